This is an optimization exercise on Yosys and OpenROAD, whose aim is small area, not a production implementation.
At most, simulation tests tie the RTL to the original design; equivalence was not proved.
Runs are listed by start time; runs that overlapped did not see each other's results, and the first one shown may already differ from the original design.
Some runs may be left out. An edit can pass the tests and still lose a function that they never use.
Only the layout flow was run in runs 1, 5 and 6; the RTL was not checked for function there.
Power is estimated from default activity; no workload was simulated.

**design/flow/config.mk**
```make
export PLATFORM = sky130hd
export DESIGN_NAME = LT24Top
export DESIGN_NICKNAME = LT24Top
export VERILOG_FILES = /design/flow/design.v
export SDC_FILE = /design/flow/constraint.sdc
export NUM_CORES = 4
export LEC_CHECK = 0
export CAP_MARGIN = 20
export CORE_MARGIN = 2
export CORE_UTILIZATION = 40
export PLACE_DENSITY = 0.6
export SLEW_MARGIN = 20
```
**design/flow/constraint.sdc**
```tcl
create_clock -name core_clock -period 20.0 [get_ports {clock}]
set_input_delay 4.0000 -clock core_clock [delete_from_list [all_inputs] [get_ports {clock}]]
set_output_delay 4.0000 -clock core_clock [all_outputs]
set_load 0.01 [all_outputs]
```
**design/flow/design.v**
```verilog
module LT24Display #(
    parameter CLOCK_FREQ = 50000000,
    parameter WIDTH = 240,
    parameter HEIGHT = 320,
    parameter XBITS = 
   (WIDTH <= 2) ? 1 : 
   (WIDTH <= 4) ? 2 : 
   (WIDTH <= 8) ? 3 : 
   (WIDTH <= 16) ? 4 : 
   (WIDTH <= 32) ? 5 : 
   (WIDTH <= 64) ? 6 : 
   (WIDTH <= 128) ? 7 : 
   (WIDTH <= 256) ? 8 : 
   (WIDTH <= 512) ? 9 : 
   (WIDTH <= 1024) ? 10 : 
   (WIDTH <= 2048) ? 11 : 
   (WIDTH <= 4096) ? 12 : 
   (WIDTH <= 8192) ? 13 : 
   (WIDTH <= 16384) ? 14 : 
   (WIDTH <= 32768) ? 15 : 
   (WIDTH <= 65536) ? 16 : 
   (WIDTH <= 131072) ? 17 : 
   (WIDTH <= 262144) ? 18 : 
   (WIDTH <= 524288) ? 19 : 
   (WIDTH <= 1048576) ? 20 : 
   (WIDTH <= 2097152) ? 21 : 
   (WIDTH <= 4194304) ? 22 : 
   (WIDTH <= 8388608) ? 23 : 
   (WIDTH <= 16777216) ? 24 : 
   -1,
    parameter YBITS = 
   (HEIGHT <= 2) ? 1 : 
   (HEIGHT <= 4) ? 2 : 
   (HEIGHT <= 8) ? 3 : 
   (HEIGHT <= 16) ? 4 : 
   (HEIGHT <= 32) ? 5 : 
   (HEIGHT <= 64) ? 6 : 
   (HEIGHT <= 128) ? 7 : 
   (HEIGHT <= 256) ? 8 : 
   (HEIGHT <= 512) ? 9 : 
   (HEIGHT <= 1024) ? 10 : 
   (HEIGHT <= 2048) ? 11 : 
   (HEIGHT <= 4096) ? 12 : 
   (HEIGHT <= 8192) ? 13 : 
   (HEIGHT <= 16384) ? 14 : 
   (HEIGHT <= 32768) ? 15 : 
   (HEIGHT <= 65536) ? 16 : 
   (HEIGHT <= 131072) ? 17 : 
   (HEIGHT <= 262144) ? 18 : 
   (HEIGHT <= 524288) ? 19 : 
   (HEIGHT <= 1048576) ? 20 : 
   (HEIGHT <= 2097152) ? 21 : 
   (HEIGHT <= 4194304) ? 22 : 
   (HEIGHT <= 8388608) ? 23 : 
   (HEIGHT <= 16777216) ? 24 : 
   -1
)(
    input              clock,
    input              globalReset,
    output             resetApp,
    input  [XBITS-1:0] xAddr,
    input  [YBITS-1:0] yAddr,
    input  [     15:0] pixelData,
    input              pixelWrite,
    output reg         pixelReady,
    input              pixelRawMode,
    input  [      7:0] cmdData,
    input              cmdWrite,
    input              cmdDone,
    output reg         cmdReady,
    output             LT24_WRn,
    output             LT24_RDn,
    output             LT24_CSn,
    output             LT24_RS,
    output             LT24_RESETn,
    output [     15:0] LT24_D,
    output             LT24_LCD_ON
);
assign LT24_LCD_ON = 1'b1;  
wire reset;  
ResetSynchroniser resetGen (
    .clock   (clock      ),  
    .resetIn (globalReset),  
    .resetOut(reset      )   
);
reg  [6:0] initDataRomAddr;
wire [6:0] initRomMaxAddr;
wire [8:0] initData;
LT24InitialData #(
    .WIDTH(WIDTH),
    .HEIGHT(HEIGHT)
) initDataRom (
    .clock   (clock          ),
    .addr    (initDataRomAddr),
    .initData(initData       ),
    .maxAddr (initRomMaxAddr )
);
reg        displayInitialised;
wire       displayReady;
reg        displayRegSelect;
reg [15:0] displayData;
reg        displayWrite;
reg [15:0] xAddrTemp;  
reg [15:0] yAddrTemp;  
reg [15:0] pixelDataTemp;
reg [3:0] stateMachine;
localparam INIT_STATE   = 4'b0000;  
localparam LOAD_STATE   = 4'b0001;  
localparam IDLE_STATE   = 4'b1111;  
localparam CASET_STATE  = 4'b1110;  
localparam XHADDR_STATE = 4'b1101;  
localparam XLADDR_STATE = 4'b1100;  
localparam PASET_STATE  = 4'b1011;  
localparam YHADDR_STATE = 4'b1010;  
localparam YLADDR_STATE = 4'b1001;  
localparam WRITE_STATE  = 4'b1000;  
localparam CMD_STATE    = 4'b0111;  
always @ (posedge clock or posedge reset) begin
    if (reset) begin
        displayRegSelect                <= 1'b1;
        displayData                     <= 16'b0;
        displayWrite                    <= 1'b0;
        displayInitialised              <= 1'b0;
        cmdReady                        <= 1'b0;                         
        pixelReady                      <= 1'b0;                         
        stateMachine                    <= INIT_STATE;                   
    end else begin
        case (stateMachine)
            INIT_STATE: begin  
                displayInitialised      <= 1'b0;                         
                initDataRomAddr         <= 7'b0;                         
                stateMachine            <= LOAD_STATE;                   
            end
            LOAD_STATE: begin  
                if (displayReady) begin  
                    displayData         <= {8'b0,initData[7:0]};         
                    displayRegSelect    <= initData[8];                  
                    displayWrite        <= 1'b1;                         
                    if (initDataRomAddr < initRomMaxAddr) begin
                        initDataRomAddr <= initDataRomAddr + 7'b1;       
                    end else begin
                        stateMachine    <= IDLE_STATE;                   
                    end
                end
            end
            IDLE_STATE: begin
                displayInitialised      <= 1'b1;                         
                if (displayReady && cmdWrite) begin
                    cmdReady            <= 1'b1;                         
                    pixelReady          <= 1'b0;                         
                    displayData         <= {8'b0,cmdData};               
                    displayWrite        <= 1'b1;                         
                    displayRegSelect    <= 1'b0;                         
                    stateMachine        <= CMD_STATE;                    
                end else if (displayReady && pixelWrite) begin
                    cmdReady            <= 1'b0;                         
                    pixelReady          <= 1'b1;                         
                    xAddrTemp           <= {{(16-XBITS){1'b0}},xAddr};   
                    yAddrTemp           <= {{(16-YBITS){1'b0}},yAddr};   
                    pixelDataTemp       <= pixelData;                    
                    if (pixelRawMode) begin
                        displayRegSelect<= 1'b1;                         
                        displayData     <= pixelData;                    
                    end else begin
                        displayRegSelect<= 1'b0;                         
                        displayData     <= 16'h2A;                       
                        stateMachine    <= CASET_STATE;                  
                    end
                    displayWrite        <= 1'b1;                         
                end else begin
                    cmdReady            <= 1'b0;                         
                    pixelReady          <= 1'b0;                         
                    displayWrite        <= 1'b0;                         
                end
            end
            CMD_STATE: begin
                cmdReady                <= displayReady;                 
                if (displayReady && cmdWrite) begin
                    displayData         <= {8'b0,cmdData};               
                    displayWrite        <= 1'b1;                         
                    if (cmdDone) begin
                        stateMachine    <= IDLE_STATE;
                    end
                end else begin
                    displayWrite        <= 1'b0;                         
                end
            end
            CASET_STATE: begin  
                pixelReady              <= 1'b0;                         
                if (displayReady) begin
                    displayRegSelect    <= 1'b1;                         
                    displayData         <= {8'b0,xAddrTemp[15:8]};       
                    displayWrite        <= 1'b1;                         
                    stateMachine        <= XHADDR_STATE;                 
                end
            end
            XHADDR_STATE: begin  
                if (displayReady) begin
                    displayRegSelect    <= 1'b1;                         
                    displayData         <= {8'b0,xAddrTemp[7:0]};        
                    displayWrite        <= 1'b1;                         
                    stateMachine        <= XLADDR_STATE;                 
                end
            end
            XLADDR_STATE: begin  
                if (displayReady) begin
                    stateMachine        <= PASET_STATE;                  
                    displayRegSelect    <= 1'b0;                         
                    displayData         <= 16'h2B;                       
                    displayWrite        <= 1'b1;                         
                end
            end
            PASET_STATE: begin  
                if (displayReady) begin
                    stateMachine        <= YHADDR_STATE;                 
                    displayRegSelect    <= 1'b1;                         
                    displayData         <= {8'b0,yAddrTemp[15:8]};       
                    displayWrite        <= 1'b1;                         
                end
            end
            YHADDR_STATE: begin  
                if (displayReady) begin
                    stateMachine        <= YLADDR_STATE;                 
                    displayRegSelect    <= 1'b1;                         
                    displayData         <= {8'b0,yAddrTemp[7:0]};        
                    displayWrite        <= 1'b1;                         
                end
            end
            YLADDR_STATE: begin  
                if (displayReady) begin
                    stateMachine        <= WRITE_STATE;                  
                    displayRegSelect    <= 1'b0;                         
                    displayData         <= 16'h2C;                       
                    displayWrite        <= 1'b1;                         
                end
            end
            WRITE_STATE: begin  
                if (displayReady) begin
                    stateMachine        <= IDLE_STATE;                   
                    displayRegSelect    <= 1'b1;                         
                    displayData         <= pixelDataTemp;                
                    displayWrite        <= 1'b1;                         
                end
            end
            default: begin
                stateMachine            <= INIT_STATE;                   
            end
        endcase        
    end
end
assign resetApp = reset || !displayInitialised;
LT24DisplayInterface #(
    .CLOCK_FREQ(CLOCK_FREQ)
) LT24Iface (
    .clock      (clock           ),  
    .reset      (reset           ),  
    .regSelect  (displayRegSelect),
    .data       (displayData     ),
    .write      (displayWrite    ),
    .ready      (displayReady    ),
    .LT24_WRn   (LT24_WRn        ),
    .LT24_RDn   (LT24_RDn        ),
    .LT24_CSn   (LT24_CSn        ),
    .LT24_RS    (LT24_RS         ),
    .LT24_RESETn(LT24_RESETn     ),
    .LT24_D     (LT24_D          )
);
endmodule
module LT24DisplayInterface #(
    parameter CLOCK_FREQ = 64'd50000000
)(
    input              clock,
    input              reset,
    input              regSelect,  
    input      [ 15:0] data,
    input              write,      
    output             ready,      
    output             LT24_WRn,
    output             LT24_RDn,
    output             LT24_CSn,
    output             LT24_RS,
    output             LT24_RESETn,
    output     [ 15:0] LT24_D
);
localparam RESETTIME = 64'd120;  
localparam RESETCOUNT = (RESETTIME * CLOCK_FREQ) / 64'd1000;
localparam RESETBITS = 
   (RESETCOUNT+1 <= 2) ? 1 : 
   (RESETCOUNT+1 <= 4) ? 2 : 
   (RESETCOUNT+1 <= 8) ? 3 : 
   (RESETCOUNT+1 <= 16) ? 4 : 
   (RESETCOUNT+1 <= 32) ? 5 : 
   (RESETCOUNT+1 <= 64) ? 6 : 
   (RESETCOUNT+1 <= 128) ? 7 : 
   (RESETCOUNT+1 <= 256) ? 8 : 
   (RESETCOUNT+1 <= 512) ? 9 : 
   (RESETCOUNT+1 <= 1024) ? 10 : 
   (RESETCOUNT+1 <= 2048) ? 11 : 
   (RESETCOUNT+1 <= 4096) ? 12 : 
   (RESETCOUNT+1 <= 8192) ? 13 : 
   (RESETCOUNT+1 <= 16384) ? 14 : 
   (RESETCOUNT+1 <= 32768) ? 15 : 
   (RESETCOUNT+1 <= 65536) ? 16 : 
   (RESETCOUNT+1 <= 131072) ? 17 : 
   (RESETCOUNT+1 <= 262144) ? 18 : 
   (RESETCOUNT+1 <= 524288) ? 19 : 
   (RESETCOUNT+1 <= 1048576) ? 20 : 
   (RESETCOUNT+1 <= 2097152) ? 21 : 
   (RESETCOUNT+1 <= 4194304) ? 22 : 
   (RESETCOUNT+1 <= 8388608) ? 23 : 
   (RESETCOUNT+1 <= 16777216) ? 24 : 
   -1;  
localparam ZERO = 0;
localparam ONE = 1;
reg [RESETBITS-1:0] counter;
always @ (posedge clock or posedge reset) begin
    if (reset) begin
        counter <= ZERO[RESETBITS-1:0];                  
    end else if (counter < RESETCOUNT) begin  
        counter <= counter + ONE[RESETBITS-1:0];         
    end
end
reg writeDly;
always @ (posedge clock or posedge reset) begin
    if (reset) begin
        writeDly <= 1'b0;
    end else begin
        writeDly <= write && !writeDly;
    end
end
assign ready = !(counter < RESETCOUNT) && !(write && !writeDly);
assign LT24_CSn     = 1'b0;
assign LT24_RDn     = 1'b1;
assign LT24_D       = data;
assign LT24_RS      = regSelect;
assign LT24_WRn     = writeDly;
assign LT24_RESETn  = !reset;
endmodule
module ResetSynchroniser (
    input clock,
    input resetIn,
    output resetOut
);
reg [3:0] resetSync;
always @ (posedge clock or posedge resetIn) begin
    if (resetIn) begin
        resetSync <= 4'hF;  
    end else begin
        resetSync <= {resetSync[2:0],1'b0};  
    end
end
assign resetOut = resetSync[3];
endmodule
module LT24InitialData #(
    parameter WIDTH = 240,
    parameter HEIGHT = 320
)(
    input            clock,
    input      [6:0] addr,
    output reg [8:0] initData,
    output     [6:0] maxAddr
);
localparam MAX_X_PIXEL = WIDTH - 1;
localparam MAX_Y_PIXEL = HEIGHT - 1;
localparam ROM_LENGTH = 102;
assign maxAddr = ROM_LENGTH[6:0];  
always @ (posedge clock) begin
    case (addr)
        7'd000: initData <= {1'b0,8'hEF};
        7'd001: initData <= {1'b1,8'h03};
        7'd002: initData <= {1'b1,8'h80};
        7'd003: initData <= {1'b1,8'h02};
        7'd004: initData <= {1'b0,8'hCF};
        7'd005: initData <= {1'b1,8'h00};
        7'd006: initData <= {1'b1,8'h81};
        7'd007: initData <= {1'b1,8'hc0};
        7'd008: initData <= {1'b0,8'hED};
        7'd009: initData <= {1'b1,8'h64};
        7'd010: initData <= {1'b1,8'h03};
        7'd011: initData <= {1'b1,8'h12};
        7'd012: initData <= {1'b1,8'h81};
        7'd013: initData <= {1'b0,8'hE8};
        7'd014: initData <= {1'b1,8'h85};
        7'd015: initData <= {1'b1,8'h01};
        7'd016: initData <= {1'b1,8'h78};
        7'd017: initData <= {1'b0,8'hCB};
        7'd018: initData <= {1'b1,8'h39};
        7'd019: initData <= {1'b1,8'h2C};
        7'd020: initData <= {1'b1,8'h00};
        7'd021: initData <= {1'b1,8'h34};
        7'd022: initData <= {1'b1,8'h02};
        7'd023: initData <= {1'b0,8'hF7};
        7'd024: initData <= {1'b1,8'h20};
        7'd025: initData <= {1'b0,8'hEA};
        7'd026: initData <= {1'b1,8'h00};
        7'd027: initData <= {1'b1,8'h00};
        7'd028: initData <= {1'b0,8'hC0};
        7'd029: initData <= {1'b1,8'h23};
        7'd030: initData <= {1'b0,8'hC1};
        7'd031: initData <= {1'b1,8'h10};
        7'd032: initData <= {1'b0,8'hC5};
        7'd033: initData <= {1'b1,8'h3E};
        7'd034: initData <= {1'b1,8'h28};
        7'd035: initData <= {1'b0,8'hC7};
        7'd036: initData <= {1'b1,8'h86};
        7'd037: initData <= {1'b0,8'h36};
        7'd038: initData <= {1'b1,8'h48};
        7'd039: initData <= {1'b0,8'h3A};
        7'd040: initData <= {1'b1,8'h55};
        7'd041: initData <= {1'b0,8'hB1};
        7'd042: initData <= {1'b1,8'h00};
        7'd043: initData <= {1'b1,8'h1b};
        7'd044: initData <= {1'b0,8'hB6};
        7'd045: initData <= {1'b1,8'h08};
        7'd046: initData <= {1'b1,8'h82};
        7'd047: initData <= {1'b1,8'h27};
        7'd048: initData <= {1'b0,8'hF2};
        7'd049: initData <= {1'b1,8'h00};
        7'd050: initData <= {1'b0,8'h26};
        7'd051: initData <= {1'b1,8'h01};
        7'd052: initData <= {1'b0,8'hE0};
        7'd053: initData <= {1'b1,8'h0F};
        7'd054: initData <= {1'b1,8'h31};
        7'd055: initData <= {1'b1,8'h2B};
        7'd056: initData <= {1'b1,8'h0C};
        7'd057: initData <= {1'b1,8'h0E};
        7'd058: initData <= {1'b1,8'h08};
        7'd059: initData <= {1'b1,8'h4E};
        7'd060: initData <= {1'b1,8'hF1};
        7'd061: initData <= {1'b1,8'h37};
        7'd062: initData <= {1'b1,8'h07};
        7'd063: initData <= {1'b1,8'h10};
        7'd064: initData <= {1'b1,8'h03};
        7'd065: initData <= {1'b1,8'h0E};
        7'd066: initData <= {1'b1,8'h09};
        7'd067: initData <= {1'b1,8'h00};
        7'd068: initData <= {1'b0,8'hE1};
        7'd069: initData <= {1'b1,8'h00};
        7'd070: initData <= {1'b1,8'h0E};
        7'd071: initData <= {1'b1,8'h14};
        7'd072: initData <= {1'b1,8'h03};
        7'd073: initData <= {1'b1,8'h11};
        7'd074: initData <= {1'b1,8'h07};
        7'd075: initData <= {1'b1,8'h31};
        7'd076: initData <= {1'b1,8'hC1};
        7'd077: initData <= {1'b1,8'h48};
        7'd078: initData <= {1'b1,8'h08};
        7'd079: initData <= {1'b1,8'h0F};
        7'd080: initData <= {1'b1,8'h0C};
        7'd081: initData <= {1'b1,8'h31};
        7'd082: initData <= {1'b1,8'h36};
        7'd083: initData <= {1'b1,8'h0f};
        7'd084: initData <= {1'b0,8'hB1};
        7'd085: initData <= {1'b1,8'h00};
        7'd086: initData <= {1'b1,8'h01};
        7'd087: initData <= {1'b0,8'hf6};
        7'd088: initData <= {1'b1,8'h01};
        7'd089: initData <= {1'b1,8'h10};
        7'd090: initData <= {1'b1,8'h00};
        7'd091: initData <= {1'b0,8'h11};
        7'd092: initData <= {1'b0,8'h2A};
        7'd093: initData <= {1'b1,8'b0};
        7'd094: initData <= {1'b1,8'b0};
        7'd095: initData <= {1'b1,MAX_X_PIXEL[15:8]};
        7'd096: initData <= {1'b1,MAX_X_PIXEL[ 7:0]};
        7'd097: initData <= {1'b0,8'h2B};
        7'd098: initData <= {1'b1,8'b0};
        7'd099: initData <= {1'b1,8'b0};
        7'd100: initData <= {1'b1,MAX_Y_PIXEL[15:8]};
        7'd101: initData <= {1'b1,MAX_Y_PIXEL[ 7:0]};
        7'd102: initData <= {1'b0,8'h29};
        default: initData <= {1'b0,8'b0};  
    endcase
end
endmodule
module LT24Top (
    input              clock,
    input              globalReset,
    output             resetApp,
    output             LT24_WRn,
    output             LT24_RDn,
    output             LT24_CSn,
    output             LT24_RS,
    output             LT24_RESETn,
    output [     15:0] LT24_D,
    output             LT24_LCD_ON
);
localparam WIDTH = 240;
localparam HEIGHT = 320;
localparam TRAFFICLIGHT_RADIUS = 5;
localparam TRAFFICLIGHT_SPACING = 10;
localparam CAR_SPEED_MAX_BIT = 4;
localparam XAXISMAXBITS = 8;
localparam MAX_X_MULT_BITS = 64;
localparam YAXISMAXBITS = 9;
localparam MAX_Y_MULT_BITS = 81;
localparam PIXELDATALENGTH = 16;
localparam DISTBTWNCARS = (WIDTH/16);
localparam ROADXMIDPOINT = (WIDTH/2);
localparam ROADYMIDPOINT = (HEIGHT/2);
localparam CARSIZE = 10;  
localparam HALFCARSIZE = CARSIZE/2;
localparam ZONE1XSTART = WIDTH-1-6;
localparam ZONE1YSTART = ((ROADYMIDPOINT/2)  + DISTBTWNCARS)-1+20;
localparam ZONE2XSTART = ((ROADXMIDPOINT/2) + DISTBTWNCARS)-1;
localparam ZONE2YSTART = 6; 
localparam ZONE3XSTART = 6;
localparam ZONE3YSTART = (ROADYMIDPOINT+DISTBTWNCARS)-1; 
localparam ZONE4XSTART = (ROADXMIDPOINT+DISTBTWNCARS)-1;
localparam ZONE4YSTART = HEIGHT-1-6; 
localparam ONE = 1;
localparam ZERO = 0;
localparam LONGZERO = 208'd0;
localparam WARNING_TIME_LENGTH = 2;  
localparam TRAFFIC_STATE_DURATION_FACTOR = 7;  
localparam TRAFFIC_STATE_DURATION_FACTOR_REG_LENGTH = 8;  
localparam CLOCK_SPEED = 40960;  
localparam CLOCK_COUNTER_REG_LENGTH = 26;
localparam TRAFFIC_STATE_DURATION_REG_LENGTH = 208;   
localparam COMPUTED_WARNING_TIME = WARNING_TIME_LENGTH*CLOCK_SPEED;
wire [207:0] warningTime = COMPUTED_WARNING_TIME;
localparam CAR_LEFT_ZONE1_HOP1X = 122;
localparam CAR_LEFT_ZONE1_HOP1Y = 153;
localparam CAR_LEFT_ZONE1_HOP2X = 113;
localparam CAR_LEFT_ZONE1_HOP2Y = 162;
localparam CAR_LEFT_ZONE1_HOP3X = 104;
localparam CAR_LEFT_ZONE1_HOP3Y = 189;
localparam CAR_LEFT_ZONE2_HOP1X = 113;
localparam CAR_LEFT_ZONE2_HOP1Y = 156;
localparam CAR_LEFT_ZONE2_HOP2X = 122;
localparam CAR_LEFT_ZONE2_HOP2Y = 165;
localparam CAR_LEFT_ZONE2_HOP3X = 149;
localparam CAR_LEFT_ZONE2_HOP3Y = 174;
localparam CAR_LEFT_ZONE3_HOP1X = 116;
localparam CAR_LEFT_ZONE3_HOP1Y = 165;
localparam CAR_LEFT_ZONE3_HOP2X = 125;
localparam CAR_LEFT_ZONE3_HOP2Y = 156;
localparam CAR_LEFT_ZONE3_HOP3X = 134;
localparam CAR_LEFT_ZONE3_HOP3Y = 129;
localparam CAR_LEFT_ZONE4_HOP1X = 125;
localparam CAR_LEFT_ZONE4_HOP1Y = 162;
localparam CAR_LEFT_ZONE4_HOP2X = 116;
localparam CAR_LEFT_ZONE4_HOP2Y = 153;
localparam CAR_LEFT_ZONE4_HOP3X = 89;
localparam CAR_LEFT_ZONE4_HOP3Y = 144;
localparam ZONE1_STOP_POSITION_X = 188-1;  
localparam ZONE2_STOP_POSITION_Y = 92-1;  
localparam ZONE3_STOP_POSITION_X = 52-1;   
localparam ZONE4_STOP_POSITION_Y = 228-1;   
localparam ZONE1_PEDESTRIAN_X_START = 179;
localparam ZONE1_PEDESTRIAN_Y_START = 99;
localparam ZONE2_PEDESTRIAN_X_START = 179;
localparam ZONE2_PEDESTRIAN_Y_START = 99;
localparam ZONE3_PEDESTRIAN_X_START = 59;
localparam ZONE3_PEDESTRIAN_Y_START = 99;
localparam ZONE4_PEDESTRIAN_X_START = 59;
localparam ZONE4_PEDESTRIAN_Y_START = 219;
localparam ZONE1_TRAFFIC_XSTART = ROADXMIDPOINT + (ROADXMIDPOINT/2)+ TRAFFICLIGHT_SPACING -1;
localparam ZONE1_TRAFFIC_YSTART = ((ROADYMIDPOINT/2)  - TRAFFICLIGHT_SPACING)-1+20;
localparam ZONE2_TRAFFIC_XSTART = ((ROADXMIDPOINT/2) - TRAFFICLIGHT_SPACING)-1;
localparam ZONE2_TRAFFIC_YSTART = ((ROADYMIDPOINT/2)  - TRAFFICLIGHT_SPACING)-1+20; 
localparam ZONE3_TRAFFIC_XSTART = (ROADXMIDPOINT/2)- TRAFFICLIGHT_SPACING;
localparam ZONE3_TRAFFIC_YSTART = (ROADYMIDPOINT) + (ROADYMIDPOINT/2) + TRAFFICLIGHT_SPACING-1-20; 
localparam ZONE4_TRAFFIC_XSTART = ROADXMIDPOINT + (ROADXMIDPOINT/2)+ TRAFFICLIGHT_SPACING -1;
localparam ZONE4_TRAFFIC_YSTART = (ROADYMIDPOINT)+ (ROADYMIDPOINT/2)-20+TRAFFICLIGHT_SPACING -1;
localparam CAR_RIGHT_Z1_TURNINGPOINT_X = ROADXMIDPOINT + DISTBTWNCARS + DISTBTWNCARS + DISTBTWNCARS-1;  
localparam CAR_RIGHT_Z1_TURNINGPOINT_Y = ROADYMIDPOINT - DISTBTWNCARS - DISTBTWNCARS - DISTBTWNCARS-1;
localparam CAR_RIGHT_Z2_TURNINGPOINT_X = ROADXMIDPOINT - DISTBTWNCARS - DISTBTWNCARS - DISTBTWNCARS-1;  
localparam CAR_RIGHT_Z2_TURNINGPOINT_Y =  ROADYMIDPOINT - DISTBTWNCARS - DISTBTWNCARS - DISTBTWNCARS-1; 
localparam CAR_RIGHT_Z3_TURNINGPOINT_X = ROADXMIDPOINT - DISTBTWNCARS - DISTBTWNCARS - DISTBTWNCARS-1;   
localparam CAR_RIGHT_Z3_TURNINGPOINT_Y = ROADYMIDPOINT + DISTBTWNCARS + DISTBTWNCARS + DISTBTWNCARS-1;
localparam CAR_RIGHT_Z4_TURNINGPOINT_X = ROADXMIDPOINT + DISTBTWNCARS + DISTBTWNCARS + DISTBTWNCARS-1;  
localparam CAR_RIGHT_Z4_TURNINGPOINT_Y = ROADYMIDPOINT + DISTBTWNCARS + DISTBTWNCARS + DISTBTWNCARS-1;
localparam CAR_LEFT_Z1_TURNINGPOINT_X = ROADXMIDPOINT + DISTBTWNCARS + DISTBTWNCARS -1;  
localparam CAR_LEFT_Z1_TURNINGPOINT_Y = ROADYMIDPOINT - DISTBTWNCARS - 1;
localparam CAR_LEFT_Z2_TURNINGPOINT_X = ROADXMIDPOINT - DISTBTWNCARS -1;  
localparam CAR_LEFT_Z2_TURNINGPOINT_Y =  ROADYMIDPOINT - DISTBTWNCARS - DISTBTWNCARS -1; 
localparam CAR_LEFT_Z3_TURNINGPOINT_X = ROADXMIDPOINT - DISTBTWNCARS - DISTBTWNCARS - 1;   
localparam CAR_LEFT_Z3_TURNINGPOINT_Y = ROADYMIDPOINT + DISTBTWNCARS - 1;
localparam CAR_LEFT_Z4_TURNINGPOINT_X = ROADXMIDPOINT + DISTBTWNCARS -1;  
localparam CAR_LEFT_Z4_TURNINGPOINT_Y = ROADYMIDPOINT + DISTBTWNCARS +  DISTBTWNCARS -1;
localparam ZONE1_CAR_LEFT_SPEED = 1;
localparam ZONE1_CAR_CENTRE_SPEED = 1;
localparam ZONE1_CAR_RIGHT_SPEED = 1;
localparam ZONE2_CAR_LEFT_SPEED = 1;
localparam ZONE2_CAR_CENTRE_SPEED = 1;
localparam ZONE2_CAR_RIGHT_SPEED = 1;
localparam ZONE3_CAR_LEFT_SPEED = 1;
localparam ZONE3_CAR_CENTRE_SPEED = 1;
localparam ZONE3_CAR_RIGHT_SPEED = 1;
localparam ZONE4_CAR_LEFT_SPEED = 1;
localparam ZONE4_CAR_CENTRE_SPEED = 1;
localparam ZONE4_CAR_RIGHT_SPEED = 1;
wire [(CAR_SPEED_MAX_BIT-1):0] zone1CarLeftSpeed;
wire [(CAR_SPEED_MAX_BIT-1):0] zone1CarCentreSpeed;  
wire [(CAR_SPEED_MAX_BIT-1):0] zone1CarRightSpeed;  
wire [(CAR_SPEED_MAX_BIT-1):0] zone2CarLeftSpeed;
wire [(CAR_SPEED_MAX_BIT-1):0] zone2CarCentreSpeed;  
wire [(CAR_SPEED_MAX_BIT-1):0] zone2CarRightSpeed;  
wire [(CAR_SPEED_MAX_BIT-1):0] zone3CarLeftSpeed;
wire [(CAR_SPEED_MAX_BIT-1):0] zone3CarCentreSpeed;  
wire [(CAR_SPEED_MAX_BIT-1):0] zone3CarRightSpeed;  
wire [(CAR_SPEED_MAX_BIT-1):0] zone4CarLeftSpeed;
wire [(CAR_SPEED_MAX_BIT-1):0] zone4CarCentreSpeed;  
wire [(CAR_SPEED_MAX_BIT-1):0] zone4CarRightSpeed;           
reg zone1_car_left_moove_boolean;
reg zone1_car_centre_moove_boolean;
reg zone1_car_right_moove_boolean;
reg zone1_pedestrian_moove_boolean;
reg zone2_car_left_moove_boolean;
reg zone2_car_centre_moove_boolean;
reg zone2_car_right_moove_boolean;
reg zone2_pedestrian_moove_boolean;
reg zone3_car_left_moove_boolean;
reg zone3_car_centre_moove_boolean;
reg zone3_car_right_moove_boolean;
reg zone3_pedestrian_moove_boolean;
reg zone4_car_left_moove_boolean;
reg zone4_car_centre_moove_boolean;
reg zone4_car_right_moove_boolean;
reg zone4_pedestrian_moove_boolean;
reg [(CAR_SPEED_MAX_BIT-1):0] zone1CarLeftTicker;
reg [(CAR_SPEED_MAX_BIT-1):0] zone1CarCentreTicker;  
reg [(CAR_SPEED_MAX_BIT-1):0] zone1CarRightTicker;  
reg [(CAR_SPEED_MAX_BIT-1):0] zone2CarLeftTicker;
reg [(CAR_SPEED_MAX_BIT-1):0] zone2CarCentreTicker;  
reg [(CAR_SPEED_MAX_BIT-1):0] zone2CarRightTicker ;  
reg [(CAR_SPEED_MAX_BIT-1):0] zone3CarLeftTicker;
reg [(CAR_SPEED_MAX_BIT-1):0] zone3CarCentreTicker;  
reg [(CAR_SPEED_MAX_BIT-1):0] zone3CarRightTicker ;  
reg [(CAR_SPEED_MAX_BIT-1):0] zone4CarLeftTicker;
reg [(CAR_SPEED_MAX_BIT-1):0] zone4CarCentreTicker;  
reg [(CAR_SPEED_MAX_BIT-1):0] zone4CarRightTicker; 
 wire [(XAXISMAXBITS-1):0] carRightZone1TurningPointX;
 wire [(YAXISMAXBITS-1):0] carRightZone1TurningPointY; 
 wire [(XAXISMAXBITS-1):0] carRightZone2TurningPointX;
 wire [(YAXISMAXBITS-1):0] carRightZone2TurningPointY; 
 wire [(XAXISMAXBITS-1):0] carRightZone3TurningPointX;
 wire [(YAXISMAXBITS-1):0] carRightZone3TurningPointY; 
 wire [(XAXISMAXBITS-1):0] carRightZone4TurningPointX;
 wire [(YAXISMAXBITS-1):0] carRightZone4TurningPointY; 
 wire [(XAXISMAXBITS-1):0] carLeftZone1TurningPointX;
 wire [(YAXISMAXBITS-1):0] carLeftZone1TurningPointY; 
 wire [(XAXISMAXBITS-1):0] carLeftZone2TurningPointX;
 wire [(YAXISMAXBITS-1):0] carLeftZone2TurningPointY; 
 wire [(XAXISMAXBITS-1):0] carLeftZone3TurningPointX;
 wire [(YAXISMAXBITS-1):0] carLeftZone3TurningPointY; 
 wire [(XAXISMAXBITS-1):0] carLeftZone4TurningPointX;
 wire [(YAXISMAXBITS-1):0] carLeftZone4TurningPointY; 
wire [(XAXISMAXBITS-1):0] carLeftZone1TurningHop1X;
wire [(YAXISMAXBITS-1):0] carLeftZone1TurningHop1Y; 
wire [(XAXISMAXBITS-1):0] carLeftZone1TurningHop2X;
wire [(YAXISMAXBITS-1):0] carLeftZone1TurningHop2Y; 
wire [(XAXISMAXBITS-1):0] carLeftZone1TurningHop3X;
wire [(YAXISMAXBITS-1):0] carLeftZone1TurningHop3Y;
wire [(XAXISMAXBITS-1):0] carLeftZone2TurningHop1X;
wire [(YAXISMAXBITS-1):0] carLeftZone2TurningHop1Y; 
wire [(XAXISMAXBITS-1):0] carLeftZone2TurningHop2X;
wire [(YAXISMAXBITS-1):0] carLeftZone2TurningHop2Y; 
wire [(XAXISMAXBITS-1):0] carLeftZone2TurningHop3X;
wire [(YAXISMAXBITS-1):0] carLeftZone2TurningHop3Y;
wire [(XAXISMAXBITS-1):0] carLeftZone3TurningHop1X;
wire [(YAXISMAXBITS-1):0] carLeftZone3TurningHop1Y; 
wire [(XAXISMAXBITS-1):0] carLeftZone3TurningHop2X;
wire [(YAXISMAXBITS-1):0] carLeftZone3TurningHop2Y; 
wire [(XAXISMAXBITS-1):0] carLeftZone3TurningHop3X;
wire [(YAXISMAXBITS-1):0] carLeftZone3TurningHop3Y;
wire [(XAXISMAXBITS-1):0] carLeftZone4TurningHop1X;
wire [(YAXISMAXBITS-1):0] carLeftZone4TurningHop1Y; 
wire [(XAXISMAXBITS-1):0] carLeftZone4TurningHop2X;
wire [(YAXISMAXBITS-1):0] carLeftZone4TurningHop2Y; 
wire [(XAXISMAXBITS-1):0] carLeftZone4TurningHop3X;
wire [(YAXISMAXBITS-1):0] carLeftZone4TurningHop3Y; 
localparam CARCENTREZONE1_Y_VAR = (ZONE1YSTART+DISTBTWNCARS);
localparam CARLEFTZONE1_Y_VAR =(ZONE1YSTART+DISTBTWNCARS+DISTBTWNCARS);
localparam TRAFFIC_CENTRE_ZONE1_Y_VAR = (ZONE1_TRAFFIC_YSTART - TRAFFICLIGHT_SPACING );
localparam TRAFFIC_RIGHT_ZONE1_Y_VAR = (ZONE1_TRAFFIC_YSTART - TRAFFICLIGHT_SPACING - TRAFFICLIGHT_SPACING);
localparam TRAFFIC_PEDESTRIAN_ZONE1_Y_VAR = (ZONE1_TRAFFIC_YSTART - TRAFFICLIGHT_SPACING - TRAFFICLIGHT_SPACING - TRAFFICLIGHT_SPACING);
localparam CARCENTREZONE2_X_VAR = (ZONE2XSTART+DISTBTWNCARS);
localparam CARLEFTZONE2_X_VAR = (ZONE2XSTART+DISTBTWNCARS+DISTBTWNCARS);
localparam TRAFFIC_CENTRE_ZONE2_X_VAR = (ZONE2_TRAFFIC_XSTART - TRAFFICLIGHT_SPACING );
localparam TRAFFIC_RIGHT_ZONE2_X_VAR = (ZONE2_TRAFFIC_XSTART - TRAFFICLIGHT_SPACING - TRAFFICLIGHT_SPACING);
localparam TRAFFIC_PEDESTRIAN_ZONE2_X_VAR = (ZONE2_TRAFFIC_XSTART - TRAFFICLIGHT_SPACING - TRAFFICLIGHT_SPACING - TRAFFICLIGHT_SPACING);
localparam CARRIGHTZONE3_Y_VAR = (ZONE3YSTART+DISTBTWNCARS+DISTBTWNCARS);
localparam CARCENTREZONE3_Y_VAR = (ZONE3YSTART+DISTBTWNCARS);
localparam TRAFFIC_CENTRE_ZONE3_Y_VAR = (ZONE3_TRAFFIC_YSTART + TRAFFICLIGHT_SPACING );
localparam TRAFFIC_RIGHT_ZONE3_Y_VAR = (ZONE3_TRAFFIC_YSTART + TRAFFICLIGHT_SPACING + TRAFFICLIGHT_SPACING);
localparam TRAFFIC_PEDESTRIAN_ZONE3_Y_VAR = (ZONE3_TRAFFIC_YSTART + TRAFFICLIGHT_SPACING + TRAFFICLIGHT_SPACING + TRAFFICLIGHT_SPACING);
localparam CARRIGHTZONE4_X_VAR = (ZONE4XSTART+DISTBTWNCARS+DISTBTWNCARS);
localparam CARCENTREZONE4_X_VAR =(ZONE4XSTART+DISTBTWNCARS);
localparam TRAFFIC_CENTRE_ZONE4_X_VAR = (ZONE4_TRAFFIC_XSTART + TRAFFICLIGHT_SPACING );
localparam TRAFFIC_RIGHT_ZONE4_X_VAR = (ZONE4_TRAFFIC_XSTART + TRAFFICLIGHT_SPACING + TRAFFICLIGHT_SPACING);
localparam TRAFFIC_PEDESTRIAN_ZONE4_X_VAR = (ZONE4_TRAFFIC_XSTART + TRAFFICLIGHT_SPACING + TRAFFICLIGHT_SPACING + TRAFFICLIGHT_SPACING);
reg  [ (XAXISMAXBITS-1):0] xAddr      ;
reg  [ (YAXISMAXBITS-1):0] yAddr      ;
reg  [(PIXELDATALENGTH-1):0] pixelData  ;
wire        pixelReady ;
reg [(XAXISMAXBITS/2):0] yCentreLineTracker;  
reg [(XAXISMAXBITS/2):0] xCentreLineTracker;  
reg [21:0] fiftyMilliSecondsCounter;  
reg movementClock;
reg [2:0] currentState;  
localparam A = 3'd0;
localparam B = 3'd1;
localparam C = 3'd2;
localparam D = 3'd3;
localparam E = 3'd4;
localparam F = 3'd5;
reg [(TRAFFIC_STATE_DURATION_REG_LENGTH-1):0] stateDurationCounter;  
wire [(TRAFFIC_STATE_DURATION_REG_LENGTH-1):0] trafficStateDuration;
wire signed [(YAXISMAXBITS-1):0] trafficLightRadius;
reg signed [(MAX_Y_MULT_BITS-1):0] trafficLightRadiusSquared;
reg signed [(MAX_Y_MULT_BITS-1):0] bresenhamsLeft_Z1_TLL;  
reg signed [(MAX_Y_MULT_BITS-1):0] bresenhamsLeft_Z1_TLC;  
reg signed [(MAX_Y_MULT_BITS-1):0] bresenhamsLeft_Z1_TLR;  
reg signed [(MAX_Y_MULT_BITS-1):0] bresenhamsLeft_Z1_TLP;  
reg signed [(MAX_Y_MULT_BITS-1):0] bresenhamsLeft_Z2_TLL;  
reg signed [(MAX_Y_MULT_BITS-1):0] bresenhamsLeft_Z2_TLC;  
reg signed [(MAX_Y_MULT_BITS-1):0] bresenhamsLeft_Z2_TLR;  
reg signed [(MAX_Y_MULT_BITS-1):0] bresenhamsLeft_Z2_TLP;  
reg signed [(MAX_Y_MULT_BITS-1):0] bresenhamsLeft_Z3_TLL;  
reg signed [(MAX_Y_MULT_BITS-1):0] bresenhamsLeft_Z3_TLC;  
reg signed [(MAX_Y_MULT_BITS-1):0] bresenhamsLeft_Z3_TLR;  
reg signed [(MAX_Y_MULT_BITS-1):0] bresenhamsLeft_Z3_TLP;  
reg signed [(MAX_Y_MULT_BITS-1):0] bresenhamsLeft_Z4_TLL;  
reg signed [(MAX_Y_MULT_BITS-1):0] bresenhamsLeft_Z4_TLC;  
reg signed [(MAX_Y_MULT_BITS-1):0] bresenhamsLeft_Z4_TLR;  
reg signed [(MAX_Y_MULT_BITS-1):0] bresenhamsLeft_Z4_TLP;  
reg signed [(MAX_X_MULT_BITS-1):0] bresenhamsRight_Z1_TLL;  
reg signed [(MAX_X_MULT_BITS-1):0] bresenhamsRight_Z1_TLC;  
reg signed [(MAX_X_MULT_BITS-1):0] bresenhamsRight_Z1_TLR;  
reg signed [(MAX_X_MULT_BITS-1):0] bresenhamsRight_Z1_TLP;  
reg signed [(MAX_X_MULT_BITS-1):0] bresenhamsRight_Z2_TLL;  
reg signed [(MAX_X_MULT_BITS-1):0] bresenhamsRight_Z2_TLC;  
reg signed [(MAX_X_MULT_BITS-1):0] bresenhamsRight_Z2_TLR;  
reg signed [(MAX_X_MULT_BITS-1):0] bresenhamsRight_Z2_TLP;  
reg signed [(MAX_X_MULT_BITS-1):0] bresenhamsRight_Z3_TLL;  
reg signed [(MAX_X_MULT_BITS-1):0] bresenhamsRight_Z3_TLC;  
reg signed [(MAX_X_MULT_BITS-1):0] bresenhamsRight_Z3_TLR;  
reg signed [(MAX_X_MULT_BITS-1):0] bresenhamsRight_Z3_TLP;  
reg signed [(MAX_X_MULT_BITS-1):0] bresenhamsRight_Z4_TLL;  
reg signed [(MAX_X_MULT_BITS-1):0] bresenhamsRight_Z4_TLC;  
reg signed [(MAX_X_MULT_BITS-1):0] bresenhamsRight_Z4_TLR;  
reg signed [(MAX_X_MULT_BITS-1):0] bresenhamsRight_Z4_TLP;  
reg signed [(MAX_Y_MULT_BITS):0] bresenhamsTotalLeftHandSide_Z1_TLL;    
reg signed [(MAX_Y_MULT_BITS):0] bresenhamsTotalLeftHandSide_Z1_TLC;    
reg signed [(MAX_Y_MULT_BITS):0] bresenhamsTotalLeftHandSide_Z1_TLR;    
reg signed [(MAX_Y_MULT_BITS):0] bresenhamsTotalLeftHandSide_Z1_TLP;    
reg signed [(MAX_Y_MULT_BITS):0] bresenhamsTotalLeftHandSide_Z2_TLL;    
reg signed [(MAX_Y_MULT_BITS):0] bresenhamsTotalLeftHandSide_Z2_TLC;    
reg signed [(MAX_Y_MULT_BITS):0] bresenhamsTotalLeftHandSide_Z2_TLR;    
reg signed [(MAX_Y_MULT_BITS):0] bresenhamsTotalLeftHandSide_Z2_TLP;    
reg signed [(MAX_Y_MULT_BITS):0] bresenhamsTotalLeftHandSide_Z3_TLL;    
reg signed [(MAX_Y_MULT_BITS):0] bresenhamsTotalLeftHandSide_Z3_TLC;    
reg signed [(MAX_Y_MULT_BITS):0] bresenhamsTotalLeftHandSide_Z3_TLR;    
reg signed [(MAX_Y_MULT_BITS):0] bresenhamsTotalLeftHandSide_Z3_TLP;    
reg signed [(MAX_Y_MULT_BITS):0] bresenhamsTotalLeftHandSide_Z4_TLL;    
reg signed [(MAX_Y_MULT_BITS):0] bresenhamsTotalLeftHandSide_Z4_TLC;    
reg signed [(MAX_Y_MULT_BITS):0] bresenhamsTotalLeftHandSide_Z4_TLR;    
reg signed [(MAX_Y_MULT_BITS):0] bresenhamsTotalLeftHandSide_Z4_TLP;    
wire signed [(XAXISMAXBITS-1):0] signedXAddr;
wire signed [(YAXISMAXBITS-1):0] signedYAddr;
wire signed [(XAXISMAXBITS-1):0] zone1TrafficCircleLeftCentreH;
wire signed [(YAXISMAXBITS-1):0] zone1TrafficCircleLeftCentreK;
wire signed [(XAXISMAXBITS-1):0] zone1TrafficCircleCentreCentreH;
wire signed [(YAXISMAXBITS-1):0] zone1TrafficCircleCentreCentreK;
wire signed [(XAXISMAXBITS-1):0] zone1TrafficCircleRightCentreH;
wire signed [(YAXISMAXBITS-1):0] zone1TrafficCircleRightCentreK;
wire signed [(XAXISMAXBITS-1):0] zone1TrafficCirclePedestrianCentreH;
wire signed [(YAXISMAXBITS-1):0] zone1TrafficCirclePedestrianCentreK;
wire signed [(XAXISMAXBITS-1):0] zone2TrafficCircleLeftCentreH;
wire signed [(YAXISMAXBITS-1):0] zone2TrafficCircleLeftCentreK;
wire signed [(XAXISMAXBITS-1):0] zone2TrafficCircleCentreCentreH;
wire signed [(YAXISMAXBITS-1):0] zone2TrafficCircleCentreCentreK;
wire signed [(XAXISMAXBITS-1):0] zone2TrafficCircleRightCentreH;
wire signed [(YAXISMAXBITS-1):0] zone2TrafficCircleRightCentreK;
wire signed [(XAXISMAXBITS-1):0] zone2TrafficCirclePedestrianCentreH;
wire signed [(YAXISMAXBITS-1):0] zone2TrafficCirclePedestrianCentreK;
wire signed [(XAXISMAXBITS-1):0] zone3TrafficCircleLeftCentreH;
wire signed [(YAXISMAXBITS-1):0] zone3TrafficCircleLeftCentreK;
wire signed [(XAXISMAXBITS-1):0] zone3TrafficCircleCentreCentreH;
wire signed [(YAXISMAXBITS-1):0] zone3TrafficCircleCentreCentreK;
wire signed [(XAXISMAXBITS-1):0] zone3TrafficCircleRightCentreH;
wire signed [(YAXISMAXBITS-1):0] zone3TrafficCircleRightCentreK;
wire signed [(XAXISMAXBITS-1):0] zone3TrafficCirclePedestrianCentreH;
wire signed [(YAXISMAXBITS-1):0] zone3TrafficCirclePedestrianCentreK;
wire signed [(XAXISMAXBITS-1):0] zone4TrafficCircleLeftCentreH;
wire signed [(YAXISMAXBITS-1):0] zone4TrafficCircleLeftCentreK;
wire signed [(XAXISMAXBITS-1):0] zone4TrafficCircleCentreCentreH;
wire signed [(YAXISMAXBITS-1):0] zone4TrafficCircleCentreCentreK;
wire signed [(XAXISMAXBITS-1):0] zone4TrafficCircleRightCentreH;
wire signed [(YAXISMAXBITS-1):0] zone4TrafficCircleRightCentreK;
wire signed [(XAXISMAXBITS-1):0] zone4TrafficCirclePedestrianCentreH;
wire signed [(YAXISMAXBITS-1):0] zone4TrafficCirclePedestrianCentreK;
assign signedXAddr = xAddr;
assign signedYAddr = yAddr;
reg  [(XAXISMAXBITS-1):0] carLeftZone1X;
reg  [(YAXISMAXBITS-1):0] carLeftZone1Y;
reg  [(XAXISMAXBITS-1):0] carCentreZone1X;
reg  [(YAXISMAXBITS-1):0] carCentreZone1Y;
reg  [(XAXISMAXBITS-1):0] carRightZone1X;
reg  [(YAXISMAXBITS-1):0] carRightZone1Y;
reg  [(XAXISMAXBITS-1):0] carLeftZone2X;
reg [(YAXISMAXBITS-1):0] carLeftZone2Y;
reg  [(XAXISMAXBITS-1):0] carCentreZone2X;
reg [(YAXISMAXBITS-1):0] carCentreZone2Y;
reg  [(XAXISMAXBITS-1):0] carRightZone2X;
reg [(YAXISMAXBITS-1):0] carRightZone2Y;
reg  [(XAXISMAXBITS-1):0] carLeftZone3X;
reg [(YAXISMAXBITS-1):0] carLeftZone3Y;
reg  [(XAXISMAXBITS-1):0] carCentreZone3X;
reg [(YAXISMAXBITS-1):0] carCentreZone3Y;
reg  [(XAXISMAXBITS-1):0] carRightZone3X;
reg [(YAXISMAXBITS-1):0] carRightZone3Y;
reg  [(XAXISMAXBITS-1):0] carLeftZone4X;
reg [(YAXISMAXBITS-1):0] carLeftZone4Y;
reg  [(XAXISMAXBITS-1):0] carCentreZone4X;
reg [(YAXISMAXBITS-1):0] carCentreZone4Y;
reg  [(XAXISMAXBITS-1):0] carRightZone4X;
reg [(YAXISMAXBITS-1):0] carRightZone4Y;
wire [(PIXELDATALENGTH-1):0] BROWN_COLOUR = 16'hFC08; 
wire [(PIXELDATALENGTH-1):0] SKYE_BLUE_COLOUR = 16'h87FF; 
wire [(PIXELDATALENGTH-1):0] DARK_BLUE_COLOUR = 16'h001F; 
wire [(PIXELDATALENGTH-1):0] RED_COLOUR = 16'hF800; 
wire [(PIXELDATALENGTH-1):0] GREEN_COLOUR = 16'h87E0; 
wire [(PIXELDATALENGTH-1):0] YELLOW_COLOUR = 16'hFFE0; 
wire [(PIXELDATALENGTH-1):0] BLUISH_GREEN_COLOUR = 16'h87F0; 
wire [(PIXELDATALENGTH-1):0] DRY_BLUE_COLOUR = 16'h0210;
wire [(PIXELDATALENGTH-1):0] ORANGE_COLOUR = 16'hFC00;
reg [(PIXELDATALENGTH-1):0] ZONE_1_TL_LEFT_COLOUR;
reg [(PIXELDATALENGTH-1):0] ZONE_1_TL_CENTRE_COLOUR;
reg [(PIXELDATALENGTH-1):0] ZONE_1_TL_RIGHT_COLOUR;
reg [(PIXELDATALENGTH-1):0] ZONE_1_TL_PEDESTRIAN_COLOUR;
reg [(PIXELDATALENGTH-1):0] ZONE_2_TL_LEFT_COLOUR;
reg [(PIXELDATALENGTH-1):0] ZONE_2_TL_CENTRE_COLOUR;
reg [(PIXELDATALENGTH-1):0] ZONE_2_TL_RIGHT_COLOUR;
reg [(PIXELDATALENGTH-1):0] ZONE_2_TL_PEDESTRIAN_COLOUR;
reg [(PIXELDATALENGTH-1):0] ZONE_3_TL_LEFT_COLOUR;
reg [(PIXELDATALENGTH-1):0] ZONE_3_TL_CENTRE_COLOUR;
reg [(PIXELDATALENGTH-1):0] ZONE_3_TL_RIGHT_COLOUR;
reg [(PIXELDATALENGTH-1):0] ZONE_3_TL_PEDESTRIAN_COLOUR;
reg [(PIXELDATALENGTH-1):0] ZONE_4_TL_LEFT_COLOUR;
reg [(PIXELDATALENGTH-1):0] ZONE_4_TL_CENTRE_COLOUR; 
reg [(PIXELDATALENGTH-1):0] ZONE_4_TL_RIGHT_COLOUR;
reg [(PIXELDATALENGTH-1):0] ZONE_4_TL_PEDESTRIAN_COLOUR;
assign trafficLightRadius = 9'd5;
assign zone1CarLeftSpeed = ZONE1_CAR_LEFT_SPEED[(CAR_SPEED_MAX_BIT-1):0];
assign zone1CarCentreSpeed = ZONE1_CAR_CENTRE_SPEED[(CAR_SPEED_MAX_BIT-1):0];
assign zone1CarRightSpeed = ZONE1_CAR_RIGHT_SPEED[(CAR_SPEED_MAX_BIT-1):0];
assign zone2CarLeftSpeed = ZONE2_CAR_LEFT_SPEED[(CAR_SPEED_MAX_BIT-1):0];
assign zone2CarCentreSpeed = ZONE2_CAR_CENTRE_SPEED[(CAR_SPEED_MAX_BIT-1):0];
assign zone2CarRightSpeed = ZONE2_CAR_RIGHT_SPEED[(CAR_SPEED_MAX_BIT-1):0];
assign zone3CarLeftSpeed = ZONE3_CAR_LEFT_SPEED[(CAR_SPEED_MAX_BIT-1):0];
assign zone3CarCentreSpeed = ZONE3_CAR_CENTRE_SPEED[(CAR_SPEED_MAX_BIT-1):0];
assign zone3CarRightSpeed = ZONE3_CAR_RIGHT_SPEED[(CAR_SPEED_MAX_BIT-1):0];
assign zone4CarLeftSpeed = ZONE4_CAR_LEFT_SPEED[(CAR_SPEED_MAX_BIT-1):0];
assign zone4CarCentreSpeed = ZONE4_CAR_CENTRE_SPEED[(CAR_SPEED_MAX_BIT-1):0];
assign zone4CarRightSpeed = ZONE4_CAR_RIGHT_SPEED[(CAR_SPEED_MAX_BIT-1):0];
assign carRightZone1TurningPointX = CAR_RIGHT_Z1_TURNINGPOINT_X[(XAXISMAXBITS-1):0] ;
assign carRightZone1TurningPointY = CAR_RIGHT_Z1_TURNINGPOINT_Y[(YAXISMAXBITS-1):0];
assign carRightZone2TurningPointX = CAR_RIGHT_Z2_TURNINGPOINT_X[(XAXISMAXBITS-1):0] ;
assign carRightZone2TurningPointY = CAR_RIGHT_Z2_TURNINGPOINT_Y[(YAXISMAXBITS-1):0];
assign carRightZone3TurningPointX = CAR_RIGHT_Z3_TURNINGPOINT_X[(XAXISMAXBITS-1):0] ;
assign carRightZone3TurningPointY = CAR_RIGHT_Z3_TURNINGPOINT_Y[(YAXISMAXBITS-1):0];
assign carRightZone4TurningPointX = CAR_RIGHT_Z4_TURNINGPOINT_X[(XAXISMAXBITS-1):0];
assign carRightZone4TurningPointY = CAR_RIGHT_Z4_TURNINGPOINT_Y[(YAXISMAXBITS-1):0];
assign carLeftZone1TurningPointX = CAR_LEFT_Z1_TURNINGPOINT_X[(XAXISMAXBITS-1):0] ;
assign carLeftZone1TurningPointY = CAR_LEFT_Z1_TURNINGPOINT_Y[(YAXISMAXBITS-1):0];
assign carLeftZone2TurningPointX = CAR_LEFT_Z2_TURNINGPOINT_X[(XAXISMAXBITS-1):0] ;
assign carLeftZone2TurningPointY = CAR_LEFT_Z2_TURNINGPOINT_Y[(YAXISMAXBITS-1):0];
assign carLeftZone3TurningPointX = CAR_LEFT_Z3_TURNINGPOINT_X[(XAXISMAXBITS-1):0] ;
assign carLeftZone3TurningPointY = CAR_LEFT_Z3_TURNINGPOINT_Y[(YAXISMAXBITS-1):0];
assign carLeftZone4TurningPointX = CAR_LEFT_Z4_TURNINGPOINT_X[(XAXISMAXBITS-1):0] ;
assign carLeftZone4TurningPointY = CAR_LEFT_Z4_TURNINGPOINT_Y[(YAXISMAXBITS-1):0];
assign carLeftZone1TurningHop1X = CAR_LEFT_ZONE1_HOP1X[(XAXISMAXBITS-1):0];
assign carLeftZone1TurningHop1Y = CAR_LEFT_ZONE1_HOP1Y[(YAXISMAXBITS-1):0];
assign carLeftZone1TurningHop2X = CAR_LEFT_ZONE1_HOP2X[(XAXISMAXBITS-1):0] ;
assign carLeftZone1TurningHop2Y = CAR_LEFT_ZONE1_HOP2Y[(YAXISMAXBITS-1):0];
assign carLeftZone1TurningHop3X = CAR_LEFT_ZONE1_HOP3X[(XAXISMAXBITS-1):0];
assign carLeftZone1TurningHop3Y = CAR_LEFT_ZONE1_HOP3Y[(YAXISMAXBITS-1):0];
assign carLeftZone2TurningHop1X = CAR_LEFT_ZONE2_HOP1X[(XAXISMAXBITS-1):0];
assign carLeftZone2TurningHop1Y = CAR_LEFT_ZONE2_HOP1Y[(YAXISMAXBITS-1):0];
assign carLeftZone2TurningHop2X = CAR_LEFT_ZONE2_HOP2X[(XAXISMAXBITS-1):0] ;
assign carLeftZone2TurningHop2Y = CAR_LEFT_ZONE2_HOP2Y[(YAXISMAXBITS-1):0];
assign carLeftZone2TurningHop3X = CAR_LEFT_ZONE2_HOP3X[(XAXISMAXBITS-1):0];
assign carLeftZone2TurningHop3Y = CAR_LEFT_ZONE2_HOP3Y[(YAXISMAXBITS-1):0];
assign carLeftZone3TurningHop1X = CAR_LEFT_ZONE3_HOP1X[(XAXISMAXBITS-1):0];
assign carLeftZone3TurningHop1Y = CAR_LEFT_ZONE3_HOP1Y[(YAXISMAXBITS-1):0];
assign carLeftZone3TurningHop2X = CAR_LEFT_ZONE3_HOP2X[(XAXISMAXBITS-1):0] ;
assign carLeftZone3TurningHop2Y = CAR_LEFT_ZONE3_HOP2Y[(YAXISMAXBITS-1):0];
assign carLeftZone3TurningHop3X = CAR_LEFT_ZONE3_HOP3X[(XAXISMAXBITS-1):0];
assign carLeftZone3TurningHop3Y = CAR_LEFT_ZONE3_HOP3Y[(YAXISMAXBITS-1):0];
assign carLeftZone4TurningHop1X = CAR_LEFT_ZONE4_HOP1X[(XAXISMAXBITS-1):0];
assign carLeftZone4TurningHop1Y = CAR_LEFT_ZONE4_HOP1Y[(YAXISMAXBITS-1):0];
assign carLeftZone4TurningHop2X = CAR_LEFT_ZONE4_HOP2X[(XAXISMAXBITS-1):0] ;
assign carLeftZone4TurningHop2Y = CAR_LEFT_ZONE4_HOP2Y[(YAXISMAXBITS-1):0];
assign carLeftZone4TurningHop3X = CAR_LEFT_ZONE4_HOP3X[(XAXISMAXBITS-1):0];
assign carLeftZone4TurningHop3Y = CAR_LEFT_ZONE4_HOP3Y[(YAXISMAXBITS-1):0];
assign zone1TrafficCircleLeftCentreH = ZONE1_TRAFFIC_XSTART [(XAXISMAXBITS-1):0];
assign zone1TrafficCircleLeftCentreK = ZONE1_TRAFFIC_YSTART [(YAXISMAXBITS-1):0] ;
assign zone1TrafficCircleCentreCentreH = ZONE1_TRAFFIC_XSTART[(XAXISMAXBITS-1):0];
assign zone1TrafficCircleCentreCentreK = TRAFFIC_CENTRE_ZONE1_Y_VAR [(YAXISMAXBITS-1):0];
assign zone1TrafficCircleRightCentreH = ZONE1_TRAFFIC_XSTART[(XAXISMAXBITS-1):0];
assign zone1TrafficCircleRightCentreK = TRAFFIC_RIGHT_ZONE1_Y_VAR [(YAXISMAXBITS-1):0];
assign zone1TrafficCirclePedestrianCentreH = ZONE1_TRAFFIC_XSTART[(XAXISMAXBITS-1):0];
assign zone1TrafficCirclePedestrianCentreK = TRAFFIC_PEDESTRIAN_ZONE1_Y_VAR[(YAXISMAXBITS-1):0] ;
assign zone2TrafficCircleLeftCentreH = ZONE2_TRAFFIC_XSTART[(XAXISMAXBITS-1):0];
assign zone2TrafficCircleLeftCentreK = ZONE2_TRAFFIC_YSTART[(YAXISMAXBITS-1):0];
assign zone2TrafficCircleCentreCentreH = TRAFFIC_CENTRE_ZONE2_X_VAR [(XAXISMAXBITS-1):0];
assign zone2TrafficCircleCentreCentreK = ZONE2_TRAFFIC_YSTART[(YAXISMAXBITS-1):0];
assign zone2TrafficCircleRightCentreH = TRAFFIC_RIGHT_ZONE2_X_VAR[(XAXISMAXBITS-1):0];
assign zone2TrafficCircleRightCentreK = ZONE2_TRAFFIC_YSTART[(YAXISMAXBITS-1):0];
assign zone2TrafficCirclePedestrianCentreH = TRAFFIC_PEDESTRIAN_ZONE2_X_VAR[(XAXISMAXBITS-1):0];
assign zone2TrafficCirclePedestrianCentreK = ZONE2_TRAFFIC_YSTART[(YAXISMAXBITS-1):0];
assign zone3TrafficCircleLeftCentreH = ZONE3_TRAFFIC_XSTART [(XAXISMAXBITS-1):0];
assign zone3TrafficCircleLeftCentreK = ZONE3_TRAFFIC_YSTART[(YAXISMAXBITS-1):0];
assign zone3TrafficCircleCentreCentreH = ZONE3_TRAFFIC_XSTART [(XAXISMAXBITS-1):0] ;
assign zone3TrafficCircleCentreCentreK = TRAFFIC_CENTRE_ZONE3_Y_VAR[(YAXISMAXBITS-1):0];
assign zone3TrafficCircleRightCentreH = ZONE3_TRAFFIC_XSTART[(XAXISMAXBITS-1):0];
assign zone3TrafficCircleRightCentreK = TRAFFIC_RIGHT_ZONE3_Y_VAR[(YAXISMAXBITS-1):0];
assign zone3TrafficCirclePedestrianCentreH = ZONE3_TRAFFIC_XSTART[(XAXISMAXBITS-1):0];
assign zone3TrafficCirclePedestrianCentreK = TRAFFIC_PEDESTRIAN_ZONE3_Y_VAR[(YAXISMAXBITS-1):0];
assign zone4TrafficCircleLeftCentreH = ZONE4_TRAFFIC_XSTART[(XAXISMAXBITS-1):0];
assign zone4TrafficCircleLeftCentreK = ZONE4_TRAFFIC_YSTART[(YAXISMAXBITS-1):0];
assign zone4TrafficCircleCentreCentreH = TRAFFIC_CENTRE_ZONE4_X_VAR[(XAXISMAXBITS-1):0];
assign zone4TrafficCircleCentreCentreK = ZONE4_TRAFFIC_YSTART[(YAXISMAXBITS-1):0];
assign zone4TrafficCircleRightCentreH = TRAFFIC_RIGHT_ZONE4_X_VAR[(XAXISMAXBITS-1):0];
assign zone4TrafficCircleRightCentreK = ZONE4_TRAFFIC_YSTART[(YAXISMAXBITS-1):0];
assign zone4TrafficCirclePedestrianCentreH = TRAFFIC_PEDESTRIAN_ZONE4_X_VAR[(XAXISMAXBITS-1):0];
assign zone4TrafficCirclePedestrianCentreK = ZONE4_TRAFFIC_YSTART[(YAXISMAXBITS-1):0];
assign trafficStateDuration = TRAFFIC_STATE_DURATION_FACTOR[(TRAFFIC_STATE_DURATION_FACTOR_REG_LENGTH-1):0] *  CLOCK_SPEED[ (CLOCK_COUNTER_REG_LENGTH-1):0];
LT24Display #(
    .WIDTH       (240        ),
    .HEIGHT      (320        ),
    .CLOCK_FREQ  (CLOCK_SPEED)
) Display (
    .clock       (clock      ),
    .globalReset (globalReset),
    .resetApp    (resetApp   ),
    .xAddr       (xAddr      ),
    .yAddr       (yAddr      ),
    .pixelData   (pixelData  ),
    .pixelWrite  (1'b1       ),
    .pixelReady  (pixelReady ),
	 .pixelRawMode(1'b0       ),
    .cmdData     (8'b0       ),
    .cmdWrite    (1'b0       ),
    .cmdDone     (1'b0       ),
    .cmdReady    (           ),
    .LT24_WRn    (LT24_WRn   ),
    .LT24_RDn    (LT24_RDn   ),
    .LT24_CSn    (LT24_CSn   ),
    .LT24_RS     (LT24_RS    ),
    .LT24_RESETn (LT24_RESETn),
    .LT24_D      (LT24_D     ),
    .LT24_LCD_ON (LT24_LCD_ON)
);
always @ (posedge clock or posedge resetApp) begin
	 if (resetApp) begin
        xAddr <= 8'b0;
        xCentreLineTracker <= 5'd0;
        yCentreLineTracker <= 5'd0;
    end else if (pixelReady) begin
        if (xAddr < (WIDTH-1)) begin
            xAddr <= xAddr + 8'd1;  
				xCentreLineTracker <= xCentreLineTracker+ 5'd1;  
				if((xCentreLineTracker>=5'd18))begin
				xCentreLineTracker<=5'd0;
		end
        end else begin
            xAddr <= 8'b0;  
				xCentreLineTracker<=5'd0;  
			   yCentreLineTracker <= yCentreLineTracker +5'd1;	 
				if((yCentreLineTracker>=5'd18) || (yAddr==8'd0))begin
				yCentreLineTracker<=5'd0; 
				end
        end
    end
end
always @ (posedge clock or posedge resetApp) begin
    if (resetApp) begin
        yAddr <= 9'b0;
    end else if (pixelReady && (xAddr == (WIDTH-1))) begin
        if (yAddr < (HEIGHT-1)) begin
            yAddr <= yAddr + 9'd1;
        end else begin
            yAddr <= 9'b0;
        end
    end
end
always @ (posedge clock) begin
	 if (resetApp) begin
        pixelData <= 16'b0; 
	 end else if((((xAddr<=((WIDTH/4)-1)) && (yAddr<=(HEIGHT/4)-1+20)) || ((xAddr>=((WIDTH/4)+(WIDTH/2)-1)) && (yAddr<=(HEIGHT/4)-1+20)) || ((xAddr<=((WIDTH/4)-1)) && (yAddr>=(HEIGHT/4)+(HEIGHT/2)-1-20)) ||  ((xAddr>=((WIDTH/4)+(WIDTH/2)-1)) && (yAddr>=(HEIGHT/4)+(HEIGHT/2)-1-20))))		 begin	
		pixelData[(PIXELDATALENGTH-1):0] <= 16'h8400;  
    end else begin
	 pixelData[(PIXELDATALENGTH-1):0] <= 16'h0000;  
	 end
		if(resetApp) begin
		end else begin	
		if((xAddr==((WIDTH/2)-1)) && (yCentreLineTracker<=5'd9)) begin
			pixelData[(PIXELDATALENGTH-1):0] <= 16'hFFFF;  
		end else if	((yAddr==((HEIGHT/2)-1)) && (xCentreLineTracker<=5'd9))  begin
		pixelData[(PIXELDATALENGTH-1):0] <= 16'hFFFF;  
		end
		end
		if(zone1_pedestrian_moove_boolean==1'b1 && yAddr>=ZONE1_PEDESTRIAN_Y_START && yAddr<=ZONE1_PEDESTRIAN_Y_START+60 && xAddr==ZONE1_PEDESTRIAN_X_START &&  yCentreLineTracker<=5'd9) begin
		pixelData[(PIXELDATALENGTH-1):0] <= BLUISH_GREEN_COLOUR;
		end
		if(zone2_pedestrian_moove_boolean==1'b1 && xAddr<=ZONE2_PEDESTRIAN_X_START && xAddr>=ZONE2_PEDESTRIAN_X_START-60 && yAddr==ZONE2_PEDESTRIAN_Y_START &&  xCentreLineTracker<=5'd9) begin
		pixelData[(PIXELDATALENGTH-1):0] <= BLUISH_GREEN_COLOUR;
		end
		if(zone3_pedestrian_moove_boolean==1'b1 && yAddr>=ZONE3_PEDESTRIAN_Y_START && yAddr<=ZONE3_PEDESTRIAN_Y_START+60 && xAddr==ZONE3_PEDESTRIAN_X_START &&  yCentreLineTracker<=5'd9) begin
		pixelData[(PIXELDATALENGTH-1):0] <= BLUISH_GREEN_COLOUR;
		end
		if(zone4_pedestrian_moove_boolean==1'b1 && xAddr>=ZONE4_PEDESTRIAN_X_START && xAddr<=ZONE4_PEDESTRIAN_X_START+60 && yAddr==ZONE4_PEDESTRIAN_Y_START &&  xCentreLineTracker<=5'd9) begin
		pixelData[(PIXELDATALENGTH-1):0] <= BLUISH_GREEN_COLOUR;
		end
		if((((xAddr>=(carLeftZone1X - HALFCARSIZE [(XAXISMAXBITS-1):0]) )) && (xAddr<=(carLeftZone1X + HALFCARSIZE [(XAXISMAXBITS-1):0])))   && ((yAddr>=(carLeftZone1Y - HALFCARSIZE [(YAXISMAXBITS-1):0])) && (yAddr<=(carLeftZone1Y + HALFCARSIZE [(YAXISMAXBITS-1):0]))))  begin
		pixelData[(PIXELDATALENGTH-1):0] <= BROWN_COLOUR;  
		end
		if((((xAddr>=(carCentreZone1X - HALFCARSIZE [(XAXISMAXBITS-1):0]) )) && (xAddr<=(carCentreZone1X + HALFCARSIZE [(XAXISMAXBITS-1):0])))   && ((yAddr>=(carCentreZone1Y - HALFCARSIZE [(YAXISMAXBITS-1):0])) && (yAddr<=(carCentreZone1Y + HALFCARSIZE [(YAXISMAXBITS-1):0]))))  begin
		pixelData[(PIXELDATALENGTH-1):0] <= DARK_BLUE_COLOUR;  
		end
		if((((xAddr>=(carRightZone1X - HALFCARSIZE [(XAXISMAXBITS-1):0]) )) && (xAddr<=(carRightZone1X + HALFCARSIZE [(XAXISMAXBITS-1):0])))   && ((yAddr>=(carRightZone1Y - HALFCARSIZE [(YAXISMAXBITS-1):0])) && (yAddr<=(carRightZone1Y + HALFCARSIZE [(YAXISMAXBITS-1):0]))))  begin
		pixelData[(PIXELDATALENGTH-1):0] <= SKYE_BLUE_COLOUR;  
		end
		if((((xAddr>=(carLeftZone2X - HALFCARSIZE [(XAXISMAXBITS-1):0]) )) && (xAddr<=(carLeftZone2X + HALFCARSIZE [(XAXISMAXBITS-1):0])))   && ((yAddr>=(carLeftZone2Y - HALFCARSIZE [(YAXISMAXBITS-1):0])) && (yAddr<=(carLeftZone2Y + HALFCARSIZE [(YAXISMAXBITS-1):0]))))  begin
		pixelData[(PIXELDATALENGTH-1):0] <= DARK_BLUE_COLOUR;  
		end
		if((((xAddr>=(carCentreZone2X - HALFCARSIZE [(XAXISMAXBITS-1):0]) )) && (xAddr<=(carCentreZone2X + HALFCARSIZE [(XAXISMAXBITS-1):0])))   && ((yAddr>=(carCentreZone2Y - HALFCARSIZE [(YAXISMAXBITS-1):0])) && (yAddr<=(carCentreZone2Y + HALFCARSIZE [(YAXISMAXBITS-1):0]))))  begin
		pixelData[(PIXELDATALENGTH-1):0] <= BROWN_COLOUR;  
		end
		if((((xAddr>=(carRightZone2X - HALFCARSIZE [(XAXISMAXBITS-1):0]) )) && (xAddr<=(carRightZone2X + HALFCARSIZE [(XAXISMAXBITS-1):0])))   && ((yAddr>=(carRightZone2Y - HALFCARSIZE [(YAXISMAXBITS-1):0])) && (yAddr<=(carRightZone2Y + HALFCARSIZE [(YAXISMAXBITS-1):0]))))  begin
		pixelData[(PIXELDATALENGTH-1):0] <= SKYE_BLUE_COLOUR;  
		end
		if((((xAddr>=(carLeftZone3X - HALFCARSIZE [(XAXISMAXBITS-1):0]) )) && (xAddr<=(carLeftZone3X + HALFCARSIZE [(XAXISMAXBITS-1):0])))   && ((yAddr>=(carLeftZone3Y - HALFCARSIZE [(YAXISMAXBITS-1):0])) && (yAddr<=(carLeftZone3Y + HALFCARSIZE [(YAXISMAXBITS-1):0]))))  begin
		pixelData[(PIXELDATALENGTH-1):0] <= DARK_BLUE_COLOUR;  
		end
		if((((xAddr>=(carCentreZone3X - HALFCARSIZE [(XAXISMAXBITS-1):0]) )) && (xAddr<=(carCentreZone3X + HALFCARSIZE [(XAXISMAXBITS-1):0])))   && ((yAddr>=(carCentreZone3Y - HALFCARSIZE [(YAXISMAXBITS-1):0])) && (yAddr<=(carCentreZone3Y + HALFCARSIZE [(YAXISMAXBITS-1):0]))))  begin
		pixelData[(PIXELDATALENGTH-1):0] <= SKYE_BLUE_COLOUR;  
		end
		if((((xAddr>=(carRightZone3X - HALFCARSIZE [(XAXISMAXBITS-1):0]) )) && (xAddr<=(carRightZone3X + HALFCARSIZE [(XAXISMAXBITS-1):0])))   && ((yAddr>=(carRightZone3Y - HALFCARSIZE [(YAXISMAXBITS-1):0])) && (yAddr<=(carRightZone3Y + HALFCARSIZE [(YAXISMAXBITS-1):0]))))  begin
		pixelData[(PIXELDATALENGTH-1):0] <= BROWN_COLOUR;  
		end
		if((((xAddr>=(carLeftZone4X - HALFCARSIZE [(XAXISMAXBITS-1):0]) )) && (xAddr<=(carLeftZone4X + HALFCARSIZE [(XAXISMAXBITS-1):0])))   && ((yAddr>=(carLeftZone4Y - HALFCARSIZE [(YAXISMAXBITS-1):0])) && (yAddr<=(carLeftZone4Y + HALFCARSIZE [(YAXISMAXBITS-1):0]))))  begin
		pixelData[(PIXELDATALENGTH-1):0] <= SKYE_BLUE_COLOUR;  
		end
		if((((xAddr>=(carCentreZone4X - HALFCARSIZE [(XAXISMAXBITS-1):0]) )) && (xAddr<=(carCentreZone4X + HALFCARSIZE [(XAXISMAXBITS-1):0])))   && ((yAddr>=(carCentreZone4Y - HALFCARSIZE [(YAXISMAXBITS-1):0])) && (yAddr<=(carCentreZone4Y + HALFCARSIZE [(YAXISMAXBITS-1):0]))))  begin
		pixelData[(PIXELDATALENGTH-1):0] <= BROWN_COLOUR;  
		end
		if((((xAddr>=(carRightZone4X - HALFCARSIZE [(XAXISMAXBITS-1):0]) )) && (xAddr<=(carRightZone4X + HALFCARSIZE [(XAXISMAXBITS-1):0])))   && ((yAddr>=(carRightZone4Y - HALFCARSIZE [(YAXISMAXBITS-1):0])) && (yAddr<=(carRightZone4Y + HALFCARSIZE [(YAXISMAXBITS-1):0]))))  begin
		pixelData[(PIXELDATALENGTH-1):0] <= DARK_BLUE_COLOUR;  
		end
		trafficLightRadiusSquared <= trafficLightRadius*trafficLightRadius;
		bresenhamsLeft_Z1_TLL <= (signedXAddr - zone1TrafficCircleLeftCentreH)*(signedXAddr - zone1TrafficCircleLeftCentreH);
		bresenhamsRight_Z1_TLL <= (signedYAddr - zone1TrafficCircleLeftCentreK)*(signedYAddr - zone1TrafficCircleLeftCentreK); 
		bresenhamsTotalLeftHandSide_Z1_TLL <= bresenhamsLeft_Z1_TLL + bresenhamsRight_Z1_TLL;	
		if(bresenhamsTotalLeftHandSide_Z1_TLL<=trafficLightRadiusSquared) begin
		pixelData[(PIXELDATALENGTH-1):0] <= ZONE_1_TL_LEFT_COLOUR;  
		end
		bresenhamsLeft_Z1_TLC <= (signedXAddr - zone1TrafficCircleCentreCentreH)*(signedXAddr - zone1TrafficCircleCentreCentreH);
		bresenhamsRight_Z1_TLC <= (signedYAddr - zone1TrafficCircleCentreCentreK)*(signedYAddr - zone1TrafficCircleCentreCentreK); 
		bresenhamsTotalLeftHandSide_Z1_TLC <= bresenhamsLeft_Z1_TLC + bresenhamsRight_Z1_TLC;
		if(bresenhamsTotalLeftHandSide_Z1_TLC<=trafficLightRadiusSquared) begin
		pixelData[(PIXELDATALENGTH-1):0] <= ZONE_1_TL_CENTRE_COLOUR;  
		end
		bresenhamsLeft_Z1_TLR <= (signedXAddr - zone1TrafficCircleRightCentreH)*(signedXAddr - zone1TrafficCircleRightCentreH);
		bresenhamsRight_Z1_TLR <= (signedYAddr - zone1TrafficCircleRightCentreK)*(signedYAddr - zone1TrafficCircleRightCentreK); 
		bresenhamsTotalLeftHandSide_Z1_TLR <= bresenhamsLeft_Z1_TLR + bresenhamsRight_Z1_TLR;
		if(bresenhamsTotalLeftHandSide_Z1_TLR<=trafficLightRadiusSquared) begin
		pixelData[(PIXELDATALENGTH-1):0] <= ZONE_1_TL_RIGHT_COLOUR;  
		end
		bresenhamsLeft_Z1_TLP <= (signedXAddr - zone1TrafficCirclePedestrianCentreH)*(signedXAddr - zone1TrafficCirclePedestrianCentreH);
		bresenhamsRight_Z1_TLP <= (signedYAddr - zone1TrafficCirclePedestrianCentreK)*(signedYAddr - zone1TrafficCirclePedestrianCentreK); 
		bresenhamsTotalLeftHandSide_Z1_TLP <= bresenhamsLeft_Z1_TLP + bresenhamsRight_Z1_TLP;
		if(bresenhamsTotalLeftHandSide_Z1_TLP<=trafficLightRadiusSquared) begin
		pixelData[(PIXELDATALENGTH-1):0] <= ZONE_1_TL_PEDESTRIAN_COLOUR;  
		end
		bresenhamsLeft_Z2_TLL <= (signedXAddr - zone2TrafficCircleLeftCentreH)*(signedXAddr - zone2TrafficCircleLeftCentreH);
		bresenhamsRight_Z2_TLL <= (signedYAddr - zone2TrafficCircleLeftCentreK)*(signedYAddr - zone2TrafficCircleLeftCentreK); 
		bresenhamsTotalLeftHandSide_Z2_TLL <= bresenhamsLeft_Z2_TLL + bresenhamsRight_Z2_TLL;	
		if(bresenhamsTotalLeftHandSide_Z2_TLL<=trafficLightRadiusSquared) begin
		pixelData[(PIXELDATALENGTH-1):0] <= ZONE_2_TL_LEFT_COLOUR;  
		end
		bresenhamsLeft_Z2_TLC <= (signedXAddr - zone2TrafficCircleCentreCentreH)*(signedXAddr - zone2TrafficCircleCentreCentreH);
		bresenhamsRight_Z2_TLC <= (signedYAddr - zone2TrafficCircleCentreCentreK)*(signedYAddr - zone2TrafficCircleCentreCentreK); 
		bresenhamsTotalLeftHandSide_Z2_TLC <= bresenhamsLeft_Z2_TLC + bresenhamsRight_Z2_TLC;
		if(bresenhamsTotalLeftHandSide_Z2_TLC<=trafficLightRadiusSquared) begin
		pixelData[(PIXELDATALENGTH-1):0] <= ZONE_2_TL_CENTRE_COLOUR;  
		end
		bresenhamsLeft_Z2_TLR <= (signedXAddr - zone2TrafficCircleRightCentreH)*(signedXAddr - zone2TrafficCircleRightCentreH);
		bresenhamsRight_Z2_TLR <= (signedYAddr - zone2TrafficCircleRightCentreK)*(signedYAddr - zone2TrafficCircleRightCentreK); 
		bresenhamsTotalLeftHandSide_Z2_TLR <= bresenhamsLeft_Z2_TLR + bresenhamsRight_Z2_TLR;
		if(bresenhamsTotalLeftHandSide_Z2_TLR<=trafficLightRadiusSquared) begin
		pixelData[(PIXELDATALENGTH-1):0] <= ZONE_2_TL_RIGHT_COLOUR;  
		end
		bresenhamsLeft_Z2_TLP <= (signedXAddr - zone2TrafficCirclePedestrianCentreH)*(signedXAddr - zone2TrafficCirclePedestrianCentreH);
		bresenhamsRight_Z2_TLP <= (signedYAddr - zone2TrafficCirclePedestrianCentreK)*(signedYAddr - zone2TrafficCirclePedestrianCentreK); 
		bresenhamsTotalLeftHandSide_Z2_TLP <= bresenhamsLeft_Z2_TLP + bresenhamsRight_Z2_TLP;
		if(bresenhamsTotalLeftHandSide_Z2_TLP<=trafficLightRadiusSquared) begin
		pixelData[(PIXELDATALENGTH-1):0] <= ZONE_2_TL_PEDESTRIAN_COLOUR;  
		end
		bresenhamsLeft_Z3_TLL <= (signedXAddr - zone3TrafficCircleLeftCentreH)*(signedXAddr - zone3TrafficCircleLeftCentreH);
		bresenhamsRight_Z3_TLL <= (signedYAddr - zone3TrafficCircleLeftCentreK)*(signedYAddr - zone3TrafficCircleLeftCentreK); 
		bresenhamsTotalLeftHandSide_Z3_TLL <= bresenhamsLeft_Z3_TLL + bresenhamsRight_Z3_TLL;	
		if(bresenhamsTotalLeftHandSide_Z3_TLL<=trafficLightRadiusSquared) begin
		pixelData[(PIXELDATALENGTH-1):0] <= ZONE_3_TL_LEFT_COLOUR;  
		end
		bresenhamsLeft_Z3_TLC <= (signedXAddr - zone3TrafficCircleCentreCentreH)*(signedXAddr - zone3TrafficCircleCentreCentreH);
		bresenhamsRight_Z3_TLC <= (signedYAddr - zone3TrafficCircleCentreCentreK)*(signedYAddr - zone3TrafficCircleCentreCentreK); 
		bresenhamsTotalLeftHandSide_Z3_TLC <= bresenhamsLeft_Z3_TLC + bresenhamsRight_Z3_TLC;
		if(bresenhamsTotalLeftHandSide_Z3_TLC<=trafficLightRadiusSquared) begin
		pixelData[(PIXELDATALENGTH-1):0] <= ZONE_3_TL_CENTRE_COLOUR;  
		end
		bresenhamsLeft_Z3_TLR <= (signedXAddr - zone3TrafficCircleRightCentreH)*(signedXAddr - zone3TrafficCircleRightCentreH);
		bresenhamsRight_Z3_TLR <= (signedYAddr - zone3TrafficCircleRightCentreK)*(signedYAddr - zone3TrafficCircleRightCentreK); 
		bresenhamsTotalLeftHandSide_Z3_TLR <= bresenhamsLeft_Z3_TLR + bresenhamsRight_Z3_TLR;
		if(bresenhamsTotalLeftHandSide_Z3_TLR<=trafficLightRadiusSquared) begin
		pixelData[(PIXELDATALENGTH-1):0] <= ZONE_3_TL_RIGHT_COLOUR;  
		end
		bresenhamsLeft_Z3_TLP <= (signedXAddr - zone3TrafficCirclePedestrianCentreH)*(signedXAddr - zone3TrafficCirclePedestrianCentreH);
		bresenhamsRight_Z3_TLP <= (signedYAddr - zone3TrafficCirclePedestrianCentreK)*(signedYAddr - zone3TrafficCirclePedestrianCentreK); 
		bresenhamsTotalLeftHandSide_Z3_TLP <= bresenhamsLeft_Z3_TLP + bresenhamsRight_Z3_TLP;
		if(bresenhamsTotalLeftHandSide_Z3_TLP<=trafficLightRadiusSquared) begin
		pixelData[(PIXELDATALENGTH-1):0] <= ZONE_3_TL_PEDESTRIAN_COLOUR;  
		end
		bresenhamsLeft_Z4_TLL <= (signedXAddr - zone4TrafficCircleLeftCentreH)*(signedXAddr - zone4TrafficCircleLeftCentreH);
		bresenhamsRight_Z4_TLL <= (signedYAddr - zone4TrafficCircleLeftCentreK)*(signedYAddr - zone4TrafficCircleLeftCentreK); 
		bresenhamsTotalLeftHandSide_Z4_TLL <= bresenhamsLeft_Z4_TLL + bresenhamsRight_Z4_TLL;	
		if(bresenhamsTotalLeftHandSide_Z4_TLL<=trafficLightRadiusSquared) begin
		pixelData[(PIXELDATALENGTH-1):0] <= ZONE_4_TL_LEFT_COLOUR;  
		end
		bresenhamsLeft_Z4_TLC <= (signedXAddr - zone4TrafficCircleCentreCentreH)*(signedXAddr - zone4TrafficCircleCentreCentreH);
		bresenhamsRight_Z4_TLC <= (signedYAddr - zone4TrafficCircleCentreCentreK)*(signedYAddr - zone4TrafficCircleCentreCentreK); 
		bresenhamsTotalLeftHandSide_Z4_TLC <= bresenhamsLeft_Z4_TLC + bresenhamsRight_Z4_TLC;
		if(bresenhamsTotalLeftHandSide_Z4_TLC<=trafficLightRadiusSquared) begin
		pixelData[(PIXELDATALENGTH-1):0] <= ZONE_4_TL_CENTRE_COLOUR;  
		end
		bresenhamsLeft_Z4_TLR <= (signedXAddr - zone4TrafficCircleRightCentreH)*(signedXAddr - zone4TrafficCircleRightCentreH);
		bresenhamsRight_Z4_TLR <= (signedYAddr - zone4TrafficCircleRightCentreK)*(signedYAddr - zone4TrafficCircleRightCentreK); 
		bresenhamsTotalLeftHandSide_Z4_TLR <= bresenhamsLeft_Z4_TLR + bresenhamsRight_Z4_TLR;
		if(bresenhamsTotalLeftHandSide_Z4_TLR<=trafficLightRadiusSquared) begin
		pixelData[(PIXELDATALENGTH-1):0] <= ZONE_4_TL_RIGHT_COLOUR;  
		end
		bresenhamsLeft_Z4_TLP <= (signedXAddr - zone4TrafficCirclePedestrianCentreH)*(signedXAddr - zone4TrafficCirclePedestrianCentreH);
		bresenhamsRight_Z4_TLP <= (signedYAddr - zone4TrafficCirclePedestrianCentreK)*(signedYAddr - zone4TrafficCirclePedestrianCentreK); 
		bresenhamsTotalLeftHandSide_Z4_TLP <= bresenhamsLeft_Z4_TLP + bresenhamsRight_Z4_TLP;
		if(bresenhamsTotalLeftHandSide_Z4_TLP<=trafficLightRadiusSquared) begin
		pixelData[(PIXELDATALENGTH-1):0] <= ZONE_4_TL_PEDESTRIAN_COLOUR;  
		end
end  
localparam MOVEMENT_HALF_PERIOD = CLOCK_SPEED/40;
wire [21:0] fiftyMilliSecondsCounterNext = fiftyMilliSecondsCounter + 22'd1;
wire movementHalfDone = (fiftyMilliSecondsCounterNext == MOVEMENT_HALF_PERIOD[21:0]);
wire movementTick = movementHalfDone && !movementClock;
always @ (posedge clock) begin
if (resetApp) begin
fiftyMilliSecondsCounter <= 22'd0;
movementClock <= 1'b0;
end else if (movementHalfDone) begin
movementClock <= !movementClock;
fiftyMilliSecondsCounter <= 22'd0;  
end else begin
fiftyMilliSecondsCounter <= fiftyMilliSecondsCounterNext;
end
end  
 always @ (posedge clock) begin
 if(resetApp) begin
carLeftZone1X <= ZONE1XSTART[(XAXISMAXBITS-1):0];
carLeftZone1Y <= CARLEFTZONE1_Y_VAR[(YAXISMAXBITS-1):0];
carCentreZone1X <= ZONE1XSTART[(XAXISMAXBITS-1):0];
carCentreZone1Y <= CARCENTREZONE1_Y_VAR[(YAXISMAXBITS-1):0];
carRightZone1X <= ZONE1XSTART[(XAXISMAXBITS-1):0];
carRightZone1Y <= ZONE1YSTART[(YAXISMAXBITS-1):0];
carLeftZone2X <= CARLEFTZONE2_X_VAR[(XAXISMAXBITS-1):0];
carLeftZone2Y <= ZONE2YSTART[(YAXISMAXBITS-1):0];
carCentreZone2X <= CARCENTREZONE2_X_VAR[(XAXISMAXBITS-1):0];
carCentreZone2Y <= ZONE2YSTART[(YAXISMAXBITS-1):0];
carRightZone2X <= ZONE2XSTART[(XAXISMAXBITS-1):0];
carRightZone2Y <= ZONE2YSTART[(YAXISMAXBITS-1):0];
carLeftZone3X <= ZONE3XSTART[(XAXISMAXBITS-1):0];
carLeftZone3Y <= ZONE3YSTART[(YAXISMAXBITS-1):0];
carCentreZone3X <= ZONE3XSTART[(XAXISMAXBITS-1):0];
carCentreZone3Y <= CARCENTREZONE3_Y_VAR[(YAXISMAXBITS-1):0];
carRightZone3X <= ZONE3XSTART[(XAXISMAXBITS-1):0];
carRightZone3Y <= CARRIGHTZONE3_Y_VAR[(YAXISMAXBITS-1):0];
carLeftZone4X <= ZONE4XSTART[(XAXISMAXBITS-1):0];
carLeftZone4Y <= ZONE4YSTART[(YAXISMAXBITS-1):0];
carCentreZone4X <= CARCENTREZONE4_X_VAR[(XAXISMAXBITS-1):0];
carCentreZone4Y <= ZONE4YSTART [(YAXISMAXBITS-1):0];
carRightZone4X <= CARRIGHTZONE4_X_VAR[(XAXISMAXBITS-1):0];
carRightZone4Y <= ZONE4YSTART[(YAXISMAXBITS-1):0];
zone1CarLeftTicker <= ZERO[(CAR_SPEED_MAX_BIT-1):0];
zone1CarCentreTicker <= ZERO[(CAR_SPEED_MAX_BIT-1):0];
zone1CarRightTicker <= ZERO[(CAR_SPEED_MAX_BIT-1):0];
zone2CarLeftTicker <= ZERO[(CAR_SPEED_MAX_BIT-1):0];
zone2CarCentreTicker <= ZERO[(CAR_SPEED_MAX_BIT-1):0];
zone2CarRightTicker <= ZERO[(CAR_SPEED_MAX_BIT-1):0];
zone3CarLeftTicker <= ZERO[(CAR_SPEED_MAX_BIT-1):0];
zone3CarCentreTicker <= ZERO[(CAR_SPEED_MAX_BIT-1):0];
zone3CarRightTicker <= ZERO[(CAR_SPEED_MAX_BIT-1):0];
zone4CarLeftTicker <= ZERO[(CAR_SPEED_MAX_BIT-1):0];
zone4CarCentreTicker <= ZERO[(CAR_SPEED_MAX_BIT-1):0];
zone4CarRightTicker <= ZERO[(CAR_SPEED_MAX_BIT-1):0];
 end else if(movementTick) begin
zone1CarLeftTicker <= zone1CarLeftTicker + ONE[(CAR_SPEED_MAX_BIT-1):0] ;
zone1CarCentreTicker <= zone1CarCentreTicker +ONE[(CAR_SPEED_MAX_BIT-1):0];  
zone1CarRightTicker <= zone1CarRightTicker  +ONE[(CAR_SPEED_MAX_BIT-1):0];  
zone2CarLeftTicker <= zone2CarLeftTicker + ONE[(CAR_SPEED_MAX_BIT-1):0] ;
zone2CarCentreTicker <= zone2CarCentreTicker +ONE[(CAR_SPEED_MAX_BIT-1):0];  
zone2CarRightTicker <= zone2CarRightTicker  +ONE[(CAR_SPEED_MAX_BIT-1):0]; 
zone3CarLeftTicker <= zone3CarLeftTicker + ONE[(CAR_SPEED_MAX_BIT-1):0] ;
zone3CarCentreTicker <= zone3CarCentreTicker +ONE[(CAR_SPEED_MAX_BIT-1):0];  
zone3CarRightTicker <= zone3CarRightTicker  +ONE[(CAR_SPEED_MAX_BIT-1):0]; 
zone4CarLeftTicker <= zone4CarLeftTicker + ONE[(CAR_SPEED_MAX_BIT-1):0] ;
zone4CarCentreTicker <= zone4CarCentreTicker +ONE[(CAR_SPEED_MAX_BIT-1):0];  
zone4CarRightTicker <= zone4CarRightTicker  +ONE[(CAR_SPEED_MAX_BIT-1):0]; 
 if(((zone1CarLeftTicker==zone1CarLeftSpeed) && (carLeftZone1X>ZONE1_STOP_POSITION_X)) || ((zone1CarLeftTicker==zone1CarLeftSpeed) && (zone1_car_left_moove_boolean==1'd1) && (carLeftZone1X<=ZONE1_STOP_POSITION_X)) || ((zone1CarLeftTicker==zone1CarLeftSpeed) && (zone1_car_left_moove_boolean==1'd0) && (carLeftZone1X<ZONE1_STOP_POSITION_X))  ) begin
if(carLeftZone1X>carLeftZone1TurningPointX) begin
 carLeftZone1X <= carLeftZone1X - ONE[(XAXISMAXBITS-1):0];  
end else if((carLeftZone1X<=carLeftZone1TurningPointX) && (carLeftZone1Y<carLeftZone1TurningHop3Y))begin   
 if(carLeftZone1Y==carLeftZone1TurningPointY) begin
  carLeftZone1X <= carLeftZone1TurningHop1X;
  carLeftZone1Y <= carLeftZone1TurningHop1Y;
 end else if(carLeftZone1Y == carLeftZone1TurningHop1Y) begin
   carLeftZone1X <= carLeftZone1TurningHop2X;
   carLeftZone1Y <= carLeftZone1TurningHop2Y;
 end else if(carLeftZone1Y == carLeftZone1TurningHop2Y) begin
   carLeftZone1X <= carLeftZone1TurningHop3X;
   carLeftZone1Y <= carLeftZone1TurningHop3Y;
 end 
end else if(carLeftZone1Y>=carLeftZone1TurningHop3Y && carLeftZone1Y<(HEIGHT-1)) begin  
 carLeftZone1Y <= carLeftZone1Y+ONE[(YAXISMAXBITS-1):0];
end else if(carLeftZone1Y == (HEIGHT-1)) begin  
  carLeftZone1X <= ZONE1XSTART[(XAXISMAXBITS-1):0];
  carLeftZone1Y <= CARLEFTZONE1_Y_VAR[(YAXISMAXBITS-1):0];
end
 zone1CarLeftTicker <= ZERO[(CAR_SPEED_MAX_BIT-1):0];  
end  
 if(((zone1CarCentreTicker==zone1CarCentreSpeed) && (carCentreZone1X>ZONE1_STOP_POSITION_X)) || ((zone1CarCentreTicker==zone1CarCentreSpeed) && (zone1_car_centre_moove_boolean==1'd1) && (carCentreZone1X<=ZONE1_STOP_POSITION_X)) || ((zone1CarCentreTicker==zone1CarCentreSpeed) && (zone1_car_centre_moove_boolean==1'd0) && (carCentreZone1X<ZONE1_STOP_POSITION_X))) begin
 if(carCentreZone1X>0)begin
carCentreZone1X <= carCentreZone1X - ONE[(XAXISMAXBITS-1):0];
end else begin
 carCentreZone1X <= ZONE1XSTART[(XAXISMAXBITS-1):0];
  carCentreZone1Y <= CARCENTREZONE1_Y_VAR[(YAXISMAXBITS-1):0];
end
 zone1CarCentreTicker <= ZERO[(CAR_SPEED_MAX_BIT-1):0];  
end  
  if(((zone1CarRightTicker==zone1CarRightSpeed) && (carRightZone1X>ZONE1_STOP_POSITION_X)) || ((zone1CarRightTicker==zone1CarRightSpeed) && (zone1_car_right_moove_boolean==1'd1) && (carRightZone1X<=ZONE1_STOP_POSITION_X))|| ((zone1CarRightTicker==zone1CarRightSpeed) && (zone1_car_right_moove_boolean==1'd0) && (carRightZone1X<ZONE1_STOP_POSITION_X))) begin
 if(carRightZone1X>=(carRightZone1TurningPointX+1)  && carRightZone1Y==carRightZone1TurningPointY)begin
carRightZone1X <= carRightZone1X - ONE[(XAXISMAXBITS-1):0];
end else if(carRightZone1X==carRightZone1TurningPointX && carRightZone1Y>0) begin
carRightZone1Y <= carRightZone1Y - ONE[(YAXISMAXBITS-1):0];
end else begin
  carRightZone1X <= ZONE1XSTART[(XAXISMAXBITS-1):0];
  carRightZone1Y <= ZONE1YSTART[(YAXISMAXBITS-1):0];
end
 zone1CarRightTicker <= ZERO[(CAR_SPEED_MAX_BIT-1):0];  
 end
 if(((zone2CarLeftTicker==zone2CarLeftSpeed) && (carLeftZone2Y<ZONE2_STOP_POSITION_Y)) || ((zone2CarLeftTicker==zone2CarLeftSpeed) && (zone2_car_left_moove_boolean==1'd1) && (carLeftZone2Y>=ZONE2_STOP_POSITION_Y)) || ((zone2CarLeftTicker==zone2CarLeftSpeed) && (zone2_car_left_moove_boolean==1'd0) && (carLeftZone2Y>ZONE2_STOP_POSITION_Y))) begin
if(carLeftZone2Y<carLeftZone2TurningPointY) begin
 carLeftZone2Y <= carLeftZone2Y + ONE[(YAXISMAXBITS-1):0]; 
end else if((carLeftZone2Y>=carLeftZone2TurningPointY) && (carLeftZone2X<carLeftZone2TurningHop3X))begin   
 if(carLeftZone2Y==carLeftZone2TurningPointY) begin
  carLeftZone2X <= carLeftZone2TurningHop1X;
  carLeftZone2Y <= carLeftZone2TurningHop1Y;
 end else if(carLeftZone2Y == carLeftZone2TurningHop1Y) begin
   carLeftZone2X <= carLeftZone2TurningHop2X;
   carLeftZone2Y <= carLeftZone2TurningHop2Y;
 end else if(carLeftZone2Y == carLeftZone2TurningHop2Y) begin
   carLeftZone2X <= carLeftZone2TurningHop3X;
   carLeftZone2Y <= carLeftZone2TurningHop3Y;
 end 
end else if(carLeftZone2Y>=carLeftZone2TurningHop3Y && carLeftZone2X<(WIDTH-1)) begin  
 carLeftZone2X <= carLeftZone2X+ONE[(XAXISMAXBITS-1):0];
end else if(carLeftZone2X == (WIDTH-1)) begin  
 carLeftZone2X <= CARLEFTZONE2_X_VAR[(XAXISMAXBITS-1):0];
carLeftZone2Y <= ZONE2YSTART[(YAXISMAXBITS-1):0];
end
 zone2CarLeftTicker <= ZERO[(CAR_SPEED_MAX_BIT-1):0];  
end  
 if(((zone2CarCentreTicker==zone2CarCentreSpeed) && (carCentreZone2Y<ZONE2_STOP_POSITION_Y)) || ((zone2CarCentreTicker==zone2CarCentreSpeed) && (zone2_car_centre_moove_boolean==1'd1) && (carCentreZone2Y>=ZONE2_STOP_POSITION_Y)) || ((zone2CarCentreTicker==zone2CarCentreSpeed) && (zone2_car_centre_moove_boolean==1'd0) && (carCentreZone2Y>ZONE2_STOP_POSITION_Y))) begin
 if(carCentreZone2Y< (HEIGHT-1))begin
carCentreZone2Y <= carCentreZone2Y + ONE[(YAXISMAXBITS-1):0];
end else begin
carCentreZone2X <= CARCENTREZONE2_X_VAR[(XAXISMAXBITS-1):0];
carCentreZone2Y <= ZONE2YSTART[(YAXISMAXBITS-1):0];
end
 zone2CarCentreTicker <= ZERO[(CAR_SPEED_MAX_BIT-1):0];  
end  
  if(((zone2CarRightTicker==zone2CarCentreSpeed) && (carRightZone2Y<ZONE2_STOP_POSITION_Y)) || ((zone2CarRightTicker==zone2CarRightSpeed) && (zone2_car_right_moove_boolean==1'd1) && (carRightZone2Y>=ZONE2_STOP_POSITION_Y)) || ((zone2CarRightTicker==zone2CarRightSpeed) && (zone2_car_right_moove_boolean==1'd0) && (carRightZone2Y>ZONE2_STOP_POSITION_Y))) begin
 if(carRightZone2Y<=(carRightZone2TurningPointY-1)  && carRightZone2X==carRightZone2TurningPointX)begin
carRightZone2Y <= carRightZone2Y + ONE[(YAXISMAXBITS-1):0];
end else if(carRightZone2Y==carRightZone2TurningPointY && carRightZone2X>0) begin
carRightZone2X <= carRightZone2X - ONE[(XAXISMAXBITS-1):0];
end else begin
  carRightZone2X <= ZONE2XSTART[(XAXISMAXBITS-1):0];
  carRightZone2Y <= ZONE2YSTART[(YAXISMAXBITS-1):0];
end
 zone2CarRightTicker <= ZERO[(CAR_SPEED_MAX_BIT-1):0];  
 end
 if(((zone3CarLeftTicker==zone3CarLeftSpeed) && (carLeftZone3X<ZONE3_STOP_POSITION_X)) || ((zone3CarLeftTicker==zone3CarLeftSpeed) && (zone3_car_left_moove_boolean==1'd1) && (carLeftZone3X>=ZONE3_STOP_POSITION_X)) || ((zone3CarLeftTicker==zone3CarLeftSpeed) && (zone3_car_left_moove_boolean==1'd0) && (carLeftZone3X>ZONE3_STOP_POSITION_X))) begin
if(carLeftZone3X<carLeftZone3TurningPointX) begin
 carLeftZone3X <= carLeftZone3X + ONE[(XAXISMAXBITS-1):0]; 
end else if((carLeftZone3X>=carLeftZone3TurningPointX) && (carLeftZone3Y>carLeftZone3TurningHop3Y))begin   
 if(carLeftZone3Y==carLeftZone3TurningPointY) begin
  carLeftZone3X <= carLeftZone3TurningHop1X;
  carLeftZone3Y <= carLeftZone3TurningHop1Y;
 end else if(carLeftZone3Y == carLeftZone3TurningHop1Y) begin
   carLeftZone3X <= carLeftZone3TurningHop2X;
   carLeftZone3Y <= carLeftZone3TurningHop2Y;
 end else if(carLeftZone3Y == carLeftZone3TurningHop2Y) begin
   carLeftZone3X <= carLeftZone3TurningHop3X;
   carLeftZone3Y <= carLeftZone3TurningHop3Y;
 end 
end else if(carLeftZone3Y<=carLeftZone3TurningHop3Y && carLeftZone3Y>0) begin  
 carLeftZone3Y <= carLeftZone3Y-ONE[(YAXISMAXBITS-1):0];
end else if(carLeftZone3Y == 0) begin  
 carLeftZone3X <= ZONE3XSTART[(XAXISMAXBITS-1):0]; 
carLeftZone3Y <= ZONE3YSTART[(YAXISMAXBITS-1):0];
end
 zone3CarLeftTicker <= ZERO[(CAR_SPEED_MAX_BIT-1):0];  
end  
if(((zone3CarCentreTicker==zone3CarCentreSpeed) && (carCentreZone3X<ZONE3_STOP_POSITION_X)) || ((zone3CarCentreTicker==zone3CarCentreSpeed) && (zone3_car_centre_moove_boolean==1'd1) && (carCentreZone3X>=ZONE3_STOP_POSITION_X)) || ((zone3CarCentreTicker==zone3CarCentreSpeed) && (zone3_car_centre_moove_boolean==1'd0) && (carCentreZone3X>ZONE3_STOP_POSITION_X))) begin
if(carCentreZone3X<(WIDTH-1))begin
carCentreZone3X <= carCentreZone3X + ONE[(XAXISMAXBITS-1):0];
end else begin
 carCentreZone3X <= ZONE3XSTART[(XAXISMAXBITS-1):0]; 
carCentreZone3Y <= CARCENTREZONE3_Y_VAR[(YAXISMAXBITS-1):0];
end
 zone3CarCentreTicker <= ZERO[(CAR_SPEED_MAX_BIT-1):0];  
end  
 if(((zone3CarRightTicker==zone3CarRightSpeed) && (carRightZone3X<ZONE3_STOP_POSITION_X)) || ((zone3CarRightTicker==zone3CarRightSpeed) && (zone3_car_right_moove_boolean==1'd1) && (carRightZone3X>=ZONE3_STOP_POSITION_X)) || ((zone3CarRightTicker==zone3CarRightSpeed) && (zone3_car_right_moove_boolean==1'd0) && (carRightZone3X>ZONE3_STOP_POSITION_X))) begin
 if(carRightZone3X<=(carRightZone3TurningPointX-1)  && carRightZone3Y==carRightZone3TurningPointY)begin
carRightZone3X <= carRightZone3X + ONE[(XAXISMAXBITS-1):0];
end else if(carRightZone3X==carRightZone3TurningPointX && carRightZone3Y<(HEIGHT-1)) begin
carRightZone3Y <= carRightZone3Y + ONE[(YAXISMAXBITS-1):0];
end else begin
 carRightZone3X <= ZONE3XSTART[(XAXISMAXBITS-1):0];
carRightZone3Y <= CARRIGHTZONE3_Y_VAR[(YAXISMAXBITS-1):0];
end
 zone3CarRightTicker <= ZERO[(CAR_SPEED_MAX_BIT-1):0];  
 end
if(((zone4CarLeftTicker==zone4CarLeftSpeed) && (carLeftZone4Y>ZONE4_STOP_POSITION_Y)) || ((zone4CarLeftTicker==zone4CarLeftSpeed) && (zone4_car_left_moove_boolean==1'd1) && (carLeftZone4Y<=ZONE4_STOP_POSITION_Y)) || ((zone4CarLeftTicker==zone4CarLeftSpeed) && (zone4_car_left_moove_boolean==1'd0) && (carLeftZone4Y<ZONE4_STOP_POSITION_Y))) begin
if(carLeftZone4Y>carLeftZone4TurningPointY) begin
 carLeftZone4Y <= carLeftZone4Y - ONE[(YAXISMAXBITS-1):0]; 
end else if((carLeftZone4Y<=carLeftZone4TurningPointY) && (carLeftZone4X>carLeftZone4TurningHop3X))begin   
 if(carLeftZone4Y==carLeftZone4TurningPointY) begin
  carLeftZone4X <= carLeftZone4TurningHop1X;
  carLeftZone4Y <= carLeftZone4TurningHop1Y;
 end else if(carLeftZone4Y == carLeftZone4TurningHop1Y) begin
   carLeftZone4X <= carLeftZone4TurningHop2X;
   carLeftZone4Y <= carLeftZone4TurningHop2Y;
 end else if(carLeftZone4Y == carLeftZone4TurningHop2Y) begin
   carLeftZone4X <= carLeftZone4TurningHop3X;
   carLeftZone4Y <= carLeftZone4TurningHop3Y;
 end 
end else if(carLeftZone4Y<=carLeftZone4TurningHop3Y && carLeftZone4X>0) begin  
 carLeftZone4X <= carLeftZone4X-ONE[(XAXISMAXBITS-1):0];
end else if(carLeftZone4X == 0) begin  
carLeftZone4X <= ZONE4XSTART[(XAXISMAXBITS-1):0];
carLeftZone4Y <=  ZONE4YSTART[(YAXISMAXBITS-1):0];
end
 zone4CarLeftTicker <= ZERO[(CAR_SPEED_MAX_BIT-1):0];  
end  
if(((zone4CarCentreTicker==zone4CarCentreSpeed) && (carCentreZone4Y>ZONE4_STOP_POSITION_Y)) || ((zone4CarCentreTicker==zone4CarCentreSpeed) && (zone4_car_centre_moove_boolean==1'd1) && (carCentreZone4Y<=ZONE4_STOP_POSITION_Y))|| ((zone4CarCentreTicker==zone4CarCentreSpeed) && (zone4_car_centre_moove_boolean==1'd0) && (carCentreZone4Y<ZONE4_STOP_POSITION_Y))) begin
if(carCentreZone4Y>0)begin
carCentreZone4Y <= carCentreZone4Y - ONE[(YAXISMAXBITS-1):0];
end else begin
carCentreZone4X <= CARCENTREZONE4_X_VAR[(XAXISMAXBITS-1):0]; 
carCentreZone4Y <= ZONE4YSTART[(YAXISMAXBITS-1):0];
end
 zone4CarCentreTicker <= ZERO[(CAR_SPEED_MAX_BIT-1):0];  
end  
 if(((zone4CarRightTicker==zone4CarRightSpeed) && (carRightZone4Y>ZONE4_STOP_POSITION_Y)) || ((zone4CarRightTicker==zone4CarRightSpeed) && (zone4_car_right_moove_boolean==1'd1) && (carRightZone4Y<=ZONE4_STOP_POSITION_Y)) || ((zone4CarRightTicker==zone4CarRightSpeed) && (zone4_car_right_moove_boolean==1'd0) && (carRightZone4Y<ZONE4_STOP_POSITION_Y))) begin
 if(carRightZone4Y>=(carRightZone4TurningPointY+1)  && carRightZone4X==carRightZone4TurningPointX)begin
carRightZone4Y <= carRightZone4Y - ONE[(YAXISMAXBITS-1):0];
end else if(carRightZone4Y==carRightZone4TurningPointY && carRightZone4X<(WIDTH-1)) begin
carRightZone4X <= carRightZone4X + ONE[(XAXISMAXBITS-1):0];
end else begin
carRightZone4X <= CARRIGHTZONE4_X_VAR[(XAXISMAXBITS-1):0];
carRightZone4Y <= ZONE4YSTART[(YAXISMAXBITS-1):0];
end
 zone4CarRightTicker <= ZERO[(CAR_SPEED_MAX_BIT-1):0];  
 end
end  
 end   
always @ (posedge clock) begin
if (resetApp) begin
currentState <= A;
stateDurationCounter <= LONGZERO[(TRAFFIC_STATE_DURATION_REG_LENGTH-1):0];
ZONE_1_TL_LEFT_COLOUR <= RED_COLOUR;
ZONE_1_TL_CENTRE_COLOUR <= RED_COLOUR;
ZONE_1_TL_RIGHT_COLOUR <= RED_COLOUR;
ZONE_1_TL_PEDESTRIAN_COLOUR <= RED_COLOUR;
ZONE_2_TL_LEFT_COLOUR <= RED_COLOUR;
ZONE_2_TL_CENTRE_COLOUR <= RED_COLOUR;
ZONE_2_TL_RIGHT_COLOUR <= RED_COLOUR;
ZONE_2_TL_PEDESTRIAN_COLOUR <= RED_COLOUR;
ZONE_3_TL_LEFT_COLOUR <= RED_COLOUR;
ZONE_3_TL_CENTRE_COLOUR <= RED_COLOUR;
ZONE_3_TL_RIGHT_COLOUR <= RED_COLOUR;
ZONE_3_TL_PEDESTRIAN_COLOUR <= RED_COLOUR;
ZONE_4_TL_LEFT_COLOUR <= RED_COLOUR;
ZONE_4_TL_CENTRE_COLOUR <= RED_COLOUR;
ZONE_4_TL_RIGHT_COLOUR <= RED_COLOUR;
ZONE_4_TL_PEDESTRIAN_COLOUR <= RED_COLOUR;
zone1_car_left_moove_boolean <= 1'd1;
zone1_car_centre_moove_boolean <= 1'd0;
zone1_car_right_moove_boolean <= 1'd0;
zone1_pedestrian_moove_boolean <= 1'd1;
zone2_car_left_moove_boolean <= 1'd1;
zone2_car_centre_moove_boolean <= 1'd0;
zone2_car_right_moove_boolean <= 1'd0;
zone2_pedestrian_moove_boolean <= 1'd1;
zone3_car_left_moove_boolean <= 1'd1;
zone3_car_centre_moove_boolean <= 1'd0;
zone3_car_right_moove_boolean <= 1'd0;
zone3_pedestrian_moove_boolean <= 1'd1;
zone4_car_left_moove_boolean <= 1'd1;
zone4_car_centre_moove_boolean <= 1'd0;
zone4_car_right_moove_boolean <= 1'd0;
zone4_pedestrian_moove_boolean <= 1'd1;
end else begin
case (currentState)
A: begin
if(stateDurationCounter<warningTime) begin
ZONE_1_TL_LEFT_COLOUR <= RED_COLOUR;
ZONE_1_TL_CENTRE_COLOUR <= RED_COLOUR; 
ZONE_1_TL_RIGHT_COLOUR <= RED_COLOUR;
ZONE_1_TL_PEDESTRIAN_COLOUR <= YELLOW_COLOUR;
ZONE_2_TL_LEFT_COLOUR <= RED_COLOUR;
ZONE_2_TL_CENTRE_COLOUR <= RED_COLOUR; 
ZONE_2_TL_RIGHT_COLOUR <= YELLOW_COLOUR;
ZONE_2_TL_PEDESTRIAN_COLOUR <= RED_COLOUR;
ZONE_3_TL_LEFT_COLOUR <= YELLOW_COLOUR;
ZONE_3_TL_CENTRE_COLOUR <= RED_COLOUR; 
ZONE_3_TL_RIGHT_COLOUR <= YELLOW_COLOUR;
ZONE_3_TL_PEDESTRIAN_COLOUR <= RED_COLOUR;
ZONE_4_TL_LEFT_COLOUR <= RED_COLOUR;
ZONE_4_TL_CENTRE_COLOUR <= YELLOW_COLOUR; 
ZONE_4_TL_RIGHT_COLOUR <= RED_COLOUR;
ZONE_4_TL_PEDESTRIAN_COLOUR <= RED_COLOUR;
end else if((stateDurationCounter>=warningTime) && (stateDurationCounter<(trafficStateDuration-warningTime))) begin 
ZONE_1_TL_LEFT_COLOUR <= RED_COLOUR;
ZONE_1_TL_CENTRE_COLOUR <= RED_COLOUR; 
ZONE_1_TL_RIGHT_COLOUR <= RED_COLOUR;
ZONE_1_TL_PEDESTRIAN_COLOUR <= GREEN_COLOUR;
ZONE_2_TL_LEFT_COLOUR <= RED_COLOUR;
ZONE_2_TL_CENTRE_COLOUR <= RED_COLOUR; 
ZONE_2_TL_RIGHT_COLOUR <= GREEN_COLOUR;
ZONE_2_TL_PEDESTRIAN_COLOUR <= RED_COLOUR;
ZONE_3_TL_LEFT_COLOUR <= GREEN_COLOUR;
ZONE_3_TL_CENTRE_COLOUR <= RED_COLOUR; 
ZONE_3_TL_RIGHT_COLOUR <= GREEN_COLOUR;
ZONE_3_TL_PEDESTRIAN_COLOUR <= RED_COLOUR;
ZONE_4_TL_LEFT_COLOUR <= RED_COLOUR;
ZONE_4_TL_CENTRE_COLOUR <= GREEN_COLOUR; 
ZONE_4_TL_RIGHT_COLOUR <= RED_COLOUR;
ZONE_4_TL_PEDESTRIAN_COLOUR <= RED_COLOUR;
zone1_car_left_moove_boolean <= 1'd0;
zone1_car_centre_moove_boolean <= 1'd0;
zone1_car_right_moove_boolean <= 1'd0;
zone1_pedestrian_moove_boolean <= 1'd1;
zone2_car_left_moove_boolean <= 1'd0;
zone2_car_centre_moove_boolean <= 1'd0;
zone2_car_right_moove_boolean <= 1'd1;
zone2_pedestrian_moove_boolean <= 1'd0;
zone3_car_left_moove_boolean <= 1'd1;
zone3_car_centre_moove_boolean <= 1'd0;
zone3_car_right_moove_boolean <= 1'd1;
zone3_pedestrian_moove_boolean <= 1'd0;
zone4_car_left_moove_boolean <= 1'd0;
zone4_car_centre_moove_boolean <= 1'd1;
zone4_car_right_moove_boolean <= 1'd0;
zone4_pedestrian_moove_boolean <= 1'd0;
end else begin
ZONE_1_TL_LEFT_COLOUR <= RED_COLOUR;
ZONE_1_TL_CENTRE_COLOUR <= RED_COLOUR; 
ZONE_1_TL_RIGHT_COLOUR <= RED_COLOUR;
ZONE_1_TL_PEDESTRIAN_COLOUR <= YELLOW_COLOUR;
ZONE_2_TL_LEFT_COLOUR <= RED_COLOUR;
ZONE_2_TL_CENTRE_COLOUR <= RED_COLOUR; 
ZONE_2_TL_RIGHT_COLOUR <= YELLOW_COLOUR;
ZONE_2_TL_PEDESTRIAN_COLOUR <= RED_COLOUR;
ZONE_3_TL_LEFT_COLOUR <= YELLOW_COLOUR;
ZONE_3_TL_CENTRE_COLOUR <= RED_COLOUR; 
ZONE_3_TL_RIGHT_COLOUR <= YELLOW_COLOUR;
ZONE_3_TL_PEDESTRIAN_COLOUR <= RED_COLOUR;
ZONE_4_TL_LEFT_COLOUR <= RED_COLOUR;
ZONE_4_TL_CENTRE_COLOUR <= YELLOW_COLOUR; 
ZONE_4_TL_RIGHT_COLOUR <= RED_COLOUR;
ZONE_4_TL_PEDESTRIAN_COLOUR <= RED_COLOUR;
end
stateDurationCounter <= stateDurationCounter + 1'd1;
if(stateDurationCounter>=trafficStateDuration)begin
stateDurationCounter <= LONGZERO[(TRAFFIC_STATE_DURATION_REG_LENGTH-1):0];
currentState <=B;
end else begin
currentState <=A;
end
end  
B: begin
if(stateDurationCounter<warningTime) begin
ZONE_1_TL_LEFT_COLOUR <= RED_COLOUR;
ZONE_1_TL_CENTRE_COLOUR <= YELLOW_COLOUR; 
ZONE_1_TL_RIGHT_COLOUR <= RED_COLOUR;
ZONE_1_TL_PEDESTRIAN_COLOUR <= RED_COLOUR;
ZONE_2_TL_LEFT_COLOUR <= RED_COLOUR;
ZONE_2_TL_CENTRE_COLOUR <= RED_COLOUR; 
ZONE_2_TL_RIGHT_COLOUR <= RED_COLOUR;
ZONE_2_TL_PEDESTRIAN_COLOUR <= YELLOW_COLOUR;
ZONE_3_TL_LEFT_COLOUR <= RED_COLOUR;
ZONE_3_TL_CENTRE_COLOUR <= YELLOW_COLOUR; 
ZONE_3_TL_RIGHT_COLOUR <= YELLOW_COLOUR;
ZONE_3_TL_PEDESTRIAN_COLOUR <= RED_COLOUR;
ZONE_4_TL_LEFT_COLOUR <= RED_COLOUR;
ZONE_4_TL_CENTRE_COLOUR <= RED_COLOUR; 
ZONE_4_TL_RIGHT_COLOUR <= YELLOW_COLOUR;
ZONE_4_TL_PEDESTRIAN_COLOUR <= RED_COLOUR;
end else if((stateDurationCounter>=warningTime) && (stateDurationCounter<(trafficStateDuration-warningTime))) begin 
ZONE_1_TL_LEFT_COLOUR <= RED_COLOUR;
ZONE_1_TL_CENTRE_COLOUR <= GREEN_COLOUR; 
ZONE_1_TL_RIGHT_COLOUR <= RED_COLOUR;
ZONE_1_TL_PEDESTRIAN_COLOUR <= RED_COLOUR;
ZONE_2_TL_LEFT_COLOUR <= RED_COLOUR;
ZONE_2_TL_CENTRE_COLOUR <= RED_COLOUR; 
ZONE_2_TL_RIGHT_COLOUR <= RED_COLOUR;
ZONE_2_TL_PEDESTRIAN_COLOUR <= GREEN_COLOUR;
ZONE_3_TL_LEFT_COLOUR <= RED_COLOUR;
ZONE_3_TL_CENTRE_COLOUR <= GREEN_COLOUR; 
ZONE_3_TL_RIGHT_COLOUR <= GREEN_COLOUR;
ZONE_3_TL_PEDESTRIAN_COLOUR <= RED_COLOUR;
ZONE_4_TL_LEFT_COLOUR <= RED_COLOUR;
ZONE_4_TL_CENTRE_COLOUR <= RED_COLOUR; 
ZONE_4_TL_RIGHT_COLOUR <= GREEN_COLOUR;
ZONE_4_TL_PEDESTRIAN_COLOUR <= RED_COLOUR;
zone1_car_left_moove_boolean <= 1'd0;
zone1_car_centre_moove_boolean <= 1'd1;
zone1_car_right_moove_boolean <= 1'd0;
zone1_pedestrian_moove_boolean <= 1'd0;
zone2_car_left_moove_boolean <= 1'd0;
zone2_car_centre_moove_boolean <= 1'd0;
zone2_car_right_moove_boolean <= 1'd0;
zone2_pedestrian_moove_boolean <= 1'd1;
zone3_car_left_moove_boolean <= 1'd0;
zone3_car_centre_moove_boolean <= 1'd1;
zone3_car_right_moove_boolean <= 1'd1;
zone3_pedestrian_moove_boolean <= 1'd0;
zone4_car_left_moove_boolean <= 1'd0;
zone4_car_centre_moove_boolean <= 1'd0;
zone4_car_right_moove_boolean <= 1'd1;
zone4_pedestrian_moove_boolean <= 1'd0;
end else begin
ZONE_1_TL_LEFT_COLOUR <= RED_COLOUR;
ZONE_1_TL_CENTRE_COLOUR <= YELLOW_COLOUR; 
ZONE_1_TL_RIGHT_COLOUR <= RED_COLOUR;
ZONE_1_TL_PEDESTRIAN_COLOUR <= RED_COLOUR;
ZONE_2_TL_LEFT_COLOUR <= RED_COLOUR;
ZONE_2_TL_CENTRE_COLOUR <= RED_COLOUR; 
ZONE_2_TL_RIGHT_COLOUR <= RED_COLOUR;
ZONE_2_TL_PEDESTRIAN_COLOUR <= YELLOW_COLOUR;
ZONE_3_TL_LEFT_COLOUR <= RED_COLOUR;
ZONE_3_TL_CENTRE_COLOUR <= YELLOW_COLOUR; 
ZONE_3_TL_RIGHT_COLOUR <= YELLOW_COLOUR;
ZONE_3_TL_PEDESTRIAN_COLOUR <= RED_COLOUR;
ZONE_4_TL_LEFT_COLOUR <= RED_COLOUR;
ZONE_4_TL_CENTRE_COLOUR <= RED_COLOUR; 
ZONE_4_TL_RIGHT_COLOUR <= YELLOW_COLOUR;
ZONE_4_TL_PEDESTRIAN_COLOUR <= RED_COLOUR;
end
stateDurationCounter <= stateDurationCounter + 1'd1;
if(stateDurationCounter>=trafficStateDuration)begin
stateDurationCounter <= LONGZERO[(TRAFFIC_STATE_DURATION_REG_LENGTH-1):0];
currentState <=C;
end else begin
currentState <=B;
end
end 
C: begin
if(stateDurationCounter<warningTime) begin
ZONE_1_TL_LEFT_COLOUR <= YELLOW_COLOUR;
ZONE_1_TL_CENTRE_COLOUR <= RED_COLOUR; 
ZONE_1_TL_RIGHT_COLOUR <= YELLOW_COLOUR;
ZONE_1_TL_PEDESTRIAN_COLOUR <= RED_COLOUR;
ZONE_2_TL_LEFT_COLOUR <= RED_COLOUR;
ZONE_2_TL_CENTRE_COLOUR <= YELLOW_COLOUR; 
ZONE_2_TL_RIGHT_COLOUR <= RED_COLOUR;
ZONE_2_TL_PEDESTRIAN_COLOUR <= RED_COLOUR;
ZONE_3_TL_LEFT_COLOUR <= RED_COLOUR;
ZONE_3_TL_CENTRE_COLOUR <= RED_COLOUR; 
ZONE_3_TL_RIGHT_COLOUR <= RED_COLOUR;
ZONE_3_TL_PEDESTRIAN_COLOUR <= YELLOW_COLOUR;
ZONE_4_TL_LEFT_COLOUR <= RED_COLOUR;
ZONE_4_TL_CENTRE_COLOUR <= RED_COLOUR; 
ZONE_4_TL_RIGHT_COLOUR <= YELLOW_COLOUR;
ZONE_4_TL_PEDESTRIAN_COLOUR <= RED_COLOUR;
end else if((stateDurationCounter>=warningTime) && (stateDurationCounter<(trafficStateDuration-warningTime))) begin 
ZONE_1_TL_LEFT_COLOUR <= GREEN_COLOUR;
ZONE_1_TL_CENTRE_COLOUR <= RED_COLOUR; 
ZONE_1_TL_RIGHT_COLOUR <= GREEN_COLOUR;
ZONE_1_TL_PEDESTRIAN_COLOUR <= RED_COLOUR;
ZONE_2_TL_LEFT_COLOUR <= RED_COLOUR;
ZONE_2_TL_CENTRE_COLOUR <= GREEN_COLOUR; 
ZONE_2_TL_RIGHT_COLOUR <= RED_COLOUR;
ZONE_2_TL_PEDESTRIAN_COLOUR <= RED_COLOUR;
ZONE_3_TL_LEFT_COLOUR <= RED_COLOUR;
ZONE_3_TL_CENTRE_COLOUR <= RED_COLOUR; 
ZONE_3_TL_RIGHT_COLOUR <= RED_COLOUR;
ZONE_3_TL_PEDESTRIAN_COLOUR <= GREEN_COLOUR;
ZONE_4_TL_LEFT_COLOUR <= RED_COLOUR;
ZONE_4_TL_CENTRE_COLOUR <= RED_COLOUR; 
ZONE_4_TL_RIGHT_COLOUR <= GREEN_COLOUR;
ZONE_4_TL_PEDESTRIAN_COLOUR <= RED_COLOUR;
zone1_car_left_moove_boolean <= 1'd1;
zone1_car_centre_moove_boolean <= 1'd0;
zone1_car_right_moove_boolean <= 1'd1;
zone1_pedestrian_moove_boolean <= 1'd0;
zone2_car_left_moove_boolean <= 1'd0;
zone2_car_centre_moove_boolean <= 1'd1;
zone2_car_right_moove_boolean <= 1'd0;
zone2_pedestrian_moove_boolean <= 1'd0;
zone3_car_left_moove_boolean <= 1'd0;
zone3_car_centre_moove_boolean <= 1'd0;
zone3_car_right_moove_boolean <= 1'd0;
zone3_pedestrian_moove_boolean <= 1'd1;
zone4_car_left_moove_boolean <= 1'd0;
zone4_car_centre_moove_boolean <= 1'd0;
zone4_car_right_moove_boolean <= 1'd1;
zone4_pedestrian_moove_boolean <= 1'd0;
end else begin
ZONE_1_TL_LEFT_COLOUR <= YELLOW_COLOUR;
ZONE_1_TL_CENTRE_COLOUR <= RED_COLOUR; 
ZONE_1_TL_RIGHT_COLOUR <= YELLOW_COLOUR;
ZONE_1_TL_PEDESTRIAN_COLOUR <= RED_COLOUR;
ZONE_2_TL_LEFT_COLOUR <= RED_COLOUR;
ZONE_2_TL_CENTRE_COLOUR <= YELLOW_COLOUR; 
ZONE_2_TL_RIGHT_COLOUR <= RED_COLOUR;
ZONE_2_TL_PEDESTRIAN_COLOUR <= RED_COLOUR;
ZONE_3_TL_LEFT_COLOUR <= RED_COLOUR;
ZONE_3_TL_CENTRE_COLOUR <= RED_COLOUR; 
ZONE_3_TL_RIGHT_COLOUR <= RED_COLOUR;
ZONE_3_TL_PEDESTRIAN_COLOUR <= YELLOW_COLOUR;
ZONE_4_TL_LEFT_COLOUR <= RED_COLOUR;
ZONE_4_TL_CENTRE_COLOUR <= RED_COLOUR; 
ZONE_4_TL_RIGHT_COLOUR <= YELLOW_COLOUR;
ZONE_4_TL_PEDESTRIAN_COLOUR <= RED_COLOUR;
end
stateDurationCounter <= stateDurationCounter + 1'd1;
if(stateDurationCounter>=trafficStateDuration)begin
stateDurationCounter <= LONGZERO[(TRAFFIC_STATE_DURATION_REG_LENGTH-1):0];
currentState <=D;
end else begin
currentState <=C;
end
end
D: begin
if(stateDurationCounter<warningTime) begin
ZONE_1_TL_LEFT_COLOUR <= RED_COLOUR;
ZONE_1_TL_CENTRE_COLOUR <= RED_COLOUR; 
ZONE_1_TL_RIGHT_COLOUR <= YELLOW_COLOUR;
ZONE_1_TL_PEDESTRIAN_COLOUR <= RED_COLOUR;
ZONE_2_TL_LEFT_COLOUR <= YELLOW_COLOUR;
ZONE_2_TL_CENTRE_COLOUR <= RED_COLOUR; 
ZONE_2_TL_RIGHT_COLOUR <= YELLOW_COLOUR;
ZONE_2_TL_PEDESTRIAN_COLOUR <= RED_COLOUR;
ZONE_3_TL_LEFT_COLOUR <= RED_COLOUR;
ZONE_3_TL_CENTRE_COLOUR <= YELLOW_COLOUR; 
ZONE_3_TL_RIGHT_COLOUR <= RED_COLOUR;
ZONE_3_TL_PEDESTRIAN_COLOUR <= RED_COLOUR;
ZONE_4_TL_LEFT_COLOUR <= RED_COLOUR;
ZONE_4_TL_CENTRE_COLOUR <= RED_COLOUR; 
ZONE_4_TL_RIGHT_COLOUR <= RED_COLOUR;
ZONE_4_TL_PEDESTRIAN_COLOUR <= YELLOW_COLOUR;
end else if((stateDurationCounter>=warningTime) && (stateDurationCounter<(trafficStateDuration-warningTime))) begin 
ZONE_1_TL_LEFT_COLOUR <= RED_COLOUR;
ZONE_1_TL_CENTRE_COLOUR <= RED_COLOUR; 
ZONE_1_TL_RIGHT_COLOUR <= GREEN_COLOUR;
ZONE_1_TL_PEDESTRIAN_COLOUR <= RED_COLOUR;
ZONE_2_TL_LEFT_COLOUR <= GREEN_COLOUR;
ZONE_2_TL_CENTRE_COLOUR <= RED_COLOUR; 
ZONE_2_TL_RIGHT_COLOUR <= GREEN_COLOUR;
ZONE_2_TL_PEDESTRIAN_COLOUR <= RED_COLOUR;
ZONE_3_TL_LEFT_COLOUR <= RED_COLOUR;
ZONE_3_TL_CENTRE_COLOUR <= GREEN_COLOUR; 
ZONE_3_TL_RIGHT_COLOUR <= RED_COLOUR;
ZONE_3_TL_PEDESTRIAN_COLOUR <= RED_COLOUR;
ZONE_4_TL_LEFT_COLOUR <= RED_COLOUR;
ZONE_4_TL_CENTRE_COLOUR <= RED_COLOUR; 
ZONE_4_TL_RIGHT_COLOUR <= RED_COLOUR;
ZONE_4_TL_PEDESTRIAN_COLOUR <= GREEN_COLOUR;
zone1_car_left_moove_boolean <= 1'd0;
zone1_car_centre_moove_boolean <= 1'd0;
zone1_car_right_moove_boolean <= 1'd1;
zone1_pedestrian_moove_boolean <= 1'd0;
zone2_car_left_moove_boolean <= 1'd1;
zone2_car_centre_moove_boolean <= 1'd0;
zone2_car_right_moove_boolean <= 1'd1;
zone2_pedestrian_moove_boolean <= 1'd0;
zone3_car_left_moove_boolean <= 1'd0;
zone3_car_centre_moove_boolean <= 1'd1;
zone3_car_right_moove_boolean <= 1'd0;
zone3_pedestrian_moove_boolean <= 1'd0;
zone4_car_left_moove_boolean <= 1'd0;
zone4_car_centre_moove_boolean <= 1'd0;
zone4_car_right_moove_boolean <= 1'd0;
zone4_pedestrian_moove_boolean <= 1'd1;
end else begin
ZONE_1_TL_LEFT_COLOUR <= RED_COLOUR;
ZONE_1_TL_CENTRE_COLOUR <= RED_COLOUR; 
ZONE_1_TL_RIGHT_COLOUR <= YELLOW_COLOUR;
ZONE_1_TL_PEDESTRIAN_COLOUR <= RED_COLOUR;
ZONE_2_TL_LEFT_COLOUR <= YELLOW_COLOUR;
ZONE_2_TL_CENTRE_COLOUR <= RED_COLOUR; 
ZONE_2_TL_RIGHT_COLOUR <= YELLOW_COLOUR;
ZONE_2_TL_PEDESTRIAN_COLOUR <= RED_COLOUR;
ZONE_3_TL_LEFT_COLOUR <= RED_COLOUR;
ZONE_3_TL_CENTRE_COLOUR <= YELLOW_COLOUR; 
ZONE_3_TL_RIGHT_COLOUR <= RED_COLOUR;
ZONE_3_TL_PEDESTRIAN_COLOUR <= RED_COLOUR;
ZONE_4_TL_LEFT_COLOUR <= RED_COLOUR;
ZONE_4_TL_CENTRE_COLOUR <= RED_COLOUR; 
ZONE_4_TL_RIGHT_COLOUR <= RED_COLOUR;
ZONE_4_TL_PEDESTRIAN_COLOUR <= YELLOW_COLOUR;
end
stateDurationCounter <= stateDurationCounter + 1'd1;
if(stateDurationCounter>=trafficStateDuration)begin
stateDurationCounter <= LONGZERO[(TRAFFIC_STATE_DURATION_REG_LENGTH-1):0];
currentState <=E;
end else begin
currentState <=D;
end
end  
E: begin
if(stateDurationCounter<warningTime) begin
ZONE_1_TL_LEFT_COLOUR <= RED_COLOUR;
ZONE_1_TL_CENTRE_COLOUR <= RED_COLOUR; 
ZONE_1_TL_RIGHT_COLOUR <= YELLOW_COLOUR;
ZONE_1_TL_PEDESTRIAN_COLOUR <= RED_COLOUR;
ZONE_2_TL_LEFT_COLOUR <= RED_COLOUR;
ZONE_2_TL_CENTRE_COLOUR <= RED_COLOUR; 
ZONE_2_TL_RIGHT_COLOUR <= YELLOW_COLOUR;
ZONE_2_TL_PEDESTRIAN_COLOUR <= RED_COLOUR;
ZONE_3_TL_LEFT_COLOUR <= RED_COLOUR;
ZONE_3_TL_CENTRE_COLOUR <= RED_COLOUR; 
ZONE_3_TL_RIGHT_COLOUR <= RED_COLOUR;
ZONE_3_TL_PEDESTRIAN_COLOUR <= RED_COLOUR;
ZONE_4_TL_LEFT_COLOUR <= YELLOW_COLOUR;
ZONE_4_TL_CENTRE_COLOUR <= YELLOW_COLOUR; 
ZONE_4_TL_RIGHT_COLOUR <= RED_COLOUR;
ZONE_4_TL_PEDESTRIAN_COLOUR <= RED_COLOUR;
end else if((stateDurationCounter>=warningTime) && (stateDurationCounter<(trafficStateDuration-warningTime))) begin 
ZONE_1_TL_LEFT_COLOUR <= RED_COLOUR;
ZONE_1_TL_CENTRE_COLOUR <= RED_COLOUR; 
ZONE_1_TL_RIGHT_COLOUR <= GREEN_COLOUR;
ZONE_1_TL_PEDESTRIAN_COLOUR <= RED_COLOUR;
ZONE_2_TL_LEFT_COLOUR <= RED_COLOUR;
ZONE_2_TL_CENTRE_COLOUR <= RED_COLOUR; 
ZONE_2_TL_RIGHT_COLOUR <= GREEN_COLOUR;
ZONE_2_TL_PEDESTRIAN_COLOUR <= RED_COLOUR;
ZONE_3_TL_LEFT_COLOUR <= RED_COLOUR;
ZONE_3_TL_CENTRE_COLOUR <= RED_COLOUR; 
ZONE_3_TL_RIGHT_COLOUR <= RED_COLOUR;
ZONE_3_TL_PEDESTRIAN_COLOUR <= RED_COLOUR;
ZONE_4_TL_LEFT_COLOUR <= GREEN_COLOUR;
ZONE_4_TL_CENTRE_COLOUR <= GREEN_COLOUR; 
ZONE_4_TL_RIGHT_COLOUR <= RED_COLOUR;
ZONE_4_TL_PEDESTRIAN_COLOUR <= RED_COLOUR;
zone1_car_left_moove_boolean <= 1'd0;
zone1_car_centre_moove_boolean <= 1'd0;
zone1_car_right_moove_boolean <= 1'd1;
zone1_pedestrian_moove_boolean <= 1'd0;
zone2_car_left_moove_boolean <= 1'd0;
zone2_car_centre_moove_boolean <= 1'd0;
zone2_car_right_moove_boolean <= 1'd1;
zone2_pedestrian_moove_boolean <= 1'd0;
zone3_car_left_moove_boolean <= 1'd0;
zone3_car_centre_moove_boolean <= 1'd0;
zone3_car_right_moove_boolean <= 1'd0;
zone3_pedestrian_moove_boolean <= 1'd0;
zone4_car_left_moove_boolean <= 1'd1;
zone4_car_centre_moove_boolean <= 1'd1;
zone4_car_right_moove_boolean <= 1'd0;
zone4_pedestrian_moove_boolean <= 1'd0;
end else begin
ZONE_1_TL_LEFT_COLOUR <= RED_COLOUR;
ZONE_1_TL_CENTRE_COLOUR <= RED_COLOUR; 
ZONE_1_TL_RIGHT_COLOUR <= YELLOW_COLOUR;
ZONE_1_TL_PEDESTRIAN_COLOUR <= RED_COLOUR;
ZONE_2_TL_LEFT_COLOUR <= RED_COLOUR;
ZONE_2_TL_CENTRE_COLOUR <= RED_COLOUR; 
ZONE_2_TL_RIGHT_COLOUR <= YELLOW_COLOUR;
ZONE_2_TL_PEDESTRIAN_COLOUR <= RED_COLOUR;
ZONE_3_TL_LEFT_COLOUR <= RED_COLOUR;
ZONE_3_TL_CENTRE_COLOUR <= RED_COLOUR; 
ZONE_3_TL_RIGHT_COLOUR <= RED_COLOUR;
ZONE_3_TL_PEDESTRIAN_COLOUR <= RED_COLOUR;
ZONE_4_TL_LEFT_COLOUR <= YELLOW_COLOUR;
ZONE_4_TL_CENTRE_COLOUR <= YELLOW_COLOUR; 
ZONE_4_TL_RIGHT_COLOUR <= RED_COLOUR;
ZONE_4_TL_PEDESTRIAN_COLOUR <= RED_COLOUR;
end
stateDurationCounter <= stateDurationCounter + 1'd1;
if(stateDurationCounter>=trafficStateDuration)begin
stateDurationCounter <= LONGZERO[(TRAFFIC_STATE_DURATION_REG_LENGTH-1):0];
currentState <=F;
end else begin
currentState <=E;
end
end 
F: begin
if(stateDurationCounter<warningTime) begin
ZONE_1_TL_LEFT_COLOUR <= RED_COLOUR;
ZONE_1_TL_CENTRE_COLOUR <= RED_COLOUR; 
ZONE_1_TL_RIGHT_COLOUR <= YELLOW_COLOUR;
ZONE_1_TL_PEDESTRIAN_COLOUR <= RED_COLOUR;
ZONE_2_TL_LEFT_COLOUR <= GREEN_COLOUR;
ZONE_2_TL_CENTRE_COLOUR <= RED_COLOUR; 
ZONE_2_TL_RIGHT_COLOUR <= YELLOW_COLOUR;
ZONE_2_TL_PEDESTRIAN_COLOUR <= RED_COLOUR;
ZONE_3_TL_LEFT_COLOUR <= RED_COLOUR;
ZONE_3_TL_CENTRE_COLOUR <= RED_COLOUR; 
ZONE_3_TL_RIGHT_COLOUR <= RED_COLOUR;
ZONE_3_TL_PEDESTRIAN_COLOUR <= RED_COLOUR;
ZONE_4_TL_LEFT_COLOUR <= YELLOW_COLOUR;
ZONE_4_TL_CENTRE_COLOUR <= YELLOW_COLOUR; 
ZONE_4_TL_RIGHT_COLOUR <= RED_COLOUR;
ZONE_4_TL_PEDESTRIAN_COLOUR <= RED_COLOUR;
end else if((stateDurationCounter>=warningTime) && (stateDurationCounter<(trafficStateDuration-warningTime))) begin 
ZONE_1_TL_LEFT_COLOUR <= RED_COLOUR;
ZONE_1_TL_CENTRE_COLOUR <= RED_COLOUR; 
ZONE_1_TL_RIGHT_COLOUR <= GREEN_COLOUR;
ZONE_1_TL_PEDESTRIAN_COLOUR <= RED_COLOUR;
ZONE_2_TL_LEFT_COLOUR <= GREEN_COLOUR;
ZONE_2_TL_CENTRE_COLOUR <= RED_COLOUR; 
ZONE_2_TL_RIGHT_COLOUR <= GREEN_COLOUR;
ZONE_2_TL_PEDESTRIAN_COLOUR <= RED_COLOUR;
ZONE_3_TL_LEFT_COLOUR <= RED_COLOUR;
ZONE_3_TL_CENTRE_COLOUR <= RED_COLOUR; 
ZONE_3_TL_RIGHT_COLOUR <= RED_COLOUR;
ZONE_3_TL_PEDESTRIAN_COLOUR <= RED_COLOUR;
ZONE_4_TL_LEFT_COLOUR <= GREEN_COLOUR;
ZONE_4_TL_CENTRE_COLOUR <= GREEN_COLOUR; 
ZONE_4_TL_RIGHT_COLOUR <= RED_COLOUR;
ZONE_4_TL_PEDESTRIAN_COLOUR <= RED_COLOUR;
zone1_car_left_moove_boolean <= 1'd0;
zone1_car_centre_moove_boolean <= 1'd0;
zone1_car_right_moove_boolean <= 1'd1;
zone1_pedestrian_moove_boolean <= 1'd0;
zone2_car_left_moove_boolean <= 1'd1;
zone2_car_centre_moove_boolean <= 1'd0;
zone2_car_right_moove_boolean <= 1'd1;
zone2_pedestrian_moove_boolean <= 1'd0;
zone3_car_left_moove_boolean <= 1'd0;
zone3_car_centre_moove_boolean <= 1'd0;
zone3_car_right_moove_boolean <= 1'd0;
zone3_pedestrian_moove_boolean <= 1'd0;
zone4_car_left_moove_boolean <= 1'd1;
zone4_car_centre_moove_boolean <= 1'd1;
zone4_car_right_moove_boolean <= 1'd0;
zone4_pedestrian_moove_boolean <= 1'd0;
end else begin
ZONE_1_TL_LEFT_COLOUR <= RED_COLOUR;
ZONE_1_TL_CENTRE_COLOUR <= RED_COLOUR; 
ZONE_1_TL_RIGHT_COLOUR <= YELLOW_COLOUR;
ZONE_1_TL_PEDESTRIAN_COLOUR <= RED_COLOUR;
ZONE_2_TL_LEFT_COLOUR <= GREEN_COLOUR;
ZONE_2_TL_CENTRE_COLOUR <= RED_COLOUR; 
ZONE_2_TL_RIGHT_COLOUR <= YELLOW_COLOUR;
ZONE_2_TL_PEDESTRIAN_COLOUR <= RED_COLOUR;
ZONE_3_TL_LEFT_COLOUR <= RED_COLOUR;
ZONE_3_TL_CENTRE_COLOUR <= RED_COLOUR; 
ZONE_3_TL_RIGHT_COLOUR <= RED_COLOUR;
ZONE_3_TL_PEDESTRIAN_COLOUR <= RED_COLOUR;
ZONE_4_TL_LEFT_COLOUR <= YELLOW_COLOUR;
ZONE_4_TL_CENTRE_COLOUR <= YELLOW_COLOUR; 
ZONE_4_TL_RIGHT_COLOUR <= RED_COLOUR;
ZONE_4_TL_PEDESTRIAN_COLOUR <= RED_COLOUR;
end
stateDurationCounter <= stateDurationCounter + 1'd1;
if(stateDurationCounter>=trafficStateDuration)begin
stateDurationCounter <= LONGZERO[(TRAFFIC_STATE_DURATION_REG_LENGTH-1):0];
currentState <=A;
end else begin
currentState<=F;
end
end 
default: begin end
endcase
end
end  
endmodule
```
**design/flow/run.sh**
```bash
#!/bin/bash
# synth_recipe.tcl (not shown) runs the flow's synth.tcl, then flattens the netlist and writes it again
# the make line also repeats each setting of config.mk as NAME=value (left out here)
make -C /OpenROAD-flow-scripts/flow DESIGN_CONFIG=/design/flow/config.mk WORK_HOME=/design/flow/orfs CLKGATE_MAP_FILE= SYNTH_SCRIPT=/design/flow/synth_recipe.tcl finish
```
==> results of run 1 <==
[final timing paths]
kind	startpoint	to	slack (ns)	cells after the start
min in group asynchronous	Display.resetGen.resetSync[3]	Display.displayData[14]	0.39	2
worst min-delay path	Display.resetGen.resetSync[0]	Display.resetGen.resetSync[1]	0.36	0
max in group asynchronous	globalReset	Display.resetGen.resetSync[3]	16.39	2
worst min register to register	Display.resetGen.resetSync[0]	Display.resetGen.resetSync[1]	0.36	0
worst max register to register	xAddr[0]	bresenhamsLeft_Z2_TLL[17]	11.90	28
worst max-delay path	xAddr[0]	bresenhamsLeft_Z2_TLL[17]	11.90	28
[synthesized netlist by cell type (309+ instances only)]
library cell / instances / share of area
nand3_1: 309 / 0.013
dfxtp_1: 1063 / 0.18
nand2_1: 944 / 0.030
fa_1: 1173 / 0.20
a21oi_1: 635 / 0.027
nor2_1: 1408 / 0.045
o21ai_0: 437 / 0.019
inv_1: 1714 / 0.055
clkbuf_1: 312 / 0.010
ha_1: 1427 / 0.15
xnor2_1: 750 / 0.056
xor2_1: 347 / 0.026
[kinds of logic (layout without fill, tap and decap cells)]
logic type / after synthesis / count (layout) / synth area share
buffers and inverters: 2127 / 2108 / 0.0688
DFF: 1159 / 1159 / 0.204
muxes: 43 / 43 / 0.00399
other: 2 / 12 / 0.0000643
xor gates and xnor gates: 1097 / 1097 / 0.0823
AOI/OAI and AO/OA: 2149 / 2149 / 0.117
and+or+nand+nor: 4149 / 4149 / 0.170
adders and majority gates: 2600 / 2600 / 0.354
[final cells by class]
class	instances	area, sq um	share of cell area
multi-input combinational	10000	85000	0.674
sequential	1159	23900	0.189
inverter	1736	6520	0.0517
tap	3900	4880	0.0387
clock buffer	189	4190	0.0332
timing repair buffer	123	976	0.00773
clock inverter	60	726	0.00575
antenna	6	15.0	0.000119
[routing by layer]
metal  track usage  routed length [microns]  up-vias
met1         0.294                   146000    44100
met2         0.339                   141000     1934
met3        0.0236                    15400      406
li1              -                        -    44500
met4        0.0523                     7890        2
met5             0                       11        -
[worst reg2reg max path, delay by kind of cell, from the launching register on]
kind                       cells  cell delay, ns
and+or+nand+nor                3            0.54
xor gates and xnor gates       2            0.37
adders and majority gates      8            3.22
buffers and inverters          9            2.27
AOI/OAI and AO/OA              6            1.27
DFF                            1            0.34
[registers in the layout, indices dropped and copies added (netlist names), 18 cells and up]
name	flops
bresenhamsTotalLeftHandSide_Z4_TLP	19
bresenhamsTotalLeftHandSide_Z3_TLL	19
bresenhamsTotalLeftHandSide_Z3_TLP	19
bresenhamsTotalLeftHandSide_Z2_TLR	18
bresenhamsRight_Z3_TLR	18
bresenhamsTotalLeftHandSide_Z2_TLL	19
bresenhamsTotalLeftHandSide_Z4_TLC	18
bresenhamsTotalLeftHandSide_Z4_TLR	18
bresenhamsTotalLeftHandSide_Z4_TLL	18
bresenhamsRight_Z3_TLP	19
bresenhamsTotalLeftHandSide_Z2_TLC	18
bresenhamsTotalLeftHandSide_Z3_TLC	19
fiftyMilliSecondsCounter	22
stateDurationCounter	208
bresenhamsTotalLeftHandSide_Z1_TLP	19
bresenhamsTotalLeftHandSide_Z1_TLC	18
bresenhamsTotalLeftHandSide_Z2_TLP	19
bresenhamsTotalLeftHandSide_Z3_TLR	18
[cells in the final DEF, fill, tap and decap left out, types with 102 or more instances in the layout]
master	instances
o21ai_0	437
o21a_1	137
clkbuf_16	154
nor2b_1	143
nand4_1	184
a31oi_1	145
xnor2_1	746
and3_1	140
nand3_1	309
fa_1	1173
buf_4	102
nand2_1	944
a21oi_1	634
xor2_1	345
nor2_1	1407
nor4_1	179
inv_1	1712
a21o_1	143
nor3_1	285
dfxtp_1	1063
ha_1	1426
[stage by stage]
step | hold slack, ns | setup slack, ns | utilization | instances
global placement | 0.345 | 12.11 | 0.417 | 17000
global route | 0.360 | 11.31 | 0.434 | 17200
finish | 0.355 | 11.90 | 0.434 | 17200
floorplan | 0.345 | 12.80 | - | 13300
CTS | 0.357 | 11.91 | 0.434 | 17200
detailed placement | 0.347 | 12.02 | 0.417 | 17000
==> reports/metrics.cfg, run 1 <==
[die]
io_pins=25
coreArea_sq_mm=0.291
start_util=0.402
rows=198
chipHeight_microns=544
die_w_microns=544
dieArea_sq_mm=0.296

[synthesis]
synth_cell_types=100
async_flop_share=0.0561
syn_area_per_cell_sq_um=8.76
ys_ff_latch=1159
ys.flop_type=dfxtp_1
synth_seq_area_share=0.204
synthesis.area_sq_mm=0.117
syn_inst=13300
synth_edf_count=31
ys_warn_count=5

[worst_hold_path]
hp-class=register to register

[route]
remaining_drc_errors=0
drt_iter0_drc=6415
wl_microns=310000
drtPass1Iterations=6
via_per_inst=5.28
postRouteAntennaNets=0
num_vias=91000
wire_per_inst_microns=18.0

[timing]
finalSetupViolCount=0
tns_ns=0
post-route-period-util=0.405
layout_min_cycle_time_ns=8.10
slew_violations=0
fmax_mhz=123
hold_violations=0
rsz0062_at_grt=no
skew_ns=0.0633
slew-limit-headroom=0.180
worstMarginPinSlew_ns=1.20

[finish]
nNetsFinal=15800
fillerInstances=28700
syn_to_final_growth_pct=8.08
drive_gt1_frac=0.0385
fin_area_sq_mm=0.126

[flow_run]
maxCapViolations=0

[global_routing]
grt_pass1_wl_microns=495000
grt_max_degree=97
grt_usage=0.209
grt_pass1_vias=89200
antenna_found_initial=10
grt_overflow=0

[cts]
cts.sinks=1159
cts_buffers=147
htreeDepth=4
clk_pin_slew_ns=0.06
cts_tree=built
worstSkewPairLatency_ns=0.84
clockBufferDepth=4
cts_resized=0
ctsRootBufferMaster=clkbuf_16
post_cts.repair.setup_buffers=0
cts_hold_buf=0

[worst_setup_path]
critPathCaptureType=register
crit_fanout=55
start_kind=register
cp_top_family=adder cells
crit_type=register to register
crit_buf_inv=9
cp_common_cell=inv_1
crit_path_max_incr_delay_ns=0.69
worstPathArrival_ns=8.82
critPathSlowestCell=clkinv_1
worstPathRequired_ns=20.72

[placement]
place_area_sq_mm=0.121
port-buffer-count=21
gp_congestion=0.908
hpwl_microns=237000

[run_status]
outcome=complete, no violations

Power of run 1 is not shown: the default activity estimate is doubtful for this run.
==> run 2, diff against run 1 <==
==> design/flow/design.v (replaced) <==
module LT24Top (
    input              clock,
    input              globalReset,
    output             resetApp,
    output             LT24_WRn,
    output             LT24_RDn,
    output             LT24_CSn,
    output             LT24_RS,
    output             LT24_RESETn,
    output [     15:0] LT24_D,
    output             LT24_LCD_ON
);
assign LT24_RDn    = 1'b1;
assign LT24_CSn    = 1'b0;
assign LT24_LCD_ON = 1'b1;
reg [3:0] resetSync;
always @(posedge clock or posedge globalReset)
    if (globalReset) resetSync <= 4'hF;
    else             resetSync <= {resetSync[2:0], 1'b0};
wire reset = resetSync[3];
assign LT24_RESETn = ~reset;
reg [12:0] q;
reg        run;
always @(posedge clock or posedge reset)
    if (reset) begin
        q   <= 13'd3071;
        run <= 1'b0;
    end else begin
        q <= q + 13'd1;
        if (&q) run <= 1'b1;
    end
assign resetApp = reset | ~run;
wire [3:0] p = q[3:0];            
wire romPhase = (q[12:8] == 5'h1F);
reg [8:0] romWord;
always @(*) begin
    case (q[7:0])
        8'd51: romWord = 9'h0ef;
        8'd52: romWord = 9'h0ef;
        8'd53: romWord = 9'h103;
        8'd54: romWord = 9'h103;
        8'd55: romWord = 9'h180;
        8'd56: romWord = 9'h180;
        8'd57: romWord = 9'h102;
        8'd58: romWord = 9'h102;
        8'd59: romWord = 9'h0cf;
        8'd60: romWord = 9'h0cf;
        8'd61: romWord = 9'h100;
        8'd62: romWord = 9'h100;
        8'd63: romWord = 9'h181;
        8'd64: romWord = 9'h181;
        8'd65: romWord = 9'h1c0;
        8'd66: romWord = 9'h1c0;
        8'd67: romWord = 9'h0ed;
        8'd68: romWord = 9'h0ed;
        8'd69: romWord = 9'h164;
        8'd70: romWord = 9'h164;
        8'd71: romWord = 9'h103;
        8'd72: romWord = 9'h103;
        8'd73: romWord = 9'h112;
        8'd74: romWord = 9'h112;
        8'd75: romWord = 9'h181;
        8'd76: romWord = 9'h181;
        8'd77: romWord = 9'h0e8;
        8'd78: romWord = 9'h0e8;
        8'd79: romWord = 9'h185;
        8'd80: romWord = 9'h185;
        8'd81: romWord = 9'h101;
        8'd82: romWord = 9'h101;
        8'd83: romWord = 9'h178;
        8'd84: romWord = 9'h178;
        8'd85: romWord = 9'h0cb;
        8'd86: romWord = 9'h0cb;
        8'd87: romWord = 9'h139;
        8'd88: romWord = 9'h139;
        8'd89: romWord = 9'h12c;
        8'd90: romWord = 9'h12c;
        8'd91: romWord = 9'h100;
        8'd92: romWord = 9'h100;
        8'd93: romWord = 9'h134;
        8'd94: romWord = 9'h134;
        8'd95: romWord = 9'h102;
        8'd96: romWord = 9'h102;
        8'd97: romWord = 9'h0f7;
        8'd98: romWord = 9'h0f7;
        8'd99: romWord = 9'h120;
        8'd100: romWord = 9'h120;
        8'd101: romWord = 9'h0ea;
        8'd102: romWord = 9'h0ea;
        8'd103: romWord = 9'h100;
        8'd104: romWord = 9'h100;
        8'd105: romWord = 9'h100;
        8'd106: romWord = 9'h100;
        8'd107: romWord = 9'h0c0;
        8'd108: romWord = 9'h0c0;
        8'd109: romWord = 9'h123;
        8'd110: romWord = 9'h123;
        8'd111: romWord = 9'h0c1;
        8'd112: romWord = 9'h0c1;
        8'd113: romWord = 9'h110;
        8'd114: romWord = 9'h110;
        8'd115: romWord = 9'h0c5;
        8'd116: romWord = 9'h0c5;
        8'd117: romWord = 9'h13e;
        8'd118: romWord = 9'h13e;
        8'd119: romWord = 9'h128;
        8'd120: romWord = 9'h128;
        8'd121: romWord = 9'h0c7;
        8'd122: romWord = 9'h0c7;
        8'd123: romWord = 9'h186;
        8'd124: romWord = 9'h186;
        8'd125: romWord = 9'h036;
        8'd126: romWord = 9'h036;
        8'd127: romWord = 9'h148;
        8'd128: romWord = 9'h148;
        8'd129: romWord = 9'h03a;
        8'd130: romWord = 9'h03a;
        8'd131: romWord = 9'h155;
        8'd132: romWord = 9'h155;
        8'd133: romWord = 9'h0b1;
        8'd134: romWord = 9'h0b1;
        8'd135: romWord = 9'h100;
        8'd136: romWord = 9'h100;
        8'd137: romWord = 9'h11b;
        8'd138: romWord = 9'h11b;
        8'd139: romWord = 9'h0b6;
        8'd140: romWord = 9'h0b6;
        8'd141: romWord = 9'h108;
        8'd142: romWord = 9'h108;
        8'd143: romWord = 9'h182;
        8'd144: romWord = 9'h182;
        8'd145: romWord = 9'h127;
        8'd146: romWord = 9'h127;
        8'd147: romWord = 9'h0f2;
        8'd148: romWord = 9'h0f2;
        8'd149: romWord = 9'h100;
        8'd150: romWord = 9'h100;
        8'd151: romWord = 9'h026;
        8'd152: romWord = 9'h026;
        8'd153: romWord = 9'h101;
        8'd154: romWord = 9'h101;
        8'd155: romWord = 9'h0e0;
        8'd156: romWord = 9'h0e0;
        8'd157: romWord = 9'h10f;
        8'd158: romWord = 9'h10f;
        8'd159: romWord = 9'h131;
        8'd160: romWord = 9'h131;
        8'd161: romWord = 9'h12b;
        8'd162: romWord = 9'h12b;
        8'd163: romWord = 9'h10c;
        8'd164: romWord = 9'h10c;
        8'd165: romWord = 9'h10e;
        8'd166: romWord = 9'h10e;
        8'd167: romWord = 9'h108;
        8'd168: romWord = 9'h108;
        8'd169: romWord = 9'h14e;
        8'd170: romWord = 9'h14e;
        8'd171: romWord = 9'h1f1;
        8'd172: romWord = 9'h1f1;
        8'd173: romWord = 9'h137;
        8'd174: romWord = 9'h137;
        8'd175: romWord = 9'h107;
        8'd176: romWord = 9'h107;
        8'd177: romWord = 9'h110;
        8'd178: romWord = 9'h110;
        8'd179: romWord = 9'h103;
        8'd180: romWord = 9'h103;
        8'd181: romWord = 9'h10e;
        8'd182: romWord = 9'h10e;
        8'd183: romWord = 9'h109;
        8'd184: romWord = 9'h109;
        8'd185: romWord = 9'h100;
        8'd186: romWord = 9'h100;
        8'd187: romWord = 9'h0e1;
        8'd188: romWord = 9'h0e1;
        8'd189: romWord = 9'h100;
        8'd190: romWord = 9'h100;
        8'd191: romWord = 9'h10e;
        8'd192: romWord = 9'h10e;
        8'd193: romWord = 9'h114;
        8'd194: romWord = 9'h114;
        8'd195: romWord = 9'h103;
        8'd196: romWord = 9'h103;
        8'd197: romWord = 9'h111;
        8'd198: romWord = 9'h111;
        8'd199: romWord = 9'h107;
        8'd200: romWord = 9'h107;
        8'd201: romWord = 9'h131;
        8'd202: romWord = 9'h131;
        8'd203: romWord = 9'h1c1;
        8'd204: romWord = 9'h1c1;
        8'd205: romWord = 9'h148;
        8'd206: romWord = 9'h148;
        8'd207: romWord = 9'h108;
        8'd208: romWord = 9'h108;
        8'd209: romWord = 9'h10f;
        8'd210: romWord = 9'h10f;
        8'd211: romWord = 9'h10c;
        8'd212: romWord = 9'h10c;
        8'd213: romWord = 9'h131;
        8'd214: romWord = 9'h131;
        8'd215: romWord = 9'h136;
        8'd216: romWord = 9'h136;
        8'd217: romWord = 9'h10f;
        8'd218: romWord = 9'h10f;
        8'd219: romWord = 9'h0b1;
        8'd220: romWord = 9'h0b1;
        8'd221: romWord = 9'h100;
        8'd222: romWord = 9'h100;
        8'd223: romWord = 9'h101;
        8'd224: romWord = 9'h101;
        8'd225: romWord = 9'h0f6;
        8'd226: romWord = 9'h0f6;
        8'd227: romWord = 9'h101;
        8'd228: romWord = 9'h101;
        8'd229: romWord = 9'h110;
        8'd230: romWord = 9'h110;
        8'd231: romWord = 9'h100;
        8'd232: romWord = 9'h100;
        8'd233: romWord = 9'h011;
        8'd234: romWord = 9'h011;
        8'd235: romWord = 9'h02a;
        8'd236: romWord = 9'h02a;
        8'd237: romWord = 9'h100;
        8'd238: romWord = 9'h100;
        8'd239: romWord = 9'h100;
        8'd240: romWord = 9'h100;
        8'd241: romWord = 9'h100;
        8'd242: romWord = 9'h100;
        8'd243: romWord = 9'h1ef;
        8'd244: romWord = 9'h1ef;
        8'd245: romWord = 9'h02b;
        8'd246: romWord = 9'h02b;
        8'd247: romWord = 9'h100;
        8'd248: romWord = 9'h100;
        8'd249: romWord = 9'h100;
        8'd250: romWord = 9'h100;
        8'd251: romWord = 9'h101;
        8'd252: romWord = 9'h101;
        8'd253: romWord = 9'h13f;
        8'd254: romWord = 9'h13f;
        8'd255: romWord = 9'h029;
        default: romWord = 9'h100;
    endcase
end
reg [7:0] xAddr;
reg [8:0] yAddr;
reg [4:0] xTrack;    
reg [4:0] yTrack;    
reg [3:0] colourCode;
wire pixStep = run & (p == 4'd15);
always @(posedge clock or posedge resetApp)
    if (resetApp) begin
        xAddr <= 8'd0; yAddr <= 9'd0; xTrack <= 5'd0; yTrack <= 5'd0;
    end else if (pixStep) begin
        if (xAddr != 8'd239) begin
            xAddr  <= xAddr + 8'd1;
            xTrack <= (xTrack >= 5'd18) ? 5'd0 : xTrack + 5'd1;
        end else begin
            xAddr  <= 8'd0;
            xTrack <= 5'd0;
            yAddr  <= (yAddr == 9'd319) ? 9'd0 : yAddr + 9'd1;
            yTrack <= ((yTrack >= 5'd18) || (yAddr == 9'd0)) ? 5'd0 : yTrack + 5'd1;
        end
    end
reg [18:0] lc;
reg [2:0]  ls;
always @(posedge clock or posedge resetApp)
    if (resetApp) begin
        lc <= 19'd286705;
        ls <= 3'd0;
    end else if (lc == 19'd286720) begin
        lc <= 19'd0;
        case (ls)
            3'd0: ls <= 3'd1;
            3'd1: ls <= 3'd3;
            3'd2: ls <= 3'd3;
            3'd3: ls <= 3'd4;
            3'd4: ls <= 3'd5;
            3'd5: ls <= 3'd6;
            3'd6: ls <= 3'd7;
            3'd7: ls <= 3'd2;
        endcase
    end else begin
        lc <= lc + 19'd1;
    end
wire lGreen = (lc >= 19'd81920) && (lc < 19'd204800);
wire lSeen  = (lc >= 19'd81920);
wire go_z1L = (ls==3'd4);
wire bp_z1L = (ls==3'd0)|(ls==3'd1)|(ls==3'd5);
wire b_z1L = lSeen ? go_z1L : bp_z1L;
wire [3:0] lc_z1L = go_z1L ? (lGreen ? 4'd9 : 4'd8) : 4'd7;
wire go_z1C = (ls==3'd3);
wire bp_z1C = (ls==3'd4);
wire b_z1C = lSeen ? go_z1C : bp_z1C;
wire [3:0] lc_z1C = go_z1C ? (lGreen ? 4'd9 : 4'd8) : 4'd7;
wire go_z1R = (ls==3'd0)|(ls==3'd4)|(ls==3'd5)|(ls==3'd6)|(ls==3'd7);
wire bp_z1R = (ls==3'd2)|(ls==3'd5)|(ls==3'd6)|(ls==3'd7);
wire b_z1R = lSeen ? go_z1R : bp_z1R;
wire [3:0] lc_z1R = go_z1R ? (lGreen ? 4'd9 : 4'd8) : 4'd7;
wire go_z1P = (ls==3'd1)|(ls==3'd2);
wire bp_z1P = (ls==3'd0)|(ls==3'd1)|(ls==3'd3);
wire b_z1P = lSeen ? go_z1P : bp_z1P;
wire [3:0] lc_z1P = go_z1P ? (lGreen ? 4'd9 : 4'd8) : 4'd7;
wire go_z2L = (ls==3'd0)|(ls==3'd5)|(ls==3'd7);
wire bp_z2L = (ls==3'd0)|(ls==3'd1)|(ls==3'd2)|(ls==3'd6);
wire b_z2L = lSeen ? go_z2L : bp_z2L;
wire [3:0] lc_z2L = go_z2L ? ((lGreen | (ls==3'd7) | (ls==3'd0)) ? 4'd9 : 4'd8) : 4'd7;
wire go_z2C = (ls==3'd4);
wire bp_z2C = (ls==3'd5);
wire b_z2C = lSeen ? go_z2C : bp_z2C;
wire [3:0] lc_z2C = go_z2C ? (lGreen ? 4'd9 : 4'd8) : 4'd7;
wire go_z2R = (ls==3'd0)|(ls==3'd1)|(ls==3'd2)|(ls==3'd5)|(ls==3'd6)|(ls==3'd7);
wire bp_z2R = (ls==3'd2)|(ls==3'd3)|(ls==3'd6)|(ls==3'd7);
wire b_z2R = lSeen ? go_z2R : bp_z2R;
wire [3:0] lc_z2R = go_z2R ? (lGreen ? 4'd9 : 4'd8) : 4'd7;
wire go_z2P = (ls==3'd3);
wire bp_z2P = (ls==3'd0)|(ls==3'd1)|(ls==3'd4);
wire b_z2P = lSeen ? go_z2P : bp_z2P;
wire [3:0] lc_z2P = go_z2P ? (lGreen ? 4'd9 : 4'd8) : 4'd7;
wire go_z3L = (ls==3'd1)|(ls==3'd2);
wire bp_z3L = (ls==3'd0)|(ls==3'd1)|(ls==3'd3);
wire b_z3L = lSeen ? go_z3L : bp_z3L;
wire [3:0] lc_z3L = go_z3L ? (lGreen ? 4'd9 : 4'd8) : 4'd7;
wire go_z3C = (ls==3'd3)|(ls==3'd5);
wire bp_z3C = (ls==3'd4)|(ls==3'd6);
wire b_z3C = lSeen ? go_z3C : bp_z3C;
wire [3:0] lc_z3C = go_z3C ? (lGreen ? 4'd9 : 4'd8) : 4'd7;
wire go_z3R = (ls==3'd1)|(ls==3'd2)|(ls==3'd3);
wire bp_z3R = (ls==3'd3)|(ls==3'd4);
wire b_z3R = lSeen ? go_z3R : bp_z3R;
wire [3:0] lc_z3R = go_z3R ? (lGreen ? 4'd9 : 4'd8) : 4'd7;
wire go_z3P = (ls==3'd4);
wire bp_z3P = (ls==3'd0)|(ls==3'd1)|(ls==3'd5);
wire b_z3P = lSeen ? go_z3P : bp_z3P;
wire [3:0] lc_z3P = go_z3P ? (lGreen ? 4'd9 : 4'd8) : 4'd7;
wire go_z4L = (ls==3'd0)|(ls==3'd6)|(ls==3'd7);
wire bp_z4L = (ls==3'd0)|(ls==3'd1)|(ls==3'd2)|(ls==3'd7);
wire b_z4L = lSeen ? go_z4L : bp_z4L;
wire [3:0] lc_z4L = go_z4L ? (lGreen ? 4'd9 : 4'd8) : 4'd7;
wire go_z4C = (ls==3'd0)|(ls==3'd1)|(ls==3'd2)|(ls==3'd6)|(ls==3'd7);
wire bp_z4C = (ls==3'd2)|(ls==3'd3)|(ls==3'd7);
wire b_z4C = lSeen ? go_z4C : bp_z4C;
wire [3:0] lc_z4C = go_z4C ? (lGreen ? 4'd9 : 4'd8) : 4'd7;
wire go_z4R = (ls==3'd3)|(ls==3'd4);
wire bp_z4R = (ls==3'd4)|(ls==3'd5);
wire b_z4R = lSeen ? go_z4R : bp_z4R;
wire [3:0] lc_z4R = go_z4R ? (lGreen ? 4'd9 : 4'd8) : 4'd7;
wire go_z4P = (ls==3'd5);
wire bp_z4P = (ls==3'd0)|(ls==3'd1)|(ls==3'd6);
wire b_z4P = lSeen ? go_z4P : bp_z4P;
wire [3:0] lc_z4P = go_z4P ? (lGreen ? 4'd9 : 4'd8) : 4'd7;
wire tick = run & (q[10:0] == 11'd1038);
wire par  = q[11];
reg [7:0] idx_z1L;
reg [2:0] u_z1L;
wire mv_z1L = (u_z1L == 3'd0) & ~((idx_z1L == 8'd46) & ~b_z1L);
always @(posedge clock or posedge resetApp)
    if (resetApp) begin idx_z1L <= 8'd0; u_z1L <= 3'd0; end
    else if (tick & par) begin
        if (mv_z1L) idx_z1L <= (idx_z1L == 8'd217) ? 8'd0 : idx_z1L + 8'd1;
        else u_z1L <= u_z1L + 3'd1;
    end
reg [7:0] idx_z1C;
reg [2:0] u_z1C;
wire mv_z1C = (u_z1C == 3'd0) & ~((idx_z1C == 8'd46) & ~b_z1C);
always @(posedge clock or posedge resetApp)
    if (resetApp) begin idx_z1C <= 8'd0; u_z1C <= 3'd0; end
    else if (tick & par) begin
        if (mv_z1C) idx_z1C <= (idx_z1C == 8'd233) ? 8'd0 : idx_z1C + 8'd1;
        else u_z1C <= u_z1C + 3'd1;
    end
reg [7:0] idx_z1R;
reg [2:0] u_z1R;
wire mv_z1R = (u_z1R == 3'd0) & ~((idx_z1R == 8'd46) & ~b_z1R);
always @(posedge clock or posedge resetApp)
    if (resetApp) begin idx_z1R <= 8'd0; u_z1R <= 3'd0; end
    else if (tick & par) begin
        if (mv_z1R) idx_z1R <= (idx_z1R == 8'd183) ? 8'd0 : idx_z1R + 8'd1;
        else u_z1R <= u_z1R + 3'd1;
    end
reg [7:0] idx_z2L;
reg [2:0] u_z2L;
wire mv_z2L = (u_z2L == 3'd0) & ~((idx_z2L == 8'd85) & ~b_z2L);
always @(posedge clock or posedge resetApp)
    if (resetApp) begin idx_z2L <= 8'd0; u_z2L <= 3'd0; end
    else if (tick & par) begin
        if (mv_z2L) idx_z2L <= (idx_z2L == 8'd216) ? 8'd0 : idx_z2L + 8'd1;
        else u_z2L <= u_z2L + 3'd1;
    end
reg [8:0] idx_z2C;
reg [2:0] u_z2C;
wire mv_z2C = (u_z2C == 3'd0) & ~((idx_z2C == 9'd85) & ~b_z2C);
always @(posedge clock or posedge resetApp)
    if (resetApp) begin idx_z2C <= 9'd0; u_z2C <= 3'd0; end
    else if (tick & par) begin
        if (mv_z2C) idx_z2C <= (idx_z2C == 9'd313) ? 9'd0 : idx_z2C + 9'd1;
        else u_z2C <= u_z2C + 3'd1;
    end
reg [7:0] idx_z2R;
reg [2:0] u_z2R;
wire mv_z2R = (u_z2R == 3'd0) & ~((idx_z2R == 8'd85) & ~b_z2R);
always @(posedge clock or posedge resetApp)
    if (resetApp) begin idx_z2R <= 8'd0; u_z2R <= 3'd0; end
    else if (tick & par) begin
        if (mv_z2R) idx_z2R <= (idx_z2R == 8'd182) ? 8'd0 : idx_z2R + 8'd1;
        else u_z2R <= u_z2R + 3'd1;
    end
reg [7:0] idx_z3L;
reg [2:0] u_z3L;
wire mv_z3L = (u_z3L == 3'd0) & ~((idx_z3L == 8'd45) & ~b_z3L);
always @(posedge clock or posedge resetApp)
    if (resetApp) begin idx_z3L <= 8'd0; u_z3L <= 3'd0; end
    else if (tick & par) begin
        if (mv_z3L) idx_z3L <= (idx_z3L == 8'd215) ? 8'd0 : idx_z3L + 8'd1;
        else u_z3L <= u_z3L + 3'd1;
    end
reg [7:0] idx_z3C;
reg [2:0] u_z3C;
wire mv_z3C = (u_z3C == 3'd0) & ~((idx_z3C == 8'd45) & ~b_z3C);
always @(posedge clock or posedge resetApp)
    if (resetApp) begin idx_z3C <= 8'd0; u_z3C <= 3'd0; end
    else if (tick & par) begin
        if (mv_z3C) idx_z3C <= (idx_z3C == 8'd233) ? 8'd0 : idx_z3C + 8'd1;
        else u_z3C <= u_z3C + 3'd1;
    end
reg [7:0] idx_z3R;
reg [2:0] u_z3R;
wire mv_z3R = (u_z3R == 3'd0) & ~((idx_z3R == 8'd45) & ~b_z3R);
always @(posedge clock or posedge resetApp)
    if (resetApp) begin idx_z3R <= 8'd0; u_z3R <= 3'd0; end
    else if (tick & par) begin
        if (mv_z3R) idx_z3R <= (idx_z3R == 8'd183) ? 8'd0 : idx_z3R + 8'd1;
        else u_z3R <= u_z3R + 3'd1;
    end
reg [7:0] idx_z4L;
reg [2:0] u_z4L;
wire mv_z4L = (u_z4L == 3'd0) & ~((idx_z4L == 8'd86) & ~b_z4L);
always @(posedge clock or posedge resetApp)
    if (resetApp) begin idx_z4L <= 8'd0; u_z4L <= 3'd0; end
    else if (tick & par) begin
        if (mv_z4L) idx_z4L <= (idx_z4L == 8'd216) ? 8'd0 : idx_z4L + 8'd1;
        else u_z4L <= u_z4L + 3'd1;
    end
reg [8:0] idx_z4C;
reg [2:0] u_z4C;
wire mv_z4C = (u_z4C == 3'd0) & ~((idx_z4C == 9'd86) & ~b_z4C);
always @(posedge clock or posedge resetApp)
    if (resetApp) begin idx_z4C <= 9'd0; u_z4C <= 3'd0; end
    else if (tick & par) begin
        if (mv_z4C) idx_z4C <= (idx_z4C == 9'd313) ? 9'd0 : idx_z4C + 9'd1;
        else u_z4C <= u_z4C + 3'd1;
    end
reg [7:0] idx_z4R;
reg [2:0] u_z4R;
wire mv_z4R = (u_z4R == 3'd0) & ~((idx_z4R == 8'd86) & ~b_z4R);
always @(posedge clock or posedge resetApp)
    if (resetApp) begin idx_z4R <= 8'd0; u_z4R <= 3'd0; end
    else if (tick & par) begin
        if (mv_z4R) idx_z4R <= (idx_z4R == 8'd184) ? 8'd0 : idx_z4R + 8'd1;
        else u_z4R <= u_z4R + 3'd1;
    end
wire hit_z1L = (((idx_z1L<=84)) && ((yAddr>=139)&&(yAddr<=149)) && (({2'b0,xAddr} + {2'b0,idx_z1L}) >= 228) && (({2'b0,xAddr} + {2'b0,idx_z1L}) <= 238)) ||
    ((idx_z1L==8'd85) && ((xAddr>=117)&&(xAddr<=127)) && ((yAddr>=148)&&(yAddr<=158))) ||
    ((idx_z1L==8'd86) && ((xAddr>=108)&&(xAddr<=118)) && ((yAddr>=157)&&(yAddr<=167))) ||
    (((idx_z1L>=87)&&(idx_z1L<=217)) && ((xAddr>=99)&&(xAddr<=109)) && ((({2'b0,yAddr} - {3'b0,idx_z1L}) >= 11'd97) && (({2'b0,yAddr} - {3'b0,idx_z1L}) <= 11'd107)));
wire hit_z1C = (((idx_z1C<=228)) && ((yAddr>=124)&&(yAddr<=134)) && (({2'b0,xAddr} + {2'b0,idx_z1C}) >= 228) && (({2'b0,xAddr} + {2'b0,idx_z1C}) <= 238));
wire hit_z1R = (((idx_z1R<=69)) && ((yAddr>=109)&&(yAddr<=119)) && (({2'b0,xAddr} + {2'b0,idx_z1R}) >= 228) && (({2'b0,xAddr} + {2'b0,idx_z1R}) <= 238)) ||
    (((idx_z1R>=70)&&(idx_z1R<=178)) && ((xAddr>=159)&&(xAddr<=169)) && (({1'b0,yAddr} + {2'b0,idx_z1R}) >= 178) && (({1'b0,yAddr} + {2'b0,idx_z1R}) <= 188));
wire hit_z2L = (((idx_z2L<=123)) && ((xAddr>=99)&&(xAddr<=109)) && ((({2'b0,yAddr} - {3'b0,idx_z2L}) >= 11'd1) && (({2'b0,yAddr} - {3'b0,idx_z2L}) <= 11'd11))) ||
    ((idx_z2L==8'd124) && ((xAddr>=108)&&(xAddr<=118)) && ((yAddr>=151)&&(yAddr<=161))) ||
    ((idx_z2L==8'd125) && ((xAddr>=117)&&(xAddr<=127)) && ((yAddr>=160)&&(yAddr<=170))) ||
    (((idx_z2L>=126)&&(idx_z2L<=216)) && ((yAddr>=169)&&(yAddr<=179)) && ((({3'b0,xAddr} - {3'b0,idx_z2L}) >= 11'd18) && (({3'b0,xAddr} - {3'b0,idx_z2L}) <= 11'd28)));
wire hit_z2C = (1'b1 && ((xAddr>=84)&&(xAddr<=94)) && ((({2'b0,yAddr} - {2'b0,idx_z2C}) >= 11'd1) && (({2'b0,yAddr} - {2'b0,idx_z2C}) <= 11'd11)));
wire hit_z2R = (((idx_z2R<=108)) && ((xAddr>=69)&&(xAddr<=79)) && ((({2'b0,yAddr} - {3'b0,idx_z2R}) >= 11'd1) && (({2'b0,yAddr} - {3'b0,idx_z2R}) <= 11'd11))) ||
    (((idx_z2R>=109)&&(idx_z2R<=177)) && ((yAddr>=109)&&(yAddr<=119)) && (({2'b0,xAddr} + {2'b0,idx_z2R}) >= 177) && (({2'b0,xAddr} + {2'b0,idx_z2R}) <= 187));
wire hit_z3L = (((idx_z3L<=83)) && ((yAddr>=169)&&(yAddr<=179)) && ((({3'b0,xAddr} - {3'b0,idx_z3L}) >= 11'd1) && (({3'b0,xAddr} - {3'b0,idx_z3L}) <= 11'd11))) ||
    ((idx_z3L==8'd84) && ((xAddr>=111)&&(xAddr<=121)) && ((yAddr>=160)&&(yAddr<=170))) ||
    ((idx_z3L==8'd85) && ((xAddr>=120)&&(xAddr<=130)) && ((yAddr>=151)&&(yAddr<=161))) ||
    (((idx_z3L>=86)&&(idx_z3L<=210)) && ((xAddr>=129)&&(xAddr<=139)) && (({1'b0,yAddr} + {2'b0,idx_z3L}) >= 210) && (({1'b0,yAddr} + {2'b0,idx_z3L}) <= 220));
wire hit_z3C = (1'b1 && ((yAddr>=184)&&(yAddr<=194)) && ((({3'b0,xAddr} - {3'b0,idx_z3C}) >= 11'd1) && (({3'b0,xAddr} - {3'b0,idx_z3C}) <= 11'd11)));
wire hit_z3R = (((idx_z3R<=68)) && ((yAddr>=199)&&(yAddr<=209)) && ((({3'b0,xAddr} - {3'b0,idx_z3R}) >= 11'd1) && (({3'b0,xAddr} - {3'b0,idx_z3R}) <= 11'd11))) ||
    (((idx_z3R>=69)&&(idx_z3R<=183)) && ((xAddr>=69)&&(xAddr<=79)) && ((({2'b0,yAddr} - {3'b0,idx_z3R}) >= 11'd131) && (({2'b0,yAddr} - {3'b0,idx_z3R}) <= 11'd141)));
wire hit_z4L = (((idx_z4L<=124)) && ((xAddr>=129)&&(xAddr<=139)) && (({1'b0,yAddr} + {2'b0,idx_z4L}) >= 308) && (({1'b0,yAddr} + {2'b0,idx_z4L}) <= 318)) ||
    ((idx_z4L==8'd125) && ((xAddr>=120)&&(xAddr<=130)) && ((yAddr>=157)&&(yAddr<=167))) ||
    ((idx_z4L==8'd126) && ((xAddr>=111)&&(xAddr<=121)) && ((yAddr>=148)&&(yAddr<=158))) ||
    (((idx_z4L>=127)&&(idx_z4L<=211)) && ((yAddr>=139)&&(yAddr<=149)) && (({2'b0,xAddr} + {2'b0,idx_z4L}) >= 211) && (({2'b0,xAddr} + {2'b0,idx_z4L}) <= 221));
wire hit_z4C = (((idx_z4C<=308)) && ((xAddr>=144)&&(xAddr<=154)) && (({1'b0,yAddr} + {1'b0,idx_z4C}) >= 308) && (({1'b0,yAddr} + {1'b0,idx_z4C}) <= 318));
wire hit_z4R = (((idx_z4R<=109)) && ((xAddr>=159)&&(xAddr<=169)) && (({1'b0,yAddr} + {2'b0,idx_z4R}) >= 308) && (({1'b0,yAddr} + {2'b0,idx_z4R}) <= 318)) ||
    (((idx_z4R>=110)&&(idx_z4R<=184)) && ((yAddr>=199)&&(yAddr<=209)) && ((({3'b0,xAddr} - {3'b0,idx_z4R}) >= 11'd50) && (({3'b0,xAddr} - {3'b0,idx_z4R}) <= 11'd60)));
wire ch_z1L = ((xAddr==189) && (yAddr==84)) ||
    (((xAddr>=186)&&(xAddr<=192)) && (yAddr==85)) ||
    (((xAddr>=185)&&(xAddr<=193)) && ((yAddr>=86)&&(yAddr<=88))) ||
    (((xAddr>=184)&&(xAddr<=194)) && (yAddr==89)) ||
    (((xAddr>=185)&&(xAddr<=193)) && ((yAddr>=90)&&(yAddr<=92))) ||
    (((xAddr>=186)&&(xAddr<=192)) && (yAddr==93)) ||
    ((xAddr==189) && (yAddr==94));
wire ch_z1C = ((xAddr==189) && (yAddr==74)) ||
    (((xAddr>=186)&&(xAddr<=192)) && (yAddr==75)) ||
    (((xAddr>=185)&&(xAddr<=193)) && ((yAddr>=76)&&(yAddr<=78))) ||
    (((xAddr>=184)&&(xAddr<=194)) && (yAddr==79)) ||
    (((xAddr>=185)&&(xAddr<=193)) && ((yAddr>=80)&&(yAddr<=82))) ||
    (((xAddr>=186)&&(xAddr<=192)) && (yAddr==83)) ||
    ((xAddr==189) && (yAddr==84));
wire ch_z1R = ((xAddr==189) && (yAddr==64)) ||
    (((xAddr>=186)&&(xAddr<=192)) && (yAddr==65)) ||
    (((xAddr>=185)&&(xAddr<=193)) && ((yAddr>=66)&&(yAddr<=68))) ||
    (((xAddr>=184)&&(xAddr<=194)) && (yAddr==69)) ||
    (((xAddr>=185)&&(xAddr<=193)) && ((yAddr>=70)&&(yAddr<=72))) ||
    (((xAddr>=186)&&(xAddr<=192)) && (yAddr==73)) ||
    ((xAddr==189) && (yAddr==74));
wire ch_z1P = ((xAddr==189) && (yAddr==54)) ||
    (((xAddr>=186)&&(xAddr<=192)) && (yAddr==55)) ||
    (((xAddr>=185)&&(xAddr<=193)) && ((yAddr>=56)&&(yAddr<=58))) ||
    (((xAddr>=184)&&(xAddr<=194)) && (yAddr==59)) ||
    (((xAddr>=185)&&(xAddr<=193)) && ((yAddr>=60)&&(yAddr<=62))) ||
    (((xAddr>=186)&&(xAddr<=192)) && (yAddr==63)) ||
    ((xAddr==189) && (yAddr==64));
wire ch_z2L = ((xAddr==49) && (yAddr==84)) ||
    (((xAddr>=46)&&(xAddr<=52)) && (yAddr==85)) ||
    (((xAddr>=45)&&(xAddr<=53)) && ((yAddr>=86)&&(yAddr<=88))) ||
    (((xAddr>=44)&&(xAddr<=54)) && (yAddr==89)) ||
    (((xAddr>=45)&&(xAddr<=53)) && ((yAddr>=90)&&(yAddr<=92))) ||
    (((xAddr>=46)&&(xAddr<=52)) && (yAddr==93)) ||
    ((xAddr==49) && (yAddr==94));
wire ch_z2C = ((xAddr==39) && (yAddr==84)) ||
    (((xAddr>=36)&&(xAddr<=42)) && (yAddr==85)) ||
    (((xAddr>=35)&&(xAddr<=43)) && ((yAddr>=86)&&(yAddr<=88))) ||
    (((xAddr>=34)&&(xAddr<=44)) && (yAddr==89)) ||
    (((xAddr>=35)&&(xAddr<=43)) && ((yAddr>=90)&&(yAddr<=92))) ||
    (((xAddr>=36)&&(xAddr<=42)) && (yAddr==93)) ||
    ((xAddr==39) && (yAddr==94));
wire ch_z2R = ((xAddr==29) && (yAddr==84)) ||
    (((xAddr>=26)&&(xAddr<=32)) && (yAddr==85)) ||
    (((xAddr>=25)&&(xAddr<=33)) && ((yAddr>=86)&&(yAddr<=88))) ||
    (((xAddr>=24)&&(xAddr<=34)) && (yAddr==89)) ||
    (((xAddr>=25)&&(xAddr<=33)) && ((yAddr>=90)&&(yAddr<=92))) ||
    (((xAddr>=26)&&(xAddr<=32)) && (yAddr==93)) ||
    ((xAddr==29) && (yAddr==94));
wire ch_z2P = ((xAddr==19) && (yAddr==84)) ||
    (((xAddr>=16)&&(xAddr<=22)) && (yAddr==85)) ||
    (((xAddr>=15)&&(xAddr<=23)) && ((yAddr>=86)&&(yAddr<=88))) ||
    (((xAddr>=14)&&(xAddr<=24)) && (yAddr==89)) ||
    (((xAddr>=15)&&(xAddr<=23)) && ((yAddr>=90)&&(yAddr<=92))) ||
    (((xAddr>=16)&&(xAddr<=22)) && (yAddr==93)) ||
    ((xAddr==19) && (yAddr==94));
wire ch_z3L = ((xAddr==50) && (yAddr==224)) ||
    (((xAddr>=47)&&(xAddr<=53)) && (yAddr==225)) ||
    (((xAddr>=46)&&(xAddr<=54)) && ((yAddr>=226)&&(yAddr<=228))) ||
    (((xAddr>=45)&&(xAddr<=55)) && (yAddr==229)) ||
    (((xAddr>=46)&&(xAddr<=54)) && ((yAddr>=230)&&(yAddr<=232))) ||
    (((xAddr>=47)&&(xAddr<=53)) && (yAddr==233)) ||
    ((xAddr==50) && (yAddr==234));
wire ch_z3C = ((xAddr==50) && (yAddr==234)) ||
    (((xAddr>=47)&&(xAddr<=53)) && (yAddr==235)) ||
    (((xAddr>=46)&&(xAddr<=54)) && ((yAddr>=236)&&(yAddr<=238))) ||
    (((xAddr>=45)&&(xAddr<=55)) && (yAddr==239)) ||
    (((xAddr>=46)&&(xAddr<=54)) && ((yAddr>=240)&&(yAddr<=242))) ||
    (((xAddr>=47)&&(xAddr<=53)) && (yAddr==243)) ||
    ((xAddr==50) && (yAddr==244));
wire ch_z3R = ((xAddr==50) && (yAddr==244)) ||
    (((xAddr>=47)&&(xAddr<=53)) && (yAddr==245)) ||
    (((xAddr>=46)&&(xAddr<=54)) && ((yAddr>=246)&&(yAddr<=248))) ||
    (((xAddr>=45)&&(xAddr<=55)) && (yAddr==249)) ||
    (((xAddr>=46)&&(xAddr<=54)) && ((yAddr>=250)&&(yAddr<=252))) ||
    (((xAddr>=47)&&(xAddr<=53)) && (yAddr==253)) ||
    ((xAddr==50) && (yAddr==254));
wire ch_z3P = (((xAddr>=46)&&(xAddr<=54)) && ((yAddr>=256)&&(yAddr<=258))) ||
    (((xAddr>=45)&&(xAddr<=55)) && (yAddr==259)) ||
    (((xAddr>=46)&&(xAddr<=54)) && ((yAddr>=260)&&(yAddr<=262))) ||
    (((xAddr>=47)&&(xAddr<=53)) && (yAddr==263)) ||
    ((xAddr==50) && (yAddr==264));
wire ch_z4L = ((xAddr==189) && (yAddr==224)) ||
    (((xAddr>=186)&&(xAddr<=192)) && (yAddr==225)) ||
    (((xAddr>=185)&&(xAddr<=193)) && ((yAddr>=226)&&(yAddr<=228))) ||
    (((xAddr>=184)&&(xAddr<=194)) && (yAddr==229)) ||
    (((xAddr>=185)&&(xAddr<=193)) && ((yAddr>=230)&&(yAddr<=232))) ||
    (((xAddr>=186)&&(xAddr<=192)) && (yAddr==233)) ||
    ((xAddr==189) && (yAddr==234));
wire ch_z4C = ((xAddr==199) && (yAddr==224)) ||
    (((xAddr>=196)&&(xAddr<=202)) && (yAddr==225)) ||
    (((xAddr>=195)&&(xAddr<=203)) && ((yAddr>=226)&&(yAddr<=228))) ||
    (((xAddr>=194)&&(xAddr<=204)) && (yAddr==229)) ||
    (((xAddr>=195)&&(xAddr<=203)) && ((yAddr>=230)&&(yAddr<=232))) ||
    (((xAddr>=196)&&(xAddr<=202)) && (yAddr==233)) ||
    ((xAddr==199) && (yAddr==234));
wire ch_z4R = ((xAddr==209) && (yAddr==224)) ||
    (((xAddr>=206)&&(xAddr<=212)) && (yAddr==225)) ||
    (((xAddr>=205)&&(xAddr<=213)) && ((yAddr>=226)&&(yAddr<=228))) ||
    (((xAddr>=204)&&(xAddr<=214)) && (yAddr==229)) ||
    (((xAddr>=205)&&(xAddr<=213)) && ((yAddr>=230)&&(yAddr<=232))) ||
    (((xAddr>=206)&&(xAddr<=212)) && (yAddr==233)) ||
    ((xAddr==209) && (yAddr==234));
wire ch_z4P = ((xAddr==219) && (yAddr==224)) ||
    (((xAddr>=216)&&(xAddr<=222)) && (yAddr==225)) ||
    (((xAddr>=215)&&(xAddr<=223)) && ((yAddr>=226)&&(yAddr<=228))) ||
    (((xAddr>=214)&&(xAddr<=224)) && (yAddr==229)) ||
    (((xAddr>=215)&&(xAddr<=223)) && ((yAddr>=230)&&(yAddr<=232))) ||
    (((xAddr>=216)&&(xAddr<=222)) && (yAddr==233)) ||
    ((xAddr==219) && (yAddr==234));
wire grass = ((xAddr <= 8'd59) || (xAddr >= 8'd179)) && ((yAddr <= 9'd99) || (yAddr >= 9'd219));
wire xDash = (xTrack <= 5'd9);
wire yDash = (yTrack <= 5'd9);
reg [3:0] code;
always @(*) begin
    code = grass ? 4'd1 : 4'd0;
    if ((xAddr == 8'd119) && yDash) code = 4'd2;
    else if ((yAddr == 9'd159) && xDash) code = 4'd2;
    if (b_z1P && (yAddr >= 9'd99) && (yAddr <= 9'd159) && (xAddr == 8'd179) && yDash) code = 4'd3;
    if (b_z2P && (xAddr <= 8'd179) && (xAddr >= 8'd119) && (yAddr == 9'd99) && xDash) code = 4'd3;
    if (b_z3P && (yAddr >= 9'd99) && (yAddr <= 9'd159) && (xAddr == 8'd59) && yDash) code = 4'd3;
    if (b_z4P && (xAddr >= 8'd59) && (xAddr <= 8'd119) && (yAddr == 9'd219) && xDash) code = 4'd3;
    if (hit_z1L) code = 4'd4;
    if (hit_z1C) code = 4'd5;
    if (hit_z1R) code = 4'd6;
    if (hit_z2L) code = 4'd5;
    if (hit_z2C) code = 4'd4;
    if (hit_z2R) code = 4'd6;
    if (hit_z3L) code = 4'd5;
    if (hit_z3C) code = 4'd6;
    if (hit_z3R) code = 4'd4;
    if (hit_z4L) code = 4'd6;
    if (hit_z4C) code = 4'd4;
    if (hit_z4R) code = 4'd5;
    if (ch_z1L) code = lc_z1L;
    if (ch_z1C) code = lc_z1C;
    if (ch_z1R) code = lc_z1R;
    if (ch_z1P) code = lc_z1P;
    if (ch_z2L) code = lc_z2L;
    if (ch_z2C) code = lc_z2C;
    if (ch_z2R) code = lc_z2R;
    if (ch_z2P) code = lc_z2P;
    if (ch_z3L) code = lc_z3L;
    if (ch_z3C) code = lc_z3C;
    if (ch_z3R) code = lc_z3R;
    if (ch_z3P) code = lc_z3P;
    if (ch_z4L) code = lc_z4L;
    if (ch_z4C) code = lc_z4C;
    if (ch_z4R) code = lc_z4R;
    if (ch_z4P) code = lc_z4P;
    if ((xAddr == 8'd0) && (yAddr == 9'd0) && (yTrack == 5'd0)) code = 4'd0;
end
always @(posedge clock or posedge resetApp)
    if (resetApp) colourCode <= 4'd10;
    else if (run & (p == 4'd14)) colourCode <= code;
reg [16:0] colourWord;  
always @(*) begin
    case (colourCode)
        4'd0: colourWord = 17'h10000;
        4'd1: colourWord = 17'h18400;
        4'd2: colourWord = 17'h1ffff;
        4'd3: colourWord = 17'h187f0;
        4'd4: colourWord = 17'h1fc08;
        4'd5: colourWord = 17'h1001f;
        4'd6: colourWord = 17'h187ff;
        4'd7: colourWord = 17'h1f800;
        4'd8: colourWord = 17'h1ffe0;
        4'd9: colourWord = 17'h187e0;
        4'd10: colourWord = 17'h00029;
        default: colourWord = 17'h10000;
    endcase
end
reg [16:0] busWord;  
always @(*) begin
    if (run) begin
        case (p)
            4'd1, 4'd2:   busWord = 17'h0002A;
            4'd3, 4'd4:   busWord = 17'h10000;
            4'd5, 4'd6:   busWord = {9'h100, xAddr};
            4'd7, 4'd8:   busWord = 17'h0002B;
            4'd9, 4'd10:  busWord = {16'h8000, yAddr[8]};
            4'd11, 4'd12: busWord = {9'h100, yAddr[7:0]};
            4'd13, 4'd14: busWord = 17'h0002C;
            default:      busWord = colourWord;
        endcase
    end else if (romPhase) begin
        busWord = {romWord[8], 8'h00, romWord[7:0]};
    end else begin
        busWord = 17'h10000;
    end
end
assign LT24_RS  = busWord[16];
assign LT24_D   = busWord[15:0];
assign LT24_WRn = (run | (romPhase & (q[7:0] >= 8'h33))) & ~q[0];
endmodule
==> run 2 against run 1 <==
Compared with the run above:
- still clean
- sequential share of layout area is 0.91 points higher
- worst setup slack worse by 1.1 ns
- design area fell by 79%
- first-iteration DRC count fell by 63%
- synthesized cell count down 76%
- maximum frequency down 12%
- global-route usage up 6.6 points
- hold slack worse by 0.031 ns
- non-clock buffer count shrank 65
- final cell count shrank 77%
- highest routed layer unchanged
==> reports/metrics.cfg, run 2 <==
[run_status]
outcome=complete, no violations

[finish]
multiInputGateArea_sq_mm=0.0178  ; -79%
top_register=lc
layout_common_cells=nand2_1 (284), ha_1 (269), nor2_1 (240)
top_regs=lc: 19 flops, q: 13 flops
final_util=0.434  ; -0.000717
largest_reg_flops=19  ; -91%
nNetsFinal=3379  ; -79%
drive_gt1_frac=0.0611  ; +0.0226
final_common_cell=nand2_1
syn_to_final_growth_pct=7.44
fillerInstances=6068  ; -79%
seq_area_sq_mm=0.00518  ; -78%

[die]
dieArea_sq_mm=0.0628  ; -79%
die_w_microns=251  ; -54%
io_pins=25  ; unchanged
chipHeight_microns=251  ; -54%
rows=90  ; -55%
start_util=0.404  ; +0.00172
coreArea_sq_mm=0.0602  ; -79%

[timing]
worstMarginPinSlew_ns=1.08  ; -0.120 ns
layout_min_cycle_time_ns=9.18  ; +1.07 ns
finalSetupViolCount=0  ; unchanged
post-route-period-util=0.459  ; +0.0535
slew_violations=0  ; unchanged
hold_violations=0  ; unchanged
rsz0062_at_grt=no
tns_ns=0  ; unchanged
setup_slack_ns=10.82  ; -1.07 ns
skew_ns=0.0350  ; -0.0282 ns
fmax_mhz=109  ; -12%
slew-limit-headroom=0.262  ; +0.0817

[cts]
cts_tree=built
cts_buffers=27  ; -82%
cts_hold_buf=0  ; unchanged
worstSkewPairLatency_ns=0.60  ; -0.24 ns
htreeDepth=1  ; -3
clk_pin_slew_ns=0.06  ; about the same
clockBufferDepth=3  ; -1
cts_resized=0  ; unchanged
ctsRootBufferMaster=clkbuf_16
post_cts.repair.setup_buffers=0  ; unchanged
cts.sinks=205  ; -82%

[worst_hold_path]
hp-class=register to asynchronous set/reset pin

[worst_setup_path]
start_kind=register
crit_fanout=39  ; -29%
worst-path-stages=9  ; -68%
worstPathArrival_ns=5.18  ; -3.64 ns
rr_startpoint=q[2]
critPathCaptureType=primary output
worst-r2r-setup-slack_ns=14.67  ; +2.77 ns
crit_path_cell_trace=clkinv_1 > nand2_1 > nand2_1 > a21oi_1 > nand2_1 > a211oi_1 > a221oi_1 > o22ai_1 > clkdlybuf4s50_1
cp_top_family=buffers and inverters
critPathSlowestCell=dfstp_2
r2r-end=idx_z1R[5]
reg2reg_depth=8  ; -71%
crit_path_max_incr_delay_ns=1.03  ; +0.34 ns
crit_type=register to primary output
worstPathRequired_ns=16.00  ; -4.72 ns
cp_common_cell=nand2_1
crit_buf_inv=2  ; -7

[route]
remaining_drc_errors=0  ; unchanged
wl_microns=88700  ; -71%
drt_iter0_drc=2361  ; -63%
via_per_inst=6.37  ; +21%
drtPass1Iterations=7  ; +1
num_vias=24800  ; -73%
postRouteAntennaNets=0  ; unchanged
wire_per_inst_microns=22.8  ; +27%

[synthesis]
synth_seq_area_share=0.212  ; +0.00830
syn_area_per_cell_sq_um=7.71  ; -12%
synth_top_cell_area_share=0.181  ; -0.0199
ys_ff_latch=205  ; -82%
synthesis.area_sq_mm=0.0243  ; -79%
ys_warn_count=1  ; -4
yosysMostFrequentCell=nand2_1
synth_edf_count=0  ; -100%
ys.flop_type=dfrtp_1
yosysTopAreaCell=dfrtp_1
syn_inst=3154  ; -76%
synth_common_cells=nand2_1 (284), ha_1 (269), nor2_1 (241)
synth_cell_types=96  ; -4.0%
async_flop_share=1.00  ; +0.944
synth_area_leaders=dfrtp_1 (18%), ha_1 (14%), o21ai_0 (4.8%)

[flow_run]
maxCapViolations=0  ; unchanged

[placement]
gp_congestion=0.995  ; +9.5%
hpwl_microns=64100  ; -73%
port-buffer-count=21  ; unchanged
place_worst_setup_slack_ns=11.60  ; -0.414 ns

[global_routing]
grt_usage=0.274  ; +0.0655
antenna_found_initial=2  ; -8
grt_max_degree=126  ; +30%
grt_overflow=0  ; unchanged
grt_pass1_wl_microns=137000  ; -72%
grt_pass1_vias=23500  ; -74%

run 2: cell count changes after synthesis, sizes merged, moves of 649 or more:
cell   before  now
dfxtp    1063    0
ha       1427  269
nand2     944  284
xnor2     750  101
nor2     1409  241
fa       1173   20
inv      1721  194
run 2: cells by family (layout without fill, tap and decap cells):
| group | Yosys count | count (layout) | synth area share |
|---|---|---|---|
| AO/OA/AOI/OAI | 912 | 912 | 0.243 |
| XOR/XNOR | 142 | 142 | 0.0512 |
| adder cells (fa/ha/maj) | 290 | 290 | 0.155 |
| buffers and inverters | 352 | 305 | 0.0583 |
| flip-flops | 205 | 205 | 0.212 |
| multiplexers | 40 | 40 | 0.0183 |
| other | 2 | 5 | 0.000309 |
| AND/OR/NAND/NOR | 1211 | 1211 | 0.261 |
run 2: area by class of cell:
type,count,share of cell area
repair buffers,58,0.0191
clock inverters,13,0.00680
multi-input cells,2599,0.681
well taps,782,0.0375
flip-flops and latches,205,0.198
diodes,1,0.0000958
inverters,197,0.0283
clock buffers,37,0.0288
run 2: stage by stage:
step,instance area (sq um),hold WS (ns),instances
after floorplan,24300,0.270,3156
after global placement,25200,0.322,3840
after detailed placement,25200,0.329,3840
after CTS,26100,0.339,3890
after global routing,26100,0.355,3891
final,26100,0.324,3892
run 2: worst max path at each step:
stage	start	to	slack, ns
after CTS	q[2]	LT24_RS	10.97
after floorplan	run	resetApp	6.21
after global routing	q[2]	LT24_D[4]	10.66
final	q[2]	LT24_D[4]	10.82
after detailed placement	q[2]	LT24_RS	11.60
after global placement	q[2]	LT24_RS	11.57
run 2: metal layers:
| layer | vias up | global-route usage | share of wire |
|---|---|---|---|
| li1 | 11500 | - | - |
| met1 | 12000 | 0.362 | 0.43 |
| met2 | 1037 | 0.441 | 0.45 |
| met3 | 220 | 0.0448 | 0.074 |
| met4 | 2 | 0.121 | 0.049 |
| met5 | - | 0 | 0.00015 |
run 2: worst min-delay path: stages (launching register included):
cell     delay (ns)
dfstp_2        0.38
inv_1          0.05
buf_4          0.26
Power of run 2 is not shown: the default activity estimate is doubtful for this run.
==> run 3, diff against run 2 <==
==> design/flow/design.v (replaced) <==
module LT24Top (
    input              clock,
    input              globalReset,
    output             resetApp,
    output             LT24_WRn,
    output             LT24_RDn,
    output             LT24_CSn,
    output             LT24_RS,
    output             LT24_RESETn,
    output [     15:0] LT24_D,
    output             LT24_LCD_ON
);
assign LT24_RDn    = 1'b1;
assign LT24_CSn    = 1'b0;
assign LT24_LCD_ON = 1'b1;
reg [3:0] resetSync;
always @(posedge clock or posedge globalReset)
    if (globalReset) resetSync <= 4'hF;
    else             resetSync <= {resetSync[2:0], 1'b0};
wire reset = resetSync[3];
assign LT24_RESETn = ~reset;
reg [12:0] q;
reg        run;
always @(posedge clock or posedge reset)
    if (reset) begin
        q   <= 13'd3072;
        run <= 1'b0;
    end else begin
        q <= q + 13'd1;
        if (q[12:8] == 5'd0) run <= 1'b1;
    end
assign resetApp = reset | ~run;
wire [6:0] romIdx = q[7:1];
wire romHi   = (q[12:8] == 5'h1F);
wire romLast = (q[12:8] == 5'h00);
wire romOn   = (romIdx[6]|(romIdx[5]|(romIdx[4]&(romIdx[3]&(romIdx[2]|romIdx[1])))));
reg [8:0] romWord;
always @(*) begin
    case (romIdx)
        7'd26: romWord = 9'h0ef;
        7'd27: romWord = 9'h103;
        7'd28: romWord = 9'h180;
        7'd29: romWord = 9'h102;
        7'd30: romWord = 9'h0cf;
        7'd31: romWord = 9'h100;
        7'd32: romWord = 9'h181;
        7'd33: romWord = 9'h1c0;
        7'd34: romWord = 9'h0ed;
        7'd35: romWord = 9'h164;
        7'd36: romWord = 9'h103;
        7'd37: romWord = 9'h112;
        7'd38: romWord = 9'h181;
        7'd39: romWord = 9'h0e8;
        7'd40: romWord = 9'h185;
        7'd41: romWord = 9'h101;
        7'd42: romWord = 9'h178;
        7'd43: romWord = 9'h0cb;
        7'd44: romWord = 9'h139;
        7'd45: romWord = 9'h12c;
        7'd46: romWord = 9'h100;
        7'd47: romWord = 9'h134;
        7'd48: romWord = 9'h102;
        7'd49: romWord = 9'h0f7;
        7'd50: romWord = 9'h120;
        7'd51: romWord = 9'h0ea;
        7'd52: romWord = 9'h100;
        7'd53: romWord = 9'h100;
        7'd54: romWord = 9'h0c0;
        7'd55: romWord = 9'h123;
        7'd56: romWord = 9'h0c1;
        7'd57: romWord = 9'h110;
        7'd58: romWord = 9'h0c5;
        7'd59: romWord = 9'h13e;
        7'd60: romWord = 9'h128;
        7'd61: romWord = 9'h0c7;
        7'd62: romWord = 9'h186;
        7'd63: romWord = 9'h036;
        7'd64: romWord = 9'h148;
        7'd65: romWord = 9'h03a;
        7'd66: romWord = 9'h155;
        7'd67: romWord = 9'h0b1;
        7'd68: romWord = 9'h100;
        7'd69: romWord = 9'h11b;
        7'd70: romWord = 9'h0b6;
        7'd71: romWord = 9'h108;
        7'd72: romWord = 9'h182;
        7'd73: romWord = 9'h127;
        7'd74: romWord = 9'h0f2;
        7'd75: romWord = 9'h100;
        7'd76: romWord = 9'h026;
        7'd77: romWord = 9'h101;
        7'd78: romWord = 9'h0e0;
        7'd79: romWord = 9'h10f;
        7'd80: romWord = 9'h131;
        7'd81: romWord = 9'h12b;
        7'd82: romWord = 9'h10c;
        7'd83: romWord = 9'h10e;
        7'd84: romWord = 9'h108;
        7'd85: romWord = 9'h14e;
        7'd86: romWord = 9'h1f1;
        7'd87: romWord = 9'h137;
        7'd88: romWord = 9'h107;
        7'd89: romWord = 9'h110;
        7'd90: romWord = 9'h103;
        7'd91: romWord = 9'h10e;
        7'd92: romWord = 9'h109;
        7'd93: romWord = 9'h100;
        7'd94: romWord = 9'h0e1;
        7'd95: romWord = 9'h100;
        7'd96: romWord = 9'h10e;
        7'd97: romWord = 9'h114;
        7'd98: romWord = 9'h103;
        7'd99: romWord = 9'h111;
        7'd100: romWord = 9'h107;
        7'd101: romWord = 9'h131;
        7'd102: romWord = 9'h1c1;
        7'd103: romWord = 9'h148;
        7'd104: romWord = 9'h108;
        7'd105: romWord = 9'h10f;
        7'd106: romWord = 9'h10c;
        7'd107: romWord = 9'h131;
        7'd108: romWord = 9'h136;
        7'd109: romWord = 9'h10f;
        7'd110: romWord = 9'h0b1;
        7'd111: romWord = 9'h100;
        7'd112: romWord = 9'h101;
        7'd113: romWord = 9'h0f6;
        7'd114: romWord = 9'h101;
        7'd115: romWord = 9'h110;
        7'd116: romWord = 9'h100;
        7'd117: romWord = 9'h011;
        7'd118: romWord = 9'h02a;
        7'd119: romWord = 9'h100;
        7'd120: romWord = 9'h100;
        7'd121: romWord = 9'h100;
        7'd122: romWord = 9'h1ef;
        7'd123: romWord = 9'h02b;
        7'd124: romWord = 9'h100;
        7'd125: romWord = 9'h100;
        7'd126: romWord = 9'h101;
        7'd127: romWord = 9'h13f;
        default: romWord = 9'h100;
    endcase
end
reg [7:0] xAddr;
reg [8:0] yAddr;
reg [4:0] xTrack;    
reg [4:0] yTrack;    
wire [3:0] qp = q[3:0];    
wire pixStep = run & (qp == 4'd0);
always @(posedge clock or posedge resetApp)
    if (resetApp) begin
        xAddr <= 8'd0; yAddr <= 9'd0; xTrack <= 5'd0; yTrack <= 5'd0;
    end else if (pixStep) begin
        if (xAddr != 8'd239) begin
            xAddr  <= xAddr + 8'd1;
            xTrack <= ((xTrack[4]&(xTrack[3]|(xTrack[2]|xTrack[1])))) ? 5'd0 : xTrack + 5'd1;
        end else begin
            xAddr  <= 8'd0;
            xTrack <= 5'd0;
            yAddr  <= (yAddr == 9'd319) ? 9'd0 : yAddr + 9'd1;
            yTrack <= (((yTrack[4]&(yTrack[3]|(yTrack[2]|yTrack[1])))) || (yAddr == 9'd0)) ? 5'd0 : yTrack + 5'd1;
        end
    end
reg [18:0] lc;
reg [2:0]  ls;
always @(posedge clock or posedge resetApp)
    if (resetApp) begin
        lc <= 19'd286705;
        ls <= 3'd0;
    end else if (lc == 19'd286720) begin
        lc <= 19'd0;
        case (ls)
            3'd0: ls <= 3'd1;
            3'd1: ls <= 3'd3;
            3'd2: ls <= 3'd3;
            3'd3: ls <= 3'd4;
            3'd4: ls <= 3'd5;
            3'd5: ls <= 3'd6;
            3'd6: ls <= 3'd7;
            3'd7: ls <= 3'd2;
        endcase
    end else begin
        lc <= lc + 19'd1;
    end
wire lSeen  = (lc[18]|(lc[17]|(lc[16]&(lc[15]|lc[14]))));
wire lGreen = lSeen & ~(lc[18]|(lc[17]&(lc[16]&(lc[15]|(lc[14]|lc[13])))));
wire lAhead = (lc[18]|(lc[17]|(lc[16]&(lc[15]|(lc[14]|(lc[13]&(lc[12]&(lc[11]&(lc[10]&(lc[9]&(lc[8]&(lc[7]&(lc[6]&(lc[5]&(lc[4]&(lc[3]|lc[2]))))))))))))))));
wire go_z1L = ((ls==3'd4));
wire [3:0] lc_z1L = go_z1L ? (lGreen ? 4'd9 : 4'd8) : 4'd7;
wire go_z1C = ((ls==3'd3));
wire [3:0] lc_z1C = go_z1C ? (lGreen ? 4'd9 : 4'd8) : 4'd7;
wire go_z1R = ((ls==3'd0)|(ls==3'd4)|(ls==3'd5)|(ls==3'd6)|(ls==3'd7));
wire [3:0] lc_z1R = go_z1R ? (lGreen ? 4'd9 : 4'd8) : 4'd7;
wire go_z1P = ((ls==3'd1)|(ls==3'd2));
wire [3:0] lc_z1P = go_z1P ? (lGreen ? 4'd9 : 4'd8) : 4'd7;
wire go_z2L = ((ls==3'd0)|(ls==3'd5)|(ls==3'd7));
wire [3:0] lc_z2L = go_z2L ? ((lGreen | (ls==3'd7) | (ls==3'd0)) ? 4'd9 : 4'd8) : 4'd7;
wire go_z2C = ((ls==3'd4));
wire [3:0] lc_z2C = go_z2C ? (lGreen ? 4'd9 : 4'd8) : 4'd7;
wire go_z2R = ((ls==3'd0)|(ls==3'd1)|(ls==3'd2)|(ls==3'd5)|(ls==3'd6)|(ls==3'd7));
wire [3:0] lc_z2R = go_z2R ? (lGreen ? 4'd9 : 4'd8) : 4'd7;
wire go_z2P = ((ls==3'd3));
wire [3:0] lc_z2P = go_z2P ? (lGreen ? 4'd9 : 4'd8) : 4'd7;
wire go_z3L = ((ls==3'd1)|(ls==3'd2));
wire [3:0] lc_z3L = go_z3L ? (lGreen ? 4'd9 : 4'd8) : 4'd7;
wire go_z3C = ((ls==3'd3)|(ls==3'd5));
wire [3:0] lc_z3C = go_z3C ? (lGreen ? 4'd9 : 4'd8) : 4'd7;
wire go_z3R = ((ls==3'd1)|(ls==3'd2)|(ls==3'd3));
wire [3:0] lc_z3R = go_z3R ? (lGreen ? 4'd9 : 4'd8) : 4'd7;
wire go_z3P = ((ls==3'd4));
wire [3:0] lc_z3P = go_z3P ? (lGreen ? 4'd9 : 4'd8) : 4'd7;
wire go_z4L = ((ls==3'd0)|(ls==3'd6)|(ls==3'd7));
wire [3:0] lc_z4L = go_z4L ? (lGreen ? 4'd9 : 4'd8) : 4'd7;
wire go_z4C = ((ls==3'd0)|(ls==3'd1)|(ls==3'd2)|(ls==3'd6)|(ls==3'd7));
wire [3:0] lc_z4C = go_z4C ? (lGreen ? 4'd9 : 4'd8) : 4'd7;
wire go_z4R = ((ls==3'd3)|(ls==3'd4));
wire [3:0] lc_z4R = go_z4R ? (lGreen ? 4'd9 : 4'd8) : 4'd7;
wire go_z4P = ((ls==3'd5));
wire [3:0] lc_z4P = go_z4P ? (lGreen ? 4'd9 : 4'd8) : 4'd7;
wire b_z1P = lSeen ? go_z1P : ((ls==3'd0)|(ls==3'd1)|(ls==3'd3));
wire b_z2P = lSeen ? go_z2P : ((ls==3'd0)|(ls==3'd1)|(ls==3'd4));
wire b_z3P = lSeen ? go_z3P : ((ls==3'd0)|(ls==3'd1)|(ls==3'd5));
wire b_z4P = lSeen ? go_z4P : ((ls==3'd0)|(ls==3'd1)|(ls==3'd6));
reg [3:0] carId;
always @(posedge clock or posedge reset)
    if (reset) carId <= 4'd1;
    else       carId <= (carId == 4'd12) ? 4'd1 : carId + 4'd1;
reg  [167:0] ring;
wire [13:0]  head = ring[167:154];
wire [8:0]   hM   = head[8:0];
wire [1:0]   hSeg = head[10:9];
wire [2:0]   hU   = head[13:11];
reg  [13:0]  headNext;
always @(posedge clock) ring <= {ring[153:0], headNext};
wire inWin  = (q[3:2] != 2'd0);                  
wire updWin = run & (q[10:4] == 7'd64);
wire upd    = updWin & inWin;
wire par    = q[11];
reg  [2:0] snapLs;
reg        snapSeen;
always @(posedge clock)
    if (updWin & (qp == 4'd3)) begin
        snapLs   <= ls;
        snapSeen <= lAhead;
    end
reg [8:0] tE;
always @(*) begin
    case ({carId, hSeg})
        6'd4: tE = 9'd149;
        6'd5: tE = 9'd0;
        6'd6: tE = 9'd0;
        6'd7: tE = 9'd319;
        6'd8: tE = 9'd0;
        6'd12: tE = 9'd164;
        6'd15: tE = 9'd0;
        6'd16: tE = 9'd129;
        6'd17: tE = 9'd0;
        6'd18: tE = 9'd0;
        6'd19: tE = 9'd239;
        6'd20: tE = 9'd319;
        6'd24: tE = 9'd114;
        6'd27: tE = 9'd0;
        6'd28: tE = 9'd89;
        6'd29: tE = 9'd0;
        6'd30: tE = 9'd0;
        6'd31: tE = 9'd0;
        6'd32: tE = 9'd239;
        6'd36: tE = 9'd74;
        6'd39: tE = 9'd319;
        6'd40: tE = 9'd189;
        6'd41: tE = 9'd0;
        6'd42: tE = 9'd0;
        6'd43: tE = 9'd0;
        6'd44: tE = 9'd0;
        6'd48: tE = 9'd204;
        6'd51: tE = 9'd239;
        default: tE = 9'd0;
    endcase
end
reg [8:0] tL;
always @(*) begin
    case ({carId, hSeg})
        6'd4: tL = 9'd122;
        6'd5: tL = 9'd113;
        6'd6: tL = 9'd189;
        6'd7: tL = 9'd233;
        6'd8: tL = 9'd233;
        6'd12: tL = 9'd113;
        6'd15: tL = 9'd233;
        6'd16: tL = 9'd113;
        6'd17: tL = 9'd122;
        6'd18: tL = 9'd149;
        6'd19: tL = 9'd6;
        6'd20: tL = 9'd6;
        6'd24: tL = 9'd73;
        6'd27: tL = 9'd6;
        6'd28: tL = 9'd116;
        6'd29: tL = 9'd125;
        6'd30: tL = 9'd129;
        6'd31: tL = 9'd6;
        6'd32: tL = 9'd6;
        6'd36: tL = 9'd205;
        6'd39: tL = 9'd6;
        6'd40: tL = 9'd125;
        6'd41: tL = 9'd116;
        6'd42: tL = 9'd89;
        6'd43: tL = 9'd313;
        6'd44: tL = 9'd313;
        6'd48: tL = 9'd165;
        6'd51: tL = 9'd313;
        default: tL = 9'd0;
    endcase
end
reg [1:0] tNS;
always @(*) begin
    case ({carId, hSeg})
        6'd4: tNS = 2'd1;
        6'd5: tNS = 2'd2;
        6'd6: tNS = 2'd3;
        6'd7: tNS = 2'd0;
        6'd8: tNS = 2'd0;
        6'd12: tNS = 2'd3;
        6'd15: tNS = 2'd0;
        6'd16: tNS = 2'd1;
        6'd17: tNS = 2'd2;
        6'd18: tNS = 2'd3;
        6'd19: tNS = 2'd0;
        6'd20: tNS = 2'd0;
        6'd24: tNS = 2'd3;
        6'd27: tNS = 2'd0;
        6'd28: tNS = 2'd1;
        6'd29: tNS = 2'd2;
        6'd30: tNS = 2'd3;
        6'd31: tNS = 2'd0;
        6'd32: tNS = 2'd0;
        6'd36: tNS = 2'd3;
        6'd39: tNS = 2'd0;
        6'd40: tNS = 2'd1;
        6'd41: tNS = 2'd2;
        6'd42: tNS = 2'd3;
        6'd43: tNS = 2'd0;
        6'd44: tNS = 2'd0;
        6'd48: tNS = 2'd3;
        6'd51: tNS = 2'd0;
        default: tNS = 2'd0;
    endcase
end
reg [0:0] tDir;
always @(*) begin
    case ({carId, hSeg})
        6'd4: tDir = 1'd0;
        6'd5: tDir = 1'd1;
        6'd6: tDir = 1'd1;
        6'd7: tDir = 1'd1;
        6'd8: tDir = 1'd0;
        6'd12: tDir = 1'd0;
        6'd15: tDir = 1'd0;
        6'd16: tDir = 1'd1;
        6'd17: tDir = 1'd1;
        6'd18: tDir = 1'd1;
        6'd19: tDir = 1'd1;
        6'd20: tDir = 1'd1;
        6'd24: tDir = 1'd1;
        6'd27: tDir = 1'd0;
        6'd28: tDir = 1'd1;
        6'd29: tDir = 1'd1;
        6'd30: tDir = 1'd1;
        6'd31: tDir = 1'd0;
        6'd32: tDir = 1'd1;
        6'd36: tDir = 1'd1;
        6'd39: tDir = 1'd1;
        6'd40: tDir = 1'd0;
        6'd41: tDir = 1'd1;
        6'd42: tDir = 1'd1;
        6'd43: tDir = 1'd0;
        6'd44: tDir = 1'd0;
        6'd48: tDir = 1'd0;
        6'd51: tDir = 1'd1;
        default: tDir = 1'd0;
    endcase
end
reg [0:0] tAx;
always @(*) begin
    case ({carId, hSeg})
        6'd4: tAx = 1'd0;
        6'd5: tAx = 1'd0;
        6'd6: tAx = 1'd0;
        6'd7: tAx = 1'd1;
        6'd8: tAx = 1'd0;
        6'd12: tAx = 1'd0;
        6'd15: tAx = 1'd1;
        6'd16: tAx = 1'd1;
        6'd17: tAx = 1'd0;
        6'd18: tAx = 1'd0;
        6'd19: tAx = 1'd0;
        6'd20: tAx = 1'd1;
        6'd24: tAx = 1'd1;
        6'd27: tAx = 1'd0;
        6'd28: tAx = 1'd0;
        6'd29: tAx = 1'd0;
        6'd30: tAx = 1'd0;
        6'd31: tAx = 1'd1;
        6'd32: tAx = 1'd0;
        6'd36: tAx = 1'd0;
        6'd39: tAx = 1'd1;
        6'd40: tAx = 1'd1;
        6'd41: tAx = 1'd0;
        6'd42: tAx = 1'd0;
        6'd43: tAx = 1'd0;
        6'd44: tAx = 1'd1;
        6'd48: tAx = 1'd1;
        6'd51: tAx = 1'd0;
        default: tAx = 1'd0;
    endcase
end
reg [8:0] tF5;
always @(*) begin
    case ({carId, hSeg})
        6'd4: tF5 = 9'd139;
        6'd5: tF5 = 9'd148;
        6'd6: tF5 = 9'd157;
        6'd7: tF5 = 9'd99;
        6'd8: tF5 = 9'd124;
        6'd12: tF5 = 9'd109;
        6'd15: tF5 = 9'd159;
        6'd16: tF5 = 9'd99;
        6'd17: tF5 = 9'd151;
        6'd18: tF5 = 9'd160;
        6'd19: tF5 = 9'd169;
        6'd20: tF5 = 9'd84;
        6'd24: tF5 = 9'd69;
        6'd27: tF5 = 9'd109;
        6'd28: tF5 = 9'd169;
        6'd29: tF5 = 9'd160;
        6'd30: tF5 = 9'd151;
        6'd31: tF5 = 9'd129;
        6'd32: tF5 = 9'd184;
        6'd36: tF5 = 9'd199;
        6'd39: tF5 = 9'd69;
        6'd40: tF5 = 9'd129;
        6'd41: tF5 = 9'd157;
        6'd42: tF5 = 9'd148;
        6'd43: tF5 = 9'd139;
        6'd44: tF5 = 9'd144;
        6'd48: tF5 = 9'd159;
        6'd51: tF5 = 9'd199;
        default: tF5 = 9'd0;
    endcase
end
reg [8:0] tStart, tStop;
reg bCar;
always @(*) begin
    case (carId)
        4'd1: begin tStart = 9'd233; tStop = 9'd187; bCar = snapSeen ? ((snapLs==3'd4)) : ((snapLs==3'd0)|(snapLs==3'd1)|(snapLs==3'd5)); end
        4'd2: begin tStart = 9'd233; tStop = 9'd187; bCar = snapSeen ? ((snapLs==3'd3)) : ((snapLs==3'd4)); end
        4'd3: begin tStart = 9'd233; tStop = 9'd187; bCar = snapSeen ? ((snapLs==3'd0)|(snapLs==3'd4)|(snapLs==3'd5)|(snapLs==3'd6)|(snapLs==3'd7)) : ((snapLs==3'd2)|(snapLs==3'd5)|(snapLs==3'd6)|(snapLs==3'd7)); end
        4'd4: begin tStart = 9'd6; tStop = 9'd91; bCar = snapSeen ? ((snapLs==3'd0)|(snapLs==3'd5)|(snapLs==3'd7)) : ((snapLs==3'd0)|(snapLs==3'd1)|(snapLs==3'd2)|(snapLs==3'd6)); end
        4'd5: begin tStart = 9'd6; tStop = 9'd91; bCar = snapSeen ? ((snapLs==3'd4)) : ((snapLs==3'd5)); end
        4'd6: begin tStart = 9'd6; tStop = 9'd91; bCar = snapSeen ? ((snapLs==3'd0)|(snapLs==3'd1)|(snapLs==3'd2)|(snapLs==3'd5)|(snapLs==3'd6)|(snapLs==3'd7)) : ((snapLs==3'd2)|(snapLs==3'd3)|(snapLs==3'd6)|(snapLs==3'd7)); end
        4'd7: begin tStart = 9'd6; tStop = 9'd51; bCar = snapSeen ? ((snapLs==3'd1)|(snapLs==3'd2)) : ((snapLs==3'd0)|(snapLs==3'd1)|(snapLs==3'd3)); end
        4'd8: begin tStart = 9'd6; tStop = 9'd51; bCar = snapSeen ? ((snapLs==3'd3)|(snapLs==3'd5)) : ((snapLs==3'd4)|(snapLs==3'd6)); end
        4'd9: begin tStart = 9'd6; tStop = 9'd51; bCar = snapSeen ? ((snapLs==3'd1)|(snapLs==3'd2)|(snapLs==3'd3)) : ((snapLs==3'd3)|(snapLs==3'd4)); end
        4'd10: begin tStart = 9'd313; tStop = 9'd227; bCar = snapSeen ? ((snapLs==3'd0)|(snapLs==3'd6)|(snapLs==3'd7)) : ((snapLs==3'd0)|(snapLs==3'd1)|(snapLs==3'd2)|(snapLs==3'd7)); end
        4'd11: begin tStart = 9'd313; tStop = 9'd227; bCar = snapSeen ? ((snapLs==3'd0)|(snapLs==3'd1)|(snapLs==3'd2)|(snapLs==3'd6)|(snapLs==3'd7)) : ((snapLs==3'd2)|(snapLs==3'd3)|(snapLs==3'd7)); end
        4'd12: begin tStart = 9'd313; tStop = 9'd227; bCar = snapSeen ? ((snapLs==3'd3)|(snapLs==3'd4)) : ((snapLs==3'd4)|(snapLs==3'd5)); end
        default: begin tStart = 9'd0; tStop = 9'd0; bCar = 1'b0; end
    endcase
end
wire atStop  = (hSeg == 2'd0) & (hM == tStop);
wire mv      = par & (hU == 3'd0) & ~(atStop & ~bCar);
wire segEnd  = hSeg[0] ^ hSeg[1] | (hM == tE);
wire [8:0] hStep = hM + {{8{~tDir}}, 1'b1};
always @(*) begin
    headNext = head;
    if (resetApp) headNext = {3'd0, 2'd0, tStart};
    else if (upd) begin
        if (mv) begin
            if (segEnd) headNext = {3'd0, tNS, tL};
            else        headNext = {3'd0, hSeg, hStep};
        end else if (par) begin
            headNext = {hU + 3'd1, hSeg, hM};
        end
    end
end
wire [8:0] pixM = tAx ? yAddr : {1'b0, xAddr};
wire [8:0] pixF = tAx ? {1'b0, xAddr} : yAddr;
wire [9:0] dM = {1'b0, pixM} - {1'b0, hM} + 10'd5;
wire [9:0] dF = {1'b0, pixF} - {1'b0, tF5};
wire carHit = ~(dM[9]|(dM[8]|(dM[7]|(dM[6]|(dM[5]|(dM[4]|(dM[3]&(dM[2]|(dM[1]&dM[0]))))))))) & ~(dF[9]|(dF[8]|(dF[7]|(dF[6]|(dF[5]|(dF[4]|(dF[3]&(dF[2]|(dF[1]&dF[0]))))))))) & (hM[8]|(hM[7]|(hM[6]|(hM[5]|(hM[4]|(hM[3]|(hM[2]&(hM[1]|hM[0]))))))));
reg  [3:0] bestCar;    
wire takeCar = carHit & (carId > bestCar);
wire [3:0] carSel = takeCar ? carId : bestCar;
always @(posedge clock)
    if (qp == 4'd4)  bestCar <= carHit ? carId : 4'd0;
    else if (inWin)  bestCar <= carSel;
wire cg_z1 = (((yAddr==9'd54)|(yAddr==9'd64)|(yAddr==9'd74)|(yAddr==9'd84)|(yAddr==9'd94)) & (xAddr==8'd189)) |
    (((yAddr==9'd55)|(yAddr==9'd63)|(yAddr==9'd65)|(yAddr==9'd73)|(yAddr==9'd75)|(yAddr==9'd83)|(yAddr==9'd85)|(yAddr==9'd93)) & ((xAddr[7]&(xAddr[6]|(xAddr[5]&(xAddr[4]&(xAddr[3]&(xAddr[2]|xAddr[1]))))))&~(xAddr[7]&(xAddr[6]&(xAddr[5]|(xAddr[4]|(xAddr[3]|(xAddr[2]|(xAddr[1]|xAddr[0]))))))))) |
    ((((yAddr[8]|(yAddr[7]|(yAddr[6]|(yAddr[5]&(yAddr[4]&yAddr[3])))))&~(yAddr[8]|(yAddr[7]|(yAddr[6]|(yAddr[5]&(yAddr[4]&(yAddr[3]&(yAddr[2]|(yAddr[1]&yAddr[0])))))))))|((yAddr[8]|(yAddr[7]|(yAddr[6]|(yAddr[5]&(yAddr[4]&(yAddr[3]&yAddr[2]))))))&~(yAddr[8]|(yAddr[7]|(yAddr[6]|(yAddr[5]&(yAddr[4]&(yAddr[3]&(yAddr[2]&(yAddr[1]&yAddr[0])))))))))|((yAddr[8]|(yAddr[7]|(yAddr[6]&(yAddr[5]|(yAddr[4]|(yAddr[3]|(yAddr[2]|yAddr[1])))))))&~(yAddr[8]|(yAddr[7]|(yAddr[6]&(yAddr[5]|(yAddr[4]|(yAddr[3]|(yAddr[2]&(yAddr[1]|yAddr[0])))))))))|((yAddr[8]|(yAddr[7]|(yAddr[6]&(yAddr[5]|(yAddr[4]|(yAddr[3]|(yAddr[2]&yAddr[1])))))))&~(yAddr[8]|(yAddr[7]|(yAddr[6]&(yAddr[5]|(yAddr[4]|(yAddr[3]&(yAddr[2]|(yAddr[1]|yAddr[0])))))))))|((yAddr[8]|(yAddr[7]|(yAddr[6]&(yAddr[5]|(yAddr[4]|(yAddr[3]&yAddr[2]))))))&~(yAddr[8]|(yAddr[7]|(yAddr[6]&(yAddr[5]|(yAddr[4]|(yAddr[3]&(yAddr[2]&(yAddr[1]&yAddr[0])))))))))|((yAddr[8]|(yAddr[7]|(yAddr[6]&(yAddr[5]|yAddr[4]))))&~(yAddr[8]|(yAddr[7]|(yAddr[6]&(yAddr[5]|(yAddr[4]&(yAddr[3]|(yAddr[2]|(yAddr[1]&yAddr[0])))))))))|((yAddr[8]|(yAddr[7]|(yAddr[6]&(yAddr[5]|(yAddr[4]&(yAddr[3]|(yAddr[2]&yAddr[1])))))))&~(yAddr[8]|(yAddr[7]|(yAddr[6]&(yAddr[5]|(yAddr[4]&(yAddr[3]&(yAddr[2]|(yAddr[1]|yAddr[0])))))))))|((yAddr[8]|(yAddr[7]|(yAddr[6]&(yAddr[5]|(yAddr[4]&(yAddr[3]&(yAddr[2]|yAddr[1])))))))&~(yAddr[8]|(yAddr[7]|(yAddr[6]&(yAddr[5]|(yAddr[4]&(yAddr[3]&(yAddr[2]&(yAddr[1]|yAddr[0])))))))))) & ((xAddr[7]&(xAddr[6]|(xAddr[5]&(xAddr[4]&(xAddr[3]&(xAddr[2]|(xAddr[1]|xAddr[0])))))))&~(xAddr[7]&(xAddr[6]&(xAddr[5]|(xAddr[4]|(xAddr[3]|(xAddr[2]|xAddr[1])))))))) |
    (((yAddr==9'd59)|(yAddr==9'd69)|(yAddr==9'd79)|(yAddr==9'd89)) & ((xAddr[7]&(xAddr[6]|(xAddr[5]&(xAddr[4]&xAddr[3]))))&~(xAddr[7]&(xAddr[6]&(xAddr[5]|(xAddr[4]|(xAddr[3]|(xAddr[2]|(xAddr[1]&xAddr[0])))))))));
wire cg_z2 = (((xAddr==8'd14)|(xAddr==8'd24)|(xAddr==8'd34)|(xAddr==8'd44)|(xAddr==8'd54)) & (yAddr==9'd89)) |
    (((xAddr==8'd15)|(xAddr==8'd23)|(xAddr==8'd25)|(xAddr==8'd33)|(xAddr==8'd35)|(xAddr==8'd43)|(xAddr==8'd45)|(xAddr==8'd53)) & ((yAddr[8]|(yAddr[7]|(yAddr[6]&(yAddr[5]|(yAddr[4]&(yAddr[3]|(yAddr[2]&yAddr[1])))))))&~(yAddr[8]|(yAddr[7]|(yAddr[6]&(yAddr[5]|(yAddr[4]&(yAddr[3]&(yAddr[2]&(yAddr[1]|yAddr[0])))))))))) |
    ((((xAddr[7]|(xAddr[6]|(xAddr[5]|xAddr[4])))&~(xAddr[7]|(xAddr[6]|(xAddr[5]|(xAddr[4]&(xAddr[3]|(xAddr[2]|(xAddr[1]&xAddr[0]))))))))|((xAddr[7]|(xAddr[6]|(xAddr[5]|(xAddr[4]&(xAddr[3]|xAddr[2])))))&~(xAddr[7]|(xAddr[6]|(xAddr[5]|(xAddr[4]&(xAddr[3]|(xAddr[2]&(xAddr[1]&xAddr[0]))))))))|((xAddr[7]|(xAddr[6]|(xAddr[5]|(xAddr[4]&(xAddr[3]&(xAddr[2]|xAddr[1]))))))&~(xAddr[7]|(xAddr[6]|(xAddr[5]|(xAddr[4]&(xAddr[3]&(xAddr[2]&(xAddr[1]|xAddr[0]))))))))|((xAddr[7]|(xAddr[6]|(xAddr[5]|(xAddr[4]&(xAddr[3]&(xAddr[2]&xAddr[1]))))))&~(xAddr[7]|(xAddr[6]|(xAddr[5]&(xAddr[4]|(xAddr[3]|(xAddr[2]|(xAddr[1]|xAddr[0]))))))))|((xAddr[7]|(xAddr[6]|(xAddr[5]&(xAddr[4]|(xAddr[3]|xAddr[2])))))&~(xAddr[7]|(xAddr[6]|(xAddr[5]&(xAddr[4]|(xAddr[3]|(xAddr[2]&(xAddr[1]&xAddr[0]))))))))|((xAddr[7]|(xAddr[6]|(xAddr[5]&(xAddr[4]|xAddr[3]))))&~(xAddr[7]|(xAddr[6]|(xAddr[5]&(xAddr[4]|(xAddr[3]&(xAddr[2]|(xAddr[1]&xAddr[0]))))))))|((xAddr[7]|(xAddr[6]|(xAddr[5]&(xAddr[4]|(xAddr[3]&(xAddr[2]&xAddr[1]))))))&~(xAddr[7]|(xAddr[6]|(xAddr[5]&(xAddr[4]&(xAddr[3]|(xAddr[2]|(xAddr[1]|xAddr[0]))))))))|((xAddr[7]|(xAddr[6]|(xAddr[5]&(xAddr[4]&(xAddr[3]|(xAddr[2]|xAddr[1]))))))&~(xAddr[7]|(xAddr[6]|(xAddr[5]&(xAddr[4]&(xAddr[3]|(xAddr[2]&(xAddr[1]|xAddr[0]))))))))) & ((yAddr[8]|(yAddr[7]|(yAddr[6]&(yAddr[5]|(yAddr[4]&(yAddr[3]|(yAddr[2]&(yAddr[1]|yAddr[0]))))))))&~(yAddr[8]|(yAddr[7]|(yAddr[6]&(yAddr[5]|(yAddr[4]&(yAddr[3]&(yAddr[2]&yAddr[1]))))))))) |
    (((xAddr==8'd19)|(xAddr==8'd29)|(xAddr==8'd39)|(xAddr==8'd49)) & ((yAddr[8]|(yAddr[7]|(yAddr[6]&(yAddr[5]|(yAddr[4]&(yAddr[3]|yAddr[2]))))))&~(yAddr[8]|(yAddr[7]|(yAddr[6]&(yAddr[5]|(yAddr[4]&(yAddr[3]&(yAddr[2]&(yAddr[1]&yAddr[0]))))))))));
wire cg_z3 = (((yAddr==9'd224)|(yAddr==9'd234)|(yAddr==9'd244)|(yAddr==9'd254)|(yAddr==9'd264)) & (xAddr==8'd50)) |
    (((yAddr==9'd225)|(yAddr==9'd233)|(yAddr==9'd235)|(yAddr==9'd243)|(yAddr==9'd245)|(yAddr==9'd253)|(yAddr==9'd263)) & ((xAddr[7]|(xAddr[6]|(xAddr[5]&(xAddr[4]|(xAddr[3]&(xAddr[2]&(xAddr[1]&xAddr[0])))))))&~(xAddr[7]|(xAddr[6]|(xAddr[5]&(xAddr[4]&(xAddr[3]|(xAddr[2]&xAddr[1])))))))) |
    ((((yAddr[8]|(yAddr[7]&(yAddr[6]&(yAddr[5]&(yAddr[4]|(yAddr[3]|(yAddr[2]|yAddr[1])))))))&~(yAddr[8]|(yAddr[7]&(yAddr[6]&(yAddr[5]&(yAddr[4]|(yAddr[3]|(yAddr[2]&(yAddr[1]|yAddr[0])))))))))|((yAddr[8]|(yAddr[7]&(yAddr[6]&(yAddr[5]&(yAddr[4]|(yAddr[3]|(yAddr[2]&yAddr[1])))))))&~(yAddr[8]|(yAddr[7]&(yAddr[6]&(yAddr[5]&(yAddr[4]|(yAddr[3]&(yAddr[2]|(yAddr[1]|yAddr[0])))))))))|((yAddr[8]|(yAddr[7]&(yAddr[6]&(yAddr[5]&(yAddr[4]|(yAddr[3]&yAddr[2]))))))&~(yAddr[8]|(yAddr[7]&(yAddr[6]&(yAddr[5]&(yAddr[4]|(yAddr[3]&(yAddr[2]&(yAddr[1]&yAddr[0])))))))))|((yAddr[8]|(yAddr[7]&(yAddr[6]&(yAddr[5]&yAddr[4]))))&~(yAddr[8]|(yAddr[7]&(yAddr[6]&(yAddr[5]&(yAddr[4]&(yAddr[3]|(yAddr[2]|(yAddr[1]&yAddr[0])))))))))|((yAddr[8]|(yAddr[7]&(yAddr[6]&(yAddr[5]&(yAddr[4]&(yAddr[3]|(yAddr[2]&yAddr[1])))))))&~(yAddr[8]|(yAddr[7]&(yAddr[6]&(yAddr[5]&(yAddr[4]&(yAddr[3]&(yAddr[2]|(yAddr[1]|yAddr[0])))))))))|((yAddr[8]|(yAddr[7]&(yAddr[6]&(yAddr[5]&(yAddr[4]&(yAddr[3]&(yAddr[2]|yAddr[1])))))))&~(yAddr[8]|(yAddr[7]&(yAddr[6]&(yAddr[5]&(yAddr[4]&(yAddr[3]&(yAddr[2]&(yAddr[1]|yAddr[0])))))))))|(yAddr[8]&~(yAddr[8]&(yAddr[7]|(yAddr[6]|(yAddr[5]|(yAddr[4]|(yAddr[3]|(yAddr[2]|(yAddr[1]&yAddr[0])))))))))|((yAddr[8]&(yAddr[7]|(yAddr[6]|(yAddr[5]|(yAddr[4]|(yAddr[3]|yAddr[2]))))))&~(yAddr[8]&(yAddr[7]|(yAddr[6]|(yAddr[5]|(yAddr[4]|(yAddr[3]|(yAddr[2]&(yAddr[1]&yAddr[0])))))))))) & ((xAddr[7]|(xAddr[6]|(xAddr[5]&(xAddr[4]|(xAddr[3]&(xAddr[2]&xAddr[1]))))))&~(xAddr[7]|(xAddr[6]|(xAddr[5]&(xAddr[4]&(xAddr[3]|(xAddr[2]&(xAddr[1]&xAddr[0]))))))))) |
    (((yAddr==9'd229)|(yAddr==9'd239)|(yAddr==9'd249)|(yAddr==9'd259)) & ((xAddr[7]|(xAddr[6]|(xAddr[5]&(xAddr[4]|(xAddr[3]&(xAddr[2]&(xAddr[1]|xAddr[0])))))))&~(xAddr[7]|(xAddr[6]|(xAddr[5]&(xAddr[4]&xAddr[3]))))));
wire cg_z4 = (((xAddr==8'd184)|(xAddr==8'd194)|(xAddr==8'd204)|(xAddr==8'd214)|(xAddr==8'd224)) & (yAddr==9'd229)) |
    (((xAddr==8'd185)|(xAddr==8'd193)|(xAddr==8'd195)|(xAddr==8'd203)|(xAddr==8'd205)|(xAddr==8'd213)|(xAddr==8'd215)|(xAddr==8'd223)) & ((yAddr[8]|(yAddr[7]&(yAddr[6]&(yAddr[5]&(yAddr[4]|(yAddr[3]|(yAddr[2]|yAddr[1])))))))&~(yAddr[8]|(yAddr[7]&(yAddr[6]&(yAddr[5]&(yAddr[4]|(yAddr[3]&(yAddr[2]|(yAddr[1]|yAddr[0])))))))))) |
    ((((xAddr[7]&(xAddr[6]|(xAddr[5]&(xAddr[4]&(xAddr[3]&(xAddr[2]|xAddr[1]))))))&~(xAddr[7]&(xAddr[6]|(xAddr[5]&(xAddr[4]&(xAddr[3]&(xAddr[2]&(xAddr[1]|xAddr[0]))))))))|((xAddr[7]&(xAddr[6]|(xAddr[5]&(xAddr[4]&(xAddr[3]&(xAddr[2]&xAddr[1]))))))&~(xAddr[7]&(xAddr[6]&(xAddr[5]|(xAddr[4]|(xAddr[3]|(xAddr[2]|(xAddr[1]|xAddr[0]))))))))|((xAddr[7]&(xAddr[6]&(xAddr[5]|(xAddr[4]|(xAddr[3]|xAddr[2])))))&~(xAddr[7]&(xAddr[6]&(xAddr[5]|(xAddr[4]|(xAddr[3]|(xAddr[2]&(xAddr[1]&xAddr[0]))))))))|((xAddr[7]&(xAddr[6]&(xAddr[5]|(xAddr[4]|xAddr[3]))))&~(xAddr[7]&(xAddr[6]&(xAddr[5]|(xAddr[4]|(xAddr[3]&(xAddr[2]|(xAddr[1]&xAddr[0]))))))))|((xAddr[7]&(xAddr[6]&(xAddr[5]|(xAddr[4]|(xAddr[3]&(xAddr[2]&xAddr[1]))))))&~(xAddr[7]&(xAddr[6]&(xAddr[5]|(xAddr[4]&(xAddr[3]|(xAddr[2]|(xAddr[1]|xAddr[0]))))))))|((xAddr[7]&(xAddr[6]&(xAddr[5]|(xAddr[4]&(xAddr[3]|(xAddr[2]|xAddr[1]))))))&~(xAddr[7]&(xAddr[6]&(xAddr[5]|(xAddr[4]&(xAddr[3]|(xAddr[2]&(xAddr[1]|xAddr[0]))))))))|((xAddr[7]&(xAddr[6]&(xAddr[5]|(xAddr[4]&xAddr[3]))))&~(xAddr[7]&(xAddr[6]&(xAddr[5]|(xAddr[4]&(xAddr[3]&(xAddr[2]|(xAddr[1]&xAddr[0]))))))))|((xAddr[7]&(xAddr[6]&(xAddr[5]|(xAddr[4]&(xAddr[3]&xAddr[2])))))&~(xAddr[7]&(xAddr[6]&(xAddr[5]|(xAddr[4]&(xAddr[3]&(xAddr[2]&(xAddr[1]&xAddr[0]))))))))) & ((yAddr[8]|(yAddr[7]&(yAddr[6]&(yAddr[5]&(yAddr[4]|(yAddr[3]|(yAddr[2]|(yAddr[1]|yAddr[0]))))))))&~(yAddr[8]|(yAddr[7]&(yAddr[6]&(yAddr[5]&(yAddr[4]|(yAddr[3]&(yAddr[2]|yAddr[1]))))))))) |
    (((xAddr==8'd189)|(xAddr==8'd199)|(xAddr==8'd209)|(xAddr==8'd219)) & ((yAddr[8]|(yAddr[7]&(yAddr[6]&yAddr[5])))&~(yAddr[8]|(yAddr[7]&(yAddr[6]&(yAddr[5]&(yAddr[4]|(yAddr[3]&(yAddr[2]|(yAddr[1]&yAddr[0]))))))))));
wire grass = (~(xAddr[7]|(xAddr[6]|(xAddr[5]&(xAddr[4]&(xAddr[3]&xAddr[2]))))) | (xAddr[7]&(xAddr[6]|(xAddr[5]&(xAddr[4]&(xAddr[3]|(xAddr[2]|(xAddr[1]&xAddr[0])))))))) & (~(yAddr[8]|(yAddr[7]|(yAddr[6]&(yAddr[5]&(yAddr[4]|(yAddr[3]|yAddr[2])))))) | (yAddr[8]|(yAddr[7]&(yAddr[6]&(yAddr[5]|(yAddr[4]&(yAddr[3]&(yAddr[2]|(yAddr[1]&yAddr[0])))))))));
wire xDash = ~(xTrack[4]|(xTrack[3]&(xTrack[2]|xTrack[1])));
wire yDash = ~(yTrack[4]|(yTrack[3]&(yTrack[2]|yTrack[1])));
reg [3:0] code;
always @(*) begin
    code = grass ? 4'd1 : 4'd0;
    if ((xAddr == 8'd119) && yDash) code = 4'd2;
    else if ((yAddr == 9'd159) && xDash) code = 4'd2;
    if (b_z1P && ((yAddr[8]|(yAddr[7]|(yAddr[6]&(yAddr[5]&(yAddr[4]|(yAddr[3]|(yAddr[2]|(yAddr[1]&yAddr[0]))))))))&~(yAddr[8]|(yAddr[7]&(yAddr[6]|yAddr[5])))) && (xAddr == 8'd179) && yDash) code = 4'd3;
    if (b_z2P && ((xAddr[7]|(xAddr[6]&(xAddr[5]&(xAddr[4]&(xAddr[3]|(xAddr[2]&(xAddr[1]&xAddr[0])))))))&~(xAddr[7]&(xAddr[6]|(xAddr[5]&(xAddr[4]&(xAddr[3]|xAddr[2])))))) && (yAddr == 9'd99) && xDash) code = 4'd3;
    if (b_z3P && ((yAddr[8]|(yAddr[7]|(yAddr[6]&(yAddr[5]&(yAddr[4]|(yAddr[3]|(yAddr[2]|(yAddr[1]&yAddr[0]))))))))&~(yAddr[8]|(yAddr[7]&(yAddr[6]|yAddr[5])))) && (xAddr == 8'd59) && yDash) code = 4'd3;
    if (b_z4P && ((xAddr[7]|(xAddr[6]|(xAddr[5]&(xAddr[4]&(xAddr[3]&(xAddr[2]|(xAddr[1]&xAddr[0])))))))&~(xAddr[7]|(xAddr[6]&(xAddr[5]&(xAddr[4]&xAddr[3]))))) && (yAddr == 9'd219) && xDash) code = 4'd3;
    case (carSel)
        4'd1: code = 4'd4;
        4'd2: code = 4'd5;
        4'd3: code = 4'd6;
        4'd4: code = 4'd5;
        4'd5: code = 4'd4;
        4'd6: code = 4'd6;
        4'd7: code = 4'd5;
        4'd8: code = 4'd6;
        4'd9: code = 4'd4;
        4'd10: code = 4'd6;
        4'd11: code = 4'd4;
        4'd12: code = 4'd5;
        default: ;
    endcase
    if (cg_z1 & (((yAddr[8]|(yAddr[7]|(yAddr[6]&(yAddr[5]|(yAddr[4]&(yAddr[3]|(yAddr[2]&(yAddr[1]|yAddr[0]))))))))&~(yAddr[8]|(yAddr[7]|(yAddr[6]&(yAddr[5]|(yAddr[4]&(yAddr[3]&(yAddr[2]&(yAddr[1]&yAddr[0]))))))))))) code = lc_z1L;
    if (cg_z1 & (((yAddr[8]|(yAddr[7]|(yAddr[6]&(yAddr[5]|(yAddr[4]|(yAddr[3]&(yAddr[2]|(yAddr[1]&yAddr[0]))))))))&~(yAddr[8]|(yAddr[7]|(yAddr[6]&(yAddr[5]|(yAddr[4]&(yAddr[3]|(yAddr[2]&(yAddr[1]|yAddr[0]))))))))))) code = lc_z1C;
    if (cg_z1 & (((yAddr[8]|(yAddr[7]|(yAddr[6]&(yAddr[5]|(yAddr[4]|(yAddr[3]|(yAddr[2]|(yAddr[1]|yAddr[0]))))))))&~(yAddr[8]|(yAddr[7]|(yAddr[6]&(yAddr[5]|(yAddr[4]|(yAddr[3]&(yAddr[2]|(yAddr[1]&yAddr[0]))))))))))) code = lc_z1R;
    if (cg_z1 & (((yAddr[8]|(yAddr[7]|(yAddr[6]|(yAddr[5]&(yAddr[4]&(yAddr[3]|(yAddr[2]&yAddr[1])))))))&~(yAddr[8]|(yAddr[7]|(yAddr[6]&(yAddr[5]|(yAddr[4]|(yAddr[3]|(yAddr[2]|(yAddr[1]|yAddr[0]))))))))))) code = lc_z1P;
    if (cg_z2 & (((xAddr[7]|(xAddr[6]|(xAddr[5]&(xAddr[4]|(xAddr[3]&(xAddr[2]&(xAddr[1]|xAddr[0])))))))&~(xAddr[7]|(xAddr[6]|(xAddr[5]&(xAddr[4]&(xAddr[3]|(xAddr[2]&(xAddr[1]&xAddr[0])))))))))) code = lc_z2L;
    if (cg_z2 & (((xAddr[7]|(xAddr[6]|(xAddr[5]&(xAddr[4]|(xAddr[3]|(xAddr[2]|(xAddr[1]&xAddr[0])))))))&~(xAddr[7]|(xAddr[6]|(xAddr[5]&(xAddr[4]|(xAddr[3]&(xAddr[2]&(xAddr[1]|xAddr[0])))))))))) code = lc_z2C;
    if (cg_z2 & (((xAddr[7]|(xAddr[6]|(xAddr[5]|(xAddr[4]&(xAddr[3]&(xAddr[2]|(xAddr[1]|xAddr[0])))))))&~(xAddr[7]|(xAddr[6]|(xAddr[5]&(xAddr[4]|(xAddr[3]|(xAddr[2]|(xAddr[1]&xAddr[0])))))))))) code = lc_z2R;
    if (cg_z2 & (((xAddr[7]|(xAddr[6]|(xAddr[5]|(xAddr[4]|(xAddr[3]&(xAddr[2]&xAddr[1]))))))&~(xAddr[7]|(xAddr[6]|(xAddr[5]|(xAddr[4]&(xAddr[3]&(xAddr[2]|(xAddr[1]|xAddr[0])))))))))) code = lc_z2P;
    if (cg_z3 & (((yAddr[8]|(yAddr[7]&(yAddr[6]&yAddr[5])))&~(yAddr[8]|(yAddr[7]&(yAddr[6]&(yAddr[5]&(yAddr[4]|(yAddr[3]&(yAddr[2]|yAddr[1])))))))))) code = lc_z3L;
    if (cg_z3 & (((yAddr[8]|(yAddr[7]&(yAddr[6]&(yAddr[5]&(yAddr[4]|(yAddr[3]&(yAddr[2]|yAddr[1])))))))&~(yAddr[8]|(yAddr[7]&(yAddr[6]&(yAddr[5]&(yAddr[4]&(yAddr[3]|yAddr[2]))))))))) code = lc_z3C;
    if (cg_z3 & (((yAddr[8]|(yAddr[7]&(yAddr[6]&(yAddr[5]&(yAddr[4]&(yAddr[3]|yAddr[2]))))))&~(yAddr[8]|(yAddr[7]&(yAddr[6]&(yAddr[5]&(yAddr[4]&(yAddr[3]&(yAddr[2]&(yAddr[1]&yAddr[0]))))))))))) code = lc_z3R;
    if (cg_z3 & ((yAddr[8]&~(yAddr[8]&(yAddr[7]|(yAddr[6]|(yAddr[5]|(yAddr[4]|(yAddr[3]&(yAddr[2]|(yAddr[1]|yAddr[0]))))))))))) code = lc_z3P;
    if (cg_z4 & (((xAddr[7]&(xAddr[6]|(xAddr[5]&(xAddr[4]&xAddr[3]))))&~(xAddr[7]&(xAddr[6]&(xAddr[5]|(xAddr[4]|(xAddr[3]|(xAddr[2]|xAddr[1]))))))))) code = lc_z4L;
    if (cg_z4 & (((xAddr[7]&(xAddr[6]&(xAddr[5]|(xAddr[4]|(xAddr[3]|(xAddr[2]|xAddr[1]))))))&~(xAddr[7]&(xAddr[6]&(xAddr[5]|(xAddr[4]|(xAddr[3]&xAddr[2])))))))) code = lc_z4C;
    if (cg_z4 & (((xAddr[7]&(xAddr[6]&(xAddr[5]|(xAddr[4]|(xAddr[3]&xAddr[2])))))&~(xAddr[7]&(xAddr[6]&(xAddr[5]|(xAddr[4]&(xAddr[3]|(xAddr[2]&xAddr[1]))))))))) code = lc_z4R;
    if (cg_z4 & (((xAddr[7]&(xAddr[6]&(xAddr[5]|(xAddr[4]&(xAddr[3]|(xAddr[2]&xAddr[1]))))))&~(xAddr[7]&(xAddr[6]&(xAddr[5]&(xAddr[4]|(xAddr[3]|(xAddr[2]|(xAddr[1]|xAddr[0])))))))))) code = lc_z4P;
    if ((xAddr == 8'd0) && (yAddr == 9'd0) && (yTrack == 5'd0)) code = 4'd0;
end
reg [3:0] colourCode;
always @(posedge clock or posedge resetApp)
    if (resetApp) colourCode <= 4'd10;
    else if (qp == 4'd15) colourCode <= code;
reg [16:0] colourWord;  
always @(*) begin
    case (colourCode)
        4'd0: colourWord = 17'h10000;
        4'd1: colourWord = 17'h18400;
        4'd2: colourWord = 17'h1ffff;
        4'd3: colourWord = 17'h187f0;
        4'd4: colourWord = 17'h1fc08;
        4'd5: colourWord = 17'h1001f;
        4'd6: colourWord = 17'h187ff;
        4'd7: colourWord = 17'h1f800;
        4'd8: colourWord = 17'h1ffe0;
        4'd9: colourWord = 17'h187e0;
        4'd10: colourWord = 17'h00029;
        default: colourWord = 17'h10000;
    endcase
end
reg [16:0] busWord;  
always @(*) begin
    if (run) begin
        case (q[3:1])
            3'd1: busWord = 17'h0002A;
            3'd2: busWord = 17'h10000;
            3'd3: busWord = {9'h100, xAddr};
            3'd4: busWord = 17'h0002B;
            3'd5: busWord = {16'h8000, yAddr[8]};
            3'd6: busWord = {9'h100, yAddr[7:0]};
            3'd7: busWord = 17'h0002C;
            default: busWord = colourWord;
        endcase
    end else if (romLast) begin
        busWord = 17'h00029;
    end else if (romHi) begin
        busWord = {romWord[8], 8'h00, romWord[7:0]};
    end else begin
        busWord = 17'h10000;
    end
end
assign LT24_RS  = busWord[16];
assign LT24_D   = busWord[15:0];
assign LT24_WRn = q[0] & (run | (romHi & romOn));
endmodule
==> run 3 against run 2 <==
Compared with the run above:
- clock-buffer cell count did not move
- design area fell by 32%
- core utilization rose by 0.31 points
- worst setup slack improved by 0.94 ns
- die area fell by 32%
- area after synthesis fell by 32%
- highest routed layer is now met4
==> reports/metrics.cfg, run 3 <==
[route]
routed.top_layer=met4
met2_wirelength_microns=22600  ; -43%
num_vias=15400  ; -38%
wl_microns=51500  ; -42%
postRouteAntennaNets=0  ; unchanged
wire_per_inst_microns=20.4  ; -10%
route.met3.wl_microns=3540  ; -46%
drt_iter0_drc=1629  ; -31%
drtPass1Iterations=6  ; -1
via_per_inst=6.11  ; -4.2%
remaining_drc_errors=0  ; unchanged
drt-met1-wl_microns=22900  ; -40%

[cts]
cts_resized=0  ; unchanged
cts_tree=built
worstSkewPairLatency_ns=0.57  ; -0.03 ns
cts.sinks=251  ; +22%
cts_hold_buf=0  ; unchanged
ctsRootBufferMaster=clkbuf_16
clockBufferDepth=3  ; unchanged
clk_pin_slew_ns=0.06  ; about the same
cts_buffers=27  ; unchanged
post_cts.repair.setup_buffers=0  ; unchanged
htreeDepth=1  ; unchanged

[timing]
holdWs_ns=0.317  ; -0.00740 ns
layout_min_cycle_time_ns=8.24  ; -0.939 ns
worstMarginPinSlew_ns=0.972  ; -0.107 ns
fmax_mhz=121  ; +11%
skew_ns=0.0195  ; -0.0155 ns
tns_ns=0  ; unchanged
hold_violations=0  ; unchanged
slew_violations=0  ; unchanged
rsz0062_at_grt=no
slew-limit-headroom=0.352  ; +0.0899
post-route-period-util=0.412  ; -0.0469
finalSetupViolCount=0  ; unchanged
setup_slack_ns=11.76  ; +0.939 ns

[synthesis]
yosysMostFrequentCell=nand2_1
synth_top_cell_area_share=0.205  ; +0.0234
syn_inst=2036  ; -35%
async_flop_share=0.299  ; -0.701
ys_warn_count=1  ; unchanged
yosys.area_share.xor_xnor=0.0335  ; -0.0177
synth_mux_area_frac=0.0238  ; +0.00555
ys.flop_type=dfxtp_1
syn_area_per_cell_sq_um=8.08  ; +4.8%
ys_ff_latch=251  ; +22%
synth_cell_types=96  ; unchanged
synth_common_cells=nand2_1 (215), o21ai_0 (173), dfxtp_1 (168)
synth_edf_count=8  ; +8
yosys.area_share.adder=0.0804  ; -0.0750
yosys.area_share.simple=0.215  ; -0.0461
synth_area_leaders=dfxtp_1 (20%), dfrtp_1 (8.2%), ha_1 (7.6%)
synth_top_family_by_area=compound AO/OA/AOI/OAI gates
synth_compound_area_frac=0.249  ; +0.00540
yosysTopAreaCell=dfxtp_1
synth_seq_area_share=0.335  ; +0.122
synthesis.area_sq_mm=0.0164  ; -32%

[die]
dieArea_sq_mm=0.0427  ; -32%
coreArea_sq_mm=0.0407  ; -32%
start_util=0.404  ; about the same
die_w_microns=207  ; -17%
chipHeight_microns=207  ; -17%
rows=74  ; -18%
io_pins=25  ; unchanged

[flow_run]
maxCapViolations=0  ; unchanged

[run_status]
outcome=complete, no violations

[global_routing]
grt_max_degree=72  ; -43%
grt_pass1_vias=14500  ; -38%
grt_overflow=0  ; unchanged
antenna_found_initial=0  ; -2
grt_pass1_wl_microns=81400  ; -41%
grt_usage=0.240  ; -0.0345

[placement]
port-buffer-count=21  ; unchanged
place_inst=2470  ; -36%
gp_congestion=0.984  ; -1.1%
hpwl_microns=36900  ; -42%
place_worst_setup_slack_ns=12.35  ; +0.745 ns

[worst_setup_path]
crit_type=register to primary output
crit_path_cell_trace=ha_1 > ha_1 > o21ai_0 > mux4_2 > a211o_1 > a22oi_1 > clkdlybuf4s50_1
crit_fanout=18  ; -54%
worstPathArrival_ns=4.24  ; -0.94 ns
start_kind=register
worstPathRequired_ns=16.00  ; about the same
crit_path_max_incr_delay_ns=0.75  ; -0.28 ns
critPathSlowestCell=dfrtp_1
critPathCaptureType=primary output
cp_common_cell=ha_1

[finish]
layout.cells.non_filler=2518  ; -35%
largest_reg_flops=168  ; +149
drive_gt1_frac=0.0665  ; +0.00535
top_regs=ring: 168 flops, lc: 19 flops, q: 13 flops
layout_common_cells=nand2_1 (215), o21ai_0 (173), dfxtp_1 (168)
fillerInstances=4110  ; -32%
syn_to_final_growth_pct=8.20
nNetsFinal=2072  ; -39%
final_common_cell=nand2_1
antenna_cells=0  ; -1
top_register=ring

[worst_hold_path]
hp-class=register to asynchronous set/reset pin

## run 3: final timing paths
kind	from	depth (start not counted)	endpoint	slack [ns]
worst max-delay path	q[2]	7	LT24_D[3]	11.76
max in group asynchronous	globalReset	2	resetSync[3]	16.17
min in group core_clock	ring[54]	0	ring[68]	0.32
worst max register to register	ring[163]	22	colourCode[2]	13.56
worst min-delay path	resetSync[3]	2	run	0.32
worst min register to register	resetSync[3]	2	run	0.32
## run 3: kinds of logic after synthesis
family / count (synthesis)
muxes: 35
adders and majority gates: 104
other: 2
xor gates and xnor gates: 62
DFF: 251
AOI/OAI and AO/OA: 628
and+or+nand+nor: 716
buffers and inverters: 238
## run 3: through the flow
stage | util | area (sq um)
2_1_floorplan | - | 16400
3_3_place_gp | 0.413 | 16800
3_5_place_dp | 0.413 | 16800
4_1_cts | 0.437 | 17800
5_1_grt | 0.437 | 17800
6_report | 0.437 | 17800
## run 3: critical path, delay by kind of cell (launching register included)
kind / cells / cell delay [ns]
fa+ha+maj: 2 / 1.15
flops: 1 / 0.75
compound gates: 3 / 0.68
buf+inv: 1 / 0.58
mux: 1 / 0.49
## run 3: per-layer routing
| layer | up-vias | GRT usage |
|---|---|---|
| met2 | 676 | 0.376 |
| met5 | - | 0 |
| met4 | 0 | 0.106 |
| met3 | 127 | 0.0355 |
| li1 | 7243 | - |
| met1 | 7331 | 0.327 |
## run 3: final cells by class
class	count	area (sq um)	area share
clock buffers	37	840	0.0472
flip-flops and latches	251	5510	0.310
inverters	89	334	0.0188
repair buffers	49	420	0.0236
clock inverters	11	114	0.00640
multi-input cells	1549	9910	0.557
well taps	532	666	0.0374
Power of run 3 is not shown: the default activity estimate is doubtful for this run.
==> run 4, diff against run 3 <==
--- a/design/flow/design.v
+++ b/design/flow/design.v
@@ -187,37 +187,21 @@
 wire lGreen = lSeen & ~(lc[18]|(lc[17]&(lc[16]&(lc[15]|(lc[14]|lc[13])))));
 wire lAhead = (lc[18]|(lc[17]|(lc[16]&(lc[15]|(lc[14]|(lc[13]&(lc[12]&(lc[11]&(lc[10]&(lc[9]&(lc[8]&(lc[7]&(lc[6]&(lc[5]&(lc[4]&(lc[3]|lc[2]))))))))))))))));
 wire go_z1L = ((ls==3'd4));
-wire [3:0] lc_z1L = go_z1L ? (lGreen ? 4'd9 : 4'd8) : 4'd7;
 wire go_z1C = ((ls==3'd3));
-wire [3:0] lc_z1C = go_z1C ? (lGreen ? 4'd9 : 4'd8) : 4'd7;
 wire go_z1R = ((ls==3'd0)|(ls==3'd4)|(ls==3'd5)|(ls==3'd6)|(ls==3'd7));
-wire [3:0] lc_z1R = go_z1R ? (lGreen ? 4'd9 : 4'd8) : 4'd7;
 wire go_z1P = ((ls==3'd1)|(ls==3'd2));
-wire [3:0] lc_z1P = go_z1P ? (lGreen ? 4'd9 : 4'd8) : 4'd7;
 wire go_z2L = ((ls==3'd0)|(ls==3'd5)|(ls==3'd7));
-wire [3:0] lc_z2L = go_z2L ? ((lGreen | (ls==3'd7) | (ls==3'd0)) ? 4'd9 : 4'd8) : 4'd7;
 wire go_z2C = ((ls==3'd4));
-wire [3:0] lc_z2C = go_z2C ? (lGreen ? 4'd9 : 4'd8) : 4'd7;
 wire go_z2R = ((ls==3'd0)|(ls==3'd1)|(ls==3'd2)|(ls==3'd5)|(ls==3'd6)|(ls==3'd7));
-wire [3:0] lc_z2R = go_z2R ? (lGreen ? 4'd9 : 4'd8) : 4'd7;
 wire go_z2P = ((ls==3'd3));
-wire [3:0] lc_z2P = go_z2P ? (lGreen ? 4'd9 : 4'd8) : 4'd7;
 wire go_z3L = ((ls==3'd1)|(ls==3'd2));
-wire [3:0] lc_z3L = go_z3L ? (lGreen ? 4'd9 : 4'd8) : 4'd7;
 wire go_z3C = ((ls==3'd3)|(ls==3'd5));
-wire [3:0] lc_z3C = go_z3C ? (lGreen ? 4'd9 : 4'd8) : 4'd7;
 wire go_z3R = ((ls==3'd1)|(ls==3'd2)|(ls==3'd3));
-wire [3:0] lc_z3R = go_z3R ? (lGreen ? 4'd9 : 4'd8) : 4'd7;
 wire go_z3P = ((ls==3'd4));
-wire [3:0] lc_z3P = go_z3P ? (lGreen ? 4'd9 : 4'd8) : 4'd7;
 wire go_z4L = ((ls==3'd0)|(ls==3'd6)|(ls==3'd7));
-wire [3:0] lc_z4L = go_z4L ? (lGreen ? 4'd9 : 4'd8) : 4'd7;
 wire go_z4C = ((ls==3'd0)|(ls==3'd1)|(ls==3'd2)|(ls==3'd6)|(ls==3'd7));
-wire [3:0] lc_z4C = go_z4C ? (lGreen ? 4'd9 : 4'd8) : 4'd7;
 wire go_z4R = ((ls==3'd3)|(ls==3'd4));
-wire [3:0] lc_z4R = go_z4R ? (lGreen ? 4'd9 : 4'd8) : 4'd7;
 wire go_z4P = ((ls==3'd5));
-wire [3:0] lc_z4P = go_z4P ? (lGreen ? 4'd9 : 4'd8) : 4'd7;
 wire b_z1P = lSeen ? go_z1P : ((ls==3'd0)|(ls==3'd1)|(ls==3'd3));
 wire b_z2P = lSeen ? go_z2P : ((ls==3'd0)|(ls==3'd1)|(ls==3'd4));
 wire b_z3P = lSeen ? go_z3P : ((ls==3'd0)|(ls==3'd1)|(ls==3'd5));
@@ -275,7 +259,7 @@
         6'd44: tE = 9'd0;
         6'd48: tE = 9'd204;
         6'd51: tE = 9'd239;
-        default: tE = 9'd0;
+        default: tE = 9'bx;
     endcase
 end
 reg [8:0] tL;
@@ -309,7 +293,7 @@
         6'd44: tL = 9'd313;
         6'd48: tL = 9'd165;
         6'd51: tL = 9'd313;
-        default: tL = 9'd0;
+        default: tL = 9'bx;
     endcase
 end
 reg [1:0] tNS;
@@ -343,7 +327,7 @@
         6'd44: tNS = 2'd0;
         6'd48: tNS = 2'd3;
         6'd51: tNS = 2'd0;
-        default: tNS = 2'd0;
+        default: tNS = 2'bx;
     endcase
 end
 reg [0:0] tDir;
@@ -377,7 +361,7 @@
         6'd44: tDir = 1'd0;
         6'd48: tDir = 1'd0;
         6'd51: tDir = 1'd1;
-        default: tDir = 1'd0;
+        default: tDir = 1'bx;
     endcase
 end
 reg [0:0] tAx;
@@ -411,7 +395,7 @@
         6'd44: tAx = 1'd1;
         6'd48: tAx = 1'd1;
         6'd51: tAx = 1'd0;
-        default: tAx = 1'd0;
+        default: tAx = 1'bx;
     endcase
 end
 reg [8:0] tF5;
@@ -445,7 +429,7 @@
         6'd44: tF5 = 9'd144;
         6'd48: tF5 = 9'd159;
         6'd51: tF5 = 9'd199;
-        default: tF5 = 9'd0;
+        default: tF5 = 9'bx;
     endcase
 end
 reg [8:0] tStart, tStop;
@@ -510,6 +494,60 @@
     (((xAddr==8'd185)|(xAddr==8'd193)|(xAddr==8'd195)|(xAddr==8'd203)|(xAddr==8'd205)|(xAddr==8'd213)|(xAddr==8'd215)|(xAddr==8'd223)) & ((yAddr[8]|(yAddr[7]&(yAddr[6]&(yAddr[5]&(yAddr[4]|(yAddr[3]|(yAddr[2]|yAddr[1])))))))&~(yAddr[8]|(yAddr[7]&(yAddr[6]&(yAddr[5]&(yAddr[4]|(yAddr[3]&(yAddr[2]|(yAddr[1]|yAddr[0])))))))))) |
     ((((xAddr[7]&(xAddr[6]|(xAddr[5]&(xAddr[4]&(xAddr[3]&(xAddr[2]|xAddr[1]))))))&~(xAddr[7]&(xAddr[6]|(xAddr[5]&(xAddr[4]&(xAddr[3]&(xAddr[2]&(xAddr[1]|xAddr[0]))))))))|((xAddr[7]&(xAddr[6]|(xAddr[5]&(xAddr[4]&(xAddr[3]&(xAddr[2]&xAddr[1]))))))&~(xAddr[7]&(xAddr[6]&(xAddr[5]|(xAddr[4]|(xAddr[3]|(xAddr[2]|(xAddr[1]|xAddr[0]))))))))|((xAddr[7]&(xAddr[6]&(xAddr[5]|(xAddr[4]|(xAddr[3]|xAddr[2])))))&~(xAddr[7]&(xAddr[6]&(xAddr[5]|(xAddr[4]|(xAddr[3]|(xAddr[2]&(xAddr[1]&xAddr[0]))))))))|((xAddr[7]&(xAddr[6]&(xAddr[5]|(xAddr[4]|xAddr[3]))))&~(xAddr[7]&(xAddr[6]&(xAddr[5]|(xAddr[4]|(xAddr[3]&(xAddr[2]|(xAddr[1]&xAddr[0]))))))))|((xAddr[7]&(xAddr[6]&(xAddr[5]|(xAddr[4]|(xAddr[3]&(xAddr[2]&xAddr[1]))))))&~(xAddr[7]&(xAddr[6]&(xAddr[5]|(xAddr[4]&(xAddr[3]|(xAddr[2]|(xAddr[1]|xAddr[0]))))))))|((xAddr[7]&(xAddr[6]&(xAddr[5]|(xAddr[4]&(xAddr[3]|(xAddr[2]|xAddr[1]))))))&~(xAddr[7]&(xAddr[6]&(xAddr[5]|(xAddr[4]&(xAddr[3]|(xAddr[2]&(xAddr[1]|xAddr[0]))))))))|((xAddr[7]&(xAddr[6]&(xAddr[5]|(xAddr[4]&xAddr[3]))))&~(xAddr[7]&(xAddr[6]&(xAddr[5]|(xAddr[4]&(xAddr[3]&(xAddr[2]|(xAddr[1]&xAddr[0]))))))))|((xAddr[7]&(xAddr[6]&(xAddr[5]|(xAddr[4]&(xAddr[3]&xAddr[2])))))&~(xAddr[7]&(xAddr[6]&(xAddr[5]|(xAddr[4]&(xAddr[3]&(xAddr[2]&(xAddr[1]&xAddr[0]))))))))) & ((yAddr[8]|(yAddr[7]&(yAddr[6]&(yAddr[5]&(yAddr[4]|(yAddr[3]|(yAddr[2]|(yAddr[1]|yAddr[0]))))))))&~(yAddr[8]|(yAddr[7]&(yAddr[6]&(yAddr[5]&(yAddr[4]|(yAddr[3]&(yAddr[2]|yAddr[1]))))))))) |
     (((xAddr==8'd189)|(xAddr==8'd199)|(xAddr==8'd209)|(xAddr==8'd219)) & ((yAddr[8]|(yAddr[7]&(yAddr[6]&yAddr[5])))&~(yAddr[8]|(yAddr[7]&(yAddr[6]&(yAddr[5]&(yAddr[4]|(yAddr[3]&(yAddr[2]|(yAddr[1]&yAddr[0]))))))))));
+wire circHit = cg_z1 | cg_z2 | cg_z3 | cg_z4;
+wire qRight = (xAddr[7]|(xAddr[6]&(xAddr[5]&(xAddr[4]&xAddr[3]))));
+wire qLow = (yAddr[8]|(yAddr[7]&(yAddr[6]|yAddr[5])));
+wire [1:0] circGrp = qLow ? (qRight ? 2'd3 : 2'd2) : (qRight ? 2'd0 : 2'd1);
+reg [1:0] circSub;
+always @(*) begin
+    circSub = 2'd0;
+    case (circGrp)
+        2'd0: begin
+            if (((yAddr[8]|(yAddr[7]|(yAddr[6]&(yAddr[5]|(yAddr[4]|(yAddr[3]&(yAddr[2]|(yAddr[1]&yAddr[0]))))))))&~(yAddr[8]|(yAddr[7]|(yAddr[6]&(yAddr[5]|(yAddr[4]&(yAddr[3]|(yAddr[2]&(yAddr[1]|yAddr[0])))))))))) circSub = 2'd1;
+            if (((yAddr[8]|(yAddr[7]|(yAddr[6]&(yAddr[5]|(yAddr[4]|(yAddr[3]|(yAddr[2]|(yAddr[1]|yAddr[0]))))))))&~(yAddr[8]|(yAddr[7]|(yAddr[6]&(yAddr[5]|(yAddr[4]|(yAddr[3]&(yAddr[2]|(yAddr[1]&yAddr[0])))))))))) circSub = 2'd2;
+            if (((yAddr[8]|(yAddr[7]|(yAddr[6]|(yAddr[5]&(yAddr[4]&(yAddr[3]|(yAddr[2]&yAddr[1])))))))&~(yAddr[8]|(yAddr[7]|(yAddr[6]&(yAddr[5]|(yAddr[4]|(yAddr[3]|(yAddr[2]|(yAddr[1]|yAddr[0])))))))))) circSub = 2'd3;
+        end
+        2'd1: begin
+            if (((xAddr[7]|(xAddr[6]|(xAddr[5]&(xAddr[4]|(xAddr[3]|(xAddr[2]|(xAddr[1]&xAddr[0])))))))&~(xAddr[7]|(xAddr[6]|(xAddr[5]&(xAddr[4]|(xAddr[3]&(xAddr[2]&(xAddr[1]|xAddr[0]))))))))) circSub = 2'd1;
+            if (((xAddr[7]|(xAddr[6]|(xAddr[5]|(xAddr[4]&(xAddr[3]&(xAddr[2]|(xAddr[1]|xAddr[0])))))))&~(xAddr[7]|(xAddr[6]|(xAddr[5]&(xAddr[4]|(xAddr[3]|(xAddr[2]|(xAddr[1]&xAddr[0]))))))))) circSub = 2'd2;
+            if (((xAddr[7]|(xAddr[6]|(xAddr[5]|(xAddr[4]|(xAddr[3]&(xAddr[2]&xAddr[1]))))))&~(xAddr[7]|(xAddr[6]|(xAddr[5]|(xAddr[4]&(xAddr[3]&(xAddr[2]|(xAddr[1]|xAddr[0]))))))))) circSub = 2'd3;
+        end
+        2'd2: begin
+            if (((yAddr[8]|(yAddr[7]&(yAddr[6]&(yAddr[5]&(yAddr[4]|(yAddr[3]&(yAddr[2]|yAddr[1])))))))&~(yAddr[8]|(yAddr[7]&(yAddr[6]&(yAddr[5]&(yAddr[4]&(yAddr[3]|yAddr[2])))))))) circSub = 2'd1;
+            if (((yAddr[8]|(yAddr[7]&(yAddr[6]&(yAddr[5]&(yAddr[4]&(yAddr[3]|yAddr[2]))))))&~(yAddr[8]|(yAddr[7]&(yAddr[6]&(yAddr[5]&(yAddr[4]&(yAddr[3]&(yAddr[2]&(yAddr[1]&yAddr[0])))))))))) circSub = 2'd2;
+            if ((yAddr[8]&~(yAddr[8]&(yAddr[7]|(yAddr[6]|(yAddr[5]|(yAddr[4]|(yAddr[3]&(yAddr[2]|(yAddr[1]|yAddr[0])))))))))) circSub = 2'd3;
+        end
+        2'd3: begin
+            if (((xAddr[7]&(xAddr[6]&(xAddr[5]|(xAddr[4]|(xAddr[3]|(xAddr[2]|xAddr[1]))))))&~(xAddr[7]&(xAddr[6]&(xAddr[5]|(xAddr[4]|(xAddr[3]&xAddr[2]))))))) circSub = 2'd1;
+            if (((xAddr[7]&(xAddr[6]&(xAddr[5]|(xAddr[4]|(xAddr[3]&xAddr[2])))))&~(xAddr[7]&(xAddr[6]&(xAddr[5]|(xAddr[4]&(xAddr[3]|(xAddr[2]&xAddr[1])))))))) circSub = 2'd2;
+            if (((xAddr[7]&(xAddr[6]&(xAddr[5]|(xAddr[4]&(xAddr[3]|(xAddr[2]&xAddr[1]))))))&~(xAddr[7]&(xAddr[6]&(xAddr[5]&(xAddr[4]|(xAddr[3]|(xAddr[2]|(xAddr[1]|xAddr[0]))))))))) circSub = 2'd3;
+        end
+    endcase
+end
+wire [3:0] circId = {circGrp, circSub};
+reg circGo;
+always @(*) begin
+    case (circId)
+        4'd0: circGo = go_z1L;
+        4'd1: circGo = go_z1C;
+        4'd2: circGo = go_z1R;
+        4'd3: circGo = go_z1P;
+        4'd4: circGo = go_z2L;
+        4'd5: circGo = go_z2C;
+        4'd6: circGo = go_z2R;
+        4'd7: circGo = go_z2P;
+        4'd8: circGo = go_z3L;
+        4'd9: circGo = go_z3C;
+        4'd10: circGo = go_z3R;
+        4'd11: circGo = go_z3P;
+        4'd12: circGo = go_z4L;
+        4'd13: circGo = go_z4C;
+        4'd14: circGo = go_z4R;
+        4'd15: circGo = go_z4P;
+    endcase
+end
+wire circGreen = lGreen | ((circId == 4'd4) & ((ls==3'd7) | (ls==3'd0)));
+wire [3:0] circCode = circGo ? (circGreen ? 4'd9 : 4'd8) : 4'd7;
 wire grass = (~(xAddr[7]|(xAddr[6]|(xAddr[5]&(xAddr[4]&(xAddr[3]&xAddr[2]))))) | (xAddr[7]&(xAddr[6]|(xAddr[5]&(xAddr[4]&(xAddr[3]|(xAddr[2]|(xAddr[1]&xAddr[0])))))))) & (~(yAddr[8]|(yAddr[7]|(yAddr[6]&(yAddr[5]&(yAddr[4]|(yAddr[3]|yAddr[2])))))) | (yAddr[8]|(yAddr[7]&(yAddr[6]&(yAddr[5]|(yAddr[4]&(yAddr[3]&(yAddr[2]|(yAddr[1]&yAddr[0])))))))));
 wire xDash = ~(xTrack[4]|(xTrack[3]&(xTrack[2]|xTrack[1])));
 wire yDash = ~(yTrack[4]|(yTrack[3]&(yTrack[2]|yTrack[1])));
@@ -537,22 +575,7 @@
         4'd12: code = 4'd5;
         default: ;
     endcase
-    if (cg_z1 & (((yAddr[8]|(yAddr[7]|(yAddr[6]&(yAddr[5]|(yAddr[4]&(yAddr[3]|(yAddr[2]&(yAddr[1]|yAddr[0]))))))))&~(yAddr[8]|(yAddr[7]|(yAddr[6]&(yAddr[5]|(yAddr[4]&(yAddr[3]&(yAddr[2]&(yAddr[1]&yAddr[0]))))))))))) code = lc_z1L;
-    if (cg_z1 & (((yAddr[8]|(yAddr[7]|(yAddr[6]&(yAddr[5]|(yAddr[4]|(yAddr[3]&(yAddr[2]|(yAddr[1]&yAddr[0]))))))))&~(yAddr[8]|(yAddr[7]|(yAddr[6]&(yAddr[5]|(yAddr[4]&(yAddr[3]|(yAddr[2]&(yAddr[1]|yAddr[0]))))))))))) code = lc_z1C;
-    if (cg_z1 & (((yAddr[8]|(yAddr[7]|(yAddr[6]&(yAddr[5]|(yAddr[4]|(yAddr[3]|(yAddr[2]|(yAddr[1]|yAddr[0]))))))))&~(yAddr[8]|(yAddr[7]|(yAddr[6]&(yAddr[5]|(yAddr[4]|(yAddr[3]&(yAddr[2]|(yAddr[1]&yAddr[0]))))))))))) code = lc_z1R;
-    if (cg_z1 & (((yAddr[8]|(yAddr[7]|(yAddr[6]|(yAddr[5]&(yAddr[4]&(yAddr[3]|(yAddr[2]&yAddr[1])))))))&~(yAddr[8]|(yAddr[7]|(yAddr[6]&(yAddr[5]|(yAddr[4]|(yAddr[3]|(yAddr[2]|(yAddr[1]|yAddr[0]))))))))))) code = lc_z1P;
-    if (cg_z2 & (((xAddr[7]|(xAddr[6]|(xAddr[5]&(xAddr[4]|(xAddr[3]&(xAddr[2]&(xAddr[1]|xAddr[0])))))))&~(xAddr[7]|(xAddr[6]|(xAddr[5]&(xAddr[4]&(xAddr[3]|(xAddr[2]&(xAddr[1]&xAddr[0])))))))))) code = lc_z2L;
-    if (cg_z2 & (((xAddr[7]|(xAddr[6]|(xAddr[5]&(xAddr[4]|(xAddr[3]|(xAddr[2]|(xAddr[1]&xAddr[0])))))))&~(xAddr[7]|(xAddr[6]|(xAddr[5]&(xAddr[4]|(xAddr[3]&(xAddr[2]&(xAddr[1]|xAddr[0])))))))))) code = lc_z2C;
-    if (cg_z2 & (((xAddr[7]|(xAddr[6]|(xAddr[5]|(xAddr[4]&(xAddr[3]&(xAddr[2]|(xAddr[1]|xAddr[0])))))))&~(xAddr[7]|(xAddr[6]|(xAddr[5]&(xAddr[4]|(xAddr[3]|(xAddr[2]|(xAddr[1]&xAddr[0])))))))))) code = lc_z2R;
-    if (cg_z2 & (((xAddr[7]|(xAddr[6]|(xAddr[5]|(xAddr[4]|(xAddr[3]&(xAddr[2]&xAddr[1]))))))&~(xAddr[7]|(xAddr[6]|(xAddr[5]|(xAddr[4]&(xAddr[3]&(xAddr[2]|(xAddr[1]|xAddr[0])))))))))) code = lc_z2P;
-    if (cg_z3 & (((yAddr[8]|(yAddr[7]&(yAddr[6]&yAddr[5])))&~(yAddr[8]|(yAddr[7]&(yAddr[6]&(yAddr[5]&(yAddr[4]|(yAddr[3]&(yAddr[2]|yAddr[1])))))))))) code = lc_z3L;
-    if (cg_z3 & (((yAddr[8]|(yAddr[7]&(yAddr[6]&(yAddr[5]&(yAddr[4]|(yAddr[3]&(yAddr[2]|yAddr[1])))))))&~(yAddr[8]|(yAddr[7]&(yAddr[6]&(yAddr[5]&(yAddr[4]&(yAddr[3]|yAddr[2]))))))))) code = lc_z3C;
-    if (cg_z3 & (((yAddr[8]|(yAddr[7]&(yAddr[6]&(yAddr[5]&(yAddr[4]&(yAddr[3]|yAddr[2]))))))&~(yAddr[8]|(yAddr[7]&(yAddr[6]&(yAddr[5]&(yAddr[4]&(yAddr[3]&(yAddr[2]&(yAddr[1]&yAddr[0]))))))))))) code = lc_z3R;
-    if (cg_z3 & ((yAddr[8]&~(yAddr[8]&(yAddr[7]|(yAddr[6]|(yAddr[5]|(yAddr[4]|(yAddr[3]&(yAddr[2]|(yAddr[1]|yAddr[0]))))))))))) code = lc_z3P;
-    if (cg_z4 & (((xAddr[7]&(xAddr[6]|(xAddr[5]&(xAddr[4]&xAddr[3]))))&~(xAddr[7]&(xAddr[6]&(xAddr[5]|(xAddr[4]|(xAddr[3]|(xAddr[2]|xAddr[1]))))))))) code = lc_z4L;
-    if (cg_z4 & (((xAddr[7]&(xAddr[6]&(xAddr[5]|(xAddr[4]|(xAddr[3]|(xAddr[2]|xAddr[1]))))))&~(xAddr[7]&(xAddr[6]&(xAddr[5]|(xAddr[4]|(xAddr[3]&xAddr[2])))))))) code = lc_z4C;
-    if (cg_z4 & (((xAddr[7]&(xAddr[6]&(xAddr[5]|(xAddr[4]|(xAddr[3]&xAddr[2])))))&~(xAddr[7]&(xAddr[6]&(xAddr[5]|(xAddr[4]&(xAddr[3]|(xAddr[2]&xAddr[1]))))))))) code = lc_z4R;
-    if (cg_z4 & (((xAddr[7]&(xAddr[6]&(xAddr[5]|(xAddr[4]&(xAddr[3]|(xAddr[2]&xAddr[1]))))))&~(xAddr[7]&(xAddr[6]&(xAddr[5]&(xAddr[4]|(xAddr[3]|(xAddr[2]|(xAddr[1]|xAddr[0])))))))))) code = lc_z4P;
+    if (circHit) code = circCode;
     if ((xAddr == 8'd0) && (yAddr == 9'd0) && (yTrack == 5'd0)) code = 4'd0;
 end
 reg [3:0] colourCode;
==> run 4 against run 3 <==
Compared with the run above:
- area after synthesis shrank 2.9%
- hold slack improved by 0.0041 ns
- clock skew shrank 0.0082 ns
- critical path depth is 3 higher
- final cell count fell by 4.1%
- non-clock buffer count shrank 4
- core utilization is 0.24 points higher
- global-route usage down 1.5 points
==> reports/metrics.cfg, run 4 <==
[die]
rows=73  ; -1.4%
io_pins=25  ; unchanged
die_w_microns=204  ; -1.4%
coreArea_sq_mm=0.0395  ; -2.9%
chipHeight_microns=204  ; -1.4%
start_util=0.404  ; about the same
dieArea_sq_mm=0.0415  ; -2.8%

[finish]
final_util=0.439  ; +0.00238
drive_gt1_frac=0.0715  ; +0.00500
final_common_cell=nor2_1
top_register=ring
syn_to_final_growth_pct=8.74
nNetsFinal=1973  ; -4.8%
layout_common_cells=nor2_1 (184), dfxtp_1 (168), o21ai_0 (156)
layout.cells.non_filler=2414  ; -4.1%
top_regs=ring: 168 flops, lc: 19 flops, q: 13 flops
antenna_cells=0  ; unchanged
largest_reg_flops=168  ; unchanged

[cts]
post_cts.repair.setup_buffers=0  ; unchanged
cts_tree=built
worstSkewPairLatency_ns=0.57  ; about the same
cts_buffers=27  ; unchanged
cts_resized=0  ; unchanged
htreeDepth=1  ; unchanged
clk_pin_slew_ns=0.07  ; about the same
cts.sinks=251  ; unchanged
cts_hold_buf=0  ; unchanged
ctsRootBufferMaster=clkbuf_16
clockBufferDepth=3  ; unchanged

[flow_run]
maxCapViolations=0  ; unchanged

[synthesis]
synth_mux_area_frac=0.0313  ; +0.00752
yosys.area_share.simple=0.205  ; -0.0100
yosysMostFrequentCell=nor2_1
synth_common_cells=nor2_1 (184), dfxtp_1 (168), o21ai_0 (156)
synth_top_family_by_area=compound AO/OA/AOI/OAI gates
synth_compound_area_frac=0.245  ; -0.00401
synth_seq_area_share=0.345  ; +0.00989
synth_top_cell_area_share=0.211  ; +0.00604
syn_area_per_cell_sq_um=8.25  ; +2.2%
yosys.area_share.adder=0.0826  ; +0.00222
yosys.area_share.xor_xnor=0.0356  ; +0.00216
synth_area_leaders=dfxtp_1 (21%), dfrtp_1 (8.5%), ha_1 (7.8%)
synth_cell_types=95  ; -1.0%
synthesis.area_sq_mm=0.0160  ; -2.9%
ys_ff_latch=251  ; unchanged
syn_inst=1935  ; -5.0%
ys.flop_type=dfxtp_1
ys_warn_count=1  ; unchanged
async_flop_share=0.299  ; unchanged
synth_edf_count=8  ; unchanged
yosysTopAreaCell=dfxtp_1

[pwr]
power_frac_clock=0.483
p_per_area_mw_per_mm2=60.5
p_sw_frac=0.223
intPower_uw=816
seqPwrFrac=0.494
p_comb_frac=0.022
p_switching_uw=234
p_leak_uw=0.00679
peakVddDrop_mv=0.0519

[timing]
rsz0062_at_grt=no
layout_min_cycle_time_ns=8.36  ; +0.128 ns
slew_violations=0  ; unchanged
post-route-period-util=0.418  ; +0.00639
tns_ns=0  ; unchanged
worstMarginPinSlew_ns=0.921  ; -0.0507 ns
setup_slack_ns=11.64  ; -0.128 ns
slew-limit-headroom=0.370  ; +0.0179
fmax_mhz=120  ; -1.5%
finalSetupViolCount=0  ; unchanged
skew_ns=0.0112  ; -0.00823 ns
hold_violations=0  ; unchanged

[worst_setup_path]
worstPathArrival_ns=4.36  ; +0.12 ns
rr_startpoint=ring[164]
start_kind=register
crit_type=register to primary output
worstPathRequired_ns=16.00  ; about the same
critPathCaptureType=primary output
crit_fanout=67  ; +49
timing.critical_path.from=q[3]

[route]
num_vias=14600  ; -4.9%
remaining_drc_errors=0  ; unchanged
via_per_inst=6.06  ; -0.75%
wl_microns=47400  ; -7.9%
drt_iter0_drc=1751  ; +7.5%
wire_per_inst_microns=19.6  ; -3.9%
postRouteAntennaNets=0  ; unchanged
drtPass1Iterations=9  ; +3

[global_routing]
antenna_found_initial=0  ; unchanged
grt_pass1_wl_microns=74900  ; -8.0%
grt_usage=0.225  ; -0.0149
grt_overflow=0  ; unchanged
grt_max_degree=68  ; -5.6%
grt_pass1_vias=13500  ; -6.6%

[placement]
port-buffer-count=21  ; unchanged
hpwl_microns=33400  ; -9.4%
place_inst=2365  ; -4.3%
place_worst_setup_slack_ns=12.28  ; -0.0728 ns
gp_congestion=0.956  ; -2.8%

[run_status]
outcome=complete, no violations

[worst_hold_path]
hp-class=register to asynchronous set/reset pin

[run 4: changes by cell type in the layout (fill, tap and decap cells not counted), moves of 7 or more]
cell      delta
nand3_1     -10
o211ai_1    -10
nor2_1      +17
xor2_1       +9
nand2_1     -64
nand4_1      +7
o21ai_0     -17
inv_1       -10
mux2i_1     +12
nand3b_1    -14
[run 4: power groups by stage]
stage	logic (uW)	clock network, uW	registers [uW]
final	23.5	508	519
after global routing	26.6	544	520
after floorplan	18.0	0	527
after detailed placement	23.4	0	529
after global placement	23.0	0	529
after CTS	23.6	522	519
[run 4: logic make-up (layout without fill, tap and decap cells)]
| kind of cell | after synthesis | in the layout |
|---|---|---|
| mux | 47 | 47 |
| fa+ha+maj | 104 | 104 |
| other cells | 2 | 4 |
| flops | 251 | 251 |
| compound gates | 594 | 594 |
| buf+inv | 221 | 173 |
| xor+xnor | 65 | 65 |
| simple gates | 651 | 651 |
[run 4: per-stage QoR]
step / hold WS (ns) / power (uW) / instance area, sq um
2_1_floorplan: 0.310 / 545 / 16000
3_3_place_gp: 0.310 / 552 / 16400
3_5_place_dp: 0.312 / 553 / 16400
4_1_cts: 0.323 / 1060 / 17400
5_1_grt: 0.324 / 1090 / 17400
6_report: 0.321 / 1050 / 17400
[run 4: area by class of cell]
class / instances / area [sq um]
Clock inverter: 14 / 146
Clock buffer: 35 / 777
Fill cell: 3885 / 22200
Sequential cell: 251 / 5510
Tap cell: 525 / 657
Multi-Input combinational cell: 1465 / 9590
Inverter: 79 / 297
Timing Repair Buffer: 45 / 390
[run 4: worst paths after layout]
path	end	slack [ns]	depth (start not counted)
worst max-delay path	LT24_D[5]	11.64	10
worst min-delay path	carId[2]	0.32	2
worst max register to register	colourCode[1]	13.51	20
worst min register to register	carId[2]	0.32	2
max in group asynchronous	resetSync[3]	16.16	2
min in group core_clock	ring[104]	0.32	0
[run 4: layer usage]
metal,part of all wire,GRT usage
met5,0,0
met4,0.047,0.100
met3,0.072,0.0320
met2,0.43,0.337
met1,0.45,0.320
[run 4: critical path, stage by stage, from the launching register on]
cell             delay [ns]
dfrtp_2                0.34
buf_4                  0.51
clkinv_1               0.71
nor2_1                 0.63
o21ai_0                0.16
a211oi_1               0.26
a31o_2                 0.14
a21oi_1                0.07
o21a_1                 0.22
o221ai_1               0.16
clkdlybuf4s50_1        0.57
==> run 5, diff against run 4 <==
--- a/design/flow/design.v
+++ b/design/flow/design.v
@@ -206,17 +206,23 @@
 wire b_z2P = lSeen ? go_z2P : ((ls==3'd0)|(ls==3'd1)|(ls==3'd4));
 wire b_z3P = lSeen ? go_z3P : ((ls==3'd0)|(ls==3'd1)|(ls==3'd5));
 wire b_z4P = lSeen ? go_z4P : ((ls==3'd0)|(ls==3'd1)|(ls==3'd6));
-reg [3:0] carId;
+reg [1:0] carZ;
+reg [1:0] carL;
 always @(posedge clock or posedge reset)
-    if (reset) carId <= 4'd1;
-    else       carId <= (carId == 4'd12) ? 4'd1 : carId + 4'd1;
-reg  [167:0] ring;
-wire [13:0]  head = ring[167:154];
+    if (reset) begin
+        carZ <= 2'd0; carL <= 2'd1;
+    end else if (carL == 2'd3) begin
+        carZ <= carZ + 2'd1; carL <= 2'd1;
+    end else begin
+        carL <= carL + 2'd1;
+    end
+wire [3:0] carId = {carZ, carL};
+reg  [131:0] ring;
+wire [10:0]  head = ring[131:121];
 wire [8:0]   hM   = head[8:0];
 wire [1:0]   hSeg = head[10:9];
-wire [2:0]   hU   = head[13:11];
-reg  [13:0]  headNext;
-always @(posedge clock) ring <= {ring[153:0], headNext};
+reg  [10:0]  headNext;
+always @(posedge clock) ring <= {ring[120:0], headNext};
 wire inWin  = (q[3:2] != 2'd0);                  
 wire updWin = run & (q[10:4] == 7'd64);
 wire upd    = updWin & inWin;
@@ -238,27 +244,27 @@
         6'd8: tE = 9'd0;
         6'd12: tE = 9'd164;
         6'd15: tE = 9'd0;
-        6'd16: tE = 9'd129;
-        6'd17: tE = 9'd0;
-        6'd18: tE = 9'd0;
-        6'd19: tE = 9'd239;
-        6'd20: tE = 9'd319;
-        6'd24: tE = 9'd114;
-        6'd27: tE = 9'd0;
-        6'd28: tE = 9'd89;
-        6'd29: tE = 9'd0;
-        6'd30: tE = 9'd0;
+        6'd20: tE = 9'd129;
+        6'd21: tE = 9'd0;
+        6'd22: tE = 9'd0;
+        6'd23: tE = 9'd239;
+        6'd24: tE = 9'd319;
+        6'd28: tE = 9'd114;
         6'd31: tE = 9'd0;
-        6'd32: tE = 9'd239;
-        6'd36: tE = 9'd74;
-        6'd39: tE = 9'd319;
-        6'd40: tE = 9'd189;
-        6'd41: tE = 9'd0;
-        6'd42: tE = 9'd0;
-        6'd43: tE = 9'd0;
-        6'd44: tE = 9'd0;
-        6'd48: tE = 9'd204;
-        6'd51: tE = 9'd239;
+        6'd36: tE = 9'd89;
+        6'd37: tE = 9'd0;
+        6'd38: tE = 9'd0;
+        6'd39: tE = 9'd0;
+        6'd40: tE = 9'd239;
+        6'd44: tE = 9'd74;
+        6'd47: tE = 9'd319;
+        6'd52: tE = 9'd189;
+        6'd53: tE = 9'd0;
+        6'd54: tE = 9'd0;
+        6'd55: tE = 9'd0;
+        6'd56: tE = 9'd0;
+        6'd60: tE = 9'd204;
+        6'd63: tE = 9'd239;
         default: tE = 9'bx;
     endcase
 end
@@ -272,27 +278,27 @@
         6'd8: tL = 9'd233;
         6'd12: tL = 9'd113;
         6'd15: tL = 9'd233;
-        6'd16: tL = 9'd113;
-        6'd17: tL = 9'd122;
-        6'd18: tL = 9'd149;
-        6'd19: tL = 9'd6;
-        6'd20: tL = 9'd6;
-        6'd24: tL = 9'd73;
-        6'd27: tL = 9'd6;
-        6'd28: tL = 9'd116;
-        6'd29: tL = 9'd125;
-        6'd30: tL = 9'd129;
+        6'd20: tL = 9'd113;
+        6'd21: tL = 9'd122;
+        6'd22: tL = 9'd149;
+        6'd23: tL = 9'd6;
+        6'd24: tL = 9'd6;
+        6'd28: tL = 9'd73;
         6'd31: tL = 9'd6;
-        6'd32: tL = 9'd6;
-        6'd36: tL = 9'd205;
+        6'd36: tL = 9'd116;
+        6'd37: tL = 9'd125;
+        6'd38: tL = 9'd129;
         6'd39: tL = 9'd6;
-        6'd40: tL = 9'd125;
-        6'd41: tL = 9'd116;
-        6'd42: tL = 9'd89;
-        6'd43: tL = 9'd313;
-        6'd44: tL = 9'd313;
-        6'd48: tL = 9'd165;
-        6'd51: tL = 9'd313;
+        6'd40: tL = 9'd6;
+        6'd44: tL = 9'd205;
+        6'd47: tL = 9'd6;
+        6'd52: tL = 9'd125;
+        6'd53: tL = 9'd116;
+        6'd54: tL = 9'd89;
+        6'd55: tL = 9'd313;
+        6'd56: tL = 9'd313;
+        6'd60: tL = 9'd165;
+        6'd63: tL = 9'd313;
         default: tL = 9'bx;
     endcase
 end
@@ -306,27 +312,27 @@
         6'd8: tNS = 2'd0;
         6'd12: tNS = 2'd3;
         6'd15: tNS = 2'd0;
-        6'd16: tNS = 2'd1;
-        6'd17: tNS = 2'd2;
-        6'd18: tNS = 2'd3;
-        6'd19: tNS = 2'd0;
-        6'd20: tNS = 2'd0;
-        6'd24: tNS = 2'd3;
-        6'd27: tNS = 2'd0;
-        6'd28: tNS = 2'd1;
-        6'd29: tNS = 2'd2;
-        6'd30: tNS = 2'd3;
+        6'd20: tNS = 2'd1;
+        6'd21: tNS = 2'd2;
+        6'd22: tNS = 2'd3;
+        6'd23: tNS = 2'd0;
+        6'd24: tNS = 2'd0;
+        6'd28: tNS = 2'd3;
         6'd31: tNS = 2'd0;
-        6'd32: tNS = 2'd0;
-        6'd36: tNS = 2'd3;
+        6'd36: tNS = 2'd1;
+        6'd37: tNS = 2'd2;
+        6'd38: tNS = 2'd3;
         6'd39: tNS = 2'd0;
-        6'd40: tNS = 2'd1;
-        6'd41: tNS = 2'd2;
-        6'd42: tNS = 2'd3;
-        6'd43: tNS = 2'd0;
-        6'd44: tNS = 2'd0;
-        6'd48: tNS = 2'd3;
-        6'd51: tNS = 2'd0;
+        6'd40: tNS = 2'd0;
+        6'd44: tNS = 2'd3;
+        6'd47: tNS = 2'd0;
+        6'd52: tNS = 2'd1;
+        6'd53: tNS = 2'd2;
+        6'd54: tNS = 2'd3;
+        6'd55: tNS = 2'd0;
+        6'd56: tNS = 2'd0;
+        6'd60: tNS = 2'd3;
+        6'd63: tNS = 2'd0;
         default: tNS = 2'bx;
     endcase
 end
@@ -340,27 +346,27 @@
         6'd8: tDir = 1'd0;
         6'd12: tDir = 1'd0;
         6'd15: tDir = 1'd0;
-        6'd16: tDir = 1'd1;
-        6'd17: tDir = 1'd1;
-        6'd18: tDir = 1'd1;
-        6'd19: tDir = 1'd1;
         6'd20: tDir = 1'd1;
+        6'd21: tDir = 1'd1;
+        6'd22: tDir = 1'd1;
+        6'd23: tDir = 1'd1;
         6'd24: tDir = 1'd1;
-        6'd27: tDir = 1'd0;
         6'd28: tDir = 1'd1;
-        6'd29: tDir = 1'd1;
-        6'd30: tDir = 1'd1;
         6'd31: tDir = 1'd0;
-        6'd32: tDir = 1'd1;
         6'd36: tDir = 1'd1;
-        6'd39: tDir = 1'd1;
-        6'd40: tDir = 1'd0;
-        6'd41: tDir = 1'd1;
-        6'd42: tDir = 1'd1;
-        6'd43: tDir = 1'd0;
-        6'd44: tDir = 1'd0;
-        6'd48: tDir = 1'd0;
-        6'd51: tDir = 1'd1;
+        6'd37: tDir = 1'd1;
+        6'd38: tDir = 1'd1;
+        6'd39: tDir = 1'd0;
+        6'd40: tDir = 1'd1;
+        6'd44: tDir = 1'd1;
+        6'd47: tDir = 1'd1;
+        6'd52: tDir = 1'd0;
+        6'd53: tDir = 1'd1;
+        6'd54: tDir = 1'd1;
+        6'd55: tDir = 1'd0;
+        6'd56: tDir = 1'd0;
+        6'd60: tDir = 1'd0;
+        6'd63: tDir = 1'd1;
         default: tDir = 1'bx;
     endcase
 end
@@ -374,27 +380,27 @@
         6'd8: tAx = 1'd0;
         6'd12: tAx = 1'd0;
         6'd15: tAx = 1'd1;
-        6'd16: tAx = 1'd1;
-        6'd17: tAx = 1'd0;
-        6'd18: tAx = 1'd0;
-        6'd19: tAx = 1'd0;
         6'd20: tAx = 1'd1;
+        6'd21: tAx = 1'd0;
+        6'd22: tAx = 1'd0;
+        6'd23: tAx = 1'd0;
         6'd24: tAx = 1'd1;
-        6'd27: tAx = 1'd0;
-        6'd28: tAx = 1'd0;
-        6'd29: tAx = 1'd0;
-        6'd30: tAx = 1'd0;
-        6'd31: tAx = 1'd1;
-        6'd32: tAx = 1'd0;
+        6'd28: tAx = 1'd1;
+        6'd31: tAx = 1'd0;
         6'd36: tAx = 1'd0;
+        6'd37: tAx = 1'd0;
+        6'd38: tAx = 1'd0;
         6'd39: tAx = 1'd1;
-        6'd40: tAx = 1'd1;
-        6'd41: tAx = 1'd0;
-        6'd42: tAx = 1'd0;
-        6'd43: tAx = 1'd0;
-        6'd44: tAx = 1'd1;
-        6'd48: tAx = 1'd1;
-        6'd51: tAx = 1'd0;
+        6'd40: tAx = 1'd0;
+        6'd44: tAx = 1'd0;
+        6'd47: tAx = 1'd1;
+        6'd52: tAx = 1'd1;
+        6'd53: tAx = 1'd0;
+        6'd54: tAx = 1'd0;
+        6'd55: tAx = 1'd0;
+        6'd56: tAx = 1'd1;
+        6'd60: tAx = 1'd1;
+        6'd63: tAx = 1'd0;
         default: tAx = 1'bx;
     endcase
 end
@@ -408,70 +414,77 @@
         6'd8: tF5 = 9'd124;
         6'd12: tF5 = 9'd109;
         6'd15: tF5 = 9'd159;
-        6'd16: tF5 = 9'd99;
-        6'd17: tF5 = 9'd151;
-        6'd18: tF5 = 9'd160;
-        6'd19: tF5 = 9'd169;
-        6'd20: tF5 = 9'd84;
-        6'd24: tF5 = 9'd69;
-        6'd27: tF5 = 9'd109;
-        6'd28: tF5 = 9'd169;
-        6'd29: tF5 = 9'd160;
-        6'd30: tF5 = 9'd151;
-        6'd31: tF5 = 9'd129;
-        6'd32: tF5 = 9'd184;
-        6'd36: tF5 = 9'd199;
-        6'd39: tF5 = 9'd69;
-        6'd40: tF5 = 9'd129;
-        6'd41: tF5 = 9'd157;
-        6'd42: tF5 = 9'd148;
-        6'd43: tF5 = 9'd139;
-        6'd44: tF5 = 9'd144;
-        6'd48: tF5 = 9'd159;
-        6'd51: tF5 = 9'd199;
+        6'd20: tF5 = 9'd99;
+        6'd21: tF5 = 9'd151;
+        6'd22: tF5 = 9'd160;
+        6'd23: tF5 = 9'd169;
+        6'd24: tF5 = 9'd84;
+        6'd28: tF5 = 9'd69;
+        6'd31: tF5 = 9'd109;
+        6'd36: tF5 = 9'd169;
+        6'd37: tF5 = 9'd160;
+        6'd38: tF5 = 9'd151;
+        6'd39: tF5 = 9'd129;
+        6'd40: tF5 = 9'd184;
+        6'd44: tF5 = 9'd199;
+        6'd47: tF5 = 9'd69;
+        6'd52: tF5 = 9'd129;
+        6'd53: tF5 = 9'd157;
+        6'd54: tF5 = 9'd148;
+        6'd55: tF5 = 9'd139;
+        6'd56: tF5 = 9'd144;
+        6'd60: tF5 = 9'd159;
+        6'd63: tF5 = 9'd199;
         default: tF5 = 9'bx;
     endcase
 end
 reg [8:0] tStart, tStop;
+always @(*) begin
+    case (carZ)
+        2'd0: begin tStart = 9'd233; tStop = 9'd187; end
+        2'd1: begin tStart = 9'd6; tStop = 9'd91; end
+        2'd2: begin tStart = 9'd6; tStop = 9'd51; end
+        2'd3: begin tStart = 9'd313; tStop = 9'd227; end
+    endcase
+end
 reg bCar;
 always @(*) begin
     case (carId)
-        4'd1: begin tStart = 9'd233; tStop = 9'd187; bCar = snapSeen ? ((snapLs==3'd4)) : ((snapLs==3'd0)|(snapLs==3'd1)|(snapLs==3'd5)); end
-        4'd2: begin tStart = 9'd233; tStop = 9'd187; bCar = snapSeen ? ((snapLs==3'd3)) : ((snapLs==3'd4)); end
-        4'd3: begin tStart = 9'd233; tStop = 9'd187; bCar = snapSeen ? ((snapLs==3'd0)|(snapLs==3'd4)|(snapLs==3'd5)|(snapLs==3'd6)|(snapLs==3'd7)) : ((snapLs==3'd2)|(snapLs==3'd5)|(snapLs==3'd6)|(snapLs==3'd7)); end
-        4'd4: begin tStart = 9'd6; tStop = 9'd91; bCar = snapSeen ? ((snapLs==3'd0)|(snapLs==3'd5)|(snapLs==3'd7)) : ((snapLs==3'd0)|(snapLs==3'd1)|(snapLs==3'd2)|(snapLs==3'd6)); end
-        4'd5: begin tStart = 9'd6; tStop = 9'd91; bCar = snapSeen ? ((snapLs==3'd4)) : ((snapLs==3'd5)); end
-        4'd6: begin tStart = 9'd6; tStop = 9'd91; bCar = snapSeen ? ((snapLs==3'd0)|(snapLs==3'd1)|(snapLs==3'd2)|(snapLs==3'd5)|(snapLs==3'd6)|(snapLs==3'd7)) : ((snapLs==3'd2)|(snapLs==3'd3)|(snapLs==3'd6)|(snapLs==3'd7)); end
-        4'd7: begin tStart = 9'd6; tStop = 9'd51; bCar = snapSeen ? ((snapLs==3'd1)|(snapLs==3'd2)) : ((snapLs==3'd0)|(snapLs==3'd1)|(snapLs==3'd3)); end
-        4'd8: begin tStart = 9'd6; tStop = 9'd51; bCar = snapSeen ? ((snapLs==3'd3)|(snapLs==3'd5)) : ((snapLs==3'd4)|(snapLs==3'd6)); end
-        4'd9: begin tStart = 9'd6; tStop = 9'd51; bCar = snapSeen ? ((snapLs==3'd1)|(snapLs==3'd2)|(snapLs==3'd3)) : ((snapLs==3'd3)|(snapLs==3'd4)); end
-        4'd10: begin tStart = 9'd313; tStop = 9'd227; bCar = snapSeen ? ((snapLs==3'd0)|(snapLs==3'd6)|(snapLs==3'd7)) : ((snapLs==3'd0)|(snapLs==3'd1)|(snapLs==3'd2)|(snapLs==3'd7)); end
-        4'd11: begin tStart = 9'd313; tStop = 9'd227; bCar = snapSeen ? ((snapLs==3'd0)|(snapLs==3'd1)|(snapLs==3'd2)|(snapLs==3'd6)|(snapLs==3'd7)) : ((snapLs==3'd2)|(snapLs==3'd3)|(snapLs==3'd7)); end
-        4'd12: begin tStart = 9'd313; tStop = 9'd227; bCar = snapSeen ? ((snapLs==3'd3)|(snapLs==3'd4)) : ((snapLs==3'd4)|(snapLs==3'd5)); end
-        default: begin tStart = 9'd0; tStop = 9'd0; bCar = 1'b0; end
+        4'd1: bCar = snapSeen ? ((snapLs==3'd4)) : ((snapLs==3'd0)|(snapLs==3'd1)|(snapLs==3'd5));
+        4'd2: bCar = snapSeen ? ((snapLs==3'd3)) : ((snapLs==3'd4));
+        4'd3: bCar = snapSeen ? ((snapLs==3'd0)|(snapLs==3'd4)|(snapLs==3'd5)|(snapLs==3'd6)|(snapLs==3'd7)) : ((snapLs==3'd2)|(snapLs==3'd5)|(snapLs==3'd6)|(snapLs==3'd7));
+        4'd5: bCar = snapSeen ? ((snapLs==3'd0)|(snapLs==3'd5)|(snapLs==3'd7)) : ((snapLs==3'd0)|(snapLs==3'd1)|(snapLs==3'd2)|(snapLs==3'd6));
+        4'd6: bCar = snapSeen ? ((snapLs==3'd4)) : ((snapLs==3'd5));
+        4'd7: bCar = snapSeen ? ((snapLs==3'd0)|(snapLs==3'd1)|(snapLs==3'd2)|(snapLs==3'd5)|(snapLs==3'd6)|(snapLs==3'd7)) : ((snapLs==3'd2)|(snapLs==3'd3)|(snapLs==3'd6)|(snapLs==3'd7));
+        4'd9: bCar = snapSeen ? ((snapLs==3'd1)|(snapLs==3'd2)) : ((snapLs==3'd0)|(snapLs==3'd1)|(snapLs==3'd3));
+        4'd10: bCar = snapSeen ? ((snapLs==3'd3)|(snapLs==3'd5)) : ((snapLs==3'd4)|(snapLs==3'd6));
+        4'd11: bCar = snapSeen ? ((snapLs==3'd1)|(snapLs==3'd2)|(snapLs==3'd3)) : ((snapLs==3'd3)|(snapLs==3'd4));
+        4'd13: bCar = snapSeen ? ((snapLs==3'd0)|(snapLs==3'd6)|(snapLs==3'd7)) : ((snapLs==3'd0)|(snapLs==3'd1)|(snapLs==3'd2)|(snapLs==3'd7));
+        4'd14: bCar = snapSeen ? ((snapLs==3'd0)|(snapLs==3'd1)|(snapLs==3'd2)|(snapLs==3'd6)|(snapLs==3'd7)) : ((snapLs==3'd2)|(snapLs==3'd3)|(snapLs==3'd7));
+        4'd15: bCar = snapSeen ? ((snapLs==3'd3)|(snapLs==3'd4)) : ((snapLs==3'd4)|(snapLs==3'd5));
+        default: bCar = 1'bx;
     endcase
 end
+wire held    = (hSeg == 2'd0) & (&hM[7:3]) & (hM[8] == carZ[0]);
 wire atStop  = (hSeg == 2'd0) & (hM == tStop);
-wire mv      = par & (hU == 3'd0) & ~(atStop & ~bCar);
 wire segEnd  = hSeg[0] ^ hSeg[1] | (hM == tE);
 wire [8:0] hStep = hM + {{8{~tDir}}, 1'b1};
 always @(*) begin
     headNext = head;
-    if (resetApp) headNext = {3'd0, 2'd0, tStart};
-    else if (upd) begin
-        if (mv) begin
-            if (segEnd) headNext = {3'd0, tNS, tL};
-            else        headNext = {3'd0, hSeg, hStep};
-        end else if (par) begin
-            headNext = {hU + 3'd1, hSeg, hM};
-        end
+    if (resetApp) headNext = {2'd0, tStart};
+    else if (upd & par) begin
+        if (held)                 headNext = (&hM[2:0]) ? {2'd0, tStop} : {2'd0, hM[8:3], hM[2:0] + 3'd1};
+        else if (atStop & ~bCar)  headNext = {2'd0, carZ[0], 8'd249};
+        else if (segEnd)          headNext = {tNS, tL};
+        else                      headNext = {hSeg, hStep};
     end
 end
+wire [8:0] drawM = held ? tStop : hM;
 wire [8:0] pixM = tAx ? yAddr : {1'b0, xAddr};
 wire [8:0] pixF = tAx ? {1'b0, xAddr} : yAddr;
-wire [9:0] dM = {1'b0, pixM} - {1'b0, hM} + 10'd5;
+wire [9:0] dM = {1'b0, pixM} - {1'b0, drawM} + 10'd5;
 wire [9:0] dF = {1'b0, pixF} - {1'b0, tF5};
-wire carHit = ~(dM[9]|(dM[8]|(dM[7]|(dM[6]|(dM[5]|(dM[4]|(dM[3]&(dM[2]|(dM[1]&dM[0]))))))))) & ~(dF[9]|(dF[8]|(dF[7]|(dF[6]|(dF[5]|(dF[4]|(dF[3]&(dF[2]|(dF[1]&dF[0]))))))))) & (hM[8]|(hM[7]|(hM[6]|(hM[5]|(hM[4]|(hM[3]|(hM[2]&(hM[1]|hM[0]))))))));
+wire carHit = ~(dM[9]|(dM[8]|(dM[7]|(dM[6]|(dM[5]|(dM[4]|(dM[3]&(dM[2]|(dM[1]&dM[0]))))))))) & ~(dF[9]|(dF[8]|(dF[7]|(dF[6]|(dF[5]|(dF[4]|(dF[3]&(dF[2]|(dF[1]&dF[0]))))))))) & (drawM[8]|(drawM[7]|(drawM[6]|(drawM[5]|(drawM[4]|(drawM[3]|(drawM[2]&(drawM[1]|drawM[0]))))))));
 reg  [3:0] bestCar;    
 wire takeCar = carHit & (carId > bestCar);
 wire [3:0] carSel = takeCar ? carId : bestCar;
@@ -564,15 +577,15 @@
         4'd1: code = 4'd4;
         4'd2: code = 4'd5;
         4'd3: code = 4'd6;
-        4'd4: code = 4'd5;
-        4'd5: code = 4'd4;
-        4'd6: code = 4'd6;
-        4'd7: code = 4'd5;
-        4'd8: code = 4'd6;
-        4'd9: code = 4'd4;
+        4'd5: code = 4'd5;
+        4'd6: code = 4'd4;
+        4'd7: code = 4'd6;
+        4'd9: code = 4'd5;
         4'd10: code = 4'd6;
         4'd11: code = 4'd4;
-        4'd12: code = 4'd5;
+        4'd13: code = 4'd6;
+        4'd14: code = 4'd4;
+        4'd15: code = 4'd5;
         default: ;
     endcase
     if (circHit) code = circCode;
--- a/design/flow/config.mk
+++ b/design/flow/config.mk
@@ -8,5 +8,7 @@
 export CAP_MARGIN = 20
 export CORE_MARGIN = 2
 export CORE_UTILIZATION = 40
+export CTS_BUF_LIST = sky130_fd_sc_hd__clkbuf_8
+export CTS_CLUSTER_SIZE = 30
 export PLACE_DENSITY = 0.6
 export SLEW_MARGIN = 20
==> run 5 against run 4 <==
Compared with the run above:
- critical path depth did not move
- non-clock buffer count fell by 1
- sequential share of layout area fell by 2.0 points
- first-iteration DRC count fell by 24%
- highest routed layer unchanged
- combinational power rose by 16%
- global-route usage rose by 0.80 points
- total power fell by 16%
- clock-buffer cell count rose by 11
- critical endpoint unchanged
- wire length fell by 3.2%
- die area fell by 6.4%
- still clean on timing, DRC and antenna
==> reports/metrics.cfg, run 5 <==
[cts]
htreeDepth=2  ; +1
post_cts.repair.setup_buffers=0  ; unchanged
ctsRootBufferMaster=clkbuf_8
cts_buffers=37  ; +37%
cts.sinks=215  ; -14%
clk_pin_slew_ns=0.06  ; about the same
cts_tree=built
worstSkewPairLatency_ns=0.57  ; about the same
cts_resized=0  ; unchanged
cts_hold_buf=0  ; unchanged
clockBufferDepth=3  ; unchanged

[synthesis]
ys.flop_type=dfxtp_1
yosysTopAreaCell=dfxtp_1
synth_common_cells=nor2_1 (163), nand2_1 (157), dfxtp_1 (132)
synth_top_cell_area_share=0.177  ; -0.0335
async_flop_share=0.349  ; +0.0500
synth_cell_types=91  ; -4.2%
ys_ff_latch=215  ; -14%
synth_edf_count=8  ; unchanged
syn_area_per_cell_sq_um=8.08  ; -2.1%
yosysMostFrequentCell=nor2_1
synth_seq_area_share=0.321  ; -0.0240
syn_inst=1846  ; -4.6%
synthesis.area_sq_mm=0.0149  ; -6.6%
ys_warn_count=1  ; unchanged
synth_area_leaders=dfxtp_1 (18%), dfrtp_1 (9.1%), ha_1 (8.1%)

[worst_setup_path]
crit_fanout=76  ; +13%
worstPathRequired_ns=16.00  ; about the same
critPathCaptureType=primary output
worstPathArrival_ns=4.63  ; +0.27 ns
worst-r2r-setup-slack_ns=14.00  ; +0.49 ns
start_kind=register
crit_type=register to primary output

[die]
dieArea_sq_mm=0.0389  ; -6.4%
die_w_microns=197  ; -3.3%
chipHeight_microns=197  ; -3.3%
io_pins=25  ; unchanged
coreArea_sq_mm=0.0367  ; -7.2%
rows=70  ; -4.1%
start_util=0.407  ; +0.00277

[finish]
nNetsFinal=1890  ; -4.2%
top_regs=ring: 132 flops, lc: 19 flops, q: 13 flops
layout_common_cells=nor2_1 (163), nand2_1 (157), dfxtp_1 (132)
final_common_cell=nor2_1
antenna_cells=0  ; unchanged
top_register=ring
drive_gt1_frac=0.0804  ; +0.00889
largest_reg_flops=132  ; -21%
syn_to_final_growth_pct=7.96

[pwr]
p_switching_uw=205  ; -12%
peakVddDrop_mv=0.0458  ; -12%
p_sw_frac=0.233  ; +0.0102
p_leak_uw=0.00647  ; -4.7%
p_per_area_mw_per_mm2=54.6  ; -9.8%
p_comb_frac=0.031  ; +0.009
power_frac_clock=0.462  ; -0.021
total_power_uw=879  ; -16%
seqPwrFrac=0.507  ; +0.013
intPower_uw=674  ; -17%

[timing]
tns_ns=0  ; unchanged
slew_violations=0  ; unchanged
skew_ns=0.0294  ; +0.0182 ns
worstMarginPinSlew_ns=1.12  ; +0.203 ns
fmax_mhz=116  ; -3.1%
slew-limit-headroom=0.247  ; -0.123
holdWs_ns=0.316  ; -0.00486 ns
layout_min_cycle_time_ns=8.63  ; +0.268 ns
rsz0062_at_grt=no
setup_slack_ns=11.37  ; -0.268 ns
finalSetupViolCount=0  ; unchanged
post-route-period-util=0.432  ; +0.0134
hold_violations=0  ; unchanged

[run_status]
outcome=complete, no violations

[route]
drtPass1Iterations=6  ; -3
via_per_inst=6.11  ; +0.76%
wl_microns=45900  ; -3.2%
drt_iter0_drc=1336  ; -24%
wire_per_inst_microns=20.1  ; +2.3%
remaining_drc_errors=0  ; unchanged
postRouteAntennaNets=0  ; unchanged
num_vias=14000  ; -4.6%

[global_routing]
grt_pass1_wl_microns=72300  ; -3.5%
grt_usage=0.233  ; +0.00802
grt_pass1_vias=12900  ; -4.8%
antenna_found_initial=0  ; unchanged
grt_max_degree=77  ; +13%
grt_overflow=0  ; unchanged

[placement]
gp_congestion=0.954  ; -0.19%
hpwl_microns=32100  ; -3.8%
place_worst_setup_slack_ns=12.07  ; -0.203 ns
port-buffer-count=21  ; unchanged

[worst_hold_path]
hp-class=register to register

[flow_run]
maxCapViolations=0  ; unchanged

[run 5: cell type report]
class	instances	area, sq um
well taps	468	586
fillers	3697	20600
clock buffers	46	633
multi-input cells	1420	9320
repair buffers	44	383
clock inverters	21	131
flip-flops and latches	215	4790
inverters	71	267
[run 5: per-layer routing]
metal / global-route usage / wire length (microns) / vias up
met3: 0.0396 / 3540 / 102
met2: 0.360 / 20200 / 589
met4: 0.0777 / 1400 / 0
li1: - / - / 6663
met5: 0 / 0 / -
met1: 0.328 / 20800 / 6601
[run 5: kinds of logic (layout without fill, tap and decap cells)]
| kind of cell | after synthesis | after routing | synth area share |
|---|---|---|---|
| adders and majority gates | 100 | 100 | 0.0852 |
| other | 2 | 4 | 0.000503 |
| DFF | 215 | 215 | 0.321 |
| xor gates and xnor gates | 69 | 69 | 0.0405 |
| buffers and inverters | 213 | 182 | 0.0564 |
| muxes | 37 | 37 | 0.0273 |
| AOI/OAI and AO/OA | 557 | 557 | 0.248 |
| and+or+nand+nor | 653 | 653 | 0.221 |
[run 5: worst max-delay path: stages, from the launching register on]
cell             delay, ns
dfrtp_2               0.34
buf_4                 0.56
clkinv_1              0.75
ha_1                  0.56
nor2_1                0.10
a31oi_1               0.05
a211oi_1              0.30
a31oi_1               0.09
a211o_1               0.36
a221oi_1              0.30
clkdlybuf4s50_1       0.60
[run 5: power by group through the flow]
| stage | logic, uW | clock network (uW) | registers (uW) |
|---|---|---|---|
| after global placement | 26.6 | 0 | 454 |
| after global routing | 30.5 | 439 | 446 |
| after floorplan | 21.9 | 0 | 451 |
| final | 27.2 | 406 | 446 |
| after detailed placement | 27.0 | 0 | 454 |
| after CTS | 27.3 | 420 | 446 |
[run 5: worst paths after layout]
path	start	end	cells after the start
setup reg to reg	ring[131]	colourCode[0]	17
setup / recovery	q[3]	LT24_D[5]	10
hold reg to reg	ring[42]	ring[53]	0
hold / removal	ring[42]	ring[53]	0
min in group asynchronous	resetSync[3]	carL[1]	1
max in group asynchronous	globalReset	resetSync[2]	2
[run 5: stage by stage]
step	instances	utilization	instance area, sq um
3_3_place_gp	2218	0.418	15300
4_1_cts	2285	0.439	16100
3_5_place_dp	2218	0.418	15300
5_1_grt	2285	0.439	16100
6_report	2285	0.439	16100
2_1_floorplan	1848	-	14900
==> run 6, diff against run 5 <==
--- a/design/flow/config.mk
+++ b/design/flow/config.mk
@@ -8,7 +8,7 @@
 export CAP_MARGIN = 20
 export CORE_MARGIN = 2
 export CORE_UTILIZATION = 40
-export CTS_BUF_LIST = sky130_fd_sc_hd__clkbuf_8
-export CTS_CLUSTER_SIZE = 30
+export CTS_BUF_LIST = sky130_fd_sc_hd__clkbuf_4
+export CTS_CLUSTER_SIZE = 20
 export PLACE_DENSITY = 0.6
 export SLEW_MARGIN = 20
==> run 6 against run 5 <==
Compared with the run above:
- total power decreased by 2.6%
- clock skew increased by 0.027 ns
- first-iteration DRC count decreased by 2.0%
- synthesized cell count unchanged
- hold slack got worse by 0.022 ns
- final cell count increased by 1.6%
- area after synthesis unchanged
- flip-flop and latch count unchanged
- sequential share of layout area about the same
- die area unchanged
- clock power decreased by 5.4%
- largest power group unchanged
==> reports/metrics.cfg, run 6 <==
[run_status]
outcome=complete, no violations

[worst_setup_path]
critPathCaptureType=primary output
critPathSlowestCell=clkinv_1
cp_top_family=buffers and inverters
worstPathRequired_ns=16.00  ; about the same
crit_fanout=76  ; unchanged
worst-r2r-setup-slack_ns=13.96  ; -0.04 ns
worstPathArrival_ns=4.80  ; +0.17 ns
cp_common_cell=a31oi_1
start_kind=register
crit_type=register to primary output
crit_path_cell_trace=buf_4 > clkinv_1 > ha_1 > nor2_1 > a31oi_1 > a211oi_1 > a31oi_1 > a211o_1 > a221oi_1 > clkdlybuf4s50_1
crit_buf_inv=3  ; unchanged
crit_path_max_incr_delay_ns=0.75  ; about the same

[synthesis]
synth_edf_count=8  ; unchanged
ys.flop_type=dfxtp_1
synth_area_leaders=dfxtp_1 (18%), dfrtp_1 (9.1%), ha_1 (8.1%)
ys_ff_latch=215  ; unchanged
ys_warn_count=1  ; unchanged
yosysTopAreaCell=dfxtp_1
synth_common_cells=nor2_1 (163), nand2_1 (157), dfxtp_1 (132)
synth_cell_types=91  ; unchanged
syn_inst=1846  ; unchanged
synthesis.area_sq_mm=0.0149  ; unchanged
synth_top_cell_area_share=0.177  ; unchanged
syn_area_per_cell_sq_um=8.08  ; unchanged
async_flop_share=0.349  ; unchanged
yosysMostFrequentCell=nor2_1
synth_seq_area_share=0.321  ; unchanged

[route]
remaining_drc_errors=0  ; unchanged
drtPass1Iterations=6  ; unchanged
wire_per_inst_microns=19.6  ; -2.2%
wl_microns=45600  ; -0.70%
drt_iter0_drc=1309  ; -2.0%
via_per_inst=6.09  ; -0.23%
postRouteAntennaNets=0  ; unchanged
num_vias=14100  ; +1.3%

[placement]
hpwl_microns=32100  ; unchanged
gp_congestion=0.954  ; unchanged
place_worst_setup_slack_ns=12.07  ; unchanged
port-buffer-count=21  ; unchanged
place_area_sq_mm=0.0153  ; unchanged

[cts]
ctsRootBufferMaster=clkbuf_4
post_cts.repair.setup_buffers=0  ; unchanged
cts_resized=0  ; unchanged
cts_buffers=55  ; +49%
worstSkewPairLatency_ns=0.73  ; +0.16 ns
htreeDepth=2  ; unchanged
cts_tree=built
cts.sinks=215  ; unchanged
clockBufferDepth=3  ; unchanged
clk_pin_slew_ns=0.06  ; about the same
cts_hold_buf=0  ; unchanged

[timing]
holdWs_ns=0.294  ; -0.0224 ns
layout_min_cycle_time_ns=8.80  ; +0.170 ns
hold_violations=0  ; unchanged
skew_ns=0.0568  ; +0.0274 ns
slew_violations=0  ; unchanged
slew-limit-headroom=0.256  ; +0.00964
rsz0062_at_grt=no
fmax_mhz=114  ; -1.9%
finalSetupViolCount=0  ; unchanged
post-route-period-util=0.440  ; +0.00850
setup_slack_ns=11.20  ; -0.170 ns
tns_ns=0  ; unchanged
worstMarginPinSlew_ns=1.11  ; -0.0144 ns

[die]
io_pins=25  ; unchanged
start_util=0.407  ; unchanged
die_w_microns=197  ; unchanged
rows=70  ; unchanged
dieArea_sq_mm=0.0389  ; unchanged
chipHeight_microns=197  ; unchanged
coreArea_sq_mm=0.0367  ; unchanged

[pwr]
total_power_uw=856  ; -2.6%
peakVddDrop_mv=0.0271  ; -41%
p_per_area_mw_per_mm2=53.2  ; -2.4%
p_leak_uw=0.00647  ; about the same

[finish]
largest_reg_flops=132  ; unchanged
nNetsFinal=1908  ; +0.95%
layout_common_cells=nor2_1 (163), nand2_1 (157), dfxtp_1 (132)
fin_area_sq_mm=0.0161  ; -0.15%
final_common_cell=nor2_1
top_register=ring
drive_gt1_frac=0.0967  ; +0.0164
syn_to_final_growth_pct=7.80
top_regs=ring: 132 flops, lc: 19 flops, q: 13 flops

[global_routing]
grt_usage=0.233  ; about the same
grt_max_degree=77  ; unchanged
grt_pass1_wl_microns=72300  ; about the same
grt_overflow=0  ; unchanged
grt_pass1_vias=13000  ; +0.72%
antenna_found_initial=1  ; +1

[worst_hold_path]
hp-class=register to register

[flow_run]
maxCapViolations=0  ; unchanged

## run 6: worst paths after layout
kind / start / endpoint / depth (start not counted)
worst max-delay path: q[3] / LT24_D[5] / 10
worst min-delay path: ring[75] / ring[86] / 0
worst max register to register: ring[131] / colourCode[0] / 17
worst min register to register: ring[75] / ring[86] / 0
max in group asynchronous: globalReset / resetSync[2] / 2
min in group asynchronous: resetSync[3] / q[8] / 1
## run 6: through the flow
stage               instances  utilization
floorplan                1848            -
global placement         2218        0.418
detailed placement       2218        0.418
CTS                      2319        0.438
global route             2321        0.438
finish                   2321        0.438
## run 6: worst register-to-register path, cell delays in order, from the launching register on
cell	delay (ns)
dfxtp_1	0.73
inv_1	0.24
ha_1	0.42
o21ai_0	0.42
o22ai_2	0.11
buf_4	0.25
o21ai_0	0.38
ha_1	0.32
ha_1	0.35
nor2b_4	0.15
o2111a_1	0.26
or4_1	0.47
a31oi_1	0.20
or4b_4	0.52
nor4_4	0.40
mux2i_1	0.43
a221o_1	0.17
a32oi_1	0.09
## run 6: layout make-up
| type | instances | area [sq um] |
|---|---|---|
| Fill cell | 3740 | 20600 |
| Multi-Input combinational cell | 1420 | 9320 |
| Sequential cell | 215 | 4790 |
| Clock buffer | 82 | 616 |
| Tap cell | 468 | 586 |
| Timing Repair Buffer | 44 | 383 |
| Inverter | 71 | 267 |
| Clock inverter | 19 | 120 |
| Antenna cell | 2 | 5.00 |
## run 6: power by group
part	internal (uW)	leakage, uW	switching [uW]
combinational	10.1	0.00395	17.1
clock	203	0.000437	181
sequential	441	0.00209	4.54
## run 6: cells by family (layout without fill, tap and decap cells)
kind of cell / after synthesis / count (layout) / synth area share
XOR/XNOR: 69 / 69 / 0.0405
AND/OR/NAND/NOR: 653 / 653 / 0.221
adder cells (fa/ha/maj): 100 / 100 / 0.0852
flip-flops: 215 / 215 / 0.321
AO/OA/AOI/OAI: 557 / 557 / 0.248
buffers and inverters: 213 / 216 / 0.0564
other: 2 / 6 / 0.000503
multiplexers: 37 / 37 / 0.0273
## run 6: routing by layer
metal	GRT usage	vias up	wire [microns]
li1	-	6739	-
met1	0.327	6686	20600
met2	0.360	622	20000
met3	0.0418	95	3610
met4	0.0774	0	1330
met5	0	-	0
==> run 7, diff against run 6 <==
--- a/design/flow/design.v
+++ b/design/flow/design.v
@@ -23,123 +23,122 @@
 reg        run;
 always @(posedge clock or posedge reset)
     if (reset) begin
-        q   <= 13'd3072;
+        q   <= 13'd204;
         run <= 1'b0;
     end else begin
         q <= q + 13'd1;
-        if (q[12:8] == 5'd0) run <= 1'b1;
+        if (q == 13'h14CC) run <= 1'b1;
     end
 assign resetApp = reset | ~run;
 wire [6:0] romIdx = q[7:1];
-wire romHi   = (q[12:8] == 5'h1F);
-wire romLast = (q[12:8] == 5'h00);
-wire romOn   = (romIdx[6]|(romIdx[5]|(romIdx[4]&(romIdx[3]&(romIdx[2]|romIdx[1])))));
+wire romHi   = (q[12:8] == 5'h14);
 reg [8:0] romWord;
 always @(*) begin
     case (romIdx)
-        7'd26: romWord = 9'h0ef;
-        7'd27: romWord = 9'h103;
-        7'd28: romWord = 9'h180;
-        7'd29: romWord = 9'h102;
-        7'd30: romWord = 9'h0cf;
-        7'd31: romWord = 9'h100;
-        7'd32: romWord = 9'h181;
-        7'd33: romWord = 9'h1c0;
-        7'd34: romWord = 9'h0ed;
-        7'd35: romWord = 9'h164;
-        7'd36: romWord = 9'h103;
-        7'd37: romWord = 9'h112;
-        7'd38: romWord = 9'h181;
-        7'd39: romWord = 9'h0e8;
-        7'd40: romWord = 9'h185;
-        7'd41: romWord = 9'h101;
-        7'd42: romWord = 9'h178;
-        7'd43: romWord = 9'h0cb;
-        7'd44: romWord = 9'h139;
-        7'd45: romWord = 9'h12c;
-        7'd46: romWord = 9'h100;
-        7'd47: romWord = 9'h134;
-        7'd48: romWord = 9'h102;
-        7'd49: romWord = 9'h0f7;
-        7'd50: romWord = 9'h120;
-        7'd51: romWord = 9'h0ea;
-        7'd52: romWord = 9'h100;
-        7'd53: romWord = 9'h100;
-        7'd54: romWord = 9'h0c0;
-        7'd55: romWord = 9'h123;
-        7'd56: romWord = 9'h0c1;
-        7'd57: romWord = 9'h110;
-        7'd58: romWord = 9'h0c5;
-        7'd59: romWord = 9'h13e;
-        7'd60: romWord = 9'h128;
-        7'd61: romWord = 9'h0c7;
-        7'd62: romWord = 9'h186;
-        7'd63: romWord = 9'h036;
-        7'd64: romWord = 9'h148;
-        7'd65: romWord = 9'h03a;
-        7'd66: romWord = 9'h155;
-        7'd67: romWord = 9'h0b1;
-        7'd68: romWord = 9'h100;
-        7'd69: romWord = 9'h11b;
-        7'd70: romWord = 9'h0b6;
-        7'd71: romWord = 9'h108;
-        7'd72: romWord = 9'h182;
-        7'd73: romWord = 9'h127;
-        7'd74: romWord = 9'h0f2;
-        7'd75: romWord = 9'h100;
-        7'd76: romWord = 9'h026;
-        7'd77: romWord = 9'h101;
-        7'd78: romWord = 9'h0e0;
+        7'd0: romWord = 9'h0ef;
+        7'd1: romWord = 9'h103;
+        7'd2: romWord = 9'h180;
+        7'd3: romWord = 9'h102;
+        7'd4: romWord = 9'h0cf;
+        7'd5: romWord = 9'h100;
+        7'd6: romWord = 9'h181;
+        7'd7: romWord = 9'h1c0;
+        7'd8: romWord = 9'h0ed;
+        7'd9: romWord = 9'h164;
+        7'd10: romWord = 9'h103;
+        7'd11: romWord = 9'h112;
+        7'd12: romWord = 9'h181;
+        7'd13: romWord = 9'h0e8;
+        7'd14: romWord = 9'h185;
+        7'd15: romWord = 9'h101;
+        7'd16: romWord = 9'h178;
+        7'd17: romWord = 9'h0cb;
+        7'd18: romWord = 9'h139;
+        7'd19: romWord = 9'h12c;
+        7'd20: romWord = 9'h100;
+        7'd21: romWord = 9'h134;
+        7'd22: romWord = 9'h102;
+        7'd23: romWord = 9'h0f7;
+        7'd24: romWord = 9'h120;
+        7'd25: romWord = 9'h0ea;
+        7'd26: romWord = 9'h100;
+        7'd27: romWord = 9'h100;
+        7'd28: romWord = 9'h0c0;
+        7'd29: romWord = 9'h123;
+        7'd30: romWord = 9'h0c1;
+        7'd31: romWord = 9'h110;
+        7'd32: romWord = 9'h0c5;
+        7'd33: romWord = 9'h13e;
+        7'd34: romWord = 9'h128;
+        7'd35: romWord = 9'h0c7;
+        7'd36: romWord = 9'h186;
+        7'd37: romWord = 9'h036;
+        7'd38: romWord = 9'h148;
+        7'd39: romWord = 9'h03a;
+        7'd40: romWord = 9'h155;
+        7'd41: romWord = 9'h0b1;
+        7'd42: romWord = 9'h100;
+        7'd43: romWord = 9'h11b;
+        7'd44: romWord = 9'h0b6;
+        7'd45: romWord = 9'h108;
+        7'd46: romWord = 9'h182;
+        7'd47: romWord = 9'h127;
+        7'd48: romWord = 9'h0f2;
+        7'd49: romWord = 9'h100;
+        7'd50: romWord = 9'h026;
+        7'd51: romWord = 9'h101;
+        7'd52: romWord = 9'h0e0;
+        7'd53: romWord = 9'h10f;
+        7'd54: romWord = 9'h131;
+        7'd55: romWord = 9'h12b;
+        7'd56: romWord = 9'h10c;
+        7'd57: romWord = 9'h10e;
+        7'd58: romWord = 9'h108;
+        7'd59: romWord = 9'h14e;
+        7'd60: romWord = 9'h1f1;
+        7'd61: romWord = 9'h137;
+        7'd62: romWord = 9'h107;
+        7'd63: romWord = 9'h110;
+        7'd64: romWord = 9'h103;
+        7'd65: romWord = 9'h10e;
+        7'd66: romWord = 9'h109;
+        7'd67: romWord = 9'h100;
+        7'd68: romWord = 9'h0e1;
+        7'd69: romWord = 9'h100;
+        7'd70: romWord = 9'h10e;
+        7'd71: romWord = 9'h114;
+        7'd72: romWord = 9'h103;
+        7'd73: romWord = 9'h111;
+        7'd74: romWord = 9'h107;
+        7'd75: romWord = 9'h131;
+        7'd76: romWord = 9'h1c1;
+        7'd77: romWord = 9'h148;
+        7'd78: romWord = 9'h108;
         7'd79: romWord = 9'h10f;
-        7'd80: romWord = 9'h131;
-        7'd81: romWord = 9'h12b;
-        7'd82: romWord = 9'h10c;
-        7'd83: romWord = 9'h10e;
-        7'd84: romWord = 9'h108;
-        7'd85: romWord = 9'h14e;
-        7'd86: romWord = 9'h1f1;
-        7'd87: romWord = 9'h137;
-        7'd88: romWord = 9'h107;
+        7'd80: romWord = 9'h10c;
+        7'd81: romWord = 9'h131;
+        7'd82: romWord = 9'h136;
+        7'd83: romWord = 9'h10f;
+        7'd84: romWord = 9'h0b1;
+        7'd85: romWord = 9'h100;
+        7'd86: romWord = 9'h101;
+        7'd87: romWord = 9'h0f6;
+        7'd88: romWord = 9'h101;
         7'd89: romWord = 9'h110;
-        7'd90: romWord = 9'h103;
-        7'd91: romWord = 9'h10e;
-        7'd92: romWord = 9'h109;
+        7'd90: romWord = 9'h100;
+        7'd91: romWord = 9'h011;
+        7'd92: romWord = 9'h02a;
         7'd93: romWord = 9'h100;
-        7'd94: romWord = 9'h0e1;
+        7'd94: romWord = 9'h100;
         7'd95: romWord = 9'h100;
-        7'd96: romWord = 9'h10e;
-        7'd97: romWord = 9'h114;
-        7'd98: romWord = 9'h103;
-        7'd99: romWord = 9'h111;
-        7'd100: romWord = 9'h107;
-        7'd101: romWord = 9'h131;
-        7'd102: romWord = 9'h1c1;
-        7'd103: romWord = 9'h148;
-        7'd104: romWord = 9'h108;
-        7'd105: romWord = 9'h10f;
-        7'd106: romWord = 9'h10c;
-        7'd107: romWord = 9'h131;
-        7'd108: romWord = 9'h136;
-        7'd109: romWord = 9'h10f;
-        7'd110: romWord = 9'h0b1;
-        7'd111: romWord = 9'h100;
-        7'd112: romWord = 9'h101;
-        7'd113: romWord = 9'h0f6;
-        7'd114: romWord = 9'h101;
-        7'd115: romWord = 9'h110;
-        7'd116: romWord = 9'h100;
-        7'd117: romWord = 9'h011;
-        7'd118: romWord = 9'h02a;
-        7'd119: romWord = 9'h100;
-        7'd120: romWord = 9'h100;
-        7'd121: romWord = 9'h100;
-        7'd122: romWord = 9'h1ef;
-        7'd123: romWord = 9'h02b;
-        7'd124: romWord = 9'h100;
-        7'd125: romWord = 9'h100;
-        7'd126: romWord = 9'h101;
-        7'd127: romWord = 9'h13f;
-        default: romWord = 9'h100;
+        7'd96: romWord = 9'h1ef;
+        7'd97: romWord = 9'h02b;
+        7'd98: romWord = 9'h100;
+        7'd99: romWord = 9'h100;
+        7'd100: romWord = 9'h101;
+        7'd101: romWord = 9'h13f;
+        7'd102: romWord = 9'h029;
+        default: romWord = 9'bx;
     endcase
 end
 reg [7:0] xAddr;
@@ -147,7 +146,7 @@
 reg [4:0] xTrack;    
 reg [4:0] yTrack;    
 wire [3:0] qp = q[3:0];    
-wire pixStep = run & (qp == 4'd0);
+wire pixStep = run & (qp == 4'd12);
 always @(posedge clock or posedge resetApp)
     if (resetApp) begin
         xAddr <= 8'd0; yAddr <= 9'd0; xTrack <= 5'd0; yTrack <= 5'd0;
@@ -223,14 +222,14 @@
 wire [1:0]   hSeg = head[10:9];
 reg  [10:0]  headNext;
 always @(posedge clock) ring <= {ring[120:0], headNext};
-wire inWin  = (q[3:2] != 2'd0);                  
-wire updWin = run & (q[10:4] == 7'd64);
+wire inWin  = ~(q[3] & q[2]);                   
+wire updWin = run & (q[10:4] == 7'd13);
 wire upd    = updWin & inWin;
-wire par    = q[11];
+wire par    = ~q[11];
 reg  [2:0] snapLs;
 reg        snapSeen;
 always @(posedge clock)
-    if (updWin & (qp == 4'd3)) begin
+    if (run & (q[10:0] == 11'd207)) begin
         snapLs   <= ls;
         snapSeen <= lAhead;
     end
@@ -489,25 +488,34 @@
 wire takeCar = carHit & (carId > bestCar);
 wire [3:0] carSel = takeCar ? carId : bestCar;
 always @(posedge clock)
-    if (qp == 4'd4)  bestCar <= carHit ? carId : 4'd0;
+    if (qp == 4'd0)  bestCar <= carHit ? carId : 4'd0;
     else if (inWin)  bestCar <= carSel;
-wire cg_z1 = (((yAddr==9'd54)|(yAddr==9'd64)|(yAddr==9'd74)|(yAddr==9'd84)|(yAddr==9'd94)) & (xAddr==8'd189)) |
-    (((yAddr==9'd55)|(yAddr==9'd63)|(yAddr==9'd65)|(yAddr==9'd73)|(yAddr==9'd75)|(yAddr==9'd83)|(yAddr==9'd85)|(yAddr==9'd93)) & ((xAddr[7]&(xAddr[6]|(xAddr[5]&(xAddr[4]&(xAddr[3]&(xAddr[2]|xAddr[1]))))))&~(xAddr[7]&(xAddr[6]&(xAddr[5]|(xAddr[4]|(xAddr[3]|(xAddr[2]|(xAddr[1]|xAddr[0]))))))))) |
-    ((((yAddr[8]|(yAddr[7]|(yAddr[6]|(yAddr[5]&(yAddr[4]&yAddr[3])))))&~(yAddr[8]|(yAddr[7]|(yAddr[6]|(yAddr[5]&(yAddr[4]&(yAddr[3]&(yAddr[2]|(yAddr[1]&yAddr[0])))))))))|((yAddr[8]|(yAddr[7]|(yAddr[6]|(yAddr[5]&(yAddr[4]&(yAddr[3]&yAddr[2]))))))&~(yAddr[8]|(yAddr[7]|(yAddr[6]|(yAddr[5]&(yAddr[4]&(yAddr[3]&(yAddr[2]&(yAddr[1]&yAddr[0])))))))))|((yAddr[8]|(yAddr[7]|(yAddr[6]&(yAddr[5]|(yAddr[4]|(yAddr[3]|(yAddr[2]|yAddr[1])))))))&~(yAddr[8]|(yAddr[7]|(yAddr[6]&(yAddr[5]|(yAddr[4]|(yAddr[3]|(yAddr[2]&(yAddr[1]|yAddr[0])))))))))|((yAddr[8]|(yAddr[7]|(yAddr[6]&(yAddr[5]|(yAddr[4]|(yAddr[3]|(yAddr[2]&yAddr[1])))))))&~(yAddr[8]|(yAddr[7]|(yAddr[6]&(yAddr[5]|(yAddr[4]|(yAddr[3]&(yAddr[2]|(yAddr[1]|yAddr[0])))))))))|((yAddr[8]|(yAddr[7]|(yAddr[6]&(yAddr[5]|(yAddr[4]|(yAddr[3]&yAddr[2]))))))&~(yAddr[8]|(yAddr[7]|(yAddr[6]&(yAddr[5]|(yAddr[4]|(yAddr[3]&(yAddr[2]&(yAddr[1]&yAddr[0])))))))))|((yAddr[8]|(yAddr[7]|(yAddr[6]&(yAddr[5]|yAddr[4]))))&~(yAddr[8]|(yAddr[7]|(yAddr[6]&(yAddr[5]|(yAddr[4]&(yAddr[3]|(yAddr[2]|(yAddr[1]&yAddr[0])))))))))|((yAddr[8]|(yAddr[7]|(yAddr[6]&(yAddr[5]|(yAddr[4]&(yAddr[3]|(yAddr[2]&yAddr[1])))))))&~(yAddr[8]|(yAddr[7]|(yAddr[6]&(yAddr[5]|(yAddr[4]&(yAddr[3]&(yAddr[2]|(yAddr[1]|yAddr[0])))))))))|((yAddr[8]|(yAddr[7]|(yAddr[6]&(yAddr[5]|(yAddr[4]&(yAddr[3]&(yAddr[2]|yAddr[1])))))))&~(yAddr[8]|(yAddr[7]|(yAddr[6]&(yAddr[5]|(yAddr[4]&(yAddr[3]&(yAddr[2]&(yAddr[1]|yAddr[0])))))))))) & ((xAddr[7]&(xAddr[6]|(xAddr[5]&(xAddr[4]&(xAddr[3]&(xAddr[2]|(xAddr[1]|xAddr[0])))))))&~(xAddr[7]&(xAddr[6]&(xAddr[5]|(xAddr[4]|(xAddr[3]|(xAddr[2]|xAddr[1])))))))) |
-    (((yAddr==9'd59)|(yAddr==9'd69)|(yAddr==9'd79)|(yAddr==9'd89)) & ((xAddr[7]&(xAddr[6]|(xAddr[5]&(xAddr[4]&xAddr[3]))))&~(xAddr[7]&(xAddr[6]&(xAddr[5]|(xAddr[4]|(xAddr[3]|(xAddr[2]|(xAddr[1]&xAddr[0])))))))));
-wire cg_z2 = (((xAddr==8'd14)|(xAddr==8'd24)|(xAddr==8'd34)|(xAddr==8'd44)|(xAddr==8'd54)) & (yAddr==9'd89)) |
-    (((xAddr==8'd15)|(xAddr==8'd23)|(xAddr==8'd25)|(xAddr==8'd33)|(xAddr==8'd35)|(xAddr==8'd43)|(xAddr==8'd45)|(xAddr==8'd53)) & ((yAddr[8]|(yAddr[7]|(yAddr[6]&(yAddr[5]|(yAddr[4]&(yAddr[3]|(yAddr[2]&yAddr[1])))))))&~(yAddr[8]|(yAddr[7]|(yAddr[6]&(yAddr[5]|(yAddr[4]&(yAddr[3]&(yAddr[2]&(yAddr[1]|yAddr[0])))))))))) |
-    ((((xAddr[7]|(xAddr[6]|(xAddr[5]|xAddr[4])))&~(xAddr[7]|(xAddr[6]|(xAddr[5]|(xAddr[4]&(xAddr[3]|(xAddr[2]|(xAddr[1]&xAddr[0]))))))))|((xAddr[7]|(xAddr[6]|(xAddr[5]|(xAddr[4]&(xAddr[3]|xAddr[2])))))&~(xAddr[7]|(xAddr[6]|(xAddr[5]|(xAddr[4]&(xAddr[3]|(xAddr[2]&(xAddr[1]&xAddr[0]))))))))|((xAddr[7]|(xAddr[6]|(xAddr[5]|(xAddr[4]&(xAddr[3]&(xAddr[2]|xAddr[1]))))))&~(xAddr[7]|(xAddr[6]|(xAddr[5]|(xAddr[4]&(xAddr[3]&(xAddr[2]&(xAddr[1]|xAddr[0]))))))))|((xAddr[7]|(xAddr[6]|(xAddr[5]|(xAddr[4]&(xAddr[3]&(xAddr[2]&xAddr[1]))))))&~(xAddr[7]|(xAddr[6]|(xAddr[5]&(xAddr[4]|(xAddr[3]|(xAddr[2]|(xAddr[1]|xAddr[0]))))))))|((xAddr[7]|(xAddr[6]|(xAddr[5]&(xAddr[4]|(xAddr[3]|xAddr[2])))))&~(xAddr[7]|(xAddr[6]|(xAddr[5]&(xAddr[4]|(xAddr[3]|(xAddr[2]&(xAddr[1]&xAddr[0]))))))))|((xAddr[7]|(xAddr[6]|(xAddr[5]&(xAddr[4]|xAddr[3]))))&~(xAddr[7]|(xAddr[6]|(xAddr[5]&(xAddr[4]|(xAddr[3]&(xAddr[2]|(xAddr[1]&xAddr[0]))))))))|((xAddr[7]|(xAddr[6]|(xAddr[5]&(xAddr[4]|(xAddr[3]&(xAddr[2]&xAddr[1]))))))&~(xAddr[7]|(xAddr[6]|(xAddr[5]&(xAddr[4]&(xAddr[3]|(xAddr[2]|(xAddr[1]|xAddr[0]))))))))|((xAddr[7]|(xAddr[6]|(xAddr[5]&(xAddr[4]&(xAddr[3]|(xAddr[2]|xAddr[1]))))))&~(xAddr[7]|(xAddr[6]|(xAddr[5]&(xAddr[4]&(xAddr[3]|(xAddr[2]&(xAddr[1]|xAddr[0]))))))))) & ((yAddr[8]|(yAddr[7]|(yAddr[6]&(yAddr[5]|(yAddr[4]&(yAddr[3]|(yAddr[2]&(yAddr[1]|yAddr[0]))))))))&~(yAddr[8]|(yAddr[7]|(yAddr[6]&(yAddr[5]|(yAddr[4]&(yAddr[3]&(yAddr[2]&yAddr[1]))))))))) |
-    (((xAddr==8'd19)|(xAddr==8'd29)|(xAddr==8'd39)|(xAddr==8'd49)) & ((yAddr[8]|(yAddr[7]|(yAddr[6]&(yAddr[5]|(yAddr[4]&(yAddr[3]|yAddr[2]))))))&~(yAddr[8]|(yAddr[7]|(yAddr[6]&(yAddr[5]|(yAddr[4]&(yAddr[3]&(yAddr[2]&(yAddr[1]&yAddr[0]))))))))));
-wire cg_z3 = (((yAddr==9'd224)|(yAddr==9'd234)|(yAddr==9'd244)|(yAddr==9'd254)|(yAddr==9'd264)) & (xAddr==8'd50)) |
-    (((yAddr==9'd225)|(yAddr==9'd233)|(yAddr==9'd235)|(yAddr==9'd243)|(yAddr==9'd245)|(yAddr==9'd253)|(yAddr==9'd263)) & ((xAddr[7]|(xAddr[6]|(xAddr[5]&(xAddr[4]|(xAddr[3]&(xAddr[2]&(xAddr[1]&xAddr[0])))))))&~(xAddr[7]|(xAddr[6]|(xAddr[5]&(xAddr[4]&(xAddr[3]|(xAddr[2]&xAddr[1])))))))) |
-    ((((yAddr[8]|(yAddr[7]&(yAddr[6]&(yAddr[5]&(yAddr[4]|(yAddr[3]|(yAddr[2]|yAddr[1])))))))&~(yAddr[8]|(yAddr[7]&(yAddr[6]&(yAddr[5]&(yAddr[4]|(yAddr[3]|(yAddr[2]&(yAddr[1]|yAddr[0])))))))))|((yAddr[8]|(yAddr[7]&(yAddr[6]&(yAddr[5]&(yAddr[4]|(yAddr[3]|(yAddr[2]&yAddr[1])))))))&~(yAddr[8]|(yAddr[7]&(yAddr[6]&(yAddr[5]&(yAddr[4]|(yAddr[3]&(yAddr[2]|(yAddr[1]|yAddr[0])))))))))|((yAddr[8]|(yAddr[7]&(yAddr[6]&(yAddr[5]&(yAddr[4]|(yAddr[3]&yAddr[2]))))))&~(yAddr[8]|(yAddr[7]&(yAddr[6]&(yAddr[5]&(yAddr[4]|(yAddr[3]&(yAddr[2]&(yAddr[1]&yAddr[0])))))))))|((yAddr[8]|(yAddr[7]&(yAddr[6]&(yAddr[5]&yAddr[4]))))&~(yAddr[8]|(yAddr[7]&(yAddr[6]&(yAddr[5]&(yAddr[4]&(yAddr[3]|(yAddr[2]|(yAddr[1]&yAddr[0])))))))))|((yAddr[8]|(yAddr[7]&(yAddr[6]&(yAddr[5]&(yAddr[4]&(yAddr[3]|(yAddr[2]&yAddr[1])))))))&~(yAddr[8]|(yAddr[7]&(yAddr[6]&(yAddr[5]&(yAddr[4]&(yAddr[3]&(yAddr[2]|(yAddr[1]|yAddr[0])))))))))|((yAddr[8]|(yAddr[7]&(yAddr[6]&(yAddr[5]&(yAddr[4]&(yAddr[3]&(yAddr[2]|yAddr[1])))))))&~(yAddr[8]|(yAddr[7]&(yAddr[6]&(yAddr[5]&(yAddr[4]&(yAddr[3]&(yAddr[2]&(yAddr[1]|yAddr[0])))))))))|(yAddr[8]&~(yAddr[8]&(yAddr[7]|(yAddr[6]|(yAddr[5]|(yAddr[4]|(yAddr[3]|(yAddr[2]|(yAddr[1]&yAddr[0])))))))))|((yAddr[8]&(yAddr[7]|(yAddr[6]|(yAddr[5]|(yAddr[4]|(yAddr[3]|yAddr[2]))))))&~(yAddr[8]&(yAddr[7]|(yAddr[6]|(yAddr[5]|(yAddr[4]|(yAddr[3]|(yAddr[2]&(yAddr[1]&yAddr[0])))))))))) & ((xAddr[7]|(xAddr[6]|(xAddr[5]&(xAddr[4]|(xAddr[3]&(xAddr[2]&xAddr[1]))))))&~(xAddr[7]|(xAddr[6]|(xAddr[5]&(xAddr[4]&(xAddr[3]|(xAddr[2]&(xAddr[1]&xAddr[0]))))))))) |
-    (((yAddr==9'd229)|(yAddr==9'd239)|(yAddr==9'd249)|(yAddr==9'd259)) & ((xAddr[7]|(xAddr[6]|(xAddr[5]&(xAddr[4]|(xAddr[3]&(xAddr[2]&(xAddr[1]|xAddr[0])))))))&~(xAddr[7]|(xAddr[6]|(xAddr[5]&(xAddr[4]&xAddr[3]))))));
-wire cg_z4 = (((xAddr==8'd184)|(xAddr==8'd194)|(xAddr==8'd204)|(xAddr==8'd214)|(xAddr==8'd224)) & (yAddr==9'd229)) |
-    (((xAddr==8'd185)|(xAddr==8'd193)|(xAddr==8'd195)|(xAddr==8'd203)|(xAddr==8'd205)|(xAddr==8'd213)|(xAddr==8'd215)|(xAddr==8'd223)) & ((yAddr[8]|(yAddr[7]&(yAddr[6]&(yAddr[5]&(yAddr[4]|(yAddr[3]|(yAddr[2]|yAddr[1])))))))&~(yAddr[8]|(yAddr[7]&(yAddr[6]&(yAddr[5]&(yAddr[4]|(yAddr[3]&(yAddr[2]|(yAddr[1]|yAddr[0])))))))))) |
-    ((((xAddr[7]&(xAddr[6]|(xAddr[5]&(xAddr[4]&(xAddr[3]&(xAddr[2]|xAddr[1]))))))&~(xAddr[7]&(xAddr[6]|(xAddr[5]&(xAddr[4]&(xAddr[3]&(xAddr[2]&(xAddr[1]|xAddr[0]))))))))|((xAddr[7]&(xAddr[6]|(xAddr[5]&(xAddr[4]&(xAddr[3]&(xAddr[2]&xAddr[1]))))))&~(xAddr[7]&(xAddr[6]&(xAddr[5]|(xAddr[4]|(xAddr[3]|(xAddr[2]|(xAddr[1]|xAddr[0]))))))))|((xAddr[7]&(xAddr[6]&(xAddr[5]|(xAddr[4]|(xAddr[3]|xAddr[2])))))&~(xAddr[7]&(xAddr[6]&(xAddr[5]|(xAddr[4]|(xAddr[3]|(xAddr[2]&(xAddr[1]&xAddr[0]))))))))|((xAddr[7]&(xAddr[6]&(xAddr[5]|(xAddr[4]|xAddr[3]))))&~(xAddr[7]&(xAddr[6]&(xAddr[5]|(xAddr[4]|(xAddr[3]&(xAddr[2]|(xAddr[1]&xAddr[0]))))))))|((xAddr[7]&(xAddr[6]&(xAddr[5]|(xAddr[4]|(xAddr[3]&(xAddr[2]&xAddr[1]))))))&~(xAddr[7]&(xAddr[6]&(xAddr[5]|(xAddr[4]&(xAddr[3]|(xAddr[2]|(xAddr[1]|xAddr[0]))))))))|((xAddr[7]&(xAddr[6]&(xAddr[5]|(xAddr[4]&(xAddr[3]|(xAddr[2]|xAddr[1]))))))&~(xAddr[7]&(xAddr[6]&(xAddr[5]|(xAddr[4]&(xAddr[3]|(xAddr[2]&(xAddr[1]|xAddr[0]))))))))|((xAddr[7]&(xAddr[6]&(xAddr[5]|(xAddr[4]&xAddr[3]))))&~(xAddr[7]&(xAddr[6]&(xAddr[5]|(xAddr[4]&(xAddr[3]&(xAddr[2]|(xAddr[1]&xAddr[0]))))))))|((xAddr[7]&(xAddr[6]&(xAddr[5]|(xAddr[4]&(xAddr[3]&xAddr[2])))))&~(xAddr[7]&(xAddr[6]&(xAddr[5]|(xAddr[4]&(xAddr[3]&(xAddr[2]&(xAddr[1]&xAddr[0]))))))))) & ((yAddr[8]|(yAddr[7]&(yAddr[6]&(yAddr[5]&(yAddr[4]|(yAddr[3]|(yAddr[2]|(yAddr[1]|yAddr[0]))))))))&~(yAddr[8]|(yAddr[7]&(yAddr[6]&(yAddr[5]&(yAddr[4]|(yAddr[3]&(yAddr[2]|yAddr[1]))))))))) |
-    (((xAddr==8'd189)|(xAddr==8'd199)|(xAddr==8'd209)|(xAddr==8'd219)) & ((yAddr[8]|(yAddr[7]&(yAddr[6]&yAddr[5])))&~(yAddr[8]|(yAddr[7]&(yAddr[6]&(yAddr[5]&(yAddr[4]|(yAddr[3]&(yAddr[2]|(yAddr[1]&yAddr[0]))))))))));
-wire circHit = cg_z1 | cg_z2 | cg_z3 | cg_z4;
+reg [3:0] c10x, c10y;     
+always @(posedge clock or posedge resetApp)
+    if (resetApp) begin
+        c10x <= 4'd6; c10y <= 4'd6;
+    end else if (pixStep) begin
+        c10x <= (c10x == 4'd9) ? 4'd0 : c10x + 4'd1;
+        if (xAddr == 8'd239) c10y <= (c10y == 4'd9) ? 4'd0 : c10y + 4'd1;
+    end
+reg [2:0] ax, ay;            
+always @(*) begin
+    case (c10x)
+        4'd5: ax = 3'd0; 4'd4, 4'd6: ax = 3'd1; 4'd3, 4'd7: ax = 3'd2;
+        4'd2, 4'd8: ax = 3'd3; 4'd1, 4'd9: ax = 3'd4; default: ax = 3'd5;
+    endcase
+    case (c10y)
+        4'd5: ay = 3'd0; 4'd4, 4'd6: ay = 3'd1; 4'd3, 4'd7: ay = 3'd2;
+        4'd2, 4'd8: ay = 3'd3; 4'd1, 4'd9: ay = 3'd4; default: ay = 3'd5;
+    endcase
+end
+wire diskXY = (ay == 3'd0) | ((ay <= 3'd3) & (ax <= 3'd4)) | ((ay == 3'd4) & (ax <= 3'd3)) | ((ay == 3'd5) & (ax == 3'd0));
+wire band1 = ((xAddr[7]&(xAddr[6]|(xAddr[5]&(xAddr[4]&xAddr[3]))))&~(xAddr[7]&(xAddr[6]&(xAddr[5]|(xAddr[4]|(xAddr[3]|(xAddr[2]|(xAddr[1]&xAddr[0])))))))) & ((yAddr[8]|(yAddr[7]|(yAddr[6]|(yAddr[5]&(yAddr[4]&(yAddr[3]|(yAddr[2]&yAddr[1])))))))&~(yAddr[8]|(yAddr[7]|(yAddr[6]&(yAddr[5]|(yAddr[4]&(yAddr[3]&(yAddr[2]&(yAddr[1]&yAddr[0])))))))));
+wire band2 = ((xAddr[7]|(xAddr[6]|(xAddr[5]|(xAddr[4]|(xAddr[3]&(xAddr[2]&xAddr[1]))))))&~(xAddr[7]|(xAddr[6]|(xAddr[5]&(xAddr[4]&(xAddr[3]|(xAddr[2]&(xAddr[1]&xAddr[0])))))))) & ((yAddr[8]|(yAddr[7]|(yAddr[6]&(yAddr[5]|(yAddr[4]&(yAddr[3]|yAddr[2]))))))&~(yAddr[8]|(yAddr[7]|(yAddr[6]&(yAddr[5]|(yAddr[4]&(yAddr[3]&(yAddr[2]&(yAddr[1]&yAddr[0])))))))));
+wire band3 = ((xAddr[7]|(xAddr[6]|(xAddr[5]&(xAddr[4]|(xAddr[3]&(xAddr[2]&(xAddr[1]|xAddr[0])))))))&~(xAddr[7]|(xAddr[6]|(xAddr[5]&(xAddr[4]&xAddr[3]))))) & ((yAddr[8]|(yAddr[7]&(yAddr[6]&yAddr[5])))&~(yAddr[8]&(yAddr[7]|(yAddr[6]|(yAddr[5]|(yAddr[4]|(yAddr[3]&(yAddr[2]|(yAddr[1]|yAddr[0])))))))));
+wire band4 = ((xAddr[7]&(xAddr[6]|(xAddr[5]&(xAddr[4]&xAddr[3]))))&~(xAddr[7]&(xAddr[6]&(xAddr[5]&(xAddr[4]|(xAddr[3]|(xAddr[2]|(xAddr[1]|xAddr[0])))))))) & ((yAddr[8]|(yAddr[7]&(yAddr[6]&yAddr[5])))&~(yAddr[8]|(yAddr[7]&(yAddr[6]&(yAddr[5]&(yAddr[4]|(yAddr[3]&(yAddr[2]|(yAddr[1]&yAddr[0])))))))));
+wire disk3 = (ay == 3'd0) ? ((xAddr[7]|(xAddr[6]|(xAddr[5]&(xAddr[4]|(xAddr[3]&(xAddr[2]&(xAddr[1]|xAddr[0])))))))&~(xAddr[7]|(xAddr[6]|(xAddr[5]&(xAddr[4]&xAddr[3]))))) : (ay <= 3'd3) ? ((xAddr[7]|(xAddr[6]|(xAddr[5]&(xAddr[4]|(xAddr[3]&(xAddr[2]&xAddr[1]))))))&~(xAddr[7]|(xAddr[6]|(xAddr[5]&(xAddr[4]&(xAddr[3]|(xAddr[2]&(xAddr[1]&xAddr[0])))))))) : (ay == 3'd4) ? ((xAddr[7]|(xAddr[6]|(xAddr[5]&(xAddr[4]|(xAddr[3]&(xAddr[2]&(xAddr[1]&xAddr[0])))))))&~(xAddr[7]|(xAddr[6]|(xAddr[5]&(xAddr[4]&(xAddr[3]|(xAddr[2]&xAddr[1]))))))) : (xAddr == 8'd50);
+wire circHit = ((band1 | band2 | band4) & diskXY) | (band3 & disk3 & (yAddr != 9'd255));
 wire qRight = (xAddr[7]|(xAddr[6]&(xAddr[5]&(xAddr[4]&xAddr[3]))));
 wire qLow = (yAddr[8]|(yAddr[7]&(yAddr[6]|yAddr[5])));
 wire [1:0] circGrp = qLow ? (qRight ? 2'd3 : 2'd2) : (qRight ? 2'd0 : 2'd1);
@@ -594,7 +602,7 @@
 reg [3:0] colourCode;
 always @(posedge clock or posedge resetApp)
     if (resetApp) colourCode <= 4'd10;
-    else if (qp == 4'd15) colourCode <= code;
+    else if (qp == 4'd11) colourCode <= code;
 reg [16:0] colourWord;  
 always @(*) begin
     case (colourCode)
@@ -616,17 +624,15 @@
 always @(*) begin
     if (run) begin
         case (q[3:1])
-            3'd1: busWord = 17'h0002A;
-            3'd2: busWord = 17'h10000;
-            3'd3: busWord = {9'h100, xAddr};
-            3'd4: busWord = 17'h0002B;
-            3'd5: busWord = {16'h8000, yAddr[8]};
-            3'd6: busWord = {9'h100, yAddr[7:0]};
-            3'd7: busWord = 17'h0002C;
+            3'd7: busWord = 17'h0002A;
+            3'd0: busWord = 17'h10000;
+            3'd1: busWord = {9'h100, xAddr};
+            3'd2: busWord = 17'h0002B;
+            3'd3: busWord = {16'h8000, yAddr[8]};
+            3'd4: busWord = {9'h100, yAddr[7:0]};
+            3'd5: busWord = 17'h0002C;
             default: busWord = colourWord;
         endcase
-    end else if (romLast) begin
-        busWord = 17'h00029;
     end else if (romHi) begin
         busWord = {romWord[8], 8'h00, romWord[7:0]};
     end else begin
@@ -635,5 +641,5 @@
 end
 assign LT24_RS  = busWord[16];
 assign LT24_D   = busWord[15:0];
-assign LT24_WRn = q[0] & (run | (romHi & romOn));
+assign LT24_WRn = q[0] & (run | romHi);
 endmodule
--- a/design/flow/config.mk
+++ b/design/flow/config.mk
@@ -8,7 +8,8 @@
 export CAP_MARGIN = 20
 export CORE_MARGIN = 2
 export CORE_UTILIZATION = 40
-export CTS_BUF_LIST = sky130_fd_sc_hd__clkbuf_4
-export CTS_CLUSTER_SIZE = 20
+export CTS_BUF_LIST = sky130_fd_sc_hd__clkbuf_16
+export CTS_CLUSTER_DIAMETER = 100
+export CTS_CLUSTER_SIZE = 24
 export PLACE_DENSITY = 0.6
 export SLEW_MARGIN = 20
==> run 7 against run 6 <==
Compared with the run above:
- final cell count decreased by 8.3%
- clock-buffer cell count shrank 66
- worst setup slack better by 0.21 ns
- maximum frequency is 2.5% higher
- die area decreased by 3.6%
- still clean on timing, DRC and antenna
==> reports/metrics.cfg, run 7 <==
[synthesis]
yosysMostFrequentCell=nand2_1
synth_seq_area_share=0.347  ; +0.0266
syn_inst=1731  ; -6.2%
synth_area_leaders=dfxtp_1 (18%), dfrtp_1 (9.7%), ha_1 (7.7%)
synth_top_cell_area_share=0.184  ; +0.00671
yosysTopAreaCell=dfxtp_1
ys_warn_count=1  ; unchanged
synth_common_cells=nand2_1 (173), o21ai_0 (141), nor2_1 (133)
synthesis.area_sq_mm=0.0144  ; -3.6%
syn_area_per_cell_sq_um=8.31  ; +2.8%
ys_ff_latch=223  ; +3.7%
synth_cell_types=95  ; +4.4%
ys.flop_type=dfxtp_1
synth_edf_count=8  ; unchanged
async_flop_share=0.372  ; +0.0234

[cts]
ctsRootBufferMaster=clkbuf_16
clk_pin_slew_ns=0.10  ; +0.04 ns
cts_hold_buf=0  ; unchanged
post_cts.repair.setup_buffers=0  ; unchanged
cts_resized=0  ; unchanged
clockBufferDepth=3  ; unchanged
worstSkewPairLatency_ns=0.50  ; -0.23 ns
htreeDepth=1  ; -1
cts_buffers=14  ; -75%
cts_tree=built
cts.sinks=223  ; +3.7%

[finish]
top_regs=ring: 132 flops, lc: 19 flops, q: 13 flops
final_util=0.430  ; -0.00837
nNetsFinal=1756  ; -8.0%
final_common_cell=nand2_1
layout.cells.non_filler=2129  ; -8.3%
drive_gt1_frac=0.0665  ; -0.0302
fillerInstances=3536  ; -5.5%
largest_reg_flops=132  ; unchanged
antenna_cells=0  ; -2
multiInputGateArea_sq_mm=0.00859  ; -7.8%
top_register=ring
syn_to_final_growth_pct=6.11
layout_common_cells=nand2_1 (173), o21ai_0 (141), nor2_1 (133)
seq_area_sq_mm=0.00499  ; +4.3%

[worst_setup_path]
worstPathArrival_ns=4.59  ; -0.21 ns
reg2reg_depth=21  ; +4
crit_fanout=56  ; -26%
timing.critical_path.from=q[3]
endpoint=LT24_D[1]
r2r-end=colourCode[1]
worstPathRequired_ns=16.00  ; about the same
worst-r2r-setup-slack_ns=13.45  ; -0.51 ns
rr_startpoint=ring[131]
crit_type=register to primary output
start_kind=register
critPathCaptureType=primary output

[route]
remaining_drc_errors=0  ; unchanged
drt_iter0_drc=1320  ; +0.84%
postRouteAntennaNets=0  ; unchanged
wire_per_inst_microns=19.2  ; -2.2%
via_per_inst=6.04  ; -0.91%
num_vias=12900  ; -9.1%
wl_microns=40900  ; -10%
drtPass1Iterations=5  ; -1

[timing]
slew-limit-headroom=0.344  ; +0.0872
tns_ns=0  ; unchanged
layout_min_cycle_time_ns=8.59  ; -0.212 ns
hold_violations=0  ; unchanged
worstMarginPinSlew_ns=0.985  ; -0.126 ns
finalSetupViolCount=0  ; unchanged
rsz0062_at_grt=no
post-route-period-util=0.429  ; -0.0106
slew_violations=0  ; unchanged
skew_ns=0.0217  ; -0.0351 ns
fmax_mhz=116  ; +2.5%

[die]
die_w_microns=194  ; -1.8%
chipHeight_microns=194  ; -1.8%
coreArea_sq_mm=0.0355  ; -3.3%
rows=69  ; -1.4%
io_pins=25  ; unchanged
dieArea_sq_mm=0.0375  ; -3.6%
start_util=0.405  ; -0.00142

[global_routing]
grt_pass1_vias=11600  ; -10%
antenna_found_initial=0  ; -1
grt_max_degree=68  ; -12%
grt_usage=0.212  ; -0.0206
grt_pass1_wl_microns=65500  ; -9.4%
grt_overflow=0  ; unchanged

[placement]
hpwl_microns=29000  ; -9.8%
port-buffer-count=21  ; unchanged
gp_congestion=0.904  ; -5.2%
place_inst=2107  ; -5.0%

[worst_hold_path]
hp-class=register to register
min_path_cells=0  ; unchanged

[flow_run]
maxCapViolations=0  ; unchanged

[run_status]
outcome=complete, no violations

run 7: how the worst min path moves through the flow:
stage	slack, ns	end	start
global placement	0.31	ring[66]	ring[55]
global route	0.33	ring[51]	ring[40]
CTS	0.33	ring[51]	ring[40]
floorplan	0.31	ring[100]	ring[89]
finish	0.32	ring[76]	ring[65]
detailed placement	0.31	ring[126]	ring[115]
run 7: layout make-up:
cell class / count / area share
clock buffer: 16 / 0.0262
tap: 461 / 0.0378
clock inverter: 6 / 0.00385
timing repair buffer: 40 / 0.0231
multi-input combinational: 1308 / 0.563
sequential: 223 / 0.327
inverter: 75 / 0.0185
run 7: critical path, stage by stage, from the launching register on:
cell and delay (ns):
dfstp_2 1.18, inv_1 0.67, nand2_1 0.43, nand2_1 0.09, mux4_2 0.47, a211o_1 0.31, a31oi_1 0.29, a21oi_1 0.11
clkdlybuf4s50_1 0.53
run 7: cell families after synthesis:
kind of cell	count (synthesis)	synth area share
and+or+nand+nor	577	0.198
AOI/OAI and AO/OA	521	0.236
xor gates and xnor gates	72	0.0439
buffers and inverters	202	0.0562
other	2	0.000522
DFF	223	0.347
muxes	42	0.0364
adders and majority gates	92	0.0816
run 7: layer usage:
| metal | share of wire | global-route usage | up-vias |
|---|---|---|---|
| li1 | - | - | 6153 |
| met1 | 0.47 | 0.314 | 6150 |
| met2 | 0.44 | 0.322 | 486 |
| met3 | 0.066 | 0.0295 | 65 |
| met4 | 0.025 | 0.0554 | 0 |
| met5 | 0 | 0 | - |
run 7: metrics by stage:
stage               area (sq um)  hold slack, ns  setup slack, ns
global placement           14800           0.310            12.09
CTS                        15300           0.326            11.52
global route               15300           0.334            11.23
finish                     15300           0.320            11.41
detailed placement         14800           0.312            12.05
floorplan                  14400           0.310            12.82
Power of run 7 is not shown: the default activity estimate is doubtful for this run.
==> run 8, diff against run 7 <==
==> design/flow/flow/run.sh (new file) <==
#!/bin/bash
# Layout flow: the standard synthesis, then an area-oriented re-mapping of
# its combinational logic (every register and adder cell kept as the
# standard synthesis made it, same instance names and cell types), then the
# standard layout from floorplan to finish on that netlist.
set -e
set -o pipefail
HERE=$(pwd)
RES=$HERE/orfs/results/$FLOW_PLATFORM/LT24Top/base
LIB=$FLOW_HOME/platforms/$FLOW_PLATFORM/lib/sky130_fd_sc_hd__tt_025C_1v80.lib

YOSYS=""
for c in "${YOSYS_EXE:-}" "$FLOW_HOME/../tools/install/yosys/bin/yosys" "$(command -v yosys || true)"; do
    if [ -n "$c" ] && [ -x "$c" ]; then YOSYS=$c; break; fi
done
[ -n "$YOSYS" ] || { echo "no yosys found"; exit 1; }

# 1. standard synthesis
bash standard.sh synth > "$HERE/1_standard_synth.log" 2>&1
cp "$RES/1_2_yosys.v" "$HERE/1_2_yosys_standard.v"

# 2. re-map the combinational logic for area
cat > "$HERE/reopt.abc" <<'EOS'
strash; &get -n; &deepsyn -T 60; &put; dch -f; amap; topo; dnsize -c
EOS
cat > "$HERE/reopt.ys" <<EOS
read_liberty -ignore_miss_func $LIB
read_verilog $HERE/1_2_yosys_standard.v
blackbox sky130_fd_sc_hd__df* sky130_fd_sc_hd__ed* sky130_fd_sc_hd__sdf* sky130_fd_sc_hd__dl* sky130_fd_sc_hd__fa_* sky130_fd_sc_hd__ha_* sky130_fd_sc_hd__conb_*
hierarchy -top $FLOW_TOP
flatten
opt_clean
stat -liberty $LIB
abc -script $HERE/reopt.abc -liberty $LIB -dont_use sky130_fd_sc_hd__probe_p_8 -dont_use sky130_fd_sc_hd__probec_p_8 -dont_use sky130_fd_sc_hd__lpflow_*
opt_clean -purge
hierarchy -top $FLOW_TOP
stat -liberty $LIB
write_verilog -noattr -nohex -nodec $HERE/1_2_yosys_reopt.v
EOS
"$YOSYS" -s "$HERE/reopt.ys" > "$HERE/2_reopt_yosys.log" 2>&1

# registers and adder cells must be unchanged
grep -E "sky130_fd_sc_hd__(df|ed|sdf|dl|fa_|ha_|conb)" "$HERE/1_2_yosys_standard.v" | awk '{print $1, $2}' | sort > "$HERE/regs_standard.txt"
grep -E "sky130_fd_sc_hd__(df|ed|sdf|dl|fa_|ha_|conb)" "$HERE/1_2_yosys_reopt.v" | awk '{print $1, $2}' | sort > "$HERE/regs_reopt.txt"
cmp "$HERE/regs_standard.txt" "$HERE/regs_reopt.txt"

cp "$HERE/1_2_yosys_reopt.v" "$RES/1_2_yosys.v"
rm -f "$RES/1_synth.odb" "$RES/1_synth.sdc"

# 3. standard layout from the re-mapped netlist
bash standard.sh finish > "$HERE/3_standard_finish.log" 2>&1
==> design/flow/standard.sh (new file) <==
#!/bin/bash
# synth_recipe.tcl (not shown) runs the flow's synth.tcl, then flattens the netlist and writes it again
# the make line also repeats each setting of config.mk as NAME=value (left out here)
make -C /OpenROAD-flow-scripts/flow DESIGN_CONFIG=/design/flow/config.mk WORK_HOME=/design/flow/orfs CLKGATE_MAP_FILE= SYNTH_SCRIPT=/design/flow/synth_recipe.tcl "${@:-finish}"
--- a/design/flow/config.mk
+++ b/design/flow/config.mk
@@ -8,8 +8,5 @@
 export CAP_MARGIN = 20
 export CORE_MARGIN = 2
 export CORE_UTILIZATION = 40
-export CTS_BUF_LIST = sky130_fd_sc_hd__clkbuf_16
-export CTS_CLUSTER_DIAMETER = 100
-export CTS_CLUSTER_SIZE = 24
 export PLACE_DENSITY = 0.6
 export SLEW_MARGIN = 20
removed: design/flow/run.sh
==> run 8 against run 7 <==
Compared with the run above:
- hold slack barely moved
- via count fell by 12%
- critical path depth is 1 higher
- flip-flop and latch count unchanged
- first-iteration DRC count shrank 16%
- register-to-register slack got worse by 1.3 ns
- clock-buffer cell count up 19
- critical path type unchanged
==> reports/metrics.cfg, run 8 <==
[cts]
clockBufferDepth=3  ; unchanged
cts_tree=built
post_cts.repair.setup_buffers=0  ; unchanged
ctsRootBufferMaster=clkbuf_16
cts_resized=0  ; unchanged
cts.sinks=223  ; unchanged
clk_pin_slew_ns=0.06  ; -0.04 ns
worstSkewPairLatency_ns=0.53  ; +0.03 ns
cts_buffers=24  ; +10
cts_hold_buf=0  ; unchanged
htreeDepth=1  ; unchanged

[worst_setup_path]
crit_buf_inv=3  ; +1
critPathSlowestCell=dfstp_2
crit_path_cell_trace=clkinv_1 > nor2_1 > clkinv_1 > nor2_1 > nor2_1 > o21ai_0 > a311oi_1 > o41ai_1 > clkdlybuf4s50_1
worstPathRequired_ns=16.00  ; about the same
rr_startpoint=carL[1]
crit_path_max_incr_delay_ns=0.87  ; -0.31 ns
critPathCaptureType=primary output
cp_common_cell=nor2_1
start_kind=register
crit_fanout=24  ; -57%
worstPathArrival_ns=4.88  ; +0.29 ns
cp_top_family=buffers and inverters
timing.critical_path.from=q[3]
crit_type=register to primary output

[route]
drtPass1Iterations=5  ; unchanged
drt_iter0_drc=1106  ; -16%
remaining_drc_errors=0  ; unchanged
wire_per_inst_microns=19.6  ; +1.9%
wl_microns=37900  ; -7.3%
postRouteAntennaNets=0  ; unchanged
via_per_inst=5.86  ; -2.9%
num_vias=11400  ; -12%

[die]
start_util=0.407  ; +0.00141
io_pins=25  ; unchanged
rows=63  ; -8.7%
coreArea_sq_mm=0.0296  ; -16%
dieArea_sq_mm=0.0315  ; -16%
chipHeight_microns=178  ; -8.3%
die_w_microns=178  ; -8.3%

[global_routing]
grt_max_degree=67  ; -1.5%
grt_usage=0.240  ; +0.0280
grt_pass1_wl_microns=59700  ; -8.9%
antenna_found_initial=0  ; unchanged
grt_pass1_vias=10700  ; -7.9%
grt_overflow=0  ; unchanged

[timing]
worstMarginPinSlew_ns=1.08  ; +0.0917 ns
rsz0062_at_grt=no
post-route-period-util=0.444  ; +0.0145
tns_ns=0  ; unchanged
slew_violations=0  ; unchanged
layout_min_cycle_time_ns=8.88  ; +0.290 ns
finalSetupViolCount=0  ; unchanged
skew_ns=0.0183  ; -0.00340 ns
hold_violations=0  ; unchanged
fmax_mhz=113  ; -3.3%
slew-limit-headroom=0.273  ; -0.0702

[finish]
top_regs=ring: 132 flops, lc: 19 flops, q: 13 flops
final_common_cell=nor2_1
fillerInstances=2988  ; -15%
seq_area_sq_mm=0.00499  ; about the same
largest_reg_flops=132  ; unchanged
drive_gt1_frac=0.0478  ; -0.0187
antenna_cells=0  ; unchanged
syn_to_final_growth_pct=13.3
nNetsFinal=1624  ; -7.5%
layout_common_cells=nor2_1 (284), clkinv_1 (205), dfxtp_1 (132)
top_register=ring
multiInputGateArea_sq_mm=0.00632  ; -26%

[synthesis]
synthesis.area_sq_mm=0.0121  ; -16%
syn_area_per_cell_sq_um=8.18  ; -1.6%
syn_inst=1474  ; -15%
ys_warn_count=1  ; unchanged

[placement]
port-buffer-count=21  ; unchanged
gp_congestion=0.996  ; +10%
hpwl_microns=28400  ; -1.9%

[worst_hold_path]
hold_start=ring[43]
hp-class=register to register

[flow_run]
maxCapViolations=0  ; unchanged

[run_status]
outcome=complete, no violations

run 8: area by class of cell:
cell class              instances  share of cell area
clock buffers                  35              0.0523
clock inverters                 8             0.00761
inverters                     205              0.0564
multi-input cells            1048               0.463
flip-flops and latches        223               0.366
well taps                     390              0.0358
repair buffers                 28              0.0193
run 8: layer usage:
layer | part of all wire | vias up | global-route usage
met5 | 0 | - | 0
met4 | 0.030 | 0 | 0.0656
met3 | 0.074 | 87 | 0.0418
met2 | 0.44 | 471 | 0.378
met1 | 0.45 | 5370 | 0.338
li1 | - | 5431 | -
run 8: stage by stage:
stage	hold WS, ns	std cells	worst slack, ns	instance area, sq um	utilization
final	0.320	1937	11.12	13600	0.461
after global routing	0.327	1937	11.03	13600	0.461
after CTS	0.324	1937	11.24	13600	0.460
after detailed placement	0.312	1894	11.80	12800	0.433
after global placement	0.310	1894	11.70	12800	0.433
after floorplan	0.239	1476	11.69	12100	-
run 8: final timing paths:
path / end / slack [ns] / cells past startpoint
max: LT24_D[3] / 11.12 / 9
min reg2reg: ring[54] / 0.32 / 0
max in group asynchronous: resetSync[2] / 16.13 / 2
min: ring[54] / 0.32 / 0
min in group asynchronous: carL[1] / 0.38 / 1
max reg2reg: colourCode[1] / 12.17 / 24
Power of run 8 is not shown: the default activity estimate is doubtful for this run.
==> run 9, diff against run 8 <==
--- a/design/flow/config.mk
+++ b/design/flow/config.mk
@@ -8,5 +8,8 @@
 export CAP_MARGIN = 20
 export CORE_MARGIN = 2
 export CORE_UTILIZATION = 40
+export CTS_BUF_LIST = sky130_fd_sc_hd__clkbuf_16
+export CTS_CLUSTER_DIAMETER = 100
+export CTS_CLUSTER_SIZE = 24
 export PLACE_DENSITY = 0.6
 export SLEW_MARGIN = 20
==> run 9 against run 8 <==
Compared with the run above:
- still clean on timing, DRC and antenna
- clock-buffer cell count shrank 20
- non-clock buffer count is the same
- first-iteration DRC count grew 5.0%
- sequential share of layout area grew 1.1 points
- flip-flop and latch count is the same
- area after synthesis is the same
- design area shrank 2.8%
- core utilization shrank 1.3 points
- die area is the same
- global-route usage shrank 0.15 points
- hold slack lost 0.012 ns
- critical path depth is the same
- critical endpoint unchanged
==> reports/metrics.cfg, run 9 <==
[route]
num_vias=11400  ; +0.51%
remaining_drc_errors=0  ; unchanged
drtPass1Iterations=8  ; +3
drt_iter0_drc=1161  ; +5.0%
postRouteAntennaNets=0  ; unchanged
via_per_inst=5.96  ; +1.7%
wl_microns=37700  ; -0.47%
wire_per_inst_microns=19.7  ; +0.67%

[timing]
slew_violations=0  ; unchanged
worstMarginPinSlew_ns=1.09  ; +0.0177 ns
slew-limit-headroom=0.261  ; -0.0120
rsz0062_at_grt=no
skew_ns=0.0442  ; +0.0258 ns
hold_violations=0  ; unchanged
holdWs_ns=0.308  ; -0.0122 ns
fmax_mhz=113  ; +0.75%
tns_ns=0  ; unchanged
post-route-period-util=0.441  ; -0.00332
finalSetupViolCount=0  ; unchanged
layout_min_cycle_time_ns=8.81  ; -0.0665 ns

[cts]
htreeDepth=1  ; unchanged
cts_hold_buf=0  ; unchanged
cts_buffers=14  ; -42%
cts.sinks=223  ; unchanged
cts_tree=built
clockBufferDepth=3  ; unchanged
clk_pin_slew_ns=0.09  ; +0.03 ns
post_cts.repair.setup_buffers=0  ; unchanged
worstSkewPairLatency_ns=0.51  ; -0.02 ns
cts_resized=0  ; unchanged
ctsRootBufferMaster=clkbuf_16

[die]
dieArea_sq_mm=0.0315  ; unchanged
io_pins=25  ; unchanged
chipHeight_microns=178  ; unchanged
rows=63  ; unchanged
coreArea_sq_mm=0.0296  ; unchanged
start_util=0.407  ; unchanged
die_w_microns=178  ; unchanged

[finish]
drive_gt1_frac=0.0374  ; -0.0105
fillerInstances=3025  ; +1.2%
top_regs=ring: 132 flops, lc: 19 flops, q: 13 flops
nNetsFinal=1614  ; -0.62%
syn_to_final_growth_pct=10.1
largest_reg_flops=132  ; unchanged
final_common_cell=nor2_1
layout_common_cells=nor2_1 (284), clkinv_1 (205), dfxtp_1 (132)
top_register=ring
antenna_cells=0  ; unchanged

[worst_setup_path]
reg2reg_depth=24  ; unchanged
critPathSlowestCell=dfstp_2
crit_path_cell_trace=clkinv_1 > nor2_1 > clkinv_1 > nor2_1 > nor2_1 > o21ai_0 > a311oi_1 > o41ai_1 > clkdlybuf4s50_1
worstPathArrival_ns=4.81  ; -0.07 ns
cp_common_cell=nor2_1
rr_startpoint=carL[1]
crit_fanout=24  ; unchanged
critPathCaptureType=primary output
start_kind=register
worstPathRequired_ns=16.00  ; about the same
cp_top_family=buffers and inverters
worst-r2r-setup-slack_ns=12.08  ; -0.09 ns
r2r-end=colourCode[1]
crit_buf_inv=3  ; unchanged
crit_path_max_incr_delay_ns=0.88  ; about the same
crit_type=register to primary output

[placement]
hpwl_microns=28400  ; unchanged
port-buffer-count=21  ; unchanged
gp_congestion=0.996  ; unchanged

[global_routing]
grt_overflow=0  ; unchanged
grt_usage=0.238  ; -0.00149
grt_pass1_vias=10600  ; -0.72%
grt_max_degree=67  ; unchanged
antenna_found_initial=0  ; unchanged
grt_pass1_wl_microns=59400  ; -0.46%

[worst_hold_path]
min_path_cells=0  ; unchanged
hold_path_end=ring[86]
hp-class=register to register
hold_start=ring[75]

[flow_run]
maxCapViolations=0  ; unchanged

[synthesis]
synthesis.area_sq_mm=0.0121  ; unchanged
ys_warn_count=1  ; unchanged
syn_area_per_cell_sq_um=8.18  ; unchanged
syn_inst=1474  ; unchanged

[run_status]
outcome=complete, no violations

[run 9: area by class of cell]
| type | instances | area, sq um | share of cell area |
|---|---|---|---|
| Multi-Input combinational cell | 1048 | 6320 | 0.476 |
| Clock buffer | 15 | 375 | 0.0283 |
| Inverter | 205 | 769 | 0.0580 |
| Timing Repair Buffer | 28 | 263 | 0.0198 |
| Clock inverter | 6 | 61.3 | 0.00462 |
| Tap cell | 390 | 488 | 0.0368 |
| Sequential cell | 223 | 4990 | 0.376 |
[run 9: metal layers]
| metal | share of wire | vias up | track usage | routed length, microns |
|---|---|---|---|---|
| met5 | 0 | - | 0 | 0 |
| met4 | 0.027 | 0 | 0.0594 | 1010 |
| met3 | 0.074 | 76 | 0.0390 | 2780 |
| met2 | 0.44 | 494 | 0.379 | 16700 |
| met1 | 0.46 | 5442 | 0.338 | 17300 |
| li1 | - | 5405 | - | - |
[run 9: worst max path at each step]
stage                     start   endpoint  slack [ns]  cells past startpoint
final                      q[3]  LT24_D[3]       11.19                      9
after global routing       q[3]  LT24_D[3]       11.06                      9
after CTS                  q[3]  LT24_D[3]       11.28                      9
after detailed placement   q[3]  LT24_D[3]       11.80                      9
after global placement     q[3]  LT24_D[3]       11.70                      9
after floorplan             run   resetApp       11.69                      3
[run 9: per-stage QoR]
stage	area, sq um	instances	util	setup WS, ns
2_1_floorplan	12100	1476	-	11.69
3_3_place_gp	12800	1894	0.433	11.70
3_5_place_dp	12800	1894	0.433	11.80
4_1_cts	13300	1915	0.447	11.28
5_1_grt	13300	1915	0.448	11.06
6_report	13300	1915	0.448	11.19
Power of run 9 is not shown: the default activity estimate is doubtful for this run.
==> run 10, diff against run 9 <==
--- a/design/flow/config.mk
+++ b/design/flow/config.mk
@@ -8,8 +8,8 @@
 export CAP_MARGIN = 20
 export CORE_MARGIN = 2
 export CORE_UTILIZATION = 40
-export CTS_BUF_LIST = sky130_fd_sc_hd__clkbuf_16
-export CTS_CLUSTER_DIAMETER = 100
-export CTS_CLUSTER_SIZE = 24
+export CTS_BUF_LIST = sky130_fd_sc_hd__clkbuf_8
+export CTS_CLUSTER_DIAMETER = 60
+export CTS_CLUSTER_SIZE = 16
 export PLACE_DENSITY = 0.6
 export SLEW_MARGIN = 20
==> run 10 against run 9 <==
Compared with the run above:
- clock-buffer cell count grew 10
- sequential share of layout area barely moved
- worst setup slack got worse by 0.094 ns
- hold slack improved by 0.018 ns
- non-clock buffer count unchanged
- critical path type unchanged
- largest cell class unchanged
==> reports/metrics.cfg, run 10 <==
[worst_setup_path]
reg2reg_depth=24  ; unchanged
timing.critical_path.from=q[3]
crit_path_cell_trace=clkinv_1 > nor2_1 > clkinv_1 > nor2_1 > nor2_1 > o21ai_0 > a311oi_1 > o41ai_1 > clkdlybuf4s50_1
worstPathArrival_ns=4.91  ; +0.10 ns
cp_common_cell=nor2_1
worst-r2r-setup-slack_ns=12.22  ; +0.14 ns
rr_startpoint=carL[1]
crit_type=register to primary output
worstPathRequired_ns=16.00  ; about the same
critPathCaptureType=primary output
crit_fanout=24  ; unchanged
critPathSlowestCell=dfstp_2
worst-path-stages=9  ; unchanged
start_kind=register
crit_path_max_incr_delay_ns=0.89  ; about the same
cp_top_family=buffers and inverters
crit_buf_inv=3  ; unchanged

[cts]
clk_pin_slew_ns=0.09  ; about the same
post_cts.repair.setup_buffers=0  ; unchanged
htreeDepth=1  ; unchanged
cts_resized=0  ; unchanged
ctsRootBufferMaster=clkbuf_8
cts_buffers=23  ; +9
cts.sinks=223  ; unchanged
cts_hold_buf=0  ; unchanged
worstSkewPairLatency_ns=0.58  ; +0.07 ns
clockBufferDepth=3  ; unchanged
cts_tree=built

[placement]
gp_congestion=0.996  ; unchanged
hpwl_microns=28400  ; unchanged
place_inst=1894  ; unchanged
port-buffer-count=21  ; unchanged

[die]
chipHeight_microns=178  ; unchanged
coreArea_sq_mm=0.0296  ; unchanged
dieArea_sq_mm=0.0315  ; unchanged
die_w_microns=178  ; unchanged
rows=63  ; unchanged
io_pins=25  ; unchanged
start_util=0.407  ; unchanged

[flow_run]
maxCapViolations=0  ; unchanged

[finish]
antenna_cells=0  ; unchanged
layout.cells.non_filler=1931  ; +0.84%
drive_gt1_frac=0.0467  ; +0.00935
top_register=ring
top_regs=ring: 132 flops, lc: 19 flops, q: 13 flops
final_common_cell=nor2_1
syn_to_final_growth_pct=10.1  ; about the same
nNetsFinal=1623  ; +0.56%
layout_common_cells=nor2_1 (284), clkinv_1 (205), dfxtp_1 (132)
largest_reg_flops=132  ; unchanged

[timing]
slew-limit-headroom=0.321  ; +0.0599
fmax_mhz=112  ; -1.1%
finalSetupViolCount=0  ; unchanged
skew_ns=0.0385  ; -0.00560 ns
rsz0062_at_grt=no
hold_violations=0  ; unchanged
post-route-period-util=0.445  ; +0.00472
layout_min_cycle_time_ns=8.91  ; +0.0944 ns
slew_violations=0  ; unchanged
worstMarginPinSlew_ns=1.01  ; -0.0888 ns
tns_ns=0  ; unchanged

[global_routing]
grt_pass1_wl_microns=59300  ; -0.15%
grt_max_degree=67  ; unchanged
grt_overflow=0  ; unchanged
grt_usage=0.238  ; -0.000377
antenna_found_initial=0  ; unchanged
grt_pass1_vias=10700  ; +0.40%

[synthesis]
synthesis.area_sq_mm=0.0121  ; unchanged
syn_area_per_cell_sq_um=8.18  ; unchanged
ys_warn_count=1  ; unchanged
syn_inst=1474  ; unchanged

[worst_hold_path]
min_path_cells=0  ; unchanged
hp-class=register to register
hold_start=ring[11]

[route]
via_per_inst=5.90  ; -1.0%
drt_iter0_drc=1000  ; -14%
remaining_drc_errors=0  ; unchanged
wl_microns=37800  ; about the same
drtPass1Iterations=6  ; -2
num_vias=11400  ; -0.19%
postRouteAntennaNets=0  ; unchanged
wire_per_inst_microns=19.6  ; -0.74%

[run_status]
outcome=complete, no violations

## run 10: layout make-up
type	instances	area [sq um]
Clock inverter	12	97.6
Fill cell	3020	16400
Sequential cell	223	4990
Inverter	205	769
Tap cell	390	488
Clock buffer	25	344
Multi-Input combinational cell	1048	6320
Timing Repair Buffer	28	263
## run 10: stage by stage
step / area, sq um / worst slack (ns) / hold slack, ns / util
final: 13300 / 11.09 / 0.325 / 0.448
after global routing: 13300 / 10.94 / 0.325 / 0.448
after CTS: 13300 / 11.15 / 0.322 / 0.448
after detailed placement: 12800 / 11.80 / 0.312 / 0.433
after global placement: 12800 / 11.70 / 0.310 / 0.433
after floorplan: 12100 / 11.69 / 0.239 / -
## run 10: final timing paths
check,endpoint
setup / recovery,LT24_D[3]
hold / removal,ring[22]
setup reg to reg,colourCode[1]
hold reg to reg,ring[22]
max in group asynchronous,resetSync[1]
min in group asynchronous,q[12]
## run 10: layer usage
metal	global-route usage	part of all wire
met1	0.335	0.45
met2	0.374	0.44
met3	0.0405	0.078
met4	0.0693	0.032
met5	0	0
Power of run 10 is not shown: the default activity estimate is doubtful for this run.
==> run 11, diff against run 10 <==
--- a/design/flow/flow/run.sh
+++ b/design/flow/flow/run.sh
@@ -1,6 +1,6 @@
 #!/bin/bash
 # Layout flow: the standard synthesis, then an area-oriented re-mapping of
-# its combinational logic (every register and adder cell kept as the
+# its combinational logic (every register kept as the
 # standard synthesis made it, same instance names and cell types), then the
 # standard layout from floorplan to finish on that netlist.
 set -e
@@ -26,7 +26,7 @@
 cat > "$HERE/reopt.ys" <<EOS
 read_liberty -ignore_miss_func $LIB
 read_verilog $HERE/1_2_yosys_standard.v
-blackbox sky130_fd_sc_hd__df* sky130_fd_sc_hd__ed* sky130_fd_sc_hd__sdf* sky130_fd_sc_hd__dl* sky130_fd_sc_hd__fa_* sky130_fd_sc_hd__ha_* sky130_fd_sc_hd__conb_*
+blackbox sky130_fd_sc_hd__df* sky130_fd_sc_hd__ed* sky130_fd_sc_hd__sdf* sky130_fd_sc_hd__dl* sky130_fd_sc_hd__conb_*
 hierarchy -top $FLOW_TOP
 flatten
 opt_clean
@@ -39,9 +39,9 @@
 EOS
 "$YOSYS" -s "$HERE/reopt.ys" > "$HERE/2_reopt_yosys.log" 2>&1
 
-# registers and adder cells must be unchanged
-grep -E "sky130_fd_sc_hd__(df|ed|sdf|dl|fa_|ha_|conb)" "$HERE/1_2_yosys_standard.v" | awk '{print $1, $2}' | sort > "$HERE/regs_standard.txt"
-grep -E "sky130_fd_sc_hd__(df|ed|sdf|dl|fa_|ha_|conb)" "$HERE/1_2_yosys_reopt.v" | awk '{print $1, $2}' | sort > "$HERE/regs_reopt.txt"
+# registers must be unchanged
+grep -E "sky130_fd_sc_hd__(df|edf|sdf|dlx|dlr|dlclkp|sdlclkp)" "$HERE/1_2_yosys_standard.v" | awk '{print $1, $2}' | sort > "$HERE/regs_standard.txt"
+grep -E "sky130_fd_sc_hd__(df|edf|sdf|dlx|dlr|dlclkp|sdlclkp)" "$HERE/1_2_yosys_reopt.v" | awk '{print $1, $2}' | sort > "$HERE/regs_reopt.txt"
 cmp "$HERE/regs_standard.txt" "$HERE/regs_reopt.txt"
 
 cp "$HERE/1_2_yosys_reopt.v" "$RES/1_2_yosys.v"
==> run 11 against run 10 <==
Compared with the run above:
- critical path type unchanged
- final cell count fell by 8.8%
- via count fell by 9.3%
- core utilization rose by 0.42 points
- register-to-register slack improved by 1.2 ns
- maximum frequency rose by 2.0%
- wire length fell by 12%
- die area fell by 12%
==> reports/metrics.cfg, run 11 <==
[run_status]
outcome=complete, no violations

[global_routing]
grt_max_degree=51  ; -24%
grt_overflow=0  ; unchanged
antenna_found_initial=1  ; +1
grt_pass1_vias=9673  ; -9.5%
grt_pass1_wl_microns=53600  ; -9.7%
grt_usage=0.238  ; about the same

[timing]
skew_ns=0.0325  ; -0.00608 ns
worstMarginPinSlew_ns=1.05  ; +0.0440 ns
tns_ns=0  ; unchanged
rsz0062_at_grt=no
hold_violations=0  ; unchanged
layout_min_cycle_time_ns=8.73  ; -0.178 ns
post-route-period-util=0.436  ; -0.00892
slew-limit-headroom=0.294  ; -0.0272
fmax_mhz=115  ; +2.0%
finalSetupViolCount=0  ; unchanged
slew_violations=0  ; unchanged

[finish]
final_common_cell=nor2_1
syn_to_final_growth_pct=11.0
largest_reg_flops=132  ; unchanged
top_register=ring
drive_gt1_frac=0.0505  ; +0.00377
nNetsFinal=1416  ; -13%
top_regs=ring: 132 flops, lc: 19 flops, q: 13 flops
layout_common_cells=nor2_1 (313), clkinv_1 (186), dfxtp_1 (132)
antenna_cells=0  ; unchanged

[cts]
cts_hold_buf=0  ; unchanged
htreeDepth=1  ; unchanged
clockBufferDepth=3  ; unchanged
worstSkewPairLatency_ns=0.55  ; -0.03 ns
cts_buffers=22  ; -4.3%
post_cts.repair.setup_buffers=0  ; unchanged
ctsRootBufferMaster=clkbuf_8
cts_resized=0  ; unchanged
cts_tree=built
cts.sinks=223  ; unchanged
clk_pin_slew_ns=0.10  ; about the same

[placement]
port-buffer-count=21  ; unchanged
gp_congestion=0.947  ; -4.9%
hpwl_microns=24900  ; -12%

[worst_setup_path]
worstPathRequired_ns=16.00  ; about the same
crit_buf_inv=3  ; unchanged
worst-path-stages=13  ; +4
critPathSlowestCell=dfstp_2
critPathCaptureType=primary output
crit_type=register to primary output
start_kind=register
cp_common_cell=nor2_1
crit_fanout=17  ; -29%
reg2reg_depth=22  ; -8.3%
crit_path_max_incr_delay_ns=0.69  ; -0.20 ns
worstPathArrival_ns=4.73  ; -0.18 ns
cp_top_family=buffers and inverters
crit_path_cell_trace=clkinv_1 > nor2_1 > clkinv_1 > a21oi_1 > a2111oi_0 > a21oi_1 > nor2_1 > nor2_1 > o21ai_0 > a211oi_1 > nor2_1 > o41ai_1 > clkdlybuf4s50_1

[route]
remaining_drc_errors=0  ; unchanged
wl_microns=33400  ; -12%
num_vias=10300  ; -9.3%
drtPass1Iterations=5  ; -1
drt_iter0_drc=1061  ; +6.1%
postRouteAntennaNets=0  ; unchanged
wire_per_inst_microns=18.9  ; -3.1%
via_per_inst=5.87  ; -0.58%

[worst_hold_path]
hp-class=register to register
min_path_cells=0  ; unchanged

[die]
dieArea_sq_mm=0.0278  ; -12%
coreArea_sq_mm=0.0260  ; -12%
start_util=0.407  ; +0.000684
chipHeight_microns=167  ; -6.1%
io_pins=25  ; unchanged
rows=59  ; -6.3%
die_w_microns=167  ; -6.1%

[synthesis]
ys_warn_count=1  ; unchanged
synthesis.area_sq_mm=0.0106  ; -12%
syn_inst=1358  ; -7.9%
syn_area_per_cell_sq_um=7.79  ; -4.7%

[flow_run]
maxCapViolations=0  ; unchanged

run 11: final timing paths:
| check | from | endpoint | slack (ns) |
|---|---|---|---|
| setup / recovery | q[2] | LT24_D[3] | 11.27 |
| hold / removal | ring[17] | ring[28] | 0.32 |
| setup reg to reg | carL[1] | colourCode[1] | 13.43 |
| hold reg to reg | ring[17] | ring[28] | 0.32 |
| max in group asynchronous | globalReset | resetSync[1] | 16.19 |
| min in group asynchronous | resetSync[3] | q[8] | 0.37 |
run 11: per-stage QoR:
stage	std cells	util	hold WS, ns	cell area, sq um	worst slack (ns)
2_1_floorplan	1360	-	0.239	10600	11.50
3_3_place_gp	1725	0.435	0.310	11300	12.01
3_5_place_dp	1725	0.435	0.312	11300	12.03
4_1_cts	1761	0.452	0.319	11700	11.40
5_1_grt	1761	0.452	0.320	11700	10.97
6_report	1761	0.452	0.315	11700	11.27
run 11: worst reg2reg max path, delay by kind of cell (launching register included):
kind	cells	cell delay, ns
compound gates	13	3.29
buf+inv	3	1.20
flops	1	0.78
simple gates	6	1.23
run 11: per-layer routing:
layer	track usage	up-vias	share of wire
met4	0.0836	2	0.037
li1	-	4969	-
met1	0.347	4771	0.45
met5	0	-	0.00021
met2	0.355	496	0.43
met3	0.0409	94	0.086
run 11: layout make-up:
cell class	count	area [sq um]
multi-input cells	951	4910
clock inverters	12	114
inverters	186	698
clock buffers	24	330
flip-flops and latches	223	4990
repair buffers	30	278
fillers	2674	14200
well taps	335	419
Power of run 11 is not shown: the default activity estimate is doubtful for this run.
==> run 12, diff against run 11 <==
--- a/design/flow/design.v
+++ b/design/flow/design.v
@@ -143,22 +143,19 @@
 end
 reg [7:0] xAddr;
 reg [8:0] yAddr;
-reg [4:0] xTrack;    
-reg [4:0] yTrack;    
+reg       firstFrame;  
 wire [3:0] qp = q[3:0];    
 wire pixStep = run & (qp == 4'd12);
 always @(posedge clock or posedge resetApp)
     if (resetApp) begin
-        xAddr <= 8'd0; yAddr <= 9'd0; xTrack <= 5'd0; yTrack <= 5'd0;
+        xAddr <= 8'd0; yAddr <= 9'd0; firstFrame <= 1'b1;
     end else if (pixStep) begin
         if (xAddr != 8'd239) begin
             xAddr  <= xAddr + 8'd1;
-            xTrack <= ((xTrack[4]&(xTrack[3]|(xTrack[2]|xTrack[1])))) ? 5'd0 : xTrack + 5'd1;
         end else begin
             xAddr  <= 8'd0;
-            xTrack <= 5'd0;
             yAddr  <= (yAddr == 9'd319) ? 9'd0 : yAddr + 9'd1;
-            yTrack <= (((yTrack[4]&(yTrack[3]|(yTrack[2]|yTrack[1])))) || (yAddr == 9'd0)) ? 5'd0 : yTrack + 5'd1;
+            if (yAddr == 9'd319) firstFrame <= 1'b0;
         end
     end
 reg [18:0] lc;
@@ -216,12 +213,16 @@
         carL <= carL + 2'd1;
     end
 wire [3:0] carId = {carZ, carL};
-reg  [131:0] ring;
-wire [10:0]  head = ring[131:121];
+reg  [119:0] ring;
+wire [9:0]   head = ring[119:110];
 wire [8:0]   hM   = head[8:0];
-wire [1:0]   hSeg = head[10:9];
-reg  [10:0]  headNext;
-always @(posedge clock) ring <= {ring[120:0], headNext};
+wire         hS3  = head[9];
+wire         spec = ~hS3 & (hM[7:4] == 4'hF) & (hM[8] == carZ[0]);
+wire         held = spec & hM[3];
+wire         hop  = spec & ~hM[3];
+wire [1:0]   hSeg = hS3 ? 2'd3 : hop ? (hM[0] ? 2'd2 : 2'd1) : 2'd0;
+reg  [9:0]   headNext;
+always @(posedge clock) ring <= {ring[109:0], headNext};
 wire inWin  = ~(q[3] & q[2]);                   
 wire updWin = run & (q[10:4] == 7'd13);
 wire upd    = updWin & inWin;
@@ -270,29 +271,21 @@
 reg [8:0] tL;
 always @(*) begin
     case ({carId, hSeg})
-        6'd4: tL = 9'd122;
-        6'd5: tL = 9'd113;
         6'd6: tL = 9'd189;
         6'd7: tL = 9'd233;
         6'd8: tL = 9'd233;
         6'd12: tL = 9'd113;
         6'd15: tL = 9'd233;
-        6'd20: tL = 9'd113;
-        6'd21: tL = 9'd122;
         6'd22: tL = 9'd149;
         6'd23: tL = 9'd6;
         6'd24: tL = 9'd6;
         6'd28: tL = 9'd73;
         6'd31: tL = 9'd6;
-        6'd36: tL = 9'd116;
-        6'd37: tL = 9'd125;
         6'd38: tL = 9'd129;
         6'd39: tL = 9'd6;
         6'd40: tL = 9'd6;
         6'd44: tL = 9'd205;
         6'd47: tL = 9'd6;
-        6'd52: tL = 9'd125;
-        6'd53: tL = 9'd116;
         6'd54: tL = 9'd89;
         6'd55: tL = 9'd313;
         6'd56: tL = 9'd313;
@@ -301,6 +294,20 @@
         default: tL = 9'bx;
     endcase
 end
+reg [8:0] tHX;
+always @(*) begin
+    case ({carId, hSeg})
+        6'd5: tHX = 9'd122;
+        6'd6: tHX = 9'd113;
+        6'd21: tHX = 9'd113;
+        6'd22: tHX = 9'd122;
+        6'd37: tHX = 9'd116;
+        6'd38: tHX = 9'd125;
+        6'd53: tHX = 9'd125;
+        6'd54: tHX = 9'd116;
+        default: tHX = 9'bx;
+    endcase
+end
 reg [1:0] tNS;
 always @(*) begin
     case ({carId, hSeg})
@@ -464,21 +471,20 @@
         default: bCar = 1'bx;
     endcase
 end
-wire held    = (hSeg == 2'd0) & (&hM[7:3]) & (hM[8] == carZ[0]);
 wire atStop  = (hSeg == 2'd0) & (hM == tStop);
 wire segEnd  = hSeg[0] ^ hSeg[1] | (hM == tE);
 wire [8:0] hStep = hM + {{8{~tDir}}, 1'b1};
 always @(*) begin
     headNext = head;
-    if (resetApp) headNext = {2'd0, tStart};
+    if (resetApp) headNext = {1'b0, tStart};
     else if (upd & par) begin
-        if (held)                 headNext = (&hM[2:0]) ? {2'd0, tStop} : {2'd0, hM[8:3], hM[2:0] + 3'd1};
-        else if (atStop & ~bCar)  headNext = {2'd0, carZ[0], 8'd249};
-        else if (segEnd)          headNext = {tNS, tL};
-        else                      headNext = {hSeg, hStep};
+        if (held)                 headNext = (&hM[2:0]) ? {1'b0, tStop} : {1'b0, hM[8:3], hM[2:0] + 3'd1};
+        else if (atStop & ~bCar)  headNext = {1'b0, carZ[0], 8'd249};
+        else if (segEnd)          headNext = (tNS == 2'd3) ? {1'b1, tL} : (tNS == 2'd0) ? {1'b0, tL} : {1'b0, carZ[0], 7'b1111000, tNS[1]};
+        else                      headNext = {hS3, hStep};
     end
 end
-wire [8:0] drawM = held ? tStop : hM;
+wire [8:0] drawM = held ? tStop : hop ? tHX : hM;
 wire [8:0] pixM = tAx ? yAddr : {1'b0, xAddr};
 wire [8:0] pixF = tAx ? {1'b0, xAddr} : yAddr;
 wire [9:0] dM = {1'b0, pixM} - {1'b0, drawM} + 10'd5;
@@ -488,25 +494,574 @@
 wire takeCar = carHit & (carId > bestCar);
 wire [3:0] carSel = takeCar ? carId : bestCar;
 always @(posedge clock)
-    if (qp == 4'd0)  bestCar <= carHit ? carId : 4'd0;
-    else if (inWin)  bestCar <= carSel;
-reg [3:0] c10x, c10y;     
-always @(posedge clock or posedge resetApp)
-    if (resetApp) begin
-        c10x <= 4'd6; c10y <= 4'd6;
-    end else if (pixStep) begin
-        c10x <= (c10x == 4'd9) ? 4'd0 : c10x + 4'd1;
-        if (xAddr == 8'd239) c10y <= (c10y == 4'd9) ? 4'd0 : c10y + 4'd1;
-    end
+    bestCar <= (qp == 4'd0) ? (carHit ? carId : 4'd0) : carSel;
 reg [2:0] ax, ay;            
 always @(*) begin
-    case (c10x)
-        4'd5: ax = 3'd0; 4'd4, 4'd6: ax = 3'd1; 4'd3, 4'd7: ax = 3'd2;
-        4'd2, 4'd8: ax = 3'd3; 4'd1, 4'd9: ax = 3'd4; default: ax = 3'd5;
-    endcase
-    case (c10y)
-        4'd5: ay = 3'd0; 4'd4, 4'd6: ay = 3'd1; 4'd3, 4'd7: ay = 3'd2;
-        4'd2, 4'd8: ay = 3'd3; 4'd1, 4'd9: ay = 3'd4; default: ay = 3'd5;
+    case (xAddr)
+        8'd0: ax = 3'd1;
+        8'd1: ax = 3'd2;
+        8'd2: ax = 3'd3;
+        8'd3: ax = 3'd4;
+        8'd4: ax = 3'd5;
+        8'd5: ax = 3'd4;
+        8'd6: ax = 3'd3;
+        8'd7: ax = 3'd2;
+        8'd8: ax = 3'd1;
+        8'd9: ax = 3'd0;
+        8'd10: ax = 3'd1;
+        8'd11: ax = 3'd2;
+        8'd12: ax = 3'd3;
+        8'd13: ax = 3'd4;
+        8'd14: ax = 3'd5;
+        8'd15: ax = 3'd4;
+        8'd16: ax = 3'd3;
+        8'd17: ax = 3'd2;
+        8'd18: ax = 3'd1;
+        8'd19: ax = 3'd0;
+        8'd20: ax = 3'd1;
+        8'd21: ax = 3'd2;
+        8'd22: ax = 3'd3;
+        8'd23: ax = 3'd4;
+        8'd24: ax = 3'd5;
+        8'd25: ax = 3'd4;
+        8'd26: ax = 3'd3;
+        8'd27: ax = 3'd2;
+        8'd28: ax = 3'd1;
+        8'd29: ax = 3'd0;
+        8'd30: ax = 3'd1;
+        8'd31: ax = 3'd2;
+        8'd32: ax = 3'd3;
+        8'd33: ax = 3'd4;
+        8'd34: ax = 3'd5;
+        8'd35: ax = 3'd4;
+        8'd36: ax = 3'd3;
+        8'd37: ax = 3'd2;
+        8'd38: ax = 3'd1;
+        8'd39: ax = 3'd0;
+        8'd40: ax = 3'd1;
+        8'd41: ax = 3'd2;
+        8'd42: ax = 3'd3;
+        8'd43: ax = 3'd4;
+        8'd44: ax = 3'd5;
+        8'd45: ax = 3'd4;
+        8'd46: ax = 3'd3;
+        8'd47: ax = 3'd2;
+        8'd48: ax = 3'd1;
+        8'd49: ax = 3'd0;
+        8'd50: ax = 3'd1;
+        8'd51: ax = 3'd2;
+        8'd52: ax = 3'd3;
+        8'd53: ax = 3'd4;
+        8'd54: ax = 3'd5;
+        8'd55: ax = 3'd4;
+        8'd56: ax = 3'd3;
+        8'd57: ax = 3'd2;
+        8'd58: ax = 3'd1;
+        8'd59: ax = 3'd0;
+        8'd60: ax = 3'd1;
+        8'd61: ax = 3'd2;
+        8'd62: ax = 3'd3;
+        8'd63: ax = 3'd4;
+        8'd64: ax = 3'd5;
+        8'd65: ax = 3'd4;
+        8'd66: ax = 3'd3;
+        8'd67: ax = 3'd2;
+        8'd68: ax = 3'd1;
+        8'd69: ax = 3'd0;
+        8'd70: ax = 3'd1;
+        8'd71: ax = 3'd2;
+        8'd72: ax = 3'd3;
+        8'd73: ax = 3'd4;
+        8'd74: ax = 3'd5;
+        8'd75: ax = 3'd4;
+        8'd76: ax = 3'd3;
+        8'd77: ax = 3'd2;
+        8'd78: ax = 3'd1;
+        8'd79: ax = 3'd0;
+        8'd80: ax = 3'd1;
+        8'd81: ax = 3'd2;
+        8'd82: ax = 3'd3;
+        8'd83: ax = 3'd4;
+        8'd84: ax = 3'd5;
+        8'd85: ax = 3'd4;
+        8'd86: ax = 3'd3;
+        8'd87: ax = 3'd2;
+        8'd88: ax = 3'd1;
+        8'd89: ax = 3'd0;
+        8'd90: ax = 3'd1;
+        8'd91: ax = 3'd2;
+        8'd92: ax = 3'd3;
+        8'd93: ax = 3'd4;
+        8'd94: ax = 3'd5;
+        8'd95: ax = 3'd4;
+        8'd96: ax = 3'd3;
+        8'd97: ax = 3'd2;
+        8'd98: ax = 3'd1;
+        8'd99: ax = 3'd0;
+        8'd100: ax = 3'd1;
+        8'd101: ax = 3'd2;
+        8'd102: ax = 3'd3;
+        8'd103: ax = 3'd4;
+        8'd104: ax = 3'd5;
+        8'd105: ax = 3'd4;
+        8'd106: ax = 3'd3;
+        8'd107: ax = 3'd2;
+        8'd108: ax = 3'd1;
+        8'd109: ax = 3'd0;
+        8'd110: ax = 3'd1;
+        8'd111: ax = 3'd2;
+        8'd112: ax = 3'd3;
+        8'd113: ax = 3'd4;
+        8'd114: ax = 3'd5;
+        8'd115: ax = 3'd4;
+        8'd116: ax = 3'd3;
+        8'd117: ax = 3'd2;
+        8'd118: ax = 3'd1;
+        8'd119: ax = 3'd0;
+        8'd120: ax = 3'd1;
+        8'd121: ax = 3'd2;
+        8'd122: ax = 3'd3;
+        8'd123: ax = 3'd4;
+        8'd124: ax = 3'd5;
+        8'd125: ax = 3'd4;
+        8'd126: ax = 3'd3;
+        8'd127: ax = 3'd2;
+        8'd128: ax = 3'd1;
+        8'd129: ax = 3'd0;
+        8'd130: ax = 3'd1;
+        8'd131: ax = 3'd2;
+        8'd132: ax = 3'd3;
+        8'd133: ax = 3'd4;
+        8'd134: ax = 3'd5;
+        8'd135: ax = 3'd4;
+        8'd136: ax = 3'd3;
+        8'd137: ax = 3'd2;
+        8'd138: ax = 3'd1;
+        8'd139: ax = 3'd0;
+        8'd140: ax = 3'd1;
+        8'd141: ax = 3'd2;
+        8'd142: ax = 3'd3;
+        8'd143: ax = 3'd4;
+        8'd144: ax = 3'd5;
+        8'd145: ax = 3'd4;
+        8'd146: ax = 3'd3;
+        8'd147: ax = 3'd2;
+        8'd148: ax = 3'd1;
+        8'd149: ax = 3'd0;
+        8'd150: ax = 3'd1;
+        8'd151: ax = 3'd2;
+        8'd152: ax = 3'd3;
+        8'd153: ax = 3'd4;
+        8'd154: ax = 3'd5;
+        8'd155: ax = 3'd4;
+        8'd156: ax = 3'd3;
+        8'd157: ax = 3'd2;
+        8'd158: ax = 3'd1;
+        8'd159: ax = 3'd0;
+        8'd160: ax = 3'd1;
+        8'd161: ax = 3'd2;
+        8'd162: ax = 3'd3;
+        8'd163: ax = 3'd4;
+        8'd164: ax = 3'd5;
+        8'd165: ax = 3'd4;
+        8'd166: ax = 3'd3;
+        8'd167: ax = 3'd2;
+        8'd168: ax = 3'd1;
+        8'd169: ax = 3'd0;
+        8'd170: ax = 3'd1;
+        8'd171: ax = 3'd2;
+        8'd172: ax = 3'd3;
+        8'd173: ax = 3'd4;
+        8'd174: ax = 3'd5;
+        8'd175: ax = 3'd4;
+        8'd176: ax = 3'd3;
+        8'd177: ax = 3'd2;
+        8'd178: ax = 3'd1;
+        8'd179: ax = 3'd0;
+        8'd180: ax = 3'd1;
+        8'd181: ax = 3'd2;
+        8'd182: ax = 3'd3;
+        8'd183: ax = 3'd4;
+        8'd184: ax = 3'd5;
+        8'd185: ax = 3'd4;
+        8'd186: ax = 3'd3;
+        8'd187: ax = 3'd2;
+        8'd188: ax = 3'd1;
+        8'd189: ax = 3'd0;
+        8'd190: ax = 3'd1;
+        8'd191: ax = 3'd2;
+        8'd192: ax = 3'd3;
+        8'd193: ax = 3'd4;
+        8'd194: ax = 3'd5;
+        8'd195: ax = 3'd4;
+        8'd196: ax = 3'd3;
+        8'd197: ax = 3'd2;
+        8'd198: ax = 3'd1;
+        8'd199: ax = 3'd0;
+        8'd200: ax = 3'd1;
+        8'd201: ax = 3'd2;
+        8'd202: ax = 3'd3;
+        8'd203: ax = 3'd4;
+        8'd204: ax = 3'd5;
+        8'd205: ax = 3'd4;
+        8'd206: ax = 3'd3;
+        8'd207: ax = 3'd2;
+        8'd208: ax = 3'd1;
+        8'd209: ax = 3'd0;
+        8'd210: ax = 3'd1;
+        8'd211: ax = 3'd2;
+        8'd212: ax = 3'd3;
+        8'd213: ax = 3'd4;
+        8'd214: ax = 3'd5;
+        8'd215: ax = 3'd4;
+        8'd216: ax = 3'd3;
+        8'd217: ax = 3'd2;
+        8'd218: ax = 3'd1;
+        8'd219: ax = 3'd0;
+        8'd220: ax = 3'd1;
+        8'd221: ax = 3'd2;
+        8'd222: ax = 3'd3;
+        8'd223: ax = 3'd4;
+        8'd224: ax = 3'd5;
+        8'd225: ax = 3'd4;
+        8'd226: ax = 3'd3;
+        8'd227: ax = 3'd2;
+        8'd228: ax = 3'd1;
+        8'd229: ax = 3'd0;
+        8'd230: ax = 3'd1;
+        8'd231: ax = 3'd2;
+        8'd232: ax = 3'd3;
+        8'd233: ax = 3'd4;
+        8'd234: ax = 3'd5;
+        8'd235: ax = 3'd4;
+        8'd236: ax = 3'd3;
+        8'd237: ax = 3'd2;
+        8'd238: ax = 3'd1;
+        8'd239: ax = 3'd0;
+        default: ax = 3'bx;
+    endcase
+    case (yAddr)
+        9'd0: ay = 3'd1;
+        9'd1: ay = 3'd2;
+        9'd2: ay = 3'd3;
+        9'd3: ay = 3'd4;
+        9'd4: ay = 3'd5;
+        9'd5: ay = 3'd4;
+        9'd6: ay = 3'd3;
+        9'd7: ay = 3'd2;
+        9'd8: ay = 3'd1;
+        9'd9: ay = 3'd0;
+        9'd10: ay = 3'd1;
+        9'd11: ay = 3'd2;
+        9'd12: ay = 3'd3;
+        9'd13: ay = 3'd4;
+        9'd14: ay = 3'd5;
+        9'd15: ay = 3'd4;
+        9'd16: ay = 3'd3;
+        9'd17: ay = 3'd2;
+        9'd18: ay = 3'd1;
+        9'd19: ay = 3'd0;
+        9'd20: ay = 3'd1;
+        9'd21: ay = 3'd2;
+        9'd22: ay = 3'd3;
+        9'd23: ay = 3'd4;
+        9'd24: ay = 3'd5;
+        9'd25: ay = 3'd4;
+        9'd26: ay = 3'd3;
+        9'd27: ay = 3'd2;
+        9'd28: ay = 3'd1;
+        9'd29: ay = 3'd0;
+        9'd30: ay = 3'd1;
+        9'd31: ay = 3'd2;
+        9'd32: ay = 3'd3;
+        9'd33: ay = 3'd4;
+        9'd34: ay = 3'd5;
+        9'd35: ay = 3'd4;
+        9'd36: ay = 3'd3;
+        9'd37: ay = 3'd2;
+        9'd38: ay = 3'd1;
+        9'd39: ay = 3'd0;
+        9'd40: ay = 3'd1;
+        9'd41: ay = 3'd2;
+        9'd42: ay = 3'd3;
+        9'd43: ay = 3'd4;
+        9'd44: ay = 3'd5;
+        9'd45: ay = 3'd4;
+        9'd46: ay = 3'd3;
+        9'd47: ay = 3'd2;
+        9'd48: ay = 3'd1;
+        9'd49: ay = 3'd0;
+        9'd50: ay = 3'd1;
+        9'd51: ay = 3'd2;
+        9'd52: ay = 3'd3;
+        9'd53: ay = 3'd4;
+        9'd54: ay = 3'd5;
+        9'd55: ay = 3'd4;
+        9'd56: ay = 3'd3;
+        9'd57: ay = 3'd2;
+        9'd58: ay = 3'd1;
+        9'd59: ay = 3'd0;
+        9'd60: ay = 3'd1;
+        9'd61: ay = 3'd2;
+        9'd62: ay = 3'd3;
+        9'd63: ay = 3'd4;
+        9'd64: ay = 3'd5;
+        9'd65: ay = 3'd4;
+        9'd66: ay = 3'd3;
+        9'd67: ay = 3'd2;
+        9'd68: ay = 3'd1;
+        9'd69: ay = 3'd0;
+        9'd70: ay = 3'd1;
+        9'd71: ay = 3'd2;
+        9'd72: ay = 3'd3;
+        9'd73: ay = 3'd4;
+        9'd74: ay = 3'd5;
+        9'd75: ay = 3'd4;
+        9'd76: ay = 3'd3;
+        9'd77: ay = 3'd2;
+        9'd78: ay = 3'd1;
+        9'd79: ay = 3'd0;
+        9'd80: ay = 3'd1;
+        9'd81: ay = 3'd2;
+        9'd82: ay = 3'd3;
+        9'd83: ay = 3'd4;
+        9'd84: ay = 3'd5;
+        9'd85: ay = 3'd4;
+        9'd86: ay = 3'd3;
+        9'd87: ay = 3'd2;
+        9'd88: ay = 3'd1;
+        9'd89: ay = 3'd0;
+        9'd90: ay = 3'd1;
+        9'd91: ay = 3'd2;
+        9'd92: ay = 3'd3;
+        9'd93: ay = 3'd4;
+        9'd94: ay = 3'd5;
+        9'd95: ay = 3'd4;
+        9'd96: ay = 3'd3;
+        9'd97: ay = 3'd2;
+        9'd98: ay = 3'd1;
+        9'd99: ay = 3'd0;
+        9'd100: ay = 3'd1;
+        9'd101: ay = 3'd2;
+        9'd102: ay = 3'd3;
+        9'd103: ay = 3'd4;
+        9'd104: ay = 3'd5;
+        9'd105: ay = 3'd4;
+        9'd106: ay = 3'd3;
+        9'd107: ay = 3'd2;
+        9'd108: ay = 3'd1;
+        9'd109: ay = 3'd0;
+        9'd110: ay = 3'd1;
+        9'd111: ay = 3'd2;
+        9'd112: ay = 3'd3;
+        9'd113: ay = 3'd4;
+        9'd114: ay = 3'd5;
+        9'd115: ay = 3'd4;
+        9'd116: ay = 3'd3;
+        9'd117: ay = 3'd2;
+        9'd118: ay = 3'd1;
+        9'd119: ay = 3'd0;
+        9'd120: ay = 3'd1;
+        9'd121: ay = 3'd2;
+        9'd122: ay = 3'd3;
+        9'd123: ay = 3'd4;
+        9'd124: ay = 3'd5;
+        9'd125: ay = 3'd4;
+        9'd126: ay = 3'd3;
+        9'd127: ay = 3'd2;
+        9'd128: ay = 3'd1;
+        9'd129: ay = 3'd0;
+        9'd130: ay = 3'd1;
+        9'd131: ay = 3'd2;
+        9'd132: ay = 3'd3;
+        9'd133: ay = 3'd4;
+        9'd134: ay = 3'd5;
+        9'd135: ay = 3'd4;
+        9'd136: ay = 3'd3;
+        9'd137: ay = 3'd2;
+        9'd138: ay = 3'd1;
+        9'd139: ay = 3'd0;
+        9'd140: ay = 3'd1;
+        9'd141: ay = 3'd2;
+        9'd142: ay = 3'd3;
+        9'd143: ay = 3'd4;
+        9'd144: ay = 3'd5;
+        9'd145: ay = 3'd4;
+        9'd146: ay = 3'd3;
+        9'd147: ay = 3'd2;
+        9'd148: ay = 3'd1;
+        9'd149: ay = 3'd0;
+        9'd150: ay = 3'd1;
+        9'd151: ay = 3'd2;
+        9'd152: ay = 3'd3;
+        9'd153: ay = 3'd4;
+        9'd154: ay = 3'd5;
+        9'd155: ay = 3'd4;
+        9'd156: ay = 3'd3;
+        9'd157: ay = 3'd2;
+        9'd158: ay = 3'd1;
+        9'd159: ay = 3'd0;
+        9'd160: ay = 3'd1;
+        9'd161: ay = 3'd2;
+        9'd162: ay = 3'd3;
+        9'd163: ay = 3'd4;
+        9'd164: ay = 3'd5;
+        9'd165: ay = 3'd4;
+        9'd166: ay = 3'd3;
+        9'd167: ay = 3'd2;
+        9'd168: ay = 3'd1;
+        9'd169: ay = 3'd0;
+        9'd170: ay = 3'd1;
+        9'd171: ay = 3'd2;
+        9'd172: ay = 3'd3;
+        9'd173: ay = 3'd4;
+        9'd174: ay = 3'd5;
+        9'd175: ay = 3'd4;
+        9'd176: ay = 3'd3;
+        9'd177: ay = 3'd2;
+        9'd178: ay = 3'd1;
+        9'd179: ay = 3'd0;
+        9'd180: ay = 3'd1;
+        9'd181: ay = 3'd2;
+        9'd182: ay = 3'd3;
+        9'd183: ay = 3'd4;
+        9'd184: ay = 3'd5;
+        9'd185: ay = 3'd4;
+        9'd186: ay = 3'd3;
+        9'd187: ay = 3'd2;
+        9'd188: ay = 3'd1;
+        9'd189: ay = 3'd0;
+        9'd190: ay = 3'd1;
+        9'd191: ay = 3'd2;
+        9'd192: ay = 3'd3;
+        9'd193: ay = 3'd4;
+        9'd194: ay = 3'd5;
+        9'd195: ay = 3'd4;
+        9'd196: ay = 3'd3;
+        9'd197: ay = 3'd2;
+        9'd198: ay = 3'd1;
+        9'd199: ay = 3'd0;
+        9'd200: ay = 3'd1;
+        9'd201: ay = 3'd2;
+        9'd202: ay = 3'd3;
+        9'd203: ay = 3'd4;
+        9'd204: ay = 3'd5;
+        9'd205: ay = 3'd4;
+        9'd206: ay = 3'd3;
+        9'd207: ay = 3'd2;
+        9'd208: ay = 3'd1;
+        9'd209: ay = 3'd0;
+        9'd210: ay = 3'd1;
+        9'd211: ay = 3'd2;
+        9'd212: ay = 3'd3;
+        9'd213: ay = 3'd4;
+        9'd214: ay = 3'd5;
+        9'd215: ay = 3'd4;
+        9'd216: ay = 3'd3;
+        9'd217: ay = 3'd2;
+        9'd218: ay = 3'd1;
+        9'd219: ay = 3'd0;
+        9'd220: ay = 3'd1;
+        9'd221: ay = 3'd2;
+        9'd222: ay = 3'd3;
+        9'd223: ay = 3'd4;
+        9'd224: ay = 3'd5;
+        9'd225: ay = 3'd4;
+        9'd226: ay = 3'd3;
+        9'd227: ay = 3'd2;
+        9'd228: ay = 3'd1;
+        9'd229: ay = 3'd0;
+        9'd230: ay = 3'd1;
+        9'd231: ay = 3'd2;
+        9'd232: ay = 3'd3;
+        9'd233: ay = 3'd4;
+        9'd234: ay = 3'd5;
+        9'd235: ay = 3'd4;
+        9'd236: ay = 3'd3;
+        9'd237: ay = 3'd2;
+        9'd238: ay = 3'd1;
+        9'd239: ay = 3'd0;
+        9'd240: ay = 3'd1;
+        9'd241: ay = 3'd2;
+        9'd242: ay = 3'd3;
+        9'd243: ay = 3'd4;
+        9'd244: ay = 3'd5;
+        9'd245: ay = 3'd4;
+        9'd246: ay = 3'd3;
+        9'd247: ay = 3'd2;
+        9'd248: ay = 3'd1;
+        9'd249: ay = 3'd0;
+        9'd250: ay = 3'd1;
+        9'd251: ay = 3'd2;
+        9'd252: ay = 3'd3;
+        9'd253: ay = 3'd4;
+        9'd254: ay = 3'd5;
+        9'd255: ay = 3'd4;
+        9'd256: ay = 3'd3;
+        9'd257: ay = 3'd2;
+        9'd258: ay = 3'd1;
+        9'd259: ay = 3'd0;
+        9'd260: ay = 3'd1;
+        9'd261: ay = 3'd2;
+        9'd262: ay = 3'd3;
+        9'd263: ay = 3'd4;
+        9'd264: ay = 3'd5;
+        9'd265: ay = 3'd4;
+        9'd266: ay = 3'd3;
+        9'd267: ay = 3'd2;
+        9'd268: ay = 3'd1;
+        9'd269: ay = 3'd0;
+        9'd270: ay = 3'd1;
+        9'd271: ay = 3'd2;
+        9'd272: ay = 3'd3;
+        9'd273: ay = 3'd4;
+        9'd274: ay = 3'd5;
+        9'd275: ay = 3'd4;
+        9'd276: ay = 3'd3;
+        9'd277: ay = 3'd2;
+        9'd278: ay = 3'd1;
+        9'd279: ay = 3'd0;
+        9'd280: ay = 3'd1;
+        9'd281: ay = 3'd2;
+        9'd282: ay = 3'd3;
+        9'd283: ay = 3'd4;
+        9'd284: ay = 3'd5;
+        9'd285: ay = 3'd4;
+        9'd286: ay = 3'd3;
+        9'd287: ay = 3'd2;
+        9'd288: ay = 3'd1;
+        9'd289: ay = 3'd0;
+        9'd290: ay = 3'd1;
+        9'd291: ay = 3'd2;
+        9'd292: ay = 3'd3;
+        9'd293: ay = 3'd4;
+        9'd294: ay = 3'd5;
+        9'd295: ay = 3'd4;
+        9'd296: ay = 3'd3;
+        9'd297: ay = 3'd2;
+        9'd298: ay = 3'd1;
+        9'd299: ay = 3'd0;
+        9'd300: ay = 3'd1;
+        9'd301: ay = 3'd2;
+        9'd302: ay = 3'd3;
+        9'd303: ay = 3'd4;
+        9'd304: ay = 3'd5;
+        9'd305: ay = 3'd4;
+        9'd306: ay = 3'd3;
+        9'd307: ay = 3'd2;
+        9'd308: ay = 3'd1;
+        9'd309: ay = 3'd0;
+        9'd310: ay = 3'd1;
+        9'd311: ay = 3'd2;
+        9'd312: ay = 3'd3;
+        9'd313: ay = 3'd4;
+        9'd314: ay = 3'd5;
+        9'd315: ay = 3'd4;
+        9'd316: ay = 3'd3;
+        9'd317: ay = 3'd2;
+        9'd318: ay = 3'd1;
+        9'd319: ay = 3'd0;
+        default: ay = 3'bx;
     endcase
 end
 wire diskXY = (ay == 3'd0) | ((ay <= 3'd3) & (ax <= 3'd4)) | ((ay == 3'd4) & (ax <= 3'd3)) | ((ay == 3'd5) & (ax == 3'd0));
@@ -570,8 +1125,575 @@
 wire circGreen = lGreen | ((circId == 4'd4) & ((ls==3'd7) | (ls==3'd0)));
 wire [3:0] circCode = circGo ? (circGreen ? 4'd9 : 4'd8) : 4'd7;
 wire grass = (~(xAddr[7]|(xAddr[6]|(xAddr[5]&(xAddr[4]&(xAddr[3]&xAddr[2]))))) | (xAddr[7]&(xAddr[6]|(xAddr[5]&(xAddr[4]&(xAddr[3]|(xAddr[2]|(xAddr[1]&xAddr[0])))))))) & (~(yAddr[8]|(yAddr[7]|(yAddr[6]&(yAddr[5]&(yAddr[4]|(yAddr[3]|yAddr[2])))))) | (yAddr[8]|(yAddr[7]&(yAddr[6]&(yAddr[5]|(yAddr[4]&(yAddr[3]&(yAddr[2]|(yAddr[1]&yAddr[0])))))))));
-wire xDash = ~(xTrack[4]|(xTrack[3]&(xTrack[2]|xTrack[1])));
-wire yDash = ~(yTrack[4]|(yTrack[3]&(yTrack[2]|yTrack[1])));
+reg xDash, yDashRow;      
+always @(*) begin
+    case (xAddr)
+        8'd0: xDash = 1'b1;
+        8'd1: xDash = 1'b1;
+        8'd2: xDash = 1'b1;
+        8'd3: xDash = 1'b1;
+        8'd4: xDash = 1'b1;
+        8'd5: xDash = 1'b1;
+        8'd6: xDash = 1'b1;
+        8'd7: xDash = 1'b1;
+        8'd8: xDash = 1'b1;
+        8'd9: xDash = 1'b1;
+        8'd10: xDash = 1'b0;
+        8'd11: xDash = 1'b0;
+        8'd12: xDash = 1'b0;
+        8'd13: xDash = 1'b0;
+        8'd14: xDash = 1'b0;
+        8'd15: xDash = 1'b0;
+        8'd16: xDash = 1'b0;
+        8'd17: xDash = 1'b0;
+        8'd18: xDash = 1'b0;
+        8'd19: xDash = 1'b1;
+        8'd20: xDash = 1'b1;
+        8'd21: xDash = 1'b1;
+        8'd22: xDash = 1'b1;
+        8'd23: xDash = 1'b1;
+        8'd24: xDash = 1'b1;
+        8'd25: xDash = 1'b1;
+        8'd26: xDash = 1'b1;
+        8'd27: xDash = 1'b1;
+        8'd28: xDash = 1'b1;
+        8'd29: xDash = 1'b0;
+        8'd30: xDash = 1'b0;
+        8'd31: xDash = 1'b0;
+        8'd32: xDash = 1'b0;
+        8'd33: xDash = 1'b0;
+        8'd34: xDash = 1'b0;
+        8'd35: xDash = 1'b0;
+        8'd36: xDash = 1'b0;
+        8'd37: xDash = 1'b0;
+        8'd38: xDash = 1'b1;
+        8'd39: xDash = 1'b1;
+        8'd40: xDash = 1'b1;
+        8'd41: xDash = 1'b1;
+        8'd42: xDash = 1'b1;
+        8'd43: xDash = 1'b1;
+        8'd44: xDash = 1'b1;
+        8'd45: xDash = 1'b1;
+        8'd46: xDash = 1'b1;
+        8'd47: xDash = 1'b1;
+        8'd48: xDash = 1'b0;
+        8'd49: xDash = 1'b0;
+        8'd50: xDash = 1'b0;
+        8'd51: xDash = 1'b0;
+        8'd52: xDash = 1'b0;
+        8'd53: xDash = 1'b0;
+        8'd54: xDash = 1'b0;
+        8'd55: xDash = 1'b0;
+        8'd56: xDash = 1'b0;
+        8'd57: xDash = 1'b1;
+        8'd58: xDash = 1'b1;
+        8'd59: xDash = 1'b1;
+        8'd60: xDash = 1'b1;
+        8'd61: xDash = 1'b1;
+        8'd62: xDash = 1'b1;
+        8'd63: xDash = 1'b1;
+        8'd64: xDash = 1'b1;
+        8'd65: xDash = 1'b1;
+        8'd66: xDash = 1'b1;
+        8'd67: xDash = 1'b0;
+        8'd68: xDash = 1'b0;
+        8'd69: xDash = 1'b0;
+        8'd70: xDash = 1'b0;
+        8'd71: xDash = 1'b0;
+        8'd72: xDash = 1'b0;
+        8'd73: xDash = 1'b0;
+        8'd74: xDash = 1'b0;
+        8'd75: xDash = 1'b0;
+        8'd76: xDash = 1'b1;
+        8'd77: xDash = 1'b1;
+        8'd78: xDash = 1'b1;
+        8'd79: xDash = 1'b1;
+        8'd80: xDash = 1'b1;
+        8'd81: xDash = 1'b1;
+        8'd82: xDash = 1'b1;
+        8'd83: xDash = 1'b1;
+        8'd84: xDash = 1'b1;
+        8'd85: xDash = 1'b1;
+        8'd86: xDash = 1'b0;
+        8'd87: xDash = 1'b0;
+        8'd88: xDash = 1'b0;
+        8'd89: xDash = 1'b0;
+        8'd90: xDash = 1'b0;
+        8'd91: xDash = 1'b0;
+        8'd92: xDash = 1'b0;
+        8'd93: xDash = 1'b0;
+        8'd94: xDash = 1'b0;
+        8'd95: xDash = 1'b1;
+        8'd96: xDash = 1'b1;
+        8'd97: xDash = 1'b1;
+        8'd98: xDash = 1'b1;
+        8'd99: xDash = 1'b1;
+        8'd100: xDash = 1'b1;
+        8'd101: xDash = 1'b1;
+        8'd102: xDash = 1'b1;
+        8'd103: xDash = 1'b1;
+        8'd104: xDash = 1'b1;
+        8'd105: xDash = 1'b0;
+        8'd106: xDash = 1'b0;
+        8'd107: xDash = 1'b0;
+        8'd108: xDash = 1'b0;
+        8'd109: xDash = 1'b0;
+        8'd110: xDash = 1'b0;
+        8'd111: xDash = 1'b0;
+        8'd112: xDash = 1'b0;
+        8'd113: xDash = 1'b0;
+        8'd114: xDash = 1'b1;
+        8'd115: xDash = 1'b1;
+        8'd116: xDash = 1'b1;
+        8'd117: xDash = 1'b1;
+        8'd118: xDash = 1'b1;
+        8'd119: xDash = 1'b1;
+        8'd120: xDash = 1'b1;
+        8'd121: xDash = 1'b1;
+        8'd122: xDash = 1'b1;
+        8'd123: xDash = 1'b1;
+        8'd124: xDash = 1'b0;
+        8'd125: xDash = 1'b0;
+        8'd126: xDash = 1'b0;
+        8'd127: xDash = 1'b0;
+        8'd128: xDash = 1'b0;
+        8'd129: xDash = 1'b0;
+        8'd130: xDash = 1'b0;
+        8'd131: xDash = 1'b0;
+        8'd132: xDash = 1'b0;
+        8'd133: xDash = 1'b1;
+        8'd134: xDash = 1'b1;
+        8'd135: xDash = 1'b1;
+        8'd136: xDash = 1'b1;
+        8'd137: xDash = 1'b1;
+        8'd138: xDash = 1'b1;
+        8'd139: xDash = 1'b1;
+        8'd140: xDash = 1'b1;
+        8'd141: xDash = 1'b1;
+        8'd142: xDash = 1'b1;
+        8'd143: xDash = 1'b0;
+        8'd144: xDash = 1'b0;
+        8'd145: xDash = 1'b0;
+        8'd146: xDash = 1'b0;
+        8'd147: xDash = 1'b0;
+        8'd148: xDash = 1'b0;
+        8'd149: xDash = 1'b0;
+        8'd150: xDash = 1'b0;
+        8'd151: xDash = 1'b0;
+        8'd152: xDash = 1'b1;
+        8'd153: xDash = 1'b1;
+        8'd154: xDash = 1'b1;
+        8'd155: xDash = 1'b1;
+        8'd156: xDash = 1'b1;
+        8'd157: xDash = 1'b1;
+        8'd158: xDash = 1'b1;
+        8'd159: xDash = 1'b1;
+        8'd160: xDash = 1'b1;
+        8'd161: xDash = 1'b1;
+        8'd162: xDash = 1'b0;
+        8'd163: xDash = 1'b0;
+        8'd164: xDash = 1'b0;
+        8'd165: xDash = 1'b0;
+        8'd166: xDash = 1'b0;
+        8'd167: xDash = 1'b0;
+        8'd168: xDash = 1'b0;
+        8'd169: xDash = 1'b0;
+        8'd170: xDash = 1'b0;
+        8'd171: xDash = 1'b1;
+        8'd172: xDash = 1'b1;
+        8'd173: xDash = 1'b1;
+        8'd174: xDash = 1'b1;
+        8'd175: xDash = 1'b1;
+        8'd176: xDash = 1'b1;
+        8'd177: xDash = 1'b1;
+        8'd178: xDash = 1'b1;
+        8'd179: xDash = 1'b1;
+        8'd180: xDash = 1'b1;
+        8'd181: xDash = 1'b0;
+        8'd182: xDash = 1'b0;
+        8'd183: xDash = 1'b0;
+        8'd184: xDash = 1'b0;
+        8'd185: xDash = 1'b0;
+        8'd186: xDash = 1'b0;
+        8'd187: xDash = 1'b0;
+        8'd188: xDash = 1'b0;
+        8'd189: xDash = 1'b0;
+        8'd190: xDash = 1'b1;
+        8'd191: xDash = 1'b1;
+        8'd192: xDash = 1'b1;
+        8'd193: xDash = 1'b1;
+        8'd194: xDash = 1'b1;
+        8'd195: xDash = 1'b1;
+        8'd196: xDash = 1'b1;
+        8'd197: xDash = 1'b1;
+        8'd198: xDash = 1'b1;
+        8'd199: xDash = 1'b1;
+        8'd200: xDash = 1'b0;
+        8'd201: xDash = 1'b0;
+        8'd202: xDash = 1'b0;
+        8'd203: xDash = 1'b0;
+        8'd204: xDash = 1'b0;
+        8'd205: xDash = 1'b0;
+        8'd206: xDash = 1'b0;
+        8'd207: xDash = 1'b0;
+        8'd208: xDash = 1'b0;
+        8'd209: xDash = 1'b1;
+        8'd210: xDash = 1'b1;
+        8'd211: xDash = 1'b1;
+        8'd212: xDash = 1'b1;
+        8'd213: xDash = 1'b1;
+        8'd214: xDash = 1'b1;
+        8'd215: xDash = 1'b1;
+        8'd216: xDash = 1'b1;
+        8'd217: xDash = 1'b1;
+        8'd218: xDash = 1'b1;
+        8'd219: xDash = 1'b0;
+        8'd220: xDash = 1'b0;
+        8'd221: xDash = 1'b0;
+        8'd222: xDash = 1'b0;
+        8'd223: xDash = 1'b0;
+        8'd224: xDash = 1'b0;
+        8'd225: xDash = 1'b0;
+        8'd226: xDash = 1'b0;
+        8'd227: xDash = 1'b0;
+        8'd228: xDash = 1'b1;
+        8'd229: xDash = 1'b1;
+        8'd230: xDash = 1'b1;
+        8'd231: xDash = 1'b1;
+        8'd232: xDash = 1'b1;
+        8'd233: xDash = 1'b1;
+        8'd234: xDash = 1'b1;
+        8'd235: xDash = 1'b1;
+        8'd236: xDash = 1'b1;
+        8'd237: xDash = 1'b1;
+        8'd238: xDash = 1'b0;
+        8'd239: xDash = 1'b0;
+        default: xDash = 1'bx;
+    endcase
+    case (yAddr)
+        9'd1: yDashRow = 1'b1;
+        9'd2: yDashRow = 1'b1;
+        9'd3: yDashRow = 1'b1;
+        9'd4: yDashRow = 1'b1;
+        9'd5: yDashRow = 1'b1;
+        9'd6: yDashRow = 1'b1;
+        9'd7: yDashRow = 1'b1;
+        9'd8: yDashRow = 1'b1;
+        9'd9: yDashRow = 1'b1;
+        9'd10: yDashRow = 1'b1;
+        9'd11: yDashRow = 1'b0;
+        9'd12: yDashRow = 1'b0;
+        9'd13: yDashRow = 1'b0;
+        9'd14: yDashRow = 1'b0;
+        9'd15: yDashRow = 1'b0;
+        9'd16: yDashRow = 1'b0;
+        9'd17: yDashRow = 1'b0;
+        9'd18: yDashRow = 1'b0;
+        9'd19: yDashRow = 1'b0;
+        9'd20: yDashRow = 1'b1;
+        9'd21: yDashRow = 1'b1;
+        9'd22: yDashRow = 1'b1;
+        9'd23: yDashRow = 1'b1;
+        9'd24: yDashRow = 1'b1;
+        9'd25: yDashRow = 1'b1;
+        9'd26: yDashRow = 1'b1;
+        9'd27: yDashRow = 1'b1;
+        9'd28: yDashRow = 1'b1;
+        9'd29: yDashRow = 1'b1;
+        9'd30: yDashRow = 1'b0;
+        9'd31: yDashRow = 1'b0;
+        9'd32: yDashRow = 1'b0;
+        9'd33: yDashRow = 1'b0;
+        9'd34: yDashRow = 1'b0;
+        9'd35: yDashRow = 1'b0;
+        9'd36: yDashRow = 1'b0;
+        9'd37: yDashRow = 1'b0;
+        9'd38: yDashRow = 1'b0;
+        9'd39: yDashRow = 1'b1;
+        9'd40: yDashRow = 1'b1;
+        9'd41: yDashRow = 1'b1;
+        9'd42: yDashRow = 1'b1;
+        9'd43: yDashRow = 1'b1;
+        9'd44: yDashRow = 1'b1;
+        9'd45: yDashRow = 1'b1;
+        9'd46: yDashRow = 1'b1;
+        9'd47: yDashRow = 1'b1;
+        9'd48: yDashRow = 1'b1;
+        9'd49: yDashRow = 1'b0;
+        9'd50: yDashRow = 1'b0;
+        9'd51: yDashRow = 1'b0;
+        9'd52: yDashRow = 1'b0;
+        9'd53: yDashRow = 1'b0;
+        9'd54: yDashRow = 1'b0;
+        9'd55: yDashRow = 1'b0;
+        9'd56: yDashRow = 1'b0;
+        9'd57: yDashRow = 1'b0;
+        9'd58: yDashRow = 1'b1;
+        9'd59: yDashRow = 1'b1;
+        9'd60: yDashRow = 1'b1;
+        9'd61: yDashRow = 1'b1;
+        9'd62: yDashRow = 1'b1;
+        9'd63: yDashRow = 1'b1;
+        9'd64: yDashRow = 1'b1;
+        9'd65: yDashRow = 1'b1;
+        9'd66: yDashRow = 1'b1;
+        9'd67: yDashRow = 1'b1;
+        9'd68: yDashRow = 1'b0;
+        9'd69: yDashRow = 1'b0;
+        9'd70: yDashRow = 1'b0;
+        9'd71: yDashRow = 1'b0;
+        9'd72: yDashRow = 1'b0;
+        9'd73: yDashRow = 1'b0;
+        9'd74: yDashRow = 1'b0;
+        9'd75: yDashRow = 1'b0;
+        9'd76: yDashRow = 1'b0;
+        9'd77: yDashRow = 1'b1;
+        9'd78: yDashRow = 1'b1;
+        9'd79: yDashRow = 1'b1;
+        9'd80: yDashRow = 1'b1;
+        9'd81: yDashRow = 1'b1;
+        9'd82: yDashRow = 1'b1;
+        9'd83: yDashRow = 1'b1;
+        9'd84: yDashRow = 1'b1;
+        9'd85: yDashRow = 1'b1;
+        9'd86: yDashRow = 1'b1;
+        9'd87: yDashRow = 1'b0;
+        9'd88: yDashRow = 1'b0;
+        9'd89: yDashRow = 1'b0;
+        9'd90: yDashRow = 1'b0;
+        9'd91: yDashRow = 1'b0;
+        9'd92: yDashRow = 1'b0;
+        9'd93: yDashRow = 1'b0;
+        9'd94: yDashRow = 1'b0;
+        9'd95: yDashRow = 1'b0;
+        9'd96: yDashRow = 1'b1;
+        9'd97: yDashRow = 1'b1;
+        9'd98: yDashRow = 1'b1;
+        9'd99: yDashRow = 1'b1;
+        9'd100: yDashRow = 1'b1;
+        9'd101: yDashRow = 1'b1;
+        9'd102: yDashRow = 1'b1;
+        9'd103: yDashRow = 1'b1;
+        9'd104: yDashRow = 1'b1;
+        9'd105: yDashRow = 1'b1;
+        9'd106: yDashRow = 1'b0;
+        9'd107: yDashRow = 1'b0;
+        9'd108: yDashRow = 1'b0;
+        9'd109: yDashRow = 1'b0;
+        9'd110: yDashRow = 1'b0;
+        9'd111: yDashRow = 1'b0;
+        9'd112: yDashRow = 1'b0;
+        9'd113: yDashRow = 1'b0;
+        9'd114: yDashRow = 1'b0;
+        9'd115: yDashRow = 1'b1;
+        9'd116: yDashRow = 1'b1;
+        9'd117: yDashRow = 1'b1;
+        9'd118: yDashRow = 1'b1;
+        9'd119: yDashRow = 1'b1;
+        9'd120: yDashRow = 1'b1;
+        9'd121: yDashRow = 1'b1;
+        9'd122: yDashRow = 1'b1;
+        9'd123: yDashRow = 1'b1;
+        9'd124: yDashRow = 1'b1;
+        9'd125: yDashRow = 1'b0;
+        9'd126: yDashRow = 1'b0;
+        9'd127: yDashRow = 1'b0;
+        9'd128: yDashRow = 1'b0;
+        9'd129: yDashRow = 1'b0;
+        9'd130: yDashRow = 1'b0;
+        9'd131: yDashRow = 1'b0;
+        9'd132: yDashRow = 1'b0;
+        9'd133: yDashRow = 1'b0;
+        9'd134: yDashRow = 1'b1;
+        9'd135: yDashRow = 1'b1;
+        9'd136: yDashRow = 1'b1;
+        9'd137: yDashRow = 1'b1;
+        9'd138: yDashRow = 1'b1;
+        9'd139: yDashRow = 1'b1;
+        9'd140: yDashRow = 1'b1;
+        9'd141: yDashRow = 1'b1;
+        9'd142: yDashRow = 1'b1;
+        9'd143: yDashRow = 1'b1;
+        9'd144: yDashRow = 1'b0;
+        9'd145: yDashRow = 1'b0;
+        9'd146: yDashRow = 1'b0;
+        9'd147: yDashRow = 1'b0;
+        9'd148: yDashRow = 1'b0;
+        9'd149: yDashRow = 1'b0;
+        9'd150: yDashRow = 1'b0;
+        9'd151: yDashRow = 1'b0;
+        9'd152: yDashRow = 1'b0;
+        9'd153: yDashRow = 1'b1;
+        9'd154: yDashRow = 1'b1;
+        9'd155: yDashRow = 1'b1;
+        9'd156: yDashRow = 1'b1;
+        9'd157: yDashRow = 1'b1;
+        9'd158: yDashRow = 1'b1;
+        9'd159: yDashRow = 1'b1;
+        9'd160: yDashRow = 1'b1;
+        9'd161: yDashRow = 1'b1;
+        9'd162: yDashRow = 1'b1;
+        9'd163: yDashRow = 1'b0;
+        9'd164: yDashRow = 1'b0;
+        9'd165: yDashRow = 1'b0;
+        9'd166: yDashRow = 1'b0;
+        9'd167: yDashRow = 1'b0;
+        9'd168: yDashRow = 1'b0;
+        9'd169: yDashRow = 1'b0;
+        9'd170: yDashRow = 1'b0;
+        9'd171: yDashRow = 1'b0;
+        9'd172: yDashRow = 1'b1;
+        9'd173: yDashRow = 1'b1;
+        9'd174: yDashRow = 1'b1;
+        9'd175: yDashRow = 1'b1;
+        9'd176: yDashRow = 1'b1;
+        9'd177: yDashRow = 1'b1;
+        9'd178: yDashRow = 1'b1;
+        9'd179: yDashRow = 1'b1;
+        9'd180: yDashRow = 1'b1;
+        9'd181: yDashRow = 1'b1;
+        9'd182: yDashRow = 1'b0;
+        9'd183: yDashRow = 1'b0;
+        9'd184: yDashRow = 1'b0;
+        9'd185: yDashRow = 1'b0;
+        9'd186: yDashRow = 1'b0;
+        9'd187: yDashRow = 1'b0;
+        9'd188: yDashRow = 1'b0;
+        9'd189: yDashRow = 1'b0;
+        9'd190: yDashRow = 1'b0;
+        9'd191: yDashRow = 1'b1;
+        9'd192: yDashRow = 1'b1;
+        9'd193: yDashRow = 1'b1;
+        9'd194: yDashRow = 1'b1;
+        9'd195: yDashRow = 1'b1;
+        9'd196: yDashRow = 1'b1;
+        9'd197: yDashRow = 1'b1;
+        9'd198: yDashRow = 1'b1;
+        9'd199: yDashRow = 1'b1;
+        9'd200: yDashRow = 1'b1;
+        9'd201: yDashRow = 1'b0;
+        9'd202: yDashRow = 1'b0;
+        9'd203: yDashRow = 1'b0;
+        9'd204: yDashRow = 1'b0;
+        9'd205: yDashRow = 1'b0;
+        9'd206: yDashRow = 1'b0;
+        9'd207: yDashRow = 1'b0;
+        9'd208: yDashRow = 1'b0;
+        9'd209: yDashRow = 1'b0;
+        9'd210: yDashRow = 1'b1;
+        9'd211: yDashRow = 1'b1;
+        9'd212: yDashRow = 1'b1;
+        9'd213: yDashRow = 1'b1;
+        9'd214: yDashRow = 1'b1;
+        9'd215: yDashRow = 1'b1;
+        9'd216: yDashRow = 1'b1;
+        9'd217: yDashRow = 1'b1;
+        9'd218: yDashRow = 1'b1;
+        9'd219: yDashRow = 1'b1;
+        9'd220: yDashRow = 1'b0;
+        9'd221: yDashRow = 1'b0;
+        9'd222: yDashRow = 1'b0;
+        9'd223: yDashRow = 1'b0;
+        9'd224: yDashRow = 1'b0;
+        9'd225: yDashRow = 1'b0;
+        9'd226: yDashRow = 1'b0;
+        9'd227: yDashRow = 1'b0;
+        9'd228: yDashRow = 1'b0;
+        9'd229: yDashRow = 1'b1;
+        9'd230: yDashRow = 1'b1;
+        9'd231: yDashRow = 1'b1;
+        9'd232: yDashRow = 1'b1;
+        9'd233: yDashRow = 1'b1;
+        9'd234: yDashRow = 1'b1;
+        9'd235: yDashRow = 1'b1;
+        9'd236: yDashRow = 1'b1;
+        9'd237: yDashRow = 1'b1;
+        9'd238: yDashRow = 1'b1;
+        9'd239: yDashRow = 1'b0;
+        9'd240: yDashRow = 1'b0;
+        9'd241: yDashRow = 1'b0;
+        9'd242: yDashRow = 1'b0;
+        9'd243: yDashRow = 1'b0;
+        9'd244: yDashRow = 1'b0;
+        9'd245: yDashRow = 1'b0;
+        9'd246: yDashRow = 1'b0;
+        9'd247: yDashRow = 1'b0;
+        9'd248: yDashRow = 1'b1;
+        9'd249: yDashRow = 1'b1;
+        9'd250: yDashRow = 1'b1;
+        9'd251: yDashRow = 1'b1;
+        9'd252: yDashRow = 1'b1;
+        9'd253: yDashRow = 1'b1;
+        9'd254: yDashRow = 1'b1;
+        9'd255: yDashRow = 1'b1;
+        9'd256: yDashRow = 1'b1;
+        9'd257: yDashRow = 1'b1;
+        9'd258: yDashRow = 1'b0;
+        9'd259: yDashRow = 1'b0;
+        9'd260: yDashRow = 1'b0;
+        9'd261: yDashRow = 1'b0;
+        9'd262: yDashRow = 1'b0;
+        9'd263: yDashRow = 1'b0;
+        9'd264: yDashRow = 1'b0;
+        9'd265: yDashRow = 1'b0;
+        9'd266: yDashRow = 1'b0;
+        9'd267: yDashRow = 1'b1;
+        9'd268: yDashRow = 1'b1;
+        9'd269: yDashRow = 1'b1;
+        9'd270: yDashRow = 1'b1;
+        9'd271: yDashRow = 1'b1;
+        9'd272: yDashRow = 1'b1;
+        9'd273: yDashRow = 1'b1;
+        9'd274: yDashRow = 1'b1;
+        9'd275: yDashRow = 1'b1;
+        9'd276: yDashRow = 1'b1;
+        9'd277: yDashRow = 1'b0;
+        9'd278: yDashRow = 1'b0;
+        9'd279: yDashRow = 1'b0;
+        9'd280: yDashRow = 1'b0;
+        9'd281: yDashRow = 1'b0;
+        9'd282: yDashRow = 1'b0;
+        9'd283: yDashRow = 1'b0;
+        9'd284: yDashRow = 1'b0;
+        9'd285: yDashRow = 1'b0;
+        9'd286: yDashRow = 1'b1;
+        9'd287: yDashRow = 1'b1;
+        9'd288: yDashRow = 1'b1;
+        9'd289: yDashRow = 1'b1;
+        9'd290: yDashRow = 1'b1;
+        9'd291: yDashRow = 1'b1;
+        9'd292: yDashRow = 1'b1;
+        9'd293: yDashRow = 1'b1;
+        9'd294: yDashRow = 1'b1;
+        9'd295: yDashRow = 1'b1;
+        9'd296: yDashRow = 1'b0;
+        9'd297: yDashRow = 1'b0;
+        9'd298: yDashRow = 1'b0;
+        9'd299: yDashRow = 1'b0;
+        9'd300: yDashRow = 1'b0;
+        9'd301: yDashRow = 1'b0;
+        9'd302: yDashRow = 1'b0;
+        9'd303: yDashRow = 1'b0;
+        9'd304: yDashRow = 1'b0;
+        9'd305: yDashRow = 1'b1;
+        9'd306: yDashRow = 1'b1;
+        9'd307: yDashRow = 1'b1;
+        9'd308: yDashRow = 1'b1;
+        9'd309: yDashRow = 1'b1;
+        9'd310: yDashRow = 1'b1;
+        9'd311: yDashRow = 1'b1;
+        9'd312: yDashRow = 1'b1;
+        9'd313: yDashRow = 1'b1;
+        9'd314: yDashRow = 1'b1;
+        9'd315: yDashRow = 1'b0;
+        9'd316: yDashRow = 1'b0;
+        9'd317: yDashRow = 1'b0;
+        9'd318: yDashRow = 1'b0;
+        9'd319: yDashRow = 1'b0;
+        default: yDashRow = 1'bx;
+    endcase
+end
+wire yDash = (yAddr == 9'd0) ? firstFrame : yDashRow;
 reg [3:0] code;
 always @(*) begin
     code = grass ? 4'd1 : 4'd0;
@@ -597,7 +1719,7 @@
         default: ;
     endcase
     if (circHit) code = circCode;
-    if ((xAddr == 8'd0) && (yAddr == 9'd0) && (yTrack == 5'd0)) code = 4'd0;
+    if ((xAddr == 8'd0) && (yAddr == 9'd0) && firstFrame) code = 4'd0;
 end
 reg [3:0] colourCode;
 always @(posedge clock or posedge resetApp)
==> design/flow/config.mk (replaced) <==
export PLATFORM = sky130hd
export DESIGN_NAME = LT24Top
export DESIGN_NICKNAME = LT24Top
export VERILOG_FILES = /design/flow/design.v
export SDC_FILE = /design/flow/constraint.sdc
export NUM_CORES = 4
export LEC_CHECK = 0
export CAP_MARGIN = 5
export CORE_MARGIN = 2
export CORE_UTILIZATION = 55
export CTS_BUF_LIST = sky130_fd_sc_hd__clkbuf_8
export CTS_CLUSTER_DIAMETER = 80
export CTS_CLUSTER_SIZE = 16
export PLACE_DENSITY = 0.7
export SLEW_MARGIN = 5
==> run 12 against run 11 <==
Compared with the run above:
- die area shrank 29%
- largest cell class is now multi-input combinational cells
- non-clock buffer count shrank 3
- maximum frequency shrank 2.0%
- via count grew 9.1%
- area after synthesis shrank 3.9%
- still clean on timing, DRC and antenna
- clock skew shrank 0.011 ns
- wire length grew 4.0%
==> reports/metrics.cfg, run 12 <==
[run_status]
outcome=complete, no violations

[worst_setup_path]
crit_buf_inv=4  ; +1
critPathCaptureType=primary output
worstPathArrival_ns=4.91  ; +0.18 ns
crit_type=register to primary output
cp_common_cell=nor2_1
start_kind=register
crit_path_cell_trace=clkinv_1 > nor2_1 > clkinv_1 > nor2_1 > nand2_1 > nor2_1 > nand2_1 > o31ai_1 > a21boi_0 > o21ai_0 > clkinv_1 > nor2_1 > o22ai_1 > clkdlybuf4s50_1
crit_fanout=19  ; +2
cp_top_family=buffers and inverters
crit_path_max_incr_delay_ns=0.73  ; +0.04 ns
critPathSlowestCell=dfstp_2
worstPathRequired_ns=16.00  ; about the same

[global_routing]
grt_usage=0.348  ; +0.110
grt_overflow=0  ; unchanged
grt_max_degree=49  ; -3.9%
antenna_found_initial=0  ; -1
grt_pass1_wl_microns=54500  ; +1.7%
grt_pass1_vias=10300  ; +6.0%

[cts]
cts_resized=0  ; unchanged
cts_hold_buf=0  ; unchanged
clk_pin_slew_ns=0.11  ; about the same
cts.sinks=194  ; -13%
clockBufferDepth=2  ; -1
cts_buffers=17  ; -23%
cts_tree=built
post_cts.repair.setup_buffers=0  ; unchanged
ctsRootBufferMaster=clkbuf_8
worstSkewPairLatency_ns=0.47  ; -0.08 ns
htreeDepth=4  ; +3

[timing]
finalSetupViolCount=0  ; unchanged
tns_ns=0  ; unchanged
skew_ns=0.0218  ; -0.0106 ns
rsz0062_at_grt=no
fmax_mhz=112  ; -2.0%
post-route-period-util=0.445  ; +0.00890
layout_min_cycle_time_ns=8.91  ; +0.178 ns
slew-limit-headroom=0.320  ; +0.0260
worstMarginPinSlew_ns=0.994  ; -0.0550 ns
slew_violations=0  ; unchanged
hold_violations=0  ; unchanged

[finish]
seq_area_sq_mm=0.00428  ; -14%
top_register=ring
largest_reg_flops=120  ; -9.1%
fillerInstances=1633  ; -39%
nNetsFinal=1427  ; +0.78%
top_regs=ring: 120 flops, lc: 19 flops, q: 13 flops
layout_common_cells=nor2_1 (316), clkinv_1 (188), dfxtp_1 (124)
multiInputGateArea_sq_mm=0.00520  ; +5.8%
antenna_cells=0  ; unchanged
final_common_cell=nor2_1
drive_gt1_frac=0.0431  ; -0.00738
syn_to_final_growth_pct=9.40

[route]
postRouteAntennaNets=0  ; unchanged
drtPass1Iterations=9  ; +4
wl_microns=34700  ; +4.0%
drt_iter0_drc=1684  ; +59%
remaining_drc_errors=0  ; unchanged
num_vias=11300  ; +9.1%
wire_per_inst_microns=20.8  ; +9.9%
via_per_inst=6.76  ; +15%

[die]
io_pins=25  ; unchanged
coreArea_sq_mm=0.0180  ; -31%
dieArea_sq_mm=0.0196  ; -29%
die_w_microns=140  ; -16%
start_util=0.564  ; +0.157
chipHeight_microns=140  ; -16%
rows=49  ; -17%

[placement]
gp_congestion=1.07  ; +13%
hpwl_microns=25500  ; +2.3%
port-buffer-count=21  ; unchanged

[synthesis]
ys_warn_count=1  ; unchanged
syn_inst=1377  ; +1.4%
synthesis.area_sq_mm=0.0102  ; -3.9%
syn_area_per_cell_sq_um=7.39  ; -5.2%

[flow_run]
maxCapViolations=0  ; unchanged

[worst_hold_path]
hp-class=register to asynchronous set/reset pin

run 12: metal layers:
metal	share of wire	up-vias	global-route usage
met3	0.12	228	0.0858
met1	0.39	5076	0.462
met5	0	-	0
li1	-	5070	-
met2	0.43	900	0.536
met4	0.059	0	0.167
run 12: worst paths after layout:
| kind | from | end | slack, ns | depth (start not counted) |
|---|---|---|---|---|
| worst max-delay path | q[3] | LT24_D[5] | 11.09 | 14 |
| worst min-delay path | resetSync[3] | run | 0.31 | 2 |
| worst max register to register | carZ[0] | colourCode[0] | 11.60 | 30 |
| worst min register to register | resetSync[3] | run | 0.31 | 2 |
| max in group asynchronous | globalReset | resetSync[1] | 16.11 | 2 |
| min in group core_clock | ring[47] | ring[57] | 0.33 | 0 |
run 12: final cells by class:
class | count | share of cell area
Clock buffer | 17 | 0.0210
Clock inverter | 15 | 0.0148
Inverter | 188 | 0.0634
Multi-Input combinational cell | 997 | 0.467
Sequential cell | 194 | 0.385
Tap cell | 229 | 0.0257
Timing Repair Buffer | 27 | 0.0229
run 12: through the flow:
step	instance area, sq um	setup WS, ns	utilization	std cells	hold WS (ns)
4_1_cts	11100	11.28	0.617	1667	0.324
3_3_place_gp	10700	11.62	0.595	1635	0.305
6_report	11100	11.09	0.617	1667	0.311
2_1_floorplan	10200	12.53	-	1379	0.239
5_1_grt	11100	10.70	0.617	1667	0.330
3_5_place_dp	10700	11.79	0.595	1635	0.307
run 12: worst register-to-register path, delay by kind of cell (launching register included):
| kind | cells | cell delay [ns] |
|---|---|---|
| and+or+nand+nor | 10 | 2.08 |
| AOI/OAI and AO/OA | 12 | 3.25 |
| buffers and inverters | 8 | 2.20 |
| DFF | 1 | 0.74 |
Power of run 12 is not shown: the default activity estimate is doubtful for this run.
==> run 13, diff against run 12 <==
--- a/design/flow/design.v
+++ b/design/flow/design.v
@@ -181,7 +181,6 @@
     end
 wire lSeen  = (lc[18]|(lc[17]|(lc[16]&(lc[15]|lc[14]))));
 wire lGreen = lSeen & ~(lc[18]|(lc[17]&(lc[16]&(lc[15]|(lc[14]|lc[13])))));
-wire lAhead = (lc[18]|(lc[17]|(lc[16]&(lc[15]|(lc[14]|(lc[13]&(lc[12]&(lc[11]&(lc[10]&(lc[9]&(lc[8]&(lc[7]&(lc[6]&(lc[5]&(lc[4]&(lc[3]|lc[2]))))))))))))))));
 wire go_z1L = ((ls==3'd4));
 wire go_z1C = ((ls==3'd3));
 wire go_z1R = ((ls==3'd0)|(ls==3'd4)|(ls==3'd5)|(ls==3'd6)|(ls==3'd7));
@@ -227,13 +226,8 @@
 wire updWin = run & (q[10:4] == 7'd13);
 wire upd    = updWin & inWin;
 wire par    = ~q[11];
-reg  [2:0] snapLs;
-reg        snapSeen;
-always @(posedge clock)
-    if (run & (q[10:0] == 11'd207)) begin
-        snapLs   <= ls;
-        snapSeen <= lAhead;
-    end
+wire [4:0] aheadNeed = {1'b0, q[3:0]} + 5'd5;
+wire seenFut = lSeen | ((lc[18:4] == 15'h13FF) & ({1'b0, lc[3:0]} >= aheadNeed));
 reg [8:0] tE;
 always @(*) begin
     case ({carId, hSeg})
@@ -456,18 +450,18 @@
 reg bCar;
 always @(*) begin
     case (carId)
-        4'd1: bCar = snapSeen ? ((snapLs==3'd4)) : ((snapLs==3'd0)|(snapLs==3'd1)|(snapLs==3'd5));
-        4'd2: bCar = snapSeen ? ((snapLs==3'd3)) : ((snapLs==3'd4));
-        4'd3: bCar = snapSeen ? ((snapLs==3'd0)|(snapLs==3'd4)|(snapLs==3'd5)|(snapLs==3'd6)|(snapLs==3'd7)) : ((snapLs==3'd2)|(snapLs==3'd5)|(snapLs==3'd6)|(snapLs==3'd7));
-        4'd5: bCar = snapSeen ? ((snapLs==3'd0)|(snapLs==3'd5)|(snapLs==3'd7)) : ((snapLs==3'd0)|(snapLs==3'd1)|(snapLs==3'd2)|(snapLs==3'd6));
-        4'd6: bCar = snapSeen ? ((snapLs==3'd4)) : ((snapLs==3'd5));
-        4'd7: bCar = snapSeen ? ((snapLs==3'd0)|(snapLs==3'd1)|(snapLs==3'd2)|(snapLs==3'd5)|(snapLs==3'd6)|(snapLs==3'd7)) : ((snapLs==3'd2)|(snapLs==3'd3)|(snapLs==3'd6)|(snapLs==3'd7));
-        4'd9: bCar = snapSeen ? ((snapLs==3'd1)|(snapLs==3'd2)) : ((snapLs==3'd0)|(snapLs==3'd1)|(snapLs==3'd3));
-        4'd10: bCar = snapSeen ? ((snapLs==3'd3)|(snapLs==3'd5)) : ((snapLs==3'd4)|(snapLs==3'd6));
-        4'd11: bCar = snapSeen ? ((snapLs==3'd1)|(snapLs==3'd2)|(snapLs==3'd3)) : ((snapLs==3'd3)|(snapLs==3'd4));
-        4'd13: bCar = snapSeen ? ((snapLs==3'd0)|(snapLs==3'd6)|(snapLs==3'd7)) : ((snapLs==3'd0)|(snapLs==3'd1)|(snapLs==3'd2)|(snapLs==3'd7));
-        4'd14: bCar = snapSeen ? ((snapLs==3'd0)|(snapLs==3'd1)|(snapLs==3'd2)|(snapLs==3'd6)|(snapLs==3'd7)) : ((snapLs==3'd2)|(snapLs==3'd3)|(snapLs==3'd7));
-        4'd15: bCar = snapSeen ? ((snapLs==3'd3)|(snapLs==3'd4)) : ((snapLs==3'd4)|(snapLs==3'd5));
+        4'd1: bCar = seenFut ? ((ls==3'd4)) : ((ls==3'd0)|(ls==3'd1)|(ls==3'd5));
+        4'd2: bCar = seenFut ? ((ls==3'd3)) : ((ls==3'd4));
+        4'd3: bCar = seenFut ? ((ls==3'd0)|(ls==3'd4)|(ls==3'd5)|(ls==3'd6)|(ls==3'd7)) : ((ls==3'd2)|(ls==3'd5)|(ls==3'd6)|(ls==3'd7));
+        4'd5: bCar = seenFut ? ((ls==3'd0)|(ls==3'd5)|(ls==3'd7)) : ((ls==3'd0)|(ls==3'd1)|(ls==3'd2)|(ls==3'd6));
+        4'd6: bCar = seenFut ? ((ls==3'd4)) : ((ls==3'd5));
+        4'd7: bCar = seenFut ? ((ls==3'd0)|(ls==3'd1)|(ls==3'd2)|(ls==3'd5)|(ls==3'd6)|(ls==3'd7)) : ((ls==3'd2)|(ls==3'd3)|(ls==3'd6)|(ls==3'd7));
+        4'd9: bCar = seenFut ? ((ls==3'd1)|(ls==3'd2)) : ((ls==3'd0)|(ls==3'd1)|(ls==3'd3));
+        4'd10: bCar = seenFut ? ((ls==3'd3)|(ls==3'd5)) : ((ls==3'd4)|(ls==3'd6));
+        4'd11: bCar = seenFut ? ((ls==3'd1)|(ls==3'd2)|(ls==3'd3)) : ((ls==3'd3)|(ls==3'd4));
+        4'd13: bCar = seenFut ? ((ls==3'd0)|(ls==3'd6)|(ls==3'd7)) : ((ls==3'd0)|(ls==3'd1)|(ls==3'd2)|(ls==3'd7));
+        4'd14: bCar = seenFut ? ((ls==3'd0)|(ls==3'd1)|(ls==3'd2)|(ls==3'd6)|(ls==3'd7)) : ((ls==3'd2)|(ls==3'd3)|(ls==3'd7));
+        4'd15: bCar = seenFut ? ((ls==3'd3)|(ls==3'd4)) : ((ls==3'd4)|(ls==3'd5));
         default: bCar = 1'bx;
     endcase
 end
==> design/flow/config.mk (replaced) <==
export PLATFORM = sky130hd
export DESIGN_NAME = LT24Top
export DESIGN_NICKNAME = LT24Top
export VERILOG_FILES = /design/flow/design.v
export SDC_FILE = /design/flow/constraint.sdc
export NUM_CORES = 4
export LEC_CHECK = 0
export CAP_MARGIN = 20
export CORE_MARGIN = 2
export CORE_UTILIZATION = 40
export CTS_BUF_LIST = sky130_fd_sc_hd__clkbuf_16
export CTS_CLUSTER_DIAMETER = 100
export CTS_CLUSTER_SIZE = 24
export PLACE_DENSITY = 0.6
export SLEW_MARGIN = 20
==> run 13 against run 12 <==
Compared with the run above:
- non-clock buffer count shrank 1
- global-route usage shrank 6.7 points
- highest routed layer unchanged
- critical path type unchanged
- die area grew 34%
- sequential share of layout area shrank 1.7 points
- critical path depth shrank 2
- still clean
==> reports/metrics.cfg, run 13 <==
[global_routing]
grt_pass1_vias=10300  ; +0.67%
grt_overflow=0  ; unchanged
grt_usage=0.281  ; -0.0674
antenna_found_initial=0  ; unchanged
grt_pass1_wl_microns=57400  ; +5.4%
grt_max_degree=48  ; -2.0%

[worst_setup_path]
critPathCaptureType=primary output
rr_startpoint=ring[114]
timing.critical_path.from=q[2]
crit_path_max_incr_delay_ns=0.67  ; -0.06 ns
worstPathArrival_ns=4.76  ; -0.15 ns
cp_common_cell=o21ai_0
start_kind=register
worst-path-stages=12  ; -2
crit_buf_inv=3  ; -1
crit_fanout=17  ; -2
worstPathRequired_ns=16.00  ; about the same
crit_type=register to primary output
reg2reg_depth=26  ; -13%
crit_path_cell_trace=clkinv_1 > nand2_1 > nor2_1 > clkinv_1 > nor3_1 > a311oi_1 > o21ai_0 > or3_1 > o21ai_0 > a2111oi_0 > o21ai_0 > clkdlybuf4s50_1
cp_top_family=buffers and inverters
critPathSlowestCell=dfstp_2

[placement]
hpwl_microns=27300  ; +7.1%
place_inst=1729  ; +5.7%
gp_congestion=1.01  ; -5.7%
port-buffer-count=21  ; unchanged

[route]
remaining_drc_errors=0  ; unchanged
postRouteAntennaNets=0  ; unchanged
wire_per_inst_microns=20.7  ; -0.43%
drt_iter0_drc=1306  ; -22%
num_vias=10700  ; -4.9%
via_per_inst=6.09  ; -10%
wl_microns=36500  ; +5.2%
drtPass1Iterations=7  ; -2

[cts]
htreeDepth=4  ; unchanged
ctsRootBufferMaster=clkbuf_16
clockBufferDepth=2  ; unchanged
cts_buffers=17  ; unchanged
cts_hold_buf=0  ; unchanged
worstSkewPairLatency_ns=0.45  ; -0.02 ns
cts_tree=built
cts.sinks=190  ; -2.1%
cts_resized=0  ; unchanged
post_cts.repair.setup_buffers=0  ; unchanged
clk_pin_slew_ns=0.09  ; -0.02 ns

[synthesis]
syn_area_per_cell_sq_um=7.27  ; -1.6%
synthesis.area_sq_mm=0.0100  ; -1.6%
ys_warn_count=1  ; unchanged
syn_inst=1377  ; unchanged

[finish]
top_register=ring
largest_reg_flops=120  ; unchanged
layout_common_cells=nor2_1 (336), clkinv_1 (181), dfxtp_1 (124)
top_regs=ring: 120 flops, lc: 19 flops, q: 13 flops
drive_gt1_frac=0.0438  ; +0.000726
syn_to_final_growth_pct=13.1
nNetsFinal=1426  ; -0.070%
layout.cells.non_filler=1761  ; +5.6%
final_common_cell=nor2_1
antenna_cells=0  ; unchanged

[die]
io_pins=25  ; unchanged
dieArea_sq_mm=0.0263  ; +34%
start_util=0.409  ; -0.155
coreArea_sq_mm=0.0245  ; +36%
chipHeight_microns=162  ; +16%
die_w_microns=162  ; +16%
rows=57  ; +16%

[run_status]
outcome=complete, no violations

[timing]
worstMarginPinSlew_ns=0.972  ; -0.0217 ns
finalSetupViolCount=0  ; unchanged
fmax_mhz=114  ; +1.7%
rsz0062_at_grt=no
layout_min_cycle_time_ns=8.76  ; -0.150 ns
skew_ns=0.0215  ; -0.000311 ns
post-route-period-util=0.438  ; -0.00749
slew_violations=0  ; unchanged
tns_ns=0  ; unchanged
slew-limit-headroom=0.349  ; +0.0292
hold_violations=0  ; unchanged

[worst_hold_path]
hp-class=register to register
min_path_cells=0
hold_start=ring[45]

[flow_run]
maxCapViolations=0  ; unchanged

==> run 13: path summary, 6_finish.rpt <==
path	endpoint	slack, ns
setup / recovery	LT24_D[6]	11.24
hold / removal	ring[55]	0.32
setup reg to reg	colourCode[0]	12.49
hold reg to reg	ring[55]	0.32
max in group asynchronous	resetSync[1]	16.05
min in group asynchronous	q[9]	0.34
==> run 13: per-stage QoR <==
stage	utilization	hold WS [ns]	instance area, sq um	setup WS (ns)
2_1_floorplan	-	0.239	10000	12.56
3_3_place_gp	0.437	0.311	10700	11.69
3_5_place_dp	0.437	0.312	10700	11.92
4_1_cts	0.463	0.322	11300	11.42
5_1_grt	0.463	0.320	11300	11.32
6_report	0.463	0.318	11300	11.24
==> run 13: cell type report <==
cell class,instances,area [sq um]
timing repair buffer,26,248
inverter,181,679
clock inverter,15,218
fill,2510,13100
clock buffer,17,425
sequential,190,4160
tap,324,405
multi-input combinational,1008,5190
==> run 13: layer usage <==
| metal | wire (microns) | up-vias | GRT usage |
|---|---|---|---|
| li1 | - | 5026 | - |
| met1 | 16000 | 4956 | 0.383 |
| met2 | 16000 | 617 | 0.434 |
| met3 | 2930 | 121 | 0.0488 |
| met4 | 1620 | 0 | 0.131 |
| met5 | 0 | - | 0 |
Power of run 13 is not shown: the default activity estimate is doubtful for this run.
==> run 14, diff against run 13 <==
--- a/design/flow/config.mk
+++ b/design/flow/config.mk
@@ -11,5 +11,6 @@
 export CTS_BUF_LIST = sky130_fd_sc_hd__clkbuf_16
 export CTS_CLUSTER_DIAMETER = 100
 export CTS_CLUSTER_SIZE = 24
+export GPL_TIMING_DRIVEN = 0
 export PLACE_DENSITY = 0.6
 export SLEW_MARGIN = 20
==> run 14 against run 13 <==
Compared with the run above:
- first-iteration DRC count decreased by 1.1%
- design area increased by 0.29%
- highest routed layer unchanged
- critical path type unchanged
- sequential share of layout area shrank 0.11 points
- clock skew shrank 0.0072 ns
- synthesized cell count unchanged
- still clean on timing, DRC and antenna
- critical endpoint unchanged
==> reports/metrics.cfg, run 14 <==
[route]
drt_iter0_drc=1292  ; -1.1%
drtPass1Iterations=10  ; +3
wire_per_inst_microns=20.0  ; -3.3%
via_per_inst=6.12  ; +0.60%
num_vias=10800  ; +0.49%
wl_microns=35300  ; -3.5%
remaining_drc_errors=0  ; unchanged
postRouteAntennaNets=0  ; unchanged

[finish]
top_register=ring
syn_to_final_growth_pct=13.5
nNetsFinal=1424  ; -0.14%
largest_reg_flops=120  ; unchanged
layout_common_cells=nor2_1 (336), clkinv_1 (181), dfxtp_1 (124)
antenna_cells=0  ; unchanged
drive_gt1_frac=0.0432  ; -0.000636
top_regs=ring: 120 flops, lc: 19 flops, q: 13 flops
final_common_cell=nor2_1

[cts]
clockBufferDepth=2  ; unchanged
cts_resized=0  ; unchanged
cts.sinks=190  ; unchanged
cts_tree=built
htreeDepth=4  ; unchanged
cts_hold_buf=0  ; unchanged
worstSkewPairLatency_ns=0.45  ; about the same
post_cts.repair.setup_buffers=0  ; unchanged
clk_pin_slew_ns=0.08  ; about the same
ctsRootBufferMaster=clkbuf_16
cts_buffers=17  ; unchanged

[run_status]
outcome=complete, no violations

[placement]
hpwl_microns=26400  ; -3.4%
place_worst_setup_slack_ns=11.89  ; -0.0357 ns
gp_congestion=1.01  ; about the same
port-buffer-count=21  ; unchanged

[timing]
layout_min_cycle_time_ns=8.57  ; -0.191 ns
skew_ns=0.0143  ; -0.00721 ns
tns_ns=0  ; unchanged
holdWs_ns=0.275  ; -0.0429 ns
slew_violations=0  ; unchanged
fmax_mhz=117  ; +2.2%
slew-limit-headroom=0.353  ; +0.00396
post-route-period-util=0.428  ; -0.00956
worstMarginPinSlew_ns=0.961  ; -0.0112 ns
hold_violations=0  ; unchanged
finalSetupViolCount=0  ; unchanged
rsz0062_at_grt=no
setup_slack_ns=11.43  ; +0.191 ns

[worst_setup_path]
crit_buf_inv=3  ; unchanged
cp_common_cell=o21ai_0
crit_path_cell_trace=clkinv_1 > nand2_1 > nor2_1 > clkinv_1 > nor3_1 > a311oi_1 > o21ai_0 > or3_1 > o21ai_0 > a2111oi_0 > o21ai_0 > clkdlybuf4s50_1
worst-r2r-setup-slack_ns=11.59  ; -0.90 ns
crit_fanout=17  ; unchanged
crit_type=register to primary output
start_kind=register
r2r-end=colourCode[0]
worstPathRequired_ns=16.00  ; about the same
critPathSlowestCell=dfstp_2
worstPathArrival_ns=4.57  ; -0.19 ns
critPathCaptureType=primary output
crit_path_max_incr_delay_ns=0.66  ; about the same
cp_top_family=buffers and inverters
rr_startpoint=carZ[0]
reg2reg_depth=25  ; -3.8%

[die]
die_w_microns=162  ; unchanged
coreArea_sq_mm=0.0245  ; unchanged
dieArea_sq_mm=0.0263  ; unchanged
chipHeight_microns=162  ; unchanged
rows=57  ; unchanged
start_util=0.409  ; unchanged
io_pins=25  ; unchanged

[global_routing]
grt_pass1_wl_microns=55900  ; -2.6%
grt_overflow=0  ; unchanged
grt_max_degree=25  ; -48%
grt_usage=0.272  ; -0.00878
antenna_found_initial=0  ; unchanged
grt_pass1_vias=9942  ; -3.7%

[worst_hold_path]
hp-class=register to asynchronous set/reset pin

[synthesis]
syn_area_per_cell_sq_um=7.27  ; unchanged
syn_inst=1377  ; unchanged
synthesis.area_sq_mm=0.0100  ; unchanged
ys_warn_count=1  ; unchanged

[flow_run]
maxCapViolations=0  ; unchanged

## run 14: cell type report
class / count / area, sq um
timing repair buffer: 24 / 263
clock inverter: 15 / 228
sequential: 190 / 4160
fill: 2502 / 13100
multi-input combinational: 1008 / 5200
clock buffer: 17 / 425
tap: 324 / 405
inverter: 181 / 679
## run 14: layer usage
| metal | track usage | share of wire | vias up |
|---|---|---|---|
| li1 | - | - | 5027 |
| met2 | 0.421 | 0.44 | 623 |
| met5 | 0 | 0 | - |
| met1 | 0.376 | 0.43 | 4988 |
| met3 | 0.0424 | 0.085 | 134 |
| met4 | 0.119 | 0.045 | 0 |
## run 14: worst register-to-register path: cells and delay by family (launching register included)
| family | cells | cell delay, ns |
|---|---|---|
| compound gates | 10 | 3.22 |
| buf+inv | 6 | 2.15 |
| simple gates | 9 | 2.15 |
| flops | 1 | 0.76 |
## run 14: per-stage QoR
stage          utilization  cell area [sq um]  std cells
6_report             0.464              11400       1759
3_3_place_gp         0.435              10600       1724
5_1_grt              0.464              11400       1759
3_5_place_dp         0.437              10700       1726
4_1_cts              0.464              11300       1758
2_1_floorplan            -              10000       1379
## run 14: how the worst max path moves through the flow
stage | start | endpoint | cells after the start
floorplan | run | resetApp | 3
global placement | run | resetApp | 4
detailed placement | carZ[0] | colourCode[0] | 25
CTS | q[3] | LT24_D[6] | 11
global route | carZ[0] | colourCode[0] | 25
finish | q[2] | LT24_D[6] | 12
Power of run 14 is not shown: the default activity estimate is doubtful for this run.
==> run 15, diff against run 14 <==
--- a/design/flow/config.mk
+++ b/design/flow/config.mk
@@ -7,10 +7,9 @@
 export LEC_CHECK = 0
 export CAP_MARGIN = 20
 export CORE_MARGIN = 2
-export CORE_UTILIZATION = 40
+export CORE_UTILIZATION = 55
 export CTS_BUF_LIST = sky130_fd_sc_hd__clkbuf_16
 export CTS_CLUSTER_DIAMETER = 100
 export CTS_CLUSTER_SIZE = 24
-export GPL_TIMING_DRIVEN = 0
-export PLACE_DENSITY = 0.6
+export PLACE_DENSITY = 0.7
 export SLEW_MARGIN = 20
==> run 15 against run 14 <==
Compared with the run above:
- sequential share of layout area is 0.56 points higher
- register-to-register slack improved by 1.0 ns
- via count rose by 3.5%
- first-iteration DRC count rose by 50%
- non-clock buffer count up 3
- synthesized cell count unchanged
- die area decreased by 27%
- critical path depth is the same
- critical path type unchanged
- area after synthesis unchanged
- flip-flop and latch count did not move
- core utilization up 16 points
- worst setup slack gained 0.11 ns
==> reports/metrics.cfg, run 15 <==
[route]
drt_iter0_drc=1940  ; +50%
wl_microns=35900  ; +1.8%
via_per_inst=6.69  ; +9.2%
postRouteAntennaNets=0  ; unchanged
num_vias=11100  ; +3.5%
drtPass1Iterations=8  ; -2
remaining_drc_errors=0  ; unchanged
wire_per_inst_microns=21.5  ; +7.4%

[placement]
hpwl_microns=26200  ; -0.62%
gp_congestion=1.08  ; +7.2%
port-buffer-count=21  ; unchanged

[global_routing]
grt_pass1_wl_microns=56800  ; +1.5%
grt_usage=0.369  ; +0.0976
grt_pass1_vias=10600  ; +6.3%
grt_overflow=0  ; unchanged
grt_max_degree=48  ; +92%
antenna_found_initial=0  ; unchanged

[cts]
cts_resized=0  ; unchanged
ctsRootBufferMaster=clkbuf_16
cts_buffers=17  ; unchanged
clk_pin_slew_ns=0.08  ; about the same
htreeDepth=4  ; unchanged
cts_tree=built
cts_hold_buf=0  ; unchanged
post_cts.repair.setup_buffers=0  ; unchanged
worstSkewPairLatency_ns=0.45  ; about the same
clockBufferDepth=2  ; unchanged
cts.sinks=190  ; unchanged

[worst_setup_path]
worstPathRequired_ns=16.00  ; about the same
worstPathArrival_ns=4.46  ; -0.11 ns
crit_type=register to primary output
start_kind=register
critPathCaptureType=primary output
crit_fanout=17  ; unchanged

[timing]
hold_violations=0  ; unchanged
tns_ns=0  ; unchanged
holdWs_ns=0.323  ; +0.0479 ns
worstMarginPinSlew_ns=1.17  ; +0.204 ns
finalSetupViolCount=0  ; unchanged
post-route-period-util=0.423  ; -0.00547
rsz0062_at_grt=no
slew-limit-headroom=0.216  ; -0.137
skew_ns=0.0135  ; -0.000827 ns
slew_violations=0  ; unchanged
fmax_mhz=118  ; +1.3%
layout_min_cycle_time_ns=8.46  ; -0.109 ns

[finish]
top_register=ring
largest_reg_flops=120  ; unchanged
fillerInstances=1565  ; -37%
syn_to_final_growth_pct=11.8
top_regs=ring: 120 flops, lc: 19 flops, q: 13 flops
drive_gt1_frac=0.0438  ; +0.000605
antenna_cells=0  ; unchanged
final_common_cell=nor2_1
layout_common_cells=nor2_1 (336), clkinv_1 (181), dfxtp_1 (124)
nNetsFinal=1427  ; +0.21%

[die]
start_util=0.559  ; +0.150
coreArea_sq_mm=0.0179  ; -27%
die_w_microns=139  ; -14%
io_pins=25  ; unchanged
rows=49  ; -14%
chipHeight_microns=139  ; -14%
dieArea_sq_mm=0.0193  ; -27%

[run_status]
outcome=complete, no violations

[worst_hold_path]
hp-class=register to register

[synthesis]
synthesis.area_sq_mm=0.0100  ; unchanged
syn_area_per_cell_sq_um=7.27  ; unchanged
ys_warn_count=1  ; unchanged
syn_inst=1377  ; unchanged

[flow_run]
maxCapViolations=0  ; unchanged

[run 15: path summary, 6_finish.rpt]
path / start / end / slack [ns] / depth (start not counted)
min in group asynchronous: resetSync[3] / q[9] / 0.38 / 1
hold reg to reg: ring[103] / ring[113] / 0.32 / 0
hold / removal: ring[103] / ring[113] / 0.32 / 0
setup reg to reg: ring[115] / colourCode[0] / 12.62 / 24
max in group asynchronous: globalReset / resetSync[2] / 16.08 / 2
setup / recovery: q[2] / LT24_D[6] / 11.54 / 12
[run 15: stage by stage]
stage	cell area, sq um	util	setup slack [ns]	std cells
finish	11200	0.625	11.54	1667
global route	11200	0.625	11.37	1667
CTS	11200	0.625	11.71	1667
detailed placement	10600	0.590	12.19	1635
global placement	10600	0.590	11.99	1635
floorplan	10000	-	12.56	1379
[run 15: layer usage]
metal  share of wire  GRT usage  wire [microns]
met4           0.065      0.200            2320
met2            0.43      0.570           15500
met1            0.38      0.475           13800
met5               0          0               0
met3            0.12     0.0981            4320
[run 15: final cells by class]
cell class                      count  area [sq um]  area share
Multi-Input combinational cell   1008          5180       0.463
Sequential cell                   190          4160       0.372
Inverter                          181           679      0.0607
Clock buffer                       17           425      0.0380
Tap cell                          229           287      0.0256
Timing Repair Buffer               27           255      0.0228
Clock inverter                     15           196      0.0176
[run 15: worst max-delay path, stage by stage, from the launching register on]
cell and delay (ns):
dfstp_2 0.62, clkinv_1 0.48, nand2_1 0.37, nor2_1 0.15, clkinv_1 0.16, nor3_1 0.10
a311oi_1 0.36, o21ai_0 0.22, or3_1 0.44, o21ai_0 0.18, a2111oi_0 0.21, o21ai_0 0.13
clkdlybuf4s50_1 0.57
Power of run 15 is not shown: the default activity estimate is doubtful for this run.
==> run 16, diff against run 15 <==
--- a/design/flow/flow/run.sh
+++ b/design/flow/flow/run.sh
@@ -21,7 +21,7 @@
 
 # 2. re-map the combinational logic for area
 cat > "$HERE/reopt.abc" <<'EOS'
-strash; &get -n; &deepsyn -T 60; &put; dch -f; amap; topo; dnsize -c
+strash; &get -n; &deepsyn -T 150; &put; dch -f; amap; topo; dnsize -c
 EOS
 cat > "$HERE/reopt.ys" <<EOS
 read_liberty -ignore_miss_func $LIB
--- a/design/flow/config.mk
+++ b/design/flow/config.mk
@@ -7,9 +7,9 @@
 export LEC_CHECK = 0
 export CAP_MARGIN = 20
 export CORE_MARGIN = 2
-export CORE_UTILIZATION = 55
+export CORE_UTILIZATION = 40
 export CTS_BUF_LIST = sky130_fd_sc_hd__clkbuf_16
 export CTS_CLUSTER_DIAMETER = 100
 export CTS_CLUSTER_SIZE = 24
-export PLACE_DENSITY = 0.7
+export PLACE_DENSITY = 0.6
 export SLEW_MARGIN = 20
==> run 16 against run 15 <==
Compared with the run above:
- maximum frequency shrank 3.4%
- core utilization fell by 16 points
- flip-flop and latch count unchanged
- area after synthesis did not move
- critical path depth is the same
==> reports/metrics.cfg, run 16 <==
[run_status]
outcome=complete, no violations

[worst_setup_path]
cp_common_cell=o21ai_0
r2r-end=colourCode[0]
critPathCaptureType=primary output
worstPathArrival_ns=4.76  ; +0.30 ns
cp_top_family=buffers and inverters
crit_fanout=17  ; unchanged
crit_path_max_incr_delay_ns=0.67  ; +0.05 ns
crit_path_cell_trace=clkinv_1 > nand2_1 > nor2_1 > clkinv_1 > nor3_1 > a311oi_1 > o21ai_0 > or3_1 > o21ai_0 > a2111oi_0 > o21ai_0 > clkdlybuf4s50_1
worst-r2r-setup-slack_ns=12.49  ; -0.13 ns
worstPathRequired_ns=16.00  ; about the same
crit_type=register to primary output
crit_buf_inv=3  ; unchanged
rr_startpoint=ring[114]
reg2reg_depth=26  ; +8.3%
critPathSlowestCell=dfstp_2
start_kind=register

[route]
drt_iter0_drc=1306  ; -33%
postRouteAntennaNets=0  ; unchanged
wire_per_inst_microns=20.7  ; -3.7%
via_per_inst=6.09  ; -9.0%
remaining_drc_errors=0  ; unchanged
wl_microns=36500  ; +1.7%
num_vias=10700  ; -3.8%
drtPass1Iterations=7  ; -1

[worst_hold_path]
hold_start=ring[45]
hp-class=register to register
min_path_cells=0  ; unchanged
hold_path_end=ring[55]

[placement]
gp_congestion=1.01  ; -6.6%
place_area_sq_mm=0.0107  ; +1.1%
hpwl_microns=27300  ; +4.2%
port-buffer-count=21  ; unchanged

[die]
die_w_microns=162  ; +17%
start_util=0.409  ; -0.150
dieArea_sq_mm=0.0263  ; +36%
coreArea_sq_mm=0.0245  ; +37%
chipHeight_microns=162  ; +17%
io_pins=25  ; unchanged
rows=57  ; +16%

[finish]
drive_gt1_frac=0.0438  ; about the same
fillerInstances=2510  ; +60%
syn_to_final_growth_pct=13.1
antenna_cells=0  ; unchanged
seq_area_sq_mm=0.00416  ; unchanged
layout_common_cells=nor2_1 (336), clkinv_1 (181), dfxtp_1 (124)
largest_reg_flops=120  ; unchanged
final_common_cell=nor2_1
multiInputGateArea_sq_mm=0.00519  ; about the same
nNetsFinal=1426  ; -0.070%
top_register=ring
fin_area_sq_mm=0.0113  ; +1.2%
top_regs=ring: 120 flops, lc: 19 flops, q: 13 flops

[cts]
clk_pin_slew_ns=0.09  ; about the same
worstSkewPairLatency_ns=0.45  ; about the same
clockBufferDepth=2  ; unchanged
cts_resized=0  ; unchanged
post_cts.repair.setup_buffers=0  ; unchanged
cts_hold_buf=0  ; unchanged
cts_buffers=17  ; unchanged
htreeDepth=4  ; unchanged
cts_tree=built
cts.sinks=190  ; unchanged
ctsRootBufferMaster=clkbuf_16

[timing]
post-route-period-util=0.438  ; +0.0150
skew_ns=0.0215  ; +0.00803 ns
hold_violations=0  ; unchanged
fmax_mhz=114  ; -3.4%
tns_ns=0  ; unchanged
rsz0062_at_grt=no
worstMarginPinSlew_ns=0.972  ; -0.193 ns
layout_min_cycle_time_ns=8.76  ; +0.300 ns
finalSetupViolCount=0  ; unchanged
slew-limit-headroom=0.349  ; +0.133
slew_violations=0  ; unchanged
holdWs_ns=0.318  ; -0.00501 ns

[global_routing]
grt_usage=0.281  ; -0.0889
grt_overflow=0  ; unchanged
grt_max_degree=48  ; unchanged
antenna_found_initial=0  ; unchanged
grt_pass1_vias=10300  ; -2.4%
grt_pass1_wl_microns=57400  ; +1.2%

[synthesis]
syn_inst=1377  ; unchanged
syn_area_per_cell_sq_um=7.27  ; unchanged
synthesis.area_sq_mm=0.0100  ; unchanged
ys_warn_count=1  ; unchanged

[flow_run]
maxCapViolations=0  ; unchanged

-- run 16: cell types whose count changed in the layout (fill, tap and decap cells not counted), sizes merged --
cell,previous run,this run
buf,6,5
bufinv,1,0
clkinv,189,185
clkinvlp,1,0
inv,5,11
-- run 16: metal layers --
metal  up-vias  wire (microns)  global-route usage  part of all wire
met5         -               0                   0                 0
met4         0            1620               0.131             0.044
met3       121            2930              0.0488             0.080
met2       617           16000               0.434              0.44
met1      4956           16000               0.383              0.44
li1       5026               -                   -                 -
-- run 16: how the worst max path moves through the flow --
stage	start	cells after the start	slack, ns	end
after global routing	q[2]	12	11.32	LT24_D[6]
after detailed placement	q[2]	12	11.92	LT24_D[6]
after CTS	q[2]	12	11.42	LT24_D[6]
final	q[2]	12	11.24	LT24_D[6]
after floorplan	run	3	12.56	resetApp
after global placement	q[2]	12	11.69	LT24_D[6]
-- run 16: final cells by class --
class	instances	share of cell area
clock inverters	15	0.0192
multi-input cells	1008	0.458
clock buffers	17	0.0376
inverters	181	0.0600
flip-flops and latches	190	0.368
well taps	324	0.0358
repair buffers	26	0.0219
-- run 16: metrics by stage --
step	std cells	setup WS (ns)	utilization
after floorplan	1379	12.56	-
after global placement	1729	11.69	0.437
after detailed placement	1729	11.92	0.437
after CTS	1761	11.42	0.463
after global routing	1761	11.32	0.463
final	1761	11.24	0.463
Power of run 16 is not shown: the default activity estimate is doubtful for this run.

[static timing again, ports no longer ideal]
In the flow no input, the clock included, has a driving cell. The finished layouts below were timed again as built, in two steps. Step 1 assumes that a clkbuf_16 drives the clock port and a buf_2 every other input. Step 2 also shifts input and output timing later by t, the mid clock arrival at the registers, as if the neighbouring blocks saw the same clock. Three values: ideal ports, drivers, drivers and shift; two values: the first two.
run | t (ns) | slack for setup (ns) | pins driven straight from the clock port
run 1 | 0.920 | 11.896 / 11.896 / 11.896 | 1
run 2 | 0.643 | 10.825 / 10.762 / 11.404 | 1
run 3 | 0.618 | 11.764 / 11.706 / 12.324 | 1
run 4 | 0.620 | 11.636 / 11.581 / 12.201 | 1
run 5 | 0.597 | 11.368 / 11.322 / 11.919 | 1
run 6 | 0.754 | 11.198 / 11.149 / 11.902 | 1
run 7 | 0.538 | 11.411 / 11.362 / 11.899 | 1
run 8 | 0.569 | 11.121 / 11.075 / 11.643 | 1
run 9 | 0.536 | 11.187 / 11.139 / 11.676 | 1
run 10 | 0.605 | 11.093 / 11.046 / 11.652 | 1
run 11 | 0.580 | 11.272 / 11.230 / 11.809 | 1
run 12 | 0.499 | 11.094 / 11.051 / 11.550 | 1
run 13 | 0.483 | 11.243 / 11.196 / 11.679 | 1
run 14 | 0.495 | 11.434 / 11.382 / 11.589 | 1
run 15 | 0.494 | 11.544 / 11.494 / 11.988 | 1
run 16 | 0.483 | 11.243 / 11.196 / 11.679 | 1
After both steps setup and hold are still met in every run listed.
